From an optimization exercise on the open Yosys and OpenROAD flow, aimed at small area; shortcuts taken in it are not production practice.
At most, simulation tests tie the RTL to the original design; equivalence was not proved.
Order is by start time. A run may have started before the one above it ended, and the first run may already hold edits.
The series may have gaps, and a smaller design here may also do less where the tests do not look.
Function not checked in runs 7, 10, 12, 13 and 23: the RTL went through the layout flow alone.

$ cat config.mk
export PLATFORM = sky130hd
export DESIGN_NAME = alu_top
export DESIGN_NICKNAME = alu_top
export VERILOG_FILES = /design/flow/design.v
export SDC_FILE = /design/flow/constraint.sdc
export NUM_CORES = 4
export LEC_CHECK = 0
export CAP_MARGIN = 20
export CORE_MARGIN = 2
export CORE_UTILIZATION = 40
export SLEW_MARGIN = 20
$ cat constraint.sdc
create_clock -name core_clock -period 8.0 [get_ports {clk}]
set_input_delay 1.6000 -clock core_clock [delete_from_list [all_inputs] [get_ports {clk}]]
set_output_delay 1.6000 -clock core_clock [all_outputs]
set_load 0.01 [all_outputs]
$ cat design.v
`timescale 1ns / 1ns
module alu_top(clk, a, b, s, result, zero);
input clk;
input [15:0] a, b;
input [3:0] s;
output reg [15:0] result;
output reg zero;
reg [15:0] a_q, b_q;
reg [3:0] s_q;
wire [15:0] alu_result;
wire alu_zero;
always @(posedge clk) begin
    a_q <= a;
    b_q <= b;
    s_q <= s;
    result <= alu_result;
    zero <= alu_zero;
end
alu u_alu(.a(a_q), .b(b_q), .s(s_q), .result(alu_result), .zero_detection(alu_zero));
endmodule

`timescale 1ns / 1ns
module three_to_one_mux(d0,d1,d2,s,y);
input [15:0] d0, d1, d2;
input [1:0] s;
output [15:0] y;
reg [15:0] y;
always@(d0 or d1 or d2 or s)
begin
case(s)
      2'b00  : y = d0;
      2'b01  : y = d1;
      2'b10  : y = d2;
      default : y = d0; 
endcase
end
endmodule
module rotate_right(n, value, result);
	input [15:0] n, value;
	output reg [15:0] result;
	reg [15:0] temp, temp2;
	always@(*)
	begin
		temp = 16'd0;
		temp2 = 16'd0;
		case(n[3:0])
			0:
				begin
				result = value;
				end
			1:
				begin
				temp = { {15 - 1 + 1{1'b0}}, value[1 - 1: 0] };
				temp2 = value >> 1;
				result = {temp[1 - 1: 0] , temp2[15 - 1: 0]};
				end
			2:
				begin
				temp = { {15 - 2 + 1{1'b0}}, value[2 - 1: 0] };
				temp2 = value >> 2;
				result = {temp[2 - 1: 0] , temp2[15 - 2: 0]};
				end
			3:
				begin
				temp = { {15 - 3 + 1{1'b0}}, value[3 - 1: 0] };
				temp2 = value >> 3;
				result = {temp[3 - 1: 0] , temp2[15 - 3: 0]};
				end
			4:
				begin
				temp = { {15 - 4 + 1{1'b0}}, value[4 - 1: 0] };
				temp2 = value >> 4;
				result = {temp[4 - 1: 0] , temp2[15 - 4: 0]};
				end
			5:
				begin
				temp = { {15 - 5 + 1{1'b0}}, value[5 - 1: 0] };
				temp2 = value >> 5;
				result = {temp[5 - 1: 0] , temp2[15 - 5: 0]};
				end
			6:
				begin
				temp = { {15 - 6 + 1{1'b0}}, value[6 - 1: 0] };
				temp2 = value >> 6;
				result = {temp[6 - 1: 0] , temp2[15 - 6: 0]};
				end
			7:
				begin
				temp = { {15 - 7 + 1{1'b0}}, value[7 - 1: 0] };
				temp2 = value >> 7;
				result = {temp[7 - 1: 0] , temp2[15 - 7: 0]};
				end
			8:
				begin
				temp = { {15 - 8 + 1{1'b0}}, value[8 - 1: 0] };
				temp2 = value >> 8;
				result = {temp[8 - 1: 0] , temp2[15 - 8: 0]};
				end
			9:
				begin
				temp = { {15 - 9 + 1{1'b0}}, value[9 - 1: 0] };
				temp2 = value >> 9;
				result = {temp[9 - 1: 0] , temp2[15 - 9: 0]};
				end
			10:
				begin
				temp = { {15 - 10 + 1{1'b0}}, value[10 - 1: 0] };
				temp2 = value >> 10;
				result = {temp[10 - 1: 0] , temp2[15 - 10: 0]};
				end
			11:
				begin
				temp = { {15 - 11 + 1{1'b0}}, value[11 - 1: 0] };
				temp2 = value >> 11;
				result = {temp[11 - 1: 0] , temp2[15 - 11: 0]};
				end
			12:
				begin
				temp = { {15 - 12 + 1{1'b0}}, value[12 - 1: 0] };
				temp2 = value >> 12;
				result = {temp[12 - 1: 0] , temp2[15 - 12: 0]};
				end
			13:
				begin
				temp = { {15 - 13 + 1{1'b0}}, value[13 - 1: 0] };
				temp2 = value >> 13;
				result = {temp[13 - 1: 0] , temp2[15 - 13: 0]};
				end
			14:
				begin
				temp = { {15 - 14 + 1{1'b0}}, value[14 - 1: 0] };
				temp2 = value >> 14;
				result = {temp[14 - 1: 0] , temp2[15 - 14: 0]};
				end
			15:
				begin
				temp = { {15 - 15 + 1{1'b0}}, value[15 - 1: 0] };
				temp2 = value >> 15;
				result = {temp[15 - 1: 0] , temp2[15 - 15: 0]};
				end
		endcase
	end
endmodule
module rotate_left(n, value, result);
	input [15:0] n, value;
	output reg [15:0] result;
	reg [15:0] temp, temp2;
	always@(*)
	begin
		temp = 16'd0;
		temp2 = 16'd0;
		case(n[3:0])
			0:
				begin
				result = value;
				end
			1:
				begin
				temp = { {15 - 1 + 1{1'b0}}, value[15:15 - 1 + 1] };
				temp2 = value << 1;
				result = {temp2[15:1] , temp[1 - 1:0]};
				end
			2:
				begin
				temp = { {15 - 2 + 1{1'b0}}, value[15:15 - 2 + 1] };
				temp2 = value << 2;
				result = {temp2[15:2] , temp[2 - 1:0]};
				end
			3:
				begin
				temp = { {15 - 3 + 1{1'b0}}, value[15:15 - 3 + 1] };
				temp2 = value << 3;
				result = {temp2[15:3] , temp[3 - 1:0]};
				end
			4:
				begin
				temp = { {15 - 4 + 1{1'b0}}, value[15:15 - 4 + 1] };
				temp2 = value << 4;
				result = {temp2[15:4] , temp[4 - 1:0]};
				end
			5:
				begin
				temp = { {15 - 5 + 1{1'b0}}, value[15:15 - 5 + 1] };
				temp2 = value << 5;
				result = {temp2[15:5] , temp[5 - 1:0]};
				end
			6:
				begin
				temp = { {15 - 6 + 1{1'b0}}, value[15:15 - 6 + 1] };
				temp2 = value << 6;
				result = {temp2[15:6] , temp[6 - 1:0]};
				end
			7:
				begin
				temp = { {15 - 7 + 1{1'b0}}, value[15:15 - 7 + 1] };
				temp2 = value << 7;
				result = {temp2[15:7] , temp[7 - 1:0]};
				end
			8:
				begin
				temp = { {15 - 8 + 1{1'b0}}, value[15:15 - 8 + 1] };
				temp2 = value << 8;
				result = {temp2[15:8] , temp[8 - 1:0]};
				end
			9:
				begin
				temp = { {15 - 9 + 1{1'b0}}, value[15:15 - 9 + 1] };
				temp2 = value << 9;
				result = {temp2[15:9] , temp[9 - 1:0]};
				end
			10:
				begin
				temp = { {15 - 10 + 1{1'b0}}, value[15:15 - 10 + 1] };
				temp2 = value << 10;
				result = {temp2[15:10] , temp[10 - 1:0]};
				end
			11:
				begin
				temp = { {15 - 11 + 1{1'b0}}, value[15:15 - 11 + 1] };
				temp2 = value << 11;
				result = {temp2[15:11] , temp[11 - 1:0]};
				end
			12:
				begin
				temp = { {15 - 12 + 1{1'b0}}, value[15:15 - 12 + 1] };
				temp2 = value << 12;
				result = {temp2[15:12] , temp[12 - 1:0]};
				end
			13:
				begin
				temp = { {15 - 13 + 1{1'b0}}, value[15:15 - 13 + 1] };
				temp2 = value << 13;
				result = {temp2[15:13] , temp[13 - 1:0]};
				end
			14:
				begin
				temp = { {15 - 14 + 1{1'b0}}, value[15:15 - 14 + 1] };
				temp2 = value << 14;
				result = {temp2[15:14] , temp[14 - 1:0]};
				end
			15:
				begin
				temp = { {15 - 15 + 1{1'b0}}, value[15:15 - 15 + 1] };
				temp2 = value << 15;
				result = {temp2[15:15] , temp[15 - 1:0]};
				end
		endcase
	end
endmodule
`timescale 1ns / 1ns
module alu(a,b,s,result,zero_detection);
input [15:0] a, b;
input [3:0] s;
output [15:0] result;
output reg zero_detection;
wire [15:0] rol_result, ror_result;
reg [15:0] other_result;
reg [1:0] mux_select;
wire [15:0] temp_result;
rotate_left rl1(.n(a), .value(b), .result(rol_result));
rotate_right rr1(.n(a), .value(b), .result(ror_result));
three_to_one_mux mux_1(.d0(rol_result),.d1(ror_result),.d2(other_result),.s(mux_select),.y(temp_result));
always@(*)
begin
 other_result = 16'd0;
 mux_select = 2'h2;
 case(s)
      4'b1111: begin other_result = a + b; mux_select = 3'h2;end   
      4'b1110: begin other_result = a - b; mux_select = 3'h2;end  
      4'b1101: begin other_result = a & b; mux_select = 3'h2;end 
      4'b1100: begin other_result = a | b; mux_select = 3'h2;end 
      4'b0001: begin other_result = a * b; mux_select = 3'h2;end
      4'b1100: begin other_result = a / b; mux_select = 3'h2;end
      4'b1010: begin other_result = a<<b; mux_select = 3'h2;end
      4'b1011: begin other_result = a>>b; mux_select = 3'h2;end
      4'b1000:    begin 
                  if (a < b) 
                        begin 
                              other_result = 16'd1; 
                              mux_select = 3'h2; 
                        end
                  else
                        begin
                              other_result = 0;
                              mux_select = 3'h2; 
                        end
                  end 
      4'b1001:    begin 
                  if(a > b) 
                        begin
                              other_result = 16'd1; 
                              mux_select = 3'h2;
                        end
                  else
                        begin
                              other_result = 0;
                              mux_select = 3'h2; 
                        end
                  end
      4'b1001: begin mux_select = 3'h0;end
      4'b1010: begin mux_select = 3'h1; end
      default: ;
endcase      
end 
always@(*)
begin
if(result == 0)
      zero_detection = 1;
else
      zero_detection = 0;
end 
assign result = temp_result;
endmodule
$ cat run.sh
#!/bin/bash
# synth_recipe.tcl (not shown) runs the flow's synth.tcl, then flattens the netlist and writes it again
# the make line also repeats each setting of config.mk as NAME=value (left out here)
make -C /OpenROAD-flow-scripts/flow DESIGN_CONFIG=/design/flow/config.mk WORK_HOME=/design/flow/orfs CLKGATE_MAP_FILE= SYNTH_SCRIPT=/design/flow/synth_recipe.tcl finish
==> impl_metrics.csv, run 1 <==
group,metric,value,unit
status,run_status,"complete, no violations",
sta,maxSlewHeadroom,0.5050,
floorplanning,die_area,23230,um^2
clock_tree,clkSlewWorstSetupHoldPaths,0.07,ns
setup_path,timing.rr.end,"zero",
finish,nFillCells,2205,
setup_path,r2r_slack,0.85,ns
setup_path,r2r_start,"a_q[1]",
detailed_routing,drtPass1Iterations,5,
setup_path,critPathMaxFanout,14,
grt,grt_pass1_wl,48380,um
place,portBuffers,53,
grt,first_global_vias,8149,
finish,layout_commonest_cell,"inv_1",
finish,n_antenna_cell,0,
clock_tree,cts_resized,0,
clock_tree,cts_inserted_buffers,5,
synthesis,synth-adder-area-share,0.3246,
sta,totalNegativeSetupSlack,0,ns
clock_tree,cts_tree,"built",
floorplanning,die_h,152.4,um
setup_path,path_cells,"clkinv_1 -> nor2_1 -> fa_1 -> fa_1 -> ha_1 -> fa_1 -> inv_1 -> fa_1 -> fa_1 -> inv_1 -> ha_1 -> o21a_1 -> o21a_1 -> a21oi_1 -> xor2_1 -> nor2_1 -> nor4_1 -> o311ai_0 -> or4_1 -> or4_1 -> nor2_1",
detailed_routing,antenna_left,0,
sta,period_minus_slack,7.145,ns
synthesis,synth-simple-area-share,0.1761,
setup_path,path_delay_family,"adder cells",
setup_path,worst_path_most_repeated_cell,"fa_1",
setup_path,crit_start,"a_q[1]",
clock_tree,cts_htree_levels,2,
synthesis,synthCells,1092,
grt,grt_max_degree,44,
finish,finalNetCount,1324,
detailed_routing,drt-total-wl,31760,um
detailed_routing,drt-wirelength-per-cell,22.88,um
floorplanning,die_w,152.4,um
finish,area_growth,10.38,%
sta,holdWs,0.8228,ns
setup_path,crit_cells,21,
place,gp_congestion,1.005,
floorplanning,io-pin-count,54,
finish,layout_common_cells,"155 x inv_1, 119 x nor2_1, 111 x nand2_1",
place,place_ws,0.8790,ns
synthesis,ys_warn_count,5,
synthesis,ys_seq_area_frac,0.1204,
grt,track_usage,0.2698,
setup_path,max_stage_delay,0.79,ns
floorplanning,coreArea,21760,um^2
grt,antenna_found_initial,2,
setup_path,ff2ff_path_depth,21,
setup_path,cp.buffers_inverters,3,
floorplanning,row_count,54,
detailed_routing,vias,8270,
synthesis,synth_xor_area_frac,0.04870,
clock_tree,cts.sinks,53,
clock_tree,cts_root_buf,"clkbuf_16",
sta,fin_skew,0.01073,ns
sta,tightestPinTransition,0.7414,ns
place,hpwl,25200,um
synthesis,ys_async_sr_fraction,0,
detailed_routing,first_iter_violations,1015,
grt,grt.overflow.total,0,
synthesis,avgSynthCellArea,8.070,um^2
sta,finalSetupViolCount,0,
clock_tree,clock_insertion_delay_worst_skew,0.31,ns
sta,rsz0062_at_grt,"false",
job,max-cap-violations,0,
worst_hold_path,hp-class,"flip-flop to flip-flop",
synthesis,netlist_area,8812,um^2
setup_path,crit_required,8.25,ns
detailed_routing,drc_errors,0,
synthesis,synth_compound_area_frac,0.1566,
setup_path,slowest_stage,"dfxtp_1",
synthesis,yosysUniqueCellTypes,77,
synthesis,synth_seq_cells,53,
sta,finalCritPeriodShare,0.8931,
detailed_routing,avgViaCountPerCell,5.958,
sta,worst_slack,0.8548,ns
clock_tree,cts_setup_buffers,0,
sta,max_freq,0.1400,GHz
setup_path,crit_path_end_kind,"flip-flop",
floorplanning,initial_core_util,0.4050,
setup_path,arrival,7.40,ns
synthesis,synth-edff-count,0,
sta,finalHoldViolCount,0,
synthesis,synthFlopType,"dfxtp_1",
setup_path,endpoint,"zero",
synthesis,synthMuxAreaShare,0.07270,
setup_path,start_kind,"flip-flop",
clock_tree,ctsLongestPathBuffers,2,
synthesis,synth_top_family_by_area,"adder cells",
setup_path,critical_path_class,"flip-flop to flip-flop",
finish,fin_util,0.4471,
clock_tree,postCtsHoldBufs,0,
sta,drv_slew,0,
finish,layout-drive-gt1-share,0.05054,
## sequential cells by signal, summed over array words and instances, names as in the netlist
| signal | count |
|---|---|
| b_q | 16 |
| zero | 1 |
| s_q | 4 |
| a_q | 16 |
| result | 16 |
## metal layers
layer / part of all wire / GRT usage
met2: 0.46 / 0.4303
met5: 0 / 0
met4: 0.042 / 0.1036
met1: 0.41 / 0.3608
met3: 0.088 / 0.05603
## final cells by class
type / instances / area [um^2] / share of cell area
tap: 280 / 350.3 / 0.03602
inverter: 159 / 596.8 / 0.06136
multi-input combinational: 817 / 6862 / 0.7054
clock inverter: 3 / 65.06 / 0.006689
timing repair buffer: 71 / 665.6 / 0.06843
clock buffer: 5 / 125.1 / 0.01286
sequential: 53 / 1062 / 0.1092
## stage by stage
step	cells	instance area, um^2
finish	1388	9727
global route	1388	9727
CTS	1388	9727
detailed placement	1380	9537
global placement	1380	9537
floorplan	1092	8812
## how the worst min path moves through the flow
stage / from / endpoint / depth (start not counted)
2_1_floorplan: b_q[4] / result[2] / 1
3_3_place_gp: s_q[0] / result[0] / 2
3_5_place_dp: s_q[3] / result[0] / 3
4_1_cts: s_q[3] / result[0] / 3
5_1_grt: s_q[0] / result[0] / 2
6_report: s_q[3] / result[0] / 3
## cell families (layout without fill, tap and decap cells)
family / count (synthesis) / in the layout
DFF: 53 / 53
muxes: 42 / 42
buffers and inverters: 222 / 238
and+or+nand+nor: 337 / 337
xor gates and xnor gates: 49 / 49
adders and majority gates: 180 / 180
AOI/OAI and AO/OA: 209 / 209
## worst reg2reg max path, stage by stage (launching register included)
cell and delay [ns]:
dfxtp_1 0.79, clkinv_1 0.58, nor2_1 0.28, fa_1 0.46, fa_1 0.44, ha_1 0.20
fa_1 0.48, inv_1 0.05, fa_1 0.50, fa_1 0.49, inv_1 0.04, ha_1 0.32
o21a_1 0.12, o21a_1 0.17, a21oi_1 0.16, xor2_1 0.21, nor2_1 0.08, nor4_1 0.42
o311ai_0 0.27, or4_1 0.52, or4_1 0.40, nor2_1 0.09
## Yosys cell counts (all sizes together), types with 16 or more instances
cell type | n | area share
a21oi | 59 | 0.034
dfxtp | 53 | 0.12
xnor2 | 34 | 0.034
fa | 81 | 0.18
mux2i | 16 | 0.018
nor2 | 119 | 0.051
nor3 | 19 | 0.011
nand2 | 111 | 0.047
o21ai | 39 | 0.022
inv | 156 | 0.066
ha | 99 | 0.14
clkbuf | 48 | 0.021
Power of run 1 is not shown: the default activity estimate is doubtful for this run.
==> inputs of run 2 (changes only) <==
--- a/design.v
+++ b/design.v
@@ -249,65 +249,330 @@
 endmodule
 `timescale 1ns / 1ns
-module alu(a,b,s,result,zero_detection);
-input [15:0] a, b;
-input [3:0] s;
-output [15:0] result;
-output reg zero_detection;
-wire [15:0] rol_result, ror_result;
-reg [15:0] other_result;
-reg [1:0] mux_select;
-wire [15:0] temp_result;
-rotate_left rl1(.n(a), .value(b), .result(rol_result));
-rotate_right rr1(.n(a), .value(b), .result(ror_result));
-three_to_one_mux mux_1(.d0(rol_result),.d1(ror_result),.d2(other_result),.s(mux_select),.y(temp_result));
-always@(*)
-begin
- other_result = 16'd0;
- mux_select = 2'h2;
- case(s)
-      4'b1111: begin other_result = a + b; mux_select = 3'h2;end   
-      4'b1110: begin other_result = a - b; mux_select = 3'h2;end  
-      4'b1101: begin other_result = a & b; mux_select = 3'h2;end 
-      4'b1100: begin other_result = a | b; mux_select = 3'h2;end 
-      4'b0001: begin other_result = a * b; mux_select = 3'h2;end
-      4'b1100: begin other_result = a / b; mux_select = 3'h2;end
-      4'b1010: begin other_result = a<<b; mux_select = 3'h2;end
-      4'b1011: begin other_result = a>>b; mux_select = 3'h2;end
-      4'b1000:    begin 
-                  if (a < b) 
-                        begin 
-                              other_result = 16'd1; 
-                              mux_select = 3'h2; 
-                        end
-                  else
-                        begin
-                              other_result = 0;
-                              mux_select = 3'h2; 
-                        end
-                  end 
-      4'b1001:    begin 
-                  if(a > b) 
-                        begin
-                              other_result = 16'd1; 
-                              mux_select = 3'h2;
-                        end
-                  else
-                        begin
-                              other_result = 0;
-                              mux_select = 3'h2; 
-                        end
-                  end
-      4'b1001: begin mux_select = 3'h0;end
-      4'b1010: begin mux_select = 3'h1; end
-      default: ;
-endcase      
-end 
-always@(*)
-begin
-if(result == 0)
-      zero_detection = 1;
-else
-      zero_detection = 0;
-end 
-assign result = temp_result;
+module alu(a, b, s, result, zero_detection);
+  input [15:0] a, b;
+  input [3:0] s;
+  output [15:0] result;
+  output zero_detection;
+  wire op_add = (s == 4'b1111);
+  wire op_sub = (s == 4'b1110);
+  wire op_and = (s == 4'b1101);
+  wire op_or  = (s == 4'b1100);
+  wire op_mul = (s == 4'b0001);
+  wire op_shl = (s == 4'b1010);
+  wire op_shr = (s == 4'b1011);
+  wire op_lt  = (s == 4'b1000);
+  wire op_gt  = (s == 4'b1001);
+  wire [15:0] a_rev = {a[0], a[1], a[2], a[3], a[4], a[5], a[6], a[7],
+                       a[8], a[9], a[10], a[11], a[12], a[13], a[14], a[15]};
+  wire [15:0] x = op_shr ? a_rev : op_and ? (a & b) : op_or ? (a | b) : a;
+  wire b_small = (b[15:4] == 12'd0);
+  wire [15:0] onehot = (op_shl | op_shr) & b_small ? (16'd1 << b[3:0]) : 16'd0;
+  wire [15:0] y = op_mul ? b : (onehot | {15'd0, op_and | op_or});
+  wire [255:0] pp;
+  genvar gi, gj;
+  generate
+    for (gi = 0; gi < 16; gi = gi + 1) begin : g_pp_i
+      for (gj = 0; gj < 16; gj = gj + 1) begin : g_pp_j
+        assign pp[gi*16+gj] = x[gi] & y[gj];
+      end
+    end
+  endgenerate
+  wire hs0, hc1;
+  alu_ha u_hs0(.a(pp[16]), .b(pp[1]), .s(hs0), .co(hc1));
+  wire fs2, fc3;
+  alu_fa u_fs2(.a(pp[17]), .b(pp[2]), .c(pp[32]), .s(fs2), .co(fc3));
+  wire hs4, hc5;
+  alu_ha u_hs4(.a(hc1), .b(fs2), .s(hs4), .co(hc5));
+  wire fs6, fc7;
+  alu_fa u_fs6(.a(pp[18]), .b(pp[33]), .c(pp[3]), .s(fs6), .co(fc7));
+  wire fs8, fc9;
+  alu_fa u_fs8(.a(pp[48]), .b(fc3), .c(fs6), .s(fs8), .co(fc9));
+  wire hs10, hc11;
+  alu_ha u_hs10(.a(hc5), .b(fs8), .s(hs10), .co(hc11));
+  wire fs12, fc13;
+  alu_fa u_fs12(.a(pp[19]), .b(pp[34]), .c(pp[49]), .s(fs12), .co(fc13));
+  wire fs14, fc15;
+  alu_fa u_fs14(.a(pp[4]), .b(pp[64]), .c(fc7), .s(fs14), .co(fc15));
+  wire fs16, fc17;
+  alu_fa u_fs16(.a(fs12), .b(fc9), .c(fs14), .s(fs16), .co(fc17));
+  wire hs18, hc19;
+  alu_ha u_hs18(.a(hc11), .b(fs16), .s(hs18), .co(hc19));
+  wire fs20, fc21;
+  alu_fa u_fs20(.a(pp[20]), .b(pp[35]), .c(pp[50]), .s(fs20), .co(fc21));
+  wire fs22, fc23;
+  alu_fa u_fs22(.a(pp[5]), .b(pp[65]), .c(pp[80]), .s(fs22), .co(fc23));
+  wire fs24, fc25;
+  alu_fa u_fs24(.a(fc13), .b(fs20), .c(fs22), .s(fs24), .co(fc25));
+  wire fs26, fc27;
+  alu_fa u_fs26(.a(fc15), .b(fs24), .c(fc17), .s(fs26), .co(fc27));
+  wire hs28, hc29;
+  alu_ha u_hs28(.a(hc19), .b(fs26), .s(hs28), .co(hc29));
+  wire fs30, fc31;
+  alu_fa u_fs30(.a(pp[21]), .b(pp[36]), .c(pp[51]), .s(fs30), .co(fc31));
+  wire fs32, fc33;
+  alu_fa u_fs32(.a(pp[66]), .b(pp[6]), .c(pp[81]), .s(fs32), .co(fc33));
+  wire fs34, fc35;
+  alu_fa u_fs34(.a(pp[96]), .b(fc21), .c(fc23), .s(fs34), .co(fc35));
+  wire fs36, fc37;
+  alu_fa u_fs36(.a(fs30), .b(fs32), .c(fc25), .s(fs36), .co(fc37));
+  wire fs38, fc39;
+  alu_fa u_fs38(.a(fs34), .b(fs36), .c(fc27), .s(fs38), .co(fc39));
+  wire hs40, hc41;
+  alu_ha u_hs40(.a(hc29), .b(fs38), .s(hs40), .co(hc41));
+  wire fs42, fc43;
+  alu_fa u_fs42(.a(pp[112]), .b(pp[22]), .c(pp[37]), .s(fs42), .co(fc43));
+  wire fs44, fc45;
+  alu_fa u_fs44(.a(pp[52]), .b(pp[67]), .c(pp[7]), .s(fs44), .co(fc45));
+  wire fs46, fc47;
+  alu_fa u_fs46(.a(pp[82]), .b(pp[97]), .c(fc31), .s(fs46), .co(fc47));
+  wire fs48, fc49;
+  alu_fa u_fs48(.a(fc33), .b(fs42), .c(fs44), .s(fs48), .co(fc49));
+  wire fs50, fc51;
+  alu_fa u_fs50(.a(fc35), .b(fs46), .c(fs48), .s(fs50), .co(fc51));
+  wire fs52, fc53;
+  alu_fa u_fs52(.a(fc37), .b(fs50), .c(fc39), .s(fs52), .co(fc53));
+  wire hs54, hc55;
+  alu_ha u_hs54(.a(hc41), .b(fs52), .s(hs54), .co(hc55));
+  wire fs56, fc57;
+  alu_fa u_fs56(.a(pp[113]), .b(pp[128]), .c(pp[23]), .s(fs56), .co(fc57));
+  wire fs58, fc59;
+  alu_fa u_fs58(.a(pp[38]), .b(pp[53]), .c(pp[68]), .s(fs58), .co(fc59));
+  wire fs60, fc61;
+  alu_fa u_fs60(.a(pp[83]), .b(pp[8]), .c(pp[98]), .s(fs60), .co(fc61));
+  wire fs62, fc63;
+  alu_fa u_fs62(.a(fc43), .b(fc45), .c(fs56), .s(fs62), .co(fc63));
+  wire fs64, fc65;
+  alu_fa u_fs64(.a(fs58), .b(fs60), .c(fc47), .s(fs64), .co(fc65));
+  wire fs66, fc67;
+  alu_fa u_fs66(.a(fc49), .b(fs62), .c(fs64), .s(fs66), .co(fc67));
+  wire fs68, fc69;
+  alu_fa u_fs68(.a(fc51), .b(fs66), .c(fc53), .s(fs68), .co(fc69));
+  wire hs70, hc71;
+  alu_ha u_hs70(.a(hc55), .b(fs68), .s(hs70), .co(hc71));
+  wire fs72, fc73;
+  alu_fa u_fs72(.a(pp[114]), .b(pp[129]), .c(pp[144]), .s(fs72), .co(fc73));
+  wire fs74, fc75;
+  alu_fa u_fs74(.a(pp[24]), .b(pp[39]), .c(pp[54]), .s(fs74), .co(fc75));
+  wire fs76, fc77;
+  alu_fa u_fs76(.a(pp[69]), .b(pp[84]), .c(pp[99]), .s(fs76), .co(fc77));
+  wire fs78, fc79;
+  alu_fa u_fs78(.a(pp[9]), .b(fc57), .c(fc59), .s(fs78), .co(fc79));
+  wire fs80, fc81;
+  alu_fa u_fs80(.a(fc61), .b(fs72), .c(fs74), .s(fs80), .co(fc81));
+  wire fs82, fc83;
+  alu_fa u_fs82(.a(fs76), .b(fc63), .c(fs78), .s(fs82), .co(fc83));
+  wire fs84, fc85;
+  alu_fa u_fs84(.a(fs80), .b(fc65), .c(fs82), .s(fs84), .co(fc85));
+  wire fs86, fc87;
+  alu_fa u_fs86(.a(fc67), .b(fs84), .c(fc69), .s(fs86), .co(fc87));
+  wire hs88, hc89;
+  alu_ha u_hs88(.a(hc71), .b(fs86), .s(hs88), .co(hc89));
+  wire fs90, fc91;
+  alu_fa u_fs90(.a(pp[100]), .b(pp[10]), .c(pp[115]), .s(fs90), .co(fc91));
+  wire fs92, fc93;
+  alu_fa u_fs92(.a(pp[130]), .b(pp[145]), .c(pp[160]), .s(fs92), .co(fc93));
+  wire fs94, fc95;
+  alu_fa u_fs94(.a(pp[25]), .b(pp[40]), .c(pp[55]), .s(fs94), .co(fc95));
+  wire fs96, fc97;
+  alu_fa u_fs96(.a(pp[70]), .b(pp[85]), .c(fc73), .s(fs96), .co(fc97));
+  wire fs98, fc99;
+  alu_fa u_fs98(.a(fc75), .b(fc77), .c(fs90), .s(fs98), .co(fc99));
+  wire fs100, fc101;
+  alu_fa u_fs100(.a(fs92), .b(fs94), .c(fc79), .s(fs100), .co(fc101));
+  wire fs102, fc103;
+  alu_fa u_fs102(.a(fc81), .b(fs96), .c(fs98), .s(fs102), .co(fc103));
+  wire fs104, fc105;
+  alu_fa u_fs104(.a(fc83), .b(fs100), .c(fs102), .s(fs104), .co(fc105));
+  wire fs106, fc107;
+  alu_fa u_fs106(.a(fc85), .b(fs104), .c(fc87), .s(fs106), .co(fc107));
+  wire hs108, hc109;
+  alu_ha u_hs108(.a(hc89), .b(fs106), .s(hs108), .co(hc109));
+  wire fs110, fc111;
+  alu_fa u_fs110(.a(pp[101]), .b(pp[116]), .c(pp[11]), .s(fs110), .co(fc111));
+  wire fs112, fc113;
+  alu_fa u_fs112(.a(pp[131]), .b(pp[146]), .c(pp[161]), .s(fs112), .co(fc113));
+  wire fs114, fc115;
+  alu_fa u_fs114(.a(pp[176]), .b(pp[26]), .c(pp[41]), .s(fs114), .co(fc115));
+  wire fs116, fc117;
+  alu_fa u_fs116(.a(pp[56]), .b(pp[71]), .c(pp[86]), .s(fs116), .co(fc117));
+  wire fs118, fc119;
+  alu_fa u_fs118(.a(fc91), .b(fc93), .c(fc95), .s(fs118), .co(fc119));
+  wire fs120, fc121;
+  alu_fa u_fs120(.a(fs110), .b(fs112), .c(fs114), .s(fs120), .co(fc121));
+  wire fs122, fc123;
+  alu_fa u_fs122(.a(fs116), .b(fc97), .c(fc99), .s(fs122), .co(fc123));
+  wire fs124, fc125;
+  alu_fa u_fs124(.a(fs118), .b(fs120), .c(fc101), .s(fs124), .co(fc125));
+  wire fs126, fc127;
+  alu_fa u_fs126(.a(fc103), .b(fs122), .c(fs124), .s(fs126), .co(fc127));
+  wire fs128, fc129;
+  alu_fa u_fs128(.a(fc105), .b(fs126), .c(fc107), .s(fs128), .co(fc129));
+  wire hs130, hc131;
+  alu_ha u_hs130(.a(hc109), .b(fs128), .s(hs130), .co(hc131));
+  wire fs132, fc133;
+  alu_fa u_fs132(.a(pp[102]), .b(pp[117]), .c(pp[12]), .s(fs132), .co(fc133));
+  wire fs134, fc135;
+  alu_fa u_fs134(.a(pp[132]), .b(pp[147]), .c(pp[162]), .s(fs134), .co(fc135));
+  wire fs136, fc137;
+  alu_fa u_fs136(.a(pp[177]), .b(pp[192]), .c(pp[27]), .s(fs136), .co(fc137));
+  wire fs138, fc139;
+  alu_fa u_fs138(.a(pp[42]), .b(pp[57]), .c(pp[72]), .s(fs138), .co(fc139));
+  wire fs140, fc141;
+  alu_fa u_fs140(.a(pp[87]), .b(fc111), .c(fc113), .s(fs140), .co(fc141));
+  wire fs142, fc143;
+  alu_fa u_fs142(.a(fc115), .b(fc117), .c(fs132), .s(fs142), .co(fc143));
+  wire fs144, fc145;
+  alu_fa u_fs144(.a(fs134), .b(fs136), .c(fs138), .s(fs144), .co(fc145));
+  wire fs146, fc147;
+  alu_fa u_fs146(.a(fc119), .b(fc121), .c(fs140), .s(fs146), .co(fc147));
+  wire fs148, fc149;
+  alu_fa u_fs148(.a(fs142), .b(fs144), .c(fc123), .s(fs148), .co(fc149));
+  wire fs150, fc151;
+  alu_fa u_fs150(.a(fs146), .b(fc125), .c(fs148), .s(fs150), .co(fc151));
+  wire fs152, fc153;
+  alu_fa u_fs152(.a(fc127), .b(fs150), .c(fc129), .s(fs152), .co(fc153));
+  wire hs154, hc155;
+  alu_ha u_hs154(.a(hc131), .b(fs152), .s(hs154), .co(hc155));
+  wire fs156, fc157;
+  alu_fa u_fs156(.a(pp[103]), .b(pp[118]), .c(pp[133]), .s(fs156), .co(fc157));
+  wire fs158, fc159;
+  alu_fa u_fs158(.a(pp[13]), .b(pp[148]), .c(pp[163]), .s(fs158), .co(fc159));
+  wire fs160, fc161;
+  alu_fa u_fs160(.a(pp[178]), .b(pp[193]), .c(pp[208]), .s(fs160), .co(fc161));
+  wire fs162, fc163;
+  alu_fa u_fs162(.a(pp[28]), .b(pp[43]), .c(pp[58]), .s(fs162), .co(fc163));
+  wire fs164, fc165;
+  alu_fa u_fs164(.a(pp[73]), .b(pp[88]), .c(fc133), .s(fs164), .co(fc165));
+  wire fs166, fc167;
+  alu_fa u_fs166(.a(fc135), .b(fc137), .c(fc139), .s(fs166), .co(fc167));
+  wire fs168, fc169;
+  alu_fa u_fs168(.a(fs156), .b(fs158), .c(fs160), .s(fs168), .co(fc169));
+  wire fs170, fc171;
+  alu_fa u_fs170(.a(fs162), .b(fc141), .c(fc143), .s(fs170), .co(fc171));
+  wire fs172, fc173;
+  alu_fa u_fs172(.a(fc145), .b(fs164), .c(fs166), .s(fs172), .co(fc173));
+  wire fs174, fc175;
+  alu_fa u_fs174(.a(fs168), .b(fc147), .c(fs170), .s(fs174), .co(fc175));
+  wire fs176, fc177;
+  alu_fa u_fs176(.a(fs172), .b(fc149), .c(fs174), .s(fs176), .co(fc177));
+  wire fs178, fc179;
+  alu_fa u_fs178(.a(fc151), .b(fs176), .c(fc153), .s(fs178), .co(fc179));
+  wire hs180, hc181;
+  alu_ha u_hs180(.a(hc155), .b(fs178), .s(hs180), .co(hc181));
+  wire fs182, fc183;
+  alu_fa u_fs182(.a(pp[104]), .b(pp[119]), .c(pp[134]), .s(fs182), .co(fc183));
+  wire fs184, fc185;
+  alu_fa u_fs184(.a(pp[149]), .b(pp[14]), .c(pp[164]), .s(fs184), .co(fc185));
+  wire fs186, fc187;
+  alu_fa u_fs186(.a(pp[179]), .b(pp[194]), .c(pp[209]), .s(fs186), .co(fc187));
+  wire fs188, fc189;
+  alu_fa u_fs188(.a(pp[224]), .b(pp[29]), .c(pp[44]), .s(fs188), .co(fc189));
+  wire fs190, fc191;
+  alu_fa u_fs190(.a(pp[59]), .b(pp[74]), .c(pp[89]), .s(fs190), .co(fc191));
+  wire fs192, fc193;
+  alu_fa u_fs192(.a(fc157), .b(fc159), .c(fc161), .s(fs192), .co(fc193));
+  wire fs194, fc195;
+  alu_fa u_fs194(.a(fc163), .b(fs182), .c(fs184), .s(fs194), .co(fc195));
+  wire fs196, fc197;
+  alu_fa u_fs196(.a(fs186), .b(fs188), .c(fs190), .s(fs196), .co(fc197));
+  wire fs198, fc199;
+  alu_fa u_fs198(.a(fc165), .b(fc167), .c(fc169), .s(fs198), .co(fc199));
+  wire fs200, fc201;
+  alu_fa u_fs200(.a(fs192), .b(fs194), .c(fs196), .s(fs200), .co(fc201));
+  wire fs202, fc203;
+  alu_fa u_fs202(.a(fc171), .b(fc173), .c(fs198), .s(fs202), .co(fc203));
+  wire fs204, fc205;
+  alu_fa u_fs204(.a(fs200), .b(fc175), .c(fs202), .s(fs204), .co(fc205));
+  wire fs206, fc207;
+  alu_fa u_fs206(.a(fc177), .b(fs204), .c(fc179), .s(fs206), .co(fc207));
+  wire hs208, hc209;
+  alu_ha u_hs208(.a(hc181), .b(fs206), .s(hs208), .co(hc209));
+  wire xs210;
+  assign xs210 = pp[105] ^ pp[120];
+  wire xs211;
+  assign xs211 = pp[135] ^ pp[150];
+  wire xs212;
+  assign xs212 = pp[15] ^ pp[165];
+  wire xs213;
+  assign xs213 = pp[180] ^ pp[195];
+  wire xs214;
+  assign xs214 = pp[210] ^ pp[225];
+  wire xs215;
+  assign xs215 = pp[240] ^ pp[30];
+  wire xs216;
+  assign xs216 = pp[45] ^ pp[60];
+  wire xs217;
+  assign xs217 = pp[75] ^ pp[90];
+  wire xs218;
+  assign xs218 = xs210 ^ xs211;
+  wire xs219;
+  assign xs219 = xs212 ^ xs213;
+  wire xs220;
+  assign xs220 = xs214 ^ xs215;
+  wire xs221;
+  assign xs221 = xs216 ^ xs217;
+  wire xs222;
+  assign xs222 = fc183 ^ fc185;
+  wire xs223;
+  assign xs223 = fc187 ^ fc189;
+  wire xs224;
+  assign xs224 = fc191 ^ xs218;
+  wire xs225;
+  assign xs225 = xs219 ^ xs220;
+  wire xs226;
+  assign xs226 = xs221 ^ xs222;
+  wire xs227;
+  assign xs227 = xs223 ^ xs224;
+  wire xs228;
+  assign xs228 = xs225 ^ fc193;
+  wire xs229;
+  assign xs229 = xs226 ^ fc195;
+  wire xs230;
+  assign xs230 = fc197 ^ xs227;
+  wire xs231;
+  assign xs231 = xs228 ^ xs229;
+  wire xs232;
+  assign xs232 = xs230 ^ fc199;
+  wire xs233;
+  assign xs233 = xs231 ^ fc201;
+  wire xs234;
+  assign xs234 = xs232 ^ xs233;
+  wire xs235;
+  assign xs235 = fc203 ^ xs234;
+  wire xs236;
+  assign xs236 = xs235 ^ fc205;
+  wire xs237;
+  assign xs237 = xs236 ^ fc207;
+  wire xs238;
+  assign xs238 = xs237 ^ hc209;
+  wire [15:0] p = {xs238, hs208, hs180, hs154, hs130, hs108, hs88, hs70, hs54, hs40, hs28, hs18, hs10, hs4, hs0, pp[0]};
+  wire [15:0] p_rev = {p[0], p[1], p[2], p[3], p[4], p[5], p[6], p[7],
+                       p[8], p[9], p[10], p[11], p[12], p[13], p[14], p[15]};
+  wire inv = op_sub | op_lt | op_gt;
+  wire [15:0] bb = b ^ {16{inv}};
+  wire [16:0] c;
+  wire [15:0] sum;
+  assign c[0] = op_sub | op_lt;
+  generate
+    for (gi = 0; gi < 16; gi = gi + 1) begin : g_add
+      alu_fa u_fa(.a(a[gi]), .b(bb[gi]), .c(c[gi]), .s(sum[gi]), .co(c[gi+1]));
+    end
+  endgenerate
+  wire cmp = c[16] ^ op_lt;
+  wire sel_p = op_mul | op_shl | op_and | op_or;
+  assign result = ({16{sel_p}} & p) | ({16{op_shr}} & p_rev) |
+                  ({16{op_add | op_sub}} & sum) | {15'd0, (op_lt | op_gt) & cmp};
+  assign zero_detection = (result == 16'd0);
+endmodule
+module alu_fa(a, b, c, s, co);
+  input a, b, c;
+  output s, co;
+  assign s = a ^ b ^ c;
+  assign co = (a & b) | (a & c) | (b & c);
+endmodule
+module alu_ha(a, b, s, co);
+  input a, b;
+  output s, co;
+  assign s = a ^ b;
+  assign co = a & b;
 endmodule
--- a/config.mk
+++ b/config.mk
@@ -10,2 +10,4 @@
 export CORE_UTILIZATION = 40
 export SLEW_MARGIN = 20
+export SYNTH_HIERARCHICAL = 1
+export SYNTH_MINIMUM_KEEP_SIZE = 0
==> impl_metrics.csv, run 2 <==
group,metric,value,unit
finish,n_antenna_cell,0,
sta,max_freq,0.1212,GHz
grt,grt_pass1_wl,26870,um
detailed_routing,antenna_left,0,
status,run_status,"failed layout checks",
sta,drv_slew,0,
detailed_routing,maxUsedRoutingLayer,"met4",
sta,rsz0062_at_grt,"true",
sta,tightestPinTransition,0.9494,ns
sta,fin_skew,0.002709,ns
finish,layout_common_cells,"138 x nor2_1, 94 x buf_4, 93 x fa_1",
place,portBuffers,53,
status,so_faults,"negative setup slack",
sta,finalHoldViolCount,0,
synthesis,synth_top_area_frac,0.3929,
synthesis,yosysTopAreaCell,"fa_1",
sta,maxSlewHeadroom,0.3671,
setup_path,crit_path_end_kind,"flip-flop",
synthesis,yosys-top-cells-area,"fa_1 39%, dfxtp_1 19%, nor2_1 9.8%",
grt,antenna_found_initial,0,
sta,finalCritPeriodShare,1.031,
worst_hold_path,hp-class,"flip-flop to flip-flop",
detailed_routing,drc_errors,0,
floorplanning,die_w,120.7,um
place,hpwl,13700,um
floorplanning,initial_core_util,0.4100,
setup_path,arrival,8.44,ns
detailed_routing,wl_met2,7927,um
job,max-cap-violations,0,
grt,first_global_vias,5061,
setup_path,start_kind,"flip-flop",
detailed_routing,met3_length,1296,um
detailed_routing,drt-total-wl,16730,um
setup_path,worst_path_most_repeated_cell,"fa_2",
finish,finalNetCount,815,
synthesis,ys_seq_area_frac,0.1946,
sta,totalNegativeSetupSlack,-0.6040,ns
finish,area_growth,30.85,%
synthesis,ys_async_sr_fraction,0,
clock_tree,cts_tree,"built",
setup_path,slowest_stage,"fa_1",
detailed_routing,avgViaCountPerCell,5.576,
sta,worst_slack,-0.2475,ns
grt,grt.overflow.total,0,
detailed_routing,wl_met1,6980,um
synthesis,synthCells,533,
grt,grt_max_degree,17,
sta,period_minus_slack,8.248,ns
synthesis,synth_seq_cells,53,
grt,track_usage,0.2424,
setup_path,crit_required,8.19,ns
clock_tree,cts_inserted_buffers,5,
floorplanning,io-pin-count,54,
synthesis,netlist_area,5451,um^2
clock_tree,postCtsHoldBufs,0,
synthesis,yosysUniqueCellTypes,43,
floorplanning,coreArea,13300,um^2
setup_path,critPathMaxFanout,5,
synthesis,avgSynthCellArea,10.23,um^2
synthesis,synth-edff-count,0,
synthesis,synthFlopType,"dfxtp_1",
clock_tree,cts_root_buf,"clkbuf_16",
place,gp_congestion,0.9881,
finish,reg_top3,"a_q: 16 flops, b_q: 16 flops, result: 16 flops",
detailed_routing,first_iter_violations,468,
clock_tree,cts.sinks,53,
clock_tree,clock_insertion_delay_worst_skew,0.30,ns
synthesis,yosysMostFrequentCell,"nor2_1",
detailed_routing,drtPass1Iterations,6,
setup_path,critical_path_class,"flip-flop to flip-flop",
finish,layout-drive-gt1-share,0.2188,
setup_path,max_stage_delay,0.46,ns
floorplanning,row_count,42,
sta,finalSetupViolCount,3,
synthesis,synth_common_cells,"142 x nor2_1, 107 x fa_1, 53 x dfxtp_1",
finish,fin_util,0.5365,
floorplanning,die_h,120.7,um
floorplanning,die_area,14580,um^2
finish,layout_commonest_cell,"nor2_1",
clock_tree,clkSlewWorstSetupHoldPaths,0.07,ns
detailed_routing,vias,4650,
synthesis,ys_warn_count,7,
detailed_routing,drt-wirelength-per-cell,20.05,um
clock_tree,cts_htree_levels,2,
clock_tree,ctsLongestPathBuffers,2,
## run 2: changes by cell type after synthesis, moves of 13 or more
cell and change:
inv_1 -139, nand2_1 -103, ha_1 -85, a21oi_1 -45, o21ai_0 -27, fa_1 +26
nor2_1 +23, a222oi_1 +22, clkbuf_1 -20, nor3_1 -17, mux2i_1 -15, mux4_2 -13
## run 2: timing repair
action                                  CTS  global route
endpoints found under the setup margin    3             3
setup buffers                             4             1
resized for setup                        13             7
cloned                                    0             0
pin swaps                                 7             5
## run 2: Yosys stat by module (local to each module, per instance)
module / copies in the design / cells / cell area, um^2
alu_fa: 107 / 1 / 20.02
alu_top: 1 / 53 / 1061
alu_ha: 14 / 1 / 12.51
alu: 1 / 359 / 2073
## run 2: cell families after synthesis
family          count (synthesis)  share of synthesized area
xor+xnor                       46                    0.07643
simple gates                  183                     0.1515
buf+inv                        51                    0.03718
compound gates                 78                     0.1134
fa+ha+maj                     121                     0.4251
mux                             1                   0.001836
flops                          53                     0.1946
## run 2: path summary, 6_finish.rpt
| path | to | slack (ns) | cells after the start | start |
|---|---|---|---|---|
| setup / recovery | zero | -0.25 | 29 | s_q[3] |
| hold / removal | result[15] | 0.78 | 4 | a_q[15] |
| setup reg to reg | zero | -0.25 | 29 | s_q[3] |
| hold reg to reg | result[15] | 0.78 | 4 | a_q[15] |
## run 2: final cells by class
cell class / count / area (um^2)
fill: 1124 / 6162
multi-input combinational: 429 / 4332
timing repair buffer: 152 / 1295
sequential: 53 / 1074
tap: 176 / 220.2
clock buffer: 6 / 138.9
inverter: 16 / 60.06
clock inverter: 2 / 13.76
## run 2: worst max-delay path, delay by kind of cell, from the launching register on
family | cells | cell delay (ns)
adders and majority gates | 14 | 4.98
xor gates and xnor gates | 8 | 1.39
DFF | 1 | 0.38
and+or+nand+nor | 2 | 0.16
AOI/OAI and AO/OA | 3 | 0.86
buffers and inverters | 2 | 0.35
## run 2: stage by stage
step                hold WS [ns]  std cells  cell area, um^2  setup slack (ns)
floorplan                 0.6362        533             5562           -0.2012
global placement          0.7655        822             6883           -0.2960
detailed placement        0.7732        822             6883           -0.3951
CTS                       0.7630        833             7094           -0.2702
global route              0.8193        834             7133           -0.5401
finish                    0.7786        834             7133           -0.2475
## run 2: metal layers
metal | track usage | vias to the layer above
met2 | 0.3898 | 259
li1 | - | 2039
met3 | 0.04387 | 34
met1 | 0.3283 | 2318
met5 | 0 | -
met4 | 0.08866 | 0
Power of run 2 is not shown: the default activity estimate is doubtful for this run.
==> inputs of run 3 (changes only) <==
--- a/design.v
+++ b/design.v
@@ -254,19 +254,19 @@
   output [15:0] result;
   output zero_detection;
-  wire op_add = (s == 4'b1111);
-  wire op_sub = (s == 4'b1110);
-  wire op_and = (s == 4'b1101);
-  wire op_or  = (s == 4'b1100);
-  wire op_mul = (s == 4'b0001);
-  wire op_shl = (s == 4'b1010);
-  wire op_shr = (s == 4'b1011);
-  wire op_lt  = (s == 4'b1000);
-  wire op_gt  = (s == 4'b1001);
+  wire c_shr   = s[3] & ~s[2] & s[1] & s[0];           
+  wire c_andor = s[3] & s[2] & ~s[1];                  
+  wire c_shift = s[3] & ~s[2] & s[1];                  
+  wire c_arith = s[3] & (s[2] ~^ s[1]);                
+  wire c_cmp   = s[3] & ~s[2] & ~s[1];                 
+  wire b_small = (b[15:4] == 12'd0);
+  wire keep    = s[3] ? (s[2] | s[1] & b_small) : (s[2:0] == 3'b001);
   wire [15:0] a_rev = {a[0], a[1], a[2], a[3], a[4], a[5], a[6], a[7],
                        a[8], a[9], a[10], a[11], a[12], a[13], a[14], a[15]};
-  wire [15:0] x = op_shr ? a_rev : op_and ? (a & b) : op_or ? (a | b) : a;
-  wire b_small = (b[15:4] == 12'd0);
-  wire [15:0] onehot = (op_shl | op_shr) & b_small ? (16'd1 << b[3:0]) : 16'd0;
-  wire [15:0] y = op_mul ? b : (onehot | {15'd0, op_and | op_or});
+  wire [15:0] x = c_shr ? a_rev : c_andor ? (s[0] ? (a & b) : (a | b)) : a;
+  wire [15:0] onehot = 16'd1 << b[3:0];
+  wire [15:0] y = ~s[3] ? b : c_shift ? onehot : 16'd1;
+  wire inv = ~(s[0] & s[1] & s[2]);
+  wire [15:0] e = {16{c_arith}} & (b ^ {16{inv}});
+  wire cin = c_arith & ~s[0];
   wire [255:0] pp;
   genvar gi, gj;
@@ -278,20 +278,20 @@
     end
   endgenerate
-  wire hs0, hc1;
-  alu_ha u_hs0(.a(pp[16]), .b(pp[1]), .s(hs0), .co(hc1));
+  wire fs0, fc1;
+  alu_fa u_fs0(.a(cin), .b(e[0]), .c(pp[0]), .s(fs0), .co(fc1));
   wire fs2, fc3;
-  alu_fa u_fs2(.a(pp[17]), .b(pp[2]), .c(pp[32]), .s(fs2), .co(fc3));
+  alu_fa u_fs2(.a(e[1]), .b(pp[16]), .c(pp[1]), .s(fs2), .co(fc3));
   wire hs4, hc5;
-  alu_ha u_hs4(.a(hc1), .b(fs2), .s(hs4), .co(hc5));
+  alu_ha u_hs4(.a(fc1), .b(fs2), .s(hs4), .co(hc5));
   wire fs6, fc7;
-  alu_fa u_fs6(.a(pp[18]), .b(pp[33]), .c(pp[3]), .s(fs6), .co(fc7));
+  alu_fa u_fs6(.a(e[2]), .b(pp[17]), .c(pp[2]), .s(fs6), .co(fc7));
   wire fs8, fc9;
-  alu_fa u_fs8(.a(pp[48]), .b(fc3), .c(fs6), .s(fs8), .co(fc9));
+  alu_fa u_fs8(.a(pp[32]), .b(fc3), .c(fs6), .s(fs8), .co(fc9));
   wire hs10, hc11;
   alu_ha u_hs10(.a(hc5), .b(fs8), .s(hs10), .co(hc11));
   wire fs12, fc13;
-  alu_fa u_fs12(.a(pp[19]), .b(pp[34]), .c(pp[49]), .s(fs12), .co(fc13));
+  alu_fa u_fs12(.a(e[3]), .b(pp[18]), .c(pp[33]), .s(fs12), .co(fc13));
   wire fs14, fc15;
-  alu_fa u_fs14(.a(pp[4]), .b(pp[64]), .c(fc7), .s(fs14), .co(fc15));
+  alu_fa u_fs14(.a(pp[3]), .b(pp[48]), .c(fc7), .s(fs14), .co(fc15));
   wire fs16, fc17;
   alu_fa u_fs16(.a(fs12), .b(fc9), .c(fs14), .s(fs16), .co(fc17));
@@ -299,7 +299,7 @@
   alu_ha u_hs18(.a(hc11), .b(fs16), .s(hs18), .co(hc19));
   wire fs20, fc21;
-  alu_fa u_fs20(.a(pp[20]), .b(pp[35]), .c(pp[50]), .s(fs20), .co(fc21));
+  alu_fa u_fs20(.a(e[4]), .b(pp[19]), .c(pp[34]), .s(fs20), .co(fc21));
   wire fs22, fc23;
-  alu_fa u_fs22(.a(pp[5]), .b(pp[65]), .c(pp[80]), .s(fs22), .co(fc23));
+  alu_fa u_fs22(.a(pp[49]), .b(pp[4]), .c(pp[64]), .s(fs22), .co(fc23));
   wire fs24, fc25;
   alu_fa u_fs24(.a(fc13), .b(fs20), .c(fs22), .s(fs24), .co(fc25));
@@ -309,9 +309,9 @@
   alu_ha u_hs28(.a(hc19), .b(fs26), .s(hs28), .co(hc29));
   wire fs30, fc31;
-  alu_fa u_fs30(.a(pp[21]), .b(pp[36]), .c(pp[51]), .s(fs30), .co(fc31));
+  alu_fa u_fs30(.a(e[5]), .b(pp[20]), .c(pp[35]), .s(fs30), .co(fc31));
   wire fs32, fc33;
-  alu_fa u_fs32(.a(pp[66]), .b(pp[6]), .c(pp[81]), .s(fs32), .co(fc33));
+  alu_fa u_fs32(.a(pp[50]), .b(pp[5]), .c(pp[65]), .s(fs32), .co(fc33));
   wire fs34, fc35;
-  alu_fa u_fs34(.a(pp[96]), .b(fc21), .c(fc23), .s(fs34), .co(fc35));
+  alu_fa u_fs34(.a(pp[80]), .b(fc21), .c(fc23), .s(fs34), .co(fc35));
   wire fs36, fc37;
   alu_fa u_fs36(.a(fs30), .b(fs32), .c(fc25), .s(fs36), .co(fc37));
@@ -321,9 +321,9 @@
   alu_ha u_hs40(.a(hc29), .b(fs38), .s(hs40), .co(hc41));
   wire fs42, fc43;
-  alu_fa u_fs42(.a(pp[112]), .b(pp[22]), .c(pp[37]), .s(fs42), .co(fc43));
+  alu_fa u_fs42(.a(e[6]), .b(pp[21]), .c(pp[36]), .s(fs42), .co(fc43));
   wire fs44, fc45;
-  alu_fa u_fs44(.a(pp[52]), .b(pp[67]), .c(pp[7]), .s(fs44), .co(fc45));
+  alu_fa u_fs44(.a(pp[51]), .b(pp[66]), .c(pp[6]), .s(fs44), .co(fc45));
   wire fs46, fc47;
-  alu_fa u_fs46(.a(pp[82]), .b(pp[97]), .c(fc31), .s(fs46), .co(fc47));
+  alu_fa u_fs46(.a(pp[81]), .b(pp[96]), .c(fc31), .s(fs46), .co(fc47));
   wire fs48, fc49;
   alu_fa u_fs48(.a(fc33), .b(fs42), .c(fs44), .s(fs48), .co(fc49));
@@ -335,9 +335,9 @@
   alu_ha u_hs54(.a(hc41), .b(fs52), .s(hs54), .co(hc55));
   wire fs56, fc57;
-  alu_fa u_fs56(.a(pp[113]), .b(pp[128]), .c(pp[23]), .s(fs56), .co(fc57));
+  alu_fa u_fs56(.a(e[7]), .b(pp[112]), .c(pp[22]), .s(fs56), .co(fc57));
   wire fs58, fc59;
-  alu_fa u_fs58(.a(pp[38]), .b(pp[53]), .c(pp[68]), .s(fs58), .co(fc59));
+  alu_fa u_fs58(.a(pp[37]), .b(pp[52]), .c(pp[67]), .s(fs58), .co(fc59));
   wire fs60, fc61;
-  alu_fa u_fs60(.a(pp[83]), .b(pp[8]), .c(pp[98]), .s(fs60), .co(fc61));
+  alu_fa u_fs60(.a(pp[7]), .b(pp[82]), .c(pp[97]), .s(fs60), .co(fc61));
   wire fs62, fc63;
   alu_fa u_fs62(.a(fc43), .b(fc45), .c(fs56), .s(fs62), .co(fc63));
@@ -351,11 +351,11 @@
   alu_ha u_hs70(.a(hc55), .b(fs68), .s(hs70), .co(hc71));
   wire fs72, fc73;
-  alu_fa u_fs72(.a(pp[114]), .b(pp[129]), .c(pp[144]), .s(fs72), .co(fc73));
+  alu_fa u_fs72(.a(e[8]), .b(pp[113]), .c(pp[128]), .s(fs72), .co(fc73));
   wire fs74, fc75;
-  alu_fa u_fs74(.a(pp[24]), .b(pp[39]), .c(pp[54]), .s(fs74), .co(fc75));
+  alu_fa u_fs74(.a(pp[23]), .b(pp[38]), .c(pp[53]), .s(fs74), .co(fc75));
   wire fs76, fc77;
-  alu_fa u_fs76(.a(pp[69]), .b(pp[84]), .c(pp[99]), .s(fs76), .co(fc77));
+  alu_fa u_fs76(.a(pp[68]), .b(pp[83]), .c(pp[8]), .s(fs76), .co(fc77));
   wire fs78, fc79;
-  alu_fa u_fs78(.a(pp[9]), .b(fc57), .c(fc59), .s(fs78), .co(fc79));
+  alu_fa u_fs78(.a(pp[98]), .b(fc57), .c(fc59), .s(fs78), .co(fc79));
   wire fs80, fc81;
   alu_fa u_fs80(.a(fc61), .b(fs72), .c(fs74), .s(fs80), .co(fc81));
@@ -369,11 +369,11 @@
   alu_ha u_hs88(.a(hc71), .b(fs86), .s(hs88), .co(hc89));
   wire fs90, fc91;
-  alu_fa u_fs90(.a(pp[100]), .b(pp[10]), .c(pp[115]), .s(fs90), .co(fc91));
+  alu_fa u_fs90(.a(e[9]), .b(pp[114]), .c(pp[129]), .s(fs90), .co(fc91));
   wire fs92, fc93;
-  alu_fa u_fs92(.a(pp[130]), .b(pp[145]), .c(pp[160]), .s(fs92), .co(fc93));
+  alu_fa u_fs92(.a(pp[144]), .b(pp[24]), .c(pp[39]), .s(fs92), .co(fc93));
   wire fs94, fc95;
-  alu_fa u_fs94(.a(pp[25]), .b(pp[40]), .c(pp[55]), .s(fs94), .co(fc95));
+  alu_fa u_fs94(.a(pp[54]), .b(pp[69]), .c(pp[84]), .s(fs94), .co(fc95));
   wire fs96, fc97;
-  alu_fa u_fs96(.a(pp[70]), .b(pp[85]), .c(fc73), .s(fs96), .co(fc97));
+  alu_fa u_fs96(.a(pp[99]), .b(pp[9]), .c(fc73), .s(fs96), .co(fc97));
   wire fs98, fc99;
   alu_fa u_fs98(.a(fc75), .b(fc77), .c(fs90), .s(fs98), .co(fc99));
@@ -381,5 +381,5 @@
   alu_fa u_fs100(.a(fs92), .b(fs94), .c(fc79), .s(fs100), .co(fc101));
   wire fs102, fc103;
-  alu_fa u_fs102(.a(fc81), .b(fs96), .c(fs98), .s(fs102), .co(fc103));
+  alu_fa u_fs102(.a(fs96), .b(fc81), .c(fs98), .s(fs102), .co(fc103));
   wire fs104, fc105;
   alu_fa u_fs104(.a(fc83), .b(fs100), .c(fs102), .s(fs104), .co(fc105));
@@ -389,11 +389,11 @@
   alu_ha u_hs108(.a(hc89), .b(fs106), .s(hs108), .co(hc109));
   wire fs110, fc111;
-  alu_fa u_fs110(.a(pp[101]), .b(pp[116]), .c(pp[11]), .s(fs110), .co(fc111));
+  alu_fa u_fs110(.a(e[10]), .b(pp[100]), .c(pp[10]), .s(fs110), .co(fc111));
   wire fs112, fc113;
-  alu_fa u_fs112(.a(pp[131]), .b(pp[146]), .c(pp[161]), .s(fs112), .co(fc113));
+  alu_fa u_fs112(.a(pp[115]), .b(pp[130]), .c(pp[145]), .s(fs112), .co(fc113));
   wire fs114, fc115;
-  alu_fa u_fs114(.a(pp[176]), .b(pp[26]), .c(pp[41]), .s(fs114), .co(fc115));
+  alu_fa u_fs114(.a(pp[160]), .b(pp[25]), .c(pp[40]), .s(fs114), .co(fc115));
   wire fs116, fc117;
-  alu_fa u_fs116(.a(pp[56]), .b(pp[71]), .c(pp[86]), .s(fs116), .co(fc117));
+  alu_fa u_fs116(.a(pp[55]), .b(pp[70]), .c(pp[85]), .s(fs116), .co(fc117));
   wire fs118, fc119;
   alu_fa u_fs118(.a(fc91), .b(fc93), .c(fc95), .s(fs118), .co(fc119));
@@ -405,5 +405,5 @@
   alu_fa u_fs124(.a(fs118), .b(fs120), .c(fc101), .s(fs124), .co(fc125));
   wire fs126, fc127;
-  alu_fa u_fs126(.a(fc103), .b(fs122), .c(fs124), .s(fs126), .co(fc127));
+  alu_fa u_fs126(.a(fs122), .b(fc103), .c(fs124), .s(fs126), .co(fc127));
   wire fs128, fc129;
   alu_fa u_fs128(.a(fc105), .b(fs126), .c(fc107), .s(fs128), .co(fc129));
@@ -411,13 +411,13 @@
   alu_ha u_hs130(.a(hc109), .b(fs128), .s(hs130), .co(hc131));
   wire fs132, fc133;
-  alu_fa u_fs132(.a(pp[102]), .b(pp[117]), .c(pp[12]), .s(fs132), .co(fc133));
+  alu_fa u_fs132(.a(e[11]), .b(pp[101]), .c(pp[116]), .s(fs132), .co(fc133));
   wire fs134, fc135;
-  alu_fa u_fs134(.a(pp[132]), .b(pp[147]), .c(pp[162]), .s(fs134), .co(fc135));
+  alu_fa u_fs134(.a(pp[11]), .b(pp[131]), .c(pp[146]), .s(fs134), .co(fc135));
   wire fs136, fc137;
-  alu_fa u_fs136(.a(pp[177]), .b(pp[192]), .c(pp[27]), .s(fs136), .co(fc137));
+  alu_fa u_fs136(.a(pp[161]), .b(pp[176]), .c(pp[26]), .s(fs136), .co(fc137));
   wire fs138, fc139;
-  alu_fa u_fs138(.a(pp[42]), .b(pp[57]), .c(pp[72]), .s(fs138), .co(fc139));
+  alu_fa u_fs138(.a(pp[41]), .b(pp[56]), .c(pp[71]), .s(fs138), .co(fc139));
   wire fs140, fc141;
-  alu_fa u_fs140(.a(pp[87]), .b(fc111), .c(fc113), .s(fs140), .co(fc141));
+  alu_fa u_fs140(.a(pp[86]), .b(fc111), .c(fc113), .s(fs140), .co(fc141));
   wire fs142, fc143;
   alu_fa u_fs142(.a(fc115), .b(fc117), .c(fs132), .s(fs142), .co(fc143));
@@ -435,13 +435,13 @@
   alu_ha u_hs154(.a(hc131), .b(fs152), .s(hs154), .co(hc155));
   wire fs156, fc157;
-  alu_fa u_fs156(.a(pp[103]), .b(pp[118]), .c(pp[133]), .s(fs156), .co(fc157));
+  alu_fa u_fs156(.a(e[12]), .b(pp[102]), .c(pp[117]), .s(fs156), .co(fc157));
   wire fs158, fc159;
-  alu_fa u_fs158(.a(pp[13]), .b(pp[148]), .c(pp[163]), .s(fs158), .co(fc159));
+  alu_fa u_fs158(.a(pp[12]), .b(pp[132]), .c(pp[147]), .s(fs158), .co(fc159));
   wire fs160, fc161;
-  alu_fa u_fs160(.a(pp[178]), .b(pp[193]), .c(pp[208]), .s(fs160), .co(fc161));
+  alu_fa u_fs160(.a(pp[162]), .b(pp[177]), .c(pp[192]), .s(fs160), .co(fc161));
   wire fs162, fc163;
-  alu_fa u_fs162(.a(pp[28]), .b(pp[43]), .c(pp[58]), .s(fs162), .co(fc163));
+  alu_fa u_fs162(.a(pp[27]), .b(pp[42]), .c(pp[57]), .s(fs162), .co(fc163));
   wire fs164, fc165;
-  alu_fa u_fs164(.a(pp[73]), .b(pp[88]), .c(fc133), .s(fs164), .co(fc165));
+  alu_fa u_fs164(.a(pp[72]), .b(pp[87]), .c(fc133), .s(fs164), .co(fc165));
   wire fs166, fc167;
   alu_fa u_fs166(.a(fc135), .b(fc137), .c(fc139), .s(fs166), .co(fc167));
@@ -451,5 +451,5 @@
   alu_fa u_fs170(.a(fs162), .b(fc141), .c(fc143), .s(fs170), .co(fc171));
   wire fs172, fc173;
-  alu_fa u_fs172(.a(fc145), .b(fs164), .c(fs166), .s(fs172), .co(fc173));
+  alu_fa u_fs172(.a(fs164), .b(fc145), .c(fs166), .s(fs172), .co(fc173));
   wire fs174, fc175;
   alu_fa u_fs174(.a(fs168), .b(fc147), .c(fs170), .s(fs174), .co(fc175));
@@ -461,13 +461,13 @@
   alu_ha u_hs180(.a(hc155), .b(fs178), .s(hs180), .co(hc181));
   wire fs182, fc183;
-  alu_fa u_fs182(.a(pp[104]), .b(pp[119]), .c(pp[134]), .s(fs182), .co(fc183));
+  alu_fa u_fs182(.a(e[13]), .b(pp[103]), .c(pp[118]), .s(fs182), .co(fc183));
   wire fs184, fc185;
-  alu_fa u_fs184(.a(pp[149]), .b(pp[14]), .c(pp[164]), .s(fs184), .co(fc185));
+  alu_fa u_fs184(.a(pp[133]), .b(pp[13]), .c(pp[148]), .s(fs184), .co(fc185));
   wire fs186, fc187;
-  alu_fa u_fs186(.a(pp[179]), .b(pp[194]), .c(pp[209]), .s(fs186), .co(fc187));
+  alu_fa u_fs186(.a(pp[163]), .b(pp[178]), .c(pp[193]), .s(fs186), .co(fc187));
   wire fs188, fc189;
-  alu_fa u_fs188(.a(pp[224]), .b(pp[29]), .c(pp[44]), .s(fs188), .co(fc189));
+  alu_fa u_fs188(.a(pp[208]), .b(pp[28]), .c(pp[43]), .s(fs188), .co(fc189));
   wire fs190, fc191;
-  alu_fa u_fs190(.a(pp[59]), .b(pp[74]), .c(pp[89]), .s(fs190), .co(fc191));
+  alu_fa u_fs190(.a(pp[58]), .b(pp[73]), .c(pp[88]), .s(fs190), .co(fc191));
   wire fs192, fc193;
   alu_fa u_fs192(.a(fc157), .b(fc159), .c(fc161), .s(fs192), .co(fc193));
@@ -488,79 +488,101 @@
   wire hs208, hc209;
   alu_ha u_hs208(.a(hc181), .b(fs206), .s(hs208), .co(hc209));
-  wire xs210;
-  assign xs210 = pp[105] ^ pp[120];
-  wire xs211;
-  assign xs211 = pp[135] ^ pp[150];
-  wire xs212;
-  assign xs212 = pp[15] ^ pp[165];
-  wire xs213;
-  assign xs213 = pp[180] ^ pp[195];
-  wire xs214;
-  assign xs214 = pp[210] ^ pp[225];
-  wire xs215;
-  assign xs215 = pp[240] ^ pp[30];
-  wire xs216;
-  assign xs216 = pp[45] ^ pp[60];
-  wire xs217;
-  assign xs217 = pp[75] ^ pp[90];
-  wire xs218;
-  assign xs218 = xs210 ^ xs211;
-  wire xs219;
-  assign xs219 = xs212 ^ xs213;
-  wire xs220;
-  assign xs220 = xs214 ^ xs215;
-  wire xs221;
-  assign xs221 = xs216 ^ xs217;
-  wire xs222;
-  assign xs222 = fc183 ^ fc185;
-  wire xs223;
-  assign xs223 = fc187 ^ fc189;
-  wire xs224;
-  assign xs224 = fc191 ^ xs218;
-  wire xs225;
-  assign xs225 = xs219 ^ xs220;
-  wire xs226;
-  assign xs226 = xs221 ^ xs222;
-  wire xs227;
-  assign xs227 = xs223 ^ xs224;
-  wire xs228;
-  assign xs228 = xs225 ^ fc193;
-  wire xs229;
-  assign xs229 = xs226 ^ fc195;
-  wire xs230;
-  assign xs230 = fc197 ^ xs227;
-  wire xs231;
-  assign xs231 = xs228 ^ xs229;
-  wire xs232;
-  assign xs232 = xs230 ^ fc199;
-  wire xs233;
-  assign xs233 = xs231 ^ fc201;
-  wire xs234;
-  assign xs234 = xs232 ^ xs233;
-  wire xs235;
-  assign xs235 = fc203 ^ xs234;
-  wire xs236;
-  assign xs236 = xs235 ^ fc205;
-  wire xs237;
-  assign xs237 = xs236 ^ fc207;
-  wire xs238;
-  assign xs238 = xs237 ^ hc209;
-  wire [15:0] p = {xs238, hs208, hs180, hs154, hs130, hs108, hs88, hs70, hs54, hs40, hs28, hs18, hs10, hs4, hs0, pp[0]};
+  wire fs210, fc211;
+  alu_fa u_fs210(.a(e[14]), .b(pp[104]), .c(pp[119]), .s(fs210), .co(fc211));
+  wire fs212, fc213;
+  alu_fa u_fs212(.a(pp[134]), .b(pp[149]), .c(pp[14]), .s(fs212), .co(fc213));
+  wire fs214, fc215;
+  alu_fa u_fs214(.a(pp[164]), .b(pp[179]), .c(pp[194]), .s(fs214), .co(fc215));
+  wire fs216, fc217;
+  alu_fa u_fs216(.a(pp[209]), .b(pp[224]), .c(pp[29]), .s(fs216), .co(fc217));
+  wire fs218, fc219;
+  alu_fa u_fs218(.a(pp[44]), .b(pp[59]), .c(pp[74]), .s(fs218), .co(fc219));
+  wire fs220, fc221;
+  alu_fa u_fs220(.a(pp[89]), .b(fc183), .c(fc185), .s(fs220), .co(fc221));
+  wire fs222, fc223;
+  alu_fa u_fs222(.a(fc187), .b(fc189), .c(fc191), .s(fs222), .co(fc223));
+  wire fs224, fc225;
+  alu_fa u_fs224(.a(fs210), .b(fs212), .c(fs214), .s(fs224), .co(fc225));
+  wire fs226, fc227;
+  alu_fa u_fs226(.a(fs216), .b(fs218), .c(fc193), .s(fs226), .co(fc227));
+  wire fs228, fc229;
+  alu_fa u_fs228(.a(fc195), .b(fc197), .c(fs220), .s(fs228), .co(fc229));
+  wire fs230, fc231;
+  alu_fa u_fs230(.a(fs222), .b(fs224), .c(fc199), .s(fs230), .co(fc231));
+  wire fs232, fc233;
+  alu_fa u_fs232(.a(fs226), .b(fc201), .c(fs228), .s(fs232), .co(fc233));
+  wire fs234, fc235;
+  alu_fa u_fs234(.a(fs230), .b(fc203), .c(fs232), .s(fs234), .co(fc235));
+  wire fs236, fc237;
+  alu_fa u_fs236(.a(fc205), .b(fs234), .c(fc207), .s(fs236), .co(fc237));
+  wire hs238, hc239;
+  alu_ha u_hs238(.a(hc209), .b(fs236), .s(hs238), .co(hc239));
+  wire xs240;
+  alu_xor u_xs240(.a(e[15]), .b(pp[105]), .y(xs240));
+  wire xs241;
+  alu_xor u_xs241(.a(pp[120]), .b(pp[135]), .y(xs241));
+  wire xs242;
+  alu_xor u_xs242(.a(pp[150]), .b(pp[15]), .y(xs242));
+  wire xs243;
+  alu_xor u_xs243(.a(pp[165]), .b(pp[180]), .y(xs243));
+  wire xs244;
+  alu_xor u_xs244(.a(pp[195]), .b(pp[210]), .y(xs244));
+  wire xs245;
+  alu_xor u_xs245(.a(pp[225]), .b(pp[240]), .y(xs245));
+  wire xs246;
+  alu_xor u_xs246(.a(pp[30]), .b(pp[45]), .y(xs246));
+  wire xs247;
+  alu_xor u_xs247(.a(pp[60]), .b(pp[75]), .y(xs247));
+  wire xs248;
+  alu_xor u_xs248(.a(pp[90]), .b(xs240), .y(xs248));
+  wire xs249;
+  alu_xor u_xs249(.a(xs241), .b(xs242), .y(xs249));
+  wire xs250;
+  alu_xor u_xs250(.a(xs243), .b(xs244), .y(xs250));
+  wire xs251;
+  alu_xor u_xs251(.a(xs245), .b(xs246), .y(xs251));
+  wire xs252;
+  alu_xor u_xs252(.a(xs247), .b(xs248), .y(xs252));
+  wire xs253;
+  alu_xor u_xs253(.a(xs249), .b(xs250), .y(xs253));
+  wire xs254;
+  alu_xor u_xs254(.a(xs251), .b(fc211), .y(xs254));
+  wire xs255;
+  alu_xor u_xs255(.a(fc213), .b(fc215), .y(xs255));
+  wire xs256;
+  alu_xor u_xs256(.a(fc217), .b(fc219), .y(xs256));
+  wire xs257;
+  alu_xor u_xs257(.a(xs252), .b(xs253), .y(xs257));
+  wire xs258;
+  alu_xor u_xs258(.a(xs254), .b(xs255), .y(xs258));
+  wire xs259;
+  alu_xor u_xs259(.a(xs256), .b(xs257), .y(xs259));
+  wire xs260;
+  alu_xor u_xs260(.a(xs258), .b(fc221), .y(xs260));
+  wire xs261;
+  alu_xor u_xs261(.a(fc223), .b(fc225), .y(xs261));
+  wire xs262;
+  alu_xor u_xs262(.a(xs259), .b(xs260), .y(xs262));
+  wire xs263;
+  alu_xor u_xs263(.a(xs261), .b(fc227), .y(xs263));
+  wire xs264;
+  alu_xor u_xs264(.a(xs262), .b(fc229), .y(xs264));
+  wire xs265;
+  alu_xor u_xs265(.a(xs263), .b(xs264), .y(xs265));
+  wire xs266;
+  alu_xor u_xs266(.a(fc231), .b(xs265), .y(xs266));
+  wire xs267;
+  alu_xor u_xs267(.a(fc233), .b(xs266), .y(xs267));
+  wire xs268;
+  alu_xor u_xs268(.a(xs267), .b(fc235), .y(xs268));
+  wire xs269;
+  alu_xor u_xs269(.a(xs268), .b(fc237), .y(xs269));
+  wire xs270;
+  alu_xor u_xs270(.a(xs269), .b(hc239), .y(xs270));
+  wire [15:0] p = {xs270, hs238, hs208, hs180, hs154, hs130, hs108, hs88, hs70, hs54, hs40, hs28, hs18, hs10, hs4, fs0};
   wire [15:0] p_rev = {p[0], p[1], p[2], p[3], p[4], p[5], p[6], p[7],
                        p[8], p[9], p[10], p[11], p[12], p[13], p[14], p[15]};
-  wire inv = op_sub | op_lt | op_gt;
-  wire [15:0] bb = b ^ {16{inv}};
-  wire [16:0] c;
-  wire [15:0] sum;
-  assign c[0] = op_sub | op_lt;
-  generate
-    for (gi = 0; gi < 16; gi = gi + 1) begin : g_add
-      alu_fa u_fa(.a(a[gi]), .b(bb[gi]), .c(c[gi]), .s(sum[gi]), .co(c[gi+1]));
-    end
-  endgenerate
-  wire cmp = c[16] ^ op_lt;
-  wire sel_p = op_mul | op_shl | op_and | op_or;
-  assign result = ({16{sel_p}} & p) | ({16{op_shr}} & p_rev) |
-                  ({16{op_add | op_sub}} & sum) | {15'd0, (op_lt | op_gt) & cmp};
+  wire cmp = (a[15] ^ b[15]) ? (a[15] ^ ~s[0]) : (p[15] ^ s[0]);
+  assign result = ({16{keep & ~c_cmp}} & (c_shr ? p_rev : p)) | {15'd0, c_cmp & cmp};
   assign zero_detection = (result == 16'd0);
 endmodule
@@ -577,2 +599,7 @@
   assign co = a & b;
 endmodule
+module alu_xor(a, b, y);
+  input a, b;
+  output y;
+  assign y = a ^ b;
+endmodule
==> impl_metrics.csv, run 3 <==
group,metric,value,unit
sta,fin_skew,0.005404,ns
synthesis,yosysUniqueCellTypes,42,
clock_tree,cts.sinks,53,
detailed_routing,drt-total-wl,15050,um
synthesis,synth_common_cells,"148 x nor2_1, 106 x fa_1, 53 x dfxtp_1",
clock_tree,clkSlewWorstSetupHoldPaths,0.07,ns
place,portBuffers,53,
detailed_routing,drtPass1Iterations,5,
worst_hold_path,hp-start,"s_q[3]",
grt,grt_max_degree,18,
sta,max_freq,0.1295,GHz
synthesis,yosysTopAreaCell,"fa_1",
job,max-cap-violations,0,
finish,area_growth,22.29,%
setup_path,r2r_slack,0.28,ns
grt,track_usage,0.2119,
sta,period_minus_slack,7.720,ns
sta,finalHoldViolCount,0,
setup_path,ff2ff_path_depth,25,
setup_path,worst_path_most_repeated_cell,"fa_1",
worst_hold_path,min_to,"result[0]",
synthesis,ys_async_sr_fraction,0,
finish,n_antenna_cell,0,
synthesis,netlist_area,5540,um^2
detailed_routing,drc_errors,0,
synthesis,synth_seq_cells,53,
grt,antenna_found_initial,0,
synthesis,synthCells,564,
finish,finalNetCount,798,
finish,layout_common_cells,"147 x nor2_1, 100 x fa_1, 53 x clkdlybuf4s50_1",
grt,first_global_vias,4621,
synthesis,yosys-top-cells-area,"fa_1 38%, dfxtp_1 19%, nor2_1 10%",
setup_path,timing.rr.end,"zero",
detailed_routing,antenna_left,0,
worst_hold_path,hold_depth,3,
sta,maxSlewHeadroom,0.4465,
floorplanning,die_area,14810,um^2
setup_path,critPathMaxFanout,11,
finish,layout-drive-gt1-share,0.1596,
floorplanning,row_count,43,
clock_tree,clock_insertion_delay_worst_skew,0.29,ns
clock_tree,cts_htree_levels,2,
clock_tree,postCtsHoldBufs,0,
synthesis,avgSynthCellArea,9.823,um^2
synthesis,ys_warn_count,7,
synthesis,yosysMostFrequentCell,"nor2_1",
floorplanning,die_w,121.7,um
setup_path,max_stage_delay,0.50,ns
setup_path,r2r_start,"s_q[2]",
detailed_routing,drt-wirelength-per-cell,18.38,um
worst_hold_path,hp-class,"flip-flop to flip-flop",
grt,grt_pass1_wl,24080,um
detailed_routing,avgViaCountPerCell,5.354,
setup_path,slowest_stage,"fa_1",
synthesis,synthFlopType,"dfxtp_1",
synthesis,synth_top_area_frac,0.3830,
detailed_routing,first_iter_violations,375,
finish,nFillCells,1256,
finish,reg_top3,"a_q: 16 flops, b_q: 16 flops, result: 16 flops",
clock_tree,ctsLongestPathBuffers,2,
clock_tree,cts_inserted_buffers,5,
sta,tightestPinTransition,0.8303,ns
setup_path,crit_path_end_kind,"flip-flop",
detailed_routing,vias,4385,
status,run_status,"complete, no violations",
clock_tree,cts_tree,"built",
place,gp_congestion,0.9444,
grt,grt.overflow.total,0,
setup_path,start_kind,"flip-flop",
sta,drv_slew,0,
floorplanning,initial_core_util,0.4038,
finish,multi_input_area,4410,um^2
floorplanning,io-pin-count,54,
setup_path,critical_path_class,"flip-flop to flip-flop",
synthesis,synth-edff-count,0,
clock_tree,cts_root_buf,"clkbuf_16",
setup_path,crit_required,8.19,ns
place,hpwl,12160,um
setup_path,arrival,7.91,ns
floorplanning,coreArea,13720,um^2
finish,layout_commonest_cell,"nor2_1",
floorplanning,die_h,121.7,um
finish,seq_area,1076,um^2
sta,totalNegativeSetupSlack,0,ns
sta,finalSetupViolCount,0,
synthesis,ys_seq_area_frac,0.1915,
sta,finalCritPeriodShare,0.9649,
## run 3: changes by cell type after synthesis, moves of 11 or more
cell,change
inv_1,-12
xnor2_1,-25
a222oi_1,-22
nand2_1,+28
nor2b_1,+11
xor2_1,+28
clkbuf_1,-12
## run 3: worst max-delay path by stage
stage | startpoint | end | slack, ns
6_report | s_q[2] | zero | 0.28
5_1_grt | s_q[2] | zero | -0.009
4_1_cts | s_q[2] | zero | 0.007
3_5_place_dp | s_q[3] | zero | -0.07
3_3_place_gp | s_q[3] | zero | 0.06
2_1_floorplan | s_q[3] | zero | 0.04
## run 3: Yosys stat by module (local to each module, per instance)
module   flops+latches  cells
alu                  0    360
alu_top             53     53
alu_fa               0      1
alu_ha               0      1
alu_xor              0      1
## run 3: cells by family after synthesis
kind of cell	after synthesis	synth area share
and+or+nand+nor	219	0.1737
DFF	53	0.1915
adders and majority gates	122	0.4192
AOI/OAI and AO/OA	84	0.1075
muxes	1	0.001807
buffers and inverters	37	0.03049
xor gates and xnor gates	48	0.07588
## run 3: area by class of cell
type                       count  share of cell area
clock inverter                 2            0.002031
inverter                       5            0.002770
tap                          180             0.03324
sequential                    53              0.1588
clock buffer                   5             0.01847
multi-input combinational    474              0.6510
timing repair buffer         100              0.1337
## run 3: critical path: cells and delay by family (launching register included)
| kind | cells | cell delay [ns] |
|---|---|---|
| AO/OA/AOI/OAI | 3 | 0.42 |
| XOR/XNOR | 2 | 0.29 |
| adder cells (fa/ha/maj) | 15 | 5.73 |
| buffers and inverters | 1 | 0.19 |
| flip-flops | 1 | 0.38 |
| AND/OR/NAND/NOR | 4 | 0.61 |
## run 3: metrics by stage
stage | util | instances | worst slack, ns | area (um^2) | hold slack (ns)
after global placement | 0.4731 | 810 | 0.05722 | 6490 | 0.7584
after CTS | 0.4846 | 817 | 0.006987 | 6649 | 0.7430
after floorplan | - | 564 | 0.03561 | 5547 | 0.6638
after global routing | 0.4938 | 819 | -0.008823 | 6775 | 0.7907
final | 0.4938 | 819 | 0.2804 | 6775 | 0.7602
after detailed placement | 0.4731 | 810 | -0.06754 | 6490 | 0.7835
## run 3: what timing repair did
action | 4_1_cts | 5_1_grt
setup buffers | 0 | 2
endpoints found under the setup margin | 2 | 3
endpoints found under the hold margin | 0 | 0
pin swaps | 0 | 6
gates resized for setup | 9 | 30
## run 3: per-layer routing
layer  global-route usage  routed length [um]  vias up
li1                     -                   -     1981
met1               0.2745                6135     2181
met2               0.3662                7593      199
met3              0.03605                 961       24
met4              0.06106                 361        0
met5                    0                   0        -
Power of run 3 is not shown: the default activity estimate is doubtful for this run.
==> inputs of run 4 (changes only) <==
--- a/design.v
+++ b/design.v
@@ -256,5 +256,4 @@
   wire c_shr   = s[3] & ~s[2] & s[1] & s[0];           
   wire c_andor = s[3] & s[2] & ~s[1];                  
-  wire c_shift = s[3] & ~s[2] & s[1];                  
   wire c_arith = s[3] & (s[2] ~^ s[1]);                
   wire c_cmp   = s[3] & ~s[2] & ~s[1];                 
@@ -263,9 +262,10 @@
   wire [15:0] a_rev = {a[0], a[1], a[2], a[3], a[4], a[5], a[6], a[7],
                        a[8], a[9], a[10], a[11], a[12], a[13], a[14], a[15]};
-  wire [15:0] x = c_shr ? a_rev : c_andor ? (s[0] ? (a & b) : (a | b)) : a;
+  wire [15:0] x = (s[1] & s[0] & ~s[2]) ? a_rev : a;
   wire [15:0] onehot = 16'd1 << b[3:0];
-  wire [15:0] y = ~s[3] ? b : c_shift ? onehot : 16'd1;
+  wire [15:0] y = ~s[3] ? b : (s[1] & ~s[2]) ? onehot : {15'd0, ~(s[2] & ~s[1])};
   wire inv = ~(s[0] & s[1] & s[2]);
-  wire [15:0] e = {16{c_arith}} & (b ^ {16{inv}});
+  wire [15:0] e = ({16{c_arith}} & (b ^ {16{inv}})) |
+                  ({16{c_andor}} & (s[0] ? (a & b) : (a | b)));
   wire cin = c_arith & ~s[0];
   wire [255:0] pp;
--- a/config.mk
+++ b/config.mk
@@ -9,4 +9,5 @@
 export CORE_MARGIN = 2
 export CORE_UTILIZATION = 40
+export GPL_TIMING_DRIVEN = 0
 export SLEW_MARGIN = 20
 export SYNTH_HIERARCHICAL = 1
==> impl_metrics.csv, run 4 <==
group,metric,value,unit
status,run_status,"complete, no violations",
grt,first_global_vias,4628,
sta,maxSlewHeadroom,0.2611,
sta,max_freq,0.1282,GHz
setup_path,start_kind,"flip-flop",
detailed_routing,vias,4333,
finish,area_growth,22.05,%
finish,finalNetCount,772,
sta,finalCritPeriodShare,0.9750,
sta,finalSetupViolCount,0,
sta,fin_skew,0.005716,ns
synthesis,synth_common_cells,"139 x nor2_1, 106 x fa_1, 53 x dfxtp_1",
sta,finalHoldViolCount,0,
synthesis,ys_async_sr_fraction,0,
floorplanning,io-pin-count,54,
worst_hold_path,hp-start,"s_q[2]",
floorplanning,die_area,14870,um^2
synthesis,synthFlopType,"dfxtp_1",
synthesis,avgSynthCellArea,10.29,um^2
detailed_routing,drtPass1Iterations,5,
place,portBuffers,53,
synthesis,yosysTopAreaCell,"fa_1",
setup_path,timing.rr.end,"zero",
finish,layout_common_cells,"136 x nor2_1, 91 x fa_1, 53 x clkdlybuf4s50_1",
worst_hold_path,hp-class,"flip-flop to flip-flop",
detailed_routing,antenna_left,0,
sta,rsz0062_at_grt,"false",
detailed_routing,drc_errors,0,
floorplanning,die_w,122.0,um
grt,grt_pass1_wl,24580,um
finish,nFillCells,1234,
sta,totalNegativeSetupSlack,0,ns
floorplanning,coreArea,13720,um^2
synthesis,synthCells,541,
clock_tree,cts_htree_levels,2,
detailed_routing,avgViaCountPerCell,5.471,
synthesis,yosysUniqueCellTypes,42,
setup_path,ff2ff_path_depth,23,
setup_path,r2r_slack,0.20,ns
detailed_routing,drt-total-wl,15500,um
grt,antenna_found_initial,0,
clock_tree,cts_tree,"built",
place,place_ws,-1.076,ns
synthesis,synth-edff-count,0,
sta,tightestPinTransition,1.108,ns
clock_tree,cts.sinks,53,
finish,stdcell_area,6793,um^2
sta,worst_slack,0.2001,ns
setup_path,critPathMaxFanout,8,
worst_hold_path,hold_depth,2,
setup_path,critical_path_class,"flip-flop to flip-flop",
finish,n_antenna_cell,0,
clock_tree,clkSlewWorstSetupHoldPaths,0.07,ns
job,max-cap-violations,0,
clock_tree,clock_insertion_delay_worst_skew,0.30,ns
sta,period_minus_slack,7.800,ns
grt,grt_max_degree,18,
clock_tree,cts_root_buf,"clkbuf_16",
synthesis,synth_top_area_frac,0.3813,
synthesis,synth_seq_cells,53,
detailed_routing,first_iter_violations,260,
setup_path,r2r_start,"s_q[1]",
grt,grt.overflow.total,0,
synthesis,ys_warn_count,7,
synthesis,yosys-top-cells-area,"fa_1 38%, dfxtp_1 19%, nor2_1 9.4%",
sta,holdWs,0.6605,ns
setup_path,crit_path_end_kind,"flip-flop",
clock_tree,cts_inserted_buffers,5,
setup_path,crit_required,8.19,ns
finish,reg_top3,"a_q: 16 flops, b_q: 16 flops, result: 16 flops",
place,hpwl,11920,um
clock_tree,ctsLongestPathBuffers,2,
setup_path,arrival,7.99,ns
synthesis,ys_seq_area_frac,0.1906,
synthesis,netlist_area,5565,um^2
grt,track_usage,0.2200,
floorplanning,die_h,122.0,um
finish,seq_area,1070,um^2
sta,drv_slew,0,
finish,multi_input_area,4532,um^2
finish,layout_commonest_cell,"nor2_1",
synthesis,yosysMostFrequentCell,"nor2_1",
floorplanning,initial_core_util,0.4057,
worst_hold_path,min_to,"result[0]",
clock_tree,postCtsHoldBufs,0,
floorplanning,row_count,43,
detailed_routing,drt-wirelength-per-cell,19.58,um
place,gp_congestion,0.8964,
finish,layout-drive-gt1-share,0.1454,
place,placed_area,6354,um^2
[run 4: changes by cell type in the layout (fill, tap and decap cells not counted), sizes merged, moves of 3 or more]
cell	before	now
nor2	148	139
a2bb2oi	12	0
clkbuf	5	12
mux2i	1	17
maj3	0	15
a22o	0	16
nor2b	11	3
o21ai	21	1
xnor2	17	3
buf	47	29
xor2	31	45
a21oi	32	16
or4	4	0
nand4b	3	0
[run 4: cells by family after synthesis]
logic type | synth area share
adder cells (fa/ha/maj) | 0.4487
XOR/XNOR | 0.07554
AND/OR/NAND/NOR | 0.1509
multiplexers | 0.03710
AO/OA/AOI/OAI | 0.06947
flip-flops | 0.1906
buffers and inverters | 0.02765
[run 4: worst max-delay path by stage]
stage	from	end	slack, ns	cells past startpoint
floorplan	s_q[2]	zero	0.005	26
global placement	s_q[2]	zero	-1.04	26
detailed placement	s_q[2]	zero	-1.08	26
CTS	s_q[2]	zero	0.02	26
global route	s_q[1]	zero	0.009	23
finish	s_q[1]	zero	0.20	23
[run 4: modules after synthesis (local to each module, per instance)]
module | area [um^2] | cells inside | flip-flops and latches | times used
alu_fa | 20.02 | 1 | 0 | 106
alu | 1936 | 337 | 0 | 1
alu_ha | 12.51 | 1 | 0 | 14
alu_xor | 8.758 | 1 | 0 | 31
alu_top | 1061 | 53 | 53 | 1
[run 4: final cells by class]
type / count / share of cell area
buffer: 25 / 0.02302
clock buffer: 5 / 0.01842
clock inverter: 3 / 0.006447
inverter: 7 / 0.004052
multi-input combinational: 455 / 0.6672
sequential: 53 / 0.1575
tap: 180 / 0.03316
timing repair buffer: 64 / 0.09026
[run 4: stage by stage]
stage | utilization | cells
after CTS | 0.4917 | 790
after global routing | 0.4951 | 792
after detailed placement | 0.4631 | 775
after floorplan | - | 541
final | 0.4951 | 792
after global placement | 0.4623 | 774
[run 4: routing by layer]
layer	track usage	vias up	share of wire
met5	0	-	0
met4	0.08477	0	0.034
met3	0.02996	41	0.074
met2	0.3677	232	0.49
met1	0.2909	2154	0.41
li1	-	1906	-
[run 4: worst max-delay path: stages, from the launching register on]
cell and delay, ns:
dfxtp_4 0.39, inv_1 0.09, ha_1 0.30, and2_2 0.25
a22o_1 0.25, fa_2 0.40, fa_1 0.51, fa_2 0.41
fa_2 0.37, fa_2 0.37, fa_2 0.36, fa_2 0.35
fa_2 0.35, fa_2 0.35, fa_2 0.35, fa_2 0.35
fa_2 0.35, fa_2 0.34, fa_2 0.37, xor2_2 0.37
xor2_4 0.22, mux2i_1 0.11, xnor2_1 0.15, o32a_1 0.33
[run 4: timing repair]
| item | CTS | global route |
|---|---|---|
| cloned | 0 | 0 |
| resized for setup | 39 | 12 |
| setup endpoints to repair | 7 | 3 |
| pin swaps | 6 | 8 |
| buffers inserted | 8 | 2 |
Power of run 4 is not shown: the default activity estimate is doubtful for this run.
==> inputs of run 5 (changes only) <==
==> flow/run.sh (new file) <==
#!/bin/bash
# The standard layout (standard.sh: the standard synthesis, then ORFS to
# finish), with the smallest buffer, sky130_fd_sc_hd__buf_1, on every port.
set -euo pipefail
bash standard.sh "BUFFER_PORTS_ARGS=-buffer_cell sky130_fd_sc_hd__buf_1" finish > orfs_make.log 2>&1
==> standard.sh (new file) <==
#!/bin/bash
# synth_recipe.tcl (not shown) runs the flow's synth.tcl, then flattens the netlist and writes it again
# the make line also repeats each setting of config.mk as NAME=value (left out here)
make -C /OpenROAD-flow-scripts/flow DESIGN_CONFIG=/design/flow/config.mk WORK_HOME=/design/flow/orfs CLKGATE_MAP_FILE= SYNTH_SCRIPT=/design/flow/synth_recipe.tcl "${@:-finish}"
removed: run.sh
==> impl_metrics.csv, run 5 <==
group,metric,value,unit
clock_tree,ctsLongestPathBuffers,2,
synthesis,ys_async_sr_fraction,0,
sta,maxSlewHeadroom,0.2551,
place,portBuffers,53,
synthesis,avgSynthCellArea,10.29,um^2
synthesis,synth-adder-area-share,0.4487,
finish,stdcell_area,6529,um^2
sta,fin_skew,0.008032,ns
grt,grt.overflow.total,0,
clock_tree,clock_insertion_delay_worst_skew,0.30,ns
synthesis,synth_common_cells,"139 x nor2_1, 106 x fa_1, 53 x dfxtp_1",
synthesis,synth-edff-count,0,
sta,worst_slack,0.1773,ns
synthesis,synthFlopType,"dfxtp_1",
place,placed_area,6011,um^2
grt,grt_max_degree,17,
finish,area_growth,17.31,%
setup_path,start_kind,"flip-flop",
grt,grtUsageMet2,0.3460,
sta,rsz0062_at_grt,"false",
grt,antenna_found_initial,0,
finish,layout_common_cells,"137 x nor2_1, 93 x fa_1, 54 x buf_1",
floorplanning,initial_core_util,0.4057,
floorplanning,die_w,122.0,um
place,hpwl,11810,um
setup_path,critPathMaxFanout,8,
detailed_routing,drtPass1Iterations,5,
detailed_routing,drc_errors,0,
synthesis,yosysUniqueCellTypes,42,
synthesis,netlist_area,5565,um^2
finish,fin_util,0.4759,
synthesis,ys_warn_count,7,
clock_tree,cts_root_buf,"clkbuf_16",
synthesis,yosysMostFrequentCell,"nor2_1",
grt,grtUsageMet1,0.2842,
status,run_status,"complete, no violations",
detailed_routing,vias,4322,
detailed_routing,avgViaCountPerCell,5.409,
synthesis,synth_compound_area_frac,0.06947,
synthesis,synth_xor_area_frac,0.07554,
synthesis,synthCells,541,
setup_path,critical_path_class,"flip-flop to flip-flop",
synthesis,synth_seq_cells,53,
finish,layout_commonest_cell,"nor2_1",
sta,drv_slew,0,
finish,layout-drive-gt1-share,0.1535,
synthesis,yosys-top-cells-area,"fa_1 38%, dfxtp_1 19%, nor2_1 9.4%",
detailed_routing,drt-wirelength-per-cell,19.12,um
synthesis,synth_top_area_frac,0.3813,
clock_tree,cts.sinks,53,
grt,track_usage,0.2153,
clock_tree,cts_inserted_buffers,5,
grt,first_global_vias,4647,
grt,grt_pass1_wl,24270,um
finish,finalNetCount,779,
floorplanning,io-pin-count,54,
synthesis,synth_top_family_by_area,"adder cells",
place,place_ws,-1.048,ns
detailed_routing,first_iter_violations,366,
place,gp_congestion,0.9246,
worst_hold_path,hp-class,"flip-flop to flip-flop",
job,max-cap-violations,0,
sta,tightestPinTransition,1.117,ns
sta,period_minus_slack,7.823,ns
detailed_routing,drt-total-wl,15280,um
synthesis,synthMuxAreaShare,0.03710,
sta,finalHoldViolCount,0,
synthesis,synth-simple-area-share,0.1509,
floorplanning,coreArea,13720,um^2
detailed_routing,antenna_left,0,
grt,met3_usage,0.04494,
floorplanning,row_count,43,
clock_tree,cts_tree,"built",
synthesis,yosysTopAreaCell,"fa_1",
clock_tree,postCtsHoldBufs,0,
finish,reg_top3,"a_q: 16 flops, b_q: 16 flops, result: 16 flops",
setup_path,crit_required,8.18,ns
clock_tree,cts_htree_levels,2,
sta,finalCritPeriodShare,0.9778,
floorplanning,die_h,122.0,um
setup_path,crit_path_end_kind,"flip-flop",
finish,n_antenna_cell,0,
sta,max_freq,0.1278,GHz
floorplanning,die_area,14870,um^2
synthesis,ys_seq_area_frac,0.1906,
grt,top_usage_layer,"met2",
setup_path,arrival,8.01,ns
clock_tree,clkSlewWorstSetupHoldPaths,0.07,ns
sta,finalSetupViolCount,0,
## run 5: cell counts after synthesis
Identical to the previous run, type by type.
## run 5: layout make-up
class                           instances  area (um^2)
Fill cell                            1295         7191
Multi-Input combinational cell        455         4534
Sequential cell                        53         1074
Timing Repair Buffer                   73        361.6
Tap cell                              180        225.2
Buffer                                 23        153.9
Clock buffer                            6        138.9
Inverter                                7        27.53
Clock inverter                          2        13.76
## run 5: critical path, cell delays in order, from the launching register on
cell and delay [ns]:
dfxtp_4 0.38, inv_2 0.08, ha_4 0.14, nand2_2 0.09
nor3_4 0.28, a22oi_2 0.14, buf_8 0.16, nor2_2 0.09
fa_1 0.44, fa_2 0.36, fa_2 0.37, fa_2 0.36
fa_2 0.35, fa_2 0.36, fa_2 0.35, fa_2 0.35
fa_2 0.35, fa_2 0.35, fa_2 0.35, fa_1 0.39
fa_2 0.35, fa_2 0.61, ha_4 0.18, xor2_4 0.19
mux2i_1 0.11, xnor2_1 0.16, o32a_1 0.34
## run 5: routing by layer
metal | share of wire | up-vias
met5 | 0 | -
met4 | 0.041 | 0
met3 | 0.078 | 44
met2 | 0.47 | 215
met1 | 0.41 | 2140
li1 | - | 1923
## run 5: path summary, 6_finish.rpt
kind,start,endpoint,slack [ns],depth (start not counted)
setup reg to reg,s_q[2],zero,0.18,26
hold reg to reg,s_q[2],result[0],0.56,1
setup / recovery,s_q[2],zero,0.18,26
hold / removal,s_q[2],result[0],0.56,1
## run 5: cells by family after synthesis
logic type / after synthesis
compound gates: 52
xor+xnor: 48
fa+ha+maj: 139
buf+inv: 33
flops: 53
mux: 17
simple gates: 199
## run 5: through the flow
step / setup TNS, ns / hold slack [ns] / std cells
after floorplan: 0 / 0.5115 / 541
after global placement: -3.140 / 0.5428 / 774
after detailed placement: -3.241 / 0.5504 / 774
after CTS: 0 / 0.5556 / 790
after global routing: 0 / 0.5740 / 799
final: 0 / 0.5649 / 799
## run 5: Yosys stat by module (local to each module, per instance)
module	copies in the design	cells
alu_ha	14	1
alu_xor	31	1
alu_top	1	53
alu_fa	106	1
alu	1	337
## run 5: what timing repair did
item	in CTS	in global routing
resized for setup	37	18
pin swaps	5	7
hold endpoints to repair	0	0
setup buffers	9	10
endpoints found under the setup margin	5	2
Power of run 5 is not shown: the default activity estimate is doubtful for this run.
==> inputs of run 6 (changes only) <==
==> design.v (replaced) <==
`timescale 1ns / 1ns
module alu_top(clk, a, b, s, result, zero);
input clk;
input [15:0] a, b;
input [3:0] s;
output reg [15:0] result;
output reg zero;
reg [15:0] a_q, b_q;
reg [3:0] s_q;
wire [15:0] alu_result;
wire alu_zero;
always @(posedge clk) begin
    a_q <= a;
    b_q <= b;
    s_q <= s;
    result <= alu_result;
    zero <= alu_zero;
end
alu u_alu(.a(a_q), .b(b_q), .s(s_q), .result(alu_result), .zero_detection(alu_zero));
endmodule

`timescale 1ns / 1ns
module three_to_one_mux(d0,d1,d2,s,y);
input [15:0] d0, d1, d2;
input [1:0] s;
output [15:0] y;
reg [15:0] y;
always@(d0 or d1 or d2 or s)
begin
case(s)
      2'b00  : y = d0;
      2'b01  : y = d1;
      2'b10  : y = d2;
      default : y = d0; 
endcase
end
endmodule
module rotate_right(n, value, result);
	input [15:0] n, value;
	output reg [15:0] result;
	reg [15:0] temp, temp2;
	always@(*)
	begin
		temp = 16'd0;
		temp2 = 16'd0;
		case(n[3:0])
			0:
				begin
				result = value;
				end
			1:
				begin
				temp = { {15 - 1 + 1{1'b0}}, value[1 - 1: 0] };
				temp2 = value >> 1;
				result = {temp[1 - 1: 0] , temp2[15 - 1: 0]};
				end
			2:
				begin
				temp = { {15 - 2 + 1{1'b0}}, value[2 - 1: 0] };
				temp2 = value >> 2;
				result = {temp[2 - 1: 0] , temp2[15 - 2: 0]};
				end
			3:
				begin
				temp = { {15 - 3 + 1{1'b0}}, value[3 - 1: 0] };
				temp2 = value >> 3;
				result = {temp[3 - 1: 0] , temp2[15 - 3: 0]};
				end
			4:
				begin
				temp = { {15 - 4 + 1{1'b0}}, value[4 - 1: 0] };
				temp2 = value >> 4;
				result = {temp[4 - 1: 0] , temp2[15 - 4: 0]};
				end
			5:
				begin
				temp = { {15 - 5 + 1{1'b0}}, value[5 - 1: 0] };
				temp2 = value >> 5;
				result = {temp[5 - 1: 0] , temp2[15 - 5: 0]};
				end
			6:
				begin
				temp = { {15 - 6 + 1{1'b0}}, value[6 - 1: 0] };
				temp2 = value >> 6;
				result = {temp[6 - 1: 0] , temp2[15 - 6: 0]};
				end
			7:
				begin
				temp = { {15 - 7 + 1{1'b0}}, value[7 - 1: 0] };
				temp2 = value >> 7;
				result = {temp[7 - 1: 0] , temp2[15 - 7: 0]};
				end
			8:
				begin
				temp = { {15 - 8 + 1{1'b0}}, value[8 - 1: 0] };
				temp2 = value >> 8;
				result = {temp[8 - 1: 0] , temp2[15 - 8: 0]};
				end
			9:
				begin
				temp = { {15 - 9 + 1{1'b0}}, value[9 - 1: 0] };
				temp2 = value >> 9;
				result = {temp[9 - 1: 0] , temp2[15 - 9: 0]};
				end
			10:
				begin
				temp = { {15 - 10 + 1{1'b0}}, value[10 - 1: 0] };
				temp2 = value >> 10;
				result = {temp[10 - 1: 0] , temp2[15 - 10: 0]};
				end
			11:
				begin
				temp = { {15 - 11 + 1{1'b0}}, value[11 - 1: 0] };
				temp2 = value >> 11;
				result = {temp[11 - 1: 0] , temp2[15 - 11: 0]};
				end
			12:
				begin
				temp = { {15 - 12 + 1{1'b0}}, value[12 - 1: 0] };
				temp2 = value >> 12;
				result = {temp[12 - 1: 0] , temp2[15 - 12: 0]};
				end
			13:
				begin
				temp = { {15 - 13 + 1{1'b0}}, value[13 - 1: 0] };
				temp2 = value >> 13;
				result = {temp[13 - 1: 0] , temp2[15 - 13: 0]};
				end
			14:
				begin
				temp = { {15 - 14 + 1{1'b0}}, value[14 - 1: 0] };
				temp2 = value >> 14;
				result = {temp[14 - 1: 0] , temp2[15 - 14: 0]};
				end
			15:
				begin
				temp = { {15 - 15 + 1{1'b0}}, value[15 - 1: 0] };
				temp2 = value >> 15;
				result = {temp[15 - 1: 0] , temp2[15 - 15: 0]};
				end
		endcase
	end
endmodule
module rotate_left(n, value, result);
	input [15:0] n, value;
	output reg [15:0] result;
	reg [15:0] temp, temp2;
	always@(*)
	begin
		temp = 16'd0;
		temp2 = 16'd0;
		case(n[3:0])
			0:
				begin
				result = value;
				end
			1:
				begin
				temp = { {15 - 1 + 1{1'b0}}, value[15:15 - 1 + 1] };
				temp2 = value << 1;
				result = {temp2[15:1] , temp[1 - 1:0]};
				end
			2:
				begin
				temp = { {15 - 2 + 1{1'b0}}, value[15:15 - 2 + 1] };
				temp2 = value << 2;
				result = {temp2[15:2] , temp[2 - 1:0]};
				end
			3:
				begin
				temp = { {15 - 3 + 1{1'b0}}, value[15:15 - 3 + 1] };
				temp2 = value << 3;
				result = {temp2[15:3] , temp[3 - 1:0]};
				end
			4:
				begin
				temp = { {15 - 4 + 1{1'b0}}, value[15:15 - 4 + 1] };
				temp2 = value << 4;
				result = {temp2[15:4] , temp[4 - 1:0]};
				end
			5:
				begin
				temp = { {15 - 5 + 1{1'b0}}, value[15:15 - 5 + 1] };
				temp2 = value << 5;
				result = {temp2[15:5] , temp[5 - 1:0]};
				end
			6:
				begin
				temp = { {15 - 6 + 1{1'b0}}, value[15:15 - 6 + 1] };
				temp2 = value << 6;
				result = {temp2[15:6] , temp[6 - 1:0]};
				end
			7:
				begin
				temp = { {15 - 7 + 1{1'b0}}, value[15:15 - 7 + 1] };
				temp2 = value << 7;
				result = {temp2[15:7] , temp[7 - 1:0]};
				end
			8:
				begin
				temp = { {15 - 8 + 1{1'b0}}, value[15:15 - 8 + 1] };
				temp2 = value << 8;
				result = {temp2[15:8] , temp[8 - 1:0]};
				end
			9:
				begin
				temp = { {15 - 9 + 1{1'b0}}, value[15:15 - 9 + 1] };
				temp2 = value << 9;
				result = {temp2[15:9] , temp[9 - 1:0]};
				end
			10:
				begin
				temp = { {15 - 10 + 1{1'b0}}, value[15:15 - 10 + 1] };
				temp2 = value << 10;
				result = {temp2[15:10] , temp[10 - 1:0]};
				end
			11:
				begin
				temp = { {15 - 11 + 1{1'b0}}, value[15:15 - 11 + 1] };
				temp2 = value << 11;
				result = {temp2[15:11] , temp[11 - 1:0]};
				end
			12:
				begin
				temp = { {15 - 12 + 1{1'b0}}, value[15:15 - 12 + 1] };
				temp2 = value << 12;
				result = {temp2[15:12] , temp[12 - 1:0]};
				end
			13:
				begin
				temp = { {15 - 13 + 1{1'b0}}, value[15:15 - 13 + 1] };
				temp2 = value << 13;
				result = {temp2[15:13] , temp[13 - 1:0]};
				end
			14:
				begin
				temp = { {15 - 14 + 1{1'b0}}, value[15:15 - 14 + 1] };
				temp2 = value << 14;
				result = {temp2[15:14] , temp[14 - 1:0]};
				end
			15:
				begin
				temp = { {15 - 15 + 1{1'b0}}, value[15:15 - 15 + 1] };
				temp2 = value << 15;
				result = {temp2[15:15] , temp[15 - 1:0]};
				end
		endcase
	end
endmodule
`timescale 1ns / 1ns
module alu(a, b, s, result, zero_detection);
  input [15:0] a, b;
  input [3:0] s;
  output [15:0] result;
  output zero_detection;
  wire c_shr   = s[3] & ~s[2] & s[1] & s[0];           
  wire c_andor = s[3] & s[2] & ~s[1];                  
  wire c_arith = s[3] & (s[2] ~^ s[1]);                
  wire c_cmp   = s[3] & ~s[2] & ~s[1];                 
  wire b_small = (b[15:4] == 12'd0);
  wire keep    = s[3] ? (s[2] | s[1] & b_small) : (s[2:0] == 3'b001);
  wire [15:0] a_rev = {a[0], a[1], a[2], a[3], a[4], a[5], a[6], a[7],
                       a[8], a[9], a[10], a[11], a[12], a[13], a[14], a[15]};
  wire [15:0] x = (s[1] & s[0] & ~s[2]) ? a_rev : a;
  wire [15:0] onehot = 16'd1 << b[3:0];
  wire [15:0] y = ~s[3] ? b : (s[1] & ~s[2]) ? onehot : {15'd0, ~(s[2] & ~s[1])};
  wire inv = ~(s[0] & s[1] & s[2]);
  wire [15:0] e = ({16{c_arith}} & (b ^ {16{inv}})) |
                  ({16{c_andor}} & (s[0] ? (a & b) : (a | b)));
  wire cin = c_arith & ~s[0];
  wire [255:0] pp;
  genvar gi, gj;
  generate
    for (gi = 0; gi < 16; gi = gi + 1) begin : g_pp_i
      for (gj = 0; gj < 16; gj = gj + 1) begin : g_pp_j
        if (gj == 1)
          assign pp[gi*16+gj] = (x[gi] & y[gj]) | e[gi+1];
        else
          assign pp[gi*16+gj] = x[gi] & y[gj];
      end
    end
  endgenerate
  wire fs0, fc1;
  alu_fa u_fs0(.a(cin), .b(e[0]), .c(pp[0]), .s(fs0), .co(fc1));
  wire fs2, fc3;
  alu_fa u_fs2(.a(pp[16]), .b(pp[1]), .c(fc1), .s(fs2), .co(fc3));
  wire fs4, fc5;
  alu_fa u_fs4(.a(pp[17]), .b(pp[2]), .c(pp[32]), .s(fs4), .co(fc5));
  wire hs6, hc7;
  alu_ha u_hs6(.a(fs4), .b(fc3), .s(hs6), .co(hc7));
  wire fs8, fc9;
  alu_fa u_fs8(.a(pp[18]), .b(pp[33]), .c(pp[3]), .s(fs8), .co(fc9));
  wire fs10, fc11;
  alu_fa u_fs10(.a(pp[48]), .b(fc5), .c(fs8), .s(fs10), .co(fc11));
  wire hs12, hc13;
  alu_ha u_hs12(.a(fs10), .b(hc7), .s(hs12), .co(hc13));
  wire fs14, fc15;
  alu_fa u_fs14(.a(pp[19]), .b(pp[34]), .c(pp[49]), .s(fs14), .co(fc15));
  wire fs16, fc17;
  alu_fa u_fs16(.a(pp[4]), .b(pp[64]), .c(fc9), .s(fs16), .co(fc17));
  wire fs18, fc19;
  alu_fa u_fs18(.a(fs14), .b(fc11), .c(fs16), .s(fs18), .co(fc19));
  wire hs20, hc21;
  alu_ha u_hs20(.a(hc13), .b(fs18), .s(hs20), .co(hc21));
  wire fs22, fc23;
  alu_fa u_fs22(.a(pp[20]), .b(pp[35]), .c(pp[50]), .s(fs22), .co(fc23));
  wire fs24, fc25;
  alu_fa u_fs24(.a(pp[5]), .b(pp[65]), .c(pp[80]), .s(fs24), .co(fc25));
  wire fs26, fc27;
  alu_fa u_fs26(.a(fc15), .b(fs22), .c(fs24), .s(fs26), .co(fc27));
  wire fs28, fc29;
  alu_fa u_fs28(.a(fc17), .b(fs26), .c(fc19), .s(fs28), .co(fc29));
  wire hs30, hc31;
  alu_ha u_hs30(.a(hc21), .b(fs28), .s(hs30), .co(hc31));
  wire fs32, fc33;
  alu_fa u_fs32(.a(pp[21]), .b(pp[36]), .c(pp[51]), .s(fs32), .co(fc33));
  wire fs34, fc35;
  alu_fa u_fs34(.a(pp[66]), .b(pp[6]), .c(pp[81]), .s(fs34), .co(fc35));
  wire fs36, fc37;
  alu_fa u_fs36(.a(pp[96]), .b(fc23), .c(fc25), .s(fs36), .co(fc37));
  wire fs38, fc39;
  alu_fa u_fs38(.a(fs32), .b(fs34), .c(fc27), .s(fs38), .co(fc39));
  wire fs40, fc41;
  alu_fa u_fs40(.a(fs36), .b(fs38), .c(fc29), .s(fs40), .co(fc41));
  wire hs42, hc43;
  alu_ha u_hs42(.a(hc31), .b(fs40), .s(hs42), .co(hc43));
  wire fs44, fc45;
  alu_fa u_fs44(.a(pp[112]), .b(pp[22]), .c(pp[37]), .s(fs44), .co(fc45));
  wire fs46, fc47;
  alu_fa u_fs46(.a(pp[52]), .b(pp[67]), .c(pp[7]), .s(fs46), .co(fc47));
  wire fs48, fc49;
  alu_fa u_fs48(.a(pp[82]), .b(pp[97]), .c(fc33), .s(fs48), .co(fc49));
  wire fs50, fc51;
  alu_fa u_fs50(.a(fc35), .b(fs44), .c(fs46), .s(fs50), .co(fc51));
  wire fs52, fc53;
  alu_fa u_fs52(.a(fc37), .b(fs48), .c(fs50), .s(fs52), .co(fc53));
  wire fs54, fc55;
  alu_fa u_fs54(.a(fc39), .b(fs52), .c(fc41), .s(fs54), .co(fc55));
  wire hs56, hc57;
  alu_ha u_hs56(.a(hc43), .b(fs54), .s(hs56), .co(hc57));
  wire fs58, fc59;
  alu_fa u_fs58(.a(pp[113]), .b(pp[128]), .c(pp[23]), .s(fs58), .co(fc59));
  wire fs60, fc61;
  alu_fa u_fs60(.a(pp[38]), .b(pp[53]), .c(pp[68]), .s(fs60), .co(fc61));
  wire fs62, fc63;
  alu_fa u_fs62(.a(pp[83]), .b(pp[8]), .c(pp[98]), .s(fs62), .co(fc63));
  wire fs64, fc65;
  alu_fa u_fs64(.a(fc45), .b(fc47), .c(fs58), .s(fs64), .co(fc65));
  wire fs66, fc67;
  alu_fa u_fs66(.a(fs60), .b(fs62), .c(fc49), .s(fs66), .co(fc67));
  wire fs68, fc69;
  alu_fa u_fs68(.a(fc51), .b(fs64), .c(fs66), .s(fs68), .co(fc69));
  wire fs70, fc71;
  alu_fa u_fs70(.a(fc53), .b(fs68), .c(fc55), .s(fs70), .co(fc71));
  wire hs72, hc73;
  alu_ha u_hs72(.a(hc57), .b(fs70), .s(hs72), .co(hc73));
  wire fs74, fc75;
  alu_fa u_fs74(.a(pp[114]), .b(pp[129]), .c(pp[144]), .s(fs74), .co(fc75));
  wire fs76, fc77;
  alu_fa u_fs76(.a(pp[24]), .b(pp[39]), .c(pp[54]), .s(fs76), .co(fc77));
  wire fs78, fc79;
  alu_fa u_fs78(.a(pp[69]), .b(pp[84]), .c(pp[99]), .s(fs78), .co(fc79));
  wire fs80, fc81;
  alu_fa u_fs80(.a(pp[9]), .b(fc59), .c(fc61), .s(fs80), .co(fc81));
  wire fs82, fc83;
  alu_fa u_fs82(.a(fc63), .b(fs74), .c(fs76), .s(fs82), .co(fc83));
  wire fs84, fc85;
  alu_fa u_fs84(.a(fs78), .b(fc65), .c(fs80), .s(fs84), .co(fc85));
  wire fs86, fc87;
  alu_fa u_fs86(.a(fs82), .b(fc67), .c(fs84), .s(fs86), .co(fc87));
  wire fs88, fc89;
  alu_fa u_fs88(.a(fc69), .b(fs86), .c(fc71), .s(fs88), .co(fc89));
  wire hs90, hc91;
  alu_ha u_hs90(.a(hc73), .b(fs88), .s(hs90), .co(hc91));
  wire fs92, fc93;
  alu_fa u_fs92(.a(pp[100]), .b(pp[10]), .c(pp[115]), .s(fs92), .co(fc93));
  wire fs94, fc95;
  alu_fa u_fs94(.a(pp[130]), .b(pp[145]), .c(pp[160]), .s(fs94), .co(fc95));
  wire fs96, fc97;
  alu_fa u_fs96(.a(pp[25]), .b(pp[40]), .c(pp[55]), .s(fs96), .co(fc97));
  wire fs98, fc99;
  alu_fa u_fs98(.a(pp[70]), .b(pp[85]), .c(fc75), .s(fs98), .co(fc99));
  wire fs100, fc101;
  alu_fa u_fs100(.a(fc77), .b(fc79), .c(fs92), .s(fs100), .co(fc101));
  wire fs102, fc103;
  alu_fa u_fs102(.a(fs94), .b(fs96), .c(fc81), .s(fs102), .co(fc103));
  wire fs104, fc105;
  alu_fa u_fs104(.a(fs98), .b(fc83), .c(fs100), .s(fs104), .co(fc105));
  wire fs106, fc107;
  alu_fa u_fs106(.a(fc85), .b(fs102), .c(fs104), .s(fs106), .co(fc107));
  wire fs108, fc109;
  alu_fa u_fs108(.a(fc87), .b(fs106), .c(fc89), .s(fs108), .co(fc109));
  wire hs110, hc111;
  alu_ha u_hs110(.a(hc91), .b(fs108), .s(hs110), .co(hc111));
  wire fs112, fc113;
  alu_fa u_fs112(.a(pp[101]), .b(pp[116]), .c(pp[11]), .s(fs112), .co(fc113));
  wire fs114, fc115;
  alu_fa u_fs114(.a(pp[131]), .b(pp[146]), .c(pp[161]), .s(fs114), .co(fc115));
  wire fs116, fc117;
  alu_fa u_fs116(.a(pp[176]), .b(pp[26]), .c(pp[41]), .s(fs116), .co(fc117));
  wire fs118, fc119;
  alu_fa u_fs118(.a(pp[56]), .b(pp[71]), .c(pp[86]), .s(fs118), .co(fc119));
  wire fs120, fc121;
  alu_fa u_fs120(.a(fc93), .b(fc95), .c(fc97), .s(fs120), .co(fc121));
  wire fs122, fc123;
  alu_fa u_fs122(.a(fs112), .b(fs114), .c(fs116), .s(fs122), .co(fc123));
  wire fs124, fc125;
  alu_fa u_fs124(.a(fs118), .b(fc99), .c(fc101), .s(fs124), .co(fc125));
  wire fs126, fc127;
  alu_fa u_fs126(.a(fs120), .b(fs122), .c(fc103), .s(fs126), .co(fc127));
  wire fs128, fc129;
  alu_fa u_fs128(.a(fs124), .b(fc105), .c(fs126), .s(fs128), .co(fc129));
  wire fs130, fc131;
  alu_fa u_fs130(.a(fc107), .b(fs128), .c(fc109), .s(fs130), .co(fc131));
  wire hs132, hc133;
  alu_ha u_hs132(.a(hc111), .b(fs130), .s(hs132), .co(hc133));
  wire fs134, fc135;
  alu_fa u_fs134(.a(pp[102]), .b(pp[117]), .c(pp[12]), .s(fs134), .co(fc135));
  wire fs136, fc137;
  alu_fa u_fs136(.a(pp[132]), .b(pp[147]), .c(pp[162]), .s(fs136), .co(fc137));
  wire fs138, fc139;
  alu_fa u_fs138(.a(pp[177]), .b(pp[192]), .c(pp[27]), .s(fs138), .co(fc139));
  wire fs140, fc141;
  alu_fa u_fs140(.a(pp[42]), .b(pp[57]), .c(pp[72]), .s(fs140), .co(fc141));
  wire fs142, fc143;
  alu_fa u_fs142(.a(pp[87]), .b(fc113), .c(fc115), .s(fs142), .co(fc143));
  wire fs144, fc145;
  alu_fa u_fs144(.a(fc117), .b(fc119), .c(fs134), .s(fs144), .co(fc145));
  wire fs146, fc147;
  alu_fa u_fs146(.a(fs136), .b(fs138), .c(fs140), .s(fs146), .co(fc147));
  wire fs148, fc149;
  alu_fa u_fs148(.a(fc121), .b(fc123), .c(fs142), .s(fs148), .co(fc149));
  wire fs150, fc151;
  alu_fa u_fs150(.a(fs144), .b(fs146), .c(fc125), .s(fs150), .co(fc151));
  wire fs152, fc153;
  alu_fa u_fs152(.a(fs148), .b(fc127), .c(fs150), .s(fs152), .co(fc153));
  wire fs154, fc155;
  alu_fa u_fs154(.a(fc129), .b(fs152), .c(fc131), .s(fs154), .co(fc155));
  wire hs156, hc157;
  alu_ha u_hs156(.a(hc133), .b(fs154), .s(hs156), .co(hc157));
  wire fs158, fc159;
  alu_fa u_fs158(.a(pp[103]), .b(pp[118]), .c(pp[133]), .s(fs158), .co(fc159));
  wire fs160, fc161;
  alu_fa u_fs160(.a(pp[13]), .b(pp[148]), .c(pp[163]), .s(fs160), .co(fc161));
  wire fs162, fc163;
  alu_fa u_fs162(.a(pp[178]), .b(pp[193]), .c(pp[208]), .s(fs162), .co(fc163));
  wire fs164, fc165;
  alu_fa u_fs164(.a(pp[28]), .b(pp[43]), .c(pp[58]), .s(fs164), .co(fc165));
  wire fs166, fc167;
  alu_fa u_fs166(.a(pp[73]), .b(pp[88]), .c(fc135), .s(fs166), .co(fc167));
  wire fs168, fc169;
  alu_fa u_fs168(.a(fc137), .b(fc139), .c(fc141), .s(fs168), .co(fc169));
  wire fs170, fc171;
  alu_fa u_fs170(.a(fs158), .b(fs160), .c(fs162), .s(fs170), .co(fc171));
  wire fs172, fc173;
  alu_fa u_fs172(.a(fs164), .b(fc143), .c(fc145), .s(fs172), .co(fc173));
  wire fs174, fc175;
  alu_fa u_fs174(.a(fs166), .b(fc147), .c(fs168), .s(fs174), .co(fc175));
  wire fs176, fc177;
  alu_fa u_fs176(.a(fs170), .b(fc149), .c(fs172), .s(fs176), .co(fc177));
  wire fs178, fc179;
  alu_fa u_fs178(.a(fs174), .b(fc151), .c(fs176), .s(fs178), .co(fc179));
  wire fs180, fc181;
  alu_fa u_fs180(.a(fc153), .b(fs178), .c(fc155), .s(fs180), .co(fc181));
  wire hs182, hc183;
  alu_ha u_hs182(.a(hc157), .b(fs180), .s(hs182), .co(hc183));
  wire fs184, fc185;
  alu_fa u_fs184(.a(pp[104]), .b(pp[119]), .c(pp[134]), .s(fs184), .co(fc185));
  wire fs186, fc187;
  alu_fa u_fs186(.a(pp[149]), .b(pp[14]), .c(pp[164]), .s(fs186), .co(fc187));
  wire fs188, fc189;
  alu_fa u_fs188(.a(pp[179]), .b(pp[194]), .c(pp[209]), .s(fs188), .co(fc189));
  wire fs190, fc191;
  alu_fa u_fs190(.a(pp[224]), .b(pp[29]), .c(pp[44]), .s(fs190), .co(fc191));
  wire fs192, fc193;
  alu_fa u_fs192(.a(pp[59]), .b(pp[74]), .c(pp[89]), .s(fs192), .co(fc193));
  wire fs194, fc195;
  alu_fa u_fs194(.a(fc159), .b(fc161), .c(fc163), .s(fs194), .co(fc195));
  wire fs196, fc197;
  alu_fa u_fs196(.a(fc165), .b(fs184), .c(fs186), .s(fs196), .co(fc197));
  wire fs198, fc199;
  alu_fa u_fs198(.a(fs188), .b(fs190), .c(fs192), .s(fs198), .co(fc199));
  wire fs200, fc201;
  alu_fa u_fs200(.a(fc167), .b(fc169), .c(fc171), .s(fs200), .co(fc201));
  wire fs202, fc203;
  alu_fa u_fs202(.a(fs194), .b(fs196), .c(fs198), .s(fs202), .co(fc203));
  wire fs204, fc205;
  alu_fa u_fs204(.a(fc173), .b(fc175), .c(fs200), .s(fs204), .co(fc205));
  wire fs206, fc207;
  alu_fa u_fs206(.a(fs202), .b(fc177), .c(fs204), .s(fs206), .co(fc207));
  wire fs208, fc209;
  alu_fa u_fs208(.a(fc179), .b(fs206), .c(fc181), .s(fs208), .co(fc209));
  wire hs210, hc211;
  alu_ha u_hs210(.a(hc183), .b(fs208), .s(hs210), .co(hc211));
  wire xs212;
  alu_xor u_xs212(.a(pp[105]), .b(pp[120]), .y(xs212));
  wire xs213;
  alu_xor u_xs213(.a(pp[135]), .b(pp[150]), .y(xs213));
  wire xs214;
  alu_xor u_xs214(.a(pp[15]), .b(pp[165]), .y(xs214));
  wire xs215;
  alu_xor u_xs215(.a(pp[180]), .b(pp[195]), .y(xs215));
  wire xs216;
  alu_xor u_xs216(.a(pp[210]), .b(pp[225]), .y(xs216));
  wire xs217;
  alu_xor u_xs217(.a(pp[240]), .b(pp[30]), .y(xs217));
  wire xs218;
  alu_xor u_xs218(.a(pp[45]), .b(pp[60]), .y(xs218));
  wire xs219;
  alu_xor u_xs219(.a(pp[75]), .b(pp[90]), .y(xs219));
  wire xs220;
  alu_xor u_xs220(.a(xs212), .b(xs213), .y(xs220));
  wire xs221;
  alu_xor u_xs221(.a(xs214), .b(xs215), .y(xs221));
  wire xs222;
  alu_xor u_xs222(.a(xs216), .b(xs217), .y(xs222));
  wire xs223;
  alu_xor u_xs223(.a(xs218), .b(xs219), .y(xs223));
  wire xs224;
  alu_xor u_xs224(.a(xs220), .b(xs221), .y(xs224));
  wire xs225;
  alu_xor u_xs225(.a(xs222), .b(xs223), .y(xs225));
  wire xs226;
  alu_xor u_xs226(.a(fc185), .b(fc187), .y(xs226));
  wire xs227;
  alu_xor u_xs227(.a(fc189), .b(fc191), .y(xs227));
  wire xs228;
  alu_xor u_xs228(.a(fc193), .b(xs224), .y(xs228));
  wire xs229;
  alu_xor u_xs229(.a(xs225), .b(xs226), .y(xs229));
  wire xs230;
  alu_xor u_xs230(.a(xs227), .b(xs228), .y(xs230));
  wire xs231;
  alu_xor u_xs231(.a(xs229), .b(fc195), .y(xs231));
  wire xs232;
  alu_xor u_xs232(.a(fc197), .b(fc199), .y(xs232));
  wire xs233;
  alu_xor u_xs233(.a(xs230), .b(xs231), .y(xs233));
  wire xs234;
  alu_xor u_xs234(.a(xs232), .b(xs233), .y(xs234));
  wire xs235;
  alu_xor u_xs235(.a(fc201), .b(fc203), .y(xs235));
  wire xs236;
  alu_xor u_xs236(.a(xs234), .b(xs235), .y(xs236));
  wire xs237;
  alu_xor u_xs237(.a(fc205), .b(xs236), .y(xs237));
  wire xs238;
  alu_xor u_xs238(.a(xs237), .b(fc207), .y(xs238));
  wire xs239;
  alu_xor u_xs239(.a(xs238), .b(fc209), .y(xs239));
  wire xs240;
  alu_xor u_xs240(.a(xs239), .b(hc211), .y(xs240));
  wire [15:0] p = {xs240, hs210, hs182, hs156, hs132, hs110, hs90, hs72, hs56, hs42, hs30, hs20, hs12, hs6, fs2, fs0};
  wire [15:0] p_rev = {p[0], p[1], p[2], p[3], p[4], p[5], p[6], p[7],
                       p[8], p[9], p[10], p[11], p[12], p[13], p[14], p[15]};
  wire cmp = (a[15] ^ b[15]) ? (a[15] ^ ~s[0]) : (p[15] ^ s[0]);
  assign result = ({16{keep & ~c_cmp}} & (c_shr ? p_rev : p)) | {15'd0, c_cmp & cmp};
  assign zero_detection = (result == 16'd0);
endmodule
module alu_fa(a, b, c, s, co);
  input a, b, c;
  output s, co;
  assign s = a ^ b ^ c;
  assign co = (a & b) | (a & c) | (b & c);
endmodule
module alu_ha(a, b, s, co);
  input a, b;
  output s, co;
  assign s = a ^ b;
  assign co = a & b;
endmodule
module alu_xor(a, b, y);
  input a, b;
  output y;
  assign y = a ^ b;
endmodule
--- a/config.mk
+++ b/config.mk
@@ -8,6 +8,7 @@
 export CAP_MARGIN = 20
 export CORE_MARGIN = 2
-export CORE_UTILIZATION = 40
+export CORE_UTILIZATION = 65
 export GPL_TIMING_DRIVEN = 0
+export PLACE_DENSITY = 0.75
 export SLEW_MARGIN = 20
 export SYNTH_HIERARCHICAL = 1
==> impl_metrics.csv, run 6 <==
group,metric,value,unit
status,run_status,"complete, no violations",
floorplanning,initial_core_util,0.6716,
detailed_routing,antenna_left,0,
setup_path,crit_required,8.21,ns
synthesis,yosysTopAreaCell,"fa_1",
synthesis,synth_seq_cells,53,
synthesis,avgSynthCellArea,9.936,um^2
sta,finalSetupViolCount,0,
detailed_routing,drc_errors,0,
synthesis,synth_top_area_frac,0.3569,
setup_path,worst_path_most_repeated_cell,"fa_2",
setup_path,arrival,8.07,ns
clock_tree,ctsLongestPathBuffers,2,
sta,drv_slew,0,
place,gp_congestion,0.9987,
floorplanning,coreArea,7767,um^2
synthesis,netlist_area,5216,um^2
synthesis,synth_common_cells,"124 x nor2_1, 93 x fa_1, 53 x dfxtp_1",
clock_tree,cts_htree_levels,2,
grt,grt_max_degree,19,
floorplanning,row_count,32,
place,hpwl,10630,um
sta,tightestPinTransition,1.118,ns
finish,stdcell_count,699,
floorplanning,io-pin-count,54,
synthesis,ys_seq_area_frac,0.2034,
setup_path,critPathMaxFanout,10,
synthesis,yosysUniqueCellTypes,37,
sta,worst_slack,0.1414,ns
clock_tree,postCtsHoldBufs,0,
grt,first_global_vias,4499,
synthesis,synthMuxAreaShare,0.03262,
finish,n_antenna_cell,0,
grt,track_usage,0.3437,
sta,period_minus_slack,7.859,ns
detailed_routing,vias,4433,
detailed_routing,drt-total-wl,14450,um
sta,maxSlewHeadroom,0.2331,
setup_path,ff2ff_path_depth,23,
setup_path,cp.buffers_inverters,1,
sta,holdWs,0.5643,ns
sta,finalCritPeriodShare,0.9823,
finish,finalNetCount,743,
detailed_routing,drtPass1Iterations,5,
finish,fin_util,0.7730,
clock_tree,cts.sinks,53,
clock_tree,cts_inserted_buffers,5,
place,place_ws,-0.9277,ns
setup_path,crit_path_end_kind,"flip-flop",
synthesis,yosys-top-cells-area,"fa_1 36%, dfxtp_1 20%, nor2_1 8.9%",
place,portBuffers,53,
detailed_routing,drt-wirelength-per-cell,20.67,um
setup_path,crit_cells,23,
detailed_routing,avgViaCountPerCell,6.342,
floorplanning,die_w,93.58,um
floorplanning,die_h,93.58,um
clock_tree,clkSlewWorstSetupHoldPaths,0.10,ns
grt,antenna_found_initial,0,
synthesis,yosysMostFrequentCell,"nor2_1",
setup_path,slowest_stage,"fa_2",
synthesis,synth_xor_area_frac,0.07724,
synthesis,synthCells,525,
floorplanning,die_area,8757,um^2
sta,max_freq,0.1272,GHz
clock_tree,clock_insertion_delay_worst_skew,0.33,ns
finish,layout_common_cells,"121 x nor2_1, 83 x fa_1, 53 x buf_1",
synthesis,ys_warn_count,8,
sta,fin_skew,0.01471,ns
clock_tree,cts_root_buf,"clkbuf_8",
setup_path,path_cells,"and2b_1 -> nand2_4 -> mux2i_4 -> buf_2 -> nor2_1 -> fa_2 -> fa_2 -> fa_2 -> fa_2 -> fa_2 -> fa_2 -> fa_2 -> fa_1 -> fa_1 -> fa_1 -> fa_1 -> fa_2 -> fa_2 -> ha_4 -> xor2_4 -> mux2i_2 -> xnor2_1 -> o32a_1",
finish,layout_commonest_cell,"nor2_1",
synthesis,synth_top_family_by_area,"adder cells",
synthesis,synth-simple-area-share,0.1454,
worst_hold_path,hp-class,"flip-flop to flip-flop",
setup_path,critical_path_class,"flip-flop to flip-flop",
grt,grt_pass1_wl,22760,um
clock_tree,cts_tree,"built",
synthesis,ys_async_sr_fraction,0,
sta,finalHoldViolCount,0,
worst_hold_path,hold_depth,1,
place,placed_cells_incl_taps,680,
setup_path,start_kind,"flip-flop",
job,max-cap-violations,0,
finish,reg_top3,"a_q: 16 flops, b_q: 16 flops, result: 16 flops",
finish,layout-drive-gt1-share,0.1457,
finish,area_growth,15.11,%
grt,grt.overflow.total,0,
setup_path,max_stage_delay,0.59,ns
synthesis,synth_compound_area_frac,0.08491,
detailed_routing,first_iter_violations,439,
synthesis,synth-edff-count,0,
setup_path,path_delay_family,"adder cells",
synthesis,synth-adder-area-share,0.4265,
synthesis,synthFlopType,"dfxtp_1",
[run 6: Yosys stat by module (local to each module, per instance)]
module	flops+latches	times used
alu_top	53	1
alu_ha	0	13
alu_fa	0	93
alu_xor	0	29
alu	0	1
[run 6: through the flow]
step	setup TNS [ns]	area (um^2)
final	0	6005
after CTS	0	5908
after detailed placement	-2.444	5543
after floorplan	0	5216
after global routing	-0.01245	6005
after global placement	-2.016	5543
[run 6: logic make-up (layout without fill, tap and decap cells)]
kind of cell	after synthesis	after routing
adder cells (fa/ha/maj)	125	125
XOR/XNOR	46	46
buffers and inverters	33	105
AO/OA/AOI/OAI	67	67
multiplexers	17	17
flip-flops	53	53
AND/OR/NAND/NOR	184	184
[run 6: area by class of cell]
class,count,area (um^2)
Timing Repair Buffer,66,296.5
Sequential cell,53,1067
Buffer,24,156.4
Tap cell,102,127.6
Inverter,7,30.03
Fill cell,554,1763
Clock inverter,3,25.02
Multi-Input combinational cell,439,4233
Clock buffer,5,68.82
[run 6: worst paths after layout]
check | from | to | slack [ns]
max reg2reg | s_q[2] | zero | 0.14
max | s_q[2] | zero | 0.14
min | s_q[2] | result[0] | 0.56
min reg2reg | s_q[2] | result[0] | 0.56
[run 6: worst reg2reg max path, stage by stage (launching register included)]
cell	delay, ns
dfxtp_4	0.41
and2b_1	0.25
nand2_4	0.21
mux2i_4	0.39
buf_2	0.32
nor2_1	0.09
fa_2	0.36
fa_2	0.40
fa_2	0.39
fa_2	0.36
fa_2	0.35
fa_2	0.36
fa_2	0.36
fa_1	0.39
fa_1	0.39
fa_1	0.40
fa_1	0.39
fa_2	0.35
fa_2	0.59
ha_4	0.18
xor2_4	0.22
mux2i_2	0.13
xnor2_1	0.15
o32a_1	0.33
[run 6: per-layer routing]
metal | vias up | share of wire | track usage
li1 | 1878 | - | -
met1 | 2168 | 0.36 | 0.4441
met2 | 313 | 0.48 | 0.5911
met3 | 74 | 0.11 | 0.05641
met4 | 0 | 0.045 | 0.1159
met5 | - | 0 | 0
[run 6: repair_timing]
action / in CTS / in global routing
buffers inserted: 10 / 3
resized for setup: 51 / 23
pin swaps: 7 / 4
gates cloned: 0 / 0
endpoints found under the setup margin: 5 / 2
Power of run 6 is not shown: the default activity estimate is doubtful for this run.
==> inputs of run 7 (changes only) <==
--- a/design.v
+++ b/design.v
@@ -254,28 +254,44 @@
   output [15:0] result;
   output zero_detection;
-  wire c_shr   = s[3] & ~s[2] & s[1] & s[0];           
+  genvar gi, gj;
+  wire c_mul   = ~s[3] & ~s[2] & ~s[1] & s[0];         
+  wire c_shift = s[3] & ~s[2] & s[1];                  
+  wire c_shr   = c_shift & s[0];                       
   wire c_andor = s[3] & s[2] & ~s[1];                  
   wire c_arith = s[3] & (s[2] ~^ s[1]);                
   wire c_cmp   = s[3] & ~s[2] & ~s[1];                 
-  wire b_small = (b[15:4] == 12'd0);
-  wire keep    = s[3] ? (s[2] | s[1] & b_small) : (s[2:0] == 3'b001);
-  wire [15:0] a_rev = {a[0], a[1], a[2], a[3], a[4], a[5], a[6], a[7],
-                       a[8], a[9], a[10], a[11], a[12], a[13], a[14], a[15]};
-  wire [15:0] x = (s[1] & s[0] & ~s[2]) ? a_rev : a;
-  wire [15:0] onehot = 16'd1 << b[3:0];
-  wire [15:0] y = ~s[3] ? b : (s[1] & ~s[2]) ? onehot : {15'd0, ~(s[2] & ~s[1])};
+  wire b_small = (b[15:4] == 12'd0);                   
+  wire rev = s[1] & s[0] & ~s[2];
+  wire [15:0] xn;
+  generate
+    for (gi = 0; gi < 16; gi = gi + 1) begin : g_x
+      alu_mux2i u_x(.a(a[gi]), .b(a[15-gi]), .s(rev), .y(xn[gi]));
+    end
+  endgenerate
+  wire ysel_b = ~s[3];
+  wire ysel_d = s[3] & ~s[2] & s[1];
+  wire [15:0] dec = 16'd1 << b[3:0];
+  wire [15:0] yn;
+  alu_aoi221 u_y0(.a1(ysel_b), .a2(b[0]), .b1(ysel_d), .b2(dec[0]), .c(c_arith), .y(yn[0]));
+  generate
+    for (gj = 1; gj < 16; gj = gj + 1) begin : g_y
+      alu_aoi22 u_y(.a1(ysel_b), .a2(b[gj]), .b1(ysel_d), .b2(dec[gj]), .y(yn[gj]));
+    end
+  endgenerate
   wire inv = ~(s[0] & s[1] & s[2]);
   wire [15:0] e = ({16{c_arith}} & (b ^ {16{inv}})) |
                   ({16{c_andor}} & (s[0] ? (a & b) : (a | b)));
+  wire [15:0] en = ~e;
   wire cin = c_arith & ~s[0];
+  wire t15 = c_cmp & s[0];
   wire [255:0] pp;
-  genvar gi, gj;
   generate
     for (gi = 0; gi < 16; gi = gi + 1) begin : g_pp_i
-      for (gj = 0; gj < 16; gj = gj + 1) begin : g_pp_j
-        if (gj == 1)
-          assign pp[gi*16+gj] = (x[gi] & y[gj]) | e[gi+1];
-        else
-          assign pp[gi*16+gj] = x[gi] & y[gj];
+      for (gj = 0; gj < 16 - gi; gj = gj + 1) begin : g_pp_j
+        if (gj == 1) begin : g_e
+          alu_oai21 u_pp(.a1(xn[gi]), .a2(yn[gj]), .b(en[gi+1]), .y(pp[gi*16+gj]));
+        end else begin : g_p
+          alu_nor2 u_pp(.a(xn[gi]), .b(yn[gj]), .y(pp[gi*16+gj]));
+        end
       end
     end
@@ -494,67 +510,79 @@
   alu_ha u_hs210(.a(hc183), .b(fs208), .s(hs210), .co(hc211));
   wire xs212;
-  alu_xor u_xs212(.a(pp[105]), .b(pp[120]), .y(xs212));
+  alu_xor u_xs212(.a(t15), .b(pp[105]), .y(xs212));
   wire xs213;
-  alu_xor u_xs213(.a(pp[135]), .b(pp[150]), .y(xs213));
+  alu_xor u_xs213(.a(pp[120]), .b(pp[135]), .y(xs213));
   wire xs214;
-  alu_xor u_xs214(.a(pp[15]), .b(pp[165]), .y(xs214));
+  alu_xor u_xs214(.a(pp[150]), .b(pp[15]), .y(xs214));
   wire xs215;
-  alu_xor u_xs215(.a(pp[180]), .b(pp[195]), .y(xs215));
+  alu_xor u_xs215(.a(pp[165]), .b(pp[180]), .y(xs215));
   wire xs216;
-  alu_xor u_xs216(.a(pp[210]), .b(pp[225]), .y(xs216));
+  alu_xor u_xs216(.a(pp[195]), .b(pp[210]), .y(xs216));
   wire xs217;
-  alu_xor u_xs217(.a(pp[240]), .b(pp[30]), .y(xs217));
+  alu_xor u_xs217(.a(pp[225]), .b(pp[240]), .y(xs217));
   wire xs218;
-  alu_xor u_xs218(.a(pp[45]), .b(pp[60]), .y(xs218));
+  alu_xor u_xs218(.a(pp[30]), .b(pp[45]), .y(xs218));
   wire xs219;
-  alu_xor u_xs219(.a(pp[75]), .b(pp[90]), .y(xs219));
+  alu_xor u_xs219(.a(pp[60]), .b(pp[75]), .y(xs219));
   wire xs220;
-  alu_xor u_xs220(.a(xs212), .b(xs213), .y(xs220));
+  alu_xor u_xs220(.a(pp[90]), .b(xs212), .y(xs220));
   wire xs221;
-  alu_xor u_xs221(.a(xs214), .b(xs215), .y(xs221));
+  alu_xor u_xs221(.a(xs213), .b(xs214), .y(xs221));
   wire xs222;
-  alu_xor u_xs222(.a(xs216), .b(xs217), .y(xs222));
+  alu_xor u_xs222(.a(xs215), .b(xs216), .y(xs222));
   wire xs223;
-  alu_xor u_xs223(.a(xs218), .b(xs219), .y(xs223));
+  alu_xor u_xs223(.a(xs217), .b(xs218), .y(xs223));
   wire xs224;
-  alu_xor u_xs224(.a(xs220), .b(xs221), .y(xs224));
+  alu_xor u_xs224(.a(xs219), .b(xs220), .y(xs224));
   wire xs225;
-  alu_xor u_xs225(.a(xs222), .b(xs223), .y(xs225));
+  alu_xor u_xs225(.a(xs221), .b(xs222), .y(xs225));
   wire xs226;
-  alu_xor u_xs226(.a(fc185), .b(fc187), .y(xs226));
+  alu_xor u_xs226(.a(xs223), .b(fc185), .y(xs226));
   wire xs227;
-  alu_xor u_xs227(.a(fc189), .b(fc191), .y(xs227));
+  alu_xor u_xs227(.a(fc187), .b(fc189), .y(xs227));
   wire xs228;
-  alu_xor u_xs228(.a(fc193), .b(xs224), .y(xs228));
+  alu_xor u_xs228(.a(fc191), .b(fc193), .y(xs228));
   wire xs229;
-  alu_xor u_xs229(.a(xs225), .b(xs226), .y(xs229));
+  alu_xor u_xs229(.a(xs224), .b(xs225), .y(xs229));
   wire xs230;
-  alu_xor u_xs230(.a(xs227), .b(xs228), .y(xs230));
+  alu_xor u_xs230(.a(xs226), .b(xs227), .y(xs230));
   wire xs231;
-  alu_xor u_xs231(.a(xs229), .b(fc195), .y(xs231));
+  alu_xor u_xs231(.a(xs228), .b(xs229), .y(xs231));
   wire xs232;
-  alu_xor u_xs232(.a(fc197), .b(fc199), .y(xs232));
+  alu_xor u_xs232(.a(xs230), .b(fc195), .y(xs232));
   wire xs233;
-  alu_xor u_xs233(.a(xs230), .b(xs231), .y(xs233));
+  alu_xor u_xs233(.a(fc197), .b(fc199), .y(xs233));
   wire xs234;
-  alu_xor u_xs234(.a(xs232), .b(xs233), .y(xs234));
+  alu_xor u_xs234(.a(xs231), .b(xs232), .y(xs234));
   wire xs235;
-  alu_xor u_xs235(.a(fc201), .b(fc203), .y(xs235));
+  alu_xor u_xs235(.a(xs233), .b(xs234), .y(xs235));
   wire xs236;
-  alu_xor u_xs236(.a(xs234), .b(xs235), .y(xs236));
+  alu_xor u_xs236(.a(fc201), .b(fc203), .y(xs236));
   wire xs237;
-  alu_xor u_xs237(.a(fc205), .b(xs236), .y(xs237));
+  alu_xor u_xs237(.a(xs235), .b(xs236), .y(xs237));
   wire xs238;
-  alu_xor u_xs238(.a(xs237), .b(fc207), .y(xs238));
+  alu_xor u_xs238(.a(fc205), .b(xs237), .y(xs238));
   wire xs239;
-  alu_xor u_xs239(.a(xs238), .b(fc209), .y(xs239));
+  alu_xor u_xs239(.a(xs238), .b(fc207), .y(xs239));
   wire xs240;
-  alu_xor u_xs240(.a(xs239), .b(hc211), .y(xs240));
-  wire [15:0] p = {xs240, hs210, hs182, hs156, hs132, hs110, hs90, hs72, hs56, hs42, hs30, hs20, hs12, hs6, fs2, fs0};
-  wire [15:0] p_rev = {p[0], p[1], p[2], p[3], p[4], p[5], p[6], p[7],
-                       p[8], p[9], p[10], p[11], p[12], p[13], p[14], p[15]};
-  wire cmp = (a[15] ^ b[15]) ? (a[15] ^ ~s[0]) : (p[15] ^ s[0]);
-  assign result = ({16{keep & ~c_cmp}} & (c_shr ? p_rev : p)) | {15'd0, c_cmp & cmp};
-  assign zero_detection = (result == 16'd0);
+  alu_xor u_xs240(.a(xs239), .b(fc209), .y(xs240));
+  wire xs241;
+  alu_xor u_xs241(.a(xs240), .b(hc211), .y(xs241));
+  wire [15:0] p = {xs241, hs210, hs182, hs156, hs132, hs110, hs90, hs72, hs56, hs42, hs30, hs20, hs12, hs6, fs2, fs0};
+  wire top_ne = a[15] ^ b[15];
+  wire cmp_top = a[15] ^ ~s[0];                        
+  wire keep = c_mul | c_andor | (s[3] & s[2] & s[1]) | (c_shift & b_small);
+  wire sel_p = keep & ~c_shr;
+  wire sel_r = c_shr & b_small;
+  wire sel_c = c_cmp & ~top_ne;                        
+  wire one_c = c_cmp & top_ne & cmp_top;               
+  alu_ao221 u_r0(.a1(p[0]), .a2(sel_p), .b1(p[15]), .b2(sel_r | sel_c), .c(one_c), .y(result[0]));
+  generate
+    for (gi = 1; gi < 16; gi = gi + 1) begin : g_r
+      alu_ao22 u_r(.a1(p[gi]), .a2(sel_p), .b1(p[15-gi]), .b2(sel_r), .y(result[gi]));
+    end
+  endgenerate
+  wire any_lo = keep & (p[13:0] != 14'd0);
+  alu_aoi221 u_z(.a1(p[15]), .a2(keep | sel_c), .b1(p[14]), .b2(keep), .c(any_lo | one_c), .y(zero_detection));
 endmodule
 module alu_fa(a, b, c, s, co);
@@ -575,2 +603,37 @@
   assign y = a ^ b;
 endmodule
+module alu_nor2(a, b, y);
+  input a, b;
+  output y;
+  assign y = ~(a | b);
+endmodule
+module alu_oai21(a1, a2, b, y);
+  input a1, a2, b;
+  output y;
+  assign y = ~((a1 | a2) & b);
+endmodule
+module alu_mux2i(a, b, s, y);
+  input a, b, s;
+  output y;
+  assign y = ~(s ? b : a);
+endmodule
+module alu_aoi22(a1, a2, b1, b2, y);
+  input a1, a2, b1, b2;
+  output y;
+  assign y = ~((a1 & a2) | (b1 & b2));
+endmodule
+module alu_aoi221(a1, a2, b1, b2, c, y);
+  input a1, a2, b1, b2, c;
+  output y;
+  assign y = ~((a1 & a2) | (b1 & b2) | c);
+endmodule
+module alu_ao22(a1, a2, b1, b2, y);
+  input a1, a2, b1, b2;
+  output y;
+  assign y = (a1 & a2) | (b1 & b2);
+endmodule
+module alu_ao221(a1, a2, b1, b2, c, y);
+  input a1, a2, b1, b2, c;
+  output y;
+  assign y = (a1 & a2) | (b1 & b2) | c;
+endmodule
==> impl_metrics.csv, run 7 <==
group,metric,value,unit
status,run_status,"complete, no violations",
place,gp_congestion,0.9471,
detailed_routing,avgViaCountPerCell,6.412,
job,max-cap-violations,0,
synthesis,synth_common_cells,"146 x nor2_1, 93 x fa_1, 53 x dfxtp_1",
setup_path,crit_path_end_kind,"flip-flop",
detailed_routing,vias,4745,
synthesis,synth-edff-count,0,
sta,drv_slew,0,
floorplanning,die_area,9051,um^2
finish,layout-drive-gt1-share,0.1417,
grt,track_usage,0.3616,
grt,top_usage_layer,"met2",
clock_tree,ctsLongestPathBuffers,2,
grt,met3_usage,0.07115,
synthesis,ys_async_sr_fraction,0,
grt,grt_max_degree,21,
setup_path,critical_path_class,"flip-flop to flip-flop",
sta,finalSetupViolCount,0,
floorplanning,die_h,95.14,um
synthesis,yosysTopAreaCell,"fa_1",
finish,layout_commonest_cell,"nor2_1",
worst_hold_path,min_to,"result[0]",
floorplanning,initial_core_util,0.6637,
finish,layout_common_cells,"146 x nor2_1, 93 x fa_1, 54 x buf_1",
sta,period_minus_slack,7.818,ns
clock_tree,clkSlewWorstSetupHoldPaths,0.10,ns
synthesis,yosys-top-cells-area,"fa_1 34%, dfxtp_1 20%, nor2_1 10%",
worst_hold_path,hp-class,"flip-flop to flip-flop",
clock_tree,cts_htree_levels,2,
clock_tree,cts_tree,"built",
place,placed_cells_incl_taps,699,
setup_path,timing.rr.end,"result[0]",
sta,max_freq,0.1279,GHz
synthesis,synthCells,541,
floorplanning,io-pin-count,54,
sta,finalHoldViolCount,0,
setup_path,crit_required,8.21,ns
clock_tree,clock_insertion_delay_worst_skew,0.33,ns
sta,maxSlewHeadroom,0.2495,
sta,tightestPinTransition,1.094,ns
finish,reg_top3,"a_q: 16 flops, b_q: 16 flops, result: 16 flops",
finish,finalNetCount,779,
finish,stdcell_count,740,
worst_hold_path,hold_depth,3,
clock_tree,cts_inserted_buffers,5,
finish,area_growth,16.06,%
detailed_routing,drc_errors,0,
synthesis,ys_seq_area_frac,0.1965,
synthesis,synthFlopType,"dfxtp_1",
detailed_routing,drtPass1Iterations,5,
grt,grtUsageMet2,0.5716,
floorplanning,die_w,95.14,um
detailed_routing,drt-total-wl,15630,um
setup_path,ff2ff_path_depth,21,
worst_hold_path,hp-start,"a_q[15]",
grt,antenna_found_initial,0,
setup_path,start_kind,"flip-flop",
synthesis,avgSynthCellArea,9.980,um^2
synthesis,netlist_area,5399,um^2
setup_path,arrival,8.03,ns
detailed_routing,first_iter_violations,489,
detailed_routing,drt-wirelength-per-cell,21.12,um
synthesis,ys_warn_count,7,
synthesis,yosysUniqueCellTypes,40,
synthesis,yosysMostFrequentCell,"nor2_1",
finish,n_antenna_cell,0,
sta,fin_skew,0.01574,ns
grt,grt_pass1_wl,24350,um
setup_path,critPathMaxFanout,11,
grt,grtUsageMet1,0.4901,
clock_tree,cts.sinks,53,
grt,grt.overflow.total,0,
detailed_routing,antenna_left,0,
synthesis,synth_seq_cells,53,
sta,finalCritPeriodShare,0.9772,
synthesis,synth_top_area_frac,0.3448,
setup_path,r2r_start,"s_q[2]",
place,portBuffers,53,
clock_tree,cts_root_buf,"clkbuf_8",
floorplanning,row_count,33,
setup_path,crit_start,"s_q[2]",
grt,first_global_vias,4674,
floorplanning,coreArea,8134,um^2
clock_tree,postCtsHoldBufs,0,
place,hpwl,10930,um
setup_path,r2r_slack,0.18,ns
[run 7: changes by cell type after synthesis, moves of 11 or more]
cell,change
a21oi_1,-15
a221o_1,+15
a22o_1,+14
a22oi_1,-26
a22oi_2,+15
inv_1,+11
nand2_1,-26
nor2_1,+22
o21ai_1,+25
xor2_1,-12
[run 7: what timing repair did]
action | in CTS | in global routing
gates cloned | 1 | 1
setup buffers | 23 | 10
resized for setup | 12 | 12
setup endpoints to repair | 7 | 5
pin swaps | 5 | 1
[run 7: how the worst max path moves through the flow]
stage           endpoint  slack [ns]  cells after the start
2_1_floorplan  result[0]        0.18                     21
3_3_place_gp        zero       -0.89                     23
3_5_place_dp        zero       -0.95                     23
4_1_cts        result[0]        0.01                     20
5_1_grt        result[0]       -0.03                     21
6_report       result[0]        0.18                     21
[run 7: through the flow]
| stage | instance area [um^2] | setup WS [ns] | hold WS (ns) | util | TNS [ns] |
|---|---|---|---|---|---|
| floorplan | 5411 | 0.1787 | 0.7479 | - | 0 |
| global placement | 5742 | -0.8886 | 0.8254 | 0.7059 | -4.540 |
| detailed placement | 5761 | -0.9524 | 0.8303 | 0.7082 | -4.955 |
| CTS | 6150 | 0.01415 | 0.8621 | 0.7560 | 0 |
| global route | 6266 | -0.03030 | 0.9440 | 0.7703 | -0.03865 |
| finish | 6266 | 0.1824 | 0.8889 | 0.7703 | 0 |
[run 7: worst max-delay path, stage by stage (launching register included)]
cell and delay, ns:
dfxtp_2 0.37, clkbuf_2 0.20, and3b_4 0.37, buf_12 0.16, mux2i_4 0.33, o21ai_1 0.13
fa_1 0.50, fa_1 0.42, fa_1 0.42, fa_1 0.40, fa_1 0.40, fa_1 0.40
fa_1 0.40, fa_1 0.41, fa_1 0.39, fa_1 0.39, fa_1 0.38, fa_1 0.39
fa_1 0.51, ha_1 0.22, xor2_1 0.20, a221o_1 0.34
[run 7: final cells by class]
| cell class | count | area (um^2) |
|---|---|---|
| Timing Repair Buffer | 86 | 471.7 |
| Tap cell | 105 | 131.4 |
| Buffer | 14 | 66.31 |
| Inverter | 20 | 82.58 |
| Timing Repair inverter | 1 | 5.005 |
| Fill cell | 574 | 1868 |
| Clock inverter | 2 | 41.29 |
| Sequential cell | 53 | 1062 |
| Clock buffer | 6 | 82.58 |
| Multi-Input combinational cell | 453 | 4323 |
[run 7: cells by family (layout without fill, tap and decap cells)]
| kind of cell | Yosys count | in the layout | synth area share |
|---|---|---|---|
| and+or+nand+nor | 180 | 181 | 0.1414 |
| adders and majority gates | 123 | 123 | 0.4074 |
| AOI/OAI and AO/OA | 100 | 100 | 0.1446 |
| DFF | 53 | 53 | 0.1965 |
| buffers and inverters | 36 | 129 | 0.02642 |
| xor gates and xnor gates | 32 | 32 | 0.05191 |
| muxes | 17 | 17 | 0.03175 |
[run 7: routing by layer]
| metal | vias up | share of wire |
|---|---|---|
| li1 | 2034 | - |
| met1 | 2301 | 0.38 |
| met2 | 340 | 0.46 |
| met3 | 70 | 0.11 |
| met4 | 0 | 0.050 |
| met5 | - | 0 |
[run 7: modules after synthesis, one instance, submodules excluded]
module      flops+latches  cells inside  copies in the design
alu_ao22                0             1                    15
alu_nor2                0             1                   121
alu_ha                  0             1                    13
alu_top                53            53                     1
alu                     0           167                     1
alu_oai21               0             1                    15
alu_aoi22               0             1                    15
alu_fa                  0             1                    93
alu_xor                 0             1                    30
alu_mux2i               0             1                    16
alu_ao221               0             1                     1
alu_aoi221              0             1                     2
Power of run 7 is not shown: the default activity estimate is doubtful for this run.
==> inputs of run 8 (changes only) <==
==> design.v (replaced) <==
`timescale 1ns / 1ns
module alu_top(clk, a, b, s, result, zero);
input clk;
input [15:0] a, b;
input [3:0] s;
output reg [15:0] result;
output reg zero;
reg [15:0] a_q, b_q;
reg [3:0] s_q;
wire [15:0] alu_result;
wire alu_zero;
always @(posedge clk) begin
    a_q <= a;
    b_q <= b;
    s_q <= s;
    result <= alu_result;
    zero <= alu_zero;
end
alu u_alu(.a(a_q), .b(b_q), .s(s_q), .result(alu_result), .zero_detection(alu_zero));
endmodule

`timescale 1ns / 1ns
module three_to_one_mux(d0,d1,d2,s,y);
input [15:0] d0, d1, d2;
input [1:0] s;
output [15:0] y;
reg [15:0] y;
always@(d0 or d1 or d2 or s)
begin
case(s)
      2'b00  : y = d0;
      2'b01  : y = d1;
      2'b10  : y = d2;
      default : y = d0; 
endcase
end
endmodule
module rotate_right(n, value, result);
	input [15:0] n, value;
	output reg [15:0] result;
	reg [15:0] temp, temp2;
	always@(*)
	begin
		temp = 16'd0;
		temp2 = 16'd0;
		case(n[3:0])
			0:
				begin
				result = value;
				end
			1:
				begin
				temp = { {15 - 1 + 1{1'b0}}, value[1 - 1: 0] };
				temp2 = value >> 1;
				result = {temp[1 - 1: 0] , temp2[15 - 1: 0]};
				end
			2:
				begin
				temp = { {15 - 2 + 1{1'b0}}, value[2 - 1: 0] };
				temp2 = value >> 2;
				result = {temp[2 - 1: 0] , temp2[15 - 2: 0]};
				end
			3:
				begin
				temp = { {15 - 3 + 1{1'b0}}, value[3 - 1: 0] };
				temp2 = value >> 3;
				result = {temp[3 - 1: 0] , temp2[15 - 3: 0]};
				end
			4:
				begin
				temp = { {15 - 4 + 1{1'b0}}, value[4 - 1: 0] };
				temp2 = value >> 4;
				result = {temp[4 - 1: 0] , temp2[15 - 4: 0]};
				end
			5:
				begin
				temp = { {15 - 5 + 1{1'b0}}, value[5 - 1: 0] };
				temp2 = value >> 5;
				result = {temp[5 - 1: 0] , temp2[15 - 5: 0]};
				end
			6:
				begin
				temp = { {15 - 6 + 1{1'b0}}, value[6 - 1: 0] };
				temp2 = value >> 6;
				result = {temp[6 - 1: 0] , temp2[15 - 6: 0]};
				end
			7:
				begin
				temp = { {15 - 7 + 1{1'b0}}, value[7 - 1: 0] };
				temp2 = value >> 7;
				result = {temp[7 - 1: 0] , temp2[15 - 7: 0]};
				end
			8:
				begin
				temp = { {15 - 8 + 1{1'b0}}, value[8 - 1: 0] };
				temp2 = value >> 8;
				result = {temp[8 - 1: 0] , temp2[15 - 8: 0]};
				end
			9:
				begin
				temp = { {15 - 9 + 1{1'b0}}, value[9 - 1: 0] };
				temp2 = value >> 9;
				result = {temp[9 - 1: 0] , temp2[15 - 9: 0]};
				end
			10:
				begin
				temp = { {15 - 10 + 1{1'b0}}, value[10 - 1: 0] };
				temp2 = value >> 10;
				result = {temp[10 - 1: 0] , temp2[15 - 10: 0]};
				end
			11:
				begin
				temp = { {15 - 11 + 1{1'b0}}, value[11 - 1: 0] };
				temp2 = value >> 11;
				result = {temp[11 - 1: 0] , temp2[15 - 11: 0]};
				end
			12:
				begin
				temp = { {15 - 12 + 1{1'b0}}, value[12 - 1: 0] };
				temp2 = value >> 12;
				result = {temp[12 - 1: 0] , temp2[15 - 12: 0]};
				end
			13:
				begin
				temp = { {15 - 13 + 1{1'b0}}, value[13 - 1: 0] };
				temp2 = value >> 13;
				result = {temp[13 - 1: 0] , temp2[15 - 13: 0]};
				end
			14:
				begin
				temp = { {15 - 14 + 1{1'b0}}, value[14 - 1: 0] };
				temp2 = value >> 14;
				result = {temp[14 - 1: 0] , temp2[15 - 14: 0]};
				end
			15:
				begin
				temp = { {15 - 15 + 1{1'b0}}, value[15 - 1: 0] };
				temp2 = value >> 15;
				result = {temp[15 - 1: 0] , temp2[15 - 15: 0]};
				end
		endcase
	end
endmodule
module rotate_left(n, value, result);
	input [15:0] n, value;
	output reg [15:0] result;
	reg [15:0] temp, temp2;
	always@(*)
	begin
		temp = 16'd0;
		temp2 = 16'd0;
		case(n[3:0])
			0:
				begin
				result = value;
				end
			1:
				begin
				temp = { {15 - 1 + 1{1'b0}}, value[15:15 - 1 + 1] };
				temp2 = value << 1;
				result = {temp2[15:1] , temp[1 - 1:0]};
				end
			2:
				begin
				temp = { {15 - 2 + 1{1'b0}}, value[15:15 - 2 + 1] };
				temp2 = value << 2;
				result = {temp2[15:2] , temp[2 - 1:0]};
				end
			3:
				begin
				temp = { {15 - 3 + 1{1'b0}}, value[15:15 - 3 + 1] };
				temp2 = value << 3;
				result = {temp2[15:3] , temp[3 - 1:0]};
				end
			4:
				begin
				temp = { {15 - 4 + 1{1'b0}}, value[15:15 - 4 + 1] };
				temp2 = value << 4;
				result = {temp2[15:4] , temp[4 - 1:0]};
				end
			5:
				begin
				temp = { {15 - 5 + 1{1'b0}}, value[15:15 - 5 + 1] };
				temp2 = value << 5;
				result = {temp2[15:5] , temp[5 - 1:0]};
				end
			6:
				begin
				temp = { {15 - 6 + 1{1'b0}}, value[15:15 - 6 + 1] };
				temp2 = value << 6;
				result = {temp2[15:6] , temp[6 - 1:0]};
				end
			7:
				begin
				temp = { {15 - 7 + 1{1'b0}}, value[15:15 - 7 + 1] };
				temp2 = value << 7;
				result = {temp2[15:7] , temp[7 - 1:0]};
				end
			8:
				begin
				temp = { {15 - 8 + 1{1'b0}}, value[15:15 - 8 + 1] };
				temp2 = value << 8;
				result = {temp2[15:8] , temp[8 - 1:0]};
				end
			9:
				begin
				temp = { {15 - 9 + 1{1'b0}}, value[15:15 - 9 + 1] };
				temp2 = value << 9;
				result = {temp2[15:9] , temp[9 - 1:0]};
				end
			10:
				begin
				temp = { {15 - 10 + 1{1'b0}}, value[15:15 - 10 + 1] };
				temp2 = value << 10;
				result = {temp2[15:10] , temp[10 - 1:0]};
				end
			11:
				begin
				temp = { {15 - 11 + 1{1'b0}}, value[15:15 - 11 + 1] };
				temp2 = value << 11;
				result = {temp2[15:11] , temp[11 - 1:0]};
				end
			12:
				begin
				temp = { {15 - 12 + 1{1'b0}}, value[15:15 - 12 + 1] };
				temp2 = value << 12;
				result = {temp2[15:12] , temp[12 - 1:0]};
				end
			13:
				begin
				temp = { {15 - 13 + 1{1'b0}}, value[15:15 - 13 + 1] };
				temp2 = value << 13;
				result = {temp2[15:13] , temp[13 - 1:0]};
				end
			14:
				begin
				temp = { {15 - 14 + 1{1'b0}}, value[15:15 - 14 + 1] };
				temp2 = value << 14;
				result = {temp2[15:14] , temp[14 - 1:0]};
				end
			15:
				begin
				temp = { {15 - 15 + 1{1'b0}}, value[15:15 - 15 + 1] };
				temp2 = value << 15;
				result = {temp2[15:15] , temp[15 - 1:0]};
				end
		endcase
	end
endmodule
`timescale 1ns / 1ns
module alu(a, b, s, result, zero_detection);
  input [15:0] a, b;
  input [3:0] s;
  output [15:0] result;
  output zero_detection;
  wire c_shr   = s[3] & ~s[2] & s[1] & s[0];           
  wire c_andor = s[3] & s[2] & ~s[1];                  
  wire c_arith = s[3] & (s[2] ~^ s[1]);                
  wire c_cmp   = s[3] & ~s[2] & ~s[1];                 
  wire b_small = (b[15:4] == 12'd0);
  wire keep    = s[3] ? (s[2] | s[1] & b_small) : (s[2:0] == 3'b001);
  wire [15:0] a_rev = {a[0], a[1], a[2], a[3], a[4], a[5], a[6], a[7],
                       a[8], a[9], a[10], a[11], a[12], a[13], a[14], a[15]};
  wire [15:0] x = (s[1] & s[0] & ~s[2]) ? a_rev : a;
  wire [15:0] onehot = 16'd1 << b[3:0];
  wire [15:0] y = ~s[3] ? b : (s[1] & ~s[2]) ? onehot : {15'd0, ~(s[2] & ~s[1])};
  wire inv = ~(s[0] & s[1] & s[2]);
  wire [15:0] e = ({16{c_arith}} & (b ^ {16{inv}})) |
                  ({16{c_andor}} & (s[0] ? (a & b) : (a | b)));
  wire cin = c_arith & ~s[0];
  wire t15 = c_cmp & s[0];
  wire [255:0] pp;
  genvar gi, gj;
  generate
    for (gi = 0; gi < 16; gi = gi + 1) begin : g_pp_i
      for (gj = 0; gj < 16; gj = gj + 1) begin : g_pp_j
        if (gj == 1)
          assign pp[gi*16+gj] = (x[gi] & y[gj]) | e[gi+1];
        else
          assign pp[gi*16+gj] = x[gi] & y[gj];
      end
    end
  endgenerate
  wire fs0, fc1;
  alu_fa u_fs0(.a(cin), .b(e[0]), .c(pp[0]), .s(fs0), .co(fc1));
  wire fs2, fc3;
  alu_fa u_fs2(.a(pp[16]), .b(pp[1]), .c(fc1), .s(fs2), .co(fc3));
  wire hs4, hc5;
  alu_ha u_hs4(.a(pp[17]), .b(pp[2]), .s(hs4), .co(hc5));
  wire fs6, fc7;
  alu_fa u_fs6(.a(pp[32]), .b(hs4), .c(fc3), .s(fs6), .co(fc7));
  wire hs8, hc9;
  alu_ha u_hs8(.a(pp[18]), .b(pp[33]), .s(hs8), .co(hc9));
  wire fs10, fc11;
  alu_fa u_fs10(.a(pp[3]), .b(pp[48]), .c(hc5), .s(fs10), .co(fc11));
  wire fs12, fc13;
  alu_fa u_fs12(.a(hs8), .b(fs10), .c(fc7), .s(fs12), .co(fc13));
  wire hs14, hc15;
  alu_ha u_hs14(.a(pp[19]), .b(pp[34]), .s(hs14), .co(hc15));
  wire fs16, fc17;
  alu_fa u_fs16(.a(pp[49]), .b(pp[4]), .c(pp[64]), .s(fs16), .co(fc17));
  wire fs18, fc19;
  alu_fa u_fs18(.a(hc9), .b(hs14), .c(fs16), .s(fs18), .co(fc19));
  wire fs20, fc21;
  alu_fa u_fs20(.a(fc11), .b(fs18), .c(fc13), .s(fs20), .co(fc21));
  wire hs22, hc23;
  alu_ha u_hs22(.a(pp[20]), .b(pp[35]), .s(hs22), .co(hc23));
  wire fs24, fc25;
  alu_fa u_fs24(.a(pp[50]), .b(pp[5]), .c(pp[65]), .s(fs24), .co(fc25));
  wire fs26, fc27;
  alu_fa u_fs26(.a(pp[80]), .b(hc15), .c(hs22), .s(fs26), .co(fc27));
  wire fs28, fc29;
  alu_fa u_fs28(.a(fc17), .b(fs24), .c(fs26), .s(fs28), .co(fc29));
  wire fs30, fc31;
  alu_fa u_fs30(.a(fc19), .b(fs28), .c(fc21), .s(fs30), .co(fc31));
  wire hs32, hc33;
  alu_ha u_hs32(.a(pp[21]), .b(pp[36]), .s(hs32), .co(hc33));
  wire fs34, fc35;
  alu_fa u_fs34(.a(pp[51]), .b(pp[66]), .c(pp[6]), .s(fs34), .co(fc35));
  wire fs36, fc37;
  alu_fa u_fs36(.a(pp[81]), .b(pp[96]), .c(hc23), .s(fs36), .co(fc37));
  wire fs38, fc39;
  alu_fa u_fs38(.a(hs32), .b(fc25), .c(fs34), .s(fs38), .co(fc39));
  wire fs40, fc41;
  alu_fa u_fs40(.a(fs36), .b(fc27), .c(fs38), .s(fs40), .co(fc41));
  wire fs42, fc43;
  alu_fa u_fs42(.a(fc29), .b(fs40), .c(fc31), .s(fs42), .co(fc43));
  wire hs44, hc45;
  alu_ha u_hs44(.a(pp[112]), .b(pp[22]), .s(hs44), .co(hc45));
  wire fs46, fc47;
  alu_fa u_fs46(.a(pp[37]), .b(pp[52]), .c(pp[67]), .s(fs46), .co(fc47));
  wire fs48, fc49;
  alu_fa u_fs48(.a(pp[7]), .b(pp[82]), .c(pp[97]), .s(fs48), .co(fc49));
  wire fs50, fc51;
  alu_fa u_fs50(.a(hc33), .b(hs44), .c(fc35), .s(fs50), .co(fc51));
  wire fs52, fc53;
  alu_fa u_fs52(.a(fs46), .b(fs48), .c(fc37), .s(fs52), .co(fc53));
  wire fs54, fc55;
  alu_fa u_fs54(.a(fc39), .b(fs50), .c(fs52), .s(fs54), .co(fc55));
  wire fs56, fc57;
  alu_fa u_fs56(.a(fc41), .b(fs54), .c(fc43), .s(fs56), .co(fc57));
  wire hs58, hc59;
  alu_ha u_hs58(.a(pp[113]), .b(pp[128]), .s(hs58), .co(hc59));
  wire fs60, fc61;
  alu_fa u_fs60(.a(pp[23]), .b(pp[38]), .c(pp[53]), .s(fs60), .co(fc61));
  wire fs62, fc63;
  alu_fa u_fs62(.a(pp[68]), .b(pp[83]), .c(pp[8]), .s(fs62), .co(fc63));
  wire fs64, fc65;
  alu_fa u_fs64(.a(pp[98]), .b(hc45), .c(hs58), .s(fs64), .co(fc65));
  wire fs66, fc67;
  alu_fa u_fs66(.a(fc47), .b(fc49), .c(fs60), .s(fs66), .co(fc67));
  wire fs68, fc69;
  alu_fa u_fs68(.a(fs62), .b(fs64), .c(fc51), .s(fs68), .co(fc69));
  wire fs70, fc71;
  alu_fa u_fs70(.a(fs66), .b(fc53), .c(fs68), .s(fs70), .co(fc71));
  wire fs72, fc73;
  alu_fa u_fs72(.a(fc55), .b(fs70), .c(fc57), .s(fs72), .co(fc73));
  wire hs74, hc75;
  alu_ha u_hs74(.a(pp[114]), .b(pp[129]), .s(hs74), .co(hc75));
  wire fs76, fc77;
  alu_fa u_fs76(.a(pp[144]), .b(pp[24]), .c(pp[39]), .s(fs76), .co(fc77));
  wire fs78, fc79;
  alu_fa u_fs78(.a(pp[54]), .b(pp[69]), .c(pp[84]), .s(fs78), .co(fc79));
  wire fs80, fc81;
  alu_fa u_fs80(.a(pp[99]), .b(pp[9]), .c(hc59), .s(fs80), .co(fc81));
  wire fs82, fc83;
  alu_fa u_fs82(.a(hs74), .b(fc61), .c(fc63), .s(fs82), .co(fc83));
  wire fs84, fc85;
  alu_fa u_fs84(.a(fs76), .b(fs78), .c(fs80), .s(fs84), .co(fc85));
  wire fs86, fc87;
  alu_fa u_fs86(.a(fc65), .b(fc67), .c(fs82), .s(fs86), .co(fc87));
  wire fs88, fc89;
  alu_fa u_fs88(.a(fs84), .b(fc69), .c(fs86), .s(fs88), .co(fc89));
  wire fs90, fc91;
  alu_fa u_fs90(.a(fc71), .b(fs88), .c(fc73), .s(fs90), .co(fc91));
  wire fs92, fc93;
  alu_fa u_fs92(.a(pp[100]), .b(pp[10]), .c(pp[115]), .s(fs92), .co(fc93));
  wire fs94, fc95;
  alu_fa u_fs94(.a(pp[130]), .b(pp[145]), .c(pp[160]), .s(fs94), .co(fc95));
  wire fs96, fc97;
  alu_fa u_fs96(.a(pp[25]), .b(pp[40]), .c(pp[55]), .s(fs96), .co(fc97));
  wire fs98, fc99;
  alu_fa u_fs98(.a(pp[70]), .b(pp[85]), .c(hc75), .s(fs98), .co(fc99));
  wire fs100, fc101;
  alu_fa u_fs100(.a(fc77), .b(fc79), .c(fs92), .s(fs100), .co(fc101));
  wire fs102, fc103;
  alu_fa u_fs102(.a(fs94), .b(fs96), .c(fc81), .s(fs102), .co(fc103));
  wire fs104, fc105;
  alu_fa u_fs104(.a(fs98), .b(fc83), .c(fs100), .s(fs104), .co(fc105));
  wire fs106, fc107;
  alu_fa u_fs106(.a(fc85), .b(fs102), .c(fc87), .s(fs106), .co(fc107));
  wire fs108, fc109;
  alu_fa u_fs108(.a(fs104), .b(fc89), .c(fs106), .s(fs108), .co(fc109));
  wire fs110, fc111;
  alu_fa u_fs110(.a(pp[101]), .b(pp[116]), .c(pp[11]), .s(fs110), .co(fc111));
  wire fs112, fc113;
  alu_fa u_fs112(.a(pp[131]), .b(pp[146]), .c(pp[161]), .s(fs112), .co(fc113));
  wire fs114, fc115;
  alu_fa u_fs114(.a(pp[176]), .b(pp[26]), .c(pp[41]), .s(fs114), .co(fc115));
  wire fs116, fc117;
  alu_fa u_fs116(.a(pp[56]), .b(pp[71]), .c(pp[86]), .s(fs116), .co(fc117));
  wire fs118, fc119;
  alu_fa u_fs118(.a(fc93), .b(fc95), .c(fc97), .s(fs118), .co(fc119));
  wire fs120, fc121;
  alu_fa u_fs120(.a(fs110), .b(fs112), .c(fs114), .s(fs120), .co(fc121));
  wire fs122, fc123;
  alu_fa u_fs122(.a(fs116), .b(fc99), .c(fc101), .s(fs122), .co(fc123));
  wire fs124, fc125;
  alu_fa u_fs124(.a(fs118), .b(fc103), .c(fs120), .s(fs124), .co(fc125));
  wire fs126, fc127;
  alu_fa u_fs126(.a(fc105), .b(fs122), .c(fs124), .s(fs126), .co(fc127));
  wire fs128, fc129;
  alu_fa u_fs128(.a(fc107), .b(fs126), .c(fc109), .s(fs128), .co(fc129));
  wire fs130, fc131;
  alu_fa u_fs130(.a(pp[102]), .b(pp[117]), .c(pp[12]), .s(fs130), .co(fc131));
  wire fs132, fc133;
  alu_fa u_fs132(.a(pp[132]), .b(pp[147]), .c(pp[162]), .s(fs132), .co(fc133));
  wire fs134, fc135;
  alu_fa u_fs134(.a(pp[177]), .b(pp[192]), .c(pp[27]), .s(fs134), .co(fc135));
  wire fs136, fc137;
  alu_fa u_fs136(.a(pp[42]), .b(pp[57]), .c(pp[72]), .s(fs136), .co(fc137));
  wire fs138, fc139;
  alu_fa u_fs138(.a(pp[87]), .b(fc111), .c(fc113), .s(fs138), .co(fc139));
  wire fs140, fc141;
  alu_fa u_fs140(.a(fc115), .b(fc117), .c(fs130), .s(fs140), .co(fc141));
  wire fs142, fc143;
  alu_fa u_fs142(.a(fs132), .b(fs134), .c(fs136), .s(fs142), .co(fc143));
  wire fs144, fc145;
  alu_fa u_fs144(.a(fc119), .b(fc121), .c(fs138), .s(fs144), .co(fc145));
  wire fs146, fc147;
  alu_fa u_fs146(.a(fs140), .b(fs142), .c(fc123), .s(fs146), .co(fc147));
  wire fs148, fc149;
  alu_fa u_fs148(.a(fc125), .b(fs144), .c(fs146), .s(fs148), .co(fc149));
  wire fs150, fc151;
  alu_fa u_fs150(.a(fc127), .b(fs148), .c(fc129), .s(fs150), .co(fc151));
  wire fs152, fc153;
  alu_fa u_fs152(.a(pp[103]), .b(pp[118]), .c(pp[133]), .s(fs152), .co(fc153));
  wire fs154, fc155;
  alu_fa u_fs154(.a(pp[13]), .b(pp[148]), .c(pp[163]), .s(fs154), .co(fc155));
  wire fs156, fc157;
  alu_fa u_fs156(.a(pp[178]), .b(pp[193]), .c(pp[208]), .s(fs156), .co(fc157));
  wire fs158, fc159;
  alu_fa u_fs158(.a(pp[28]), .b(pp[43]), .c(pp[58]), .s(fs158), .co(fc159));
  wire fs160, fc161;
  alu_fa u_fs160(.a(pp[73]), .b(pp[88]), .c(fc131), .s(fs160), .co(fc161));
  wire fs162, fc163;
  alu_fa u_fs162(.a(fc133), .b(fc135), .c(fc137), .s(fs162), .co(fc163));
  wire fs164, fc165;
  alu_fa u_fs164(.a(fs152), .b(fs154), .c(fs156), .s(fs164), .co(fc165));
  wire fs166, fc167;
  alu_fa u_fs166(.a(fs158), .b(fc139), .c(fc141), .s(fs166), .co(fc167));
  wire fs168, fc169;
  alu_fa u_fs168(.a(fs160), .b(fc143), .c(fs162), .s(fs168), .co(fc169));
  wire fs170, fc171;
  alu_fa u_fs170(.a(fs164), .b(fc145), .c(fs166), .s(fs170), .co(fc171));
  wire fs172, fc173;
  alu_fa u_fs172(.a(fs168), .b(fc147), .c(fs170), .s(fs172), .co(fc173));
  wire fs174, fc175;
  alu_fa u_fs174(.a(fc149), .b(fs172), .c(fc151), .s(fs174), .co(fc175));
  wire fs176, fc177;
  alu_fa u_fs176(.a(pp[104]), .b(pp[119]), .c(pp[134]), .s(fs176), .co(fc177));
  wire fs178, fc179;
  alu_fa u_fs178(.a(pp[149]), .b(pp[14]), .c(pp[164]), .s(fs178), .co(fc179));
  wire fs180, fc181;
  alu_fa u_fs180(.a(pp[179]), .b(pp[194]), .c(pp[209]), .s(fs180), .co(fc181));
  wire fs182, fc183;
  alu_fa u_fs182(.a(pp[224]), .b(pp[29]), .c(pp[44]), .s(fs182), .co(fc183));
  wire fs184, fc185;
  alu_fa u_fs184(.a(pp[59]), .b(pp[74]), .c(pp[89]), .s(fs184), .co(fc185));
  wire fs186, fc187;
  alu_fa u_fs186(.a(fc153), .b(fc155), .c(fc157), .s(fs186), .co(fc187));
  wire fs188, fc189;
  alu_fa u_fs188(.a(fc159), .b(fs176), .c(fs178), .s(fs188), .co(fc189));
  wire fs190, fc191;
  alu_fa u_fs190(.a(fs180), .b(fs182), .c(fs184), .s(fs190), .co(fc191));
  wire fs192, fc193;
  alu_fa u_fs192(.a(fc161), .b(fc163), .c(fc165), .s(fs192), .co(fc193));
  wire fs194, fc195;
  alu_fa u_fs194(.a(fs186), .b(fs188), .c(fs190), .s(fs194), .co(fc195));
  wire fs196, fc197;
  alu_fa u_fs196(.a(fc167), .b(fc169), .c(fs192), .s(fs196), .co(fc197));
  wire fs198, fc199;
  alu_fa u_fs198(.a(fs194), .b(fc171), .c(fs196), .s(fs198), .co(fc199));
  wire fs200, fc201;
  alu_fa u_fs200(.a(fc173), .b(fs198), .c(fc175), .s(fs200), .co(fc201));
  wire xs202;
  alu_xor u_xs202(.a(t15), .b(pp[105]), .y(xs202));
  wire xs203;
  alu_xor u_xs203(.a(pp[120]), .b(pp[135]), .y(xs203));
  wire xs204;
  alu_xor u_xs204(.a(pp[150]), .b(pp[15]), .y(xs204));
  wire xs205;
  alu_xor u_xs205(.a(pp[165]), .b(pp[180]), .y(xs205));
  wire xs206;
  alu_xor u_xs206(.a(pp[195]), .b(pp[210]), .y(xs206));
  wire xs207;
  alu_xor u_xs207(.a(pp[225]), .b(pp[240]), .y(xs207));
  wire xs208;
  alu_xor u_xs208(.a(pp[30]), .b(pp[45]), .y(xs208));
  wire xs209;
  alu_xor u_xs209(.a(pp[60]), .b(pp[75]), .y(xs209));
  wire xs210;
  alu_xor u_xs210(.a(pp[90]), .b(xs202), .y(xs210));
  wire xs211;
  alu_xor u_xs211(.a(xs203), .b(xs204), .y(xs211));
  wire xs212;
  alu_xor u_xs212(.a(xs205), .b(xs206), .y(xs212));
  wire xs213;
  alu_xor u_xs213(.a(xs207), .b(xs208), .y(xs213));
  wire xs214;
  alu_xor u_xs214(.a(xs209), .b(xs210), .y(xs214));
  wire xs215;
  alu_xor u_xs215(.a(xs211), .b(xs212), .y(xs215));
  wire xs216;
  alu_xor u_xs216(.a(xs213), .b(fc177), .y(xs216));
  wire xs217;
  alu_xor u_xs217(.a(fc179), .b(fc181), .y(xs217));
  wire xs218;
  alu_xor u_xs218(.a(fc183), .b(fc185), .y(xs218));
  wire xs219;
  alu_xor u_xs219(.a(xs214), .b(xs215), .y(xs219));
  wire xs220;
  alu_xor u_xs220(.a(xs216), .b(xs217), .y(xs220));
  wire xs221;
  alu_xor u_xs221(.a(xs218), .b(xs219), .y(xs221));
  wire xs222;
  alu_xor u_xs222(.a(xs220), .b(fc187), .y(xs222));
  wire xs223;
  alu_xor u_xs223(.a(fc189), .b(fc191), .y(xs223));
  wire xs224;
  alu_xor u_xs224(.a(xs221), .b(xs222), .y(xs224));
  wire xs225;
  alu_xor u_xs225(.a(xs223), .b(xs224), .y(xs225));
  wire xs226;
  alu_xor u_xs226(.a(fc193), .b(fc195), .y(xs226));
  wire xs227;
  alu_xor u_xs227(.a(xs225), .b(xs226), .y(xs227));
  wire xs228;
  alu_xor u_xs228(.a(fc197), .b(xs227), .y(xs228));
  wire xs229;
  alu_xor u_xs229(.a(xs228), .b(fc199), .y(xs229));
  wire xs230;
  alu_xor u_xs230(.a(xs229), .b(fc201), .y(xs230));
  wire ix231;
  alu_xor u_ix231(.a(fs108), .b(fc91), .y(ix231));
  wire in232, ix233;
  alu_nand2 u_in232(.a(fs108), .b(fc91), .y(in232));
  alu_xnor u_ix233(.a(fs128), .b(in232), .y(ix233));
  wire ia234;
  alu_and2 u_ia234(.a(fs108), .b(fs128), .y(ia234));
  wire in235, ix236;
  alu_nand2 u_in235(.a(ia234), .b(fc91), .y(in235));
  alu_xnor u_ix236(.a(fs150), .b(in235), .y(ix236));
  wire ia237;
  alu_and2 u_ia237(.a(ia234), .b(fs150), .y(ia237));
  wire in238, ix239;
  alu_nand2 u_in238(.a(ia237), .b(fc91), .y(in238));
  alu_xnor u_ix239(.a(fs174), .b(in238), .y(ix239));
  wire ia240;
  alu_and2 u_ia240(.a(ia237), .b(fs174), .y(ia240));
  wire in241, ix242;
  alu_nand2 u_in241(.a(ia240), .b(fc91), .y(in241));
  alu_xnor u_ix242(.a(fs200), .b(in241), .y(ix242));
  wire ia243;
  alu_and2 u_ia243(.a(ia240), .b(fs200), .y(ia243));
  wire in244, ix245;
  alu_nand2 u_in244(.a(ia243), .b(fc91), .y(in244));
  alu_xnor u_ix245(.a(xs230), .b(in244), .y(ix245));
  wire [15:0] p = {ix245, ix242, ix239, ix236, ix233, ix231, fs90, fs72, fs56, fs42, fs30, fs20, fs12, fs6, fs2, fs0};
  wire top_ne = a[15] ^ b[15];
  wire cmp_top = a[15] ^ ~s[0];
  wire keep_p = keep & ~c_cmp;
  wire sel_p = keep_p & ~c_shr;
  wire sel_r = keep_p & c_shr;
  wire sel_c = c_cmp & ~top_ne;                        
  wire one_c = c_cmp & top_ne & cmp_top;               
  alu_ao221 u_r0(.a1(p[0]), .a2(sel_p), .b1(p[15]), .b2(sel_r | sel_c), .c(one_c), .y(result[0]));
  generate
    for (gi = 1; gi < 16; gi = gi + 1) begin : g_r
      alu_ao22 u_r(.a1(p[gi]), .a2(sel_p), .b1(p[15-gi]), .b2(sel_r), .y(result[gi]));
    end
  endgenerate
  wire any_lo = keep_p & (p[13:0] != 14'd0);
  alu_aoi221 u_z(.a1(p[15]), .a2(keep_p | sel_c), .b1(p[14]), .b2(keep_p), .c(any_lo | one_c), .y(zero_detection));
endmodule
module alu_fa(a, b, c, s, co);
  input a, b, c;
  output s, co;
  assign s = a ^ b ^ c;
  assign co = (a & b) | (a & c) | (b & c);
endmodule
module alu_ha(a, b, s, co);
  input a, b;
  output s, co;
  assign s = a ^ b;
  assign co = a & b;
endmodule
module alu_xor(a, b, y);
  input a, b;
  output y;
  assign y = a ^ b;
endmodule
module alu_xnor(a, b, y);
  input a, b;
  output y;
  assign y = ~(a ^ b);
endmodule
module alu_nand2(a, b, y);
  input a, b;
  output y;
  assign y = ~(a & b);
endmodule
module alu_and2(a, b, y);
  input a, b;
  output y;
  assign y = a & b;
endmodule
module alu_ao22(a1, a2, b1, b2, y);
  input a1, a2, b1, b2;
  output y;
  assign y = (a1 & a2) | (b1 & b2);
endmodule
module alu_ao221(a1, a2, b1, b2, c, y);
  input a1, a2, b1, b2, c;
  output y;
  assign y = (a1 & a2) | (b1 & b2) | c;
endmodule
module alu_aoi221(a1, a2, b1, b2, c, y);
  input a1, a2, b1, b2, c;
  output y;
  assign y = ~((a1 & a2) | (b1 & b2) | c);
endmodule
==> impl_metrics.csv, run 8 <==
group,metric,value,unit
setup_path,max_stage_delay,0.49,ns
setup_path,crit_required,8.22,ns
finish,area_growth,7.987,%
clock_tree,ctsLongestPathBuffers,2,
setup_path,critPathMaxFanout,10,
synthesis,yosysTopAreaCell,"fa_1",
setup_path,crit_start,"s_q[2]",
sta,period_minus_slack,7.434,ns
grt,grt_pass1_wl,22450,um
sta,finalCritPeriodShare,0.9292,
place,portBuffers,53,
sta,max_freq,0.1345,GHz
place,placed_cells_incl_taps,672,
synthesis,ys_seq_area_frac,0.1969,
synthesis,synth_seq_cells,53,
setup_path,crit_path_end_kind,"flip-flop",
finish,layout_commonest_cell,"nor2_1",
sta,fin_skew,0.01954,ns
detailed_routing,antenna_left,0,
synthesis,synth-edff-count,0,
clock_tree,clkSlewWorstSetupHoldPaths,0.11,ns
worst_hold_path,hp-start,"s_q[0]",
sta,tightestPinTransition,0.9941,ns
synthesis,yosys-top-cells-area,"fa_1 35%, dfxtp_1 20%, nor2_1 9.1%",
detailed_routing,drc_errors,0,
floorplanning,initial_core_util,0.6625,
grt,grt_max_degree,19,
sta,drv_slew,0,
finish,stdcell_count,680,
floorplanning,die_h,95.05,um
floorplanning,die_area,9035,um^2
place,gp_congestion,1.013,
floorplanning,row_count,33,
finish,layout-drive-gt1-share,0.09739,
worst_hold_path,hold_depth,4,
detailed_routing,drtPass1Iterations,5,
status,run_status,"complete, no violations",
synthesis,yosysUniqueCellTypes,46,
job,max-cap-violations,0,
finish,finalNetCount,716,
place,hpwl,10950,um
setup_path,ff2ff_path_depth,24,
synthesis,avgSynthCellArea,10.48,um^2
setup_path,arrival,7.66,ns
sta,finalHoldViolCount,0,
clock_tree,cts.sinks,53,
grt,grt.overflow.total,0,
synthesis,synth_common_cells,"130 x nor2_1, 93 x fa_1, 53 x dfxtp_1",
grt,first_global_vias,4346,
setup_path,path_cells,"inv_2 -> ha_1 -> nor3b_2 -> o2bb2ai_1 -> mux2i_2 -> buf_2 -> nor2_1 -> fa_1 -> fa_1 -> fa_1 -> fa_1 -> fa_1 -> fa_1 -> fa_1 -> fa_1 -> fa_1 -> fa_1 -> nand2_1 -> xnor2_1 -> nor4_1 -> nand2_1 -> nor4_1 -> o21bai_1 -> a221oi_2",
setup_path,timing.rr.end,"zero",
grt,track_usage,0.3334,
sta,holdWs,0.8402,ns
finish,multi_input_area,4128,um^2
clock_tree,cts_htree_levels,2,
setup_path,r2r_start,"s_q[2]",
finish,reg_top3,"a_q: 16 flops, b_q: 16 flops, result: 16 flops",
floorplanning,die_w,95.05,um
synthesis,netlist_area,5389,um^2
worst_hold_path,hp-class,"flip-flop to flip-flop",
setup_path,worst_path_most_repeated_cell,"fa_1",
clock_tree,cts_inserted_buffers,5,
synthesis,synthCells,514,
detailed_routing,vias,4167,
worst_hold_path,min_to,"result[0]",
detailed_routing,drt-wirelength-per-cell,20.45,um
clock_tree,postCtsHoldBufs,0,
finish,seq_area,1061,um^2
clock_tree,cts_setup_buffers,0,
finish,layout_common_cells,"130 x nor2_1, 93 x fa_1, 53 x dfxtp_1, 53 x buf_1, 30 x xor2_1",
setup_path,r2r_slack,0.57,ns
sta,totalNegativeSetupSlack,0,ns
finish,nFillCells,609,
sta,worst_slack,0.5661,ns
clock_tree,clock_insertion_delay_worst_skew,0.33,ns
clock_tree,cts_resized,0,
synthesis,yosysMostFrequentCell,"nor2_1",
clock_tree,cts_tree,"built",
synthesis,synth_top_area_frac,0.3455,
sta,maxSlewHeadroom,0.3348,
setup_path,start_kind,"flip-flop",
grt,antenna_found_initial,0,
setup_path,slowest_stage,"fa_1",
finish,n_antenna_cell,0,
synthesis,synthFlopType,"dfxtp_1",
floorplanning,io-pin-count,54,
setup_path,critical_path_class,"flip-flop to flip-flop",
detailed_routing,drt-total-wl,13910,um
sta,rsz0062_at_grt,"false",
sta,finalSetupViolCount,0,
synthesis,ys_warn_count,8,
detailed_routing,avgViaCountPerCell,6.128,
synthesis,ys_async_sr_fraction,0,
clock_tree,cts_root_buf,"clkbuf_8",
floorplanning,coreArea,8134,um^2
place,place_ws,0.7505,ns
detailed_routing,first_iter_violations,289,
-- run 8: worst max-delay path, delay by kind of cell (launching register included) --
family	cells	cell delay (ns)
AO/OA/AOI/OAI	3	0.50
XOR/XNOR	1	0.12
adder cells (fa/ha/maj)	11	4.36
buffers and inverters	2	0.41
flip-flops	1	0.42
multiplexers	1	0.44
AND/OR/NAND/NOR	6	1.09
-- run 8: final cells by class --
cell class | count | share of cell area
Multi-Input combinational cell | 428 | 0.7093
Sequential cell | 53 | 0.1823
Timing Repair Buffer | 53 | 0.03419
Buffer | 25 | 0.03010
Tap cell | 105 | 0.02258
Clock buffer | 5 | 0.01183
Inverter | 8 | 0.005160
Clock inverter | 3 | 0.004515
-- run 8: cell families (layout without fill, tap and decap cells) --
| kind of cell | Yosys count | count (layout) | synth area share |
|---|---|---|---|
| AND/OR/NAND/NOR | 184 | 184 | 0.1446 |
| adder cells (fa/ha/maj) | 120 | 120 | 0.4012 |
| AO/OA/AOI/OAI | 55 | 55 | 0.08731 |
| flip-flops | 53 | 53 | 0.1969 |
| XOR/XNOR | 52 | 52 | 0.08451 |
| buffers and inverters | 33 | 94 | 0.03808 |
| multiplexers | 17 | 17 | 0.04737 |
-- run 8: per-stage QoR --
step                      instance area (um^2)    util
after global routing                      5819  0.7154
after floorplan                           5389       -
after detailed placement                  5724  0.7037
after CTS                                 5819  0.7154
after global placement                    5719  0.7031
final                                     5819  0.7154
-- run 8: Yosys stat by module (local to each module, per instance) --
module | flops+latches | cell area [um^2] | times used
alu_ao22 | 0 | 8.758 | 15
alu_top | 53 | 1061 | 1
alu_nand2 | 0 | 3.754 | 5
alu_xor | 0 | 8.758 | 30
alu_xnor | 0 | 8.758 | 5
alu_fa | 0 | 20.02 | 93
alu | 0 | 1859 | 1
alu_ao221 | 0 | 10.01 | 1
alu_aoi221 | 0 | 15.01 | 1
alu_ha | 0 | 12.51 | 8
alu_and2 | 0 | 6.256 | 4
-- run 8: worst max path at each step --
| stage | end | slack, ns | cells after the start |
|---|---|---|---|
| finish | zero | 0.57 | 24 |
| floorplan | zero | 1.61 | 24 |
| CTS | zero | 0.68 | 24 |
| detailed placement | zero | 0.75 | 24 |
| global placement | zero | 0.88 | 24 |
| global route | zero | 0.24 | 24 |
-- run 8: routing by layer --
layer,up-vias,part of all wire,global-route usage
met5,-,0,0
met4,0,0.053,0.1872
met1,2031,0.40,0.4244
met3,52,0.084,0.06957
met2,248,0.47,0.5325
li1,1836,-,-
Power of run 8 is not shown: the default activity estimate is doubtful for this run.
==> inputs of run 9 (changes only) <==
==> flow/run.sh (replaced) <==
#!/bin/bash
# The standard layout (standard.sh: the standard synthesis, then ORFS to
# finish), with the smallest buffer, sky130_fd_sc_hd__buf_1, on every port and
# ORFS's power recovery (downsizing gates off the critical paths) after global
# routing.
set -euo pipefail
bash standard.sh "BUFFER_PORTS_ARGS=-buffer_cell sky130_fd_sc_hd__buf_1" RECOVER_POWER=100 finish > orfs_make.log 2>&1
==> impl_metrics.csv, run 9 <==
group,metric,value,unit
worst_hold_path,min_to,"result[0]",
synthesis,yosys-top-cells-area,"fa_1 35%, dfxtp_1 20%, nor2_1 9.1%",
finish,n_antenna_cell,0,
setup_path,ff2ff_path_depth,24,
finish,layout-drive-gt1-share,0.09217,
detailed_routing,antenna_left,0,
place,portBuffers,53,
detailed_routing,drt-total-wl,13900,um
clock_tree,cts_inserted_buffers,5,
setup_path,path_delay_family,"adder cells",
synthesis,ys_async_sr_fraction,0,
finish,nFillCells,609,
synthesis,synth_seq_cells,53,
worst_hold_path,hp-start,"s_q[0]",
grt,first_global_vias,4346,
floorplanning,die_h,95.05,um
grt,track_usage,0.3334,
clock_tree,clkSlewWorstSetupHoldPaths,0.10,ns
clock_tree,cts_resized,0,
worst_hold_path,hold_depth,4,
setup_path,r2r_slack,0.50,ns
setup_path,start_kind,"flip-flop",
setup_path,timing.rr.end,"zero",
floorplanning,die_area,9035,um^2
finish,layout_common_cells,"131 x nor2_1, 93 x fa_1, 53 x dfxtp_1, 53 x buf_1, 30 x xor2_1",
setup_path,max_stage_delay,0.48,ns
sta,finalSetupViolCount,0,
synthesis,avgSynthCellArea,10.48,um^2
floorplanning,die_w,95.05,um
detailed_routing,avgViaCountPerCell,6.166,
finish,finalNetCount,716,
detailed_routing,drt-wirelength-per-cell,20.44,um
sta,totalNegativeSetupSlack,0,ns
floorplanning,io-pin-count,54,
place,hpwl,10950,um
clock_tree,ctsLongestPathBuffers,2,
clock_tree,clock_insertion_delay_worst_skew,0.33,ns
synthesis,synthCells,514,
setup_path,r2r_start,"s_q[2]",
synthesis,ys_warn_count,8,
synthesis,yosysTopAreaCell,"fa_1",
synthesis,yosysMostFrequentCell,"nor2_1",
setup_path,cp.buffers_inverters,2,
finish,multi_input_area,4120,um^2
synthesis,synthFlopType,"dfxtp_1",
detailed_routing,drtPass1Iterations,5,
job,max-cap-violations,0,
clock_tree,cts.sinks,53,
clock_tree,cts_setup_buffers,0,
worst_hold_path,hp-class,"flip-flop to flip-flop",
sta,finalCritPeriodShare,0.9380,
detailed_routing,vias,4193,
sta,period_minus_slack,7.504,ns
grt,grt.overflow.total,0,
synthesis,yosysUniqueCellTypes,46,
sta,finalHoldViolCount,0,
detailed_routing,drc_errors,0,
floorplanning,initial_core_util,0.6625,
synthesis,synth-edff-count,0,
setup_path,critical_path_class,"flip-flop to flip-flop",
setup_path,crit_required,8.22,ns
grt,antenna_found_initial,0,
synthesis,netlist_area,5389,um^2
setup_path,path_cells,"inv_1 -> ha_1 -> nor3b_1 -> o2bb2ai_1 -> mux2i_2 -> buf_2 -> nor2_1 -> fa_1 -> fa_1 -> fa_1 -> fa_1 -> fa_1 -> fa_1 -> fa_1 -> fa_1 -> fa_1 -> fa_1 -> nand2_1 -> xnor2_1 -> nor4_1 -> nand2_1 -> nor4_1 -> o21bai_1 -> a221oi_2",
status,run_status,"complete, no violations",
clock_tree,postCtsHoldBufs,0,
synthesis,ys_seq_area_frac,0.1969,
synthesis,synth_common_cells,"130 x nor2_1, 93 x fa_1, 53 x dfxtp_1",
sta,maxSlewHeadroom,0.3317,
setup_path,crit_cells,24,
setup_path,crit_path_end_kind,"flip-flop",
grt,grt_max_degree,19,
setup_path,critPathMaxFanout,10,
setup_path,worst_path_most_repeated_cell,"fa_1",
sta,tightestPinTransition,0.9988,ns
sta,fin_skew,0.01748,ns
floorplanning,row_count,33,
grt,grt_pass1_wl,22450,um
detailed_routing,first_iter_violations,285,
finish,layout_commonest_cell,"nor2_1",
setup_path,slowest_stage,"fa_1",
finish,seq_area,1061,um^2
floorplanning,coreArea,8134,um^2
sta,max_freq,0.1333,GHz
sta,rsz0062_at_grt,"false",
sta,drv_slew,0,
finish,area_growth,7.848,%
synthesis,synth_top_area_frac,0.3455,
clock_tree,cts_root_buf,"clkbuf_8",
place,gp_congestion,1.013,
clock_tree,cts_tree,"built",
setup_path,arrival,7.73,ns
clock_tree,cts_htree_levels,2,
finish,reg_top3,"a_q: 16 flops, b_q: 16 flops, result: 16 flops",
## run 9: cell counts after synthesis
Identical to the previous run, type by type.
## run 9: worst max-delay path by stage
| stage | start | to | slack, ns |
|---|---|---|---|
| final | s_q[2] | zero | 0.50 |
| after CTS | s_q[2] | zero | 0.68 |
| after global placement | s_q[2] | zero | 0.88 |
| after floorplan | s_q[2] | zero | 1.61 |
| after global routing | s_q[2] | zero | 0.18 |
| after detailed placement | s_q[2] | zero | 0.75 |
## run 9: cell type report
class	instances	area share
multi-input combinational	428	0.7089
sequential	53	0.1826
timing repair buffer	53	0.03423
buffer	25	0.03014
tap	105	0.02260
clock buffer	5	0.01184
inverter	8	0.005167
clock inverter	3	0.004521
## run 9: per-stage QoR
step                cell area (um^2)  worst slack, ns  instances  hold slack [ns]  utilization
global placement                5719           0.8817        672           0.7971       0.7031
finish                          5812           0.4958        680           0.8371       0.7145
floorplan                       5389            1.606        514           0.7196            -
detailed placement              5724           0.7505        672           0.7963       0.7037
global route                    5812           0.1845        680           0.9249       0.7145
CTS                             5819           0.6784        680           0.8333       0.7154
## run 9: kinds of logic (layout without fill, tap and decap cells)
kind of cell	count (synthesis)	in the layout	share of synthesized area
flops	53	53	0.1969
buf+inv	33	94	0.03808
fa+ha+maj	120	120	0.4012
compound gates	55	55	0.08731
mux	17	17	0.04737
xor+xnor	52	52	0.08451
simple gates	184	184	0.1446
## run 9: tightest hold or removal path: stages, from the launching register on
cell     delay [ns]
dfxtp_1        0.32
buf_4          0.16
a21oi_1        0.08
nor2_1         0.10
a221o_1        0.14
## run 9: per-module statistics from Yosys (local to each module, per instance)
module | cells inside | cell area [um^2] | times used | flops+latches
alu | 299 | 1859 | 1 | 0
alu_top | 53 | 1061 | 1 | 53
alu_fa | 1 | 20.02 | 93 | 0
alu_aoi221 | 1 | 15.01 | 1 | 0
alu_ha | 1 | 12.51 | 8 | 0
alu_ao221 | 1 | 10.01 | 1 | 0
alu_ao22 | 1 | 8.758 | 15 | 0
alu_xnor | 1 | 8.758 | 5 | 0
alu_xor | 1 | 8.758 | 30 | 0
alu_and2 | 1 | 6.256 | 4 | 0
alu_nand2 | 1 | 3.754 | 5 | 0
## run 9: per-layer routing
metal / GRT usage / vias up / routed length, um
li1: - / 1843 / -
met1: 0.4244 / 2039 / 5368
met2: 0.5325 / 258 / 6541
met3: 0.06957 / 53 / 1279
met4: 0.1872 / 0 / 712
met5: 0 / - / 0
Power of run 9 is not shown: the default activity estimate is doubtful for this run.
==> inputs of run 10 (changes only) <==
--- a/design.v
+++ b/design.v
@@ -262,5 +262,14 @@
   wire [15:0] a_rev = {a[0], a[1], a[2], a[3], a[4], a[5], a[6], a[7],
                        a[8], a[9], a[10], a[11], a[12], a[13], a[14], a[15]};
-  wire [15:0] x = (s[1] & s[0] & ~s[2]) ? a_rev : a;
+  wire rev;
+  alu_and3b u_rev(.a(s[1]), .b(s[0]), .cn(s[2]), .y(rev));
+  wire [15:0] xn;
+  genvar gi, gj;
+  generate
+    for (gi = 0; gi < 16; gi = gi + 1) begin : g_x
+      alu_mux2i u_x(.a(a[gi]), .b(a_rev[gi]), .s(rev), .y(xn[gi]));
+    end
+  endgenerate
+  wire [15:0] x = ~xn;
   wire [15:0] onehot = 16'd1 << b[3:0];
   wire [15:0] y = ~s[3] ? b : (s[1] & ~s[2]) ? onehot : {15'd0, ~(s[2] & ~s[1])};
@@ -271,5 +280,4 @@
   wire t15 = c_cmp & s[0];
   wire [255:0] pp;
-  genvar gi, gj;
   generate
     for (gi = 0; gi < 16; gi = gi + 1) begin : g_pp_i
@@ -567,5 +575,10 @@
   alu_nand2 u_in244(.a(ia243), .b(fc91), .y(in244));
   alu_xnor u_ix245(.a(xs230), .b(in244), .y(ix245));
+  wire ina246;
+  alu_nand2 u_ina246(.a(ia243), .b(xs230), .y(ina246));
   wire [15:0] p = {ix245, ix242, ix239, ix236, ix233, ix231, fs90, fs72, fs56, fs42, fs30, fs20, fs12, fs6, fs2, fs0};
+  wire blk_or = fs108 | fs128 | fs150 | fs174 | fs200 | xs230;
+  wire blk_nand = ina246;
+  wire late = fc91;
   wire top_ne = a[15] ^ b[15];
   wire cmp_top = a[15] ^ ~s[0];
@@ -581,6 +594,8 @@
     end
   endgenerate
-  wire any_lo = keep_p & (p[13:0] != 14'd0);
-  alu_aoi221 u_z(.a1(p[15]), .a2(keep_p | sel_c), .b1(p[14]), .b2(keep_p), .c(any_lo | one_c), .y(zero_detection));
+  wire hi_or;
+  alu_mux2 u_hi(.a(blk_or), .b(blk_nand), .s(late), .y(hi_or));
+  wire lo_or = keep_p & (p[9:0] != 10'd0) | one_c;
+  alu_aoi221 u_z(.a1(keep_p), .a2(hi_or), .b1(sel_c), .b2(p[15]), .c(lo_or), .y(zero_detection));
 endmodule
 module alu_fa(a, b, c, s, co);
@@ -616,4 +631,19 @@
   assign y = a & b;
 endmodule
+module alu_mux2(a, b, s, y);
+  input a, b, s;
+  output y;
+  assign y = s ? b : a;
+endmodule
+module alu_mux2i(a, b, s, y);
+  input a, b, s;
+  output y;
+  assign y = ~(s ? b : a);
+endmodule
+module alu_and3b(a, b, cn, y);
+  input a, b, cn;
+  output y;
+  assign y = a & b & ~cn;
+endmodule
 module alu_ao22(a1, a2, b1, b2, y);
   input a1, a2, b1, b2;
==> impl_metrics.csv, run 10 <==
group,metric,value,unit
place,portBuffers,53,
synthesis,synth_top_area_frac,0.3436,
synthesis,avgSynthCellArea,10.40,um^2
detailed_routing,avgViaCountPerCell,6.160,
job,max-cap-violations,0,
clock_tree,cts.sinks,53,
synthesis,synth_seq_cells,53,
clock_tree,cts_inserted_buffers,5,
synthesis,ys_warn_count,8,
floorplanning,io-pin-count,54,
finish,n_antenna_cell,0,
sta,fin_skew,0.006495,ns
clock_tree,cts_htree_levels,2,
finish,layout_commonest_cell,"nor2_1",
grt,track_usage,0.3230,
sta,max_freq,0.1338,GHz
sta,drv_slew,0,
synthesis,netlist_area,5419,um^2
finish,layout-drive-gt1-share,0.07560,
clock_tree,clkSlewWorstSetupHoldPaths,0.09,ns
floorplanning,row_count,33,
grt,antenna_found_initial,0,
detailed_routing,antenna_left,0,
grt,grt_max_degree,17,
sta,maxSlewHeadroom,0.3953,
synthesis,ys_async_sr_fraction,0,
synthesis,synth_common_cells,"128 x nor2_1, 93 x fa_1, 53 x dfxtp_1",
finish,nFillCells,619,
detailed_routing,drtPass1Iterations,5,
status,run_status,"complete, no violations",
place,hpwl,10810,um
setup_path,crit_required,8.21,ns
sta,finalCritPeriodShare,0.9345,
grt,grt.overflow.total,0,
sta,rsz0062_at_grt,"false",
synthesis,yosysUniqueCellTypes,51,
place,gp_congestion,0.9854,
clock_tree,cts_tree,"built",
synthesis,synthCells,521,
finish,area_growth,7.781,%
grt,first_global_vias,4292,
finish,reg_top3,"a_q: 16 flops, b_q: 16 flops, result: 16 flops",
floorplanning,die_w,95.31,um
synthesis,yosys-top-cells-area,"fa_1 34%, dfxtp_1 20%, nor2_1 8.9%",
floorplanning,coreArea,8134,um^2
floorplanning,initial_core_util,0.6662,
setup_path,critical_path_class,"flip-flop to flip-flop",
setup_path,start_kind,"flip-flop",
sta,finalHoldViolCount,0,
sta,finalSetupViolCount,0,
finish,finalNetCount,724,
detailed_routing,vias,4232,
floorplanning,die_area,9083,um^2
sta,period_minus_slack,7.476,ns
detailed_routing,drt-wirelength-per-cell,19.78,um
worst_hold_path,hp-class,"flip-flop to flip-flop",
synthesis,yosysMostFrequentCell,"nor2_1",
finish,layout_common_cells,"128 x nor2_1, 93 x fa_1, 56 x buf_1",
setup_path,arrival,7.68,ns
setup_path,critPathMaxFanout,16,
synthesis,ys_seq_area_frac,0.1958,
detailed_routing,drt-total-wl,13590,um
clock_tree,cts_root_buf,"clkbuf_8",
synthesis,synthFlopType,"dfxtp_1",
detailed_routing,first_iter_violations,292,
sta,tightestPinTransition,0.9071,ns
sta,totalNegativeSetupSlack,0,ns
synthesis,synth-edff-count,0,
grt,grt_pass1_wl,22020,um
floorplanning,die_h,95.31,um
setup_path,crit_path_end_kind,"flip-flop",
detailed_routing,drc_errors,0,
clock_tree,ctsLongestPathBuffers,2,
clock_tree,clock_insertion_delay_worst_skew,0.30,ns
synthesis,yosysTopAreaCell,"fa_1",
## run 10: changes by cell type in the layout (fill, tap and decap cells not counted), moves of 2 or more
cell	change
mux2i_2	-6
buf_12	-2
mux2i_4	-4
nor2b_1	-2
nor2_1	-3
buf_1	+3
mux2i_1	+10
clkbuf_1	+6
nor2b_4	+2
nor3_2	-2
buf_6	+3
buf_4	-2
buf_2	-4
## run 10: cell families (layout without fill, tap and decap cells)
logic type,count (synthesis),count (layout),synth area share
AND/OR/NAND/NOR,187,187,0.1538
XOR/XNOR,52,52,0.08404
multiplexers,18,18,0.03648
buffers and inverters,35,96,0.03694
AO/OA/AOI/OAI,56,56,0.09398
adder cells (fa/ha/maj),120,120,0.3990
flip-flops,53,53,0.1958
## run 10: cell type report
cell class | instances | area (um^2) | area share
buffer | 28 | 173.9 | 0.02978
multi-input combinational | 433 | 4163 | 0.7127
sequential | 53 | 1061 | 0.1817
tap | 105 | 131.4 | 0.02249
clock inverter | 1 | 8.758 | 0.001500
clock buffer | 6 | 72.57 | 0.01243
inverter | 7 | 26.28 | 0.004499
timing repair buffer | 54 | 203.9 | 0.03492
## run 10: metal layers
| metal | GRT usage | share of wire |
|---|---|---|
| met4 | 0.09903 | 0.028 |
| met1 | 0.4411 | 0.40 |
| met2 | 0.5305 | 0.49 |
| met5 | 0 | 0 |
| met3 | 0.05296 | 0.087 |
## run 10: worst max-delay path, stage by stage, from the launching register on
cell and delay [ns]:
dfxtp_1 0.40, and3b_2 0.62, mux2i_1 0.75, clkbuf_1 0.50, nor2_1 0.15, fa_1 0.48, fa_1 0.53, fa_1 0.42
fa_1 0.41, fa_1 0.42, fa_1 0.39, fa_1 0.39, fa_1 0.41, fa_1 0.40, xor2_1 0.25, nor4_1 0.24
nand2_1 0.09, mux2_4 0.27, a221oi_1 0.26
## run 10: per-stage QoR
stage               instances  area [um^2]  hold slack [ns]  worst slack (ns)  utilization
floorplan                 521         5419           0.7923             1.395            -
global placement          679         5749           0.8796            0.4042       0.7068
detailed placement        680         5761           0.8247            0.2733       0.7082
CTS                       687         5842           0.8416            0.2375       0.7182
global route              687         5841           0.9101            0.2659       0.7180
finish                    687         5841           0.8463            0.5241       0.7180
## run 10: timing repair
item | 4_1_cts | 5_1_grt
hold buffers | 0 | 0
endpoints found under the setup margin | 0 | 1
resized for setup | 0 | 1
setup buffers | 0 | 0
## run 10: path summary, 6_finish.rpt
check	slack, ns	start	cells after the start	end
min	0.85	s_q[2]	2	result[15]
min reg2reg	0.85	s_q[2]	2	result[15]
max	0.52	s_q[2]	18	zero
max reg2reg	0.52	s_q[2]	18	zero
## run 10: modules after synthesis (local to each module, per instance), a selection
module    flops+latches  cells inside  times used  cell area [um^2]
alu_xnor              0             1           5             8.758
alu_fa                0             1          93             20.02
alu_ha                0             1           8             12.51
alu                   0           287           1              1702
alu_mux2              0             1           1             15.01
alu_xor               0             1          30             8.758
Power of run 10 is not shown: the default activity estimate is doubtful for this run.
==> inputs of run 11 (changes only) <==
--- a/design.v
+++ b/design.v
@@ -262,14 +262,5 @@
   wire [15:0] a_rev = {a[0], a[1], a[2], a[3], a[4], a[5], a[6], a[7],
                        a[8], a[9], a[10], a[11], a[12], a[13], a[14], a[15]};
-  wire rev;
-  alu_and3b u_rev(.a(s[1]), .b(s[0]), .cn(s[2]), .y(rev));
-  wire [15:0] xn;
-  genvar gi, gj;
-  generate
-    for (gi = 0; gi < 16; gi = gi + 1) begin : g_x
-      alu_mux2i u_x(.a(a[gi]), .b(a_rev[gi]), .s(rev), .y(xn[gi]));
-    end
-  endgenerate
-  wire [15:0] x = ~xn;
+  wire [15:0] x = (s[1] & s[0] & ~s[2]) ? a_rev : a;
   wire [15:0] onehot = 16'd1 << b[3:0];
   wire [15:0] y = ~s[3] ? b : (s[1] & ~s[2]) ? onehot : {15'd0, ~(s[2] & ~s[1])};
@@ -280,4 +271,5 @@
   wire t15 = c_cmp & s[0];
   wire [255:0] pp;
+  genvar gi, gj;
   generate
     for (gi = 0; gi < 16; gi = gi + 1) begin : g_pp_i
@@ -575,10 +567,5 @@
   alu_nand2 u_in244(.a(ia243), .b(fc91), .y(in244));
   alu_xnor u_ix245(.a(xs230), .b(in244), .y(ix245));
-  wire ina246;
-  alu_nand2 u_ina246(.a(ia243), .b(xs230), .y(ina246));
   wire [15:0] p = {ix245, ix242, ix239, ix236, ix233, ix231, fs90, fs72, fs56, fs42, fs30, fs20, fs12, fs6, fs2, fs0};
-  wire blk_or = fs108 | fs128 | fs150 | fs174 | fs200 | xs230;
-  wire blk_nand = ina246;
-  wire late = fc91;
   wire top_ne = a[15] ^ b[15];
   wire cmp_top = a[15] ^ ~s[0];
@@ -594,8 +581,6 @@
     end
   endgenerate
-  wire hi_or;
-  alu_mux2 u_hi(.a(blk_or), .b(blk_nand), .s(late), .y(hi_or));
-  wire lo_or = keep_p & (p[9:0] != 10'd0) | one_c;
-  alu_aoi221 u_z(.a1(keep_p), .a2(hi_or), .b1(sel_c), .b2(p[15]), .c(lo_or), .y(zero_detection));
+  wire any_lo = keep_p & (p[13:0] != 14'd0);
+  alu_aoi221 u_z(.a1(p[15]), .a2(keep_p | sel_c), .b1(p[14]), .b2(keep_p), .c(any_lo | one_c), .y(zero_detection));
 endmodule
 module alu_fa(a, b, c, s, co);
@@ -631,19 +616,4 @@
   assign y = a & b;
 endmodule
-module alu_mux2(a, b, s, y);
-  input a, b, s;
-  output y;
-  assign y = s ? b : a;
-endmodule
-module alu_mux2i(a, b, s, y);
-  input a, b, s;
-  output y;
-  assign y = ~(s ? b : a);
-endmodule
-module alu_and3b(a, b, cn, y);
-  input a, b, cn;
-  output y;
-  assign y = a & b & ~cn;
-endmodule
 module alu_ao22(a1, a2, b1, b2, y);
   input a1, a2, b1, b2;
==> flow/run.sh (replaced) <==
#!/bin/bash
# The standard layout (standard.sh: the standard synthesis, then ORFS to
# finish) with three ORFS options: the smallest buffer, sky130_fd_sc_hd__buf_1,
# on every port; the buffers Yosys/ABC put in removed before placement (ORFS
# re-buffers where slew, capacitance or timing need it); and ORFS's power
# recovery (downsizing gates off the critical paths) after global routing.
set -euo pipefail
bash standard.sh "BUFFER_PORTS_ARGS=-buffer_cell sky130_fd_sc_hd__buf_1" REMOVE_ABC_BUFFERS=1 RECOVER_POWER=100 finish > orfs_make.log 2>&1
==> impl_metrics.csv, run 11 <==
group,metric,value,unit
status,run_status,"complete, no violations",
clock_tree,cts_htree_levels,2,
setup_path,arrival,7.88,ns
synthesis,yosys-top-cells-area,"fa_1 35%, dfxtp_1 20%, nor2_1 9.1%",
place,hpwl,10150,um
clock_tree,clkSlewWorstSetupHoldPaths,0.11,ns
finish,layout_common_cells,"130 x nor2_1, 93 x fa_1, 53 x dfxtp_1, 53 x buf_1, 30 x xor2_1",
floorplanning,die_area,9035,um^2
floorplanning,coreArea,8134,um^2
finish,layout-drive-gt1-share,0.06534,
grt,track_usage,0.3225,
clock_tree,cts_tree,"built",
setup_path,critPathMaxFanout,16,
clock_tree,cts_root_buf,"clkbuf_8",
floorplanning,die_h,95.05,um
floorplanning,initial_core_util,0.6625,
setup_path,path_cells,"ha_1 -> nor3b_1 -> o2bb2ai_1 -> mux2i_2 -> nor2_1 -> fa_1 -> fa_1 -> fa_1 -> fa_1 -> fa_1 -> fa_1 -> fa_1 -> fa_1 -> fa_1 -> fa_1 -> nand2_1 -> xnor2_1 -> nor4_1 -> nand2_1 -> nor4_1 -> o21bai_1 -> a221oi_2",
setup_path,crit_path_end_kind,"flip-flop",
sta,drv_slew,0,
sta,fin_skew,0.01395,ns
clock_tree,cts.sinks,53,
setup_path,max_stage_delay,0.86,ns
place,portBuffers,53,
setup_path,crit_required,8.24,ns
floorplanning,io-pin-count,54,
setup_path,worst_path_most_repeated_cell,"fa_1",
setup_path,critical_path_class,"flip-flop to flip-flop",
clock_tree,postCtsHoldBufs,0,
finish,n_antenna_cell,0,
worst_hold_path,hp-class,"flip-flop to flip-flop",
sta,tightestPinTransition,1.130,ns
detailed_routing,drt-total-wl,13380,um
detailed_routing,avgViaCountPerCell,6.285,
synthesis,yosysMostFrequentCell,"nor2_1",
setup_path,r2r_slack,0.36,ns
setup_path,start_kind,"flip-flop",
sta,finalHoldViolCount,0,
setup_path,slowest_stage,"mux2i_2",
clock_tree,cts_setup_buffers,0,
finish,finalNetCount,693,
clock_tree,ctsLongestPathBuffers,2,
job,max-cap-violations,0,
grt,grt_pass1_wl,21780,um
synthesis,ys_seq_area_frac,0.1969,
floorplanning,row_count,33,
clock_tree,clock_insertion_delay_worst_skew,0.33,ns
detailed_routing,vias,4123,
detailed_routing,drt-wirelength-per-cell,20.40,um
synthesis,synthFlopType,"dfxtp_1",
place,gp_congestion,0.8890,
sta,totalNegativeSetupSlack,0,ns
synthesis,netlist_area,5389,um^2
synthesis,ys_warn_count,8,
grt,antenna_found_initial,0,
finish,area_growth,5.433,%
detailed_routing,antenna_left,0,
sta,finalSetupViolCount,0,
detailed_routing,first_iter_violations,441,
synthesis,synth_common_cells,"130 x nor2_1, 93 x fa_1, 53 x dfxtp_1",
floorplanning,die_w,95.05,um
synthesis,ys_async_sr_fraction,0,
sta,maxSlewHeadroom,0.2427,
synthesis,synth_seq_cells,53,
synthesis,avgSynthCellArea,10.48,um^2
sta,period_minus_slack,7.639,ns
grt,first_global_vias,4319,
sta,rsz0062_at_grt,"false",
synthesis,yosysUniqueCellTypes,46,
sta,finalCritPeriodShare,0.9549,
detailed_routing,drc_errors,0,
synthesis,synth-edff-count,0,
finish,reg_top3,"a_q: 16 flops, b_q: 16 flops, result: 16 flops",
synthesis,synthCells,514,
grt,grt.overflow.total,0,
synthesis,yosysTopAreaCell,"fa_1",
clock_tree,cts_inserted_buffers,5,
detailed_routing,drtPass1Iterations,5,
finish,layout_commonest_cell,"nor2_1",
sta,max_freq,0.1309,GHz
synthesis,synth_top_area_frac,0.3455,
grt,grt_max_degree,20,
-- run 11: routing by layer --
metal / up-vias / track usage / share of wire
met4: 0 / 0.1329 / 0.043
met2: 264 / 0.5390 / 0.48
li1: 1786 / - / -
met1: 2026 / 0.4078 / 0.38
met3: 47 / 0.07194 / 0.096
met5: - / 0 / 0
-- run 11: stage by stage --
step | utilization | setup slack, ns | hold WS [ns] | std cells | cell area, um^2
global route | 0.6985 | 0.02223 | 0.9839 | 656 | 5682
detailed placement | 0.6827 | 0.3879 | 0.8619 | 647 | 5553
floorplan | - | 1.413 | 0.7758 | 489 | 5214
global placement | 0.6816 | 0.2276 | 0.8613 | 647 | 5544
CTS | 0.6959 | 0.3058 | 0.9115 | 654 | 5660
finish | 0.6985 | 0.3612 | 0.9544 | 656 | 5682
-- run 11: layout make-up --
class / instances / area, um^2
Timing Repair Buffer: 55 / 214.0
Sequential cell: 53 / 1061
Inverter: 8 / 30.03
Multi-Input combinational cell: 428 / 4138
Clock inverter: 2 / 38.79
Tap cell: 105 / 131.4
Fill cell: 640 / 2452
Clock buffer: 5 / 68.82
-- run 11: logic make-up (layout without fill, tap and decap cells) --
logic type               after synthesis  in the layout  synth area share
multiplexers                          17             17           0.04737
flip-flops                            53             53            0.1969
AND/OR/NAND/NOR                      184            184            0.1446
buffers and inverters                 33             70           0.03808
XOR/XNOR                              52             52           0.08451
AO/OA/AOI/OAI                         55             55           0.08731
adder cells (fa/ha/maj)              120            120            0.4012
-- run 11: modules after synthesis, one instance, submodules excluded --
module / cells / copies in the design / flip-flops and latches
alu: 299 / 1 / 0
alu_top: 53 / 1 / 53
alu_fa: 1 / 93 / 0
alu_aoi221: 1 / 1 / 0
alu_ha: 1 / 8 / 0
alu_ao221: 1 / 1 / 0
alu_ao22: 1 / 15 / 0
alu_xnor: 1 / 5 / 0
alu_xor: 1 / 30 / 0
alu_and2: 1 / 4 / 0
alu_nand2: 1 / 5 / 0
-- run 11: worst paths after layout --
path / depth (start not counted) / start / endpoint
worst min register to register: 4 / s_q[1] / result[0]
worst min-delay path: 4 / s_q[1] / result[0]
worst max-delay path: 22 / s_q[1] / zero
worst max register to register: 22 / s_q[1] / zero
-- run 11: critical path: cells and delay by family, from the launching register on --
kind / cells / cell delay, ns
mux: 1 / 0.86
xor+xnor: 1 / 0.15
flops: 1 / 0.47
compound gates: 3 / 0.47
simple gates: 6 / 1.13
fa+ha+maj: 11 / 4.46
-- run 11: repair_timing --
action,CTS,global route
gates resized for setup,0,1
setup endpoints to repair,0,1
hold endpoints to repair,0,0
Power of run 11 is not shown: the default activity estimate is doubtful for this run.
==> inputs of run 12 (changes only) <==
--- a/design.v
+++ b/design.v
@@ -262,5 +262,14 @@
   wire [15:0] a_rev = {a[0], a[1], a[2], a[3], a[4], a[5], a[6], a[7],
                        a[8], a[9], a[10], a[11], a[12], a[13], a[14], a[15]};
-  wire [15:0] x = (s[1] & s[0] & ~s[2]) ? a_rev : a;
+  wire rev;
+  alu_and3b u_rev(.a(s[1]), .b(s[0]), .cn(s[2]), .y(rev));
+  wire [15:0] xn;
+  genvar gi, gj;
+  generate
+    for (gi = 0; gi < 16; gi = gi + 1) begin : g_x
+      alu_mux2i u_x(.a(a[gi]), .b(a_rev[gi]), .s(rev), .y(xn[gi]));
+    end
+  endgenerate
+  wire [15:0] x = ~xn;
   wire [15:0] onehot = 16'd1 << b[3:0];
   wire [15:0] y = ~s[3] ? b : (s[1] & ~s[2]) ? onehot : {15'd0, ~(s[2] & ~s[1])};
@@ -271,5 +280,4 @@
   wire t15 = c_cmp & s[0];
   wire [255:0] pp;
-  genvar gi, gj;
   generate
     for (gi = 0; gi < 16; gi = gi + 1) begin : g_pp_i
@@ -567,5 +575,10 @@
   alu_nand2 u_in244(.a(ia243), .b(fc91), .y(in244));
   alu_xnor u_ix245(.a(xs230), .b(in244), .y(ix245));
+  wire ina246;
+  alu_nand2 u_ina246(.a(ia243), .b(xs230), .y(ina246));
   wire [15:0] p = {ix245, ix242, ix239, ix236, ix233, ix231, fs90, fs72, fs56, fs42, fs30, fs20, fs12, fs6, fs2, fs0};
+  wire blk_or = fs108 | fs128 | fs150 | fs174 | fs200 | xs230;
+  wire blk_nand = ina246;
+  wire late = fc91;
   wire top_ne = a[15] ^ b[15];
   wire cmp_top = a[15] ^ ~s[0];
@@ -581,6 +594,8 @@
     end
   endgenerate
-  wire any_lo = keep_p & (p[13:0] != 14'd0);
-  alu_aoi221 u_z(.a1(p[15]), .a2(keep_p | sel_c), .b1(p[14]), .b2(keep_p), .c(any_lo | one_c), .y(zero_detection));
+  wire hi_or;
+  alu_mux2 u_hi(.a(blk_or), .b(blk_nand), .s(late), .y(hi_or));
+  wire lo_or = keep_p & (p[9:0] != 10'd0) | one_c;
+  alu_aoi221 u_z(.a1(keep_p), .a2(hi_or), .b1(sel_c), .b2(p[15]), .c(lo_or), .y(zero_detection));
 endmodule
 module alu_fa(a, b, c, s, co);
@@ -616,4 +631,19 @@
   assign y = a & b;
 endmodule
+module alu_mux2(a, b, s, y);
+  input a, b, s;
+  output y;
+  assign y = s ? b : a;
+endmodule
+module alu_mux2i(a, b, s, y);
+  input a, b, s;
+  output y;
+  assign y = ~(s ? b : a);
+endmodule
+module alu_and3b(a, b, cn, y);
+  input a, b, cn;
+  output y;
+  assign y = a & b & ~cn;
+endmodule
 module alu_ao22(a1, a2, b1, b2, y);
   input a1, a2, b1, b2;
==> impl_metrics.csv, run 12 <==
group,metric,value,unit
grt,track_usage,0.3164,
floorplanning,row_count,33,
setup_path,max_stage_delay,1.03,ns
detailed_routing,avgViaCountPerCell,6.218,
sta,holdWs,0.8441,ns
grt,top_usage_layer,"met2",
finish,layout_common_cells,"128 x nor2_1, 93 x fa_1, 53 x dfxtp_1, 53 x buf_1, 30 x xor2_1",
clock_tree,cts_tree,"built",
synthesis,ys_warn_count,8,
synthesis,netlist_area,5419,um^2
floorplanning,io-pin-count,54,
setup_path,start_kind,"flip-flop",
synthesis,yosysMostFrequentCell,"nor2_1",
grt,grt.overflow.total,0,
grt,grt_pass1_wl,21340,um
place,place_ws,0.3014,ns
synthesis,avgSynthCellArea,10.40,um^2
place,placed_area,5647,um^2
synthesis,synth_seq_cells,53,
grt,grtUsageMet2,0.5493,
grt,antenna_found_initial,0,
clock_tree,cts_inserted_buffers,5,
worst_hold_path,hold_depth,3,
setup_path,path_cells,"and3b_1 -> mux2i_2 -> nor2_1 -> fa_1 -> fa_1 -> fa_1 -> fa_1 -> fa_1 -> fa_1 -> fa_1 -> fa_1 -> fa_1 -> and2_0 -> nand2_1 -> xnor2_1 -> a221oi_1",
detailed_routing,vias,4129,
sta,rsz0062_at_grt,"false",
setup_path,worst_path_most_repeated_cell,"fa_1",
detailed_routing,antenna_left,0,
synthesis,yosysUniqueCellTypes,51,
sta,maxSlewHeadroom,0.2071,
place,hpwl,10390,um
clock_tree,cts_resized,0,
setup_path,crit_path_end_kind,"flip-flop",
floorplanning,coreArea,8134,um^2
synthesis,synthCells,521,
sta,tightestPinTransition,1.189,ns
setup_path,r2r_start,"s_q[1]",
synthesis,synth_common_cells,"128 x nor2_1, 93 x fa_1, 53 x dfxtp_1",
synthesis,yosysTopAreaCell,"fa_1",
worst_hold_path,hp-class,"flip-flop to flip-flop",
clock_tree,clock_insertion_delay_worst_skew,0.32,ns
synthesis,synthFlopType,"dfxtp_1",
synthesis,ys_seq_area_frac,0.1958,
clock_tree,clkSlewWorstSetupHoldPaths,0.10,ns
detailed_routing,first_iter_violations,295,
floorplanning,die_area,9083,um^2
grt,grtUsageMet1,0.4053,
detailed_routing,drt-wirelength-per-cell,20.08,um
clock_tree,postCtsHoldBufs,0,
detailed_routing,drtPass1Iterations,5,
sta,finalCritPeriodShare,0.9699,
sta,finalHoldViolCount,0,
setup_path,critPathMaxFanout,16,
setup_path,arrival,7.94,ns
finish,reg_top3,"a_q: 16 flops, b_q: 16 flops, result: 16 flops",
finish,layout-drive-gt1-share,0.06261,
floorplanning,die_w,95.31,um
finish,stdcell_area,5724,um^2
job,max-cap-violations,0,
sta,worst_slack,0.2406,ns
clock_tree,cts_root_buf,"clkbuf_8",
status,run_status,"complete, no violations",
setup_path,r2r_slack,0.24,ns
clock_tree,cts.sinks,53,
place,portBuffers,53,
sta,fin_skew,0.004377,ns
finish,area_growth,5.634,%
sta,drv_slew,0,
setup_path,critical_path_class,"flip-flop to flip-flop",
synthesis,synth_top_area_frac,0.3436,
finish,finalNetCount,700,
synthesis,ys_async_sr_fraction,0,
grt,met3_usage,0.04348,
clock_tree,cts_htree_levels,2,
finish,n_antenna_cell,0,
synthesis,yosys-top-cells-area,"fa_1 34%, dfxtp_1 20%, nor2_1 8.9%",
finish,layout_commonest_cell,"nor2_1",
synthesis,synth-edff-count,0,
setup_path,slowest_stage,"and3b_1",
worst_hold_path,min_to,"result[14]",
sta,max_freq,0.1289,GHz
sta,finalSetupViolCount,0,
grt,first_global_vias,4281,
grt,grt_max_degree,21,
setup_path,ff2ff_path_depth,16,
clock_tree,ctsLongestPathBuffers,2,
sta,period_minus_slack,7.759,ns
setup_path,timing.rr.end,"zero",
worst_hold_path,hp-start,"s_q[0]",
place,gp_congestion,0.9176,
finish,fin_util,0.7037,
floorplanning,initial_core_util,0.6662,
detailed_routing,drt-total-wl,13330,um
floorplanning,die_h,95.31,um
detailed_routing,drc_errors,0,
setup_path,crit_required,8.18,ns
clock_tree,cts_setup_buffers,0,
## run 12: how the worst max path moves through the flow
stage | cells after the start | endpoint | from
2_1_floorplan | 17 | zero | s_q[1]
3_3_place_gp | 16 | result[15] | s_q[1]
3_5_place_dp | 16 | result[15] | s_q[1]
4_1_cts | 16 | result[15] | s_q[1]
5_1_grt | 17 | zero | s_q[1]
6_report | 16 | zero | s_q[1]
## run 12: metal layers
| layer | part of all wire | vias to the layer above |
|---|---|---|
| met5 | 0 | - |
| met3 | 0.073 | 42 |
| met2 | 0.51 | 215 |
| met1 | 0.39 | 2063 |
| met4 | 0.033 | 0 |
| li1 | - | 1809 |
## run 12: cell type report
type	count	area (um^2)
clock inverter	2	15.01
fill	632	2410
tap	105	131.4
clock buffer	6	72.57
inverter	7	26.28
multi-input combinational	433	4177
sequential	53	1061
timing repair buffer	58	241.5
## run 12: cell families (layout without fill, tap and decap cells)
logic type | after synthesis | in the layout | share of synthesized area
simple gates | 187 | 187 | 0.1538
fa+ha+maj | 120 | 120 | 0.3990
compound gates | 56 | 56 | 0.09398
flops | 53 | 53 | 0.1958
xor+xnor | 52 | 52 | 0.08404
buf+inv | 35 | 73 | 0.03694
mux | 18 | 18 | 0.03648
## run 12: worst max-delay path: cells and delay by family, from the launching register on
family | cells | cell delay [ns]
adders and majority gates | 9 | 4.06
and+or+nand+nor | 4 | 1.49
muxes | 1 | 0.93
DFF | 1 | 0.58
xor gates and xnor gates | 1 | 0.41
AOI/OAI and AO/OA | 1 | 0.14
## run 12: per-module statistics from Yosys (local to each module, per instance), a selection
| module | cells | flops+latches | area, um^2 |
|---|---|---|---|
| alu_mux2 | 1 | 0 | 15.01 |
| alu_ha | 1 | 0 | 12.51 |
| alu_fa | 1 | 0 | 20.02 |
| alu_top | 53 | 53 | 1061 |
| alu_xnor | 1 | 0 | 8.758 |
| alu_ao221 | 1 | 0 | 10.01 |
| alu | 287 | 0 | 1702 |
| alu_nand2 | 1 | 0 | 3.754 |
| alu_aoi221 | 1 | 0 | 15.01 |
| alu_xor | 1 | 0 | 8.758 |
| alu_and2 | 1 | 0 | 6.256 |
| alu_and3b | 1 | 0 | 8.758 |
| alu_mux2i | 1 | 0 | 10.01 |
## run 12: per-stage QoR
stage           TNS, ns  cells
2_1_floorplan         0    493
3_3_place_gp   -0.04432    651
3_5_place_dp          0    656
4_1_cts               0    664
5_1_grt               0    664
6_report              0    664
Power of run 12 is not shown: the default activity estimate is doubtful for this run.
==> inputs of run 13 (changes only) <==
--- a/design.v
+++ b/design.v
@@ -272,6 +272,16 @@
   endgenerate
   wire [15:0] x = ~xn;
-  wire [15:0] onehot = 16'd1 << b[3:0];
-  wire [15:0] y = ~s[3] ? b : (s[1] & ~s[2]) ? onehot : {15'd0, ~(s[2] & ~s[1])};
+  wire [3:0] dlo = {4{s[3] & ~s[2] & s[1]}} & (4'd1 << b[1:0]);
+  wire [3:0] dhi = 4'd1 << b[3:2];
+  wire [15:0] y;
+  generate
+    for (gi = 0; gi < 16; gi = gi + 1) begin : g_y
+      if (gi == 0) begin : g_y0
+        assign y[gi] = (~s[3] & b[gi]) | (dlo[gi%4] & dhi[gi/4]) | (s[3] & ~(s[2] & ~s[1]) & ~(~s[2] & s[1]));
+      end else begin : g_yj
+        assign y[gi] = (~s[3] & b[gi]) | (dlo[gi%4] & dhi[gi/4]);
+      end
+    end
+  endgenerate
   wire inv = ~(s[0] & s[1] & s[2]);
   wire [15:0] e = ({16{c_arith}} & (b ^ {16{inv}})) |
==> impl_metrics.csv, run 13 <==
group,metric,value,unit
detailed_routing,drc_errors,0,
worst_hold_path,hp-class,"flip-flop to flip-flop",
clock_tree,clkSlewWorstSetupHoldPaths,0.10,ns
floorplanning,die_h,94.52,um
detailed_routing,drtPass1Iterations,6,
sta,period_minus_slack,7.752,ns
finish,fin_util,0.7056,
floorplanning,die_w,94.52,um
status,run_status,"complete, no violations",
setup_path,r2r_start,"s_q[0]",
detailed_routing,drt-wirelength-per-cell,19.51,um
synthesis,synth_common_cells,"141 x nor2_1, 93 x fa_1, 53 x dfxtp_1",
setup_path,critPathMaxFanout,25,
setup_path,timing.rr.end,"result[0]",
sta,tightestPinTransition,1.134,ns
finish,reg_top3,"a_q: 16 flops, b_q: 16 flops, result: 16 flops",
job,max-cap-violations,0,
grt,track_usage,0.3209,
synthesis,ys_warn_count,8,
grt,grt_pass1_wl,21780,um
sta,maxSlewHeadroom,0.2397,
synthesis,yosys-top-cells-area,"fa_1 35%, dfxtp_1 20%, nor2_1 9.9%",
setup_path,critical_path_class,"flip-flop to flip-flop",
setup_path,r2r_slack,0.25,ns
synthesis,avgSynthCellArea,9.809,um^2
finish,layout_common_cells,"141 x nor2_1, 93 x fa_1, 53 x dfxtp_1, 53 x buf_1, 45 x xor2_1",
clock_tree,cts_root_buf,"clkbuf_8",
clock_tree,cts_setup_buffers,0,
worst_hold_path,min_to,"zero",
sta,fin_skew,0.01988,ns
setup_path,arrival,8.01,ns
sta,drv_slew,0,
synthesis,synth_top_area_frac,0.3495,
finish,layout_commonest_cell,"nor2_1",
detailed_routing,drt-total-wl,13380,um
finish,stdcell_count,686,
grt,grt.overflow.total,0,
sta,finalHoldViolCount,0,
sta,finalCritPeriodShare,0.9691,
finish,layout-drive-gt1-share,0.05336,
place,placed_cells_incl_taps,677,
clock_tree,clock_insertion_delay_worst_skew,0.32,ns
grt,antenna_found_initial,0,
clock_tree,cts_tree,"built",
clock_tree,ctsLongestPathBuffers,2,
finish,area_growth,7.212,%
floorplanning,row_count,33,
setup_path,crit_required,8.26,ns
synthesis,synthCells,543,
setup_path,ff2ff_path_depth,16,
sta,max_freq,0.1290,GHz
synthesis,yosysTopAreaCell,"fa_1",
grt,grt_max_degree,26,
sta,rsz0062_at_grt,"false",
detailed_routing,antenna_left,0,
clock_tree,cts_inserted_buffers,5,
synthesis,yosysMostFrequentCell,"nor2_1",
clock_tree,cts.sinks,53,
finish,finalNetCount,722,
place,portBuffers,53,
synthesis,netlist_area,5326,um^2
floorplanning,die_area,8934,um^2
floorplanning,coreArea,8093,um^2
place,gp_congestion,0.9168,
worst_hold_path,hold_depth,2,
detailed_routing,vias,4261,
floorplanning,io-pin-count,54,
worst_hold_path,hp-start,"s_q[3]",
floorplanning,initial_core_util,0.6582,
synthesis,ys_async_sr_fraction,0,
detailed_routing,avgViaCountPerCell,6.211,
sta,finalSetupViolCount,0,
synthesis,yosysUniqueCellTypes,40,
setup_path,start_kind,"flip-flop",
synthesis,ys_seq_area_frac,0.1992,
detailed_routing,first_iter_violations,386,
setup_path,crit_path_end_kind,"flip-flop",
clock_tree,cts_htree_levels,2,
place,hpwl,10170,um
sta,holdWs,0.8010,ns
synthesis,synth-edff-count,0,
synthesis,synth_seq_cells,53,
grt,first_global_vias,4505,
synthesis,synthFlopType,"dfxtp_1",
finish,n_antenna_cell,0,
[run 13: changes by cell type after synthesis, moves of 15 or more]
cell / before / now
maj3_1: 15 / 0
xor2_1: 30 / 45
xnor2_1: 22 / 7
o21ai_0: 3 / 31
o221ai_1: 15 / 0
[run 13: logic make-up after synthesis]
family / share of synthesized area
and+or+nand+nor: 0.1611
adders and majority gates: 0.3777
AOI/OAI and AO/OA: 0.1177
DFF: 0.1992
xor gates and xnor gates: 0.08551
buffers and inverters: 0.02584
muxes: 0.03289
[run 13: final cells by class]
class / instances / area (um^2)
clock buffer: 6 / 72.57
clock inverter: 2 / 38.79
fill: 653 / 2382
inverter: 5 / 18.77
multi-input combinational: 458 / 4151
sequential: 53 / 1061
tap: 105 / 131.4
timing repair buffer: 57 / 236.5
[run 13: timing repair]
item                       CTS  global route
resized for setup            1             1
setup endpoints to repair    3             3
hold buffers                 0             0
[run 13: critical path: stages, from the launching register on]
cell and delay, ns:
dfxtp_1 0.90, and3b_2 0.70, mux2i_2 0.91, nor2_1 0.20, fa_1 0.46, fa_1 0.53
fa_1 0.43, fa_1 0.41, fa_1 0.41, fa_1 0.39, fa_1 0.39, fa_1 0.41
fa_1 0.61, and2_1 0.18, nand2_1 0.07, xnor2_1 0.46, a221o_1 0.22
[run 13: modules after synthesis, one instance, submodules excluded, excerpt]
module,cell area (um^2),times used,flops+latches
alu,1609,1,0
alu_and3b,8.758,1,0
alu_ao221,10.01,1,0
alu_aoi221,15.01,1,0
alu_fa,20.02,93,0
alu_ha,12.51,8,0
alu_mux2,15.01,1,0
alu_top,1061,1,53
alu_xor,8.758,30,0
[run 13: layer usage]
| metal | global-route usage | share of wire | up-vias |
|---|---|---|---|
| met2 | 0.5417 | 0.49 | 261 |
| met1 | 0.4098 | 0.38 | 2077 |
| met3 | 0.05507 | 0.089 | 52 |
| met4 | 0.1389 | 0.040 | 0 |
| li1 | - | - | 1871 |
| met5 | 0 | 0 | - |
[run 13: how the worst max path moves through the flow]
stage,end,cells past startpoint,slack (ns),start
final,result[0],16,0.25,s_q[0]
after global routing,result[0],16,0.02,s_q[0]
after CTS,result[0],16,0.27,s_q[0]
after global placement,result[15],16,-0.29,s_q[0]
after floorplan,zero,17,1.04,s_q[0]
after detailed placement,result[0],16,-0.04,s_q[0]
[run 13: per-stage QoR]
stage | setup slack [ns] | instance area [um^2] | TNS, ns
CTS | 0.2726 | 5703 | 0
global route | 0.02170 | 5710 | 0
floorplan | 1.039 | 5207 | 0
detailed placement | -0.03649 | 5590 | -0.06311
global placement | -0.2921 | 5538 | -0.8441
finish | 0.2476 | 5710 | 0
Power of run 13 is not shown: the default activity estimate is doubtful for this run.
==> inputs of run 14 (changes only) <==
--- a/design.v
+++ b/design.v
@@ -284,7 +284,9 @@
     end
   endgenerate
-  wire inv = ~(s[0] & s[1] & s[2]);
-  wire [15:0] e = ({16{c_arith}} & (b ^ {16{inv}})) |
-                  ({16{c_andor}} & (s[0] ? (a & b) : (a | b)));
+  wire inv = c_arith & ~(s[0] & s[1] & s[2]);
+  wire k_e = c_arith | (c_andor & ~s[0]);
+  wire [15:0] e_a = a & {16{c_andor}};
+  wire [15:0] e_b = b ^ {16{inv}};
+  wire [15:0] e = (e_a & e_b) | (e_a & {16{k_e}}) | (e_b & {16{k_e}});
   wire cin = c_arith & ~s[0];
   wire t15 = c_cmp & s[0];
==> impl_metrics.csv, run 14 <==
group,metric,value,unit
job,max-cap-violations,0,
sta,tightestPinTransition,1.200,ns
synthesis,synth_xor_area_frac,0.06970,
sta,fin_skew,0.01090,ns
finish,stdcell_area,5620,um^2
finish,finalNetCount,692,
clock_tree,cts_htree_levels,2,
synthesis,synth_common_cells,"125 x nor2_1, 93 x fa_1, 53 x dfxtp_1",
floorplanning,die_h,94.11,um
detailed_routing,vias,4269,
sta,rsz0062_at_grt,"false",
finish,reg_top3,"a_q: 16 flops, b_q: 16 flops, result: 16 flops",
sta,finalHoldViolCount,0,
synthesis,synth-simple-area-share,0.1641,
detailed_routing,drc_errors,0,
detailed_routing,antenna_left,0,
sta,holdWs,0.9314,ns
setup_path,crit_path_end_kind,"flip-flop",
detailed_routing,drtPass1Iterations,5,
floorplanning,initial_core_util,0.6760,
synthesis,synthMuxAreaShare,0.03722,
detailed_routing,drt-wirelength-per-cell,20.79,um
synthesis,synthCells,518,
floorplanning,io-pin-count,54,
sta,period_minus_slack,7.715,ns
setup_path,critPathMaxFanout,24,
synthesis,yosysMostFrequentCell,"nor2_1",
floorplanning,die_area,8856,um^2
synthesis,avgSynthCellArea,10.19,um^2
finish,n_antenna_cell,0,
synthesis,yosysTopAreaCell,"fa_1",
finish,nFillCells,641,
clock_tree,cts_inserted_buffers,5,
synthesis,ys_async_sr_fraction,0,
clock_tree,ctsLongestPathBuffers,2,
synthesis,synth-edff-count,0,
place,placed_area,5505,um^2
grt,grt_pass1_wl,22310,um
floorplanning,row_count,32,
place,portBuffers,53,
detailed_routing,drt-total-wl,13620,um
worst_hold_path,hp-class,"flip-flop to flip-flop",
sta,finalCritPeriodShare,0.9643,
clock_tree,clkSlewWorstSetupHoldPaths,0.11,ns
clock_tree,cts.sinks,53,
sta,drv_slew,0,
synthesis,synth_compound_area_frac,0.1214,
setup_path,arrival,7.96,ns
grt,track_usage,0.3351,
synthesis,synth-adder-area-share,0.3765,
grt,first_global_vias,4405,
status,run_status,"complete, no violations",
place,hpwl,10150,um
finish,fin_util,0.7199,
grt,antenna_found_initial,0,
finish,layout-drive-gt1-share,0.06510,
finish,area_growth,6.496,%
synthesis,synthFlopType,"dfxtp_1",
synthesis,ys_warn_count,8,
place,gp_congestion,0.9341,
synthesis,synth_seq_cells,53,
synthesis,synth_top_family_by_area,"adder cells",
synthesis,netlist_area,5278,um^2
floorplanning,die_w,94.11,um
finish,layout_common_cells,"125 x nor2_1, 93 x fa_1, 53 x dfxtp_1, 53 x buf_1, 37 x xor2_1",
synthesis,yosysUniqueCellTypes,52,
grt,grt_max_degree,31,
synthesis,yosys-top-cells-area,"fa_1 35%, dfxtp_1 20%, nor2_1 8.9%",
detailed_routing,first_iter_violations,429,
setup_path,crit_required,8.24,ns
synthesis,ys_seq_area_frac,0.2010,
grt,grt.overflow.total,0,
clock_tree,clock_insertion_delay_worst_skew,0.32,ns
synthesis,synth_top_area_frac,0.3528,
detailed_routing,avgViaCountPerCell,6.518,
finish,layout_commonest_cell,"nor2_1",
sta,maxSlewHeadroom,0.1772,
sta,finalSetupViolCount,0,
setup_path,critical_path_class,"flip-flop to flip-flop",
setup_path,start_kind,"flip-flop",
clock_tree,cts_tree,"built",
floorplanning,coreArea,7807,um^2
sta,max_freq,0.1296,GHz
clock_tree,cts_root_buf,"clkbuf_8",
==> run 14: path summary, 6_finish.rpt <==
kind,slack (ns),startpoint,depth (start not counted),to
hold / removal,0.93,s_q[1],2,result[0]
setup / recovery,0.29,s_q[1],20,zero
hold reg to reg,0.93,s_q[1],2,result[0]
setup reg to reg,0.29,s_q[1],20,zero
==> run 14: per-stage QoR <==
step	worst slack (ns)	instances	TNS, ns
after CTS	0.2002	653	0
after global placement	-0.2531	643	-0.2531
after global routing	0.002769	655	0
final	0.2854	655	0
after detailed placement	0.2131	645	0
after floorplan	0.9374	488	0
==> run 14: cell type report <==
type | instances | area [um^2] | area share
repair buffers | 57 | 234.0 | 0.04163
flip-flops and latches | 53 | 1061 | 0.1888
inverters | 5 | 18.77 | 0.003339
well taps | 102 | 127.6 | 0.02271
clock inverters | 3 | 28.78 | 0.005120
clock buffers | 5 | 68.82 | 0.01224
multi-input cells | 430 | 4081 | 0.7262
==> run 14: timing repair <==
item                                    4_1_cts  5_1_grt
endpoints found under the setup margin        0        3
gates resized for setup                       0        1
hold buffers                                  0        0
setup buffers                                 0        0
==> run 14: worst max-delay path, cell delays in order, from the launching register on <==
cell and delay [ns]:
dfxtp_1 0.58, inv_1 0.16, ha_1 0.34, nand2_1 0.12, a31o_1 0.84, xor2_1 0.19, o21ai_1 0.11, fa_1 0.43
fa_1 0.40, fa_1 0.41, fa_1 0.39, fa_1 0.40, fa_1 0.41, fa_1 0.40, fa_1 0.40, fa_1 0.40
fa_1 0.48, or4_1 0.53, o41ai_1 0.37, o21bai_1 0.12, a221oi_2 0.16
==> run 14: cell families (layout without fill, tap and decap cells) <==
logic type,Yosys count,after routing
AO/OA/AOI/OAI,75,75
XOR/XNOR,42,42
adder cells (fa/ha/maj),103,103
buffers and inverters,35,70
flip-flops,53,53
multiplexers,19,19
AND/OR/NAND/NOR,191,191
==> run 14: Yosys stat by module (local to each module, per instance), a selection <==
| module | copies in the design | area (um^2) | cells inside | flip-flops and latches |
|---|---|---|---|---|
| alu | 1 | 1560 | 284 | 0 |
| alu_and2 | 4 | 6.256 | 1 | 0 |
| alu_ao22 | 15 | 8.758 | 1 | 0 |
| alu_aoi221 | 1 | 15.01 | 1 | 0 |
| alu_fa | 93 | 20.02 | 1 | 0 |
| alu_mux2 | 1 | 15.01 | 1 | 0 |
| alu_top | 1 | 1061 | 53 | 53 |
| alu_xnor | 5 | 8.758 | 1 | 0 |
==> run 14: layer usage <==
layer  vias up  part of all wire  global-route usage
li1       1834                 -                   -
met1      2092              0.38              0.4284
met2       285              0.50              0.5673
met3        58             0.086             0.06340
met4         0             0.041              0.1268
met5         -                 0                   0
Power of run 14 is not shown: the default activity estimate is doubtful for this run.
==> inputs of run 15 (changes only) <==
--- a/design.v
+++ b/design.v
@@ -271,22 +271,27 @@
     end
   endgenerate
-  wire [15:0] x = ~xn;
+  wire ysel_b = ~s[3];
   wire [3:0] dlo = {4{s[3] & ~s[2] & s[1]}} & (4'd1 << b[1:0]);
   wire [3:0] dhi = 4'd1 << b[3:2];
-  wire [15:0] y;
+  wire y_one = s[3] & (s[2] ~^ s[1]);
+  wire [15:0] yn;
+  alu_aoi221 u_y0(.a1(ysel_b), .a2(b[0]), .b1(dlo[0]), .b2(dhi[0]), .c(y_one), .y(yn[0]));
   generate
-    for (gi = 0; gi < 16; gi = gi + 1) begin : g_y
-      if (gi == 0) begin : g_y0
-        assign y[gi] = (~s[3] & b[gi]) | (dlo[gi%4] & dhi[gi/4]) | (s[3] & ~(s[2] & ~s[1]) & ~(~s[2] & s[1]));
-      end else begin : g_yj
-        assign y[gi] = (~s[3] & b[gi]) | (dlo[gi%4] & dhi[gi/4]);
-      end
+    for (gi = 1; gi < 16; gi = gi + 1) begin : g_y
+      alu_aoi22 u_y(.a1(ysel_b), .a2(b[gi]), .b1(dlo[gi%4]), .b2(dhi[gi/4]), .y(yn[gi]));
     end
   endgenerate
-  wire inv = c_arith & ~(s[0] & s[1] & s[2]);
+  wire inv = ~s[2] | (s[1] & ~s[0]);
   wire k_e = c_arith | (c_andor & ~s[0]);
-  wire [15:0] e_a = a & {16{c_andor}};
-  wire [15:0] e_b = b ^ {16{inv}};
-  wire [15:0] e = (e_a & e_b) | (e_a & {16{k_e}}) | (e_b & {16{k_e}});
+  wire [15:0] en;
+  generate
+    for (gi = 0; gi < 16; gi = gi + 1) begin : g_e
+      wire ea_n, eb_n;
+      alu_nand2 u_ea(.a(a[gi]), .b(c_andor), .y(ea_n));
+      alu_xnor u_eb(.a(b[gi]), .b(inv), .y(eb_n));
+      alu_maj3 u_e(.a(ea_n), .b(eb_n), .c(~k_e), .y(en[gi]));
+    end
+  endgenerate
+  wire [15:0] e = ~en;
   wire cin = c_arith & ~s[0];
   wire t15 = c_cmp & s[0];
@@ -294,9 +299,10 @@
   generate
     for (gi = 0; gi < 16; gi = gi + 1) begin : g_pp_i
-      for (gj = 0; gj < 16; gj = gj + 1) begin : g_pp_j
-        if (gj == 1)
-          assign pp[gi*16+gj] = (x[gi] & y[gj]) | e[gi+1];
-        else
-          assign pp[gi*16+gj] = x[gi] & y[gj];
+      for (gj = 0; gj < 16 - gi; gj = gj + 1) begin : g_pp_j
+        if (gj == 1) begin : g_e
+          alu_oai21 u_pp(.a1(xn[gi]), .a2(yn[gj]), .b(en[gi+1]), .y(pp[gi*16+gj]));
+        end else begin : g_p
+          alu_nor2 u_pp(.a(xn[gi]), .b(yn[gj]), .y(pp[gi*16+gj]));
+        end
       end
     end
@@ -608,6 +614,8 @@
   wire hi_or;
   alu_mux2 u_hi(.a(blk_or), .b(blk_nand), .s(late), .y(hi_or));
-  wire lo_or = keep_p & (p[9:0] != 10'd0) | one_c;
-  alu_aoi221 u_z(.a1(keep_p), .a2(hi_or), .b1(sel_c), .b2(p[15]), .c(lo_or), .y(zero_detection));
+  wire hi_or9;
+  alu_or2 u_hi9(.a(hi_or), .b(p[9]), .y(hi_or9));
+  wire lo_or = keep_p & (p[8:0] != 9'd0) | one_c;
+  alu_aoi221 u_z(.a1(keep_p), .a2(hi_or9), .b1(sel_c), .b2(p[15]), .c(lo_or), .y(zero_detection));
 endmodule
 module alu_fa(a, b, c, s, co);
@@ -643,4 +651,29 @@
   assign y = a & b;
 endmodule
+module alu_nor2(a, b, y);
+  input a, b;
+  output y;
+  assign y = ~(a | b);
+endmodule
+module alu_oai21(a1, a2, b, y);
+  input a1, a2, b;
+  output y;
+  assign y = ~((a1 | a2) & b);
+endmodule
+module alu_aoi22(a1, a2, b1, b2, y);
+  input a1, a2, b1, b2;
+  output y;
+  assign y = ~((a1 & a2) | (b1 & b2));
+endmodule
+module alu_maj3(a, b, c, y);
+  input a, b, c;
+  output y;
+  assign y = (a & b) | (a & c) | (b & c);
+endmodule
+module alu_or2(a, b, y);
+  input a, b;
+  output y;
+  assign y = a | b;
+endmodule
 module alu_mux2(a, b, s, y);
   input a, b, s;
==> impl_metrics.csv, run 15 <==
group,metric,value,unit
floorplanning,row_count,32,
finish,layout-drive-gt1-share,0.1056,
synthesis,netlist_area,5119,um^2
setup_path,start_kind,"flip-flop",
synthesis,ys_seq_area_frac,0.2073,
setup_path,max_stage_delay,0.91,ns
detailed_routing,avgViaCountPerCell,6.131,
synthesis,ys_async_sr_fraction,0,
synthesis,synth-edff-count,0,
grt,grt_pass1_wl,21330,um
job,max-cap-violations,0,
finish,reg_top3,"a_q: 16 flops, b_q: 16 flops, result: 16 flops",
sta,max_freq,0.1334,GHz
setup_path,path_cells,"inv_1 -> nor2_1 -> a221oi_1 -> buf_4 -> nor2_1 -> ha_1 -> fa_1 -> fa_1 -> fa_1 -> fa_1 -> fa_1 -> fa_1 -> fa_1 -> fa_1 -> xor2_1 -> nor4_1 -> nand2_1 -> mux2_4 -> or2_0 -> a221oi_2",
setup_path,critPathMaxFanout,18,
grt,met3_usage,0.05696,
clock_tree,cts_inserted_buffers,5,
finish,stdcell_count,651,
finish,nFillCells,585,
synthesis,synth_top_area_frac,0.3637,
clock_tree,clock_insertion_delay_worst_skew,0.30,ns
floorplanning,die_w,92.74,um
sta,period_minus_slack,7.496,ns
synthesis,synth_common_cells,"129 x nor2_1, 93 x fa_1, 53 x dfxtp_1",
status,run_status,"complete, no violations",
sta,drv_slew,0,
clock_tree,ctsLongestPathBuffers,2,
detailed_routing,drtPass1Iterations,7,
synthesis,yosysMostFrequentCell,"nor2_1",
finish,n_antenna_cell,0,
setup_path,worst_path_most_repeated_cell,"fa_1",
clock_tree,cts_root_buf,"clkbuf_8",
setup_path,crit_required,8.23,ns
synthesis,synthFlopType,"dfxtp_1",
detailed_routing,antenna_left,0,
detailed_routing,drt-total-wl,12840,um
synthesis,synthCells,484,
sta,finalHoldViolCount,0,
grt,track_usage,0.3260,
clock_tree,cts_setup_buffers,0,
floorplanning,io-pin-count,54,
finish,finalNetCount,686,
setup_path,slowest_stage,"a221oi_1",
floorplanning,coreArea,7687,um^2
clock_tree,cts.sinks,53,
place,portBuffers,53,
setup_path,path_delay_family,"adder cells",
grt,grt.overflow.total,0,
sta,finalSetupViolCount,0,
floorplanning,die_h,92.74,um
clock_tree,cts_resized,0,
place,hpwl,10260,um
floorplanning,initial_core_util,0.6659,
place,gp_congestion,0.9162,
setup_path,arrival,7.73,ns
grt,grtUsageMet1,0.4062,
place,placed_cells_incl_taps,643,
grt,top_usage_layer,"met2",
finish,layout_common_cells,"129 x nor2_1, 93 x fa_1, 53 x dfxtp_1, 53 x buf_1, 31 x xor2_1",
finish,area_growth,9.386,%
synthesis,yosysUniqueCellTypes,34,
clock_tree,cts_tree,"built",
detailed_routing,drc_errors,0,
sta,rsz0062_at_grt,"false",
setup_path,crit_path_end_kind,"flip-flop",
setup_path,critical_path_class,"flip-flop to flip-flop",
synthesis,ys_warn_count,7,
finish,layout_commonest_cell,"nor2_1",
sta,tightestPinTransition,1.137,ns
clock_tree,postCtsHoldBufs,0,
detailed_routing,first_iter_violations,335,
grt,grtUsageMet2,0.5584,
worst_hold_path,hp-class,"flip-flop to flip-flop",
synthesis,yosysTopAreaCell,"fa_1",
detailed_routing,vias,3991,
grt,antenna_found_initial,0,
synthesis,yosys-top-cells-area,"fa_1 36%, dfxtp_1 21%, nor2_1 9.5%",
clock_tree,clkSlewWorstSetupHoldPaths,0.10,ns
grt,first_global_vias,4279,
synthesis,avgSynthCellArea,10.58,um^2
clock_tree,cts_htree_levels,2,
sta,maxSlewHeadroom,0.2420,
grt,grt_max_degree,19,
floorplanning,die_area,8601,um^2
sta,finalCritPeriodShare,0.9370,
detailed_routing,drt-wirelength-per-cell,19.72,um
setup_path,cp.buffers_inverters,2,
synthesis,synth_seq_cells,53,
sta,fin_skew,0.007257,ns
==> run 15: cell count changes after synthesis, sizes merged, moves of 13 or more <==
cell	previous run	this run
buf	19	1
maj3	0	16
nand2	12	28
nand3	15	2
o21ai	3	17
xnor2	5	21
==> run 15: modules after synthesis, one instance, submodules excluded, excerpt <==
module	times used	area, um^2
alu_and2	4	6.256
alu_nand2	22	3.754
alu_top	1	1061
alu_aoi22	15	12.51
alu_ao22	15	8.758
alu_mux2i	16	10.01
alu_nor2	121	3.754
alu_ha	8	12.51
alu_oai21	15	5.005
alu	1	282.8
alu_mux2	1	15.01
alu_maj3	16	11.26
alu_fa	93	20.02
alu_xor	30	8.758
==> run 15: final cells by class <==
class                           instances  area (um^2)  share of cell area
Clock buffer                            6        72.57             0.01296
Tap cell                              102        127.6             0.02279
Clock inverter                          2        15.01            0.002682
Timing Repair Buffer                   58        251.5             0.04492
Inverter                                3        11.26            0.002011
Multi-Input combinational cell        427         4060              0.7251
Sequential cell                        53         1061              0.1895
==> run 15: layer usage <==
metal | wire, um | up-vias
met1 | 4867 | 1965
met5 | 0 | -
met2 | 6411 | 234
li1 | - | 1744
met3 | 1016 | 48
met4 | 544 | 0
==> run 15: worst min-delay path, cell delays in order (launching register included) <==
cell      delay (ns)
dfxtp_1         0.42
nand2_1         0.11
o211ai_2        0.12
a221oi_2        0.08
==> run 15: final timing paths <==
kind,start,end,slack [ns],depth (start not counted)
worst min register to register,s_q[3],zero,0.77,3
worst min-delay path,s_q[3],zero,0.77,3
worst max-delay path,s_q[3],zero,0.50,20
worst max register to register,s_q[3],zero,0.50,20
==> run 15: cell families (layout without fill, tap and decap cells) <==
logic type / count (synthesis) / count (layout) / synth area share
simple gates: 186 / 186 / 0.1506
fa+ha+maj: 117 / 117 / 0.4185
compound gates: 54 / 54 / 0.09411
flops: 53 / 53 / 0.2073
xor+xnor: 52 / 52 / 0.08898
mux: 18 / 18 / 0.03618
buf+inv: 4 / 69 / 0.004400
==> run 15: per-stage QoR <==
step | setup TNS, ns | worst slack [ns] | utilization | hold WS (ns) | area [um^2]
final | 0 | 0.5040 | 0.7284 | 0.7675 | 5599
after global routing | 0 | 0.3034 | 0.7284 | 0.8418 | 5599
after CTS | 0 | 0.2362 | 0.7285 | 0.7648 | 5600
after detailed placement | 0 | 0.2784 | 0.7171 | 0.7491 | 5513
after global placement | -0.7783 | -0.3925 | 0.7069 | 0.7284 | 5434
after floorplan | 0 | 0.4889 | - | 0.6689 | 5107
Power of run 15 is not shown: the default activity estimate is doubtful for this run.
==> inputs of run 16 (changes only) <==
==> flow/run.sh (replaced) <==
#!/bin/bash
# The standard layout (standard.sh: the standard synthesis, then ORFS to
# finish) with three ORFS options: the smallest buffer, sky130_fd_sc_hd__buf_1,
# on every port; the buffers Yosys/ABC put in removed before placement (ORFS
# re-buffers where slew, capacitance or timing need it); ABC sizing its gates
# for a light load (ABC_LOAD_IN_FF=1), so they start small; and ORFS's power
# recovery (downsizing gates off the critical paths) after global routing.
set -euo pipefail
bash standard.sh "BUFFER_PORTS_ARGS=-buffer_cell sky130_fd_sc_hd__buf_1" REMOVE_ABC_BUFFERS=1 RECOVER_POWER=100 ABC_LOAD_IN_FF=1 finish > orfs_make.log 2>&1
==> impl_metrics.csv, run 16 <==
group,metric,value,unit
clock_tree,cts_inserted_buffers,5,
synthesis,yosys-top-cells-area,"fa_1 37%, dfxtp_1 21%, nor2_1 9.6%",
detailed_routing,drt-wirelength-per-cell,19.55,um
synthesis,synth-adder-area-share,0.4262,
synthesis,avgSynthCellArea,10.38,um^2
place,hpwl,10140,um
grt,grt_max_degree,19,
floorplanning,die_area,8452,um^2
sta,max_freq,0.1324,GHz
sta,finalCritPeriodShare,0.9440,
floorplanning,coreArea,7607,um^2
synthesis,synthFlopType,"dfxtp_1",
sta,period_minus_slack,7.552,ns
grt,track_usage,0.3267,
detailed_routing,drc_errors,0,
grt,antenna_found_initial,0,
setup_path,critical_path_class,"flip-flop to flip-flop",
synthesis,ys_seq_area_frac,0.2111,
place,portBuffers,53,
finish,layout-drive-gt1-share,0.07928,
detailed_routing,first_iter_violations,377,
sta,drv_slew,0,
synthesis,synth_top_area_frac,0.3704,
clock_tree,cts.sinks,53,
job,max-cap-violations,0,
worst_hold_path,hp-class,"flip-flop to flip-flop",
finish,stdcell_area,5575,um^2
finish,finalNetCount,692,
grt,grt.overflow.total,0,
clock_tree,cts_setup_buffers,0,
detailed_routing,vias,4045,
synthesis,synth_top_family_by_area,"adder cells",
synthesis,yosysUniqueCellTypes,33,
setup_path,max_stage_delay,0.83,ns
synthesis,yosysMostFrequentCell,"nor2_1",
grt,first_global_vias,4283,
setup_path,start_kind,"flip-flop",
synthesis,synth-simple-area-share,0.1531,
detailed_routing,antenna_left,0,
synthesis,synthCells,484,
setup_path,slowest_stage,"a22oi_1",
sta,tightestPinTransition,1.192,ns
setup_path,crit_required,8.22,ns
synthesis,synth_common_cells,"129 x nor2_1, 93 x fa_1, 53 x dfxtp_1",
synthesis,synth_seq_cells,53,
place,placed_area,5461,um^2
floorplanning,die_w,91.94,um
finish,nFillCells,587,
sta,rsz0062_at_grt,"false",
synthesis,synth_xor_area_frac,0.09061,
clock_tree,clock_insertion_delay_worst_skew,0.32,ns
synthesis,synthMuxAreaShare,0.03610,
clock_tree,cts_root_buf,"clkbuf_8",
setup_path,crit_path_end_kind,"flip-flop",
finish,layout_common_cells,"129 x nor2_1, 93 x fa_1, 53 x dfxtp_1, 53 x buf_1, 31 x xor2_1",
detailed_routing,drtPass1Iterations,5,
place,gp_congestion,0.9133,
finish,area_growth,10.93,%
setup_path,path_cells,"nand2b_1 -> nor2_1 -> and3_1 -> a22oi_1 -> nor2_1 -> fa_1 -> fa_1 -> fa_1 -> fa_1 -> fa_1 -> fa_1 -> fa_1 -> fa_1 -> fa_1 -> xor2_1 -> nor4_1 -> nand2_1 -> mux2_1 -> or2_0 -> a221oi_1",
sta,finalHoldViolCount,0,
clock_tree,cts_resized,0,
sta,finalSetupViolCount,0,
detailed_routing,avgViaCountPerCell,6.157,
setup_path,critPathMaxFanout,9,
floorplanning,io-pin-count,54,
clock_tree,clkSlewWorstSetupHoldPaths,0.09,ns
sta,maxSlewHeadroom,0.2026,
synthesis,synth_compound_area_frac,0.07842,
floorplanning,die_h,91.94,um
finish,layout_commonest_cell,"nor2_1",
clock_tree,cts_htree_levels,2,
synthesis,synth-edff-count,0,
status,run_status,"complete, no violations",
clock_tree,cts_tree,"built",
finish,n_antenna_cell,0,
clock_tree,ctsLongestPathBuffers,2,
sta,fin_skew,0.01314,ns
floorplanning,row_count,32,
synthesis,ys_warn_count,7,
synthesis,netlist_area,5026,um^2
floorplanning,initial_core_util,0.6607,
setup_path,arrival,7.77,ns
detailed_routing,drt-total-wl,12850,um
clock_tree,postCtsHoldBufs,0,
grt,grt_pass1_wl,21110,um
synthesis,yosysTopAreaCell,"fa_1",
finish,reg_top3,"a_q: 16 flops, b_q: 16 flops, result: 16 flops",
synthesis,ys_async_sr_fraction,0,
setup_path,worst_path_most_repeated_cell,"fa_1",
-- run 16: cell count changes after synthesis, moves of 2 or more --
cell	change
a221oi_2	-2
and2_0	+5
a221oi_1	+2
and2_1	-5
a22oi_2	-15
a22oi_1	+15
-- run 16: cell type report --
| class | instances | area [um^2] | share of cell area |
|---|---|---|---|
| clock buffer | 6 | 72.57 | 0.01302 |
| inverter | 3 | 11.26 | 0.002020 |
| multi-input combinational | 427 | 3970 | 0.7121 |
| tap | 102 | 127.6 | 0.02289 |
| sequential | 53 | 1061 | 0.1903 |
| clock inverter | 2 | 38.79 | 0.006957 |
| timing repair buffer | 64 | 294.0 | 0.05274 |
-- run 16: cell families (layout without fill, tap and decap cells) --
kind of cell,count (synthesis),count (layout)
fa+ha+maj,117,117
simple gates,186,186
buf+inv,4,75
xor+xnor,52,52
flops,53,53
mux,18,18
compound gates,54,54
-- run 16: worst paths after layout --
kind / start / endpoint / slack [ns] / depth (start not counted)
hold / removal: s_q[3] / zero / 0.78 / 3
hold reg to reg: s_q[3] / zero / 0.78 / 3
setup reg to reg: s_q[2] / zero / 0.45 / 20
setup / recovery: s_q[2] / zero / 0.45 / 20
-- run 16: modules after synthesis, one instance, submodules excluded, a selection --
module,cells inside,flip-flops and latches,copies in the design
alu_nand2,1,0,22
alu_xnor,1,0,21
alu_xor,1,0,30
alu_nor2,1,0,121
alu_maj3,1,0,16
alu_ao22,1,0,15
alu_or2,1,0,1
alu_oai21,1,0,15
-- run 16: metrics by stage --
stage | std cells | setup slack, ns | hold WS [ns] | util | TNS, ns
2_1_floorplan | 483 | 0.4843 | 0.6753 | - | 0
3_3_place_gp | 638 | -0.4248 | 0.7391 | 0.7021 | -0.7339
3_5_place_dp | 648 | 0.1973 | 0.7673 | 0.7179 | 0
4_1_cts | 656 | 0.1544 | 0.7810 | 0.7326 | 0
5_1_grt | 657 | 0.07414 | 0.8601 | 0.7329 | 0
6_report | 657 | 0.4477 | 0.7785 | 0.7329 | 0
-- run 16: metal layers --
metal  vias up  part of all wire  GRT usage
met1      2022              0.38     0.4089
met5         -                 0          0
met2       224              0.52     0.5711
li1       1759                 -          -
met3        40             0.071    0.06081
met4         0             0.031     0.1144
-- run 16: worst max-delay path: cells and delay by family, from the launching register on --
family	cells	cell delay, ns
flops	1	0.49
simple gates	7	1.46
xor+xnor	1	0.24
fa+ha+maj	9	3.84
mux	1	0.29
compound gates	2	1.12
Power of run 16 is not shown: the default activity estimate is doubtful for this run.
==> inputs of run 17 (changes only) <==
--- a/config.mk
+++ b/config.mk
@@ -6,10 +6,11 @@
 export NUM_CORES = 4
 export LEC_CHECK = 0
-export CAP_MARGIN = 20
+export CAP_MARGIN = 5
 export CORE_MARGIN = 2
 export CORE_UTILIZATION = 65
+export CTS_BUF_LIST = sky130_fd_sc_hd__clkbuf_4 sky130_fd_sc_hd__clkbuf_8
 export GPL_TIMING_DRIVEN = 0
 export PLACE_DENSITY = 0.75
-export SLEW_MARGIN = 20
+export SLEW_MARGIN = 5
 export SYNTH_HIERARCHICAL = 1
 export SYNTH_MINIMUM_KEEP_SIZE = 0
==> impl_metrics.csv, run 17 <==
group,metric,value,unit
status,run_status,"complete, no violations",
setup_path,r2r_start,"s_q[2]",
job,max-cap-violations,0,
synthesis,synth_top_area_frac,0.3704,
synthesis,synth_seq_cells,53,
synthesis,synth-adder-area-share,0.4262,
synthesis,synthFlopType,"dfxtp_1",
floorplanning,die_area,8452,um^2
finish,layout_commonest_cell,"nor2_1",
floorplanning,row_count,32,
grt,antenna_found_initial,0,
floorplanning,io-pin-count,54,
sta,holdWs,0.7961,ns
place,gp_congestion,0.9133,
synthesis,synth_compound_area_frac,0.07842,
worst_hold_path,hp-start,"s_q[3]",
synthesis,synth_top_family_by_area,"adder cells",
synthesis,synth-edff-count,0,
synthesis,synth-simple-area-share,0.1531,
finish,n_antenna_cell,0,
finish,finalNetCount,688,
clock_tree,ctsLongestPathBuffers,2,
clock_tree,cts.sinks,53,
synthesis,synth_common_cells,"129 x nor2_1, 93 x fa_1, 53 x dfxtp_1",
floorplanning,coreArea,7607,um^2
synthesis,synth_xor_area_frac,0.09061,
setup_path,critPathMaxFanout,15,
floorplanning,die_w,91.94,um
sta,finalCritPeriodShare,0.9478,
floorplanning,die_h,91.94,um
finish,layout-drive-gt1-share,0.07804,
detailed_routing,drt-wirelength-per-cell,19.30,um
finish,layout_common_cells,"129 x nor2_1, 93 x fa_1, 53 x dfxtp_1, 53 x buf_1, 31 x xor2_1",
synthesis,ys_async_sr_fraction,0,
synthesis,synthCells,484,
sta,finalSetupViolCount,0,
synthesis,avgSynthCellArea,10.38,um^2
detailed_routing,drt-total-wl,12600,um
synthesis,yosysUniqueCellTypes,33,
sta,max_freq,0.1319,GHz
grt,grt_pass1_wl,20710,um
clock_tree,clkSlewWorstSetupHoldPaths,0.10,ns
grt,track_usage,0.3194,
worst_hold_path,min_to,"zero",
sta,rsz0062_at_grt,"false",
sta,maxSlewHeadroom,0.1478,
worst_hold_path,hp-class,"flip-flop to flip-flop",
floorplanning,initial_core_util,0.6607,
sta,drv_slew,0,
detailed_routing,antenna_left,0,
grt,grt_max_degree,19,
synthesis,ys_seq_area_frac,0.2111,
sta,fin_skew,0.01235,ns
detailed_routing,first_iter_violations,293,
sta,tightestPinTransition,1.278,ns
clock_tree,cts_setup_buffers,0,
clock_tree,cts_inserted_buffers,5,
detailed_routing,vias,3974,
setup_path,crit_path_end_kind,"flip-flop",
synthesis,yosysMostFrequentCell,"nor2_1",
setup_path,crit_start,"s_q[2]",
grt,grt.overflow.total,0,
setup_path,start_kind,"flip-flop",
setup_path,timing.rr.end,"zero",
finish,reg_top3,"a_q: 16 flops, b_q: 16 flops, result: 16 flops",
clock_tree,cts_root_buf,"clkbuf_8",
synthesis,yosysTopAreaCell,"fa_1",
grt,first_global_vias,4255,
setup_path,critical_path_class,"flip-flop to flip-flop",
setup_path,crit_required,8.22,ns
worst_hold_path,hold_depth,3,
place,portBuffers,53,
setup_path,ff2ff_path_depth,21,
setup_path,arrival,7.80,ns
synthesis,yosys-top-cells-area,"fa_1 37%, dfxtp_1 21%, nor2_1 9.6%",
detailed_routing,drtPass1Iterations,5,
synthesis,netlist_area,5026,um^2
synthesis,ys_warn_count,7,
clock_tree,clock_insertion_delay_worst_skew,0.31,ns
synthesis,synthMuxAreaShare,0.03610,
clock_tree,cts_tree,"built",
sta,period_minus_slack,7.582,ns
sta,finalHoldViolCount,0,
detailed_routing,avgViaCountPerCell,6.086,
clock_tree,cts_htree_levels,2,
finish,area_growth,10.28,%
setup_path,r2r_slack,0.42,ns
detailed_routing,drc_errors,0,
place,hpwl,9901,um
==> run 17: critical path, cell delays in order (launching register included) <==
cell      delay (ns)
dfxtp_1         0.48
nand2b_1        0.29
nor2_1          0.15
nand2_1         0.09
nor2_1          0.08
a22oi_1         0.98
o21ai_1         0.25
fa_1            0.46
fa_1            0.43
fa_1            0.49
fa_1            0.40
fa_1            0.41
fa_1            0.39
fa_1            0.41
fa_1            0.40
fa_1            0.38
xor2_1          0.24
nor4_1          0.21
nand2_1         0.08
mux2_1          0.29
or2_0           0.27
a221oi_1        0.29
==> run 17: what timing repair did <==
action / 4_1_cts / 5_1_grt
hold buffers: 0 / 0
resized for setup: 1 / 3
setup endpoints to repair: 1 / 3
==> run 17: final cells by class <==
cell class              instances  area (um^2)
well taps                     102        127.6
multi-input cells             427         3981
flip-flops and latches         53         1061
clock inverters                 2        15.01
clock buffers                   6        76.32
fillers                       578         2064
inverters                       3        11.26
repair buffers                 60        270.3
==> run 17: worst max path at each step <==
stage	end	slack, ns	cells after the start
after detailed placement	zero	-0.01	18
after floorplan	zero	0.48	20
after global placement	zero	-0.42	20
final	zero	0.42	21
after CTS	zero	0.05	18
after global routing	zero	0.05	21
==> run 17: logic make-up after synthesis <==
group           after synthesis
simple gates                186
fa+ha+maj                   117
compound gates               54
flops                        53
xor+xnor                     52
mux                          18
buf+inv                       4
==> run 17: per-module statistics from Yosys, one instance, submodules excluded, a selection <==
module,cells,area (um^2),times used,flops+latches
alu_xor,1,8.758,30,0
alu_fa,1,20.02,93,0
alu_mux2,1,11.26,1,0
alu_nand2,1,3.754,22,0
alu_nor2,1,3.754,121,0
alu_or2,1,6.256,1,0
alu_ao22,1,8.758,15,0
alu_ha,1,12.51,8,0
alu_and3b,1,8.758,1,0
alu_maj3,1,11.26,16,0
alu_mux2i,1,10.01,16,0
==> run 17: per-layer routing <==
metal	wire, um	track usage
met1	4712	0.3976
met2	6345	0.5502
met3	1039	0.06081
met4	505	0.1306
met5	0	0
==> run 17: stage by stage <==
step                      utilization  setup slack (ns)  instances  area, um^2   TNS, ns
final                          0.7286            0.4175        653        5543         0
after global routing           0.7286           0.04687        653        5543         0
after CTS                      0.7263           0.05398        652        5525         0
after detailed placement       0.7138          -0.01216        644        5430  -0.01216
after global placement         0.7021           -0.4248        638        5341   -0.7339
after floorplan                     -            0.4843        483        5015         0
Power of run 17 is not shown: the default activity estimate is doubtful for this run.
==> inputs of run 18 (changes only) <==
--- a/config.mk
+++ b/config.mk
@@ -9,5 +9,4 @@
 export CORE_MARGIN = 2
 export CORE_UTILIZATION = 65
-export CTS_BUF_LIST = sky130_fd_sc_hd__clkbuf_4 sky130_fd_sc_hd__clkbuf_8
 export GPL_TIMING_DRIVEN = 0
 export PLACE_DENSITY = 0.75
==> impl_metrics.csv, run 18 <==
group,metric,value,unit
status,run_status,"complete, no violations",
sta,holdWs,0.7980,ns
setup_path,crit_path_end_kind,"flip-flop",
detailed_routing,vias,3967,
sta,finalHoldViolCount,0,
clock_tree,cts_inserted_buffers,5,
detailed_routing,drc_errors,0,
sta,max_freq,0.1318,GHz
synthesis,synthCells,484,
synthesis,ys_seq_area_frac,0.2111,
worst_hold_path,min_to,"zero",
setup_path,cp.buffers_inverters,0,
sta,tightestPinTransition,1.270,ns
detailed_routing,drtPass1Iterations,5,
grt,grt_pass1_wl,20690,um
synthesis,synthFlopType,"dfxtp_1",
setup_path,path_delay_family,"adder cells",
sta,finalCritPeriodShare,0.9484,
floorplanning,initial_core_util,0.6607,
synthesis,netlist_area,5026,um^2
clock_tree,cts_tree,"built",
place,gp_congestion,0.9133,
place,hpwl,9901,um
setup_path,crit_required,8.22,ns
setup_path,slowest_stage,"a22oi_1",
grt,grt_max_degree,19,
worst_hold_path,hp-class,"flip-flop to flip-flop",
setup_path,start_kind,"flip-flop",
detailed_routing,first_iter_violations,310,
floorplanning,die_w,91.94,um
synthesis,yosysTopAreaCell,"fa_1",
detailed_routing,antenna_left,0,
place,placed_area,5430,um^2
sta,period_minus_slack,7.587,ns
sta,finalSetupViolCount,0,
setup_path,crit_start,"s_q[2]",
finish,n_antenna_cell,0,
clock_tree,cts_root_buf,"clkbuf_8",
synthesis,synth-edff-count,0,
finish,area_growth,10.21,%
clock_tree,cts_htree_levels,2,
finish,reg_top3,"a_q: 16 flops, b_q: 16 flops, result: 16 flops",
clock_tree,cts.sinks,53,
synthesis,ys_async_sr_fraction,0,
floorplanning,io-pin-count,54,
clock_tree,clkSlewWorstSetupHoldPaths,0.10,ns
sta,rsz0062_at_grt,"false",
setup_path,r2r_slack,0.41,ns
sta,maxSlewHeadroom,0.1534,
sta,drv_slew,0,
setup_path,path_cells,"nand2b_1 -> nor2_1 -> nand2_1 -> nor2_1 -> a22oi_1 -> o21ai_1 -> fa_1 -> fa_1 -> fa_1 -> fa_1 -> fa_1 -> fa_1 -> fa_1 -> fa_1 -> fa_1 -> xor2_1 -> nor4_1 -> nand2_1 -> mux2_1 -> or2_0 -> a221oi_1",
grt,track_usage,0.3197,
grt,first_global_vias,4227,
floorplanning,coreArea,7607,um^2
synthesis,synth_common_cells,"129 x nor2_1, 93 x fa_1, 53 x dfxtp_1",
worst_hold_path,hold_depth,3,
detailed_routing,drt-wirelength-per-cell,19.33,um
finish,finalNetCount,688,
setup_path,worst_path_most_repeated_cell,"fa_1",
detailed_routing,drt-total-wl,12620,um
synthesis,yosys-top-cells-area,"fa_1 37%, dfxtp_1 21%, nor2_1 9.6%",
grt,grt.overflow.total,0,
sta,fin_skew,0.01179,ns
floorplanning,die_area,8452,um^2
setup_path,critPathMaxFanout,15,
setup_path,max_stage_delay,0.97,ns
synthesis,synth_seq_cells,53,
finish,layout_commonest_cell,"nor2_1",
clock_tree,clock_insertion_delay_worst_skew,0.31,ns
clock_tree,ctsLongestPathBuffers,2,
floorplanning,die_h,91.94,um
job,max-cap-violations,0,
worst_hold_path,hp-start,"s_q[3]",
finish,stdcell_area,5539,um^2
synthesis,yosysMostFrequentCell,"nor2_1",
setup_path,critical_path_class,"flip-flop to flip-flop",
grt,antenna_found_initial,0,
synthesis,avgSynthCellArea,10.38,um^2
setup_path,timing.rr.end,"zero",
place,portBuffers,53,
finish,layout_common_cells,"129 x nor2_1, 93 x fa_1, 53 x dfxtp_1, 53 x buf_1, 31 x xor2_1",
synthesis,ys_warn_count,7,
setup_path,r2r_start,"s_q[2]",
detailed_routing,avgViaCountPerCell,6.075,
setup_path,ff2ff_path_depth,21,
setup_path,arrival,7.81,ns
floorplanning,row_count,32,
finish,layout-drive-gt1-share,0.07623,
synthesis,synth_top_area_frac,0.3704,
synthesis,yosysUniqueCellTypes,33,
-- run 18: cell counts after synthesis --
Identical to the previous run, type by type.
-- run 18: through the flow --
stage                 util  cells  TNS (ns)  setup slack [ns]
floorplan                -    483         0            0.4843
detailed placement  0.7138    644  -0.01216          -0.01216
global placement    0.7021    638   -0.7339           -0.4248
finish              0.7281    653         0            0.4127
global route        0.7281    653         0           0.04716
CTS                 0.7258    652         0           0.06962
-- run 18: worst max path at each step --
stage	to	slack (ns)	cells after the start
6_report	zero	0.41	21
5_1_grt	zero	0.05	21
4_1_cts	zero	0.07	18
3_5_place_dp	zero	-0.01	18
3_3_place_gp	zero	-0.42	20
2_1_floorplan	zero	0.48	20
-- run 18: cell type report --
| cell class | count | area (um^2) |
|---|---|---|
| Multi-Input combinational cell | 427 | 3981 |
| Fill cell | 577 | 2068 |
| Tap cell | 102 | 127.6 |
| Sequential cell | 53 | 1061 |
| Timing Repair Buffer | 60 | 270.3 |
| Clock inverter | 2 | 15.01 |
| Clock buffer | 6 | 72.57 |
| Inverter | 3 | 11.26 |
-- run 18: worst min-delay path: stages (launching register included) --
cell,delay [ns]
dfxtp_1,0.43
nand2_1,0.12
o211ai_2,0.12
a221oi_1,0.10
-- run 18: logic make-up after synthesis --
kind of cell	Yosys count	share of synthesized area
muxes	18	0.03610
xor gates and xnor gates	52	0.09062
AOI/OAI and AO/OA	54	0.07842
buffers and inverters	4	0.004481
DFF	53	0.2111
and+or+nand+nor	186	0.1531
adders and majority gates	117	0.4262
-- run 18: repair_timing --
item / CTS / global route
hold buffers: 0 / 0
resized for setup: 1 / 3
hold endpoints to repair: 0 / 0
setup endpoints to repair: 1 / 3
buffers inserted: 0 / 0
pin swaps: 0 / 0
-- run 18: layer usage --
metal  vias to the layer above  track usage  part of all wire
li1                       1751            -                 -
met1                      1926       0.4010              0.37
met2                       247       0.5466              0.50
met3                        43      0.05916             0.090
met4                         0       0.1356             0.034
met5                         -            0                 0
-- run 18: per-module statistics from Yosys (local to each module, per instance), a selection --
module      copies in the design  area (um^2)  flip-flops and latches
alu_aoi221                     2        8.758                       0
alu_xnor                      21        8.758                       0
alu_aoi22                     15        7.507                       0
alu_ao22                      15        8.758                       0
alu_mux2i                     16        10.01                       0
alu_nand2                     22        3.754                       0
alu_mux2                       1        11.26                       0
alu_maj3                      16        11.26                       0
alu_top                        1         1061                      53
alu                            1        281.5                       0
alu_fa                        93        20.02                       0
alu_and2                       4        6.256                       0
Power of run 18 is not shown: the default activity estimate is doubtful for this run.
==> inputs of run 19 (changes only) <==
--- a/flow/run.sh
+++ b/flow/run.sh
@@ -6,4 +6,6 @@
 # for a light load (ABC_LOAD_IN_FF=1), so they start small; and ORFS's power
 # recovery (downsizing gates off the critical paths) after global routing.
+# Clock tree synthesis runs with ORFS's default arguments plus
+# -dont_use_dummy_load, so it adds no load cells that drive nothing.
 set -euo pipefail
-bash standard.sh "BUFFER_PORTS_ARGS=-buffer_cell sky130_fd_sc_hd__buf_1" REMOVE_ABC_BUFFERS=1 RECOVER_POWER=100 ABC_LOAD_IN_FF=1 finish > orfs_make.log 2>&1
+bash standard.sh "BUFFER_PORTS_ARGS=-buffer_cell sky130_fd_sc_hd__buf_1" REMOVE_ABC_BUFFERS=1 RECOVER_POWER=100 ABC_LOAD_IN_FF=1 "CTS_ARGS=-sink_clustering_enable -repair_clock_nets -dont_use_dummy_load" finish > orfs_make.log 2>&1
==> impl_metrics.csv, run 19 <==
group,metric,value,unit
sta,worst_slack,0.3046,ns
finish,stdcell_count,650,
detailed_routing,avgViaCountPerCell,6.100,
sta,drv_slew,0,
clock_tree,cts_inserted_buffers,5,
setup_path,arrival,7.91,ns
clock_tree,ctsLongestPathBuffers,2,
setup_path,critical_path_class,"flip-flop to flip-flop",
setup_path,timing.rr.end,"zero",
grt,grt_pass1_wl,20720,um
worst_hold_path,hp-start,"s_q[3]",
synthesis,ys_seq_area_frac,0.2111,
floorplanning,die_area,8452,um^2
setup_path,r2r_slack,0.30,ns
setup_path,crit_path_end_kind,"flip-flop",
clock_tree,cts_htree_levels,2,
synthesis,avgSynthCellArea,10.38,um^2
floorplanning,die_h,91.94,um
grt,first_global_vias,4229,
clock_tree,cts_root_buf,"clkbuf_8",
synthesis,ys_warn_count,7,
sta,tightestPinTransition,1.354,ns
floorplanning,initial_core_util,0.6607,
finish,layout_common_cells,"129 x nor2_1, 93 x fa_1, 53 x dfxtp_1, 53 x buf_1, 31 x xor2_1",
floorplanning,row_count,32,
clock_tree,cts.sinks,53,
clock_tree,clock_insertion_delay_worst_skew,0.31,ns
floorplanning,io-pin-count,54,
finish,finalNetCount,688,
sta,fin_skew,0.01114,ns
grt,top_usage_layer,"met2",
synthesis,netlist_area,5026,um^2
worst_hold_path,hp-class,"flip-flop to flip-flop",
grt,grt.overflow.total,0,
synthesis,yosysUniqueCellTypes,33,
setup_path,crit_required,8.22,ns
detailed_routing,first_iter_violations,351,
detailed_routing,antenna_left,0,
clock_tree,clkSlewWorstSetupHoldPaths,0.10,ns
synthesis,synth_common_cells,"129 x nor2_1, 93 x fa_1, 53 x dfxtp_1",
finish,n_antenna_cell,0,
grt,antenna_found_initial,0,
grt,grtUsageMet2,0.5527,
synthesis,synth_seq_cells,53,
sta,finalSetupViolCount,0,
place,hpwl,9901,um
detailed_routing,drt-total-wl,12640,um
sta,finalHoldViolCount,0,
setup_path,r2r_start,"s_q[2]",
floorplanning,coreArea,7607,um^2
sta,max_freq,0.1299,GHz
worst_hold_path,hold_depth,3,
setup_path,critPathMaxFanout,15,
grt,grt_max_degree,19,
finish,layout-drive-gt1-share,0.07299,
synthesis,synth_top_area_frac,0.3704,
synthesis,synthFlopType,"dfxtp_1",
detailed_routing,drc_errors,0,
place,place_ws,-0.01216,ns
synthesis,yosysMostFrequentCell,"nor2_1",
sta,period_minus_slack,7.695,ns
grt,grtUsageMet1,0.4010,
clock_tree,postCtsHoldBufs,0,
status,run_status,"complete, no violations",
clock_tree,cts_tree,"built",
sta,rsz0062_at_grt,"false",
setup_path,ff2ff_path_depth,21,
synthesis,yosys-top-cells-area,"fa_1 37%, dfxtp_1 21%, nor2_1 9.6%",
place,placed_cells_incl_taps,644,
detailed_routing,drt-wirelength-per-cell,19.45,um
sta,maxSlewHeadroom,0.09726,
grt,track_usage,0.3196,
place,portBuffers,53,
worst_hold_path,min_to,"zero",
floorplanning,die_w,91.94,um
finish,reg_top3,"a_q: 16 flops, b_q: 16 flops, result: 16 flops",
finish,area_growth,9.833,%
setup_path,start_kind,"flip-flop",
sta,finalCritPeriodShare,0.9619,
detailed_routing,drtPass1Iterations,5,
synthesis,synthCells,484,
place,gp_congestion,0.9133,
job,max-cap-violations,0,
grt,met3_usage,0.05505,
finish,layout_commonest_cell,"nor2_1",
synthesis,synth-edff-count,0,
detailed_routing,vias,3965,
synthesis,ys_async_sr_fraction,0,
synthesis,yosysTopAreaCell,"fa_1",
clock_tree,cts_setup_buffers,0,
==> run 19: cell counts after synthesis <==
Identical to the previous run, type by type.
==> run 19: layout make-up <==
cell class,instances,area [um^2]
Multi-Input combinational cell,427,3981
Clock buffer,5,68.82
Tap cell,102,127.6
Inverter,3,11.26
Timing Repair Buffer,60,270.3
Sequential cell,53,1061
Fill cell,582,2087
==> run 19: worst max-delay path, cell delays in order, from the launching register on <==
cell and delay [ns]:
dfxtp_1 0.49, nand2b_1 0.30, nor2_1 0.16, nand2_1 0.10, nor2_1 0.09, a22oi_1 1.03
o21ai_1 0.26, fa_1 0.46, fa_1 0.43, fa_1 0.49, fa_1 0.40, fa_1 0.41
fa_1 0.39, fa_1 0.41, fa_1 0.40, fa_1 0.38, xor2_1 0.24, nor4_1 0.21
nand2_1 0.08, mux2_1 0.29, or2_0 0.28, a221oi_1 0.29
==> run 19: logic make-up after synthesis <==
family | after synthesis | share of synthesized area
AND/OR/NAND/NOR | 186 | 0.1531
adder cells (fa/ha/maj) | 117 | 0.4262
AO/OA/AOI/OAI | 54 | 0.07842
flip-flops | 53 | 0.2111
XOR/XNOR | 52 | 0.09062
multiplexers | 18 | 0.03610
buffers and inverters | 4 | 0.004481
==> run 19: metrics by stage <==
stage | setup TNS, ns | instance area (um^2) | util | hold slack (ns)
4_1_cts | 0 | 5503 | 0.7234 | 0.7968
2_1_floorplan | 0 | 5015 | - | 0.6753
3_5_place_dp | -0.01216 | 5430 | 0.7138 | 0.7804
5_1_grt | 0 | 5520 | 0.7257 | 0.8616
3_3_place_gp | -0.7339 | 5341 | 0.7021 | 0.7391
6_report | 0 | 5520 | 0.7257 | 0.7947
==> run 19: routing by layer <==
layer / share of wire / vias to the layer above
met1: 0.38 / 1925
met2: 0.50 / 248
met5: 0 / -
met3: 0.087 / 43
met4: 0.037 / 0
li1: - / 1749
==> run 19: worst max-delay path by stage <==
stage | from | endpoint | slack [ns]
finish | s_q[2] | zero | 0.30
global route | s_q[2] | zero | 0.02
CTS | s_q[0] | zero | 0.08
detailed placement | s_q[0] | zero | -0.01
global placement | s_q[1] | zero | -0.42
floorplan | s_q[1] | zero | 0.48
==> run 19: per-module statistics from Yosys, one instance, submodules excluded, excerpt <==
module	cell area, um^2	flops+latches	cells inside
alu_fa	20.02	0	1
alu_ha	12.51	0	1
alu_and3b	8.758	0	1
alu_ao22	8.758	0	1
alu_maj3	11.26	0	1
alu_top	1061	53	53
alu_oai21	5.005	0	1
alu_aoi22	7.507	0	1
==> run 19: timing repair <==
item	4_1_cts	5_1_grt
resized for setup	1	3
pin swaps	0	0
endpoints found under the setup margin	1	3
Power of run 19 is not shown: the default activity estimate is doubtful for this run.
==> inputs of run 20 (changes only) <==
--- a/flow/run.sh
+++ b/flow/run.sh
@@ -9,3 +9,3 @@
 # -dont_use_dummy_load, so it adds no load cells that drive nothing.
 set -euo pipefail
-bash standard.sh "BUFFER_PORTS_ARGS=-buffer_cell sky130_fd_sc_hd__buf_1" REMOVE_ABC_BUFFERS=1 RECOVER_POWER=100 ABC_LOAD_IN_FF=1 "CTS_ARGS=-sink_clustering_enable -repair_clock_nets -dont_use_dummy_load" finish > orfs_make.log 2>&1
+bash standard.sh "BUFFER_PORTS_ARGS=-buffer_cell sky130_fd_sc_hd__buf_1" REMOVE_ABC_BUFFERS=1 RECOVER_POWER=100 ABC_LOAD_IN_FF=1 "CTS_ARGS=-sink_clustering_enable -repair_clock_nets -dont_use_dummy_load -sink_clustering_size 60 -sink_clustering_max_diameter 200" finish > orfs_make.log 2>&1
==> impl_metrics.csv, run 20 <==
group,metric,value,unit
setup_path,slowest_stage,"a22oi_1",
floorplanning,initial_core_util,0.6607,
synthesis,yosysMostFrequentCell,"nor2_1",
detailed_routing,drtPass1Iterations,5,
detailed_routing,drt-total-wl,12640,um
place,placed_area,5430,um^2
sta,drv_slew,0,
place,placed_cells_incl_taps,644,
synthesis,yosys-top-cells-area,"fa_1 37%, dfxtp_1 21%, nor2_1 9.6%",
setup_path,path_cells,"nand2b_1 -> nor2_1 -> nand2_1 -> nor2_1 -> a22oi_1 -> o21ai_1 -> fa_1 -> fa_1 -> fa_1 -> fa_1 -> fa_1 -> fa_1 -> fa_1 -> fa_1 -> fa_1 -> xor2_1 -> nor4_1 -> nand2_1 -> mux2_1 -> or2_0 -> a221oi_1",
clock_tree,cts_setup_buffers,0,
sta,finalCritPeriodShare,0.9619,
setup_path,arrival,7.91,ns
sta,rsz0062_at_grt,"false",
floorplanning,die_w,91.94,um
sta,finalSetupViolCount,0,
sta,fin_skew,0.01114,ns
place,portBuffers,53,
floorplanning,die_h,91.94,um
synthesis,yosysUniqueCellTypes,33,
setup_path,timing.rr.end,"zero",
synthesis,synth_compound_area_frac,0.07842,
synthesis,synth_seq_cells,53,
setup_path,crit_start,"s_q[2]",
setup_path,start_kind,"flip-flop",
finish,n_antenna_cell,0,
finish,layout_commonest_cell,"nor2_1",
grt,grtUsageMet1,0.4010,
clock_tree,ctsLongestPathBuffers,2,
detailed_routing,avgViaCountPerCell,6.100,
detailed_routing,vias,3965,
finish,layout-drive-gt1-share,0.07299,
synthesis,synthCells,484,
sta,period_minus_slack,7.695,ns
clock_tree,cts_htree_levels,2,
floorplanning,row_count,32,
synthesis,netlist_area,5026,um^2
synthesis,synth_top_family_by_area,"adder cells",
grt,met3_usage,0.05505,
floorplanning,die_area,8452,um^2
place,hpwl,9901,um
setup_path,r2r_start,"s_q[2]",
finish,fin_util,0.7257,
clock_tree,cts_root_buf,"clkbuf_8",
finish,reg_top3,"a_q: 16 flops, b_q: 16 flops, result: 16 flops",
grt,grtUsageMet2,0.5527,
clock_tree,clkSlewWorstSetupHoldPaths,0.10,ns
grt,grt_max_degree,19,
synthesis,synthMuxAreaShare,0.03610,
sta,holdWs,0.7947,ns
setup_path,ff2ff_path_depth,21,
detailed_routing,drt-wirelength-per-cell,19.45,um
clock_tree,clock_insertion_delay_worst_skew,0.31,ns
place,gp_congestion,0.9133,
finish,finalNetCount,688,
grt,track_usage,0.3196,
finish,layout_common_cells,"129 x nor2_1, 93 x fa_1, 53 x dfxtp_1, 53 x buf_1, 31 x xor2_1",
setup_path,path_delay_family,"adder cells",
finish,stdcell_area,5520,um^2
clock_tree,cts_tree,"built",
grt,top_usage_layer,"met2",
detailed_routing,first_iter_violations,351,
grt,antenna_found_initial,0,
status,run_status,"complete, no violations",
sta,tightestPinTransition,1.354,ns
setup_path,crit_required,8.22,ns
setup_path,critPathMaxFanout,15,
sta,max_freq,0.1299,GHz
synthesis,yosysTopAreaCell,"fa_1",
synthesis,synth-edff-count,0,
finish,area_growth,9.833,%
setup_path,endpoint,"zero",
sta,finalHoldViolCount,0,
synthesis,synth_common_cells,"129 x nor2_1, 93 x fa_1, 53 x dfxtp_1",
sta,maxSlewHeadroom,0.09726,
synthesis,avgSynthCellArea,10.38,um^2
detailed_routing,drc_errors,0,
synthesis,ys_async_sr_fraction,0,
clock_tree,cts_inserted_buffers,5,
detailed_routing,antenna_left,0,
synthesis,synth-adder-area-share,0.4262,
setup_path,critical_path_class,"flip-flop to flip-flop",
synthesis,ys_warn_count,7,
setup_path,crit_cells,21,
grt,first_global_vias,4229,
job,max-cap-violations,0,
floorplanning,coreArea,7607,um^2
finish,stdcell_count,650,
grt,grt_pass1_wl,20720,um
synthesis,synthFlopType,"dfxtp_1",
synthesis,ys_seq_area_frac,0.2111,
synthesis,synth_xor_area_frac,0.09061,
synthesis,synth_top_area_frac,0.3704,
synthesis,synth-simple-area-share,0.1531,
setup_path,worst_path_most_repeated_cell,"fa_1",
setup_path,crit_path_end_kind,"flip-flop",
setup_path,max_stage_delay,1.03,ns
clock_tree,cts.sinks,53,
worst_hold_path,hp-class,"flip-flop to flip-flop",
floorplanning,io-pin-count,54,
grt,grt.overflow.total,0,
setup_path,r2r_slack,0.30,ns
setup_path,cp.buffers_inverters,0,
## run 20: layer usage
metal  vias up  part of all wire
li1       1749                 -
met1      1925              0.38
met2       248              0.50
met3        43             0.087
met4         0             0.037
met5         -                 0
## run 20: per-stage QoR
step | setup TNS, ns | setup WS [ns]
4_1_cts | 0 | 0.07953
3_3_place_gp | -0.7339 | -0.4248
5_1_grt | 0 | 0.01548
3_5_place_dp | -0.01216 | -0.01216
2_1_floorplan | 0 | 0.4843
6_report | 0 | 0.3046
## run 20: worst min-delay path by stage
stage,slack (ns),from,endpoint,depth (start not counted)
finish,0.79,s_q[3],zero,3
global route,0.86,s_q[0],result[0],2
CTS,0.80,s_q[3],zero,3
detailed placement,0.78,s_q[3],zero,3
global placement,0.74,s_q[3],zero,3
floorplan,0.68,s_q[3],zero,3
## run 20: layout make-up
type                    instances  area, um^2
clock buffers                   5       68.82
fillers                       582        2087
inverters                       3       11.26
multi-input cells             427        3981
flip-flops and latches         53        1061
well taps                     102       127.6
repair buffers                 60       270.3
## run 20: logic make-up after synthesis
kind of cell | Yosys count
DFF | 53
xor gates and xnor gates | 52
adders and majority gates | 117
muxes | 18
and+or+nand+nor | 186
buffers and inverters | 4
AOI/OAI and AO/OA | 54
## run 20: modules after synthesis (local to each module, per instance), a selection
module      area (um^2)  flops+latches  copies in the design
alu_aoi221        8.758              0                     2
alu_nand2         3.754              0                    22
alu               281.5              0                     1
alu_or2           6.256              0                     1
alu_top            1061             53                     1
alu_nor2          3.754              0                   121
alu_fa            20.02              0                    93
alu_and3b         8.758              0                     1
## run 20: repair_timing
item	CTS	global route
pin swaps	0	0
endpoints found under the setup margin	1	3
resized for setup	1	3
hold buffers	0	0
## run 20: worst register-to-register path, cell delays in order (launching register included)
cell      delay [ns]
dfxtp_1         0.49
nand2b_1        0.30
nor2_1          0.16
nand2_1         0.10
nor2_1          0.09
a22oi_1         1.03
o21ai_1         0.26
fa_1            0.46
fa_1            0.43
fa_1            0.49
fa_1            0.40
fa_1            0.41
fa_1            0.39
fa_1            0.42
fa_1            0.40
fa_1            0.38
xor2_1          0.24
nor4_1          0.21
nand2_1         0.08
mux2_1          0.29
or2_0           0.28
a221oi_1        0.29
Power of run 20 is not shown: the default activity estimate is doubtful for this run.
==> inputs of run 21 (changes only) <==
--- a/flow/run.sh
+++ b/flow/run.sh
@@ -9,3 +9,3 @@
 # -dont_use_dummy_load, so it adds no load cells that drive nothing.
 set -euo pipefail
-bash standard.sh "BUFFER_PORTS_ARGS=-buffer_cell sky130_fd_sc_hd__buf_1" REMOVE_ABC_BUFFERS=1 RECOVER_POWER=100 ABC_LOAD_IN_FF=1 "CTS_ARGS=-sink_clustering_enable -repair_clock_nets -dont_use_dummy_load -sink_clustering_size 60 -sink_clustering_max_diameter 200" finish > orfs_make.log 2>&1
+bash standard.sh "BUFFER_PORTS_ARGS=-buffer_cell sky130_fd_sc_hd__buf_1" REMOVE_ABC_BUFFERS=1 RECOVER_POWER=100 ABC_LOAD_IN_FF=1 "CTS_ARGS=-sink_clustering_enable -repair_clock_nets -dont_use_dummy_load -sink_clustering_size 30 -sink_clustering_max_diameter 200" finish > orfs_make.log 2>&1
==> impl_metrics.csv, run 21 <==
group,metric,value,unit
sta,drv_slew,0,
sta,period_minus_slack,7.695,ns
floorplanning,die_w,91.94,um
floorplanning,row_count,32,
detailed_routing,drt-total-wl,12640,um
setup_path,critical_path_class,"flip-flop to flip-flop",
synthesis,netlist_area,5026,um^2
setup_path,ff2ff_path_depth,21,
grt,antenna_found_initial,0,
sta,tightestPinTransition,1.354,ns
setup_path,endpoint,"zero",
grt,grt.overflow.total,0,
floorplanning,initial_core_util,0.6607,
sta,max_freq,0.1299,GHz
clock_tree,clock_insertion_delay_worst_skew,0.31,ns
finish,layout_commonest_cell,"nor2_1",
clock_tree,postCtsHoldBufs,0,
synthesis,synth_common_cells,"129 x nor2_1, 93 x fa_1, 53 x dfxtp_1",
finish,finalNetCount,688,
synthesis,ys_async_sr_fraction,0,
detailed_routing,antenna_left,0,
job,max-cap-violations,0,
sta,rsz0062_at_grt,"false",
setup_path,r2r_slack,0.30,ns
synthesis,yosys-top-cells-area,"fa_1 37%, dfxtp_1 21%, nor2_1 9.6%",
setup_path,arrival,7.91,ns
sta,finalSetupViolCount,0,
sta,maxSlewHeadroom,0.09726,
floorplanning,coreArea,7607,um^2
detailed_routing,drc_errors,0,
floorplanning,die_area,8452,um^2
synthesis,ys_warn_count,7,
synthesis,synth-edff-count,0,
detailed_routing,drt-wirelength-per-cell,19.45,um
detailed_routing,avgViaCountPerCell,6.100,
clock_tree,cts_setup_buffers,0,
synthesis,yosysUniqueCellTypes,33,
setup_path,start_kind,"flip-flop",
synthesis,yosysMostFrequentCell,"nor2_1",
detailed_routing,first_iter_violations,351,
synthesis,synthFlopType,"dfxtp_1",
finish,reg_top3,"a_q: 16 flops, b_q: 16 flops, result: 16 flops",
place,place_ws,-0.01216,ns
place,gp_congestion,0.9133,
detailed_routing,vias,3965,
clock_tree,ctsLongestPathBuffers,2,
clock_tree,cts_root_buf,"clkbuf_8",
finish,stdcell_area,5520,um^2
clock_tree,cts.sinks,53,
finish,n_antenna_cell,0,
place,portBuffers,53,
sta,totalNegativeSetupSlack,0,ns
place,placed_area,5430,um^2
sta,fin_skew,0.01114,ns
clock_tree,cts_inserted_buffers,5,
synthesis,avgSynthCellArea,10.38,um^2
setup_path,crit_path_end_kind,"flip-flop",
clock_tree,clkSlewWorstSetupHoldPaths,0.10,ns
finish,layout-drive-gt1-share,0.07299,
worst_hold_path,hp-class,"flip-flop to flip-flop",
finish,nFillCells,582,
floorplanning,die_h,91.94,um
grt,track_usage,0.3196,
finish,layout_common_cells,"129 x nor2_1, 93 x fa_1, 53 x dfxtp_1, 53 x buf_1, 31 x xor2_1",
setup_path,crit_required,8.22,ns
grt,grt_max_degree,19,
clock_tree,cts_resized,1,
setup_path,timing.rr.end,"zero",
finish,multi_input_area,3981,um^2
finish,seq_area,1061,um^2
synthesis,synthCells,484,
floorplanning,io-pin-count,54,
finish,area_growth,9.833,%
setup_path,critPathMaxFanout,15,
setup_path,crit_start,"s_q[2]",
synthesis,synth_top_area_frac,0.3704,
synthesis,ys_seq_area_frac,0.2111,
place,hpwl,9901,um
grt,grt_pass1_wl,20720,um
synthesis,yosysTopAreaCell,"fa_1",
detailed_routing,drtPass1Iterations,5,
sta,finalCritPeriodShare,0.9619,
sta,worst_slack,0.3046,ns
clock_tree,cts_htree_levels,2,
grt,first_global_vias,4229,
synthesis,synth_seq_cells,53,
sta,finalHoldViolCount,0,
clock_tree,cts_tree,"built",
sta,holdWs,0.7947,ns
status,run_status,"complete, no violations",
setup_path,r2r_start,"s_q[2]",
==> run 21: cell counts in the layout (fill, tap and decap cells not counted) <==
Identical to the previous run, type by type.
==> run 21: final cells by class <==
class	instances	area share
tap	102	0.02312
timing repair buffer	60	0.04896
clock buffer	5	0.01247
multi-input combinational	427	0.7212
inverter	3	0.002040
sequential	53	0.1922
==> run 21: through the flow <==
step | cells | utilization
floorplan | 483 | -
global placement | 638 | 0.7021
detailed placement | 644 | 0.7138
CTS | 649 | 0.7234
global route | 650 | 0.7257
finish | 650 | 0.7257
==> run 21: worst max-delay path: stages, from the launching register on <==
cell and delay [ns]:
dfxtp_1 0.49, nand2b_1 0.30, nor2_1 0.16, nand2_1 0.10, nor2_1 0.09, a22oi_1 1.03
o21ai_1 0.26, fa_1 0.46, fa_1 0.43, fa_1 0.49, fa_1 0.40, fa_1 0.41
fa_1 0.39, fa_1 0.41, fa_1 0.40, fa_1 0.38, xor2_1 0.24, nor4_1 0.21
nand2_1 0.08, mux2_1 0.29, or2_0 0.28, a221oi_1 0.29
==> run 21: logic make-up after synthesis <==
| logic type | share of synthesized area |
|---|---|
| compound gates | 0.07842 |
| simple gates | 0.1531 |
| mux | 0.03610 |
| xor+xnor | 0.09062 |
| buf+inv | 0.004481 |
| fa+ha+maj | 0.4262 |
| flops | 0.2111 |
==> run 21: worst min path at each step <==
stage	depth (start not counted)	slack [ns]	start	endpoint
final	3	0.79	s_q[3]	zero
after global routing	2	0.86	s_q[0]	result[0]
after CTS	3	0.80	s_q[3]	zero
after detailed placement	3	0.78	s_q[3]	zero
after global placement	3	0.74	s_q[3]	zero
after floorplan	3	0.68	s_q[3]	zero
==> run 21: Yosys stat by module, one instance, submodules excluded, a selection <==
module / copies in the design / cell area [um^2]
alu_mux2i: 16 / 10.01
alu_ao22: 15 / 8.758
alu_nand2: 22 / 3.754
alu_maj3: 16 / 11.26
alu_aoi221: 2 / 8.758
alu_and3b: 1 / 8.758
alu_nor2: 121 / 3.754
alu_xnor: 21 / 8.758
alu_aoi22: 15 / 7.507
alu_xor: 30 / 8.758
alu_oai21: 15 / 5.005
alu_mux2: 1 / 11.26
alu_ao221: 1 / 10.01
==> run 21: layer usage <==
metal,up-vias,GRT usage,wire (um)
li1,1749,-,-
met2,248,0.5527,6320
met1,1925,0.4010,4754
met3,43,0.05505,1094
met4,0,0.1281,471
met5,-,0,0
Power of run 21 is not shown: the default activity estimate is doubtful for this run.
==> inputs of run 22 (changes only) <==
--- a/flow/run.sh
+++ b/flow/run.sh
@@ -9,3 +9,3 @@
 # -dont_use_dummy_load, so it adds no load cells that drive nothing.
 set -euo pipefail
-bash standard.sh "BUFFER_PORTS_ARGS=-buffer_cell sky130_fd_sc_hd__buf_1" REMOVE_ABC_BUFFERS=1 RECOVER_POWER=100 ABC_LOAD_IN_FF=1 "CTS_ARGS=-sink_clustering_enable -repair_clock_nets -dont_use_dummy_load -sink_clustering_size 30 -sink_clustering_max_diameter 200" finish > orfs_make.log 2>&1
+bash standard.sh "BUFFER_PORTS_ARGS=-buffer_cell sky130_fd_sc_hd__buf_1" REMOVE_ABC_BUFFERS=1 RECOVER_POWER=100 ABC_LOAD_IN_FF=1 "CTS_ARGS=-repair_clock_nets -dont_use_dummy_load" finish > orfs_make.log 2>&1
==> impl_metrics.csv, run 22 <==
group,metric,value,unit
status,run_status,"complete, no violations",
finish,stdcell_area,5520,um^2
setup_path,critPathMaxFanout,15,
synthesis,synth-edff-count,0,
detailed_routing,antenna_left,0,
setup_path,worst_path_most_repeated_cell,"fa_1",
synthesis,synth_seq_cells,53,
sta,maxSlewHeadroom,0.09726,
clock_tree,ctsLongestPathBuffers,2,
grt,first_global_vias,4229,
place,portBuffers,53,
synthesis,yosysUniqueCellTypes,33,
floorplanning,coreArea,7607,um^2
grt,antenna_found_initial,0,
synthesis,yosysTopAreaCell,"fa_1",
clock_tree,cts_htree_levels,2,
grt,grt_max_degree,19,
setup_path,start_kind,"flip-flop",
setup_path,crit_path_end_kind,"flip-flop",
sta,rsz0062_at_grt,"false",
setup_path,crit_required,8.22,ns
finish,reg_top3,"a_q: 16 flops, b_q: 16 flops, result: 16 flops",
clock_tree,clkSlewWorstSetupHoldPaths,0.10,ns
grt,track_usage,0.3196,
finish,n_antenna_cell,0,
detailed_routing,first_iter_violations,351,
worst_hold_path,hp-class,"flip-flop to flip-flop",
floorplanning,io-pin-count,54,
finish,layout-drive-gt1-share,0.07299,
clock_tree,postCtsHoldBufs,0,
setup_path,slowest_stage,"a22oi_1",
synthesis,synth_common_cells,"129 x nor2_1, 93 x fa_1, 53 x dfxtp_1",
synthesis,synth_top_area_frac,0.3704,
detailed_routing,vias,3965,
detailed_routing,drt-wirelength-per-cell,19.45,um
finish,layout_common_cells,"129 x nor2_1, 93 x fa_1, 53 x dfxtp_1, 53 x buf_1, 31 x xor2_1",
detailed_routing,drc_errors,0,
setup_path,critical_path_class,"flip-flop to flip-flop",
detailed_routing,drt-total-wl,12640,um
finish,nFillCells,582,
sta,finalSetupViolCount,0,
synthesis,avgSynthCellArea,10.38,um^2
synthesis,netlist_area,5026,um^2
floorplanning,initial_core_util,0.6607,
sta,fin_skew,0.01114,ns
setup_path,max_stage_delay,1.03,ns
floorplanning,die_h,91.94,um
sta,finalHoldViolCount,0,
setup_path,cp.buffers_inverters,0,
place,hpwl,9901,um
grt,grt.overflow.total,0,
finish,stdcell_count,650,
floorplanning,die_w,91.94,um
synthesis,yosysMostFrequentCell,"nor2_1",
clock_tree,cts_root_buf,"clkbuf_8",
synthesis,ys_seq_area_frac,0.2111,
sta,drv_slew,0,
sta,period_minus_slack,7.695,ns
place,gp_congestion,0.9133,
place,placed_area,5430,um^2
setup_path,path_cells,"nand2b_1 -> nor2_1 -> nand2_1 -> nor2_1 -> a22oi_1 -> o21ai_1 -> fa_1 -> fa_1 -> fa_1 -> fa_1 -> fa_1 -> fa_1 -> fa_1 -> fa_1 -> fa_1 -> xor2_1 -> nor4_1 -> nand2_1 -> mux2_1 -> or2_0 -> a221oi_1",
place,placed_cells_incl_taps,644,
sta,max_freq,0.1299,GHz
clock_tree,cts_inserted_buffers,5,
synthesis,yosys-top-cells-area,"fa_1 37%, dfxtp_1 21%, nor2_1 9.6%",
detailed_routing,avgViaCountPerCell,6.100,
setup_path,arrival,7.91,ns
synthesis,ys_async_sr_fraction,0,
synthesis,ys_warn_count,7,
clock_tree,cts_tree,"built",
floorplanning,row_count,32,
detailed_routing,drtPass1Iterations,5,
synthesis,synthFlopType,"dfxtp_1",
clock_tree,cts.sinks,53,
job,max-cap-violations,0,
finish,finalNetCount,688,
sta,finalCritPeriodShare,0.9619,
setup_path,path_delay_family,"adder cells",
finish,area_growth,9.833,%
finish,fin_util,0.7257,
floorplanning,die_area,8452,um^2
clock_tree,clock_insertion_delay_worst_skew,0.31,ns
sta,tightestPinTransition,1.354,ns
synthesis,synthCells,484,
finish,layout_commonest_cell,"nor2_1",
grt,grt_pass1_wl,20720,um
==> run 22: cell counts in the layout (fill, tap and decap cells not counted) <==
No cell type changed its count.
==> run 22: cell families after synthesis <==
group | count (synthesis) | share of synthesized area
AO/OA/AOI/OAI | 54 | 0.07842
AND/OR/NAND/NOR | 186 | 0.1531
XOR/XNOR | 52 | 0.09062
adder cells (fa/ha/maj) | 117 | 0.4262
buffers and inverters | 4 | 0.004481
multiplexers | 18 | 0.03610
flip-flops | 53 | 0.2111
==> run 22: what timing repair did <==
item	CTS	global route
buffers inserted	0	0
gates resized for setup	1	3
endpoints found under the setup margin	1	3
pin swaps	0	0
==> run 22: metrics by stage <==
step	hold slack [ns]	TNS, ns	setup WS [ns]
after detailed placement	0.7804	-0.01216	-0.01216
after global placement	0.7391	-0.7339	-0.4248
after CTS	0.7968	0	0.07953
final	0.7947	0	0.3046
after global routing	0.8616	0	0.01548
after floorplan	0.6753	0	0.4843
==> run 22: final cells by class <==
cell class	count	area, um^2	share of cell area
Sequential cell	53	1061	0.1922
Clock buffer	5	68.82	0.01247
Timing Repair Buffer	60	270.3	0.04896
Inverter	3	11.26	0.002040
Tap cell	102	127.6	0.02312
Multi-Input combinational cell	427	3981	0.7212
==> run 22: worst min-delay path, stage by stage, from the launching register on <==
cell      delay, ns
dfxtp_1        0.43
nand2_1        0.12
o211ai_2       0.12
a221oi_1       0.10
==> run 22: final timing paths <==
path / from / to / slack, ns / cells after the start
setup reg to reg: s_q[2] / zero / 0.30 / 21
setup / recovery: s_q[2] / zero / 0.30 / 21
hold reg to reg: s_q[3] / zero / 0.79 / 3
hold / removal: s_q[3] / zero / 0.79 / 3
==> run 22: Yosys stat by module, one instance, submodules excluded, a selection <==
module / cells inside / times used / area, um^2 / flops+latches
alu_or2: 1 / 1 / 6.256 / 0
alu_aoi221: 1 / 2 / 8.758 / 0
alu_and3b: 1 / 1 / 8.758 / 0
alu_xnor: 1 / 21 / 8.758 / 0
alu_maj3: 1 / 16 / 11.26 / 0
alu_oai21: 1 / 15 / 5.005 / 0
alu_and2: 1 / 4 / 6.256 / 0
alu_mux2i: 1 / 16 / 10.01 / 0
alu_xor: 1 / 30 / 8.758 / 0
alu_nand2: 1 / 22 / 3.754 / 0
alu_aoi22: 1 / 15 / 7.507 / 0
alu_ha: 1 / 8 / 12.51 / 0
alu_ao22: 1 / 15 / 8.758 / 0
alu_mux2: 1 / 1 / 11.26 / 0
==> run 22: routing by layer <==
| layer | global-route usage | part of all wire | wire length [um] | vias to the layer above |
|---|---|---|---|---|
| li1 | - | - | - | 1749 |
| met1 | 0.4010 | 0.38 | 4754 | 1925 |
| met2 | 0.5527 | 0.50 | 6320 | 248 |
| met3 | 0.05505 | 0.087 | 1094 | 43 |
| met4 | 0.1281 | 0.037 | 471 | 0 |
| met5 | 0 | 0 | 0 | - |
Power of run 22 is not shown: the default activity estimate is doubtful for this run.
==> inputs of run 23 (changes only) <==
--- a/design.v
+++ b/design.v
@@ -284,4 +284,6 @@
   wire inv = ~s[2] | (s[1] & ~s[0]);
   wire k_e = c_arith | (c_andor & ~s[0]);
+  wire inv15 = inv ^ (c_cmp & s[0]);      
+  wire [15:0] inv_v = {inv15, {15{inv}}};
   wire [15:0] en;
   generate
@@ -289,5 +291,5 @@
       wire ea_n, eb_n;
       alu_nand2 u_ea(.a(a[gi]), .b(c_andor), .y(ea_n));
-      alu_xnor u_eb(.a(b[gi]), .b(inv), .y(eb_n));
+      alu_xnor u_eb(.a(b[gi]), .b(inv_v[gi]), .y(eb_n));
       alu_maj3 u_e(.a(ea_n), .b(eb_n), .c(~k_e), .y(en[gi]));
     end
@@ -295,5 +297,5 @@
   wire [15:0] e = ~en;
   wire cin = c_arith & ~s[0];
-  wire t15 = c_cmp & s[0];
+  wire blk_nor;
   wire [255:0] pp;
   generate
@@ -511,92 +513,89 @@
   alu_fa u_fs200(.a(fc173), .b(fs198), .c(fc175), .s(fs200), .co(fc201));
   wire xs202;
-  alu_xor u_xs202(.a(t15), .b(pp[105]), .y(xs202));
+  alu_xor u_xs202(.a(pp[105]), .b(pp[120]), .y(xs202));
   wire xs203;
-  alu_xor u_xs203(.a(pp[120]), .b(pp[135]), .y(xs203));
+  alu_xor u_xs203(.a(pp[135]), .b(pp[150]), .y(xs203));
   wire xs204;
-  alu_xor u_xs204(.a(pp[150]), .b(pp[15]), .y(xs204));
+  alu_xor u_xs204(.a(pp[15]), .b(pp[165]), .y(xs204));
   wire xs205;
-  alu_xor u_xs205(.a(pp[165]), .b(pp[180]), .y(xs205));
+  alu_xor u_xs205(.a(pp[180]), .b(pp[195]), .y(xs205));
   wire xs206;
-  alu_xor u_xs206(.a(pp[195]), .b(pp[210]), .y(xs206));
+  alu_xor u_xs206(.a(pp[210]), .b(pp[225]), .y(xs206));
   wire xs207;
-  alu_xor u_xs207(.a(pp[225]), .b(pp[240]), .y(xs207));
+  alu_xor u_xs207(.a(pp[240]), .b(pp[30]), .y(xs207));
   wire xs208;
-  alu_xor u_xs208(.a(pp[30]), .b(pp[45]), .y(xs208));
+  alu_xor u_xs208(.a(pp[45]), .b(pp[60]), .y(xs208));
   wire xs209;
-  alu_xor u_xs209(.a(pp[60]), .b(pp[75]), .y(xs209));
+  alu_xor u_xs209(.a(pp[75]), .b(pp[90]), .y(xs209));
   wire xs210;
-  alu_xor u_xs210(.a(pp[90]), .b(xs202), .y(xs210));
+  alu_xor u_xs210(.a(xs202), .b(xs203), .y(xs210));
   wire xs211;
-  alu_xor u_xs211(.a(xs203), .b(xs204), .y(xs211));
+  alu_xor u_xs211(.a(xs204), .b(xs205), .y(xs211));
   wire xs212;
-  alu_xor u_xs212(.a(xs205), .b(xs206), .y(xs212));
+  alu_xor u_xs212(.a(xs206), .b(xs207), .y(xs212));
   wire xs213;
-  alu_xor u_xs213(.a(xs207), .b(xs208), .y(xs213));
+  alu_xor u_xs213(.a(xs208), .b(xs209), .y(xs213));
   wire xs214;
-  alu_xor u_xs214(.a(xs209), .b(xs210), .y(xs214));
+  alu_xor u_xs214(.a(xs210), .b(xs211), .y(xs214));
   wire xs215;
-  alu_xor u_xs215(.a(xs211), .b(xs212), .y(xs215));
+  alu_xor u_xs215(.a(xs212), .b(xs213), .y(xs215));
   wire xs216;
-  alu_xor u_xs216(.a(xs213), .b(fc177), .y(xs216));
+  alu_xor u_xs216(.a(fc177), .b(fc179), .y(xs216));
   wire xs217;
-  alu_xor u_xs217(.a(fc179), .b(fc181), .y(xs217));
+  alu_xor u_xs217(.a(fc181), .b(fc183), .y(xs217));
   wire xs218;
-  alu_xor u_xs218(.a(fc183), .b(fc185), .y(xs218));
+  alu_xor u_xs218(.a(fc185), .b(xs214), .y(xs218));
   wire xs219;
-  alu_xor u_xs219(.a(xs214), .b(xs215), .y(xs219));
+  alu_xor u_xs219(.a(xs215), .b(xs216), .y(xs219));
   wire xs220;
-  alu_xor u_xs220(.a(xs216), .b(xs217), .y(xs220));
+  alu_xor u_xs220(.a(xs217), .b(xs218), .y(xs220));
   wire xs221;
-  alu_xor u_xs221(.a(xs218), .b(xs219), .y(xs221));
+  alu_xor u_xs221(.a(xs219), .b(fc187), .y(xs221));
   wire xs222;
-  alu_xor u_xs222(.a(xs220), .b(fc187), .y(xs222));
+  alu_xor u_xs222(.a(fc189), .b(fc191), .y(xs222));
   wire xs223;
-  alu_xor u_xs223(.a(fc189), .b(fc191), .y(xs223));
+  alu_xor u_xs223(.a(xs220), .b(xs221), .y(xs223));
   wire xs224;
-  alu_xor u_xs224(.a(xs221), .b(xs222), .y(xs224));
+  alu_xor u_xs224(.a(xs222), .b(xs223), .y(xs224));
   wire xs225;
-  alu_xor u_xs225(.a(xs223), .b(xs224), .y(xs225));
+  alu_xor u_xs225(.a(fc193), .b(fc195), .y(xs225));
   wire xs226;
-  alu_xor u_xs226(.a(fc193), .b(fc195), .y(xs226));
+  alu_xor u_xs226(.a(xs224), .b(xs225), .y(xs226));
   wire xs227;
-  alu_xor u_xs227(.a(xs225), .b(xs226), .y(xs227));
+  alu_xor u_xs227(.a(fc197), .b(xs226), .y(xs227));
   wire xs228;
-  alu_xor u_xs228(.a(fc197), .b(xs227), .y(xs228));
+  alu_xor u_xs228(.a(xs227), .b(fc199), .y(xs228));
   wire xs229;
-  alu_xor u_xs229(.a(xs228), .b(fc199), .y(xs229));
-  wire xs230;
-  alu_xor u_xs230(.a(xs229), .b(fc201), .y(xs230));
-  wire ix231;
-  alu_xor u_ix231(.a(fs108), .b(fc91), .y(ix231));
-  wire in232, ix233;
-  alu_nand2 u_in232(.a(fs108), .b(fc91), .y(in232));
-  alu_xnor u_ix233(.a(fs128), .b(in232), .y(ix233));
-  wire ia234;
-  alu_and2 u_ia234(.a(fs108), .b(fs128), .y(ia234));
-  wire in235, ix236;
-  alu_nand2 u_in235(.a(ia234), .b(fc91), .y(in235));
-  alu_xnor u_ix236(.a(fs150), .b(in235), .y(ix236));
-  wire ia237;
-  alu_and2 u_ia237(.a(ia234), .b(fs150), .y(ia237));
-  wire in238, ix239;
-  alu_nand2 u_in238(.a(ia237), .b(fc91), .y(in238));
-  alu_xnor u_ix239(.a(fs174), .b(in238), .y(ix239));
-  wire ia240;
-  alu_and2 u_ia240(.a(ia237), .b(fs174), .y(ia240));
-  wire in241, ix242;
-  alu_nand2 u_in241(.a(ia240), .b(fc91), .y(in241));
-  alu_xnor u_ix242(.a(fs200), .b(in241), .y(ix242));
-  wire ia243;
-  alu_and2 u_ia243(.a(ia240), .b(fs200), .y(ia243));
-  wire in244, ix245;
-  alu_nand2 u_in244(.a(ia243), .b(fc91), .y(in244));
-  alu_xnor u_ix245(.a(xs230), .b(in244), .y(ix245));
-  wire ina246;
-  alu_nand2 u_ina246(.a(ia243), .b(xs230), .y(ina246));
-  wire [15:0] p = {ix245, ix242, ix239, ix236, ix233, ix231, fs90, fs72, fs56, fs42, fs30, fs20, fs12, fs6, fs2, fs0};
-  wire blk_or = fs108 | fs128 | fs150 | fs174 | fs200 | xs230;
-  wire blk_nand = ina246;
-  wire late = fc91;
+  alu_xor u_xs229(.a(xs228), .b(fc201), .y(xs229));
+  wire ix230;
+  alu_xor u_ix230(.a(fs108), .b(fc91), .y(ix230));
+  wire in231, ix232;
+  alu_nand2 u_in231(.a(fs108), .b(fc91), .y(in231));
+  alu_xnor u_ix232(.a(fs128), .b(in231), .y(ix232));
+  wire ia233;
+  alu_and2 u_ia233(.a(fs108), .b(fs128), .y(ia233));
+  wire in234, ix235;
+  alu_nand2 u_in234(.a(ia233), .b(fc91), .y(in234));
+  alu_xnor u_ix235(.a(fs150), .b(in234), .y(ix235));
+  wire ia236;
+  alu_and2 u_ia236(.a(ia233), .b(fs150), .y(ia236));
+  wire in237, ix238;
+  alu_nand2 u_in237(.a(ia236), .b(fc91), .y(in237));
+  alu_xnor u_ix238(.a(fs174), .b(in237), .y(ix238));
+  wire ia239;
+  alu_and2 u_ia239(.a(ia236), .b(fs174), .y(ia239));
+  wire in240, ix241;
+  alu_nand2 u_in240(.a(ia239), .b(fc91), .y(in240));
+  alu_xnor u_ix241(.a(fs200), .b(in240), .y(ix241));
+  wire ia242;
+  alu_and2 u_ia242(.a(ia239), .b(fs200), .y(ia242));
+  wire in243, ix244;
+  alu_nand2 u_in243(.a(ia242), .b(fc91), .y(in243));
+  alu_xnor u_ix244(.a(xs229), .b(in243), .y(ix244));
+  wire hx245, hm246;
+  alu_xor u_hx245(.a(xs229), .b(fc91), .y(hx245));
+  alu_mux2i u_hm246(.a(blk_nor), .b(ia242), .s(fc91), .y(hm246));
+  assign blk_nor = ~(fs108 | fs128 | fs150 | fs174 | fs200);
+  wire [15:0] p = {ix244, ix241, ix238, ix235, ix232, ix230, fs90, fs72, fs56, fs42, fs30, fs20, fs12, fs6, fs2, fs0};
   wire top_ne = a[15] ^ b[15];
   wire cmp_top = a[15] ^ ~s[0];
@@ -612,8 +611,6 @@
     end
   endgenerate
-  wire hi_or;
-  alu_mux2 u_hi(.a(blk_or), .b(blk_nand), .s(late), .y(hi_or));
   wire hi_or9;
-  alu_or2 u_hi9(.a(hi_or), .b(p[9]), .y(hi_or9));
+  alu_or3 u_hi9(.a(hx245), .b(hm246), .c(p[9]), .y(hi_or9));
   wire lo_or = keep_p & (p[8:0] != 9'd0) | one_c;
   alu_aoi221 u_z(.a1(keep_p), .a2(hi_or9), .b1(sel_c), .b2(p[15]), .c(lo_or), .y(zero_detection));
@@ -671,4 +668,9 @@
   assign y = (a & b) | (a & c) | (b & c);
 endmodule
+module alu_or3(a, b, c, y);
+  input a, b, c;
+  output y;
+  assign y = a | b | c;
+endmodule
 module alu_or2(a, b, y);
   input a, b;
--- a/flow/run.sh
+++ b/flow/run.sh
@@ -9,3 +9,3 @@
 # -dont_use_dummy_load, so it adds no load cells that drive nothing.
 set -euo pipefail
-bash standard.sh "BUFFER_PORTS_ARGS=-buffer_cell sky130_fd_sc_hd__buf_1" REMOVE_ABC_BUFFERS=1 RECOVER_POWER=100 ABC_LOAD_IN_FF=1 "CTS_ARGS=-repair_clock_nets -dont_use_dummy_load" finish > orfs_make.log 2>&1
+bash standard.sh "BUFFER_PORTS_ARGS=-buffer_cell sky130_fd_sc_hd__buf_1" REMOVE_ABC_BUFFERS=1 RECOVER_POWER=100 ABC_LOAD_IN_FF=1 "CTS_ARGS=-sink_clustering_enable -repair_clock_nets -dont_use_dummy_load" finish > orfs_make.log 2>&1
==> impl_metrics.csv, run 23 <==
group,metric,value,unit
finish,layout-drive-gt1-share,0.07832,
detailed_routing,avgViaCountPerCell,6.137,
sta,holdWs,0.8251,ns
synthesis,yosysTopAreaCell,"fa_1",
sta,drv_slew,0,
detailed_routing,drtPass1Iterations,7,
finish,stdcell_area,5533,um^2
setup_path,critical_path_class,"flip-flop to flip-flop",
synthesis,synthFlopType,"dfxtp_1",
clock_tree,cts_root_buf,"clkbuf_8",
setup_path,critPathMaxFanout,21,
synthesis,ys_async_sr_fraction,0,
job,max-cap-violations,0,
sta,period_minus_slack,7.720,ns
sta,totalNegativeSetupSlack,0,ns
synthesis,avgSynthCellArea,10.41,um^2
sta,max_freq,0.1295,GHz
synthesis,synth-simple-area-share,0.1524,
synthesis,netlist_area,5026,um^2
finish,area_growth,10.08,%
sta,finalCritPeriodShare,0.9651,
synthesis,synth_xor_area_frac,0.09236,
setup_path,arrival,7.92,ns
sta,finalHoldViolCount,0,
place,hpwl,9796,um
grt,first_global_vias,4141,
grt,grt_max_degree,22,
finish,finalNetCount,689,
setup_path,slowest_stage,"a22oi_1",
synthesis,synth-adder-area-share,0.4262,
clock_tree,cts_inserted_buffers,5,
sta,fin_skew,0.02810,ns
setup_path,path_delay_family,"adder cells",
synthesis,synth_compound_area_frac,0.07891,
detailed_routing,vias,3995,
synthesis,synthMuxAreaShare,0.03386,
detailed_routing,drt-total-wl,12600,um
worst_hold_path,hp-class,"flip-flop to flip-flop",
setup_path,cp.buffers_inverters,1,
grt,grt.overflow.total,0,
synthesis,synthCells,483,
detailed_routing,first_iter_violations,242,
clock_tree,clkSlewWorstSetupHoldPaths,0.09,ns
setup_path,crit_required,8.20,ns
synthesis,synth_top_family_by_area,"adder cells",
synthesis,synth_seq_cells,53,
synthesis,yosys-top-cells-area,"fa_1 37%, dfxtp_1 21%, nor2_1 9.6%",
sta,finalSetupViolCount,0,
place,gp_congestion,0.9210,
setup_path,max_stage_delay,1.04,ns
floorplanning,die_w,91.94,um
clock_tree,cts.sinks,53,
detailed_routing,drc_errors,0,
place,portBuffers,53,
clock_tree,cts_tree,"built",
detailed_routing,drt-wirelength-per-cell,19.36,um
synthesis,synth_common_cells,"129 x nor2_1, 93 x fa_1, 53 x dfxtp_1",
synthesis,yosysMostFrequentCell,"nor2_1",
floorplanning,row_count,32,
setup_path,path_cells,"inv_2 -> nor3_1 -> and3_1 -> a22oi_1 -> nor2_1 -> fa_1 -> fa_1 -> fa_1 -> fa_1 -> fa_1 -> fa_1 -> fa_1 -> fa_1 -> fa_1 -> or4_1 -> nor2_1 -> mux2i_1 -> or3_1 -> a221oi_1",
clock_tree,ctsLongestPathBuffers,2,
floorplanning,die_h,91.94,um
synthesis,ys_warn_count,7,
synthesis,synth_top_area_frac,0.3704,
grt,grt_pass1_wl,20670,um
sta,rsz0062_at_grt,"false",
finish,n_antenna_cell,0,
synthesis,yosysUniqueCellTypes,37,
sta,maxSlewHeadroom,0.08814,
grt,track_usage,0.3212,
setup_path,start_kind,"flip-flop",
floorplanning,coreArea,7607,um^2
status,run_status,"complete, no violations",
clock_tree,clock_insertion_delay_worst_skew,0.32,ns
setup_path,worst_path_most_repeated_cell,"fa_1",
detailed_routing,antenna_left,0,
sta,tightestPinTransition,1.368,ns
place,placed_area,5441,um^2
finish,layout_common_cells,"129 x nor2_1, 93 x fa_1, 53 x dfxtp_1, 53 x buf_1, 32 x xor2_1",
finish,reg_top3,"a_q: 16 flops, b_q: 16 flops, result: 16 flops",
grt,antenna_found_initial,0,
finish,layout_commonest_cell,"nor2_1",
synthesis,synth-edff-count,0,
clock_tree,cts_htree_levels,2,
synthesis,ys_seq_area_frac,0.2111,
floorplanning,initial_core_util,0.6607,
floorplanning,die_area,8452,um^2
floorplanning,io-pin-count,54,
setup_path,crit_path_end_kind,"flip-flop",
run 23: cell types whose count changed after synthesis, moves of 2 or more:
cell	before	now
or4_1	0	2
nor4_1	7	4
nand3_1	2	0
nand2b_1	2	0
inv_2	0	2
a21oi_1	0	2
run 23: what timing repair did:
item | in CTS | in global routing
buffers inserted | 0 | 0
cloned | 0 | 0
gates resized for setup | 2 | 2
setup endpoints to repair | 1 | 1
hold buffers | 0 | 0
endpoints found under the hold margin | 0 | 0
run 23: layout make-up:
cell class	instances	area, um^2
fillers	569	2074
inverters	4	15.01
clock buffers	5	68.82
multi-input cells	425	3971
repair buffers	62	289.0
well taps	102	127.6
flip-flops and latches	53	1061
run 23: tightest hold or removal path: cells and delay by family (launching register included):
family	cells	cell delay, ns
AOI/OAI and AO/OA	1	0.09
and+or+nand+nor	1	0.10
DFF	1	0.40
xor gates and xnor gates	1	0.18
run 23: final timing paths:
path | startpoint | to | slack, ns | cells after the start
worst max-delay path | s_q[3] | zero | 0.28 | 19
worst min-delay path | a_q[15] | zero | 0.83 | 3
worst min register to register | a_q[15] | zero | 0.83 | 3
worst max register to register | s_q[3] | zero | 0.28 | 19
run 23: per-layer routing:
metal / vias up / part of all wire / GRT usage / wire, um
met4: 0 / 0.040 / 0.1331 / 504
met1: 1947 / 0.38 / 0.4142 / 4790
li1: 1752 / - / - / -
met3: 43 / 0.093 / 0.06327 / 1172
met2: 253 / 0.49 / 0.5349 / 6135
met5: - / 0 / 0 / 0
run 23: stage by stage:
| step | setup slack [ns] | util | std cells |
|---|---|---|---|
| final | 0.2796 | 0.7273 | 651 |
| after global routing | 0.04477 | 0.7273 | 651 |
| after CTS | 0.1334 | 0.7253 | 649 |
| after detailed placement | -0.08503 | 0.7153 | 644 |
| after global placement | -0.4298 | 0.7021 | 637 |
| after floorplan | 0.4819 | - | 482 |
run 23: logic make-up (layout without fill, tap and decap cells):
group	count (synthesis)	in the layout
buf+inv	5	71
simple gates	182	182
flops	53	53
mux	17	17
fa+ha+maj	117	117
xor+xnor	53	53
compound gates	56	56
run 23: per-module statistics from Yosys (local to each module, per instance), a selection:
module	flops+latches	area [um^2]
alu_and3b	0	8.758
alu_ao22	0	8.758
alu_ha	0	12.51
alu_nand2	0	3.754
alu_oai21	0	5.005
alu_or3	0	6.256
Power of run 23 is not shown: the default activity estimate is doubtful for this run.
==> inputs of run 24 (changes only) <==
==> design.v: back to that of run 15 <==
--- a/config.mk
+++ b/config.mk
@@ -8,7 +8,7 @@
 export CAP_MARGIN = 5
 export CORE_MARGIN = 2
-export CORE_UTILIZATION = 65
+export CORE_UTILIZATION = 58
 export GPL_TIMING_DRIVEN = 0
-export PLACE_DENSITY = 0.75
+export PLACE_DENSITY = 0.68
 export SLEW_MARGIN = 5
 export SYNTH_HIERARCHICAL = 1
==> impl_metrics.csv, run 24 <==
group,metric,value,unit
status,run_status,"complete, no violations",
synthesis,synth_common_cells,"129 x nor2_1, 93 x fa_1, 53 x dfxtp_1",
floorplanning,die_w,97.09,um
finish,area_growth,9.958,%
sta,fin_skew,0.02074,ns
grt,grt_pass1_wl,20580,um
synthesis,netlist_area,5026,um^2
floorplanning,coreArea,8299,um^2
synthesis,yosysTopAreaCell,"fa_1",
setup_path,r2r_slack,0.46,ns
synthesis,synth-edff-count,0,
sta,period_minus_slack,7.540,ns
synthesis,ys_async_sr_fraction,0,
synthesis,synth-adder-area-share,0.4262,
synthesis,avgSynthCellArea,10.38,um^2
detailed_routing,first_iter_violations,341,
worst_hold_path,hold_depth,3,
floorplanning,initial_core_util,0.6056,
worst_hold_path,min_to,"zero",
sta,finalCritPeriodShare,0.9424,
synthesis,synthCells,484,
finish,n_antenna_cell,0,
job,max-cap-violations,0,
setup_path,crit_path_end_kind,"flip-flop",
finish,nFillCells,681,
grt,grt.overflow.total,0,
setup_path,start_kind,"flip-flop",
place,portBuffers,53,
grt,first_global_vias,4035,
clock_tree,cts_setup_buffers,0,
clock_tree,cts_root_buf,"clkbuf_8",
place,gp_congestion,0.9142,
synthesis,yosysUniqueCellTypes,33,
clock_tree,clkSlewWorstSetupHoldPaths,0.09,ns
synthesis,synth-simple-area-share,0.1531,
setup_path,slowest_stage,"a22oi_1",
synthesis,synth_top_family_by_area,"adder cells",
setup_path,arrival,7.75,ns
setup_path,critical_path_class,"flip-flop to flip-flop",
setup_path,ff2ff_path_depth,20,
finish,reg_top3,"a_q: 16 flops, b_q: 16 flops, result: 16 flops",
synthesis,synthMuxAreaShare,0.03610,
floorplanning,die_area,9426,um^2
sta,drv_slew,0,
floorplanning,die_h,97.09,um
grt,track_usage,0.2789,
detailed_routing,antenna_left,0,
setup_path,critPathMaxFanout,15,
setup_path,max_stage_delay,0.98,ns
finish,layout_common_cells,"129 x nor2_1, 93 x fa_1, 53 x dfxtp_1, 53 x buf_1, 31 x xor2_1",
sta,rsz0062_at_grt,"false",
worst_hold_path,hp-class,"flip-flop to flip-flop",
synthesis,ys_warn_count,7,
synthesis,synthFlopType,"dfxtp_1",
synthesis,synth_xor_area_frac,0.09061,
sta,finalHoldViolCount,0,
clock_tree,postCtsHoldBufs,0,
clock_tree,clock_insertion_delay_worst_skew,0.31,ns
finish,finalNetCount,689,
synthesis,yosys-top-cells-area,"fa_1 37%, dfxtp_1 21%, nor2_1 9.6%",
detailed_routing,drt-total-wl,12600,um
worst_hold_path,hp-start,"s_q[3]",
setup_path,path_cells,"nand2b_1 -> nor2_1 -> nand2_1 -> nor2_1 -> a22oi_1 -> o21ai_1 -> fa_1 -> fa_1 -> fa_1 -> fa_1 -> fa_1 -> fa_1 -> fa_1 -> fa_1 -> fa_1 -> xor2_1 -> nand2_1 -> mux2_1 -> or2_0 -> a221oi_1",
sta,totalNegativeSetupSlack,0,ns
sta,tightestPinTransition,1.275,ns
finish,layout_commonest_cell,"nor2_1",
clock_tree,cts_tree,"built",
place,hpwl,9741,um
setup_path,crit_required,8.21,ns
detailed_routing,drtPass1Iterations,6,
synthesis,synth_compound_area_frac,0.07842,
clock_tree,cts_htree_levels,2,
detailed_routing,avgViaCountPerCell,5.942,
synthesis,yosysMostFrequentCell,"nor2_1",
setup_path,timing.rr.end,"zero",
sta,finalSetupViolCount,0,
grt,grt_max_degree,19,
sta,max_freq,0.1326,GHz
clock_tree,cts_inserted_buffers,5,
sta,maxSlewHeadroom,0.1499,
setup_path,worst_path_most_repeated_cell,"fa_1",
synthesis,synth_seq_cells,53,
floorplanning,io-pin-count,54,
synthesis,ys_seq_area_frac,0.2111,
clock_tree,cts.sinks,53,
detailed_routing,drt-wirelength-per-cell,19.27,um
floorplanning,row_count,33,
clock_tree,ctsLongestPathBuffers,2,
detailed_routing,vias,3886,
synthesis,synth_top_area_frac,0.3704,
detailed_routing,drc_errors,0,
grt,antenna_found_initial,0,
setup_path,r2r_start,"s_q[2]",
finish,layout-drive-gt1-share,0.07286,
## run 24: cell count changes in the layout (fill, tap and decap cells not counted), moves of 2 or more
cell      previous run  this run
or4_1                2         0
inv_2                2         0
nor4_1               4         7
nand3_1              0         2
nand2b_1             0         2
o21ai_0              0         2
a21oi_1              2         0
## run 24: kinds of logic (layout without fill, tap and decap cells)
kind of cell / after synthesis / in the layout
mux: 18 / 18
buf+inv: 4 / 69
compound gates: 54 / 54
fa+ha+maj: 117 / 117
flops: 53 / 53
simple gates: 186 / 186
xor+xnor: 52 / 52
## run 24: per-module statistics from Yosys, one instance, submodules excluded, a selection
module	flip-flops and latches	area, um^2
alu_maj3	0	11.26
alu_top	53	1061
alu_and3b	0	8.758
alu_xor	0	8.758
alu_and2	0	6.256
alu_or2	0	6.256
alu_ao22	0	8.758
alu_oai21	0	5.005
alu_ha	0	12.51
alu_mux2i	0	10.01
alu_nand2	0	3.754
alu_xnor	0	8.758
## run 24: area by class of cell
type                            count  area (um^2)  area share
Sequential cell                    53         1061      0.1920
Inverter                            3        11.26    0.002038
Clock buffer                        5        68.82     0.01245
Tap cell                          105        131.4     0.02377
Multi-Input combinational cell    427         3976      0.7195
Timing Repair Buffer               61        277.8     0.05026
## run 24: stage by stage
stage,utilization,cell area (um^2),worst slack (ns),std cells,hold WS (ns)
6_report,0.6659,5527,0.4605,654,0.7707
3_3_place_gp,0.6441,5345,-0.4863,641,0.7459
4_1_cts,0.6635,5507,0.01319,652,0.7650
5_1_grt,0.6659,5527,0.05084,654,0.8471
2_1_floorplan,-,5015,0.4843,483,0.6753
3_5_place_dp,0.6548,5434,-0.04328,647,0.7580
## run 24: worst max path at each step
stage,end,startpoint,cells past startpoint,slack (ns)
floorplan,zero,s_q[1],20,0.48
CTS,zero,s_q[0],17,0.01
detailed placement,zero,s_q[0],17,-0.04
global route,zero,s_q[2],21,0.05
global placement,zero,s_q[1],20,-0.49
finish,zero,s_q[2],20,0.46
## run 24: timing repair
| action | 4_1_cts | 5_1_grt |
|---|---|---|
| setup endpoints to repair | 1 | 3 |
| gates resized for setup | 1 | 2 |
| gates cloned | 0 | 0 |
## run 24: per-layer routing
layer  share of wire  global-route usage
met5               0                   0
met4           0.021             0.06067
met3           0.081             0.04173
met2            0.50              0.4813
met1            0.40              0.3767
## run 24: critical path, delay by kind of cell (launching register included)
family	cells	cell delay, ns
AO/OA/AOI/OAI	3	1.52
XOR/XNOR	1	0.42
adder cells (fa/ha/maj)	9	3.77
flip-flops	1	0.47
multiplexers	1	0.30
AND/OR/NAND/NOR	6	0.97
Power of run 24 is not shown: the default activity estimate is doubtful for this run.
==> inputs of run 25 (changes only) <==
--- a/config.mk
+++ b/config.mk
@@ -8,7 +8,7 @@
 export CAP_MARGIN = 5
 export CORE_MARGIN = 2
-export CORE_UTILIZATION = 58
+export CORE_UTILIZATION = 72
 export GPL_TIMING_DRIVEN = 0
-export PLACE_DENSITY = 0.68
+export PLACE_DENSITY = 0.82
 export SLEW_MARGIN = 5
 export SYNTH_HIERARCHICAL = 1
==> impl_metrics.csv, run 25 <==
group,metric,value,unit
clock_tree,cts_htree_levels,2,
sta,drv_slew,0,
sta,max_freq,0.1299,GHz
sta,finalSetupViolCount,0,
synthesis,yosysMostFrequentCell,"nor2_1",
clock_tree,cts_inserted_buffers,5,
place,gp_congestion,0.9573,
grt,grt.overflow.total,0,
detailed_routing,drt-wirelength-per-cell,21.27,um
grt,first_global_vias,4345,
floorplanning,io-pin-count,54,
sta,rsz0062_at_grt,"false",
finish,stdcell_count,627,
finish,layout_commonest_cell,"nor2_1",
synthesis,synthCells,484,
setup_path,start_kind,"flip-flop",
setup_path,critPathMaxFanout,13,
floorplanning,die_area,7665,um^2
finish,nFillCells,423,
synthesis,yosysUniqueCellTypes,33,
synthesis,ys_async_sr_fraction,0,
clock_tree,ctsLongestPathBuffers,2,
status,run_status,"complete, no violations",
place,placed_area,5388,um^2
detailed_routing,vias,4198,
clock_tree,cts_tree,"built",
finish,n_antenna_cell,0,
grt,track_usage,0.3675,
place,placed_cells_incl_taps,621,
floorplanning,die_w,87.55,um
synthesis,synth_common_cells,"129 x nor2_1, 93 x fa_1, 53 x dfxtp_1",
finish,layout_common_cells,"129 x nor2_1, 93 x fa_1, 53 x dfxtp_1, 53 x buf_1, 31 x xor2_1",
detailed_routing,drtPass1Iterations,8,
detailed_routing,drt-total-wl,13330,um
setup_path,arrival,7.90,ns
floorplanning,initial_core_util,0.7439,
synthesis,synth_top_area_frac,0.3704,
clock_tree,cts_root_buf,"clkbuf_8",
setup_path,crit_path_end_kind,"flip-flop",
finish,area_growth,8.887,%
synthesis,synthFlopType,"dfxtp_1",
setup_path,crit_required,8.20,ns
setup_path,r2r_slack,0.30,ns
detailed_routing,first_iter_violations,555,
floorplanning,die_h,87.55,um
place,place_ws,0.05031,ns
sta,finalCritPeriodShare,0.9626,
sta,finalHoldViolCount,0,
sta,period_minus_slack,7.701,ns
synthesis,synth_seq_cells,53,
synthesis,yosysTopAreaCell,"fa_1",
synthesis,synth-edff-count,0,
clock_tree,clock_insertion_delay_worst_skew,0.32,ns
worst_hold_path,hp-class,"flip-flop to flip-flop",
clock_tree,clkSlewWorstSetupHoldPaths,0.09,ns
sta,tightestPinTransition,1.331,ns
place,portBuffers,53,
synthesis,ys_seq_area_frac,0.2111,
floorplanning,row_count,30,
grt,grt_pass1_wl,20930,um
floorplanning,coreArea,6756,um^2
detailed_routing,drc_errors,0,
detailed_routing,antenna_left,0,
sta,worst_slack,0.2991,ns
sta,fin_skew,0.03163,ns
clock_tree,cts_setup_buffers,0,
place,hpwl,9988,um
job,max-cap-violations,0,
grt,grt_max_degree,19,
clock_tree,cts.sinks,53,
detailed_routing,avgViaCountPerCell,6.695,
finish,finalNetCount,687,
synthesis,yosys-top-cells-area,"fa_1 37%, dfxtp_1 21%, nor2_1 9.6%",
grt,antenna_found_initial,0,
setup_path,critical_path_class,"flip-flop to flip-flop",
finish,layout-drive-gt1-share,0.06947,
synthesis,netlist_area,5026,um^2
synthesis,ys_warn_count,7,
finish,stdcell_area,5473,um^2
synthesis,avgSynthCellArea,10.38,um^2
sta,maxSlewHeadroom,0.1127,
finish,reg_top3,"a_q: 16 flops, b_q: 16 flops, result: 16 flops",
## run 25: cell counts after synthesis
No cell type changed its count.
## run 25: Yosys stat by module, one instance, submodules excluded, a selection
| module | area, um^2 | copies in the design | flops+latches | cells inside |
|---|---|---|---|---|
| alu_top | 1061 | 1 | 53 | 53 |
| alu_fa | 20.02 | 93 | 0 | 1 |
| alu_maj3 | 11.26 | 16 | 0 | 1 |
| alu_mux2i | 10.01 | 16 | 0 | 1 |
| alu_ao221 | 10.01 | 1 | 0 | 1 |
| alu_xnor | 8.758 | 21 | 0 | 1 |
| alu_aoi221 | 8.758 | 2 | 0 | 1 |
| alu_xor | 8.758 | 30 | 0 | 1 |
| alu_ao22 | 8.758 | 15 | 0 | 1 |
| alu_and3b | 8.758 | 1 | 0 | 1 |
| alu_or2 | 6.256 | 1 | 0 | 1 |
| alu_and2 | 6.256 | 4 | 0 | 1 |
| alu_oai21 | 5.005 | 15 | 0 | 1 |
| alu_nor2 | 3.754 | 121 | 0 | 1 |
| alu_nand2 | 3.754 | 22 | 0 | 1 |
## run 25: cells by family after synthesis
kind of cell / synth area share
mux: 0.03610
fa+ha+maj: 0.4262
simple gates: 0.1531
buf+inv: 0.004481
flops: 0.2111
compound gates: 0.07842
xor+xnor: 0.09062
## run 25: worst paths after layout
check | cells past startpoint | to | from
hold / removal | 2 | result[0] | s_q[0]
setup / recovery | 19 | zero | s_q[2]
setup reg to reg | 19 | zero | s_q[2]
hold reg to reg | 2 | result[0] | s_q[0]
## run 25: critical path: stages (launching register included)
cell	delay, ns
dfxtp_1	0.48
nand2b_1	0.29
nor2_1	0.16
and3_1	0.27
a22oi_1	1.01
nor2_1	0.20
fa_1	0.47
fa_1	0.51
fa_1	0.43
fa_1	0.40
fa_1	0.41
fa_1	0.38
fa_1	0.39
fa_1	0.39
fa_1	0.39
xor2_1	0.41
nand2_1	0.10
mux2_1	0.31
or2_0	0.26
a221oi_1	0.32
## run 25: routing by layer
metal | share of wire | GRT usage
met5 | 0 | 0
met4 | 0.062 | 0.2014
met3 | 0.098 | 0.07257
met2 | 0.49 | 0.6116
met1 | 0.35 | 0.4529
## run 25: metrics by stage
step | hold slack, ns | TNS, ns | util
after CTS | 0.7763 | 0 | 0.8076
after detailed placement | 0.7540 | 0 | 0.7974
final | 0.7809 | 0 | 0.8100
after global routing | 0.8324 | 0 | 0.8100
after floorplan | 0.6753 | 0 | -
after global placement | 0.7425 | -0.6903 | 0.7865
## run 25: final cells by class
class | count | area (um^2) | share of cell area
repair buffers | 59 | 255.2 | 0.04664
multi-input cells | 427 | 3976 | 0.7266
inverters | 3 | 11.26 | 0.002058
flip-flops and latches | 53 | 1061 | 0.1939
clock buffers | 5 | 68.82 | 0.01257
well taps | 80 | 100.1 | 0.01829
## run 25: repair_timing
action | in CTS | in global routing
hold buffers | 0 | 0
setup endpoints to repair | 0 | 1
resized for setup | 0 | 3
Power of run 25 is not shown: the default activity estimate is doubtful for this run.
==> inputs of run 26 (changes only) <==
--- a/config.mk
+++ b/config.mk
@@ -8,7 +8,7 @@
 export CAP_MARGIN = 5
 export CORE_MARGIN = 2
-export CORE_UTILIZATION = 72
-export GPL_TIMING_DRIVEN = 0
-export PLACE_DENSITY = 0.82
+export CORE_UTILIZATION = 65
+export GPL_TIMING_DRIVEN = 1
+export PLACE_DENSITY = 0.75
 export SLEW_MARGIN = 5
 export SYNTH_HIERARCHICAL = 1
==> impl_metrics.csv, run 26 <==
group,metric,value,unit
floorplanning,die_h,91.94,um
finish,layout_common_cells,"129 x nor2_1, 93 x fa_1, 53 x dfxtp_1, 53 x buf_1, 31 x xor2_1",
detailed_routing,drt-total-wl,13170,um
sta,finalSetupViolCount,0,
synthesis,yosysTopAreaCell,"fa_1",
place,portBuffers,53,
synthesis,ys_async_sr_fraction,0,
grt,grt_pass1_wl,21690,um
synthesis,synthFlopType,"dfxtp_1",
clock_tree,cts_resized,0,
grt,first_global_vias,4380,
grt,track_usage,0.3354,
clock_tree,ctsLongestPathBuffers,2,
detailed_routing,vias,4060,
place,gp_congestion,0.9106,
synthesis,synth-edff-count,0,
floorplanning,io-pin-count,54,
sta,tightestPinTransition,0.8736,ns
floorplanning,coreArea,7607,um^2
synthesis,yosysUniqueCellTypes,33,
floorplanning,row_count,32,
sta,rsz0062_at_grt,"false",
floorplanning,initial_core_util,0.6607,
synthesis,synth_top_area_frac,0.3704,
finish,area_growth,10.93,%
synthesis,ys_seq_area_frac,0.2111,
clock_tree,cts.sinks,53,
setup_path,critical_path_class,"flip-flop to flip-flop",
synthesis,avgSynthCellArea,10.38,um^2
finish,layout_commonest_cell,"nor2_1",
clock_tree,cts_inserted_buffers,5,
setup_path,start_kind,"flip-flop",
grt,grt_max_degree,19,
clock_tree,cts_htree_levels,2,
grt,antenna_found_initial,0,
synthesis,synth_seq_cells,53,
setup_path,crit_required,8.20,ns
sta,period_minus_slack,7.215,ns
setup_path,crit_path_end_kind,"flip-flop",
floorplanning,die_w,91.94,um
sta,maxSlewHeadroom,0.4123,
synthesis,synth_common_cells,"129 x nor2_1, 93 x fa_1, 53 x dfxtp_1",
status,run_status,"complete, no violations",
finish,nFillCells,583,
sta,finalHoldViolCount,0,
sta,max_freq,0.1386,GHz
sta,drv_slew,0,
floorplanning,die_area,8452,um^2
finish,n_antenna_cell,0,
synthesis,yosys-top-cells-area,"fa_1 37%, dfxtp_1 21%, nor2_1 9.6%",
synthesis,ys_warn_count,7,
job,max-cap-violations,0,
sta,finalCritPeriodShare,0.9018,
clock_tree,cts_root_buf,"clkbuf_8",
setup_path,critPathMaxFanout,16,
grt,grt.overflow.total,0,
detailed_routing,first_iter_violations,425,
finish,reg_top3,"a_q: 16 flops, b_q: 16 flops, result: 16 flops",
detailed_routing,drtPass1Iterations,6,
clock_tree,clkSlewWorstSetupHoldPaths,0.08,ns
place,hpwl,10380,um
synthesis,yosysMostFrequentCell,"nor2_1",
finish,finalNetCount,703,
clock_tree,cts_setup_buffers,0,
detailed_routing,avgViaCountPerCell,6.105,
clock_tree,clock_insertion_delay_worst_skew,0.32,ns
detailed_routing,drt-wirelength-per-cell,19.80,um
detailed_routing,drc_errors,0,
synthesis,synthCells,484,
worst_hold_path,hp-class,"flip-flop to flip-flop",
sta,totalNegativeSetupSlack,0,ns
clock_tree,cts_tree,"built",
synthesis,netlist_area,5026,um^2
detailed_routing,antenna_left,0,
clock_tree,postCtsHoldBufs,0,
setup_path,arrival,7.42,ns
finish,layout-drive-gt1-share,0.07993,
sta,fin_skew,0.03381,ns
[run 26: cell counts after synthesis]
Identical to the previous run, type by type.
[run 26: kinds of logic (layout without fill, tap and decap cells)]
kind of cell             Yosys count  after routing  synth area share
AND/OR/NAND/NOR                  186            186            0.1531
adder cells (fa/ha/maj)          117            117            0.4262
AO/OA/AOI/OAI                     54             54           0.07842
flip-flops                        53             53            0.2111
XOR/XNOR                          52             52           0.09062
multiplexers                      18             18           0.03610
buffers and inverters              4             83          0.004481
[run 26: path summary, 6_finish.rpt]
kind / from / endpoint / slack, ns / cells after the start
worst max-delay path: s_q[0] / zero / 0.79 / 20
worst min register to register: s_q[3] / zero / 0.82 / 3
worst min-delay path: s_q[3] / zero / 0.82 / 3
worst max register to register: s_q[0] / zero / 0.79 / 20
[run 26: per-layer routing]
layer	track usage	vias up	routed length (um)
li1	-	1778	-
met1	0.4214	1969	4930
met2	0.5705	252	6410
met3	0.05752	61	1099
met4	0.1517	0	727
met5	0	-	0
[run 26: area by class of cell]
cell class              instances  area [um^2]  share of cell area
repair buffers                 75        361.6             0.06486
multi-input cells             427         3945              0.7076
flip-flops and latches         53         1061              0.1903
inverters                       3        11.26            0.002020
clock buffers                   5        68.82             0.01234
well taps                     102        127.6             0.02289
[run 26: modules after synthesis (local to each module, per instance), excerpt]
module     cell area [um^2]  times used  cells  flops+latches
alu_xor               8.758          30      1              0
alu_oai21             5.005          15      1              0
alu_nand2             3.754          22      1              0
alu_mux2              11.26           1      1              0
alu_nor2              3.754         121      1              0
alu_or2               6.256           1      1              0
alu_xnor              8.758          21      1              0
[run 26: worst max-delay path, stage by stage (launching register included)]
cell and delay, ns:
dfxtp_1 0.49, and3b_1 0.21, clkbuf_2 0.46, mux2i_1 0.56, buf_4 0.29, nor2_1 0.09, fa_1 0.45, fa_1 0.52
fa_1 0.43, fa_1 0.40, fa_1 0.42, fa_1 0.40, fa_1 0.39, fa_1 0.39, fa_1 0.39, xor2_1 0.21
nor4_1 0.22, nand2_1 0.09, mux2_1 0.27, or2_0 0.19, a221oi_1 0.25
[run 26: through the flow]
step,util,setup slack (ns),hold slack [ns],std cells,instance area [um^2]
3_3_place_gp,0.7243,1.160,0.7792,660,5510
4_1_cts,0.7334,0.9758,0.8194,665,5579
5_1_grt,0.7329,0.3200,0.9014,665,5575
6_report,0.7329,0.7855,0.8156,665,5575
3_5_place_dp,0.7243,1.109,0.8015,660,5510
2_1_floorplan,-,0.4843,0.6753,483,5015
Power of run 26 is not shown: the default activity estimate is doubtful for this run.
==> inputs of run 27 (changes only) <==
==> flow/run.sh (replaced) <==
#!/bin/bash
# The standard layout (standard.sh: the standard synthesis, then ORFS to
# finish) with these ORFS options: the smallest buffer, sky130_fd_sc_hd__buf_1,
# on every port; the buffers Yosys/ABC put in removed before placement (ORFS
# re-buffers where slew, capacitance or timing need it); ABC sizing its gates
# for a light load (ABC_LOAD_IN_FF=1); ORFS's power recovery (downsizing gates
# off the critical paths) after global routing; and clock tree synthesis with
# ORFS's default arguments plus -dont_use_dummy_load.
# Between synthesis and floorplan, flow/downsize.tcl puts every gate at its
# smallest drive strength; ORFS's repair steps size up what needs it.
set -euo pipefail
ARGS=("BUFFER_PORTS_ARGS=-buffer_cell sky130_fd_sc_hd__buf_1" REMOVE_ABC_BUFFERS=1 RECOVER_POWER=100 ABC_LOAD_IN_FF=1 "CTS_ARGS=-sink_clustering_enable -repair_clock_nets -dont_use_dummy_load")
bash standard.sh "${ARGS[@]}" synth > orfs_make_synth.log 2>&1
R=orfs/results/$FLOW_PLATFORM/alu_top/base
LIB_FILE=$FLOW_HOME/platforms/$FLOW_PLATFORM/lib/sky130_fd_sc_hd__tt_025C_1v80.lib SYNTH_ODB=$R/1_synth.odb \
  openroad -no_init -exit flow/downsize.tcl > downsize.log 2>&1
bash standard.sh "${ARGS[@]}" finish > orfs_make.log 2>&1
==> flow/downsize.tcl (new file) <==
# Puts every gate of the synthesized netlist at its smallest drive strength
# (the same cell type, so the same function and footprint), leaving it to the
# ORFS repair steps that follow to size up or buffer where slew, capacitance
# or timing need it. Registers keep their type (only their drive may change).
read_liberty $::env(LIB_FILE)
read_db $::env(SYNTH_ODB)
set db [ord::get_db]
set block [ord::get_db_block]
set n 0
foreach inst [$block getInsts] {
  set m [[$inst getMaster] getName]
  if {![regexp {^(sky130_fd_sc_hd__[a-z0-9]+)_([0-9]+)$} $m -> base size]} { continue }
  set best $m
  set best_area [expr {[[$inst getMaster] getWidth] * [[$inst getMaster] getHeight]}]
  foreach s {0 1 2} {
    set cand ${base}_$s
    if {$cand eq $m} { continue }
    set cm [$db findMaster $cand]
    if {$cm eq "NULL"} { continue }
    set a [expr {[$cm getWidth] * [$cm getHeight]}]
    if {$a < $best_area} { set best $cand; set best_area $a }
  }
  if {$best ne $m} {
    replace_cell [$inst getName] $best
    incr n
  }
}
puts "downsize: replaced $n cells"
write_db $::env(SYNTH_ODB)
--- a/config.mk
+++ b/config.mk
@@ -9,5 +9,5 @@
 export CORE_MARGIN = 2
 export CORE_UTILIZATION = 65
-export GPL_TIMING_DRIVEN = 1
+export GPL_TIMING_DRIVEN = 0
 export PLACE_DENSITY = 0.75
 export SLEW_MARGIN = 5
==> impl_metrics.csv, run 27 <==
group,metric,value,unit
synthesis,synth-edff-count,0,
sta,finalHoldViolCount,0,
detailed_routing,drt-wirelength-per-cell,19.38,um
finish,stdcell_count,647,
sta,drv_slew,0,
place,portBuffers,53,
setup_path,critical_path_class,"flip-flop to flip-flop",
setup_path,path_cells,"nand2b_1 -> nor2_1 -> nand2_1 -> nor2_1 -> a22oi_1 -> nor2_1 -> fa_1 -> fa_1 -> fa_1 -> fa_1 -> fa_1 -> fa_1 -> fa_1 -> fa_1 -> fa_1 -> xor2_1 -> nand2_1 -> mux2_1 -> or2_0 -> a221oi_1",
sta,tightestPinTransition,1.424,ns
sta,finalSetupViolCount,0,
synthesis,netlist_area,4992,um^2
floorplanning,io-pin-count,54,
setup_path,worst_path_most_repeated_cell,"fa_1",
setup_path,crit_path_end_kind,"flip-flop",
clock_tree,cts_inserted_buffers,5,
synthesis,avgSynthCellArea,10.31,um^2
sta,maxSlewHeadroom,0.05050,
floorplanning,die_area,8398,um^2
finish,n_antenna_cell,0,
grt,grt_pass1_wl,20290,um
floorplanning,row_count,31,
floorplanning,die_h,91.64,um
sta,finalCritPeriodShare,0.9457,
place,placed_cells_incl_taps,640,
synthesis,ys_warn_count,7,
finish,layout-drive-gt1-share,0.03832,
job,max-cap-violations,0,
synthesis,yosys-top-cells-area,"fa_1 37%, dfxtp_1 21%, nor2_1 9.6%",
synthesis,synth_top_area_frac,0.3704,
sta,fin_skew,0.02838,ns
floorplanning,die_w,91.64,um
detailed_routing,avgViaCountPerCell,6.096,
place,gp_congestion,0.8651,
clock_tree,clock_insertion_delay_worst_skew,0.31,ns
grt,antenna_found_initial,0,
clock_tree,postCtsHoldBufs,0,
synthesis,ys_async_sr_fraction,0,
detailed_routing,first_iter_violations,350,
status,run_status,"complete, no violations",
synthesis,yosysTopAreaCell,"fa_1",
grt,track_usage,0.3130,
grt,grt_max_degree,20,
clock_tree,ctsLongestPathBuffers,2,
synthesis,ys_seq_area_frac,0.2111,
detailed_routing,drc_errors,0,
sta,period_minus_slack,7.566,ns
setup_path,crit_required,8.20,ns
place,hpwl,9582,um
finish,layout_common_cells,"129 x nor2_1, 93 x fa_1, 53 x dfxtp_1, 53 x buf_1, 31 x xor2_1",
finish,finalNetCount,688,
setup_path,arrival,7.76,ns
synthesis,yosysUniqueCellTypes,33,
clock_tree,cts_htree_levels,2,
detailed_routing,vias,3944,
synthesis,synthFlopType,"dfxtp_1",
grt,first_global_vias,3966,
setup_path,start_kind,"flip-flop",
synthesis,synth_common_cells,"129 x nor2_1, 93 x fa_1, 53 x dfxtp_1",
sta,rsz0062_at_grt,"false",
place,place_ws,0.1238,ns
detailed_routing,drt-total-wl,12540,um
grt,grt.overflow.total,0,
synthesis,yosysMostFrequentCell,"nor2_1",
worst_hold_path,hp-class,"flip-flop to flip-flop",
detailed_routing,antenna_left,0,
synthesis,synthCells,484,
clock_tree,cts.sinks,53,
detailed_routing,drtPass1Iterations,7,
finish,area_growth,9.950,%
synthesis,yosys_area,5026,um^2
synthesis,synth_seq_cells,53,
setup_path,slowest_stage,"a22oi_1",
finish,fin_util,0.7488,
finish,reg_top3,"a_q: 16 flops, b_q: 16 flops, result: 16 flops",
setup_path,max_stage_delay,1.04,ns
finish,layout_commonest_cell,"nor2_1",
sta,worst_slack,0.4343,ns
setup_path,critPathMaxFanout,11,
sta,max_freq,0.1322,GHz
clock_tree,cts_tree,"built",
floorplanning,coreArea,7331,um^2
floorplanning,initial_core_util,0.6810,
clock_tree,cts_root_buf,"clkbuf_8",
clock_tree,clkSlewWorstSetupHoldPaths,0.11,ns
==> run 27: cell counts after synthesis <==
No cell type changed its count.
==> run 27: critical path: cells and delay by family, from the launching register on <==
family	cells	cell delay [ns]
DFF	1	0.49
xor gates and xnor gates	1	0.42
and+or+nand+nor	7	1.11
AOI/OAI and AO/OA	2	1.29
adders and majority gates	9	3.82
muxes	1	0.31
==> run 27: kinds of logic (layout without fill, tap and decap cells) <==
logic type / count (synthesis) / in the layout / synth area share
AOI/OAI and AO/OA: 54 / 54 / 0.07842
xor gates and xnor gates: 52 / 52 / 0.09062
adders and majority gates: 117 / 117 / 0.4262
buffers and inverters: 4 / 68 / 0.004481
DFF: 53 / 53 / 0.2111
muxes: 18 / 18 / 0.03610
and+or+nand+nor: 186 / 186 / 0.1531
==> run 27: per-layer routing <==
layer,part of all wire,up-vias,routed length (um),GRT usage
li1,-,1743,-,-
met1,0.40,1904,5032,0.4439
met2,0.47,266,5949,0.5055
met3,0.10,31,1295,0.05834
met4,0.021,0,261,0.07323
met5,0,-,0,0
==> run 27: layout make-up <==
cell class | instances | area [um^2]
Timing Repair Buffer | 60 | 274.0
Fill cell | 517 | 1842
Clock buffer | 5 | 68.82
Inverter | 3 | 11.26
Sequential cell | 53 | 1061
Multi-Input combinational cell | 427 | 3950
Tap cell | 99 | 123.9
==> run 27: worst paths after layout <==
path                             start        end  slack, ns  cells after the start
worst max-delay path            s_q[2]       zero       0.43                     20
worst min-delay path            s_q[0]  result[0]       0.88                      2
worst max register to register  s_q[2]       zero       0.43                     20
worst min register to register  s_q[0]  result[0]       0.88                      2
==> run 27: per-stage QoR <==
stage / TNS, ns / area [um^2] / hold slack (ns)
CTS: 0 / 5465 / 0.8843
global placement: -0.7594 / 5311 / 0.7797
finish: 0 / 5489 / 0.8775
global route: 0 / 5489 / 0.9527
detailed placement: 0 / 5396 / 0.8217
floorplan: 0 / 4989 / 0.6977
==> run 27: per-module statistics from Yosys, one instance, submodules excluded, a selection <==
module / cells / copies in the design / area (um^2)
alu_and3b: 1 / 1 / 8.758
alu_ao22: 1 / 15 / 8.758
alu_ao221: 1 / 1 / 10.01
alu_aoi221: 1 / 2 / 8.758
alu_fa: 1 / 93 / 20.02
alu_ha: 1 / 8 / 12.51
alu_maj3: 1 / 16 / 11.26
alu_mux2i: 1 / 16 / 10.01
alu_nand2: 1 / 22 / 3.754
alu_nor2: 1 / 121 / 3.754
alu_oai21: 1 / 15 / 5.005
alu_or2: 1 / 1 / 6.256
alu_xnor: 1 / 21 / 8.758
alu_xor: 1 / 30 / 8.758
==> run 27: repair_timing <==
action                                 in CTS  in global routing
setup endpoints to repair                   0                  2
endpoints found under the hold margin       0                  0
setup buffers                               0                  0
resized for setup                           0                  3
Power of run 27 is not shown: the default activity estimate is doubtful for this run.
==> inputs of run 28 (changes only) <==
--- a/design.v
+++ b/design.v
@@ -262,11 +262,12 @@
   wire [15:0] a_rev = {a[0], a[1], a[2], a[3], a[4], a[5], a[6], a[7],
                        a[8], a[9], a[10], a[11], a[12], a[13], a[14], a[15]};
-  wire rev;
+  wire rev, nrev;
   alu_and3b u_rev(.a(s[1]), .b(s[0]), .cn(s[2]), .y(rev));
+  alu_nand3b u_nrev(.a(s[1]), .b(s[0]), .cn(s[2]), .y(nrev));
   wire [15:0] xn;
   genvar gi, gj;
   generate
     for (gi = 0; gi < 16; gi = gi + 1) begin : g_x
-      alu_mux2i u_x(.a(a[gi]), .b(a_rev[gi]), .s(rev), .y(xn[gi]));
+      alu_aoi22 u_x(.a1(a[gi]), .a2(nrev), .b1(a_rev[gi]), .b2(rev), .y(xn[gi]));
     end
   endgenerate
@@ -686,4 +687,9 @@
   assign y = ~(s ? b : a);
 endmodule
+module alu_nand3b(a, b, cn, y);
+  input a, b, cn;
+  output y;
+  assign y = ~(a & b & ~cn);
+endmodule
 module alu_and3b(a, b, cn, y);
   input a, b, cn;
==> impl_metrics.csv, run 28 <==
group,metric,value,unit
grt,grt.overflow.total,0,
detailed_routing,antenna_left,0,
grt,track_usage,0.3287,
detailed_routing,drc_errors,0,
synthesis,netlist_area,4960,um^2
detailed_routing,vias,3976,
floorplanning,die_w,91.35,um
setup_path,critPathMaxFanout,13,
synthesis,synth_common_cells,"129 x nor2_1, 93 x fa_1, 53 x dfxtp_1",
detailed_routing,drt-wirelength-per-cell,19.77,um
synthesis,synthCells,485,
sta,finalHoldViolCount,0,
floorplanning,die_area,8345,um^2
finish,multi_input_area,3934,um^2
place,gp_congestion,0.9412,
synthesis,synth_seq_cells,53,
grt,grt_pass1_wl,21000,um
synthesis,avgSynthCellArea,10.23,um^2
clock_tree,clock_insertion_delay_worst_skew,0.29,ns
sta,max_freq,0.1316,GHz
synthesis,synthMuxAreaShare,0.004260,
sta,tightestPinTransition,1.317,ns
job,max-cap-violations,0,
clock_tree,cts.sinks,53,
synthesis,ys_seq_area_frac,0.2125,
synthesis,yosysTopAreaCell,"fa_1",
setup_path,r2r_start,"s_q[2]",
finish,n_antenna_cell,0,
synthesis,synth-edff-count,0,
setup_path,endpoint,"zero",
synthesis,yosys_area,4994,um^2
sta,finalSetupViolCount,0,
detailed_routing,avgViaCountPerCell,6.155,
synthesis,ys_async_sr_fraction,0,
synthesis,synth_compound_area_frac,0.1030,
floorplanning,row_count,31,
setup_path,start_kind,"flip-flop",
synthesis,synth_top_family_by_area,"adder cells",
setup_path,ff2ff_path_depth,20,
floorplanning,io-pin-count,54,
detailed_routing,drtPass1Iterations,5,
clock_tree,ctsLongestPathBuffers,2,
sta,maxSlewHeadroom,0.1219,
finish,layout_commonest_cell,"nor2_1",
finish,seq_area,1061,um^2
synthesis,ys_warn_count,7,
detailed_routing,first_iter_violations,475,
synthesis,synth-simple-area-share,0.1556,
sta,drv_slew,0,
sta,totalNegativeSetupSlack,0,ns
synthesis,yosysUniqueCellTypes,34,
setup_path,r2r_slack,0.40,ns
worst_hold_path,hold_depth,2,
clock_tree,cts_root_buf,"clkbuf_8",
clock_tree,cts_htree_levels,2,
finish,layout-drive-gt1-share,0.03656,
floorplanning,initial_core_util,0.6766,
setup_path,timing.rr.end,"zero",
synthesis,synth_top_area_frac,0.3728,
finish,finalNetCount,687,
setup_path,arrival,7.79,ns
sta,finalCritPeriodShare,0.9500,
setup_path,crit_path_end_kind,"flip-flop",
grt,grt_max_degree,19,
setup_path,critical_path_class,"flip-flop to flip-flop",
setup_path,crit_required,8.19,ns
finish,stdcell_count,646,
sta,fin_skew,0.009787,ns
clock_tree,cts_inserted_buffers,5,
sta,rsz0062_at_grt,"false",
worst_hold_path,hp-class,"flip-flop to flip-flop",
synthesis,synthFlopType,"dfxtp_1",
floorplanning,die_h,91.35,um
status,run_status,"complete, no violations",
synthesis,synth_xor_area_frac,0.09121,
finish,layout_common_cells,"129 x nor2_1, 93 x fa_1, 53 x dfxtp_1, 53 x buf_1, 31 x xor2_1",
synthesis,yosysMostFrequentCell,"nor2_1",
synthesis,yosys-top-cells-area,"fa_1 37%, dfxtp_1 21%, nor2_1 9.7%",
grt,antenna_found_initial,0,
sta,holdWs,0.8920,ns
finish,reg_top3,"a_q: 16 flops, b_q: 16 flops, result: 16 flops",
place,placed_cells_incl_taps,641,
synthesis,synth-adder-area-share,0.4290,
place,hpwl,10040,um
finish,nFillCells,531,
clock_tree,clkSlewWorstSetupHoldPaths,0.08,ns
finish,area_growth,9.738,%
grt,first_global_vias,4091,
place,portBuffers,53,
clock_tree,postCtsHoldBufs,0,
clock_tree,cts_tree,"built",
sta,period_minus_slack,7.600,ns
setup_path,crit_start,"s_q[2]",
floorplanning,coreArea,7331,um^2
detailed_routing,drt-total-wl,12770,um
==> run 28: cell count changes after synthesis <==
cell	delta
nand3b_1	+1
a22oi_1	+16
mux2i_1	-16
==> run 28: cell families (layout without fill, tap and decap cells) <==
kind of cell               count (synthesis)  after routing
and+or+nand+nor                          187            187
adders and majority gates                117            117
AOI/OAI and AO/OA                         70             70
DFF                                       53             53
xor gates and xnor gates                  52             52
buffers and inverters                      4             66
muxes                                      2              2
==> run 28: layout make-up <==
class / count / area share
clock buffer: 5 / 0.01264
inverter: 3 / 0.002069
multi-input combinational: 428 / 0.7228
sequential: 53 / 0.1949
tap: 99 / 0.02276
timing repair buffer: 58 / 0.04483
==> run 28: critical path, stage by stage (launching register included) <==
cell and delay, ns:
dfxtp_1 0.49, nand2b_1 0.27, nor2_1 0.16, and3_1 0.26, a22oi_1 0.98, nor2_1 0.18
fa_1 0.48, fa_1 0.47, fa_1 0.48, fa_1 0.40, fa_1 0.42, fa_1 0.39
fa_1 0.39, fa_1 0.39, fa_1 0.39, xor2_1 0.22, nor4_1 0.19, nand2_1 0.08
mux2_1 0.31, or2_0 0.25, a221oi_1 0.28
==> run 28: repair_timing <==
action	in CTS	in global routing
buffers inserted	0	0
resized for setup	0	8
endpoints found under the setup margin	0	1
hold endpoints to repair	0	0
==> run 28: how the worst min path moves through the flow <==
stage	to	from
global placement	result[0]	s_q[0]
floorplan	result[0]	s_q[0]
global route	result[0]	s_q[0]
detailed placement	result[0]	s_q[0]
finish	result[0]	s_q[0]
CTS	result[0]	s_q[0]
==> run 28: metal layers <==
metal | track usage | vias up | part of all wire
met2 | 0.5370 | 244 | 0.49
met3 | 0.04647 | 41 | 0.079
met1 | 0.4520 | 1931 | 0.40
met4 | 0.1187 | 0 | 0.031
li1 | - | 1760 | -
met5 | 0 | - | 0
==> run 28: metrics by stage <==
step	util	instance area, um^2	setup slack, ns
global route	0.7424	5443	0.02470
CTS	0.7370	5403	0.2444
floorplan	-	4956	0.4337
global placement	0.7201	5279	-0.4561
detailed placement	0.7276	5334	0.2761
finish	0.7424	5443	0.4003
==> run 28: modules after synthesis, one instance, submodules excluded, excerpt <==
module	cells inside	times used
alu_top	53	1
alu	49	1
alu_ha	1	8
alu_maj3	1	16
alu_ao22	1	15
alu_and3b	1	1
alu_xor	1	30
alu_nand3b	1	1
alu_or2	1	1
alu_nor2	1	121
alu_nand2	1	22
Power of run 28 is not shown: the default activity estimate is doubtful for this run.
==> inputs of run 29 (changes only) <==
--- a/config.mk
+++ b/config.mk
@@ -6,10 +6,10 @@
 export NUM_CORES = 4
 export LEC_CHECK = 0
-export CAP_MARGIN = 5
+export CAP_MARGIN = 10
 export CORE_MARGIN = 2
 export CORE_UTILIZATION = 65
 export GPL_TIMING_DRIVEN = 0
 export PLACE_DENSITY = 0.75
-export SLEW_MARGIN = 5
+export SLEW_MARGIN = 10
 export SYNTH_HIERARCHICAL = 1
 export SYNTH_MINIMUM_KEEP_SIZE = 0
==> impl_metrics.csv, run 29 <==
group,metric,value,unit
status,run_status,"complete, no violations",
floorplanning,coreArea,7331,um^2
synthesis,synth_top_area_frac,0.3728,
place,place_ws,0.2788,ns
place,placed_cells_incl_taps,642,
place,hpwl,10120,um
synthesis,ys_warn_count,7,
clock_tree,ctsLongestPathBuffers,2,
grt,grt.overflow.total,0,
synthesis,avgSynthCellArea,10.23,um^2
detailed_routing,drt-total-wl,12710,um
synthesis,yosys_area,4994,um^2
synthesis,ys_async_sr_fraction,0,
setup_path,crit_required,8.19,ns
setup_path,critPathMaxFanout,16,
setup_path,critical_path_class,"flip-flop to flip-flop",
synthesis,netlist_area,4960,um^2
synthesis,synthCells,485,
clock_tree,cts_htree_levels,2,
detailed_routing,vias,3956,
setup_path,arrival,7.86,ns
setup_path,cp.buffers_inverters,2,
finish,layout_common_cells,"129 x nor2_1, 93 x fa_1, 53 x dfxtp_1, 53 x buf_1, 31 x xor2_1",
finish,stdcell_count,650,
sta,period_minus_slack,7.664,ns
sta,finalSetupViolCount,0,
floorplanning,io-pin-count,54,
detailed_routing,first_iter_violations,364,
synthesis,yosysTopAreaCell,"fa_1",
job,max-cap-violations,0,
sta,rsz0062_at_grt,"false",
finish,area_growth,9.864,%
floorplanning,initial_core_util,0.6766,
sta,maxSlewHeadroom,0.1282,
grt,antenna_found_initial,0,
setup_path,slowest_stage,"nand3b_1",
clock_tree,cts_inserted_buffers,5,
setup_path,crit_start,"s_q[1]",
clock_tree,postCtsHoldBufs,0,
setup_path,path_cells,"nand3b_1 -> a22oi_1 -> clkbuf_1 -> buf_4 -> nor2_1 -> fa_1 -> fa_1 -> fa_1 -> fa_1 -> fa_1 -> fa_1 -> fa_1 -> fa_1 -> fa_1 -> xor2_1 -> nor4_1 -> nand2_1 -> mux2_1 -> or2_0 -> a221oi_1",
sta,totalNegativeSetupSlack,0,ns
clock_tree,cts_setup_buffers,0,
synthesis,yosysUniqueCellTypes,34,
detailed_routing,drt-wirelength-per-cell,19.56,um
detailed_routing,avgViaCountPerCell,6.086,
finish,reg_top3,"a_q: 16 flops, b_q: 16 flops, result: 16 flops",
sta,finalCritPeriodShare,0.9580,
detailed_routing,drc_errors,0,
setup_path,start_kind,"flip-flop",
worst_hold_path,hp-class,"flip-flop to flip-flop",
place,placed_area,5341,um^2
finish,n_antenna_cell,0,
synthesis,synth_common_cells,"129 x nor2_1, 93 x fa_1, 53 x dfxtp_1",
synthesis,synth_seq_cells,53,
floorplanning,row_count,31,
grt,grt_max_degree,19,
clock_tree,clkSlewWorstSetupHoldPaths,0.09,ns
finish,stdcell_area,5449,um^2
sta,max_freq,0.1305,GHz
clock_tree,cts_root_buf,"clkbuf_8",
floorplanning,die_area,8345,um^2
clock_tree,cts_resized,0,
synthesis,ys_seq_area_frac,0.2125,
floorplanning,die_w,91.35,um
clock_tree,clock_insertion_delay_worst_skew,0.30,ns
setup_path,worst_path_most_repeated_cell,"fa_1",
sta,tightestPinTransition,1.308,ns
grt,track_usage,0.3330,
setup_path,crit_path_end_kind,"flip-flop",
synthesis,yosys-top-cells-area,"fa_1 37%, dfxtp_1 21%, nor2_1 9.7%",
setup_path,path_delay_family,"adder cells",
place,portBuffers,53,
grt,first_global_vias,4106,
clock_tree,cts_tree,"built",
sta,worst_slack,0.3360,ns
clock_tree,cts.sinks,53,
sta,drv_slew,0,
synthesis,synth-edff-count,0,
sta,fin_skew,0.01766,ns
finish,finalNetCount,691,
synthesis,synthFlopType,"dfxtp_1",
finish,layout_commonest_cell,"nor2_1",
place,gp_congestion,0.9412,
grt,grt_pass1_wl,21300,um
worst_hold_path,hp-start,"s_q[0]",
synthesis,yosysMostFrequentCell,"nor2_1",
sta,finalHoldViolCount,0,
setup_path,r2r_start,"s_q[1]",
detailed_routing,antenna_left,0,
detailed_routing,drtPass1Iterations,5,
floorplanning,die_h,91.35,um
setup_path,max_stage_delay,0.65,ns
finish,layout-drive-gt1-share,0.03448,
-- run 29: changes by cell type in the layout (fill, tap and decap cells not counted) --
cell | previous run | this run
clkbuf_1 | 0 | 1
buf_4 | 3 | 6
a22oi_1 | 23 | 27
a22oi_2 | 8 | 4
-- run 29: modules after synthesis (local to each module, per instance), a selection --
module / cells / copies in the design / area [um^2]
alu_xor: 1 / 30 / 8.758
alu_nor2: 1 / 121 / 3.754
alu_and3b: 1 / 1 / 8.758
alu_top: 53 / 1 / 1061
alu_fa: 1 / 93 / 20.02
alu_nand2: 1 / 22 / 3.754
alu_aoi221: 1 / 2 / 8.758
alu_and2: 1 / 4 / 6.256
alu_oai21: 1 / 15 / 5.005
alu: 49 / 1 / 281.5
alu_or2: 1 / 1 / 6.256
alu_ao22: 1 / 15 / 8.758
alu_ha: 1 / 8 / 12.51
alu_aoi22: 1 / 31 / 7.507
alu_xnor: 1 / 21 / 8.758
alu_nand3b: 1 / 1 / 7.507
-- run 29: cell type report --
class	count	area, um^2
tap	99	123.9
fill	546	1882
multi-input combinational	428	3914
sequential	53	1061
clock buffer	5	68.82
timing repair buffer	62	270.3
inverter	3	11.26
-- run 29: worst paths after layout --
check	slack [ns]	cells past startpoint	end
worst max-delay path	0.34	20	zero
worst max register to register	0.34	20	zero
worst min register to register	0.89	2	result[0]
worst min-delay path	0.89	2	result[0]
-- run 29: worst reg2reg max path, stage by stage, from the launching register on --
cell	delay, ns
dfxtp_1	0.54
nand3b_1	0.65
a22oi_1	0.38
clkbuf_1	0.49
buf_4	0.28
nor2_1	0.08
fa_1	0.52
fa_1	0.43
fa_1	0.48
fa_1	0.40
fa_1	0.42
fa_1	0.39
fa_1	0.39
fa_1	0.39
fa_1	0.39
xor2_1	0.22
nor4_1	0.19
nand2_1	0.08
mux2_1	0.31
or2_0	0.25
a221oi_1	0.28
-- run 29: layer usage --
layer	track usage	vias to the layer above	part of all wire
met5	0	-	0
met4	0.1023	0	0.028
met3	0.04730	38	0.085
met2	0.5451	263	0.49
met1	0.4649	1889	0.40
li1	-	1766	-
-- run 29: cell families after synthesis --
| logic type | after synthesis | synth area share |
|---|---|---|
| adder cells (fa/ha/maj) | 117 | 0.4290 |
| multiplexers | 2 | 0.004260 |
| AO/OA/AOI/OAI | 70 | 0.1030 |
| buffers and inverters | 4 | 0.004510 |
| XOR/XNOR | 52 | 0.09121 |
| flip-flops | 53 | 0.2125 |
| AND/OR/NAND/NOR | 187 | 0.1556 |
-- run 29: per-stage QoR --
step / hold WS [ns] / utilization
floorplan: 0.7184 / -
global placement: 0.8138 / 0.7201
detailed placement: 0.8561 / 0.7286
CTS: 0.8795 / 0.7380
global route: 0.9587 / 0.7433
finish: 0.8927 / 0.7433
Power of run 29 is not shown: the default activity estimate is doubtful for this run.
==> inputs of run 30 (changes only) <==
--- a/config.mk
+++ b/config.mk
@@ -6,10 +6,10 @@
 export NUM_CORES = 4
 export LEC_CHECK = 0
-export CAP_MARGIN = 10
+export CAP_MARGIN = 5
 export CORE_MARGIN = 2
-export CORE_UTILIZATION = 65
+export CORE_UTILIZATION = 72
 export GPL_TIMING_DRIVEN = 0
-export PLACE_DENSITY = 0.75
-export SLEW_MARGIN = 10
+export PLACE_DENSITY = 0.82
+export SLEW_MARGIN = 5
 export SYNTH_HIERARCHICAL = 1
 export SYNTH_MINIMUM_KEEP_SIZE = 0
==> impl_metrics.csv, run 30 <==
group,metric,value,unit
grt,grt.overflow.total,0,
synthesis,synth_common_cells,"129 x nor2_1, 93 x fa_1, 53 x dfxtp_1",
synthesis,yosysTopAreaCell,"fa_1",
status,run_status,"complete, no violations",
synthesis,ys_seq_area_frac,0.2125,
finish,area_growth,9.460,%
sta,finalSetupViolCount,0,
job,max-cap-violations,0,
place,hpwl,9741,um
setup_path,worst_path_most_repeated_cell,"fa_1",
sta,period_minus_slack,7.757,ns
floorplanning,io-pin-count,54,
synthesis,synth_top_area_frac,0.3728,
sta,totalNegativeSetupSlack,0,ns
synthesis,yosys_area,4994,um^2
detailed_routing,drt-total-wl,12660,um
floorplanning,initial_core_util,0.7382,
place,gp_congestion,0.9497,
sta,holdWs,0.8788,ns
finish,layout_common_cells,"129 x nor2_1, 93 x fa_1, 53 x dfxtp_1, 53 x buf_1, 31 x xor2_1",
setup_path,crit_required,8.22,ns
finish,reg_top3,"a_q: 16 flops, b_q: 16 flops, result: 16 flops",
setup_path,crit_path_end_kind,"flip-flop",
detailed_routing,drt-wirelength-per-cell,20.06,um
sta,drv_slew,0,
setup_path,r2r_start,"s_q[0]",
setup_path,r2r_slack,0.24,ns
finish,fin_util,0.8080,
synthesis,synthCells,485,
grt,track_usage,0.3675,
setup_path,slowest_stage,"a22oi_1",
setup_path,ff2ff_path_depth,17,
setup_path,arrival,7.97,ns
setup_path,start_kind,"flip-flop",
synthesis,yosysMostFrequentCell,"nor2_1",
synthesis,ys_async_sr_fraction,0,
grt,grt_pass1_wl,20900,um
finish,finalNetCount,691,
sta,worst_slack,0.2429,ns
synthesis,avgSynthCellArea,10.23,um^2
sta,finalCritPeriodShare,0.9696,
clock_tree,cts_tree,"built",
detailed_routing,drc_errors,0,
clock_tree,cts.sinks,53,
place,portBuffers,53,
synthesis,synth_seq_cells,53,
clock_tree,cts_inserted_buffers,5,
finish,layout-drive-gt1-share,0.03085,
floorplanning,coreArea,6719,um^2
sta,tightestPinTransition,1.362,ns
sta,finalHoldViolCount,0,
sta,maxSlewHeadroom,0.09190,
floorplanning,row_count,30,
clock_tree,cts_root_buf,"clkbuf_8",
setup_path,critPathMaxFanout,16,
grt,first_global_vias,4205,
setup_path,timing.rr.end,"zero",
setup_path,path_cells,"nand3b_1 -> a22oi_1 -> nor2_1 -> fa_1 -> fa_1 -> fa_1 -> fa_1 -> fa_1 -> fa_1 -> fa_1 -> fa_1 -> fa_1 -> xor2_1 -> nand2_1 -> mux2_1 -> or2_0 -> a221oi_1",
setup_path,crit_start,"s_q[0]",
floorplanning,die_h,87.00,um
clock_tree,postCtsHoldBufs,0,
grt,antenna_found_initial,0,
sta,max_freq,0.1289,GHz
floorplanning,die_w,87.00,um
setup_path,endpoint,"zero",
finish,layout_commonest_cell,"nor2_1",
floorplanning,die_area,7568,um^2
detailed_routing,avgViaCountPerCell,6.504,
sta,rsz0062_at_grt,"false",
synthesis,synth-edff-count,0,
detailed_routing,vias,4104,
clock_tree,cts_htree_levels,2,
finish,n_antenna_cell,0,
synthesis,ys_warn_count,7,
detailed_routing,first_iter_violations,516,
clock_tree,ctsLongestPathBuffers,2,
sta,fin_skew,0.02372,ns
worst_hold_path,hp-class,"flip-flop to flip-flop",
synthesis,yosys-top-cells-area,"fa_1 37%, dfxtp_1 21%, nor2_1 9.7%",
synthesis,netlist_area,4960,um^2
grt,grt_max_degree,19,
detailed_routing,antenna_left,0,
setup_path,max_stage_delay,1.21,ns
synthesis,yosysUniqueCellTypes,34,
setup_path,critical_path_class,"flip-flop to flip-flop",
clock_tree,clock_insertion_delay_worst_skew,0.31,ns
place,place_ws,0.2198,ns
synthesis,synthFlopType,"dfxtp_1",
clock_tree,clkSlewWorstSetupHoldPaths,0.09,ns
detailed_routing,drtPass1Iterations,7,
run 30: cell counts after synthesis:
No cell type changed its count.
run 30: worst max-delay path, delay by kind of cell (launching register included):
kind            cells  cell delay (ns)
compound gates      2             1.49
xor+xnor            1             0.40
fa+ha+maj           9             3.77
flops               1             0.54
mux                 1             0.32
simple gates        4             1.13
run 30: timing repair:
item,in CTS,in global routing
endpoints found under the setup margin,0,1
setup buffers,0,0
gates resized for setup,0,1
run 30: worst min-delay path by stage:
stage,from,end,depth (start not counted)
2_1_floorplan,s_q[0],result[0],2
3_3_place_gp,s_q[0],result[0],2
3_5_place_dp,s_q[0],result[0],2
4_1_cts,s_q[3],zero,3
5_1_grt,s_q[1],result[0],2
6_report,s_q[3],zero,3
run 30: kinds of logic after synthesis:
kind of cell,synth area share
AOI/OAI and AO/OA,0.1030
xor gates and xnor gates,0.09121
adders and majority gates,0.4290
buffers and inverters,0.004510
DFF,0.2125
muxes,0.004260
and+or+nand+nor,0.1556
run 30: metrics by stage:
stage | instances | instance area (um^2)
finish | 631 | 5429
floorplan | 484 | 4956
CTS | 628 | 5398
global route | 631 | 5429
global placement | 617 | 5255
detailed placement | 623 | 5329
run 30: final cells by class:
| class | count | area [um^2] |
|---|---|---|
| fill | 426 | 1290 |
| tap | 80 | 100.1 |
| clock buffer | 5 | 68.82 |
| sequential | 53 | 1061 |
| timing repair buffer | 62 | 289.0 |
| multi-input combinational | 428 | 3899 |
| inverter | 3 | 11.26 |
run 30: metal layers:
layer | track usage | up-vias | share of wire
li1 | - | 1771 | -
met4 | 0.1577 | 0 | 0.050
met5 | 0 | - | 0
met3 | 0.08815 | 73 | 0.11
met1 | 0.4583 | 1962 | 0.35
met2 | 0.6128 | 298 | 0.49
run 30: per-module statistics from Yosys, one instance, submodules excluded, a selection:
| module | times used | cells |
|---|---|---|
| alu | 1 | 49 |
| alu_fa | 93 | 1 |
| alu_or2 | 1 | 1 |
| alu_and2 | 4 | 1 |
| alu_nor2 | 121 | 1 |
| alu_xor | 30 | 1 |
| alu_aoi221 | 2 | 1 |
| alu_nand2 | 22 | 1 |
| alu_ao221 | 1 | 1 |
| alu_top | 1 | 53 |
| alu_mux2 | 1 | 1 |
| alu_xnor | 21 | 1 |
| alu_aoi22 | 31 | 1 |
Power of run 30 is not shown: the default activity estimate is doubtful for this run.
==> inputs of run 31 (changes only) <==
--- a/design.v
+++ b/design.v
@@ -594,10 +594,5 @@
   alu_nand2 u_in244(.a(ia243), .b(fc91), .y(in244));
   alu_xnor u_ix245(.a(xs230), .b(in244), .y(ix245));
-  wire ina246;
-  alu_nand2 u_ina246(.a(ia243), .b(xs230), .y(ina246));
   wire [15:0] p = {ix245, ix242, ix239, ix236, ix233, ix231, fs90, fs72, fs56, fs42, fs30, fs20, fs12, fs6, fs2, fs0};
-  wire blk_or = fs108 | fs128 | fs150 | fs174 | fs200 | xs230;
-  wire blk_nand = ina246;
-  wire late = fc91;
   wire top_ne = a[15] ^ b[15];
   wire cmp_top = a[15] ^ ~s[0];
@@ -613,8 +608,5 @@
     end
   endgenerate
-  wire hi_or;
-  alu_mux2 u_hi(.a(blk_or), .b(blk_nand), .s(late), .y(hi_or));
-  wire hi_or9;
-  alu_or2 u_hi9(.a(hi_or), .b(p[9]), .y(hi_or9));
+  wire hi_or9 = (p[15:9] != 7'd0);
   wire lo_or = keep_p & (p[8:0] != 9'd0) | one_c;
   alu_aoi221 u_z(.a1(keep_p), .a2(hi_or9), .b1(sel_c), .b2(p[15]), .c(lo_or), .y(zero_detection));
--- a/config.mk
+++ b/config.mk
@@ -8,7 +8,7 @@
 export CAP_MARGIN = 5
 export CORE_MARGIN = 2
-export CORE_UTILIZATION = 72
+export CORE_UTILIZATION = 65
 export GPL_TIMING_DRIVEN = 0
-export PLACE_DENSITY = 0.82
+export PLACE_DENSITY = 0.75
 export SLEW_MARGIN = 5
 export SYNTH_HIERARCHICAL = 1
==> impl_metrics.csv, run 31 <==
group,metric,value,unit
status,run_status,"complete, no violations",
detailed_routing,vias,3949,
synthesis,synth_seq_cells,53,
detailed_routing,drt-total-wl,12240,um
detailed_routing,wl_met1,5020,um
place,gp_congestion,0.9318,
setup_path,max_stage_delay,0.97,ns
floorplanning,die_w,91.18,um
synthesis,synthFlopType,"dfxtp_1",
floorplanning,die_h,91.18,um
synthesis,yosys-top-cells-area,"fa_1 37%, dfxtp_1 21%, nor2_1 9.7%",
setup_path,worst_path_most_repeated_cell,"fa_1",
setup_path,critPathMaxFanout,16,
synthesis,synth_top_area_frac,0.3743,
detailed_routing,drtPass1Iterations,5,
floorplanning,row_count,31,
finish,layout_common_cells,"128 x nor2_1, 93 x fa_1, 53 x dfxtp_1, 53 x buf_1, 31 x xor2_1",
place,hpwl,9597,um
setup_path,crit_required,8.15,ns
synthesis,synthCells,482,
synthesis,synth_compound_area_frac,0.1034,
setup_path,start_kind,"flip-flop",
synthesis,synth-edff-count,0,
detailed_routing,drc_errors,0,
clock_tree,clock_insertion_delay_worst_skew,0.30,ns
clock_tree,postCtsHoldBufs,0,
finish,n_antenna_cell,0,
setup_path,cp.buffers_inverters,1,
synthesis,ys_async_sr_fraction,0,
job,max-cap-violations,0,
clock_tree,cts_inserted_buffers,5,
synthesis,netlist_area,4940,um^2
clock_tree,cts_tree,"built",
synthesis,synthMuxAreaShare,0.002013,
grt,grt_max_degree,19,
clock_tree,cts_root_buf,"clkbuf_8",
setup_path,slowest_stage,"a22oi_1",
worst_hold_path,hp-class,"flip-flop to flip-flop",
setup_path,crit_cells,19,
setup_path,path_delay_family,"adder cells",
clock_tree,cts.sinks,53,
grt,antenna_found_initial,0,
grt,first_global_vias,4041,
clock_tree,ctsLongestPathBuffers,2,
detailed_routing,avgViaCountPerCell,6.122,
grt,grt.overflow.total,0,
sta,fin_skew,0.01769,ns
sta,drv_slew,0,
detailed_routing,antenna_left,0,
setup_path,path_cells,"nand3b_1 -> a22oi_1 -> buf_6 -> nor2_1 -> fa_1 -> fa_1 -> fa_1 -> fa_1 -> fa_1 -> fa_1 -> fa_1 -> fa_1 -> fa_1 -> and2_0 -> nand2_1 -> xnor2_1 -> nor4_1 -> nand2_1 -> a221oi_1",
setup_path,ff2ff_path_depth,19,
synthesis,synth-simple-area-share,0.1545,
sta,rsz0062_at_grt,"false",
clock_tree,cts_setup_buffers,0,
sta,finalCritPeriodShare,0.9594,
synthesis,yosysUniqueCellTypes,32,
finish,stdcell_count,645,
synthesis,synth_common_cells,"128 x nor2_1, 93 x fa_1, 53 x dfxtp_1",
grt,track_usage,0.3198,
floorplanning,die_area,8313,um^2
finish,layout-drive-gt1-share,0.02930,
synthesis,synth_xor_area_frac,0.09157,
detailed_routing,wl_met2,5897,um
synthesis,synth-adder-area-share,0.4307,
setup_path,critical_path_class,"flip-flop to flip-flop",
worst_hold_path,hold_depth,3,
sta,tightestPinTransition,1.416,ns
setup_path,crit_path_end_kind,"flip-flop",
sta,max_freq,0.1303,GHz
grt,grt_pass1_wl,20690,um
detailed_routing,met3_length,994,um
finish,finalNetCount,686,
synthesis,avgSynthCellArea,10.25,um^2
sta,period_minus_slack,7.675,ns
finish,layout_commonest_cell,"nor2_1",
finish,area_growth,9.701,%
sta,totalNegativeSetupSlack,0,ns
detailed_routing,drt-wirelength-per-cell,18.98,um
floorplanning,coreArea,7292,um^2
synthesis,ys_warn_count,7,
sta,finalSetupViolCount,0,
synthesis,yosysTopAreaCell,"fa_1",
synthesis,synth_top_family_by_area,"adder cells",
synthesis,ys_seq_area_frac,0.2133,
detailed_routing,maxUsedRoutingLayer,"met4",
sta,finalHoldViolCount,0,
synthesis,yosys_area,4974,um^2
clock_tree,clkSlewWorstSetupHoldPaths,0.09,ns
floorplanning,io-pin-count,54,
finish,nFillCells,586,
place,portBuffers,53,
detailed_routing,first_iter_violations,377,
clock_tree,cts_htree_levels,2,
place,placed_cells_incl_taps,638,
floorplanning,initial_core_util,0.6774,
synthesis,yosysMostFrequentCell,"nor2_1",
finish,reg_top3,"a_q: 16 flops, b_q: 16 flops, result: 16 flops",
sta,maxSlewHeadroom,0.05609,
setup_path,arrival,7.82,ns
[run 31: cell types whose count changed after synthesis]
cell     delta
nor2_1      -1
nand2_1     -1
or2_0       -1
nor3_1      +1
mux2_1      -1
[run 31: metal layers]
metal / GRT usage / vias to the layer above
li1: - / 1755
met1: 0.4494 / 1916
met2: 0.5222 / 242
met3: 0.04481 / 36
met4: 0.09596 / 0
met5: 0 / -
[run 31: tightest hold or removal path, delay by kind of cell (launching register included)]
family	cells	cell delay [ns]
compound gates	2	0.31
flops	1	0.43
simple gates	1	0.09
[run 31: path summary, 6_finish.rpt]
check | startpoint | endpoint | slack (ns)
setup / recovery | s_q[0] | zero | 0.32
hold / removal | s_q[3] | zero | 0.88
setup reg to reg | s_q[0] | zero | 0.32
hold reg to reg | s_q[3] | zero | 0.88
[run 31: cell type report]
| cell class | count | area [um^2] | area share |
|---|---|---|---|
| Tap cell | 99 | 123.9 | 0.02286 |
| Timing Repair Buffer | 60 | 270.3 | 0.04987 |
| Clock buffer | 5 | 68.82 | 0.01270 |
| Inverter | 3 | 11.26 | 0.002078 |
| Sequential cell | 53 | 1061 | 0.1958 |
| Multi-Input combinational cell | 425 | 3884 | 0.7167 |
[run 31: logic make-up (layout without fill, tap and decap cells)]
| logic type | after synthesis | after routing |
|---|---|---|
| multiplexers | 1 | 1 |
| AO/OA/AOI/OAI | 70 | 70 |
| flip-flops | 53 | 53 |
| XOR/XNOR | 52 | 52 |
| adder cells (fa/ha/maj) | 117 | 117 |
| AND/OR/NAND/NOR | 185 | 185 |
| buffers and inverters | 4 | 68 |
[run 31: repair_timing]
item / CTS / global route
gates resized for setup: 0 / 2
endpoints found under the hold margin: 0 / 0
setup endpoints to repair: 0 / 1
[run 31: Yosys stat by module, one instance, submodules excluded, a selection]
| module | times used | area (um^2) | cells |
|---|---|---|---|
| alu_top | 1 | 1061 | 53 |
| alu | 1 | 282.8 | 49 |
| alu_fa | 93 | 20.02 | 1 |
| alu_ha | 8 | 12.51 | 1 |
| alu_maj3 | 16 | 11.26 | 1 |
| alu_ao221 | 1 | 10.01 | 1 |
| alu_xor | 30 | 8.758 | 1 |
| alu_aoi221 | 2 | 8.758 | 1 |
| alu_and3b | 1 | 8.758 | 1 |
| alu_xnor | 21 | 8.758 | 1 |
| alu_nand3b | 1 | 7.507 | 1 |
| alu_aoi22 | 31 | 7.507 | 1 |
| alu_oai21 | 15 | 5.005 | 1 |
| alu_nand2 | 21 | 3.754 | 1 |
| alu_nor2 | 121 | 3.754 | 1 |
[run 31: metrics by stage]
stage	utilization	instance area (um^2)	worst slack (ns)	hold WS, ns
CTS	0.7397	5394	0.2200	0.8732
finish	0.7431	5419	0.3249	0.8838
detailed placement	0.7303	5325	0.2286	0.8579
global placement	0.7212	5259	-0.3778	0.8098
floorplan	-	4936	0.6019	0.7184
global route	0.7431	5419	0.02143	0.9212
Power of run 31 is not shown: the default activity estimate is doubtful for this run.

==> static timing again, ports no longer ideal <==
Ports are ideal in the flow. The routed layouts listed here were re-timed in OpenROAD. Step 1 assumes that a clkbuf_16 drives the clock port and a buf_2 every other input. Step 2 also shifts input and output timing later by t, the mid clock arrival at the registers, as if the neighbouring blocks saw the same clock. a / b / c = ideal ports / drivers / drivers and shift; a / b = the first two.
run | t, ns | setup slack, ns | worst hold slack (ns) | clock arrival spread, ns | worst register clock-pin slew, ns
run 1 | 0.351 | 0.855 / 0.855 / 0.855 | 0.823 / 0.823 / 0.823 | 0.016 / 0.015 | 0.08 / 0.08
run 2 | 0.338 | -0.248 / -0.248 / -0.248 | 0.779 / 0.779 / 0.779 | 0.003 / 0.003 | 0.07 / 0.07
run 3 | 0.324 | 0.280 / 0.280 / 0.280 | 0.760 / 0.760 / 0.760 | 0.006 / 0.005 | 0.07 / 0.07
run 4 | 0.338 | 0.200 / 0.200 / 0.200 | 0.661 / 0.661 / 0.661 | 0.006 / 0.006 | 0.07 / 0.07
run 5 | 0.333 | 0.177 / 0.177 / 0.177 | 0.565 / 0.565 / 0.565 | 0.008 / 0.008 | 0.07 / 0.07
run 6 | 0.348 | 0.141 / 0.141 / 0.141 | 0.564 / 0.564 / 0.564 | 0.015 / 0.015 | 0.11 / 0.11
run 7 | 0.345 | 0.182 / 0.182 / 0.182 | 0.889 / 0.889 / 0.889 | 0.026 / 0.025 | 0.12 / 0.12
run 8 | 0.349 | 0.566 / 0.566 / 0.566 | 0.840 / 0.840 / 0.840 | 0.020 / 0.020 | 0.12 / 0.12
run 9 | 0.349 | 0.496 / 0.496 / 0.496 | 0.837 / 0.837 / 0.837 | 0.018 / 0.018 | 0.12 / 0.12
run 10 | 0.327 | 0.524 / 0.524 / 0.524 | 0.846 / 0.846 / 0.846 | 0.006 / 0.006 | 0.09 / 0.09
run 11 | 0.347 | 0.361 / 0.361 / 0.361 | 0.954 / 0.954 / 0.954 | 0.019 / 0.019 | 0.11 / 0.11
run 12 | 0.346 | 0.241 / 0.241 / 0.241 | 0.844 / 0.844 / 0.844 | 0.005 / 0.005 | 0.10 / 0.10
run 13 | 0.335 | 0.248 / 0.248 / 0.248 | 0.801 / 0.801 / 0.801 | 0.020 / 0.020 | 0.11 / 0.11
run 14 | 0.351 | 0.285 / 0.285 / 0.285 | 0.931 / 0.931 / 0.931 | 0.011 / 0.011 | 0.12 / 0.12
run 15 | 0.326 | 0.504 / 0.504 / 0.504 | 0.767 / 0.767 / 0.767 | 0.008 / 0.008 | 0.10 / 0.10
run 16 | 0.340 | 0.448 / 0.448 / 0.448 | 0.779 / 0.779 / 0.779 | 0.014 / 0.013 | 0.11 / 0.11
run 17 | 0.330 | 0.418 / 0.418 / 0.418 | 0.796 / 0.796 / 0.796 | 0.013 / 0.012 | 0.10 / 0.10
run 18 | 0.333 | 0.413 / 0.413 / 0.413 | 0.798 / 0.798 / 0.798 | 0.014 / 0.014 | 0.11 / 0.11
run 19 | 0.328 | 0.305 / 0.305 / 0.305 | 0.795 / 0.795 / 0.795 | 0.012 / 0.012 | 0.10 / 0.10
run 20 | 0.328 | 0.305 / 0.305 / 0.305 | 0.795 / 0.795 / 0.795 | 0.012 / 0.012 | 0.10 / 0.10
run 21 | 0.328 | 0.305 / 0.305 / 0.305 | 0.795 / 0.795 / 0.795 | 0.012 / 0.012 | 0.10 / 0.10
run 22 | 0.328 | 0.305 / 0.305 / 0.305 | 0.795 / 0.795 / 0.795 | 0.012 / 0.012 | 0.10 / 0.10
run 23 | 0.337 | 0.280 / 0.280 / 0.280 | 0.825 / 0.825 / 0.825 | 0.028 / 0.028 | 0.11 / 0.11
run 24 | 0.330 | 0.460 / 0.460 / 0.460 | 0.771 / 0.771 / 0.771 | 0.022 / 0.022 | 0.11 / 0.11
run 25 | 0.337 | 0.299 / 0.299 / 0.299 | 0.781 / 0.781 / 0.781 | 0.032 / 0.032 | 0.12 / 0.12
run 26 | 0.337 | 0.785 / 0.785 / 0.785 | 0.816 / 0.816 / 0.816 | 0.034 / 0.034 | 0.12 / 0.12
run 27 | 0.325 | 0.434 / 0.434 / 0.434 | 0.878 / 0.878 / 0.878 | 0.029 / 0.028 | 0.11 / 0.11
run 28 | 0.318 | 0.400 / 0.400 / 0.400 | 0.892 / 0.892 / 0.892 | 0.010 / 0.010 | 0.09 / 0.09
run 29 | 0.317 | 0.336 / 0.336 / 0.336 | 0.893 / 0.893 / 0.893 | 0.018 / 0.017 | 0.09 / 0.09
run 30 | 0.332 | 0.243 / 0.243 / 0.243 | 0.879 / 0.879 / 0.879 | 0.024 / 0.023 | 0.11 / 0.11
run 31 | 0.319 | 0.325 / 0.325 / 0.325 | 0.884 / 0.884 / 0.884 | 0.018 / 0.018 | 0.09 / 0.09
